From an optimization exercise on the open Yosys and OpenROAD flow, aimed at small area and a short achievable clock period; shortcuts taken in it are not production practice.
RTL that was checked went through simulation tests only; none was proved equivalent to the original.
Runs are listed by start time; runs that overlapped did not see each other's results, and the first one shown may already differ from the original design.
Some runs may be left out. An edit can pass the tests and still lose a function that they never use.
Function not checked in runs 9 to 11, 17, 19 to 27, 31 and 34: the RTL went through the layout flow alone.
No activity file was given, so power comes from the tool's default toggle rates.

File: flow/run.sh
#!/bin/bash
# synth_recipe.tcl (not shown) runs the flow's synth.tcl, then flattens the netlist and writes it again
# the make line also repeats each setting of config.mk as NAME=value (left out here)
make -C /OpenROAD-flow-scripts/flow DESIGN_CONFIG=/design/flow/config.mk WORK_HOME=/design/flow/orfs CLKGATE_MAP_FILE= SYNTH_SCRIPT=/design/flow/synth_recipe.tcl finish
File: flow/config.mk
export PLATFORM = sky130hd
export DESIGN_NAME = FIR
export DESIGN_NICKNAME = FIR
export VERILOG_FILES = /design/flow/design.v
export SDC_FILE = /design/flow/constraint.sdc
export NUM_CORES = 4
export LEC_CHECK = 0
export ABC_CLOCK_PERIOD_IN_PS = 2000
export CAP_MARGIN = 20
export CORE_MARGIN = 2
export CORE_UTILIZATION = 40
export SETUP_SLACK_MARGIN = 5
export SLEW_MARGIN = 20
export SYNTH_HIERARCHICAL = 1
File: flow/constraint.sdc
create_clock -name core_clock -period 13.0 [get_ports {clk}]
set_input_delay 2.6000 -clock core_clock [delete_from_list [all_inputs] [get_ports {clk}]]
set_output_delay 2.6000 -clock core_clock [all_outputs]
set_load 0.01 [all_outputs]
File: flow/design.v
module FIR(Dout, Din, clk, reset);
output	[17:0]	Dout;
input 	[7:0] 	Din;
input 		clk, reset;
reg [7:0] h1, h2, h3, h4, h5, h6, h7;
reg [15:0] R;
wire s1, c1;
HA u1 (.a(h2[0]), .b(h4[0]), .s(s1), .co(c1));
wire s2, c2;
FA u2 (.a(h2[1]), .b(h4[1]), .c(c1), .s(s2), .co(c2));
wire s3, c3;
FA u3 (.a(h2[2]), .b(h4[2]), .c(c2), .s(s3), .co(c3));
wire s4, c4;
FA u4 (.a(h2[3]), .b(h4[3]), .c(c3), .s(s4), .co(c4));
wire s5, c5;
FA u5 (.a(h2[4]), .b(h4[4]), .c(c4), .s(s5), .co(c5));
wire s6, c6;
FA u6 (.a(h2[5]), .b(h4[5]), .c(c5), .s(s6), .co(c6));
wire s7, c7;
FA u7 (.a(h2[6]), .b(h4[6]), .c(c6), .s(s7), .co(c7));
wire s8, c8;
FA u8 (.a(h2[7]), .b(h4[7]), .c(c7), .s(s8), .co(c8));
wire s9, c9;
FA u9 (.a(h6[0]), .b(h7[0]), .c(Din[0]), .s(s9), .co(c9));
wire n10 = ~s1;
wire s11, c11;
FA u11 (.a(h6[1]), .b(h7[1]), .c(n10), .s(s11), .co(c11));
wire s12, c12;
FA u12 (.a(s11), .b(Din[1]), .c(c9), .s(s12), .co(c12));
wire n13 = ~h7[2];
wire s14, c14;
FA u14 (.a(h3[0]), .b(n13), .c(h6[2]), .s(s14), .co(c14));
wire n15 = ~c11;
wire s16, c16;
FA u16 (.a(s14), .b(s2), .c(n15), .s(s16), .co(c16));
wire n17 = ~s16;
wire s18, c18;
FA u18 (.a(n17), .b(Din[2]), .c(c12), .s(s18), .co(c18));
wire s19, c19;
FA u19 (.a(h6[3]), .b(h7[3]), .c(h6[2]), .s(s19), .co(c19));
wire s20, c20;
FA u20 (.a(h3[1]), .b(h7[0]), .c(c14), .s(s20), .co(c20));
wire s21, c21;
FA u21 (.a(s20), .b(s3), .c(c16), .s(s21), .co(c21));
wire n22 = ~s21;
wire s23, c23;
FA u23 (.a(s19), .b(n22), .c(Din[3]), .s(s23), .co(c23));
wire s24, c24;
FA u24 (.a(h6[0]), .b(h6[4]), .c(h7[4]), .s(s24), .co(c24));
wire s25, c25;
FA u25 (.a(h3[0]), .b(h3[2]), .c(h7[1]), .s(s25), .co(c25));
wire s26, c26;
FA u26 (.a(s1), .b(c19), .c(s24), .s(s26), .co(c26));
wire n27 = ~s26;
wire s28, c28;
FA u28 (.a(s25), .b(c20), .c(n27), .s(s28), .co(c28));
wire s29, c29;
FA u29 (.a(s28), .b(s4), .c(c21), .s(s29), .co(c29));
wire n30 = ~s29;
wire s31, c31;
FA u31 (.a(n30), .b(Din[0]), .c(Din[4]), .s(s31), .co(c31));
wire s32, c32;
FA u32 (.a(h6[1]), .b(h6[5]), .c(h7[5]), .s(s32), .co(c32));
wire s33, c33;
FA u33 (.a(h1[0]), .b(h5[0]), .c(h3[0]), .s(s33), .co(c33));
wire s34, c34;
FA u34 (.a(h3[1]), .b(h3[3]), .c(h7[2]), .s(s34), .co(c34));
wire s35, c35;
FA u35 (.a(s1), .b(c24), .c(s32), .s(s35), .co(c35));
wire s36, c36;
FA u36 (.a(c25), .b(s33), .c(s34), .s(s36), .co(c36));
wire s37, c37;
FA u37 (.a(s2), .b(c26), .c(s35), .s(s37), .co(c37));
wire n38 = ~s37;
wire s39, c39;
FA u39 (.a(s36), .b(n38), .c(c28), .s(s39), .co(c39));
wire s40, c40;
FA u40 (.a(s39), .b(s5), .c(c29), .s(s40), .co(c40));
wire n41 = ~s40;
wire s42, c42;
FA u42 (.a(Din[1]), .b(Din[5]), .c(n41), .s(s42), .co(c42));
wire s43, c43;
FA u43 (.a(h6[2]), .b(h6[6]), .c(h7[6]), .s(s43), .co(c43));
wire s44, c44;
FA u44 (.a(h1[1]), .b(h5[1]), .c(h3[1]), .s(s44), .co(c44));
wire s45, c45;
FA u45 (.a(h3[2]), .b(h3[4]), .c(h7[3]), .s(s45), .co(c45));
wire s46, c46;
FA u46 (.a(c33), .b(c34), .c(s44), .s(s46), .co(c46));
wire n47 = ~s45;
wire s48, c48;
FA u48 (.a(c32), .b(s43), .c(n47), .s(s48), .co(c48));
wire s49, c49;
FA u49 (.a(s2), .b(c35), .c(s48), .s(s49), .co(c49));
wire n50 = ~s3;
wire s51, c51;
FA u51 (.a(c36), .b(s46), .c(n50), .s(s51), .co(c51));
wire n52 = ~s51;
wire s53, c53;
FA u53 (.a(c37), .b(s49), .c(n52), .s(s53), .co(c53));
wire s54, c54;
FA u54 (.a(s53), .b(Din[2]), .c(Din[6]), .s(s54), .co(c54));
wire s55, c55;
FA u55 (.a(c39), .b(s6), .c(c40), .s(s55), .co(c55));
wire n56 = ~s55;
wire s57, c57;
FA u57 (.a(s54), .b(n56), .c(c42), .s(s57), .co(c57));
wire s58, c58;
FA u58 (.a(h6[3]), .b(h6[7]), .c(h7[7]), .s(s58), .co(c58));
wire s59, c59;
FA u59 (.a(h1[2]), .b(h5[2]), .c(h3[2]), .s(s59), .co(c59));
wire s60, c60;
FA u60 (.a(h3[3]), .b(h3[5]), .c(h7[4]), .s(s60), .co(c60));
wire s61, c61;
FA u61 (.a(c44), .b(c45), .c(s59), .s(s61), .co(c61));
wire n62 = ~s60;
wire s63, c63;
FA u63 (.a(c43), .b(s58), .c(n62), .s(s63), .co(c63));
wire s64, c64;
FA u64 (.a(c48), .b(s63), .c(s3), .s(s64), .co(c64));
wire s65, c65;
FA u65 (.a(c49), .b(s4), .c(s64), .s(s65), .co(c65));
wire s66, c66;
FA u66 (.a(c46), .b(s61), .c(c51), .s(s66), .co(c66));
wire n67 = ~s66;
wire s68, c68;
FA u68 (.a(s65), .b(n67), .c(c53), .s(s68), .co(c68));
wire s69, c69;
FA u69 (.a(Din[3]), .b(Din[7]), .c(s68), .s(s69), .co(c69));
wire n70 = ~c54;
wire s71, c71;
FA u71 (.a(s7), .b(n70), .c(c55), .s(s71), .co(c71));
wire n72 = ~s71;
wire s73, c73;
FA u73 (.a(s69), .b(n72), .c(c57), .s(s73), .co(c73));
wire s74, c74;
FA u74 (.a(h1[3]), .b(h5[3]), .c(h3[3]), .s(s74), .co(c74));
wire s75, c75;
FA u75 (.a(h3[4]), .b(h3[6]), .c(h7[5]), .s(s75), .co(c75));
wire s76, c76;
FA u76 (.a(c59), .b(c60), .c(s74), .s(s76), .co(c76));
wire n77 = ~s75;
wire s78, c78;
FA u78 (.a(h6[4]), .b(c58), .c(n77), .s(s78), .co(c78));
wire n79 = ~c63;
wire s80, c80;
FA u80 (.a(c61), .b(s76), .c(n79), .s(s80), .co(c80));
wire s81, c81;
FA u81 (.a(s78), .b(s4), .c(c64), .s(s81), .co(c81));
wire s82, c82;
FA u82 (.a(s5), .b(c65), .c(s81), .s(s82), .co(c82));
wire s83, c83;
FA u83 (.a(Din[4]), .b(s82), .c(c68), .s(s83), .co(c83));
wire s84, c84;
FA u84 (.a(s80), .b(c66), .c(s8), .s(s84), .co(c84));
wire n85 = ~c71;
wire s86, c86;
FA u86 (.a(c69), .b(s83), .c(n85), .s(s86), .co(c86));
wire n87 = ~s84;
wire s88, c88;
FA u88 (.a(n87), .b(s86), .c(c73), .s(s88), .co(c88));
wire s89, c89;
FA u89 (.a(h1[4]), .b(h5[4]), .c(h3[4]), .s(s89), .co(c89));
wire s90, c90;
FA u90 (.a(h3[5]), .b(h3[7]), .c(h7[6]), .s(s90), .co(c90));
wire s91, c91;
FA u91 (.a(h6[5]), .b(c74), .c(c75), .s(s91), .co(c91));
wire s92, c92;
FA u92 (.a(s89), .b(s90), .c(c76), .s(s92), .co(c92));
wire s93, c93;
FA u93 (.a(s91), .b(s92), .c(c80), .s(s93), .co(c93));
wire s94, c94;
FA u94 (.a(c78), .b(s5), .c(c81), .s(s94), .co(c94));
wire s95, c95;
FA u95 (.a(s6), .b(c82), .c(s94), .s(s95), .co(c95));
wire s96, c96;
FA u96 (.a(Din[5]), .b(s95), .c(c83), .s(s96), .co(c96));
wire s97, c97;
FA u97 (.a(s93), .b(c8), .c(c84), .s(s97), .co(c97));
wire n98 = ~s97;
wire s99, c99;
FA u99 (.a(s96), .b(c86), .c(n98), .s(s99), .co(c99));
wire s100, c100;
FA u100 (.a(h1[5]), .b(h5[5]), .c(h3[5]), .s(s100), .co(c100));
wire n101 = ~h6[6];
wire s102, c102;
FA u102 (.a(n101), .b(h3[6]), .c(h7[7]), .s(s102), .co(c102));
wire s103, c103;
FA u103 (.a(c89), .b(c90), .c(s100), .s(s103), .co(c103));
wire s104, c104;
FA u104 (.a(s102), .b(c91), .c(s103), .s(s104), .co(c104));
wire n105 = ~h6[5];
wire s106, c106;
FA u106 (.a(n105), .b(c92), .c(s104), .s(s106), .co(c106));
wire s107, c107;
FA u107 (.a(s6), .b(c94), .c(Din[6]), .s(s107), .co(c107));
wire s108, c108;
FA u108 (.a(s7), .b(c95), .c(s107), .s(s108), .co(c108));
wire n109 = ~s108;
wire s110, c110;
FA u110 (.a(s106), .b(c93), .c(n109), .s(s110), .co(c110));
wire n111 = ~c96;
wire s112, c112;
FA u112 (.a(n111), .b(s110), .c(c97), .s(s112), .co(c112));
wire s113, c113;
FA u113 (.a(h1[6]), .b(h5[6]), .c(h3[6]), .s(s113), .co(c113));
wire s114, c114;
FA u114 (.a(h3[7]), .b(h6[7]), .c(c100), .s(s114), .co(c114));
wire s115, c115;
FA u115 (.a(s113), .b(c102), .c(c103), .s(s115), .co(c115));
wire s116, c116;
FA u116 (.a(s114), .b(c104), .c(s115), .s(s116), .co(c116));
wire n117 = ~Din[7];
wire s118, c118;
FA u118 (.a(c106), .b(s116), .c(n117), .s(s118), .co(c118));
wire s119, c119;
FA u119 (.a(s7), .b(c107), .c(s8), .s(s119), .co(c119));
wire n120 = ~s118;
wire s121, c121;
FA u121 (.a(n120), .b(c108), .c(s119), .s(s121), .co(c121));
wire n122 = ~s121;
wire s123, c123;
FA u123 (.a(c110), .b(n122), .c(c112), .s(s123), .co(c123));
wire n124 = ~h6[7];
wire s125, c125;
FA u125 (.a(h5[7]), .b(h3[7]), .c(n124), .s(s125), .co(c125));
wire n126 = ~h1[7];
wire s127, c127;
FA u127 (.a(n126), .b(c113), .c(s125), .s(s127), .co(c127));
wire s128, c128;
FA u128 (.a(c114), .b(s127), .c(c115), .s(s128), .co(c128));
wire s129, c129;
FA u129 (.a(c116), .b(s128), .c(c118), .s(s129), .co(c129));
wire s130, c130;
FA u130 (.a(c8), .b(s8), .c(c119), .s(s130), .co(c130));
wire n131 = ~s129;
wire s132, c132;
FA u132 (.a(n131), .b(s130), .c(c121), .s(s132), .co(c132));
wire s133, c133;
FA u133 (.a(n126), .b(c125), .c(c127), .s(s133), .co(c133));
wire s134, c134;
FA u134 (.a(s133), .b(c128), .c(c129), .s(s134), .co(c134));
wire n135 = ~s134;
wire s136, c136;
FA u136 (.a(c8), .b(n135), .c(c130), .s(s136), .co(c136));
wire s137, c137;
FA u137 (.a(n126), .b(c133), .c(c134), .s(s137), .co(c137));
wire n138 = c18 ^ s23;
wire n139 = c18 & s23;
wire n140 = c23 ^ s31;
wire n141 = c23 & s31;
wire n142 = c31 ^ s42;
wire n143 = c31 & s42;
wire n144 = c88 ^ s99;
wire n145 = c88 & s99;
wire n146 = c99 ^ ~s112;
wire n147 = c99 & ~s112;
wire n148 = ~c123 ^ s132;
wire n149 = ~c123 & s132;
wire n150 = c132 ^ s136;
wire n151 = c132 & s136;
wire n152 = c136 ^ ~s137;
wire n153 = c136 & ~s137;
wire n154 = h1[7] ^ ~c137;
wire n155 = h1[7] & ~c137;
wire n156 = s12 & s9;
wire n157 = s18 & s12;
wire n158 = n138 & s18;
wire n159 = n141 | (n140 & n139);
wire n160 = n140 & n138;
wire n161 = n143 | (n142 & n141);
wire n162 = n142 & n140;
wire n163 = s57 & n143;
wire n164 = s57 & n142;
wire n165 = s73 & s57;
wire n166 = s88 & s73;
wire n167 = n144 & s88;
wire n168 = n147 | (n146 & n145);
wire n169 = n146 & n144;
wire n170 = ~s123 & n147;
wire n171 = ~s123 & n146;
wire n172 = n148 & ~s123;
wire n173 = n151 | (n150 & n149);
wire n174 = n150 & n148;
wire n175 = n153 | (n152 & n151);
wire n176 = n152 & n150;
wire n177 = n155 | (n154 & n153);
wire n178 = n154 & n152;
wire n179 = n157 & s9;
wire n180 = n158 & n156;
wire n181 = n160 & n157;
wire n182 = n161 | (n162 & n139);
wire n183 = n162 & n158;
wire n184 = n163 | (n164 & n159);
wire n185 = n164 & n160;
wire n186 = n165 & n161;
wire n187 = n165 & n162;
wire n188 = n166 & n163;
wire n189 = n166 & n164;
wire n190 = n167 & n165;
wire n191 = n169 & n166;
wire n192 = n170 | (n171 & n145);
wire n193 = n171 & n167;
wire n194 = n149 | (n172 & n168);
wire n195 = n172 & n169;
wire n196 = n173 | (n174 & n170);
wire n197 = n174 & n171;
wire n198 = n175 | (n176 & n149);
wire n199 = n176 & n172;
wire n200 = n177 | (n178 & n173);
wire n201 = n178 & n174;
wire n202 = n181 & s9;
wire n203 = n183 & n156;
wire n204 = n185 & n179;
wire n205 = n186 | (n187 & n139);
wire n206 = n187 & n180;
wire n207 = n188 | (n189 & n159);
wire n208 = n189 & n181;
wire n209 = n145 | (n190 & n182);
wire n210 = n190 & n183;
wire n211 = n168 | (n191 & n184);
wire n212 = n191 & n185;
wire n213 = n192 | (n193 & n186);
wire n214 = n193 & n187;
wire n215 = n194 | (n195 & n188);
wire n216 = n195 & n189;
wire n217 = n196 | (n197 & n145);
wire n218 = n197 & n190;
wire n219 = n198 | (n199 & n168);
wire n220 = n199 & n191;
wire n221 = n200 | (n201 & n192);
wire n222 = n201 & n193;
wire n223 = n208 & s9;
wire n224 = n210 & n156;
wire n225 = n212 & n179;
wire n226 = n213 | (n214 & n139);
wire n227 = n214 & n180;
wire n228 = n215 | (n216 & n159);
wire n229 = n216 & n202;
wire n230 = n217 | (n218 & n182);
wire n231 = n218 & n203;
wire n232 = n219 | (n220 & n184);
wire n233 = n220 & n204;
wire n234 = n221 | (n222 & n205);
wire n235 = n222 & n206;
wire n236 = n140 ^ n139;
wire n237 = n142 ^ n159;
wire n238 = s57 ^ n182;
wire n239 = s73 ^ n184;
wire n240 = s88 ^ n205;
wire n241 = n144 ^ n207;
wire n242 = n146 ^ n209;
wire n243 = ~s123 ^ n211;
wire n244 = n148 ^ n226;
wire n245 = n150 ^ n228;
wire n246 = n152 ^ n230;
wire n247 = n154 ^ n232;
wire [15:0] Rn = {n247, n246, n245, n244, n243, n242, n241, n240, n239, n238, n237, n236, n138, s18, s12, s9};
wire n248 = ~Din[0];
wire s249, c249;
HA u249 (.a(R[0]), .b(n248), .s(s249), .co(c249));
wire n250 = ~Din[1];
wire s251, c251;
HA u251 (.a(R[1]), .b(n250), .s(s251), .co(c251));
wire n252 = ~Din[2];
wire s253, c253;
HA u253 (.a(R[2]), .b(n252), .s(s253), .co(c253));
wire n254 = ~Din[3];
wire s255, c255;
FA u255 (.a(R[3]), .b(Din[0]), .c(n254), .s(s255), .co(c255));
wire n256 = ~Din[4];
wire s257, c257;
FA u257 (.a(R[4]), .b(Din[1]), .c(n256), .s(s257), .co(c257));
wire n258 = ~Din[5];
wire s259, c259;
FA u259 (.a(R[5]), .b(Din[2]), .c(n258), .s(s259), .co(c259));
wire n260 = ~Din[6];
wire s261, c261;
FA u261 (.a(R[6]), .b(Din[3]), .c(n260), .s(s261), .co(c261));
wire s262, c262;
FA u262 (.a(R[7]), .b(Din[4]), .c(n117), .s(s262), .co(c262));
wire s263, c263;
HA u263 (.a(R[8]), .b(Din[5]), .s(s263), .co(c263));
wire s264, c264;
HA u264 (.a(R[9]), .b(Din[6]), .s(s264), .co(c264));
wire s265, c265;
HA u265 (.a(R[10]), .b(Din[7]), .s(s265), .co(c265));
wire n266 = s251 ^ c249;
wire n267 = s251 & c249;
wire n268 = s253 ^ c251;
wire n269 = s253 & c251;
wire n270 = s255 ^ c253;
wire n271 = s255 & c253;
wire n272 = s257 ^ c255;
wire n273 = s257 & c255;
wire n274 = s259 ^ c257;
wire n275 = s259 & c257;
wire n276 = s261 ^ c259;
wire n277 = s261 & c259;
wire n278 = s262 ^ c261;
wire n279 = s262 & c261;
wire n280 = s263 ^ c262;
wire n281 = s263 & c262;
wire n282 = s264 ^ c263;
wire n283 = s264 & c263;
wire n284 = s265 ^ c264;
wire n285 = s265 & c264;
wire n286 = R[11] ^ c265;
wire n287 = R[11] & c265;
wire n288 = n266 & s249;
wire n289 = n269 | (n268 & n267);
wire n290 = n268 & n266;
wire n291 = n271 | (n270 & n269);
wire n292 = n270 & n268;
wire n293 = n273 | (n272 & n271);
wire n294 = n272 & n270;
wire n295 = n275 | (n274 & n273);
wire n296 = n274 & n272;
wire n297 = n277 | (n276 & n275);
wire n298 = n276 & n274;
wire n299 = n279 | (n278 & n277);
wire n300 = n278 & n276;
wire n301 = n281 | (n280 & n279);
wire n302 = n280 & n278;
wire n303 = n283 | (n282 & n281);
wire n304 = n282 & n280;
wire n305 = n285 | (n284 & n283);
wire n306 = n284 & n282;
wire n307 = n287 | (n286 & n285);
wire n308 = n286 & n284;
wire n309 = R[12] & n287;
wire n310 = R[12] & n286;
wire n311 = R[13] & R[12];
wire n312 = R[14] & R[13];
wire n313 = R[15] & R[14];
wire n314 = n290 & s249;
wire n315 = n291 | (n292 & n267);
wire n316 = n292 & n288;
wire n317 = n293 | (n294 & n289);
wire n318 = n294 & n290;
wire n319 = n295 | (n296 & n291);
wire n320 = n296 & n292;
wire n321 = n297 | (n298 & n293);
wire n322 = n298 & n294;
wire n323 = n299 | (n300 & n295);
wire n324 = n300 & n296;
wire n325 = n301 | (n302 & n297);
wire n326 = n302 & n298;
wire n327 = n303 | (n304 & n299);
wire n328 = n304 & n300;
wire n329 = n305 | (n306 & n301);
wire n330 = n306 & n302;
wire n331 = n307 | (n308 & n303);
wire n332 = n308 & n304;
wire n333 = n309 | (n310 & n305);
wire n334 = n310 & n306;
wire n335 = n311 & n307;
wire n336 = n311 & n308;
wire n337 = n312 & n309;
wire n338 = n312 & n310;
wire n339 = n313 & n311;
wire n340 = n318 & s249;
wire n341 = n319 | (n320 & n267);
wire n342 = n320 & n288;
wire n343 = n321 | (n322 & n289);
wire n344 = n322 & n314;
wire n345 = n323 | (n324 & n315);
wire n346 = n324 & n316;
wire n347 = n325 | (n326 & n317);
wire n348 = n326 & n318;
wire n349 = n327 | (n328 & n319);
wire n350 = n328 & n320;
wire n351 = n329 | (n330 & n321);
wire n352 = n330 & n322;
wire n353 = n331 | (n332 & n323);
wire n354 = n332 & n324;
wire n355 = n333 | (n334 & n325);
wire n356 = n334 & n326;
wire n357 = n335 | (n336 & n327);
wire n358 = n336 & n328;
wire n359 = n337 | (n338 & n329);
wire n360 = n338 & n330;
wire n361 = n339 & n331;
wire n362 = n339 & n332;
wire n363 = n348 & s249;
wire n364 = n349 | (n350 & n267);
wire n365 = n350 & n288;
wire n366 = n351 | (n352 & n289);
wire n367 = n352 & n314;
wire n368 = n353 | (n354 & n315);
wire n369 = n354 & n316;
wire n370 = n355 | (n356 & n317);
wire n371 = n356 & n340;
wire n372 = n357 | (n358 & n341);
wire n373 = n358 & n342;
wire n374 = n359 | (n360 & n343);
wire n375 = n360 & n344;
wire n376 = n361 | (n362 & n345);
wire n377 = n362 & n346;
wire n378 = n268 ^ n267;
wire n379 = n270 ^ n289;
wire n380 = n272 ^ n315;
wire n381 = n274 ^ n317;
wire n382 = n276 ^ n341;
wire n383 = n278 ^ n343;
wire n384 = n280 ^ n345;
wire n385 = n282 ^ n347;
wire n386 = n284 ^ n364;
wire n387 = n286 ^ n366;
wire n388 = R[12] ^ n368;
wire n389 = R[13] ^ n370;
wire n390 = R[14] ^ n372;
wire n391 = R[15] ^ n374;
wire [15:0] y = {n391, n390, n389, n388, n387, n386, n385, n384, n383, n382, n381, n380, n379, n378, n266, s249};
always @(posedge clk)
begin
	if (reset)
	begin
		h1 <= 8'hff;
		h2 <= 8'h00;
		h3 <= 8'hff;
		h4 <= 8'h00;
		h5 <= 8'hff;
		h6 <= 8'h00;
		h7 <= 8'hff;
		R <= 16'd65281;
	end
	else
	begin
		h1 <= ~Din;
		h2 <= ~h1;
		h3 <= ~h2;
		h4 <= ~h3;
		h5 <= ~h4;
		h6 <= ~h5;
		h7 <= ~h6;
		R <= Rn;
	end
end
assign Dout = {2'b00, y};
endmodule
module FA(input a, input b, input c, output s, output co);
assign s = a ^ b ^ c;
assign co = (a & b) | (a & c) | (b & c);
endmodule
module HA(input a, input b, output s, output co);
assign s = a ^ b;
assign co = a & b;
endmodule
==> out/results.ini, run 1 <==
[run]
maxCapViolCount = 0

[grt]
grt_overflow = 0
gr-usage-all-layers_pct = 15.4
grt_max_degree = 41
grt_pass1_wl_um = 16800
grt_pass1_vias = 3357
antenna_found_initial = 0

[clock_network]
cts_sinks = 72
cts_buffer_depth = 2
cts_hold_buffers = 0
clk_latency_ps = 330
clk_pin_slew_ps = 60
htreeDepth = 3
cts_setup_buffers = 0
cts_buffers = 9
clockRootBuffer = clkbuf_16
cts_tree = built

[timing]
rsz0062_at_grt = no
slew_viol_final = 0
hold_violations = 0
period_share_pct = 60.4
clock.fmax_mhz = 127
setup_viol = 0
fin_crit_ps = 7850
finalSetupTns_ps = 0
maxSlewHeadroom_pct = 67.5
worstMarginPinSlew_ps = 481
clock_skew_ps = 7.44

[placed_design]
dp.cells = 648
dpl.hpwl_um = 8000
globalplace.congestion = 0.843
port_buffers = 25

[die]
ios = 28
start_util_pct = 40.7
fp.dieH_um = 120
die_x_um = 120
core-area_um2 = 13100
dieArea_um2 = 14300
num_rows = 42

[critical_path]
worstSetupEndpointType = primary output
path_cells = clkdlybuf4s15_2, inv_1, fa_1, ha_2, nand3_1, nor2_1, o21ai_2, a311oi_2, xnor2_1, clkdlybuf4s50_1
worstPathMaxFanout = 6
cp_top_family = buffers and inverters
crit_slowest_cell = clkdlybuf4s50_1
worst_ep_arrival_time_ps = 5250
cp.required_ps = 10400
path_buf_inv = 3
critical-path-max-stage-delay_ps = 550
start_kind = input pin
crit_type = in2out

[route]
drc = 0
wl_per_cell_um = 14.5
ant_nets = 0
dr.first_iter.drc_count = 153
routed_wl_um = 9650
via_per_inst = 4.77
first_pass_iters = 4
num_vias = 3170

[yosys]
ys_types = 44
synth.avg_cell_area_um2 = 11.3
ys_ff_latch = 72
syn-instance-count = 472
syn_area_um2 = 5350
ys_warn_count = 7
ys_seq_area_share_pct = 26.9

[final_layout]
final_cell_mix = 110 x fa_1, 72 x dfxtp_1, 49 x inv_1, 45 x nand2_1, 36 x nor2_1
drive_above_1_share_pct = 7.99
final_cells = 664
final_nets = 629
area_delta_synth_final_pct = 12.6
num-fill-cells = 1220
antenna_cells = 0
final_common_cell = fa_1

[run_status]
status = complete, no violations

[power]
peakVddDrop_mv = 0.0883
p_per_area_nw_per_um2 = 215
power_leakage_nw = 2.48
total_power_mw = 1.30

[worst_hold_path]
hold_path_class = reg2reg

-- modules after synthesis (local to each module, per instance) --
module | cells inside | times used
FA | 1 | 108
FIR | 357 | 1
HA | 1 | 7
-- where the power goes --
| group | internal [mW] | leakage (nW) | total [mW] | switching (mW) |
|---|---|---|---|---|
| clock network | 0.189 | 0.164 | 0.285 | 0.0966 |
| logic | 0.361 | 1.73 | 0.753 | 0.392 |
| registers | 0.245 | 0.591 | 0.259 | 0.0142 |
| total | 0.795 | 2.48 | 1.30 | 0.503 |
-- worst register-to-register path: cells and delay by family (launching register included) --
| family | cells | cell delay, ps |
|---|---|---|
| simple gates | 2 | 310 |
| fa+ha+maj | 12 | 4890 |
| flops | 1 | 320 |
| buf+inv | 1 | 50 |
| compound gates | 3 | 730 |
-- registers in the layout, indices dropped and copies added, names as in the netlist --
signal / flops
R: 16
h1: 8
h2: 8
h3: 8
h4: 8
h5: 8
h6: 8
h7: 8
-- metal layers --
metal / vias up / part of all wire (%) / global-route usage, %
li1: 1500 / - / -
met1: 1620 / 45 / 20.7
met2: 45 / 51 / 25.0
met3: 5 / 3.4 / 3.94
met4: 0 / 0.84 / 3.60
met5: - / 0 / 0
-- cell type report --
type	instances	area [um2]	area share, %
clock buffer	10	229	3.80
clock inverter	6	115	1.91
inverter	50	188	3.12
multi-input combinational	323	3580	59.5
sequential	72	1440	23.9
tap	176	220	3.66
timing repair buffer	27	248	4.11
-- Yosys cell counts --
library cell    n  area (um2)
a21o_1          4        30.0
o21bai_1        2        15.0
nor2_1         36         135
o22ai_1         1        6.26
nor3b_1         1        7.51
a31oi_2         1        12.5
nand4b_1        1        8.76
or2_2           2        12.5
buf_2           1        5.00
clkbuf_1        6        22.5
o31ai_2         2        25.0
or4_1           1        7.51
and4_1          1        8.76
nand2b_1        2        12.5
dfxtp_1        72        1440
a21oi_1        18        90.1
and3_1          1        6.26
or3_1           2        12.5
xnor2_1        12         105
o31ai_1         2        15.0
o211ai_1        3        22.5
nand4_2         1        12.5
nand3_1         7        35.0
a211o_1         2        17.5
and2_1          1        6.26
o311ai_0        1        8.76
ha_1           26         325
a21oi_2         2        17.5
nor2b_1         6        37.5
nand4_1         2        12.5
nor3_1          8        40.0
nor4_1          1        6.26
inv_1          50         188
nand2_1        45         169
o211a_1         1        10.0
xor2_1          6        52.6
o21ai_0         6        30.0
conb_1          1        3.75
o21a_1          1        7.51
buf_1           3        11.3
o21ai_1         2        10.0
fa_1          110        2200
buf_4          18         135
a311oi_1        1        8.76
-- cell families after synthesis --
group / Yosys count / share of synthesized area, %
DFF: 72 / 26.9
buffers and inverters: 78 / 6.76
and+or+nand+nor: 118 / 9.92
adders and majority gates: 136 / 47.3
AOI/OAI and AO/OA: 49 / 6.11
xor gates and xnor gates: 18 / 2.95
other: 1 / 0.0701
-- per-stage QoR --
step / util, % / hold WS (ps) / setup slack [ps] / cell area [um2]
4_1_cts: 45.8 / 396 / 5000 / 6020
3_3_place_gp: 43.1 / 371 / 4590 / 5660
3_5_place_dp: 43.1 / 382 / 4540 / 5660
2_1_floorplan: - / 362 / 5890 / 5350
5_1_grt: 45.8 / 405 / 5000 / 6020
6_report: 45.8 / 390 / 5150 / 6020
-- repair_timing --
action | 4_1_cts | 5_1_grt
gates resized for setup | 24 | 17
endpoints found under the hold margin | 0 | 0
pin swaps | 0 | 1
setup endpoints to repair | 10 | 7
-- worst paths after layout --
check	startpoint	to	slack [ps]	cells past startpoint
worst min register to register	h4[0]$_SDFF_PP0_	h5[0]$_SDFF_PP1_	390	1
worst min-delay path	h4[0]$_SDFF_PP0_	h5[0]$_SDFF_PP1_	390	1
worst max register to register	h2[0]$_SDFF_PP0_	R[15]$_SDFF_PP1_	6640	18
worst max-delay path	Din[4]	Dout[12]	5150	10
==> run 2: changes to the inputs <==
--- a/flow/config.mk
+++ b/flow/config.mk
@@ -9,6 +9,7 @@
 export CAP_MARGIN = 20
 export CORE_MARGIN = 2
 export CORE_UTILIZATION = 40
+export GPL_TIMING_DRIVEN = 1
 export SETUP_SLACK_MARGIN = 5
 export SLEW_MARGIN = 20
 export SYNTH_HIERARCHICAL = 1
==> run 2 against run 1 <==
Maximum frequency did not move. Non-clock buffer count did not move. Synthesized cell count did not move. Synthesized area did not move. Final cell count did not move. First-iteration DRC count did not move. Sequential power barely moved. Clock-buffer cell count did not move. Critical endpoint unchanged.
==> out/results.ini, run 2 <==
[final_layout]
num-fill-cells = 1220
postLayoutCellArea_um2 = 6020
largest_reg_flops = 16
final_cell_mix = 110 x fa_1, 72 x dfxtp_1, 49 x inv_1, 45 x nand2_1, 36 x nor2_1
antenna_cells = 0
drive_above_1_share_pct = 7.99
final_common_cell = fa_1
top_register = R
area_delta_synth_final_pct = 12.6
final_nets = 629

[power]
peakVddDrop_mv = 0.0883
sequentialPowerShare_pct = 20.0
p_int_mw = 0.795
combPwrFrac_pct = 58.0
p_per_area_nw_per_um2 = 215
power_switching_share_pct = 38.8
power_leakage_nw = 2.48
p_switching_mw = 0.503
p_clk_share_pct = 22.0
total_power_mw = 1.30

[yosys]
synth_area_leaders = fa_1 41%, dfxtp_1 27%, ha_1 6.1%
yosysMostFrequentCell = fa_1
ys_top_cells_by_count = 110 x fa_1, 72 x dfxtp_1, 50 x inv_1
synth_top_area_cell = fa_1
synth.top_cell.area_share_pct = 41.2
syn_area_um2 = 5350
ys_warn_count = 7
ys_types = 44
synth_ff_type = dfxtp_1
synthArstFlopShare_pct = 0
ys_ff_latch = 72
syn-instance-count = 472
ys_seq_area_share_pct = 26.9
synth.avg_cell_area_um2 = 11.3
synth_edf_count = 0

[grt]
grt_pass1_wl_um = 16800
use_met1_pct = 20.7
grt_max_degree = 41
grt_overflow = 0
grt-busiest-layer = met2
gr-usage-all-layers_pct = 15.4
grt_util_met2_pct = 25.0
antenna_found_initial = 0
grt_pass1_vias = 3357
global_route.usage.met3_pct = 3.94

[route]
ant_nets = 0
dr.first_iter.drc_count = 153
routed_wl_um = 9650
drc = 0
first_pass_iters = 4
via_per_inst = 4.77
wl_per_cell_um = 14.5
num_vias = 3170

[die]
core-area_um2 = 13100
num_rows = 42
dieArea_um2 = 14300
start_util_pct = 40.7
fp.dieH_um = 120
die_x_um = 120
ios = 28

[clock_network]
cts_setup_buffers = 0
cts_tree = built
cts_sinks = 72
htreeDepth = 3
cts_buffer_depth = 2
cts_buffers = 9
cts_hold_buffers = 0
clockRootBuffer = clkbuf_16
clk_pin_slew_ps = 60
clk_latency_ps = 330

[critical_path]
crit_type = in2out
path_buf_inv = 3
cp_top_family = buffers and inverters
start_kind = input pin
worstPathMaxFanout = 6
crit_slowest_cell = clkdlybuf4s50_1
worst_ep_arrival_time_ps = 5250
path_cells = clkdlybuf4s15_2, inv_1, fa_1, ha_2, nand3_1, nor2_1, o21ai_2, a311oi_2, xnor2_1, clkdlybuf4s50_1
cp.required_ps = 10400
critical-path-max-stage-delay_ps = 550
worstSetupEndpointType = primary output

[timing]
fin_crit_ps = 7850
maxSlewHeadroom_pct = 67.5
worstMarginPinSlew_ps = 481
clock_skew_ps = 7.44
rsz0062_at_grt = no
setup_viol = 0
slew_viol_final = 0
hold_violations = 0
clock.fmax_mhz = 127
period_share_pct = 60.4
finalSetupTns_ps = 0

[placed_design]
post_dp_cell_area_um2 = 5660
globalplace.congestion = 0.843
dpl.hpwl_um = 8000
port_buffers = 25

[worst_hold_path]
hold_path_class = reg2reg

[run]
maxCapViolCount = 0

[run_status]
status = complete, no violations

[run 2: cell counts after synthesis]
Identical to the previous run, type by type.
[run 2: cell families (layout without fill, tap and decap cells)]
| family | after synthesis | count (layout) | share of synthesized area (%) |
|---|---|---|---|
| DFF | 72 | 72 | 26.9 |
| adders and majority gates | 136 | 136 | 47.3 |
| AOI/OAI and AO/OA | 49 | 49 | 6.11 |
| other | 1 | 2 | 0.0701 |
| xor gates and xnor gates | 18 | 18 | 2.95 |
| buffers and inverters | 78 | 93 | 6.76 |
| and+or+nand+nor | 118 | 118 | 9.92 |
[run 2: what timing repair did]
item,4_1_cts,5_1_grt
setup endpoints to repair,10,7
pin swaps,0,1
gates resized for setup,24,17
[run 2: worst reg2reg max path, delay by kind of cell, from the launching register on]
kind	cells	cell delay, ps
and+or+nand+nor	2	310
buffers and inverters	1	50
adders and majority gates	12	4890
AOI/OAI and AO/OA	3	730
DFF	1	320
[run 2: per-module statistics from Yosys (local to each module, per instance)]
module / cell area, um2 / copies in the design / cells
FIR: 3100 / 1 / 357
HA: 12.5 / 7 / 1
FA: 20.0 / 108 / 1
[run 2: metal layers]
metal  part of all wire [%]  up-vias
li1                       -     1500
met1                     45     1620
met2                     51       45
met3                    3.4        5
met5                      0        -
met4                   0.84        0
[run 2: cell type report]
type	instances	area, um2	share of cell area (%)
Inverter	50	188	3.12
Sequential cell	72	1440	23.9
Tap cell	176	220	3.66
Timing Repair Buffer	27	248	4.11
Clock inverter	6	115	1.91
Multi-Input combinational cell	323	3580	59.5
Clock buffer	10	229	3.80
[run 2: worst paths after layout]
| path | start | end | slack, ps | cells after the start |
|---|---|---|---|---|
| setup / recovery | Din[4] | Dout[12] | 5150 | 10 |
| hold / removal | h4[0]$_SDFF_PP0_ | h5[0]$_SDFF_PP1_ | 390 | 1 |
| setup reg to reg | h2[0]$_SDFF_PP0_ | R[15]$_SDFF_PP1_ | 6640 | 18 |
| hold reg to reg | h4[0]$_SDFF_PP0_ | h5[0]$_SDFF_PP1_ | 390 | 1 |
[run 2: power by group through the flow]
| stage | combinational (mW) | sequential, mW | clock [mW] |
|---|---|---|---|
| after floorplan | 0.610 | 0.261 | 0 |
| after global placement | 0.734 | 0.264 | 0 |
| after detailed placement | 0.747 | 0.265 | 0 |
| after CTS | 0.755 | 0.260 | 0.292 |
| after global routing | 0.853 | 0.263 | 0.302 |
| final | 0.753 | 0.259 | 0.285 |
[run 2: metrics by stage]
stage          instances  hold slack, ps  setup slack (ps)  util [%]
4_1_cts              664             396              5000      45.8
2_1_floorplan        473             362              5890         -
3_5_place_dp         648             382              4540      43.1
6_report             664             390              5150      45.8
5_1_grt              664             405              5000      45.8
3_3_place_gp         648             371              4590      43.1
==> run 3: changes to the inputs <==
--- a/flow/config.mk
+++ b/flow/config.mk
@@ -9,7 +9,9 @@
 export CAP_MARGIN = 20
 export CORE_MARGIN = 2
 export CORE_UTILIZATION = 40
-export GPL_TIMING_DRIVEN = 1
+export CTS_BUF_LIST = sky130_fd_sc_hd__clkbuf_8
+export CTS_CLUSTER_DIAMETER = 100
+export CTS_CLUSTER_SIZE = 36
 export SETUP_SLACK_MARGIN = 5
 export SLEW_MARGIN = 20
 export SYNTH_HIERARCHICAL = 1
==> run 3 against run 2 <==
Still clean. Synthesized area is the same. Critical path depth is the same. Routed wire length shrank 0.45%. Clock power shrank 24%. Via count is essentially flat. Clock skew grew 0.94 ps. Sequential power is essentially flat. Power shrank 5.2%. Critical path type unchanged.
==> out/results.ini, run 3 <==
[run_status]
status = complete, no violations

[clock_network]
clk_latency_ps = 360
cts_buffer_depth = 2
clockRootBuffer = clkbuf_8
cts_sinks = 72
clk_pin_slew_ps = 80
cts_setup_buffers = 0
cts_buffers = 9
htreeDepth = 3
cts_tree = built

[critical_path]
worstSetupEndpointType = primary output
crit_type = in2out
rr_endpoint = R[15]$_SDFF_PP1_
reg2reg_from = h2[0]$_SDFF_PP0_
critical-path-max-stage-delay_ps = 560
cp.required_ps = 10400
path_cells = clkdlybuf4s15_2, inv_1, fa_1, ha_2, nand3_1, nor2_1, o21ai_2, a311oi_2, xnor2_1, clkdlybuf4s50_1
crit_slowest_cell = clkdlybuf4s50_1
reg2reg_depth = 18
worstPathMaxFanout = 6
critPathLaunch = Din[4]
start_kind = input pin
worst_ep_arrival_time_ps = 5260
r2r_slack_ps = 6640

[worst_hold_path]
hold_depth = 1
hold_path_class = reg2reg
hold_path_end = h5[0]$_SDFF_PP1_
holdCritStartpoint = h4[0]$_SDFF_PP0_

[grt]
grt_overflow = 0
antenna_found_initial = 0
grt_max_degree = 41
gr-usage-all-layers_pct = 15.3
grt_pass1_vias = 3362
grt_pass1_wl_um = 16700

[die]
fp.dieH_um = 120
core-area_um2 = 13100
ios = 28
num_rows = 42
start_util_pct = 40.7
die_x_um = 120
dieArea_um2 = 14300

[yosys]
ys_types = 44
synth.avg_cell_area_um2 = 11.3
ys_seq_area_share_pct = 26.9
syn_area_um2 = 5350
synth_area_leaders = fa_1 41%, dfxtp_1 27%, ha_1 6.1%
syn-instance-count = 472
ys_top_cells_by_count = 110 x fa_1, 72 x dfxtp_1, 50 x inv_1
synthArstFlopShare_pct = 0
ys_warn_count = 7
synth_ff_type = dfxtp_1
ys_ff_latch = 72
yosysMostFrequentCell = fa_1
synth_top_area_cell = fa_1
synth_edf_count = 0
synth.top_cell.area_share_pct = 41.2

[final_layout]
top_register = R
final_cell_mix = 110 x fa_1, 72 x dfxtp_1, 50 x inv_1, 45 x nand2_1, 36 x nor2_1
area_delta_synth_final_pct = 10.7
drive_above_1_share_pct = 7.99
final_cells = 664
final_common_cell = fa_1
postLayoutCellArea_um2 = 5920
final_nets = 629
largest_reg_flops = 16
antenna_cells = 0
finish.utilization_pct = 45.1

[run]
maxCapViolCount = 0

[timing]
finalSetupTns_ps = 0
slew_viol_final = 0
fin_crit_ps = 7860
rsz0062_at_grt = no
hold_violations = 0
worstMarginPinSlew_ps = 493
clock.fmax_mhz = 127
clock_skew_ps = 8.38
setup_slack_ps = 5140
period_share_pct = 60.5
maxSlewHeadroom_pct = 66.7
setup_viol = 0

[route]
num_vias = 3173
drc = 0
first_pass_iters = 4
ant_nets = 0
met1_length_um = 4340
wl_met2_um = 4870
highest_layer = met4
via_per_inst = 4.78
dr.first_iter.drc_count = 118
wl_met3_um = 277
routed_wl_um = 9610
wl_per_cell_um = 14.5

[placed_design]
globalplace.congestion = 0.843
dpl.hpwl_um = 8000
post_dp_cell_area_um2 = 5660
pre_cts_ws_ps = 4540
port_buffers = 25
dp.cells = 648

[power]
p_per_area_nw_per_um2 = 208
peakVddDrop_mv = 0.0881
power_leakage_nw = 2.44

run 3: cell counts after synthesis:
Identical to the previous run, type by type.
run 3: report_power, final:
part | leakage, nW | internal (mW) | switching (mW) | total, mW
logic | 1.73 | 0.361 | 0.392 | 0.753
registers | 0.591 | 0.245 | 0.0141 | 0.259
clock network | 0.122 | 0.128 | 0.0897 | 0.218
run 3: kinds of logic after synthesis:
family / Yosys count / synth area share, %
other cells: 1 / 0.0701
fa+ha+maj: 136 / 47.3
simple gates: 118 / 9.92
flops: 72 / 26.9
compound gates: 49 / 6.11
xor+xnor: 18 / 2.95
buf+inv: 78 / 6.76
run 3: stage by stage:
| step | power (mW) | hold WS, ps |
|---|---|---|
| 5_1_grt | 1.35 | 411 |
| 3_3_place_gp | 0.998 | 371 |
| 4_1_cts | 1.24 | 401 |
| 3_5_place_dp | 1.01 | 382 |
| 2_1_floorplan | 0.871 | 362 |
| 6_report | 1.23 | 395 |
run 3: modules after synthesis (local to each module, per instance):
module	flip-flops and latches	cells inside	copies in the design	area, um2
FIR	72	357	1	3100
FA	0	1	108	20.0
HA	0	1	7	12.5
run 3: timing repair:
action                     4_1_cts  5_1_grt
pin swaps                        0        1
hold buffers                     0        0
gates resized for setup         24       17
setup endpoints to repair       10        7
gates cloned                     0        0
run 3: area by class of cell:
cell class                 count  area (um2)
sequential                    72        1440
tap                          176         220
clock inverter                 7         119
inverter                      50         188
clock buffer                   9         124
timing repair buffer          27         248
multi-input combinational    323        3580
fill                        1230        7220
run 3: how the worst max path moves through the flow:
stage          slack (ps)       end
2_1_floorplan        5890  Dout[11]
3_3_place_gp         4590  Dout[11]
3_5_place_dp         4540  Dout[11]
4_1_cts              5000  Dout[12]
5_1_grt              5000  Dout[15]
6_report             5140  Dout[12]
run 3: critical path: cells and delay by family:
kind | cells | cell delay (ps)
buf+inv | 3 | 910
fa+ha+maj | 2 | 860
compound gates | 2 | 430
simple gates | 2 | 310
xor+xnor | 1 | 150
run 3: per-layer routing:
layer / vias up / global-route usage, %
li1: 1497 / -
met3: 12 / 3.23
met1: 1620 / 20.5
met2: 44 / 24.9
met4: 0 / 5.37
met5: - / 0
==> run 4: changes to the inputs <==
==> flow/flow/run.sh (new file) <==
#!/bin/bash
# Layout flow: the standard flow (standard.sh), with its standard synthesis
# unchanged, then the layout steps with a larger setup margin for repair_timing,
# faster port buffers and a smaller clock tree. Each step's full output goes to
# a log in this folder.
set -euo pipefail
bash standard.sh synth > log_synth.txt 2>&1
bash standard.sh SETUP_SLACK_MARGIN=6.5 \
  "BUFFER_PORTS_ARGS=-buffer_cell sky130_fd_sc_hd__buf_2" \
  "CTS_ARGS=-sink_clustering_enable -repair_clock_nets -dont_use_dummy_load -buf_list sky130_fd_sc_hd__clkbuf_8 -sink_clustering_size 36 -sink_clustering_max_diameter 100" \
  finish > log_layout.txt 2>&1
==> flow/standard.sh (new file) <==
#!/bin/bash
# synth_recipe.tcl (not shown) runs the flow's synth.tcl, then flattens the netlist and writes it again
# the make line also repeats each setting of config.mk as NAME=value (left out here)
make -C /OpenROAD-flow-scripts/flow DESIGN_CONFIG=/design/flow/config.mk WORK_HOME=/design/flow/orfs CLKGATE_MAP_FILE= SYNTH_SCRIPT=/design/flow/synth_recipe.tcl "${@:-finish}"
--- a/flow/config.mk
+++ b/flow/config.mk
@@ -9,9 +9,5 @@
 export CAP_MARGIN = 20
 export CORE_MARGIN = 2
 export CORE_UTILIZATION = 40
-export CTS_BUF_LIST = sky130_fd_sc_hd__clkbuf_8
-export CTS_CLUSTER_DIAMETER = 100
-export CTS_CLUSTER_SIZE = 36
-export SETUP_SLACK_MARGIN = 5
 export SLEW_MARGIN = 20
 export SYNTH_HIERARCHICAL = 1
removed: flow/run.sh
==> run 4 against run 3 <==
Final area grew 6.0%. Combinational power grew 12%. Clock skew grew 19 ps. First-iteration DRC count is 14% higher. Critical path depth shrank 1. Routed wire length increased by 9.1%. Sequential share of layout area fell by 1.4 points. Power is 0.96% higher. Final cell count is 2.4% higher. Non-clock buffer count is 23 higher. Clock-buffer cell count is the same. Flip-flop and latch count stayed put.
==> out/results.ini, run 4 <==
[run_status]
status = complete, no violations

[timing]
worstMarginPinSlew_ps = 768
clock.fmax_mhz = 138
maxSlewHeadroom_pct = 48.8
setup_viol = 0
rsz0062_at_grt = yes
period_share_pct = 55.7
fin_crit_ps = 7240
clock_skew_ps = 27.2
finalSetupTns_ps = 0
hold_violations = 0
slew_viol_final = 0

[clock_network]
cts_sinks = 72
clk_pin_slew_ps = 80
clockRootBuffer = clkbuf_8
htreeDepth = 3
cts_tree = built
cts_buffer_depth = 2
cts_hold_buffers = 0
clk_latency_ps = 350
cts_buffers = 9

[route]
dr.first_iter.drc_count = 134
first_pass_iters = 4
routed_wl_um = 10500
drc = 0
via_per_inst = 4.83
wl_per_cell_um = 15.4
ant_nets = 0
num_vias = 3285

[yosys]
synth.avg_cell_area_um2 = 11.3
ys_warn_count = 7
yosysMostFrequentCell = fa_1
ys_ff_latch = 72
synth_top_area_cell = fa_1
syn_area_um2 = 5350
ys_types = 44
synth.top_cell.area_share_pct = 41.2
ys_seq_area_share_pct = 26.9
ys_top_cells_by_count = 110 x fa_1, 72 x dfxtp_1, 50 x inv_1
synth_ff_type = dfxtp_1
synthArstFlopShare_pct = 0
synth_edf_count = 0
synth_area_leaders = fa_1 41%, dfxtp_1 27%, ha_1 6.1%
syn-instance-count = 472

[grt]
gr-usage-all-layers_pct = 16.0
grt_pass1_wl_um = 17600
grt_max_degree = 38
grt_pass1_vias = 3620
antenna_found_initial = 0
grt_overflow = 0

[critical_path]
path_buf_inv = 2
worstPathMaxFanout = 5
cp.required_ps = 10400
reg2reg_depth = 18
crit_slowest_cell = fa_1
start_kind = input pin
rr_endpoint = R[15]$_SDFF_PP1_
crit_type = in2out
path_cells = buf_12, fa_1, ha_4, a211o_1, a31oi_4, o21ai_2, o31ai_2, xnor2_1, buf_2
critical-path-max-stage-delay_ps = 550
worst_ep_arrival_time_ps = 4640
reg2reg_from = h2[0]$_SDFF_PP0_
worstSetupEndpointType = primary output
r2r_slack_ps = 6820
cp_top_family = compound AO/OA/AOI/OAI gates

[die]
ios = 28
fp.dieH_um = 120
start_util_pct = 40.7
dieArea_um2 = 14300
num_rows = 42
core-area_um2 = 13100
die_x_um = 120

[power]
peakVddDrop_mv = 0.0836
combPwrFrac_pct = 68.3
power_switching_share_pct = 43.2
p_int_mw = 0.705
p_per_area_nw_per_um2 = 198
p_switching_mw = 0.536
power_leakage_nw = 2.54
sequentialPowerShare_pct = 20.9
p_clk_share_pct = 10.8

[final_layout]
drive_above_1_share_pct = 22.6
final_cell_mix = 104 x fa_1, 72 x dfxtp_1, 45 x inv_1, 44 x nand2_1, 33 x nor2_1
final_common_cell = fa_1
antenna_cells = 0
finish.utilization_pct = 47.8
final_nets = 652
area_delta_synth_final_pct = 17.4
top_register = R
largest_reg_flops = 16
num-fill-cells = 1190

[worst_hold_path]
holdCritStartpoint = h4[4]$_SDFF_PP0_
hold_path_end = h5[4]$_SDFF_PP1_
hold_depth = 1
hold_path_class = reg2reg

[placed_design]
globalplace.congestion = 0.811
dpl.hpwl_um = 8140
port_buffers = 25

[run]
maxCapViolCount = 0

[run 4: modules after synthesis, one instance, submodules excluded]
module	copies in the design	flip-flops and latches	cell area [um2]
FA	108	0	20.0
HA	7	0	12.5
FIR	1	72	3100
[run 4: area by class of cell]
type	instances	area (um2)	share of cell area [%]
sequential	72	1440	23.0
timing repair buffer	50	435	6.94
inverter	50	213	3.39
multi-input combinational	323	3840	61.2
clock buffer	9	124	1.97
tap	176	220	3.51
[run 4: cell families (layout without fill, tap and decap cells)]
family / count (synthesis) / in the layout / share of synthesized area [%]
AND/OR/NAND/NOR: 118 / 118 / 9.92
XOR/XNOR: 18 / 18 / 2.95
other: 1 / 2 / 0.0701
flip-flops: 72 / 72 / 26.9
adder cells (fa/ha/maj): 136 / 136 / 47.3
buffers and inverters: 78 / 109 / 6.76
AO/OA/AOI/OAI: 49 / 49 / 6.11
[run 4: per-stage QoR]
step / instance area (um2) / power, mW / hold slack (ps) / instances / worst slack [ps]
floorplan: 5480 / 0.899 / 362 / 473 / 5910
global placement: 5650 / 0.977 / 368 / 647 / 5510
detailed placement: 5650 / 0.990 / 376 / 647 / 5470
CTS: 6020 / 1.19 / 397 / 665 / 5710
global route: 6280 / 1.36 / 414 / 680 / 5700
finish: 6280 / 1.24 / 394 / 680 / 5760
[run 4: routing by layer]
metal	vias up	track usage, %	wire [um]
met3	11	3.33	343
met1	1691	20.3	4560
met2	51	27.5	5440
met5	-	0	0
li1	1532	-	-
met4	0	4.63	153
[run 4: timing repair]
| item | CTS | global route |
|---|---|---|
| buffers inserted | 9 | 15 |
| pin swaps | 25 | 20 |
| endpoints found under the setup margin | 14 | 15 |
| hold endpoints to repair | 0 | 0 |
| gates resized for setup | 40 | 31 |
[run 4: power groups by stage]
stage	Sequential, mW	Clock (mW)	Combinational [mW]
6_report	0.260	0.135	0.847
2_1_floorplan	0.261	0	0.638
4_1_cts	0.260	0.139	0.792
5_1_grt	0.263	0.149	0.949
3_3_place_gp	0.264	0	0.713
3_5_place_dp	0.265	0	0.725
[run 4: how the worst max path moves through the flow]
stage | cells past startpoint | slack (ps) | end | startpoint
after floorplan | 10 | 5910 | Dout[11] | Din[5]
after global placement | 10 | 5510 | Dout[15] | Din[5]
after detailed placement | 10 | 5470 | Dout[11] | Din[5]
after CTS | 10 | 5710 | Dout[11] | Din[5]
after global routing | 9 | 5700 | Dout[11] | Din[2]
final | 9 | 5760 | Dout[11] | Din[2]
[run 4: worst reg2reg max path, delay by kind of cell (launching register included)]
kind            cells  cell delay [ps]
compound gates      3              640
fa+ha+maj          11             4770
simple gates        1              170
buf+inv             3              200
flops               1              320
==> run 5: changes to the inputs <==
--- a/flow/flow/run.sh
+++ b/flow/flow/run.sh
@@ -5,7 +5,7 @@
 # a log in this folder.
 set -euo pipefail
 bash standard.sh synth > log_synth.txt 2>&1
-bash standard.sh SETUP_SLACK_MARGIN=6.5 \
+bash standard.sh SETUP_SLACK_MARGIN=5.0 \
   "BUFFER_PORTS_ARGS=-buffer_cell sky130_fd_sc_hd__buf_2" \
   "CTS_ARGS=-sink_clustering_enable -repair_clock_nets -dont_use_dummy_load -buf_list sky130_fd_sc_hd__clkbuf_8 -sink_clustering_size 36 -sink_clustering_max_diameter 100" \
   finish > log_layout.txt 2>&1
==> run 5 against run 4 <==
Highest routed layer unchanged. Sequential share of layout area increased by 2.5 points. Flip-flop and latch count unchanged. Synthesized area unchanged.
==> out/results.ini, run 5 <==
[power]
peakVddDrop_mv = 0.106
p_per_area_nw_per_um2 = 193
total_power_mw = 1.09
power_leakage_nw = 2.37

[grt]
grt_max_degree = 40
antenna_found_initial = 0
grt_pass1_wl_um = 16700
grt_overflow = 0
grt_pass1_vias = 3440
gr-usage-all-layers_pct = 15.1

[yosys]
synth_area_leaders = fa_1 41%, dfxtp_1 27%, ha_1 6.1%
synth.top_cell.area_share_pct = 41.2
ys_warn_count = 7
synth_edf_count = 0
synth.avg_cell_area_um2 = 11.3
synth_top_area_cell = fa_1
ys_seq_area_share_pct = 26.9
syn-instance-count = 472
syn_area_um2 = 5350
ys_types = 44
ys_top_cells_by_count = 110 x fa_1, 72 x dfxtp_1, 50 x inv_1
synthArstFlopShare_pct = 0
ys_ff_latch = 72
synth_ff_type = dfxtp_1
yosysMostFrequentCell = fa_1

[final_layout]
area_delta_synth_final_pct = 5.87
final_common_cell = fa_1
top_register = R
final_nets = 629
finish.utilization_pct = 43.1
antenna_cells = 0
final_cells = 657
final_cell_mix = 110 x fa_1, 72 x dfxtp_1, 50 x inv_1, 45 x nand2_1, 36 x nor2_1
drive_above_1_share_pct = 9.15
largest_reg_flops = 16

[worst_hold_path]
hold_path_end = h3[2]$_SDFF_PP1_
hold_depth = 1
hold_path_class = reg2reg
holdCritStartpoint = h2[2]$_SDFF_PP0_

[timing]
rsz0062_at_grt = no
finalSetupTns_ps = 0
clock.fmax_mhz = 133
fin_crit_ps = 7540
hold_violations = 0
hold-worst-slack_ps = 394
clock_skew_ps = 16.1
worstMarginPinSlew_ps = 491
period_share_pct = 58.0
maxSlewHeadroom_pct = 66.9
setup_viol = 0
slew_viol_final = 0

[clock_network]
cts_buffers = 9
cts-resized-gates = 0
cts_setup_buffers = 0
cts_tree = built
clk_pin_slew_ps = 70
cts_sinks = 72
cts_hold_buffers = 0
htreeDepth = 3
clk_latency_ps = 340
cts_buffer_depth = 2
clockRootBuffer = clkbuf_8

[die]
dieArea_um2 = 14300
die_x_um = 120
num_rows = 42
core-area_um2 = 13100
fp.dieH_um = 120
start_util_pct = 40.7
ios = 28

[critical_path]
worst_ep_arrival_time_ps = 4940
worstPathMaxFanout = 7
start_kind = input pin
r2r_slack_ps = 6660
cp.required_ps = 10400
worstSetupEndpointType = primary output
reg2reg_from = h2[0]$_SDFF_PP0_
reg2reg_depth = 18
crit_type = in2out
rr_endpoint = R[15]$_SDFF_PP1_

[route]
met1_length_um = 4270
num_vias = 3162
highest_layer = met4
wl_met2_um = 4940
first_pass_iters = 4
routed_wl_um = 9530
drc = 0
dr.first_iter.drc_count = 137
via_per_inst = 4.81
ant_nets = 0
wl_per_cell_um = 14.5
wl_met3_um = 236

[placed_design]
dp.cells = 648
globalplace.congestion = 0.829
port_buffers = 25
dpl.hpwl_um = 8060

[run]
maxCapViolCount = 0

[run_status]
status = complete, no violations

==> run 5: cell counts after synthesis <==
No cell type changed its count.
==> run 5: critical path, stage by stage <==
cell and delay, ps:
buf_2 190, inv_1 80, fa_1 430, ha_1 390, a211o_1 300, a31oi_2 250, o21ai_1 160, o31ai_2 230
xnor2_1 150, buf_2 150
==> run 5: logic make-up (layout without fill, tap and decap cells) <==
kind of cell | after synthesis | after routing | share of synthesized area [%]
DFF | 72 | 72 | 26.9
xor gates and xnor gates | 18 | 18 | 2.95
AOI/OAI and AO/OA | 49 | 49 | 6.11
other | 1 | 2 | 0.0701
buffers and inverters | 78 | 86 | 6.76
and+or+nand+nor | 118 | 118 | 9.92
adders and majority gates | 136 | 136 | 47.3
==> run 5: stage by stage <==
step | cell area (um2) | setup WS (ps)
global placement | 5540 | 5550
global route | 5660 | 5300
floorplan | 5350 | 5890
CTS | 5660 | 5460
detailed placement | 5540 | 5470
finish | 5660 | 5460
==> run 5: worst max-delay path by stage <==
stage | cells after the start | startpoint | end | slack, ps
after floorplan | 10 | Din[5] | Dout[11] | 5890
after global placement | 10 | Din[5] | Dout[11] | 5550
after detailed placement | 10 | Din[5] | Dout[11] | 5470
after CTS | 10 | Din[5] | Dout[11] | 5460
after global routing | 11 | Din[1] | Dout[11] | 5300
final | 10 | Din[5] | Dout[11] | 5460
==> run 5: power breakdown <==
part | internal (mW) | total [mW] | switching (mW)
clock | 0.0618 | 0.133 | 0.0711
combinational | 0.310 | 0.698 | 0.389
sequential | 0.245 | 0.259 | 0.0140
total | 0.616 | 1.09 | 0.474
==> run 5: per-layer routing <==
layer	GRT usage (%)	up-vias
met3	3.37	6
met2	25.2	30
met1	20.3	1638
met4	3.53	0
li1	-	1488
met5	0	-
==> run 5: area by class of cell <==
class	instances	area, um2
Tap cell	176	220
Sequential cell	72	1440
Multi-Input combinational cell	323	3550
Inverter	50	188
Fill cell	1267	7470
Timing Repair Buffer	27	140
Clock buffer	9	124
==> run 5: modules after synthesis (local to each module, per instance) <==
module / flip-flops and latches / area [um2]
HA: 0 / 12.5
FIR: 72 / 3100
FA: 0 / 20.0
==> run 6: changes to the inputs <==
--- a/flow/flow/run.sh
+++ b/flow/flow/run.sh
@@ -5,7 +5,7 @@
 # a log in this folder.
 set -euo pipefail
 bash standard.sh synth > log_synth.txt 2>&1
-bash standard.sh SETUP_SLACK_MARGIN=5.0 \
+bash standard.sh SETUP_SLACK_MARGIN=6.0 \
   "BUFFER_PORTS_ARGS=-buffer_cell sky130_fd_sc_hd__buf_2" \
   "CTS_ARGS=-sink_clustering_enable -repair_clock_nets -dont_use_dummy_load -buf_list sky130_fd_sc_hd__clkbuf_8 -sink_clustering_size 36 -sink_clustering_max_diameter 100" \
   finish > log_layout.txt 2>&1
==> run 6 against run 5 <==
Flip-flop and latch count unchanged. Routed wire length increased by 2.5%. Final area increased by 6.5%. Via count increased by 2.7%. Maximum frequency increased by 4.2%. Clock skew decreased by 4.4 ps. Sequential power about the same. Setup slack improved by 310 ps. Largest cell class unchanged.
==> out/results.ini, run 6 <==
[critical_path]
worstSetupEndpointType = primary output
critical-path-max-stage-delay_ps = 540
worstPathMaxFanout = 6
cp_top_family = compound AO/OA/AOI/OAI gates
crit_cells = 9
worst_ep_arrival_time_ps = 4630
start_kind = input pin
path_cells = buf_12, fa_1, ha_4, a211o_1, a31oi_4, o21ai_2, o31ai_2, xnor2_1, buf_2
reg2reg_depth = 18
path_buf_inv = 2
crit_slowest_cell = fa_1
cp.required_ps = 10400
crit_type = in2out

[yosys]
ys_warn_count = 7
synthArstFlopShare_pct = 0
synth_area_leaders = fa_1 41%, dfxtp_1 27%, ha_1 6.1%
ys_types = 44
synth_top_area_cell = fa_1
synth_edf_count = 0
yosysMostFrequentCell = fa_1
synth.avg_cell_area_um2 = 11.3
ys_ff_latch = 72
syn_area_um2 = 5350
synth_ff_type = dfxtp_1
syn-instance-count = 472
synth.top_cell.area_share_pct = 41.2
ys_seq_area_share_pct = 26.9
ys_top_cells_by_count = 110 x fa_1, 72 x dfxtp_1, 50 x inv_1

[route]
via_per_inst = 4.85
drc = 0
first_pass_iters = 4
wl_per_cell_um = 14.6
routed_wl_um = 9780
num_vias = 3247
ant_nets = 0
dr.first_iter.drc_count = 123

[clock_network]
clockRootBuffer = clkbuf_8
clk_latency_ps = 350
cts_buffers = 9
htreeDepth = 3
cts_sinks = 72
cts_hold_buffers = 0
clk_pin_slew_ps = 70
cts_tree = built
cts_buffer_depth = 2

[grt]
gr-usage-all-layers_pct = 14.8
antenna_found_initial = 0
grt_pass1_vias = 3345
grt_pass1_wl_um = 16400
grt_overflow = 0
grt_max_degree = 40

[run_status]
status = complete, no violations

[placed_design]
port_buffers = 25
globalplace.congestion = 0.826
pre_cts_ws_ps = 5430
dpl.hpwl_um = 7880

[timing]
finalSetupTns_ps = 0
hold_violations = 0
slew_viol_final = 0
setup_slack_ps = 5770
rsz0062_at_grt = yes
setup_viol = 0
period_share_pct = 55.6
worstMarginPinSlew_ps = 506
clock_skew_ps = 11.7
fin_crit_ps = 7230
clock.fmax_mhz = 138
maxSlewHeadroom_pct = 65.8

[worst_hold_path]
hold_path_class = reg2reg
hold_depth = 1

[die]
start_util_pct = 40.7
dieArea_um2 = 14300
ios = 28
num_rows = 42
core-area_um2 = 13100
die_x_um = 120
fp.dieH_um = 120

[final_layout]
drive_above_1_share_pct = 17.0
antenna_cells = 0
largest_reg_flops = 16
final_common_cell = fa_1
final_nets = 642
final_cell_mix = 109 x fa_1, 72 x dfxtp_1, 45 x inv_1, 44 x nand2_1, 35 x nor2_1
top_register = R
area_delta_synth_final_pct = 12.7

[run]
maxCapViolCount = 0

[power]
peakVddDrop_mv = 0.0871
power_leakage_nw = 2.46
p_per_area_nw_per_um2 = 195

[run 6: cell counts after synthesis]
No cell type changed its count.
[run 6: path summary, 6_finish.rpt]
path,startpoint,to,slack (ps)
setup reg to reg,h2[0]$_SDFF_PP0_,R[15]$_SDFF_PP1_,6680
setup / recovery,Din[2],Dout[11],5770
hold reg to reg,h2[0]$_SDFF_PP0_,h3[0]$_SDFF_PP1_,390
hold / removal,h2[0]$_SDFF_PP0_,h3[0]$_SDFF_PP1_,390
[run 6: final cells by class]
class | instances | area [um2]
clock buffers | 9 | 124
fillers | 1215 | 7110
inverters | 50 | 195
multi-input cells | 323 | 3730
flip-flops and latches | 72 | 1440
well taps | 176 | 220
repair buffers | 40 | 323
[run 6: timing repair]
action | 4_1_cts | 5_1_grt
setup buffers | 9 | 4
endpoints found under the setup margin | 11 | 11
pin swaps | 21 | 21
cloned | 0 | 0
resized for setup | 39 | 23
[run 6: power breakdown]
group | switching, mW | internal [mW]
Sequential | 0.0147 | 0.245
Clock | 0.0726 | 0.0617
Combinational | 0.418 | 0.361
Total | 0.506 | 0.668
[run 6: routing by layer]
layer	GRT usage (%)	vias to the layer above	share of wire, %	wire length, um
met5	0	-	0	0
met3	3.47	9	3.6	355
li1	-	1510	-	-
met1	19.9	1691	45	4370
met4	3.09	0	0.91	89
met2	24.7	37	51	4960
[run 6: cells by family (layout without fill, tap and decap cells)]
kind of cell	after synthesis	after routing	synth area share, %
other	1	2	0.0701
buffers and inverters	78	99	6.76
AOI/OAI and AO/OA	49	49	6.11
DFF	72	72	26.9
adders and majority gates	136	136	47.3
and+or+nand+nor	118	118	9.92
xor gates and xnor gates	18	18	2.95
[run 6: per-stage QoR]
| step | instances | instance area, um2 | total power, mW | hold slack (ps) | util (%) |
|---|---|---|---|---|---|
| 2_1_floorplan | 473 | 5370 | 0.877 | 362 | - |
| 3_3_place_gp | 648 | 5550 | 0.950 | 371 | 42.2 |
| 3_5_place_dp | 648 | 5550 | 0.963 | 373 | 42.2 |
| 4_1_cts | 666 | 5900 | 1.17 | 393 | 44.9 |
| 5_1_grt | 670 | 6030 | 1.29 | 411 | 45.9 |
| 6_report | 670 | 6030 | 1.17 | 388 | 45.9 |
[run 6: modules after synthesis, one instance, submodules excluded]
module  cells  copies in the design  flip-flops and latches  area (um2)
FIR       357                     1                      72        3100
HA          1                     7                       0        12.5
FA          1                   108                       0        20.0
==> run 7: changes to the inputs <==
--- a/flow/flow/run.sh
+++ b/flow/flow/run.sh
@@ -5,7 +5,7 @@
 # a log in this folder.
 set -euo pipefail
 bash standard.sh synth > log_synth.txt 2>&1
-bash standard.sh SETUP_SLACK_MARGIN=6.0 \
+bash standard.sh SETUP_SLACK_MARGIN=4.0 \
   "BUFFER_PORTS_ARGS=-buffer_cell sky130_fd_sc_hd__buf_2" \
   "CTS_ARGS=-sink_clustering_enable -repair_clock_nets -dont_use_dummy_load -buf_list sky130_fd_sc_hd__clkbuf_8 -sink_clustering_size 36 -sink_clustering_max_diameter 100" \
   finish > log_layout.txt 2>&1
==> run 7 against run 6 <==
Still clean on timing, DRC and antenna. Final cell count shrank 1.9%. Flip-flop and latch count is the same. Via count shrank 2.6%. Clock-buffer cell count is the same. Synthesized area is the same. Largest cell class unchanged. Largest power group unchanged.
==> out/results.ini, run 7 <==
[worst_hold_path]
hold_path_class = reg2reg

[yosys]
syn-instance-count = 472
ys_types = 44
synth_top_area_cell = fa_1
synth.avg_cell_area_um2 = 11.3
ys_seq_area_share_pct = 26.9
synth_area_leaders = fa_1 41%, dfxtp_1 27%, ha_1 6.1%
ys_top_cells_by_count = 110 x fa_1, 72 x dfxtp_1, 50 x inv_1
synthArstFlopShare_pct = 0
yosysMostFrequentCell = fa_1
syn_area_um2 = 5350
synth.top_cell.area_share_pct = 41.2
synth_edf_count = 0
ys_warn_count = 7
ys_ff_latch = 72
synth_ff_type = dfxtp_1

[route]
ant_nets = 0
dr.first_iter.drc_count = 137
via_per_inst = 4.81
wl_per_cell_um = 14.5
routed_wl_um = 9530
drc = 0
first_pass_iters = 4
num_vias = 3162

[grt]
grt_pass1_vias = 3440
gr-usage-all-layers_pct = 15.1
grt_overflow = 0
grt_pass1_wl_um = 16700
grt_max_degree = 40
antenna_found_initial = 0

[final_layout]
multi_input_area_um2 = 3550
num-fill-cells = 1267
final_common_cell = fa_1
largest_reg_flops = 16
final-seq-area_um2 = 1440
area_delta_synth_final_pct = 5.87
top_register = R
final_nets = 629
antenna_cells = 0
drive_above_1_share_pct = 9.15
final_cell_mix = 110 x fa_1, 72 x dfxtp_1, 50 x inv_1, 45 x nand2_1, 36 x nor2_1

[clock_network]
cts_tree = built
cts_sinks = 72
cts-resized-gates = 0
cts_hold_buffers = 0
clockRootBuffer = clkbuf_8
cts_buffers = 9
cts_buffer_depth = 2
clk_pin_slew_ps = 70
htreeDepth = 3
clk_latency_ps = 340
cts_setup_buffers = 0

[run]
maxCapViolCount = 0

[timing]
clock.fmax_mhz = 133
worstMarginPinSlew_ps = 491
finalSetupTns_ps = 0
setup_viol = 0
clock_skew_ps = 16.1
fin_crit_ps = 7540
slew_viol_final = 0
maxSlewHeadroom_pct = 66.9
rsz0062_at_grt = no
hold_violations = 0
period_share_pct = 58.0

[power]
peakVddDrop_mv = 0.106
total_power_mw = 1.09
power_leakage_nw = 2.37
p_per_area_nw_per_um2 = 193

[critical_path]
crit_slowest_cell = fa_1
start_kind = input pin
cp.required_ps = 10400
path_cells = buf_2, inv_1, fa_1, ha_1, a211o_1, a31oi_2, o21ai_1, o31ai_2, xnor2_1, buf_2
crit_type = in2out
critical-path-max-stage-delay_ps = 430
cp_top_family = compound AO/OA/AOI/OAI gates
crit_path_frequent_cell = buf_2
worst_ep_arrival_time_ps = 4940
worstPathMaxFanout = 7
worstSetupEndpointType = primary output
path_buf_inv = 3

[die]
fp.dieH_um = 120
die_x_um = 120
num_rows = 42
dieArea_um2 = 14300
ios = 28
core-area_um2 = 13100
start_util_pct = 40.7

[placed_design]
port_buffers = 25
dpl.hpwl_um = 8060
globalplace.congestion = 0.829

[run_status]
status = complete, no violations

## run 7: cell type report
type / count / share of cell area [%]
Timing Repair Buffer: 27 / 2.47
Multi-Input combinational cell: 323 / 62.7
Sequential cell: 72 / 25.5
Clock buffer: 9 / 2.19
Tap cell: 176 / 3.89
Inverter: 50 / 3.31
## run 7: cells by family after synthesis
family                   count (synthesis)  synth area share [%]
adder cells (fa/ha/maj)                136                  47.3
AO/OA/AOI/OAI                           49                  6.11
flip-flops                              72                  26.9
buffers and inverters                   78                  6.76
other                                    1                0.0701
XOR/XNOR                                18                  2.95
AND/OR/NAND/NOR                        118                  9.92
## run 7: power by group
group / internal (mW) / leakage (nW) / switching (mW)
Combinational: 0.310 / 1.71 / 0.389
Clock: 0.0618 / 0.0647 / 0.0711
Sequential: 0.245 / 0.591 / 0.0140
Total: 0.616 / 2.37 / 0.474
## run 7: worst reg2reg max path: cells and delay by family (launching register included)
kind / cells / cell delay, ps
compound gates: 3 / 710
fa+ha+maj: 12 / 4860
buf+inv: 1 / 50
flops: 1 / 320
simple gates: 2 / 310
## run 7: path summary, 6_finish.rpt
kind / startpoint / to / slack [ps] / cells past startpoint
hold / removal: h2[2]$_SDFF_PP0_ / h3[2]$_SDFF_PP1_ / 390 / 1
hold reg to reg: h2[2]$_SDFF_PP0_ / h3[2]$_SDFF_PP1_ / 390 / 1
setup reg to reg: h2[0]$_SDFF_PP0_ / R[15]$_SDFF_PP1_ / 6660 / 18
setup / recovery: Din[5] / Dout[11] / 5460 / 10
## run 7: per-layer routing
layer,up-vias,wire length [um],global-route usage [%]
li1,1488,-,-
met1,1638,4270,20.3
met2,30,4940,25.2
met3,6,236,3.37
met4,0,85,3.53
met5,-,0,0
## run 7: Yosys stat by module (local to each module, per instance)
| module | flops+latches | times used | cells inside | area [um2] |
|---|---|---|---|---|
| FIR | 72 | 1 | 357 | 3100 |
| FA | 0 | 108 | 1 | 20.0 |
| HA | 0 | 7 | 1 | 12.5 |
## run 7: stage by stage
step	cells	setup WS [ps]	hold WS [ps]	utilization, %	instance area, um2
floorplan	473	5890	362	-	5350
global placement	648	5550	371	42.2	5540
detailed placement	648	5470	379	42.2	5540
CTS	657	5460	396	43.1	5660
global route	657	5300	414	43.1	5660
finish	657	5460	394	43.1	5660
==> run 8: changes to the inputs <==
--- a/flow/flow/run.sh
+++ b/flow/flow/run.sh
@@ -5,7 +5,7 @@
 # a log in this folder.
 set -euo pipefail
 bash standard.sh synth > log_synth.txt 2>&1
-bash standard.sh SETUP_SLACK_MARGIN=4.0 \
+bash standard.sh SETUP_SLACK_MARGIN=5.5 \
   "BUFFER_PORTS_ARGS=-buffer_cell sky130_fd_sc_hd__buf_2" \
   "CTS_ARGS=-sink_clustering_enable -repair_clock_nets -dont_use_dummy_load -buf_list sky130_fd_sc_hd__clkbuf_8 -sink_clustering_size 36 -sink_clustering_max_diameter 100" \
   finish > log_layout.txt 2>&1
==> run 8 against run 7 <==
Synthesized cell count stayed put. Core utilization grew 0.51 points. Critical path type unchanged. Power increased by 1.7%. Worst hold slack improved by 0.52 ps. Still clean on timing, DRC and antenna. Die area unchanged. Highest routed layer unchanged. Clock-buffer cell count is the same.
==> out/results.ini, run 8 <==
[timing]
clock.fmax_mhz = 135
clock_skew_ps = 16.1
setup_viol = 0
maxSlewHeadroom_pct = 66.9
period_share_pct = 56.9
hold-worst-slack_ps = 395
slew_viol_final = 0
finalSetupTns_ps = 0
worstMarginPinSlew_ps = 491
hold_violations = 0
fin_crit_ps = 7400
rsz0062_at_grt = no

[clock_network]
clockRootBuffer = clkbuf_8
clk_latency_ps = 340
cts_hold_buffers = 0
htreeDepth = 3
cts_buffers = 9
clk_pin_slew_ps = 70
cts_buffer_depth = 2
cts_tree = built
cts_sinks = 72

[route]
first_pass_iters = 4
drc = 0
via_per_inst = 4.82
num_vias = 3174
ant_nets = 0
routed_wl_um = 9550
wl_per_cell_um = 14.5
dr.first_iter.drc_count = 132

[critical_path]
rr_endpoint = R[15]$_SDFF_PP1_
reg2reg_depth = 18
worstPathMaxFanout = 7
r2r_slack_ps = 6660
cp.required_ps = 10400
worstSetupEndpointType = primary output
worst_ep_arrival_time_ps = 4800
reg2reg_from = h2[0]$_SDFF_PP0_
crit_type = in2out
start_kind = input pin

[grt]
grt_max_degree = 40
grt_pass1_vias = 3440
grt_pass1_wl_um = 16700
antenna_found_initial = 0
grt_overflow = 0
gr-usage-all-layers_pct = 15.1

[yosys]
synth_area_leaders = fa_1 41%, dfxtp_1 27%, ha_1 6.1%
syn_area_um2 = 5350
yosysMostFrequentCell = fa_1
synth.top_cell.area_share_pct = 41.2
ys_top_cells_by_count = 110 x fa_1, 72 x dfxtp_1, 50 x inv_1
ys_warn_count = 7
synth.avg_cell_area_um2 = 11.3
ys_types = 44
synth_top_area_cell = fa_1
synth_edf_count = 0
syn-instance-count = 472
ys_ff_latch = 72
ys_seq_area_share_pct = 26.9
synthArstFlopShare_pct = 0
synth_ff_type = dfxtp_1

[power]
p_per_area_nw_per_um2 = 193
p_switching_mw = 0.481
p_clk_share_pct = 12.0
sequentialPowerShare_pct = 23.4
power_leakage_nw = 2.38
peakVddDrop_mv = 0.106
total_power_mw = 1.11
combPwrFrac_pct = 64.6
power_switching_share_pct = 43.4
p_int_mw = 0.628

[worst_hold_path]
hold_path_end = h3[2]$_SDFF_PP1_
holdCritStartpoint = h2[2]$_SDFF_PP0_
hold_path_class = reg2reg
hold_depth = 1

[placed_design]
globalplace.congestion = 0.829
post_dp_cell_area_um2 = 5540
dpl.hpwl_um = 8060
port_buffers = 25

[final_layout]
antenna_cells = 0
num-fill-cells = 1257
drive_above_1_share_pct = 11.0
final_cell_mix = 109 x fa_1, 72 x dfxtp_1, 50 x inv_1, 45 x nand2_1, 35 x nor2_1
final-seq-area_um2 = 1440
top_register = R
multi_input_area_um2 = 3590
area_delta_synth_final_pct = 7.13
largest_reg_flops = 16
final_common_cell = fa_1
finish.utilization_pct = 43.6
final_nets = 631
postLayoutCellArea_um2 = 5730

[run]
maxCapViolCount = 0

[die]
start_util_pct = 40.7
ios = 28
core-area_um2 = 13100
dieArea_um2 = 14300
num_rows = 42
die_x_um = 120
fp.dieH_um = 120

[run_status]
status = complete, no violations

[run 8: critical path, cell delays in order]
cell and delay (ps):
buf_2 160, fa_1 560, ha_4 230, a211o_1 330, a31oi_4 210, o21ai_2 110
o31ai_2 290, xnor2_1 150, buf_2 150
[run 8: power by group through the flow]
stage               Sequential [mW]  Clock (mW)  Combinational [mW]
finish                        0.259       0.133               0.716
global placement              0.264           0               0.683
detailed placement            0.265           0               0.701
floorplan                     0.261           0               0.610
global route                  0.263       0.148               0.810
CTS                           0.260       0.140               0.712
[run 8: per-module statistics from Yosys (local to each module, per instance)]
module	times used	flops+latches
FIR	1	72
FA	108	0
HA	7	0
[run 8: cells by family after synthesis]
group                    after synthesis  share of synthesized area (%)
other                                  1                         0.0701
XOR/XNOR                              18                           2.95
flip-flops                            72                           26.9
AND/OR/NAND/NOR                      118                           9.92
buffers and inverters                 78                           6.76
AO/OA/AOI/OAI                         49                           6.11
adder cells (fa/ha/maj)              136                           47.3
[run 8: cell type report]
cell class / count / area share [%]
inverter: 50 / 3.28
sequential: 72 / 25.2
tap: 176 / 3.84
multi-input combinational: 323 / 62.7
timing repair buffer: 29 / 2.90
clock buffer: 9 / 2.16
[run 8: worst max path at each step]
stage / startpoint / end / slack, ps / cells past startpoint
floorplan: Din[5] / Dout[11] / 5890 / 10
global placement: Din[5] / Dout[11] / 5550 / 10
detailed placement: Din[5] / Dout[11] / 5470 / 10
CTS: Din[4] / Dout[12] / 5510 / 10
global route: Din[1] / Dout[11] / 5500 / 11
finish: Din[2] / Dout[11] / 5600 / 9
[run 8: per-layer routing]
metal | vias to the layer above | global-route usage [%] | share of wire (%)
met5 | - | 0 | 0
met4 | 0 | 3.53 | 0.98
met3 | 8 | 3.37 | 2.8
met2 | 34 | 25.2 | 52
met1 | 1639 | 20.3 | 44
li1 | 1493 | - | -
[run 8: what timing repair did]
item                                    CTS  global route
gates resized for setup                   2            12
endpoints found under the setup margin    1             7
pin swaps                                 0             4
gates cloned                              0             0
buffers inserted                          0             2
[run 8: through the flow]
step / setup slack [ps] / std cells
after CTS: 5510 / 657
final: 5600 / 659
after global placement: 5550 / 648
after floorplan: 5890 / 473
after global routing: 5500 / 659
after detailed placement: 5470 / 648
==> run 9: changes to the inputs <==
==> flow/design.v (replaced) <==
module FIR(Dout, Din, clk, reset);
output	[17:0]	Dout;
input 	[7:0] 	Din;
input 		clk, reset;
reg [7:0] h1, h2, h3, h4, h5, h6, h7;
reg [15:0] R;
wire s1, c1;
HA u1 (.a(h2[0]), .b(h4[0]), .s(s1), .co(c1));
wire s2, c2;
FA u2 (.a(h2[1]), .b(h4[1]), .c(c1), .s(s2), .co(c2));
wire s3, c3;
FA u3 (.a(h2[2]), .b(h4[2]), .c(c2), .s(s3), .co(c3));
wire s4, c4;
FA u4 (.a(h2[3]), .b(h4[3]), .c(c3), .s(s4), .co(c4));
wire s5, c5;
FA u5 (.a(h2[4]), .b(h4[4]), .c(c4), .s(s5), .co(c5));
wire s6, c6;
FA u6 (.a(h2[5]), .b(h4[5]), .c(c5), .s(s6), .co(c6));
wire s7, c7;
FA u7 (.a(h2[6]), .b(h4[6]), .c(c6), .s(s7), .co(c7));
wire s8, c8;
FA u8 (.a(h2[7]), .b(h4[7]), .c(c7), .s(s8), .co(c8));
wire s9, c9;
FA u9 (.a(h6[0]), .b(h7[0]), .c(Din[0]), .s(s9), .co(c9));
wire n10 = ~s1;
wire s11, c11;
FA u11 (.a(h6[1]), .b(h7[1]), .c(n10), .s(s11), .co(c11));
wire s12, c12;
FA u12 (.a(s11), .b(Din[1]), .c(c9), .s(s12), .co(c12));
wire n13 = ~h7[2];
wire s14, c14;
FA u14 (.a(h3[0]), .b(n13), .c(h6[2]), .s(s14), .co(c14));
wire n15 = ~c11;
wire s16, c16;
FA u16 (.a(s14), .b(s2), .c(n15), .s(s16), .co(c16));
wire n17 = ~s16;
wire s18, c18;
FA u18 (.a(n17), .b(Din[2]), .c(c12), .s(s18), .co(c18));
wire s19, c19;
FA u19 (.a(h6[3]), .b(h7[3]), .c(h6[2]), .s(s19), .co(c19));
wire s20, c20;
FA u20 (.a(h3[1]), .b(h7[0]), .c(c14), .s(s20), .co(c20));
wire s21, c21;
FA u21 (.a(s20), .b(s3), .c(c16), .s(s21), .co(c21));
wire n22 = ~s21;
wire s23, c23;
FA u23 (.a(s19), .b(n22), .c(Din[3]), .s(s23), .co(c23));
wire s24, c24;
FA u24 (.a(h6[0]), .b(h6[4]), .c(h7[4]), .s(s24), .co(c24));
wire s25, c25;
FA u25 (.a(h3[0]), .b(h3[2]), .c(h7[1]), .s(s25), .co(c25));
wire s26, c26;
FA u26 (.a(s1), .b(c19), .c(s24), .s(s26), .co(c26));
wire n27 = ~s26;
wire s28, c28;
FA u28 (.a(s25), .b(c20), .c(n27), .s(s28), .co(c28));
wire s29, c29;
FA u29 (.a(s28), .b(s4), .c(c21), .s(s29), .co(c29));
wire s30, c30;
FA u30 (.a(Din[0]), .b(Din[4]), .c(c23), .s(s30), .co(c30));
wire s31, c31;
FA u31 (.a(h6[1]), .b(h6[5]), .c(h7[5]), .s(s31), .co(c31));
wire s32, c32;
FA u32 (.a(h1[0]), .b(h5[0]), .c(h3[0]), .s(s32), .co(c32));
wire s33, c33;
FA u33 (.a(h3[1]), .b(h3[3]), .c(h7[2]), .s(s33), .co(c33));
wire s34, c34;
FA u34 (.a(s1), .b(c24), .c(s31), .s(s34), .co(c34));
wire s35, c35;
FA u35 (.a(c25), .b(s32), .c(s33), .s(s35), .co(c35));
wire s36, c36;
FA u36 (.a(s2), .b(c26), .c(s34), .s(s36), .co(c36));
wire n37 = ~s36;
wire s38, c38;
FA u38 (.a(s35), .b(n37), .c(c28), .s(s38), .co(c38));
wire s39, c39;
FA u39 (.a(s38), .b(s5), .c(c29), .s(s39), .co(c39));
wire n40 = ~s39;
wire s41, c41;
FA u41 (.a(Din[1]), .b(Din[5]), .c(n40), .s(s41), .co(c41));
wire s42, c42;
FA u42 (.a(h6[2]), .b(h6[6]), .c(h7[6]), .s(s42), .co(c42));
wire s43, c43;
FA u43 (.a(h1[1]), .b(h5[1]), .c(h3[1]), .s(s43), .co(c43));
wire s44, c44;
FA u44 (.a(h3[2]), .b(h3[4]), .c(h7[3]), .s(s44), .co(c44));
wire s45, c45;
FA u45 (.a(c32), .b(c33), .c(s43), .s(s45), .co(c45));
wire s46, c46;
FA u46 (.a(c31), .b(s42), .c(s2), .s(s46), .co(c46));
wire s47, c47;
FA u47 (.a(s44), .b(c35), .c(s45), .s(s47), .co(c47));
wire s48, c48;
FA u48 (.a(c34), .b(s3), .c(s46), .s(s48), .co(c48));
wire n49 = ~s47;
wire s50, c50;
FA u50 (.a(c36), .b(n49), .c(s48), .s(s50), .co(c50));
wire s51, c51;
FA u51 (.a(s50), .b(Din[2]), .c(Din[6]), .s(s51), .co(c51));
wire s52, c52;
FA u52 (.a(c38), .b(s6), .c(c39), .s(s52), .co(c52));
wire n53 = ~s52;
wire s54, c54;
FA u54 (.a(s51), .b(n53), .c(c41), .s(s54), .co(c54));
wire s55, c55;
FA u55 (.a(h6[3]), .b(h6[7]), .c(h7[7]), .s(s55), .co(c55));
wire s56, c56;
FA u56 (.a(h1[2]), .b(h5[2]), .c(h3[2]), .s(s56), .co(c56));
wire s57, c57;
FA u57 (.a(h3[3]), .b(h3[5]), .c(h7[4]), .s(s57), .co(c57));
wire s58, c58;
FA u58 (.a(c43), .b(c44), .c(s56), .s(s58), .co(c58));
wire s59, c59;
FA u59 (.a(s57), .b(c45), .c(s58), .s(s59), .co(c59));
wire s60, c60;
FA u60 (.a(c42), .b(s55), .c(s3), .s(s60), .co(c60));
wire s61, c61;
FA u61 (.a(c46), .b(s4), .c(c48), .s(s61), .co(c61));
wire s62, c62;
FA u62 (.a(s60), .b(c50), .c(s61), .s(s62), .co(c62));
wire s63, c63;
FA u63 (.a(Din[3]), .b(Din[7]), .c(s62), .s(s63), .co(c63));
wire s64, c64;
FA u64 (.a(c47), .b(s59), .c(s7), .s(s64), .co(c64));
wire s65, c65;
FA u65 (.a(c51), .b(s63), .c(c54), .s(s65), .co(c65));
wire n66 = ~s65;
wire s67, c67;
FA u67 (.a(c52), .b(s64), .c(n66), .s(s67), .co(c67));
wire s68, c68;
FA u68 (.a(h1[3]), .b(h5[3]), .c(h3[3]), .s(s68), .co(c68));
wire s69, c69;
FA u69 (.a(h3[4]), .b(h3[6]), .c(h7[5]), .s(s69), .co(c69));
wire s70, c70;
FA u70 (.a(c56), .b(c57), .c(s68), .s(s70), .co(c70));
wire s71, c71;
FA u71 (.a(s69), .b(c58), .c(s70), .s(s71), .co(c71));
wire s72, c72;
FA u72 (.a(h6[4]), .b(c55), .c(s4), .s(s72), .co(c72));
wire s73, c73;
FA u73 (.a(c60), .b(s5), .c(c61), .s(s73), .co(c73));
wire s74, c74;
FA u74 (.a(s72), .b(Din[4]), .c(c62), .s(s74), .co(c74));
wire s75, c75;
FA u75 (.a(s73), .b(c63), .c(s74), .s(s75), .co(c75));
wire s76, c76;
FA u76 (.a(c59), .b(s71), .c(s8), .s(s76), .co(c76));
wire n77 = ~s75;
wire s78, c78;
FA u78 (.a(c64), .b(n77), .c(s76), .s(s78), .co(c78));
wire n79 = ~c65;
wire s80, c80;
FA u80 (.a(n79), .b(s78), .c(c67), .s(s80), .co(c80));
wire s81, c81;
FA u81 (.a(h1[4]), .b(h5[4]), .c(h3[4]), .s(s81), .co(c81));
wire s82, c82;
FA u82 (.a(h3[5]), .b(h3[7]), .c(h7[6]), .s(s82), .co(c82));
wire s83, c83;
FA u83 (.a(h6[5]), .b(c68), .c(c69), .s(s83), .co(c83));
wire s84, c84;
FA u84 (.a(s81), .b(s82), .c(c70), .s(s84), .co(c84));
wire s85, c85;
FA u85 (.a(s83), .b(c71), .c(s84), .s(s85), .co(c85));
wire s86, c86;
FA u86 (.a(s5), .b(c72), .c(s6), .s(s86), .co(c86));
wire s87, c87;
FA u87 (.a(c73), .b(Din[5]), .c(s86), .s(s87), .co(c87));
wire s88, c88;
FA u88 (.a(c74), .b(s87), .c(c75), .s(s88), .co(c88));
wire s89, c89;
FA u89 (.a(s85), .b(c8), .c(c76), .s(s89), .co(c89));
wire n90 = ~s88;
wire s91, c91;
FA u91 (.a(n90), .b(s89), .c(c78), .s(s91), .co(c91));
wire s92, c92;
FA u92 (.a(h1[5]), .b(h5[5]), .c(h3[5]), .s(s92), .co(c92));
wire s93, c93;
FA u93 (.a(h3[6]), .b(h7[7]), .c(c81), .s(s93), .co(c93));
wire s94, c94;
FA u94 (.a(c82), .b(s92), .c(c83), .s(s94), .co(c94));
wire s95, c95;
FA u95 (.a(s93), .b(s94), .c(c84), .s(s95), .co(c95));
wire n96 = ~c85;
wire s97, c97;
FA u97 (.a(h6[6]), .b(h6[5]), .c(n96), .s(s97), .co(c97));
wire s98, c98;
FA u98 (.a(s97), .b(s6), .c(Din[6]), .s(s98), .co(c98));
wire s99, c99;
FA u99 (.a(s7), .b(c86), .c(s98), .s(s99), .co(c99));
wire s100, c100;
FA u100 (.a(c87), .b(s99), .c(c88), .s(s100), .co(c100));
wire s101, c101;
FA u101 (.a(s95), .b(c89), .c(c91), .s(s101), .co(c101));
wire s102, c102;
FA u102 (.a(h1[6]), .b(h5[6]), .c(h3[6]), .s(s102), .co(c102));
wire s103, c103;
FA u103 (.a(h3[7]), .b(h6[7]), .c(c92), .s(s103), .co(c103));
wire s104, c104;
FA u104 (.a(s102), .b(c93), .c(s103), .s(s104), .co(c104));
wire s105, c105;
FA u105 (.a(c94), .b(s104), .c(c95), .s(s105), .co(c105));
wire s106, c106;
FA u106 (.a(c97), .b(Din[7]), .c(s7), .s(s106), .co(c106));
wire s107, c107;
FA u107 (.a(c98), .b(s8), .c(s106), .s(s107), .co(c107));
wire s108, c108;
FA u108 (.a(c99), .b(s107), .c(c100), .s(s108), .co(c108));
wire n109 = ~s108;
wire s110, c110;
FA u110 (.a(s105), .b(n109), .c(c101), .s(s110), .co(c110));
wire s111, c111;
FA u111 (.a(h5[7]), .b(h3[7]), .c(c102), .s(s111), .co(c111));
wire s112, c112;
FA u112 (.a(c103), .b(s111), .c(c104), .s(s112), .co(c112));
wire n113 = ~s112;
wire s114, c114;
FA u114 (.a(h6[7]), .b(h1[7]), .c(n113), .s(s114), .co(c114));
wire s115, c115;
FA u115 (.a(s114), .b(c8), .c(s8), .s(s115), .co(c115));
wire s116, c116;
FA u116 (.a(c106), .b(c107), .c(s115), .s(s116), .co(c116));
wire n117 = ~c105;
wire s118, c118;
FA u118 (.a(n117), .b(s116), .c(c108), .s(s118), .co(c118));
wire n119 = ~h1[7];
wire s120, c120;
FA u120 (.a(n119), .b(c111), .c(c112), .s(s120), .co(c120));
wire s121, c121;
FA u121 (.a(c114), .b(c8), .c(c115), .s(s121), .co(c121));
wire n122 = ~s120;
wire s123, c123;
FA u123 (.a(n122), .b(s121), .c(c116), .s(s123), .co(c123));
wire s124, c124;
FA u124 (.a(h1[7]), .b(c121), .c(c123), .s(s124), .co(c124));
wire n125 = c18 ^ s23;
wire n126 = c18 & s23;
wire n127 = ~s29 ^ s30;
wire n128 = ~s29 & s30;
wire n129 = c30 ^ s41;
wire n130 = c30 & s41;
wire n131 = ~c80 ^ ~s91;
wire n132 = ~c80 & ~s91;
wire n133 = s100 ^ ~s101;
wire n134 = s100 & ~s101;
wire n135 = ~c110 ^ s118;
wire n136 = ~c110 & s118;
wire n137 = c118 ^ s123;
wire n138 = c118 & s123;
wire n139 = ~c120 ^ s124;
wire n140 = ~c120 & s124;
wire n141 = h1[7] ^ c124;
wire n142 = h1[7] & c124;
wire n143 = s12 & s9;
wire n144 = n125 & s18;
wire n145 = n130 | (n129 & n128);
wire n146 = n129 & n127;
wire n147 = ~s67 & s54;
wire n148 = n131 & ~s80;
wire n149 = ~s110 & n134;
wire n150 = ~s110 & n133;
wire n151 = n138 | (n137 & n136);
wire n152 = n137 & n135;
wire n153 = n142 | (n141 & n140);
wire n154 = n141 & n139;
wire n155 = s18 & n143;
wire n156 = n144 & n143;
wire n157 = s54 & n145;
wire n158 = s54 & n146;
wire n159 = n147 & n145;
wire n160 = n147 & n146;
wire n161 = n134 | (n133 & n132);
wire n162 = n133 & n148;
wire n163 = n149 | (n150 & n132);
wire n164 = n150 & n148;
wire n165 = n140 | (n139 & n151);
wire n166 = n139 & n152;
wire n167 = n153 | (n154 & n151);
wire n168 = n154 & n152;
wire n169 = n128 | (n127 & n126);
wire n170 = n127 & n156;
wire n171 = n145 | (n146 & n126);
wire n172 = n146 & n156;
wire n173 = n157 | (n158 & n126);
wire n174 = n158 & n156;
wire n175 = n159 | (n160 & n126);
wire n176 = n160 & n156;
wire n177 = n136 | (n135 & n163);
wire n178 = n135 & n164;
wire n179 = n151 | (n152 & n163);
wire n180 = n152 & n164;
wire n181 = n165 | (n166 & n163);
wire n182 = n166 & n164;
wire n183 = n167 | (n168 & n163);
wire n184 = n168 & n164;
wire n185 = ~s80 & n175;
wire n186 = ~s80 & n176;
wire n187 = n132 | (n148 & n175);
wire n188 = n148 & n176;
wire n189 = n161 | (n162 & n175);
wire n190 = n162 & n176;
wire n191 = n163 | (n164 & n175);
wire n192 = n164 & n176;
wire n193 = n177 | (n178 & n175);
wire n194 = n178 & n176;
wire n195 = n179 | (n180 & n175);
wire n196 = n180 & n176;
wire n197 = n181 | (n182 & n175);
wire n198 = n182 & n176;
wire n199 = n183 | (n184 & n175);
wire n200 = n184 & n176;
wire n201 = n127 ^ n126;
wire n202 = n129 ^ n169;
wire n203 = s54 ^ n171;
wire n204 = ~s67 ^ n173;
wire n205 = ~s80 ^ n175;
wire n206 = n131 ^ n185;
wire n207 = n133 ^ n187;
wire n208 = ~s110 ^ n189;
wire n209 = n135 ^ n191;
wire n210 = n137 ^ n193;
wire n211 = n139 ^ n195;
wire n212 = n141 ^ n197;
wire [15:0] Rn = {n212, n211, n210, n209, n208, n207, n206, n205, n204, n203, n202, n201, n125, s18, s12, s9};
wire [15:0] y;
FIR_dout udout (.R(R), .Din(Din), .y(y));
always @(posedge clk)
begin
	if (reset)
	begin
		h1 <= 8'hff;
		h2 <= 8'h00;
		h3 <= 8'hff;
		h4 <= 8'h00;
		h5 <= 8'hff;
		h6 <= 8'h00;
		h7 <= 8'hff;
		R <= 16'd65281;
	end
	else
	begin
		h1 <= ~Din;
		h2 <= ~h1;
		h3 <= ~h2;
		h4 <= ~h3;
		h5 <= ~h4;
		h6 <= ~h5;
		h7 <= ~h6;
		R <= Rn;
	end
end
assign Dout = {2'b00, y};
endmodule
module FIR_dout(input [15:0] R, input [7:0] Din, output [15:0] y);
wire n213 = ~Din[0];
wire s214, c214;
HA u214 (.a(R[0]), .b(n213), .s(s214), .co(c214));
wire n215 = ~Din[1];
wire s216, c216;
HA u216 (.a(R[1]), .b(n215), .s(s216), .co(c216));
wire n217 = ~Din[2];
wire s218, c218;
HA u218 (.a(R[2]), .b(n217), .s(s218), .co(c218));
wire n219 = ~Din[3];
wire s220, c220;
FA u220 (.a(R[3]), .b(Din[0]), .c(n219), .s(s220), .co(c220));
wire n221 = ~Din[4];
wire s222, c222;
FA u222 (.a(R[4]), .b(Din[1]), .c(n221), .s(s222), .co(c222));
wire n223 = ~Din[5];
wire s224, c224;
FA u224 (.a(R[5]), .b(Din[2]), .c(n223), .s(s224), .co(c224));
wire n225 = ~Din[6];
wire s226, c226;
FA u226 (.a(R[6]), .b(Din[3]), .c(n225), .s(s226), .co(c226));
wire n227 = ~Din[7];
wire s228, c228;
FA u228 (.a(R[7]), .b(Din[4]), .c(n227), .s(s228), .co(c228));
wire s229, c229;
HA u229 (.a(R[8]), .b(Din[5]), .s(s229), .co(c229));
wire s230, c230;
HA u230 (.a(R[9]), .b(Din[6]), .s(s230), .co(c230));
wire s231, c231;
HA u231 (.a(R[10]), .b(Din[7]), .s(s231), .co(c231));
wire [15:0] ya = {R[15], R[14], R[13], R[12], R[11], s231, s230, s229, s228, s226, s224, s222, s220, s218, s216, s214};
wire [15:0] yb = {1'b0, 1'b0, 1'b0, 1'b0, c231, c230, c229, c228, c226, c224, c222, c220, c218, c216, c214, 1'b0};
wire [15:0] y = ya + yb;
endmodule
module FA(input a, input b, input c, output s, output co);
assign s = a ^ b ^ c;
assign co = (a & b) | (a & c) | (b & c);
endmodule
module HA(input a, input b, output s, output co);
assign s = a ^ b;
assign co = a & b;
endmodule
==> run 9 against run 8 <==
Clock-buffer cell count stayed put. First-iteration DRC count is 41% higher. Via count is 4.3% lower. Routed wire length is 0.37% higher. Synthesized cell count is 6.4% lower. Critical path depth is 1 higher.
==> out/results.ini, run 9 <==
[power]
total_power_mw = 1.13
power_leakage_nw = 2.36
peakVddDrop_mv = 0.0978
p_switching_mw = 0.488
p_per_area_nw_per_um2 = 200
p_clk_share_pct = 11.8
sequentialPowerShare_pct = 23.0
power_switching_share_pct = 43.0
p_int_mw = 0.647
combPwrFrac_pct = 65.2

[timing]
finalSetupTns_ps = 0
clock.fmax_mhz = 136
setup_slack_ps = 5630
rsz0062_at_grt = yes
maxSlewHeadroom_pct = 50.3
clock_skew_ps = 28.2
slew_viol_final = 0
setup_viol = 0
fin_crit_ps = 7370
hold_violations = 0
worstMarginPinSlew_ps = 745
period_share_pct = 56.7

[grt]
grt_pass1_wl_um = 17200
antenna_found_initial = 0
grt_pass1_vias = 3446
grt_max_degree = 38
gr-usage-all-layers_pct = 15.6
grt_overflow = 0

[clock_network]
clk_pin_slew_ps = 60
cts-resized-gates = 0
clockRootBuffer = clkbuf_8
cts_sinks = 72
htreeDepth = 3
cts_buffers = 9
cts_hold_buffers = 0
cts_tree = built
clk_latency_ps = 350
cts_setup_buffers = 0
cts_buffer_depth = 2

[route]
ant_nets = 0
routed_wl_um = 9580
via_per_inst = 4.77
wl_per_cell_um = 15.1
dr.first_iter.drc_count = 186
num_vias = 3036
first_pass_iters = 4
drc = 0

[final_layout]
final_cell_mix = 110 x fa_1, 72 x dfxtp_1, 42 x nand2_1, 41 x inv_1, 35 x nor2_1
top_register = R
multi_input_area_um2 = 3600
area_delta_synth_final_pct = 7.88
final-seq-area_um2 = 1440
largest_reg_flops = 16
antenna_cells = 0
num-fill-cells = 1233
drive_above_1_share_pct = 11.0
final_nets = 613
final_common_cell = fa_1

[yosys]
synth_ff_type = dfxtp_1
ys_ff_latch = 72
synth.avg_cell_area_um2 = 11.9
synth.top_cell.area_share_pct = 41.9
syn_area_um2 = 5250
synthArstFlopShare_pct = 0
synth_top_area_cell = fa_1
yosysMostFrequentCell = fa_1
ys_seq_area_share_pct = 27.4
synth_area_leaders = fa_1 42%, dfxtp_1 27%, ha_1 6.4%
ys_warn_count = 7
ys_top_cells_by_count = 110 x fa_1, 72 x dfxtp_1, 42 x nand2_1
ys_types = 51
syn-instance-count = 442
synth_edf_count = 0

[die]
start_util_pct = 41.3
die_x_um = 119
dieArea_um2 = 14100
num_rows = 41
fp.dieH_um = 119
core-area_um2 = 12700
ios = 28

[worst_hold_path]
hold_path_class = reg2reg
hold_path_end = h5[0]$_SDFF_PP1_
hold_depth = 1
holdCritStartpoint = h4[0]$_SDFF_PP0_

[critical_path]
start_kind = input pin
worst_ep_arrival_time_ps = 4770
worstPathMaxFanout = 5
crit_slowest_cell = fa_1
cp.required_ps = 10400
critPathLaunch = Din[5]
rr_endpoint = R[15]$_SDFF_PP1_
r2r_slack_ps = 6220
crit_type = in2out
reg2reg_depth = 18
reg2reg_from = h2[0]$_SDFF_PP0_
worstSetupEndpointType = primary output
path_cells = buf_2, inv_1, fa_1, ha_2, a21oi_1, nand2_1, o211ai_2, and4b_1, nor3_2, buf_2
critical-path-max-stage-delay_ps = 490
crit_path_frequent_cell = buf_2

[placed_design]
pre_cts_ws_ps = 5610
globalplace.congestion = 0.834
dpl.hpwl_um = 7990
port_buffers = 25

[run_status]
status = complete, no violations

[run]
maxCapViolCount = 0

run 9: cell count changes in the layout (fill, tap and decap cells not counted), moves of 3 or more:
cell | previous run | this run
a21oi_1 | 18 | 15
inv_1 | 50 | 41
xnor2_1 | 12 | 9
buf_2 | 22 | 25
nand2_1 | 45 | 42
buf_4 | 4 | 1
o211ai_1 | 3 | 0
run 9: how the worst max path moves through the flow:
stage                     endpoint  cells after the start
final                     Dout[12]                     10
after CTS                 Dout[15]                     10
after global placement    Dout[15]                     10
after detailed placement  Dout[15]                     10
after floorplan           Dout[12]                      8
after global routing      Dout[15]                     10
run 9: power by group through the flow:
stage | registers, mW | logic (mW) | clock network (mW)
floorplan | 0.261 | 0.592 | 0
global placement | 0.266 | 0.723 | 0
detailed placement | 0.266 | 0.741 | 0
CTS | 0.261 | 0.747 | 0.140
global route | 0.265 | 0.855 | 0.150
finish | 0.261 | 0.740 | 0.134
run 9: stage by stage:
stage / hold WS (ps) / util [%] / cells / cell area [um2]
detailed placement: 372 / 43.5 / 627 / 5530
CTS: 384 / 44.4 / 636 / 5650
global route: 387 / 44.5 / 636 / 5670
floorplan: 362 / - / 443 / 5260
global placement: 366 / 43.5 / 627 / 5530
finish: 380 / 44.5 / 636 / 5670
run 9: layout make-up:
class                           count  area share, %
Timing Repair Buffer               26           2.34
Clock buffer                        9           2.19
Inverter                           41           2.72
Sequential cell                    72           25.4
Multi-Input combinational cell    316           63.5
Tap cell                          172           3.80
run 9: layer usage:
| layer | routed length (um) | global-route usage [%] |
|---|---|---|
| met1 | 4740 | 21.5 |
| met4 | 98 | 4.17 |
| met5 | 0 | 0 |
| met2 | 4480 | 25.6 |
| met3 | 262 | 2.70 |
run 9: cells by family (layout without fill, tap and decap cells):
kind of cell / Yosys count / in the layout / synth area share (%)
XOR/XNOR: 16 / 16 / 2.67
multiplexers: 2 / 2 / 0.381
AO/OA/AOI/OAI: 47 / 47 / 6.77
other: 1 / 2 / 0.0714
AND/OR/NAND/NOR: 112 / 112 / 9.93
flip-flops: 72 / 72 / 27.4
adder cells (fa/ha/maj): 137 / 137 / 48.4
buffers and inverters: 55 / 76 / 4.38
run 9: Yosys stat by module (local to each module, per instance):
module | area, um2 | copies in the design | flip-flops and latches
FIR_dout | 704 | 1 | 0
FIR | 2300 | 1 | 72
HA | 12.5 | 7 | 0
FA | 20.0 | 108 | 0
run 9: worst max-delay path, delay by kind of cell:
family / cells / cell delay [ps]
buf+inv: 3 / 400
simple gates: 3 / 440
fa+ha+maj: 2 / 790
compound gates: 2 / 530
==> run 10: changes to the inputs <==
--- a/flow/flow/run.sh
+++ b/flow/flow/run.sh
@@ -5,7 +5,7 @@
 # a log in this folder.
 set -euo pipefail
 bash standard.sh synth > log_synth.txt 2>&1
-bash standard.sh SETUP_SLACK_MARGIN=5.5 \
+bash standard.sh SETUP_SLACK_MARGIN=6.3 \
   "BUFFER_PORTS_ARGS=-buffer_cell sky130_fd_sc_hd__buf_2" \
   "CTS_ARGS=-sink_clustering_enable -repair_clock_nets -dont_use_dummy_load -buf_list sky130_fd_sc_hd__clkbuf_8 -sink_clustering_size 36 -sink_clustering_max_diameter 100" \
   finish > log_layout.txt 2>&1
==> run 10 against run 9 <==
Clock-buffer cell count did not move. Clock power barely moved. Global-route usage rose by 0.71 points. Maximum frequency rose by 2.8%. Largest power group unchanged.
==> out/results.ini, run 10 <==
[power]
p_per_area_nw_per_um2 = 212
power_leakage_nw = 2.52
peakVddDrop_mv = 0.149

[clock_network]
cts_tree = built
clockRootBuffer = clkbuf_8
clk_latency_ps = 360
cts_sinks = 72
cts_buffer_depth = 2
htreeDepth = 3
clk_pin_slew_ps = 80
cts_buffers = 9

[timing]
rsz0062_at_grt = yes
finalSetupTns_ps = 0
period_share_pct = 55.2
clock.fmax_mhz = 139
setup_viol = 0
maxSlewHeadroom_pct = 50.6
slew_viol_final = 0
setup_slack_ps = 5830
worstMarginPinSlew_ps = 741
clock_skew_ps = 26.5
hold_violations = 0
fin_crit_ps = 7170

[die]
start_util_pct = 41.3
num_rows = 41
core-area_um2 = 12700
ios = 28
fp.dieH_um = 119
die_x_um = 119
dieArea_um2 = 14100

[yosys]
synth_top_area_cell = fa_1
yosysMostFrequentCell = fa_1
yosys.area_share.adder_pct = 48.4
synth_simple_gate_area_share_pct = 9.93
synthMuxAreaShare_pct = 0.381
synth_xor_area_share_pct = 2.67
synth.avg_cell_area_um2 = 11.9
syn_area_um2 = 5250
ys_warn_count = 7
synth_top_family_by_area = adder cells
synth_area_leaders = fa_1 42%, dfxtp_1 27%, ha_1 6.4%
ys_top_cells_by_count = 110 x fa_1, 72 x dfxtp_1, 42 x nand2_1
synth.top_cell.area_share_pct = 41.9
synth_ff_type = dfxtp_1
synth_compound_area_share_pct = 6.77
syn-instance-count = 442
ys_seq_area_share_pct = 27.4
ys_ff_latch = 72
synthArstFlopShare_pct = 0
synth_edf_count = 0
ys_types = 51

[final_layout]
antenna_cells = 0
top_register = R
largest_reg_flops = 16
multi_input_area_um2 = 3920
num-fill-cells = 1175
final_common_cell = fa_1
area_delta_synth_final_pct = 19.6
final_cell_mix = 97 x fa_1, 70 x dfxtp_1, 39 x nand2_1, 35 x inv_1, 35 x nor2_1
final_nets = 635
final-seq-area_um2 = 1440
drive_above_1_share_pct = 25.1

[placed_design]
port_buffers = 25
globalplace.congestion = 0.842
dpl.hpwl_um = 8070
pre_cts_ws_ps = 5680

[run]
maxCapViolCount = 0

[critical_path]
worstPathMaxFanout = 4
crit_type = in2out
worstSetupEndpointType = primary output
worst_ep_arrival_time_ps = 4570
start_kind = input pin
cp.required_ps = 10400

[grt]
gr-usage-all-layers_pct = 16.3
grt_pass1_vias = 3545
grt_max_degree = 39
grt_overflow = 0
antenna_found_initial = 0
grt_pass1_wl_um = 17600

[route]
first_pass_iters = 4
dr.first_iter.drc_count = 146
num_vias = 3177
drc = 0
routed_wl_um = 10400
wl_per_cell_um = 15.9
via_per_inst = 4.83
ant_nets = 0

[run_status]
status = complete, no violations

[worst_hold_path]
hold_path_class = reg2reg

run 10: cell counts after synthesis:
No cell type changed its count.
run 10: final timing paths:
path	from	endpoint	slack (ps)	cells past startpoint
worst max-delay path	Din[0]	Dout[11]	5830	9
worst max register to register	h4[0]$_SDFF_PP0_	R[12]$_SDFF_PP1_	6500	18
worst min-delay path	h4[3]$_SDFF_PP0_	h5[3]$_SDFF_PP1_	390	1
worst min register to register	h4[3]$_SDFF_PP0_	h5[3]$_SDFF_PP1_	390	1
run 10: cell type report:
type | count | area share (%)
Sequential cell | 72 | 23.0
Timing Repair Buffer | 48 | 6.55
Tap cell | 172 | 3.42
Multi-Input combinational cell | 316 | 62.4
Clock buffer | 9 | 1.97
Inverter | 41 | 2.69
run 10: through the flow:
| step | hold WS (ps) | utilization [%] | instances | instance area, um2 | power, mW |
|---|---|---|---|---|---|
| final | 388 | 49.4 | 658 | 6280 | 1.33 |
| after global routing | 407 | 49.4 | 658 | 6280 | 1.46 |
| after CTS | 385 | 47.6 | 647 | 6050 | 1.24 |
| after detailed placement | 374 | 44.3 | 627 | 5640 | 1.04 |
| after global placement | 366 | 44.3 | 627 | 5640 | 1.03 |
| after floorplan | 362 | - | 443 | 5370 | 0.881 |
run 10: cells by family after synthesis:
logic type / count (synthesis)
multiplexers: 2
adder cells (fa/ha/maj): 137
buffers and inverters: 55
flip-flops: 72
other: 1
AO/OA/AOI/OAI: 47
XOR/XNOR: 16
AND/OR/NAND/NOR: 112
run 10: metal layers:
| layer | track usage [%] | wire length [um] | share of wire [%] |
|---|---|---|---|
| met5 | 0 | 0 | 0 |
| met4 | 5.06 | 169 | 1.6 |
| met3 | 3.28 | 273 | 2.6 |
| met2 | 26.3 | 5020 | 48 |
| met1 | 22.3 | 4980 | 48 |
run 10: critical path: stages:
cell       delay (ps)
buf_12            110
fa_1              510
ha_4              320
a21oi_4            70
o211ai_4          210
o2111ai_4         190
a32oi_2           260
xor2_1            150
buf_2             140
run 10: repair_timing:
action,4_1_cts,5_1_grt
endpoints found under the setup margin,14,17
hold buffers,0,0
buffers inserted,11,11
pin swaps,28,32
resized for setup,48,35
run 10: power breakdown:
part / internal [mW] / switching [mW] / leakage (nW)
logic: 0.456 / 0.479 / 1.86
registers: 0.245 / 0.0172 / 0.591
clock network: 0.0616 / 0.0723 / 0.0647
run 10: per-module statistics from Yosys (local to each module, per instance):
module,copies in the design,cells inside
FA,108,1
FIR,1,229
FIR_dout,1,98
HA,7,1
==> run 11: changes to the inputs <==
--- a/flow/flow/run.sh
+++ b/flow/flow/run.sh
@@ -5,7 +5,7 @@
 # a log in this folder.
 set -euo pipefail
 bash standard.sh synth > log_synth.txt 2>&1
-bash standard.sh SETUP_SLACK_MARGIN=6.3 \
+bash standard.sh SETUP_SLACK_MARGIN=6.0 \
   "BUFFER_PORTS_ARGS=-buffer_cell sky130_fd_sc_hd__buf_2" \
   "CTS_ARGS=-sink_clustering_enable -repair_clock_nets -dont_use_dummy_load -buf_list sky130_fd_sc_hd__clkbuf_8 -sink_clustering_size 36 -sink_clustering_max_diameter 100" \
   finish > log_layout.txt 2>&1
==> run 11 against run 10 <==
Largest power group unchanged. Critical path depth rose by 1. Maximum frequency up 0.21%. Synthesized cell count did not move. Flip-flop and latch count unchanged. Critical endpoint is now Dout[12]. Global-route usage hardly changed. Final area down 2.9%. Routed wire length fell by 3.2%.
==> out/results.ini, run 11 <==
[grt]
antenna_found_initial = 0
grt_pass1_wl_um = 17900
grt_pass1_vias = 3546
grt_overflow = 0
gr-usage-all-layers_pct = 16.3
grt_max_degree = 38

[worst_hold_path]
hold_path_class = reg2reg
hold_depth = 1

[placed_design]
globalplace.congestion = 0.834
port_buffers = 25
dpl.hpwl_um = 7990

[yosys]
syn_area_um2 = 5250
synth_simple_gate_area_share_pct = 9.93
synth_area_leaders = fa_1 42%, dfxtp_1 27%, ha_1 6.4%
ys_types = 51
syn-instance-count = 442
synthMuxAreaShare_pct = 0.381
synth_edf_count = 0
synth.avg_cell_area_um2 = 11.9
synth_xor_area_share_pct = 2.67
ys_top_cells_by_count = 110 x fa_1, 72 x dfxtp_1, 42 x nand2_1
synth_compound_area_share_pct = 6.77
synth_top_area_cell = fa_1
synth_top_family_by_area = adder cells
synth.top_cell.area_share_pct = 41.9
yosys.area_share.adder_pct = 48.4
ys_ff_latch = 72
ys_seq_area_share_pct = 27.4
synthArstFlopShare_pct = 0
ys_warn_count = 7
yosysMostFrequentCell = fa_1
synth_ff_type = dfxtp_1

[timing]
setup_viol = 0
hold-worst-slack_ps = 380
clock.fmax_mhz = 140
clock_skew_ps = 29.1
worstMarginPinSlew_ps = 757
period_share_pct = 55.0
hold_violations = 0
slew_viol_final = 0
fin_crit_ps = 7160
maxSlewHeadroom_pct = 49.5
rsz0062_at_grt = yes
finalSetupTns_ps = 0

[power]
power_leakage_nw = 2.51
peakVddDrop_mv = 0.102
p_per_area_nw_per_um2 = 201
total_power_mw = 1.23

[critical_path]
start_kind = input pin
cp.required_ps = 10400
worst_ep_arrival_time_ps = 4560
worstSetupEndpointType = primary output
worstPathMaxFanout = 4
crit_type = in2out
reg2reg_depth = 18

[die]
num_rows = 41
fp.dieH_um = 119
start_util_pct = 41.3
ios = 28
core-area_um2 = 12700
die_x_um = 119
dieArea_um2 = 14100

[route]
dr.first_iter.drc_count = 137
via_per_inst = 4.79
wl_per_cell_um = 15.4
drc = 0
first_pass_iters = 6
ant_nets = 0
routed_wl_um = 10100
num_vias = 3137

[final_layout]
final_nets = 632
area_delta_synth_final_pct = 16.1
largest_reg_flops = 16
final_common_cell = fa_1
top_register = R
antenna_cells = 0
drive_above_1_share_pct = 18.8
finish.utilization_pct = 47.9
num-fill-cells = 1182
final_cell_mix = 109 x fa_1, 72 x dfxtp_1, 41 x nand2_1, 38 x inv_1, 35 x nor2_1

[clock_network]
cts_tree = built
cts_hold_buffers = 0
clockRootBuffer = clkbuf_8
clk_latency_ps = 350
cts_buffers = 9
cts_sinks = 72
clk_pin_slew_ps = 60
htreeDepth = 3
cts_buffer_depth = 2

[run_status]
status = complete, no violations

[run]
maxCapViolCount = 0

run 11: cell counts after synthesis:
Identical to the previous run, type by type.
run 11: metrics by stage:
step	cell area, um2	std cells	setup WS (ps)
floorplan	5260	443	6120
finish	6100	655	5840
CTS	5950	648	5790
detailed placement	5530	627	5610
global placement	5530	627	5650
global route	6100	655	5760
run 11: critical path, stage by stage:
cell and delay [ps]:
buf_12 110, fa_1 490, ha_4 320, nand2_4 50, buf_6 120, nor3b_4 270
o211ai_4 120, and4b_1 210, nor3_2 130, buf_2 140
run 11: what timing repair did:
action	CTS	global route
endpoints found under the setup margin	11	13
hold endpoints to repair	0	0
resized for setup	47	16
pin swaps	24	22
buffers inserted	12	7
run 11: area by class of cell:
cell class	instances	area [um2]	area share, %
multi-input cells	316	3770	61.9
flip-flops and latches	72	1440	23.6
repair buffers	45	385	6.32
well taps	172	215	3.53
inverters	41	159	2.61
clock buffers	9	124	2.03
run 11: path summary, 6_finish.rpt:
kind                    start          endpoint  slack (ps)
max reg2reg  h2[0]$_SDFF_PP0_  R[15]$_SDFF_PP1_        6340
min reg2reg  h4[0]$_SDFF_PP0_  h5[0]$_SDFF_PP1_         380
min          h4[0]$_SDFF_PP0_  h5[0]$_SDFF_PP1_         380
max                    Din[2]          Dout[12]        5840
run 11: kinds of logic after synthesis:
family | Yosys count
adders and majority gates | 137
and+or+nand+nor | 112
DFF | 72
buffers and inverters | 55
AOI/OAI and AO/OA | 47
xor gates and xnor gates | 16
muxes | 2
other | 1
run 11: Yosys stat by module, one instance, submodules excluded:
module,copies in the design,flops+latches
FA,108,0
FIR_dout,1,0
HA,7,0
FIR,1,72
run 11: power breakdown:
group          internal (mW)  total (mW)  switching, mW
clock                 0.0617       0.135         0.0731
sequential             0.245       0.262         0.0170
combinational          0.396       0.831          0.435
total                  0.702        1.23          0.526
run 11: routing by layer:
layer | wire (um) | global-route usage [%] | vias to the layer above
li1 | - | - | 1483
met1 | 4990 | 22.7 | 1601
met2 | 4750 | 26.7 | 43
met3 | 239 | 2.75 | 10
met4 | 116 | 4.09 | 0
met5 | 0 | 0 | -
==> run 12: changes to the inputs <==
--- a/flow/design.v
+++ b/flow/design.v
@@ -383,7 +383,7 @@
 HA u231 (.a(R[10]), .b(Din[7]), .s(s231), .co(c231));
 wire [15:0] ya = {R[15], R[14], R[13], R[12], R[11], s231, s230, s229, s228, s226, s224, s222, s220, s218, s216, s214};
 wire [15:0] yb = {1'b0, 1'b0, 1'b0, 1'b0, c231, c230, c229, c228, c226, c224, c222, c220, c218, c216, c214, 1'b0};
-wire [15:0] y = ya + yb;
+assign y = ya + yb;
 endmodule
 module FA(input a, input b, input c, output s, output co);
 assign s = a ^ b ^ c;
--- a/flow/flow/run.sh
+++ b/flow/flow/run.sh
@@ -5,7 +5,7 @@
 # a log in this folder.
 set -euo pipefail
 bash standard.sh synth > log_synth.txt 2>&1
-bash standard.sh SETUP_SLACK_MARGIN=6.0 \
+bash standard.sh SETUP_SLACK_MARGIN=5.5 \
   "BUFFER_PORTS_ARGS=-buffer_cell sky130_fd_sc_hd__buf_2" \
   "CTS_ARGS=-sink_clustering_enable -repair_clock_nets -dont_use_dummy_load -buf_list sky130_fd_sc_hd__clkbuf_8 -sink_clustering_size 36 -sink_clustering_max_diameter 100" \
   finish > log_layout.txt 2>&1
==> run 12 against run 11 <==
Still clean on timing, DRC and antenna. Routed wire length down 5.1%. Clock skew shrank 0.90 ps. Global-route usage is 0.69 points lower. Combinational power fell by 11%. Register-to-register slack got worse by 120 ps. Clock-buffer cell count unchanged. Synthesized area stayed put. First-iteration DRC count rose by 36%. Critical path depth stayed put. Critical endpoint unchanged.
==> out/results.ini, run 12 <==
[yosys]
synth_area_leaders = fa_1 42%, dfxtp_1 27%, ha_1 6.4%
synth_ff_type = dfxtp_1
synth_top_area_cell = fa_1
syn_area_um2 = 5250
ys_ff_latch = 72
ys_seq_area_share_pct = 27.4
ys_top_cells_by_count = 110 x fa_1, 72 x dfxtp_1, 42 x nand2_1
syn-instance-count = 442
synth_edf_count = 0
ys_types = 51
yosysMostFrequentCell = fa_1
ys_warn_count = 7
synthArstFlopShare_pct = 0
synth.top_cell.area_share_pct = 41.9
synth.avg_cell_area_um2 = 11.9

[clock_network]
clk_latency_ps = 350
cts-resized-gates = 0
cts_buffers = 9
cts_hold_buffers = 0
cts_tree = built
clockRootBuffer = clkbuf_8
cts_buffer_depth = 2
clk_pin_slew_ps = 60
cts_sinks = 72
cts_setup_buffers = 0
htreeDepth = 3

[critical_path]
crit_type = in2out
rr_endpoint = R[15]$_SDFF_PP1_
reg2reg_depth = 18
reg2reg_from = h2[0]$_SDFF_PP0_
start_kind = input pin
cp.required_ps = 10400
worstPathMaxFanout = 5
worstSetupEndpointType = primary output
r2r_slack_ps = 6220
worst_ep_arrival_time_ps = 4770

[route]
first_pass_iters = 4
dr.first_iter.drc_count = 186
wl_per_cell_um = 15.1
via_per_inst = 4.77
ant_nets = 0
num_vias = 3036
routed_wl_um = 9580
drc = 0

[grt]
gr-usage-all-layers_pct = 15.6
grt_pass1_vias = 3446
grt_overflow = 0
grt_pass1_wl_um = 17200
antenna_found_initial = 0
grt_max_degree = 38

[worst_hold_path]
hold_depth = 1
hold_path_class = reg2reg
hold_path_end = h5[0]$_SDFF_PP1_
holdCritStartpoint = h4[0]$_SDFF_PP0_

[final_layout]
top_register = R
antenna_cells = 0
final_common_cell = fa_1
drive_above_1_share_pct = 11.0
final_nets = 613
largest_reg_flops = 16
num-fill-cells = 1233
area_delta_synth_final_pct = 7.88
final_cell_mix = 110 x fa_1, 72 x dfxtp_1, 42 x nand2_1, 41 x inv_1, 35 x nor2_1
postLayoutCellArea_um2 = 5670

[placed_design]
globalplace.congestion = 0.834
dpl.hpwl_um = 7990
port_buffers = 25
post_dp_cell_area_um2 = 5530

[power]
power_leakage_nw = 2.36
peakVddDrop_mv = 0.0978
p_per_area_nw_per_um2 = 200
total_power_mw = 1.13

[timing]
finalSetupTns_ps = 0
period_share_pct = 56.7
worstMarginPinSlew_ps = 745
maxSlewHeadroom_pct = 50.3
fin_crit_ps = 7370
setup_viol = 0
slew_viol_final = 0
clock_skew_ps = 28.2
clock.fmax_mhz = 136
hold_violations = 0
rsz0062_at_grt = yes

[run]
maxCapViolCount = 0

[die]
dieArea_um2 = 14100
core-area_um2 = 12700
start_util_pct = 41.3
fp.dieH_um = 119
die_x_um = 119
num_rows = 41
ios = 28

[run_status]
status = complete, no violations

-- run 12: cell count changes in the layout (fill, tap and decap cells not counted), moves of 4 or more --
cell	change
buf_12	-6
buf_6	-4
buf_4	-17
ha_1	+6
buf_2	+8
ha_4	-6
-- run 12: worst max path at each step --
stage	from	endpoint	slack (ps)	cells past startpoint
after floorplan	Din[4]	Dout[12]	6120	8
after global placement	Din[4]	Dout[15]	5650	10
after detailed placement	Din[4]	Dout[15]	5610	10
after CTS	Din[4]	Dout[15]	5600	10
after global routing	Din[5]	Dout[15]	5480	10
final	Din[5]	Dout[12]	5630	10
-- run 12: cells by family after synthesis --
family                     synth area share, %
DFF                                       27.4
muxes                                    0.381
xor gates and xnor gates                  2.67
AOI/OAI and AO/OA                         6.77
buffers and inverters                     4.38
and+or+nand+nor                           9.93
adders and majority gates                 48.4
other                                   0.0714
-- run 12: modules after synthesis, one instance, submodules excluded --
| module | area, um2 | copies in the design | flops+latches |
|---|---|---|---|
| FIR | 2300 | 1 | 72 |
| FIR_dout | 704 | 1 | 0 |
| FA | 20.0 | 108 | 0 |
| HA | 12.5 | 7 | 0 |
-- run 12: per-layer routing --
metal  GRT usage, %  share of wire [%]
met1           21.5                 49
met5              0                  0
met4           4.17                1.0
met2           25.6                 47
met3           2.70                2.7
-- run 12: worst max-delay path: stages --
cell and delay (ps):
buf_2 190, inv_1 80, fa_1 490, ha_2 300, a21oi_1 250, nand2_1 140, o211ai_2 280, and4b_1 250
nor3_2 50, buf_2 130
-- run 12: power by group --
| group | switching, mW | total [mW] | internal [mW] | leakage, nW |
|---|---|---|---|---|
| Clock | 0.0722 | 0.134 | 0.0617 | 0.0647 |
| Combinational | 0.400 | 0.740 | 0.340 | 1.71 |
| Sequential | 0.0161 | 0.261 | 0.245 | 0.591 |
| Total | 0.488 | 1.13 | 0.647 | 2.36 |
-- run 12: stage by stage --
step,setup slack [ps],cells,hold slack [ps],utilization (%)
after floorplan,6120,443,362,-
after global placement,5650,627,366,43.5
after detailed placement,5610,627,372,43.5
after CTS,5600,636,384,44.4
after global routing,5480,636,387,44.5
final,5630,636,380,44.5
-- run 12: layout make-up --
cell class	instances	area (um2)	area share, %
clock buffer	9	124	2.19
inverter	41	154	2.72
multi-input combinational	316	3600	63.5
sequential	72	1440	25.4
tap	172	215	3.80
timing repair buffer	26	133	2.34
==> run 13: changes to the inputs <==
--- a/flow/flow/run.sh
+++ b/flow/flow/run.sh
@@ -7,5 +7,5 @@
 bash standard.sh synth > log_synth.txt 2>&1
 bash standard.sh SETUP_SLACK_MARGIN=5.5 \
   "BUFFER_PORTS_ARGS=-buffer_cell sky130_fd_sc_hd__buf_2" \
-  "CTS_ARGS=-sink_clustering_enable -repair_clock_nets -dont_use_dummy_load -buf_list sky130_fd_sc_hd__clkbuf_8 -sink_clustering_size 36 -sink_clustering_max_diameter 100" \
+  "CTS_ARGS=-sink_clustering_enable -repair_clock_nets -dont_use_dummy_load -buf_list sky130_fd_sc_hd__clkbuf_4 -root_buf sky130_fd_sc_hd__clkbuf_8 -sink_clustering_size 36 -sink_clustering_max_diameter 100" \
   finish > log_layout.txt 2>&1
==> run 13 against run 12 <==
Sequential share of layout area unchanged. First-iteration DRC count unchanged. Global-route usage unchanged. Maximum frequency unchanged. Routed wire length unchanged. Synthesized cell count unchanged. Final cell count unchanged. Combinational power about the same. Final area unchanged. Setup slack unchanged. Die area unchanged. Via count unchanged. Critical path type unchanged. Largest power group unchanged.
==> out/results.ini, run 13 <==
[timing]
hold_violations = 0
fin_crit_ps = 7370
setup_slack_ps = 5630
clock_skew_ps = 28.2
slew_viol_final = 0
period_share_pct = 56.7
worstMarginPinSlew_ps = 745
finalSetupTns_ps = 0
hold-worst-slack_ps = 380
maxSlewHeadroom_pct = 50.3
clock.fmax_mhz = 136
setup_viol = 0
rsz0062_at_grt = yes

[final_layout]
num-fill-cells = 1233
drive_above_1_share_pct = 11.0
antenna_cells = 0
final_cell_mix = 110 x fa_1, 72 x dfxtp_1, 42 x nand2_1, 41 x inv_1, 35 x nor2_1
top_register = R
largest_reg_flops = 16
final_common_cell = fa_1
area_delta_synth_final_pct = 7.88
multi_input_area_um2 = 3600
final_nets = 613
final-seq-area_um2 = 1440

[critical_path]
path_buf_inv = 3
worstSetupEndpointType = primary output
worst_ep_arrival_time_ps = 4770
cp_top_family = adder cells
worstPathMaxFanout = 5
crit_path_frequent_cell = buf_2
critical-path-max-stage-delay_ps = 490
cp.required_ps = 10400
crit_type = in2out
start_kind = input pin
crit_slowest_cell = fa_1
path_cells = buf_2, inv_1, fa_1, ha_2, a21oi_1, nand2_1, o211ai_2, and4b_1, nor3_2, buf_2

[power]
power_leakage_nw = 2.36
p_per_area_nw_per_um2 = 200
peakVddDrop_mv = 0.0978

[placed_design]
pre_cts_ws_ps = 5610
port_buffers = 25
dpl.hpwl_um = 7990
globalplace.congestion = 0.834

[yosys]
ys_top_cells_by_count = 110 x fa_1, 72 x dfxtp_1, 42 x nand2_1
syn-instance-count = 442
ys_warn_count = 7
synth_top_area_cell = fa_1
ys_ff_latch = 72
ys_types = 51
synth.top_cell.area_share_pct = 41.9
yosysMostFrequentCell = fa_1
synth.avg_cell_area_um2 = 11.9
synth_edf_count = 0
synth_area_leaders = fa_1 42%, dfxtp_1 27%, ha_1 6.4%
ys_seq_area_share_pct = 27.4
syn_area_um2 = 5250
synthArstFlopShare_pct = 0
synth_ff_type = dfxtp_1

[clock_network]
cts_buffers = 9
cts_buffer_depth = 2
clk_pin_slew_ps = 60
cts_tree = built
clk_latency_ps = 350
clockRootBuffer = clkbuf_8
cts_sinks = 72
htreeDepth = 3

[die]
dieArea_um2 = 14100
start_util_pct = 41.3
ios = 28
core-area_um2 = 12700
die_x_um = 119
fp.dieH_um = 119
num_rows = 41

[worst_hold_path]
hold_path_class = reg2reg

[grt]
grt_overflow = 0
antenna_found_initial = 0
use_met1_pct = 21.5
grt_util_met2_pct = 25.6
global_route.usage.met3_pct = 2.70
gr-usage-all-layers_pct = 15.6
grt-busiest-layer = met2
grt_pass1_wl_um = 17200
grt_pass1_vias = 3446
grt_max_degree = 38

[route]
num_vias = 3036
drc = 0
first_pass_iters = 4
via_per_inst = 4.77
routed_wl_um = 9580
wl_per_cell_um = 15.1
dr.first_iter.drc_count = 186
ant_nets = 0

[run]
maxCapViolCount = 0

[run_status]
status = complete, no violations

==> run 13: timing repair <==
action / CTS / global route
gates resized for setup: 0 / 2
endpoints found under the hold margin: 0 / 0
setup buffers: 0 / 0
endpoints found under the setup margin: 0 / 4
hold buffers: 0 / 0
==> run 13: area by class of cell <==
class / count / share of cell area [%]
Multi-Input combinational cell: 316 / 63.5
Timing Repair Buffer: 26 / 2.34
Sequential cell: 72 / 25.4
Clock buffer: 9 / 2.19
Tap cell: 172 / 3.80
Inverter: 41 / 2.72
==> run 13: per-stage QoR <==
| step | std cells | instance area (um2) | util [%] | total power [mW] |
|---|---|---|---|---|
| after floorplan | 443 | 5260 | - | 0.853 |
| after global placement | 627 | 5530 | 43.5 | 0.989 |
| after detailed placement | 627 | 5530 | 43.5 | 1.01 |
| after CTS | 636 | 5650 | 44.4 | 1.15 |
| after global routing | 636 | 5670 | 44.5 | 1.27 |
| final | 636 | 5670 | 44.5 | 1.13 |
==> run 13: worst paths after layout <==
kind | cells past startpoint | start | slack, ps | end
hold / removal | 1 | h4[0]$_SDFF_PP0_ | 380 | h5[0]$_SDFF_PP1_
hold reg to reg | 1 | h4[0]$_SDFF_PP0_ | 380 | h5[0]$_SDFF_PP1_
setup reg to reg | 18 | h2[0]$_SDFF_PP0_ | 6220 | R[15]$_SDFF_PP1_
setup / recovery | 10 | Din[5] | 5630 | Dout[12]
==> run 13: kinds of logic (layout without fill, tap and decap cells) <==
group,after synthesis,after routing,share of synthesized area [%]
AO/OA/AOI/OAI,47,47,6.77
other,1,2,0.0714
XOR/XNOR,16,16,2.67
buffers and inverters,55,76,4.38
AND/OR/NAND/NOR,112,112,9.93
flip-flops,72,72,27.4
adder cells (fa/ha/maj),137,137,48.4
multiplexers,2,2,0.381
==> run 13: metal layers <==
layer | wire length, um | vias to the layer above | share of wire (%)
li1 | - | 1444 | -
met3 | 262 | 8 | 2.7
met2 | 4480 | 43 | 47
met5 | 0 | - | 0
met4 | 98 | 0 | 1.0
met1 | 4740 | 1541 | 49
==> run 13: worst register-to-register path, stage by stage, from the launching register on <==
cell	delay, ps
dfxtp_1	310
ha_1	220
fa_1	410
fa_1	390
fa_1	400
fa_1	400
fa_1	410
fa_1	430
fa_1	620
fa_1	480
fa_1	390
fa_1	390
fa_1	480
inv_1	40
ha_1	320
a21oi_1	330
o31ai_4	170
o21a_1	210
o31a_1	270
==> run 13: modules after synthesis (local to each module, per instance) <==
module,flip-flops and latches,cell area [um2]
FA,0,20.0
HA,0,12.5
FIR_dout,0,704
FIR,72,2300
==> run 13: power by group <==
part	switching, mW	total, mW	internal, mW
combinational	0.400	0.740	0.340
sequential	0.0161	0.261	0.245
clock	0.0722	0.134	0.0617
total	0.488	1.13	0.647
==> run 14: changes to the inputs <==
--- a/flow/flow/run.sh
+++ b/flow/flow/run.sh
@@ -7,5 +7,5 @@
 bash standard.sh synth > log_synth.txt 2>&1
 bash standard.sh SETUP_SLACK_MARGIN=5.5 \
   "BUFFER_PORTS_ARGS=-buffer_cell sky130_fd_sc_hd__buf_2" \
-  "CTS_ARGS=-sink_clustering_enable -repair_clock_nets -dont_use_dummy_load -buf_list sky130_fd_sc_hd__clkbuf_4 -root_buf sky130_fd_sc_hd__clkbuf_8 -sink_clustering_size 36 -sink_clustering_max_diameter 100" \
+  "CTS_ARGS=-sink_clustering_enable -repair_clock_nets -dont_use_dummy_load -buf_list sky130_fd_sc_hd__clkbuf_8 -sink_clustering_size 36 -sink_clustering_max_diameter 100" \
   finish > log_layout.txt 2>&1
--- a/flow/config.mk
+++ b/flow/config.mk
@@ -5,7 +5,7 @@
 export SDC_FILE = /design/flow/constraint.sdc
 export NUM_CORES = 4
 export LEC_CHECK = 0
-export ABC_CLOCK_PERIOD_IN_PS = 2000
+export ABC_CLOCK_PERIOD_IN_PS = 1200
 export CAP_MARGIN = 20
 export CORE_MARGIN = 2
 export CORE_UTILIZATION = 40
==> run 14 against run 13 <==
Non-clock buffer count stayed put. Die area unchanged. Combinational power barely moved. Routed wire length unchanged. First-iteration DRC count stayed put. Flip-flop and latch count unchanged. Sequential share of layout area is the same.
==> out/results.ini, run 14 <==
[critical_path]
critical-path-max-stage-delay_ps = 490
crit_slowest_cell = fa_1
crit_type = in2out
path_cells = buf_2, inv_1, fa_1, ha_2, a21oi_1, nand2_1, o211ai_2, and4b_1, nor3_2, buf_2
r2r_slack_ps = 6220
path_buf_inv = 3
start_kind = input pin
cp.required_ps = 10400
reg2reg_depth = 18
worstSetupEndpointType = primary output
crit_path_frequent_cell = buf_2
reg2reg_from = h2[0]$_SDFF_PP0_
rr_endpoint = R[15]$_SDFF_PP1_
cp_top_family = adder cells
worst_ep_arrival_time_ps = 4770
worstPathMaxFanout = 5

[timing]
clock.fmax_mhz = 136
period_share_pct = 56.7
slew_viol_final = 0
setup_slack_ps = 5630
hold_violations = 0
rsz0062_at_grt = yes
finalSetupTns_ps = 0
setup_viol = 0
clock_skew_ps = 28.2
worstMarginPinSlew_ps = 745
maxSlewHeadroom_pct = 50.3
fin_crit_ps = 7370

[route]
first_pass_iters = 4
num_vias = 3036
drc = 0
ant_nets = 0
wl_per_cell_um = 15.1
dr.first_iter.drc_count = 186
via_per_inst = 4.77
routed_wl_um = 9580

[worst_hold_path]
hold_depth = 1
holdCritStartpoint = h4[0]$_SDFF_PP0_
hold_path_end = h5[0]$_SDFF_PP1_
hold_path_class = reg2reg

[die]
start_util_pct = 41.3
core-area_um2 = 12700
fp.dieH_um = 119
dieArea_um2 = 14100
ios = 28
num_rows = 41
die_x_um = 119

[power]
p_switching_mw = 0.488
power_leakage_nw = 2.36
power_switching_share_pct = 43.0
peakVddDrop_mv = 0.0978
combPwrFrac_pct = 65.2
sequentialPowerShare_pct = 23.0
p_clk_share_pct = 11.8
p_per_area_nw_per_um2 = 200
p_int_mw = 0.647

[yosys]
ys_seq_area_share_pct = 27.4
synth_top_area_cell = fa_1
synth_ff_type = dfxtp_1
ys_top_cells_by_count = 110 x fa_1, 72 x dfxtp_1, 42 x nand2_1
synthMuxAreaShare_pct = 0.381
synth_edf_count = 0
ys_warn_count = 7
synth_xor_area_share_pct = 2.67
syn-instance-count = 442
synth_simple_gate_area_share_pct = 9.93
synth_area_leaders = fa_1 42%, dfxtp_1 27%, ha_1 6.4%
synth.avg_cell_area_um2 = 11.9
ys_ff_latch = 72
synth_top_family_by_area = adder cells
ys_types = 51
yosysMostFrequentCell = fa_1
syn_area_um2 = 5250
yosys.area_share.adder_pct = 48.4
synth.top_cell.area_share_pct = 41.9
synth_compound_area_share_pct = 6.77
synthArstFlopShare_pct = 0

[clock_network]
clk_pin_slew_ps = 60
clockRootBuffer = clkbuf_8
cts_buffers = 9
cts-resized-gates = 0
clk_latency_ps = 350
cts_tree = built
htreeDepth = 3
cts_buffer_depth = 2
cts_setup_buffers = 0
cts_sinks = 72
cts_hold_buffers = 0

[final_layout]
postLayoutCellArea_um2 = 5670
num-fill-cells = 1233
final_cell_mix = 110 x fa_1, 72 x dfxtp_1, 42 x nand2_1, 41 x inv_1, 35 x nor2_1
multi_input_area_um2 = 3600
final_common_cell = fa_1
final-seq-area_um2 = 1440
antenna_cells = 0
top_register = R
drive_above_1_share_pct = 11.0
largest_reg_flops = 16
area_delta_synth_final_pct = 7.88
final_nets = 613

[grt]
grt_overflow = 0
antenna_found_initial = 0
grt_pass1_vias = 3446
gr-usage-all-layers_pct = 15.6
grt_pass1_wl_um = 17200
grt_max_degree = 38

[placed_design]
post_dp_cell_area_um2 = 5530
globalplace.congestion = 0.834
dpl.hpwl_um = 7990
pre_cts_ws_ps = 5610
port_buffers = 25

[run]
maxCapViolCount = 0

[run_status]
status = complete, no violations

[run 14: cell counts after synthesis]
No cell type changed its count.
[run 14: kinds of logic after synthesis]
kind of cell | after synthesis
AOI/OAI and AO/OA | 47
xor gates and xnor gates | 16
adders and majority gates | 137
buffers and inverters | 55
DFF | 72
muxes | 2
other | 1
and+or+nand+nor | 112
[run 14: through the flow]
stage,hold slack (ps),instances,total power [mW],util (%)
2_1_floorplan,362,443,0.853,-
3_3_place_gp,366,627,0.989,43.5
3_5_place_dp,372,627,1.01,43.5
4_1_cts,384,636,1.15,44.4
5_1_grt,387,636,1.27,44.5
6_report,380,636,1.13,44.5
[run 14: power groups by stage]
stage	clock [mW]	combinational [mW]	sequential, mW
final	0.134	0.740	0.261
after global routing	0.150	0.855	0.265
after CTS	0.140	0.747	0.261
after detailed placement	0	0.741	0.266
after global placement	0	0.723	0.266
after floorplan	0	0.592	0.261
[run 14: worst max-delay path by stage]
stage,from,endpoint,slack (ps),depth (start not counted)
2_1_floorplan,Din[4],Dout[12],6120,8
3_3_place_gp,Din[4],Dout[15],5650,10
3_5_place_dp,Din[4],Dout[15],5610,10
4_1_cts,Din[4],Dout[15],5600,10
5_1_grt,Din[5],Dout[15],5480,10
6_report,Din[5],Dout[12],5630,10
[run 14: layout make-up]
cell class              instances  share of cell area [%]
multi-input cells             316                    63.5
repair buffers                 26                    2.34
inverters                      41                    2.72
flip-flops and latches         72                    25.4
clock buffers                   9                    2.19
well taps                     172                    3.80
[run 14: worst reg2reg max path, delay by kind of cell, from the launching register on]
| family | cells | cell delay (ps) |
|---|---|---|
| DFF | 1 | 310 |
| buffers and inverters | 1 | 40 |
| adders and majority gates | 13 | 5340 |
| AOI/OAI and AO/OA | 4 | 980 |
[run 14: per-module statistics from Yosys (local to each module, per instance)]
module	cells	flip-flops and latches	area, um2	copies in the design
FIR	229	72	2300	1
FA	1	0	20.0	108
FIR_dout	98	0	704	1
HA	1	0	12.5	7
[run 14: metal layers]
metal | track usage, % | share of wire [%]
met5 | 0 | 0
met4 | 4.17 | 1.0
met3 | 2.70 | 2.7
met2 | 25.6 | 47
met1 | 21.5 | 49
==> run 15: changes to the inputs <==
--- a/flow/flow/run.sh
+++ b/flow/flow/run.sh
@@ -6,6 +6,6 @@
 set -euo pipefail
 bash standard.sh synth > log_synth.txt 2>&1
 bash standard.sh SETUP_SLACK_MARGIN=5.5 \
-  "BUFFER_PORTS_ARGS=-buffer_cell sky130_fd_sc_hd__buf_2" \
+  "BUFFER_PORTS_ARGS=-buffer_cell sky130_fd_sc_hd__buf_1" \
   "CTS_ARGS=-sink_clustering_enable -repair_clock_nets -dont_use_dummy_load -buf_list sky130_fd_sc_hd__clkbuf_8 -sink_clustering_size 36 -sink_clustering_max_diameter 100" \
   finish > log_layout.txt 2>&1
--- a/flow/config.mk
+++ b/flow/config.mk
@@ -5,7 +5,7 @@
 export SDC_FILE = /design/flow/constraint.sdc
 export NUM_CORES = 4
 export LEC_CHECK = 0
-export ABC_CLOCK_PERIOD_IN_PS = 1200
+export ABC_CLOCK_PERIOD_IN_PS = 2000
 export CAP_MARGIN = 20
 export CORE_MARGIN = 2
 export CORE_UTILIZATION = 40
==> run 15 against run 14 <==
Critical path depth is the same. First-iteration DRC count shrank 19%. Final cell count is 0.16% higher. Largest power group unchanged.
==> out/results.ini, run 15 <==
[final_layout]
num-fill-cells = 1233
final_cell_mix = 110 x fa_1, 72 x dfxtp_1, 42 x nand2_1, 41 x inv_1, 35 x nor2_1
top_register = R
final_nets = 614
largest_reg_flops = 16
drive_above_1_share_pct = 7.96
area_delta_synth_final_pct = 8.00
final_cells = 637
final_common_cell = fa_1
antenna_cells = 0

[die]
dieArea_um2 = 14100
ios = 28
start_util_pct = 41.3
fp.dieH_um = 119
num_rows = 41
die_x_um = 119
core-area_um2 = 12700

[timing]
period_share_pct = 56.4
clock_skew_ps = 31.6
finalSetupTns_ps = 0
clock.fmax_mhz = 136
rsz0062_at_grt = no
fin_crit_ps = 7330
hold-worst-slack_ps = 393
slew_viol_final = 0
hold_violations = 0
setup_viol = 0

[yosys]
ys_ff_latch = 72
ys_warn_count = 7
synth_area_leaders = fa_1 42%, dfxtp_1 27%, ha_1 6.4%
ys_seq_area_share_pct = 27.4
ys_types = 51
syn-instance-count = 442
synth_top_family_by_area = adder cells
synthArstFlopShare_pct = 0
synth_edf_count = 0
synth_top_area_cell = fa_1
synth_ff_type = dfxtp_1
synth_simple_gate_area_share_pct = 9.93
synth.top_cell.area_share_pct = 41.9
synth.avg_cell_area_um2 = 11.9
yosys.area_share.adder_pct = 48.4
synth_compound_area_share_pct = 6.77
synth_xor_area_share_pct = 2.67
syn_area_um2 = 5250
ys_top_cells_by_count = 110 x fa_1, 72 x dfxtp_1, 42 x nand2_1
synthMuxAreaShare_pct = 0.381
yosysMostFrequentCell = fa_1

[route]
via_per_inst = 4.82
ant_nets = 0
dr.first_iter.drc_count = 150
drc = 0
first_pass_iters = 4
routed_wl_um = 9750
num_vias = 3070
wl_per_cell_um = 15.3

[critical_path]
reg2reg_from = h2[0]$_SDFF_PP0_
path_cells = clkbuf_4, inv_1, fa_1, ha_2, nand2_2, o211ai_2, o2111ai_4, o31ai_4, xor2_1, clkbuf_2
crit_type = in2out
worstSetupEndpointType = primary output
r2r_slack_ps = 6230
worst_ep_arrival_time_ps = 4730
reg2reg_depth = 18
rr_endpoint = R[15]$_SDFF_PP1_
critical-path-max-stage-delay_ps = 440
crit_slowest_cell = fa_1
cp.required_ps = 10400
start_kind = input pin
worstPathMaxFanout = 5

[grt]
gr-usage-all-layers_pct = 15.5
grt_util_met2_pct = 25.3
grt_pass1_wl_um = 17100
grt_max_degree = 38
antenna_found_initial = 0
grt_overflow = 0
global_route.usage.met3_pct = 2.46
grt-busiest-layer = met2
grt_pass1_vias = 3440
use_met1_pct = 21.4

[worst_hold_path]
hold_depth = 1
holdCritStartpoint = h2[0]$_SDFF_PP0_
hold_path_end = h3[0]$_SDFF_PP1_
hold_path_class = reg2reg

[clock_network]
clk_latency_ps = 360
cts_sinks = 72
clk_pin_slew_ps = 60
clockRootBuffer = clkbuf_8
htreeDepth = 3
cts_hold_buffers = 0
cts_buffers = 9
cts_setup_buffers = 0
cts_tree = built
cts_buffer_depth = 2

[placed_design]
dpl.hpwl_um = 8040
port_buffers = 25
dp.cells = 628
globalplace.congestion = 0.825

[power]
peakVddDrop_mv = 0.101
power_leakage_nw = 2.33
p_per_area_nw_per_um2 = 201

[run]
maxCapViolCount = 0

[run_status]
status = complete, no violations

run 15: cell counts after synthesis:
No cell type changed its count.
run 15: per-stage QoR:
stage                     utilization, %  total power [mW]  setup WS, ps  area, um2
final                               44.6              1.14          5670       5670
after global routing                44.6              1.26          5510       5670
after CTS                           44.3              1.14          5510       5640
after detailed placement            43.3             0.992          5370       5500
after global placement              43.3             0.976          5410       5500
after floorplan                        -             0.853          6120       5260
run 15: how the worst max path moves through the flow:
stage	startpoint	to	slack, ps
after detailed placement	Din[4]	Dout[15]	5370
after global placement	Din[4]	Dout[15]	5410
after global routing	Din[5]	Dout[12]	5510
after CTS	Din[0]	Dout[15]	5510
after floorplan	Din[4]	Dout[12]	6120
final	Din[4]	Dout[15]	5670
run 15: kinds of logic after synthesis:
family | count (synthesis)
compound gates | 47
xor+xnor | 16
fa+ha+maj | 137
buf+inv | 55
flops | 72
mux | 2
other cells | 1
simple gates | 112
run 15: per-module statistics from Yosys, one instance, submodules excluded:
module,copies in the design,flops+latches,cells
FA,108,0,1
FIR,1,72,229
HA,7,0,1
FIR_dout,1,0,98
run 15: layout make-up:
class / instances / area [um2] / share of cell area [%]
sequential: 72 / 1440 / 25.4
multi-input combinational: 316 / 3610 / 63.7
tap: 172 / 215 / 3.79
timing repair buffer: 27 / 125 / 2.21
clock buffer: 9 / 124 / 2.18
inverter: 41 / 154 / 2.71
run 15: per-layer routing:
metal	part of all wire [%]	wire, um	up-vias
met5	0	0	-
met4	1.6	157	0
met3	3.3	326	14
met2	47	4560	54
met1	48	4710	1558
li1	-	-	1444
run 15: power breakdown:
group / leakage [nW] / switching [mW] / total, mW / internal (mW)
sequential: 0.591 / 0.0162 / 0.261 / 0.245
clock: 0.0647 / 0.0746 / 0.136 / 0.0617
combinational: 1.67 / 0.412 / 0.741 / 0.329
total: 2.33 / 0.503 / 1.14 / 0.636
run 15: critical path, delay by kind of cell:
kind | cells | cell delay, ps
buf+inv | 3 | 410
xor+xnor | 1 | 170
fa+ha+maj | 2 | 830
simple gates | 1 | 100
compound gates | 3 | 630
run 15: repair_timing:
action / in CTS / in global routing
gates resized for setup: 6 / 10
hold endpoints to repair: 0 / 0
setup endpoints to repair: 6 / 6
pin swaps: 0 / 1
==> run 16: changes to the inputs <==
--- a/flow/flow/run.sh
+++ b/flow/flow/run.sh
@@ -6,6 +6,6 @@
 set -euo pipefail
 bash standard.sh synth > log_synth.txt 2>&1
 bash standard.sh SETUP_SLACK_MARGIN=5.5 \
-  "BUFFER_PORTS_ARGS=-buffer_cell sky130_fd_sc_hd__buf_1" \
+  "BUFFER_PORTS_ARGS=-buffer_cell sky130_fd_sc_hd__buf_2" \
   "CTS_ARGS=-sink_clustering_enable -repair_clock_nets -dont_use_dummy_load -buf_list sky130_fd_sc_hd__clkbuf_8 -sink_clustering_size 36 -sink_clustering_max_diameter 100" \
   finish > log_layout.txt 2>&1
--- a/flow/config.mk
+++ b/flow/config.mk
@@ -8,6 +8,6 @@
 export ABC_CLOCK_PERIOD_IN_PS = 2000
 export CAP_MARGIN = 20
 export CORE_MARGIN = 2
-export CORE_UTILIZATION = 40
+export CORE_UTILIZATION = 65
 export SLEW_MARGIN = 20
 export SYNTH_HIERARCHICAL = 1
==> run 16 against run 15 <==
Still clean on timing, DRC and antenna. First-iteration DRC count fell by 53%. Final area fell by 1.8%. Clock power fell by 4%. Synthesized area did not move. Final cell count fell by 11%. Synthesized cell count did not move. Maximum frequency barely moved. Combinational power fell by 0.9%. Critical path depth did not move. Largest cell class unchanged.
==> out/results.ini, run 16 <==
[run_status]
status = complete, no violations

[grt]
grt_max_degree = 39
antenna_found_initial = 0
grt_pass1_vias = 3346
grt_pass1_wl_um = 15800
gr-usage-all-layers_pct = 23.9
grt_overflow = 0

[critical_path]
crit_type = in2out
worstPathMaxFanout = 5
cp.required_ps = 10400
start_kind = input pin
worst_ep_arrival_time_ps = 4730
worstSetupEndpointType = primary output
reg2reg_depth = 18

[yosys]
yosys.area_share.adder_pct = 48.4
synth.top_cell.area_share_pct = 41.9
syn_area_um2 = 5250
synth_compound_area_share_pct = 6.77
synth_area_leaders = fa_1 42%, dfxtp_1 27%, ha_1 6.4%
ys_top_cells_by_count = 110 x fa_1, 72 x dfxtp_1, 42 x nand2_1
ys_warn_count = 7
synth_top_family_by_area = adder cells
yosysMostFrequentCell = fa_1
ys_types = 51
synthMuxAreaShare_pct = 0.381
synth_simple_gate_area_share_pct = 9.93
synthArstFlopShare_pct = 0
ys_ff_latch = 72
synth_top_area_cell = fa_1
syn-instance-count = 442
synth_xor_area_share_pct = 2.67
synth.avg_cell_area_um2 = 11.9
synth_ff_type = dfxtp_1
synth_edf_count = 0
ys_seq_area_share_pct = 27.4

[timing]
slew_viol_final = 0
clock_skew_ps = 41.0
setup_viol = 0
hold_violations = 0
worstMarginPinSlew_ps = 705
clock.fmax_mhz = 136
period_share_pct = 56.4
rsz0062_at_grt = no
hold-worst-slack_ps = 392
finalSetupTns_ps = 0
maxSlewHeadroom_pct = 53.0
fin_crit_ps = 7330

[route]
num_vias = 3066
dr.first_iter.drc_count = 71
routed_wl_um = 9140
ant_nets = 0
wl_per_cell_um = 16.2
first_pass_iters = 4
drc = 0
via_per_inst = 5.42

[die]
fp.dieH_um = 93.9
die_x_um = 93.9
ios = 28
dieArea_um2 = 8820
core-area_um2 = 7770
start_util_pct = 67.6
num_rows = 32

[placed_design]
port_buffers = 25
dpl.hpwl_um = 7540
dp.cells = 557
globalplace.congestion = 0.807
post_dp_cell_area_um2 = 5440

[final_layout]
antenna_cells = 0
final_cells = 566
area_delta_synth_final_pct = 6.05
final-seq-area_um2 = 1440
final_common_cell = fa_1
drive_above_1_share_pct = 11.0
largest_reg_flops = 16
final_cell_mix = 110 x fa_1, 72 x dfxtp_1, 42 x nand2_1, 41 x inv_1, 35 x nor2_1
finish.utilization_pct = 71.7
top_register = R
final_nets = 613
postLayoutCellArea_um2 = 5570
num-fill-cells = 582
multi_input_area_um2 = 3590

[clock_network]
cts_buffers = 9
cts_sinks = 72
cts_buffer_depth = 2
htreeDepth = 3
cts_tree = built
cts_setup_buffers = 0
clk_pin_slew_ps = 60
clockRootBuffer = clkbuf_8
clk_latency_ps = 350

[power]
peakVddDrop_mv = 0.0839
power_leakage_nw = 2.37
p_per_area_nw_per_um2 = 202

[worst_hold_path]
hold_path_class = reg2reg
hold_depth = 1

[run]
maxCapViolCount = 0

run 16: cell types whose count changed in the layout (fill, tap and decap cells not counted), moves of 2 or more:
cell	before	now
buf_1	16	0
buf_2	4	25
clkbuf_2	3	0
clkbuf_4	2	0
run 16: area by class of cell:
class                           count  area share [%]
Timing Repair Buffer               26            2.38
Sequential cell                    72            25.9
Tap cell                          102            2.29
Multi-Input combinational cell    316            64.5
Clock buffer                        9            2.22
Inverter                           41            2.76
run 16: worst paths after layout:
check	start	to	slack (ps)
max reg2reg	h2[0]$_SDFF_PP0_	R[15]$_SDFF_PP1_	6190
max	Din[4]	Dout[12]	5670
min	h4[0]$_SDFF_PP0_	h5[0]$_SDFF_PP1_	390
min reg2reg	h4[0]$_SDFF_PP0_	h5[0]$_SDFF_PP1_	390
run 16: kinds of logic (layout without fill, tap and decap cells):
family	after synthesis	count (layout)
simple gates	112	112
flops	72	72
xor+xnor	16	16
other cells	1	2
fa+ha+maj	137	137
buf+inv	55	76
compound gates	47	47
mux	2	2
run 16: critical path, stage by stage:
cell and delay [ps]:
buf_2 200, inv_1 80, fa_1 440, ha_1 370, nand2_2 110, nor3b_4 230
o211ai_2 160, and4b_1 240, nor3_2 150, buf_2 140
run 16: report_power, final:
| group | internal (mW) | leakage, nW | total (mW) | switching (mW) |
|---|---|---|---|---|
| registers | 0.245 | 0.591 | 0.261 | 0.0163 |
| clock network | 0.0616 | 0.0647 | 0.131 | 0.0695 |
| logic | 0.338 | 1.71 | 0.734 | 0.396 |
| total | 0.645 | 2.37 | 1.13 | 0.482 |
run 16: per-layer routing:
layer  track usage [%]  vias up  share of wire [%]
met5                 0        -                  0
met1              31.1     1567                 46
li1                  -     1444                  -
met4              5.68        0                1.1
met3              4.41       10                2.8
met2              42.1       45                 50
run 16: Yosys stat by module, one instance, submodules excluded:
module,flops+latches,area [um2],cells inside,times used
FIR,72,2300,229,1
FIR_dout,0,704,98,1
FA,0,20.0,1,108
HA,0,12.5,1,7
run 16: timing repair:
action | in CTS | in global routing
endpoints found under the setup margin | 0 | 2
resized for setup | 0 | 2
hold buffers | 0 | 0
run 16: through the flow:
step | setup slack [ps] | power, mW
finish | 5670 | 1.13
global placement | 5700 | 0.976
global route | 5510 | 1.24
detailed placement | 5620 | 0.999
floorplan | 6120 | 0.853
CTS | 5600 | 1.13
==> run 17: changes to the inputs <==
--- a/flow/design.v
+++ b/flow/design.v
@@ -351,39 +351,7 @@
 assign Dout = {2'b00, y};
 endmodule
 module FIR_dout(input [15:0] R, input [7:0] Din, output [15:0] y);
-wire n213 = ~Din[0];
-wire s214, c214;
-HA u214 (.a(R[0]), .b(n213), .s(s214), .co(c214));
-wire n215 = ~Din[1];
-wire s216, c216;
-HA u216 (.a(R[1]), .b(n215), .s(s216), .co(c216));
-wire n217 = ~Din[2];
-wire s218, c218;
-HA u218 (.a(R[2]), .b(n217), .s(s218), .co(c218));
-wire n219 = ~Din[3];
-wire s220, c220;
-FA u220 (.a(R[3]), .b(Din[0]), .c(n219), .s(s220), .co(c220));
-wire n221 = ~Din[4];
-wire s222, c222;
-FA u222 (.a(R[4]), .b(Din[1]), .c(n221), .s(s222), .co(c222));
-wire n223 = ~Din[5];
-wire s224, c224;
-FA u224 (.a(R[5]), .b(Din[2]), .c(n223), .s(s224), .co(c224));
-wire n225 = ~Din[6];
-wire s226, c226;
-FA u226 (.a(R[6]), .b(Din[3]), .c(n225), .s(s226), .co(c226));
-wire n227 = ~Din[7];
-wire s228, c228;
-FA u228 (.a(R[7]), .b(Din[4]), .c(n227), .s(s228), .co(c228));
-wire s229, c229;
-HA u229 (.a(R[8]), .b(Din[5]), .s(s229), .co(c229));
-wire s230, c230;
-HA u230 (.a(R[9]), .b(Din[6]), .s(s230), .co(c230));
-wire s231, c231;
-HA u231 (.a(R[10]), .b(Din[7]), .s(s231), .co(c231));
-wire [15:0] ya = {R[15], R[14], R[13], R[12], R[11], s231, s230, s229, s228, s226, s224, s222, s220, s218, s216, s214};
-wire [15:0] yb = {1'b0, 1'b0, 1'b0, 1'b0, c231, c230, c229, c228, c226, c224, c222, c220, c218, c216, c214, 1'b0};
-assign y = ya + yb;
+assign y = R + {5'b0, Din, 3'b0} + {8'b0, ~Din};
 endmodule
 module FA(input a, input b, input c, output s, output co);
 assign s = a ^ b ^ c;
==> run 17 against run 16 <==
Still clean. Register-to-register slack better by 20 ps. Setup slack worse by 43 ps. Global-route usage up 2.3 points. Synthesized cell count down 1.8%. Sequential share of layout area up 0.13 points. Clock skew down 18 ps. Synthesized area down 2.0%. Final area down 0.49%. Final cell count down 0.71%. Sequential power down 2%. Routed wire length up 1.1%. Clock-buffer cell count unchanged. Critical path type unchanged.
==> out/results.ini, run 17 <==
[clock_network]
clockRootBuffer = clkbuf_8
htreeDepth = 3
clk_latency_ps = 350
cts_buffers = 9
cts_hold_buffers = 0
cts_tree = built
cts_buffer_depth = 2
cts_setup_buffers = 0
clk_pin_slew_ps = 80
cts_sinks = 72

[run_status]
status = complete, no violations

[grt]
grt_pass1_wl_um = 16800
antenna_found_initial = 0
gr-usage-all-layers_pct = 26.2
grt_max_degree = 39
grt_overflow = 0
grt_pass1_vias = 3468

[yosys]
ys_ff_latch = 72
synth_ff_type = dfxtp_1
ys_types = 44
syn-instance-count = 434
ys_warn_count = 7
synth_area_leaders = fa_1 43%, dfxtp_1 28%, ha_1 6.6%
synth.avg_cell_area_um2 = 11.9
synth_top_area_cell = fa_1
synthArstFlopShare_pct = 0
syn_area_um2 = 5150
ys_top_cells_by_count = 110 x fa_1, 72 x dfxtp_1, 50 x inv_1
yosysMostFrequentCell = fa_1
synth.top_cell.area_share_pct = 42.8
ys_seq_area_share_pct = 28.0
synth_edf_count = 0

[final_layout]
largest_reg_flops = 16
drive_above_1_share_pct = 11.7
final_cell_mix = 110 x fa_1, 72 x dfxtp_1, 49 x inv_1, 43 x nand2_1, 33 x nor2_1
num-fill-cells = 585
final_common_cell = fa_1
antenna_cells = 0
final_nets = 609
final-seq-area_um2 = 1440
multi_input_area_um2 = 3530
area_delta_synth_final_pct = 7.63
top_register = R
finish.utilization_pct = 72.1

[timing]
rsz0062_at_grt = yes
worstMarginPinSlew_ps = 710
fin_crit_ps = 7370
setup_slack_ps = 5630
clock_skew_ps = 22.6
finalSetupTns_ps = 0
clock.fmax_mhz = 136
hold_violations = 0
setup_viol = 0
maxSlewHeadroom_pct = 52.7
period_share_pct = 56.7
slew_viol_final = 0

[critical_path]
start_kind = input pin
worst_ep_arrival_time_ps = 4770
rr_endpoint = R[15]$_SDFF_PP1_
reg2reg_from = h2[0]$_SDFF_PP0_
worstPathMaxFanout = 4
crit_type = in2out
worstSetupEndpointType = primary output
cp.required_ps = 10400
reg2reg_depth = 18
r2r_slack_ps = 6210

[die]
fp.dieH_um = 93.0
start_util_pct = 67.0
die_x_um = 93.0
core-area_um2 = 7690
ios = 28
dieArea_um2 = 8650
num_rows = 32

[power]
power_leakage_nw = 2.35
peakVddDrop_mv = 0.160
p_per_area_nw_per_um2 = 205

[route]
routed_wl_um = 9240
num_vias = 2978
via_per_inst = 5.30
first_pass_iters = 4
dr.first_iter.drc_count = 61
drc = 0
ant_nets = 0
wl_per_cell_um = 16.4

[worst_hold_path]
holdCritStartpoint = h4[0]$_SDFF_PP0_
hold_depth = 1
hold_path_end = h5[0]$_SDFF_PP1_
hold_path_class = reg2reg

[placed_design]
globalplace.congestion = 0.811
pre_cts_ws_ps = 5540
dpl.hpwl_um = 7600
port_buffers = 25

[run]
maxCapViolCount = 0

==> run 17: critical path, cell delays in order <==
cell	delay, ps
buf_2	140
inv_1	80
ha_1	280
ha_1	220
fa_1	470
a21oi_2	200
o21ai_1	150
a211oi_2	270
a211oi_2	70
xor2_1	150
buf_2	140
==> run 17: how the worst max path moves through the flow <==
| stage | from | cells past startpoint | slack (ps) | endpoint |
|---|---|---|---|---|
| 3_5_place_dp | Din[1] | 11 | 5540 | Dout[11] |
| 5_1_grt | Din[1] | 11 | 5480 | Dout[9] |
| 6_report | Din[1] | 11 | 5630 | Dout[11] |
| 4_1_cts | Din[1] | 11 | 5520 | Dout[11] |
| 3_3_place_gp | Din[1] | 11 | 5570 | Dout[11] |
| 2_1_floorplan | Din[1] | 9 | 5950 | Dout[11] |
==> run 17: cell type report <==
cell class | instances | area share [%]
repair buffers | 26 | 2.39
flip-flops and latches | 72 | 26.0
clock buffers | 9 | 2.23
inverters | 50 | 3.39
well taps | 102 | 2.30
multi-input cells | 303 | 63.7
==> run 17: cells by family after synthesis <==
| group | count (synthesis) | synth area share (%) |
|---|---|---|
| other | 1 | 0.0728 |
| AO/OA/AOI/OAI | 46 | 6.46 |
| AND/OR/NAND/NOR | 99 | 8.38 |
| buffers and inverters | 60 | 4.52 |
| XOR/XNOR | 18 | 3.06 |
| adder cells (fa/ha/maj) | 137 | 49.3 |
| multiplexers | 1 | 0.194 |
| flip-flops | 72 | 28.0 |
==> run 17: what timing repair did <==
action,4_1_cts,5_1_grt
resized for setup,0,11
endpoints found under the setup margin,0,7
endpoints found under the hold margin,0,0
==> run 17: where the power goes <==
part           switching [mW]  internal [mW]  total (mW)
Combinational           0.409          0.340       0.749
Sequential             0.0113          0.245       0.256
Clock                  0.0707         0.0617       0.132
==> run 17: routing by layer <==
metal  global-route usage, %  wire (um)  vias to the layer above
met5                       0          0                        -
met4                    6.37        107                        0
met3                    5.08        278                        8
met2                    45.2       4820                       40
met1                    34.7       4030                     1525
li1                        -          -                     1405
==> run 17: metrics by stage <==
step	hold slack [ps]	instances	total power [mW]	area, um2
after floorplan	362	435	0.827	5150
after global placement	373	553	0.981	5370
after detailed placement	373	553	0.992	5370
after CTS	395	562	1.13	5490
after global routing	403	562	1.27	5540
final	392	562	1.14	5540
==> run 17: Yosys stat by module, one instance, submodules excluded <==
module	cell area (um2)	copies in the design
HA	12.5	1
FIR_dout	777	1
FIR	2300	1
FA	20.0	103
==> run 18: changes to the inputs <==
--- a/flow/design.v
+++ b/flow/design.v
@@ -351,7 +351,39 @@
 assign Dout = {2'b00, y};
 endmodule
 module FIR_dout(input [15:0] R, input [7:0] Din, output [15:0] y);
-assign y = R + {5'b0, Din, 3'b0} + {8'b0, ~Din};
+wire n213 = ~Din[0];
+wire s214, c214;
+HA u214 (.a(R[0]), .b(n213), .s(s214), .co(c214));
+wire n215 = ~Din[1];
+wire s216, c216;
+HA u216 (.a(R[1]), .b(n215), .s(s216), .co(c216));
+wire n217 = ~Din[2];
+wire s218, c218;
+HA u218 (.a(R[2]), .b(n217), .s(s218), .co(c218));
+wire n219 = ~Din[3];
+wire s220, c220;
+FA u220 (.a(R[3]), .b(Din[0]), .c(n219), .s(s220), .co(c220));
+wire n221 = ~Din[4];
+wire s222, c222;
+FA u222 (.a(R[4]), .b(Din[1]), .c(n221), .s(s222), .co(c222));
+wire n223 = ~Din[5];
+wire s224, c224;
+FA u224 (.a(R[5]), .b(Din[2]), .c(n223), .s(s224), .co(c224));
+wire n225 = ~Din[6];
+wire s226, c226;
+FA u226 (.a(R[6]), .b(Din[3]), .c(n225), .s(s226), .co(c226));
+wire n227 = ~Din[7];
+wire s228, c228;
+FA u228 (.a(R[7]), .b(Din[4]), .c(n227), .s(s228), .co(c228));
+wire s229, c229;
+HA u229 (.a(R[8]), .b(Din[5]), .s(s229), .co(c229));
+wire s230, c230;
+HA u230 (.a(R[9]), .b(Din[6]), .s(s230), .co(c230));
+wire s231, c231;
+HA u231 (.a(R[10]), .b(Din[7]), .s(s231), .co(c231));
+wire [15:0] ya = {R[15], R[14], R[13], R[12], R[11], s231, s230, s229, s228, s226, s224, s222, s220, s218, s216, s214};
+wire [15:0] yb = {1'b0, 1'b0, 1'b0, 1'b0, c231, c230, c229, c228, c226, c224, c222, c220, c218, c216, c214, 1'b0};
+assign y = ya + yb;
 endmodule
 module FA(input a, input b, input c, output s, output co);
 assign s = a ^ b ^ c;
--- a/flow/config.mk
+++ b/flow/config.mk
@@ -5,6 +5,7 @@
 export SDC_FILE = /design/flow/constraint.sdc
 export NUM_CORES = 4
 export LEC_CHECK = 0
+export ABC_AREA = 1
 export ABC_CLOCK_PERIOD_IN_PS = 2000
 export CAP_MARGIN = 20
 export CORE_MARGIN = 2
==> run 18 against run 17 <==
First-iteration DRC count up 110%. Register-to-register slack about the same. Combinational power up 5.6%. Worst hold slack worse by 9.0 ps. Critical path depth up 3. Non-clock buffer count unchanged. Synthesized area up 6.0%. Sequential share of layout area down 1.2 points. Core utilization down 1.2 points. Critical path type unchanged. Critical endpoint is now Dout[15]. Largest cell class unchanged. Largest power group unchanged. Highest routed layer unchanged.
==> out/results.ini, run 18 <==
[final_layout]
final_nets = 724
final_cells = 680
top_register = R
num-fill-cells = 642
final_cell_mix = 122 x nand2_1, 110 x fa_1, 86 x inv_1, 72 x dfxtp_1, 48 x nor2_1
antenna_cells = 0
drive_above_1_share_pct = 10.3
area_delta_synth_final_pct = 6.26
postLayoutCellArea_um2 = 5800
final_common_cell = nand2_1
finish.utilization_pct = 70.9
largest_reg_flops = 16

[power]
p_per_area_nw_per_um2 = 204
power_leakage_nw = 2.78
peakVddDrop_mv = 0.0990

[clock_network]
cts_buffer_depth = 2
cts_setup_buffers = 0
cts_sinks = 72
cts_hold_buffers = 0
cts-resized-gates = 0
htreeDepth = 3
cts_buffers = 9
cts_tree = built
clk_pin_slew_ps = 80
clk_latency_ps = 350
clockRootBuffer = clkbuf_8

[timing]
finalSetupTns_ps = 0
slew_viol_final = 0
period_share_pct = 54.6
hold_violations = 0
rsz0062_at_grt = no
clock.fmax_mhz = 141
setup_viol = 0
fin_crit_ps = 7090
maxSlewHeadroom_pct = 57.7
worstMarginPinSlew_ps = 635
clock_skew_ps = 32.5

[grt]
grt_max_degree = 34
antenna_found_initial = 0
grt_util_met2_pct = 46.2
grt-busiest-layer = met2
gr-usage-all-layers_pct = 26.1
use_met1_pct = 34.0
grt_pass1_wl_um = 17500
global_route.usage.met3_pct = 4.27
grt_pass1_vias = 3746
grt_overflow = 0

[route]
via_per_inst = 5.18
dr.first_iter.drc_count = 128
first_pass_iters = 5
wl_per_cell_um = 14.8
ant_nets = 0
routed_wl_um = 10000
drc = 0
num_vias = 3521

[critical_path]
worstPathMaxFanout = 5
cp.required_ps = 10400
reg2reg_from = h2[0]$_SDFF_PP0_
critPathLaunch = Din[1]
worst_ep_arrival_time_ps = 4490
crit_type = in2out
start_kind = input pin
worstSetupEndpointType = primary output

[yosys]
synth_compound_area_share_pct = 1.03
ys_ff_latch = 72
yosys.area_share.adder_pct = 46.5
ys_seq_area_share_pct = 26.4
synth.avg_cell_area_um2 = 9.94
synth_simple_gate_area_share_pct = 17.2
synthMuxAreaShare_pct = 0
syn-instance-count = 549
synth_top_area_cell = fa_1
ys_types = 29
synthArstFlopShare_pct = 0
synth_top_family_by_area = adder cells
ys_top_cells_by_count = 122 x nand2_1, 110 x fa_1, 86 x inv_1
synth_xor_area_share_pct = 1.60
synth_edf_count = 0
synth.top_cell.area_share_pct = 40.3
ys_warn_count = 7
synth_area_leaders = fa_1 40%, dfxtp_1 26%, nand2_1 8.4%
syn_area_um2 = 5460
synth_ff_type = dfxtp_1
yosysMostFrequentCell = nand2_1

[placed_design]
dp.cells = 671
globalplace.congestion = 0.850
post_dp_cell_area_um2 = 5680
port_buffers = 25
dpl.hpwl_um = 8470

[die]
dieArea_um2 = 9150
fp.dieH_um = 95.6
die_x_um = 95.6
start_util_pct = 66.8
core-area_um2 = 8180
num_rows = 33
ios = 28

[worst_hold_path]
holdCritStartpoint = h4[0]$_SDFF_PP0_
hold_path_class = reg2reg

[run_status]
status = complete, no violations

[run]
maxCapViolCount = 0

[run 18: kinds of logic after synthesis]
group,after synthesis
other,1
AO/OA/AOI/OAI,10
XOR/XNOR,10
buffers and inverters,100
flip-flops,72
adder cells (fa/ha/maj),137
AND/OR/NAND/NOR,219
[run 18: per-stage QoR]
step	power [mW]	hold slack [ps]	setup WS, ps
after floorplan	0.882	370	6360
after global placement	1.03	377	5950
after detailed placement	1.06	386	5910
after CTS	1.19	389	5890
after global routing	1.32	404	5750
final	1.18	383	5910
[run 18: path summary, 6_finish.rpt]
check | end | cells after the start | slack (ps)
max | Dout[15] | 14 | 5910
min | h5[0]$_SDFF_PP1_ | 1 | 380
max reg2reg | R[15]$_SDFF_PP1_ | 23 | 6200
min reg2reg | h5[0]$_SDFF_PP1_ | 1 | 380
[run 18: power by group]
group	internal [mW]	switching, mW
clock	0.0617	0.0715
sequential	0.245	0.0155
combinational	0.320	0.471
[run 18: Yosys stat by module (local to each module, per instance)]
| module | cells | cell area (um2) |
|---|---|---|
| FA | 1 | 20.0 |
| FIR | 277 | 2390 |
| FIR_dout | 157 | 816 |
| HA | 1 | 12.5 |
[run 18: final cells by class]
class | count | area [um2] | area share (%)
repair buffers | 26 | 133 | 2.29
well taps | 105 | 131 | 2.27
multi-input cells | 378 | 3630 | 62.6
inverters | 90 | 338 | 5.83
flip-flops and latches | 72 | 1440 | 24.9
clock buffers | 9 | 124 | 2.14
[run 18: per-layer routing]
layer	up-vias	part of all wire (%)
met3	10	3.8
met4	0	1.0
met1	1769	43
met5	-	0
li1	1677	-
met2	65	52
[run 18: critical path: stages]
cell and delay (ps):
buf_2 190, inv_1 70, ha_1 280, ha_1 230
fa_1 430, nand2_2 110, nand2_1 50, nand3_1 90
nand2_2 90, nand2_1 90, nand2_1 50, nand2_1 60
nand2_1 40, buf_2 130
==> run 19: changes to the inputs <==
--- a/flow/design.v
+++ b/flow/design.v
@@ -351,39 +351,7 @@
 assign Dout = {2'b00, y};
 endmodule
 module FIR_dout(input [15:0] R, input [7:0] Din, output [15:0] y);
-wire n213 = ~Din[0];
-wire s214, c214;
-HA u214 (.a(R[0]), .b(n213), .s(s214), .co(c214));
-wire n215 = ~Din[1];
-wire s216, c216;
-HA u216 (.a(R[1]), .b(n215), .s(s216), .co(c216));
-wire n217 = ~Din[2];
-wire s218, c218;
-HA u218 (.a(R[2]), .b(n217), .s(s218), .co(c218));
-wire n219 = ~Din[3];
-wire s220, c220;
-FA u220 (.a(R[3]), .b(Din[0]), .c(n219), .s(s220), .co(c220));
-wire n221 = ~Din[4];
-wire s222, c222;
-FA u222 (.a(R[4]), .b(Din[1]), .c(n221), .s(s222), .co(c222));
-wire n223 = ~Din[5];
-wire s224, c224;
-FA u224 (.a(R[5]), .b(Din[2]), .c(n223), .s(s224), .co(c224));
-wire n225 = ~Din[6];
-wire s226, c226;
-FA u226 (.a(R[6]), .b(Din[3]), .c(n225), .s(s226), .co(c226));
-wire n227 = ~Din[7];
-wire s228, c228;
-FA u228 (.a(R[7]), .b(Din[4]), .c(n227), .s(s228), .co(c228));
-wire s229, c229;
-HA u229 (.a(R[8]), .b(Din[5]), .s(s229), .co(c229));
-wire s230, c230;
-HA u230 (.a(R[9]), .b(Din[6]), .s(s230), .co(c230));
-wire s231, c231;
-HA u231 (.a(R[10]), .b(Din[7]), .s(s231), .co(c231));
-wire [15:0] ya = {R[15], R[14], R[13], R[12], R[11], s231, s230, s229, s228, s226, s224, s222, s220, s218, s216, s214};
-wire [15:0] yb = {1'b0, 1'b0, 1'b0, 1'b0, c231, c230, c229, c228, c226, c224, c222, c220, c218, c216, c214, 1'b0};
-assign y = ya + yb;
+assign y = R + {5'b0, Din, 3'b0} + {8'b0, ~Din};
 endmodule
 module FA(input a, input b, input c, output s, output co);
 assign s = a ^ b ^ c;
--- a/flow/flow/run.sh
+++ b/flow/flow/run.sh
@@ -7,5 +7,5 @@
 bash standard.sh synth > log_synth.txt 2>&1
 bash standard.sh SETUP_SLACK_MARGIN=5.5 \
   "BUFFER_PORTS_ARGS=-buffer_cell sky130_fd_sc_hd__buf_2" \
-  "CTS_ARGS=-sink_clustering_enable -repair_clock_nets -dont_use_dummy_load -buf_list sky130_fd_sc_hd__clkbuf_8 -sink_clustering_size 36 -sink_clustering_max_diameter 100" \
+  "CTS_ARGS=-sink_clustering_enable -repair_clock_nets -dont_use_dummy_load -buf_list sky130_fd_sc_hd__clkbuf_8 -sink_clustering_size 24 -sink_clustering_max_diameter 60 -sink_clustering_levels 1" \
   finish > log_layout.txt 2>&1
--- a/flow/config.mk
+++ b/flow/config.mk
@@ -5,7 +5,6 @@
 export SDC_FILE = /design/flow/constraint.sdc
 export NUM_CORES = 4
 export LEC_CHECK = 0
-export ABC_AREA = 1
 export ABC_CLOCK_PERIOD_IN_PS = 2000
 export CAP_MARGIN = 20
 export CORE_MARGIN = 2
==> run 19 against run 18 <==
Still clean on timing, DRC and antenna. Critical path depth is 3 lower. Non-clock buffer count stayed put. Global-route usage is 0.16 points higher. Register-to-register slack is essentially flat. Sequential share of layout area up 1.2 points. Die area fell by 5.4%. Core utilization up 1.2 points. First-iteration DRC count decreased by 52%. Setup slack got worse by 280 ps. Final cell count fell by 17%.
==> out/results.ini, run 19 <==
[route]
first_pass_iters = 4
dr.first_iter.drc_count = 61
num_vias = 2978
ant_nets = 0
routed_wl_um = 9240
drc = 0
via_per_inst = 5.30
wl_per_cell_um = 16.4

[yosys]
synth_ff_type = dfxtp_1
synth_area_leaders = fa_1 43%, dfxtp_1 28%, ha_1 6.6%
yosysMostFrequentCell = fa_1
ys_ff_latch = 72
synthArstFlopShare_pct = 0
synth_edf_count = 0
ys_seq_area_share_pct = 28.0
synth.avg_cell_area_um2 = 11.9
ys_types = 44
synth_top_area_cell = fa_1
ys_top_cells_by_count = 110 x fa_1, 72 x dfxtp_1, 50 x inv_1
syn-instance-count = 434
syn_area_um2 = 5150
ys_warn_count = 7
synth.top_cell.area_share_pct = 42.8

[grt]
grt_pass1_wl_um = 16800
grt_max_degree = 39
grt_overflow = 0
gr-usage-all-layers_pct = 26.2
grt_pass1_vias = 3468
antenna_found_initial = 0

[critical_path]
critPathLaunch = Din[1]
crit_type = in2out
r2r_slack_ps = 6210
crit_slowest_cell = fa_1
reg2reg_from = h2[0]$_SDFF_PP0_
rr_endpoint = R[15]$_SDFF_PP1_
start_kind = input pin
cp.required_ps = 10400
worst_ep_arrival_time_ps = 4770
worstSetupEndpointType = primary output
worstPathMaxFanout = 4
critical-path-max-stage-delay_ps = 470
reg2reg_depth = 18
crit_end = Dout[11]
path_cells = buf_2, inv_1, ha_1, ha_1, fa_1, a21oi_2, o21ai_1, a211oi_2, a211oi_2, xor2_1, buf_2

[clock_network]
cts_hold_buffers = 0
clockRootBuffer = clkbuf_8
clk_pin_slew_ps = 80
cts_buffer_depth = 2
cts_buffers = 9
clk_latency_ps = 350
cts-resized-gates = 0
cts_setup_buffers = 0
cts_tree = built
htreeDepth = 3
cts_sinks = 72

[power]
p_switching_mw = 0.491
p_per_area_nw_per_um2 = 205
peakVddDrop_mv = 0.160
total_power_mw = 1.14
p_clk_share_pct = 11.6
power_switching_share_pct = 43.1
p_int_mw = 0.647
combPwrFrac_pct = 65.8
power_leakage_nw = 2.35
sequentialPowerShare_pct = 22.5

[final_layout]
final_cell_mix = 110 x fa_1, 72 x dfxtp_1, 49 x inv_1, 43 x nand2_1, 33 x nor2_1
multi_input_area_um2 = 3530
postLayoutCellArea_um2 = 5540
drive_above_1_share_pct = 11.7
largest_reg_flops = 16
area_delta_synth_final_pct = 7.63
antenna_cells = 0
final_common_cell = fa_1
top_register = R
final_nets = 609
final-seq-area_um2 = 1440
finish.utilization_pct = 72.1
num-fill-cells = 585

[timing]
slew_viol_final = 0
fin_crit_ps = 7370
rsz0062_at_grt = yes
hold_violations = 0
worstMarginPinSlew_ps = 710
clock_skew_ps = 22.6
clock.fmax_mhz = 136
finalSetupTns_ps = 0
maxSlewHeadroom_pct = 52.7
setup_viol = 0
period_share_pct = 56.7

[die]
start_util_pct = 67.0
fp.dieH_um = 93.0
num_rows = 32
dieArea_um2 = 8650
ios = 28
die_x_um = 93.0
core-area_um2 = 7690

[placed_design]
port_buffers = 25
dpl.hpwl_um = 7600
globalplace.congestion = 0.811
post_dp_cell_area_um2 = 5370

[run_status]
status = complete, no violations

[run]
maxCapViolCount = 0

[worst_hold_path]
holdCritStartpoint = h4[0]$_SDFF_PP0_
hold_path_class = reg2reg

## run 19: worst min path at each step
stage,end,slack [ps],cells after the start
after global routing,h5[0]$_SDFF_PP1_,400,1
after global placement,h5[0]$_SDFF_PP1_,370,1
final,h5[0]$_SDFF_PP1_,390,1
after CTS,h3[2]$_SDFF_PP1_,400,1
after floorplan,h5[0]$_SDFF_PP1_,360,1
after detailed placement,h3[0]$_SDFF_PP1_,370,1
## run 19: cell type report
class	instances	share of cell area [%]
clock buffer	9	2.23
inverter	50	3.39
multi-input combinational	303	63.7
sequential	72	26.0
tap	102	2.30
timing repair buffer	26	2.39
## run 19: metrics by stage
stage | instances | hold slack [ps] | setup WS [ps]
floorplan | 435 | 362 | 5950
global placement | 553 | 373 | 5570
detailed placement | 553 | 373 | 5540
CTS | 562 | 395 | 5520
global route | 562 | 403 | 5480
finish | 562 | 392 | 5630
## run 19: routing by layer
metal,global-route usage (%),routed length [um]
met5,0,0
met4,6.37,107
met3,5.08,278
met2,45.2,4820
met1,34.7,4030
## run 19: logic make-up after synthesis
kind of cell | share of synthesized area, %
flops | 28.0
other cells | 0.0728
simple gates | 8.38
compound gates | 6.46
xor+xnor | 3.06
mux | 0.194
fa+ha+maj | 49.3
buf+inv | 4.52
## run 19: worst max-delay path, delay by kind of cell
kind	cells	cell delay, ps
AO/OA/AOI/OAI	4	690
XOR/XNOR	1	150
adder cells (fa/ha/maj)	3	970
buffers and inverters	3	360
## run 19: power groups by stage
stage	sequential [mW]	combinational (mW)	clock (mW)
finish	0.256	0.749	0.132
global route	0.259	0.868	0.146
CTS	0.257	0.738	0.137
detailed placement	0.261	0.731	0
global placement	0.261	0.720	0
floorplan	0.259	0.568	0
## run 19: Yosys stat by module (local to each module, per instance)
module	cell area [um2]	cells	flip-flops and latches
FIR	2300	229	72
HA	12.5	1	0
FIR_dout	777	101	0
FA	20.0	1	0
==> run 20: changes to the inputs <==
--- a/flow/flow/run.sh
+++ b/flow/flow/run.sh
@@ -7,5 +7,5 @@
 bash standard.sh synth > log_synth.txt 2>&1
 bash standard.sh SETUP_SLACK_MARGIN=5.5 \
   "BUFFER_PORTS_ARGS=-buffer_cell sky130_fd_sc_hd__buf_2" \
-  "CTS_ARGS=-sink_clustering_enable -repair_clock_nets -dont_use_dummy_load -buf_list sky130_fd_sc_hd__clkbuf_8 -sink_clustering_size 24 -sink_clustering_max_diameter 60 -sink_clustering_levels 1" \
+  "CTS_ARGS=-repair_clock_nets -dont_use_dummy_load -buf_list sky130_fd_sc_hd__clkbuf_4 -root_buf sky130_fd_sc_hd__clkbuf_16" \
   finish > log_layout.txt 2>&1
==> run 20 against run 19 <==
Still clean. Setup slack better by 69 ps. Non-clock buffer count unchanged. Clock-buffer cell count unchanged. Synthesized cell count unchanged. Register-to-register slack worse by 40 ps. Final area up 1.9%. Combinational power up 0.9%. First-iteration DRC count down 1.6%. Routed wire length up 4.8%. Maximum frequency up 0.95%. Clock skew down 4.5 ps. Power up 6.7%. Critical path type unchanged. Largest cell class unchanged. Largest power group unchanged.
==> out/results.ini, run 20 <==
[timing]
maxSlewHeadroom_pct = 53.4
finalSetupTns_ps = 0
clock.fmax_mhz = 137
fin_crit_ps = 7300
period_share_pct = 56.2
clock_skew_ps = 18.1
hold_violations = 0
slew_viol_final = 0
worstMarginPinSlew_ps = 700
setup_viol = 0
rsz0062_at_grt = yes

[placed_design]
dpl.hpwl_um = 7600
globalplace.congestion = 0.811
port_buffers = 25

[yosys]
synthArstFlopShare_pct = 0
synth_xor_area_share_pct = 3.06
synth_top_family_by_area = adder cells
ys_top_cells_by_count = 110 x fa_1, 72 x dfxtp_1, 50 x inv_1
synth.avg_cell_area_um2 = 11.9
syn-instance-count = 434
yosysMostFrequentCell = fa_1
synthMuxAreaShare_pct = 0.194
yosys.area_share.adder_pct = 49.3
synth_top_area_cell = fa_1
ys_warn_count = 7
synth_simple_gate_area_share_pct = 8.38
synth_compound_area_share_pct = 6.46
syn_area_um2 = 5150
synth_ff_type = dfxtp_1
ys_seq_area_share_pct = 28.0
synth.top_cell.area_share_pct = 42.8
synth_area_leaders = fa_1 43%, dfxtp_1 28%, ha_1 6.6%
ys_types = 44
ys_ff_latch = 72
synth_edf_count = 0

[critical_path]
reg2reg_depth = 18
r2r_slack_ps = 6170
crit_slowest_cell = fa_1
start_kind = input pin
reg2reg_from = h2[0]$_SDFF_PP0_
rr_endpoint = R[15]$_SDFF_PP1_
worst_ep_arrival_time_ps = 4700
path_cells = buf_2, inv_1, fa_1, inv_1, ha_1, a211oi_2, nor2_1, o31ai_2, a21oi_1, xor2_1, buf_2
worstPathMaxFanout = 6
worstSetupEndpointType = primary output
crit_end = Dout[14]
critPathLaunch = Din[3]
cp.required_ps = 10400
critical-path-max-stage-delay_ps = 510
crit_type = in2out

[grt]
grt_pass1_wl_um = 17300
grt_max_degree = 39
antenna_found_initial = 0
global_route.usage.met3_pct = 4.27
grt-busiest-layer = met2
use_met1_pct = 35.7
grt_pass1_vias = 3481
grt_overflow = 0
grt_util_met2_pct = 46.5
gr-usage-all-layers_pct = 27.4

[power]
sequentialPowerShare_pct = 21.2
p_switching_mw = 0.504
power_switching_share_pct = 41.6
power_leakage_nw = 2.40
total_power_mw = 1.21
p_per_area_nw_per_um2 = 215
p_int_mw = 0.709
p_clk_share_pct = 16.6
combPwrFrac_pct = 62.3
peakVddDrop_mv = 0.170

[route]
via_per_inst = 5.35
num_vias = 3006
wl_per_cell_um = 17.2
first_pass_iters = 4
dr.first_iter.drc_count = 60
ant_nets = 0
drc = 0
routed_wl_um = 9680

[final_layout]
num-fill-cells = 558
area_delta_synth_final_pct = 9.72
final_common_cell = fa_1
antenna_cells = 0
largest_reg_flops = 16
top_register = R
final_nets = 609
drive_above_1_share_pct = 12.4
final_cell_mix = 109 x fa_1, 72 x dfxtp_1, 48 x inv_1, 43 x nand2_1, 33 x nor2_1

[clock_network]
cts_buffers = 9
cts_hold_buffers = 0
cts_sinks = 72
cts_buffer_depth = 2
clk_latency_ps = 330
htreeDepth = 3
clk_pin_slew_ps = 60
cts_tree = built
cts_setup_buffers = 0
clockRootBuffer = clkbuf_16

[die]
num_rows = 32
dieArea_um2 = 8650
core-area_um2 = 7690
ios = 28
start_util_pct = 67.0
fp.dieH_um = 93.0
die_x_um = 93.0

[run_status]
status = complete, no violations

[run]
maxCapViolCount = 0

[worst_hold_path]
hold_path_class = reg2reg

==> run 20: final cells by class <==
class	count	area, um2	share of cell area, %
inverters	50	188	3.32
repair buffers	26	133	2.35
well taps	102	128	2.26
clock buffers	9	225	3.99
flip-flops and latches	72	1440	25.5
multi-input cells	303	3540	62.6
==> run 20: power by group through the flow <==
stage                     combinational (mW)  sequential [mW]  clock (mW)
after floorplan                        0.568            0.259           0
after global placement                 0.720            0.261           0
after detailed placement               0.731            0.261           0
after CTS                              0.743            0.257       0.207
after global routing                   0.871            0.259       0.215
final                                  0.756            0.257       0.201
==> run 20: worst min-delay path by stage <==
| stage | startpoint | end | slack, ps | cells after the start |
|---|---|---|---|---|
| after CTS | h4[0]$_SDFF_PP0_ | h5[0]$_SDFF_PP1_ | 390 | 1 |
| after floorplan | h4[0]$_SDFF_PP0_ | h5[0]$_SDFF_PP1_ | 360 | 1 |
| final | h2[0]$_SDFF_PP0_ | h3[0]$_SDFF_PP1_ | 390 | 1 |
| after global placement | h4[0]$_SDFF_PP0_ | h5[0]$_SDFF_PP1_ | 370 | 1 |
| after global routing | h4[0]$_SDFF_PP0_ | h5[0]$_SDFF_PP1_ | 400 | 1 |
| after detailed placement | h2[0]$_SDFF_PP0_ | h3[0]$_SDFF_PP1_ | 370 | 1 |
==> run 20: timing repair <==
action,in CTS,in global routing
hold endpoints to repair,0,0
resized for setup,0,14
setup endpoints to repair,0,7
==> run 20: per-module statistics from Yosys (local to each module, per instance) <==
module	cells inside	flip-flops and latches	copies in the design	cell area, um2
FIR	229	72	1	2300
FIR_dout	101	0	1	777
FA	1	0	103	20.0
HA	1	0	1	12.5
==> run 20: cell families after synthesis <==
| group | Yosys count |
|---|---|
| adders and majority gates | 137 |
| and+or+nand+nor | 99 |
| DFF | 72 |
| buffers and inverters | 60 |
| AOI/OAI and AO/OA | 46 |
| xor gates and xnor gates | 18 |
| other | 1 |
| muxes | 1 |
==> run 20: per-layer routing <==
metal	wire length [um]	up-vias
met5	0	-
met3	352	22
met4	282	0
met2	5040	53
met1	4010	1524
li1	-	1407
==> run 20: metrics by stage <==
step / hold slack [ps] / cells / cell area, um2 / utilization (%) / setup slack [ps]
after global placement: 373 / 553 / 5370 / 69.8 / 5570
final: 390 / 562 / 5650 / 73.5 / 5700
after floorplan: 362 / 435 / 5150 / - / 5950
after detailed placement: 373 / 553 / 5370 / 69.8 / 5540
after global routing: 398 / 562 / 5650 / 73.5 / 5490
after CTS: 392 / 562 / 5590 / 72.8 / 5510
==> run 20: critical path, delay by kind of cell <==
kind	cells	cell delay, ps
AOI/OAI and AO/OA	3	650
xor gates and xnor gates	1	150
adders and majority gates	2	780
buffers and inverters	4	430
and+or+nand+nor	1	90
==> run 21: changes to the inputs <==
--- a/flow/flow/run.sh
+++ b/flow/flow/run.sh
@@ -7,5 +7,5 @@
 bash standard.sh synth > log_synth.txt 2>&1
 bash standard.sh SETUP_SLACK_MARGIN=5.5 \
   "BUFFER_PORTS_ARGS=-buffer_cell sky130_fd_sc_hd__buf_2" \
-  "CTS_ARGS=-repair_clock_nets -dont_use_dummy_load -buf_list sky130_fd_sc_hd__clkbuf_4 -root_buf sky130_fd_sc_hd__clkbuf_16" \
+  "CTS_ARGS=-sink_clustering_enable -repair_clock_nets -dont_use_dummy_load -buf_list sky130_fd_sc_hd__clkbuf_4 -root_buf sky130_fd_sc_hd__clkbuf_8 -tree_buf sky130_fd_sc_hd__clkbuf_4" \
   finish > log_layout.txt 2>&1
==> run 21 against run 20 <==
Still clean on timing, DRC and antenna. Register-to-register slack better by 40 ps. Sequential power hardly changed. Maximum frequency is 0.94% lower. Non-clock buffer count stayed put. Via count is 0.93% lower. Core utilization is 1.4 points lower. Synthesized cell count stayed put. Critical path type unchanged. Largest cell class unchanged. Largest power group unchanged.
==> out/results.ini, run 21 <==
[final_layout]
drive_above_1_share_pct = 11.7
finish.utilization_pct = 72.1
num-fill-cells = 585
final_common_cell = fa_1
final-seq-area_um2 = 1440
multi_input_area_um2 = 3530
largest_reg_flops = 16
antenna_cells = 0
postLayoutCellArea_um2 = 5540
final_cell_mix = 110 x fa_1, 72 x dfxtp_1, 49 x inv_1, 43 x nand2_1, 33 x nor2_1
final_nets = 609
top_register = R
area_delta_synth_final_pct = 7.63

[yosys]
synth_top_area_cell = fa_1
synth.avg_cell_area_um2 = 11.9
synth_edf_count = 0
ys_types = 44
synth.top_cell.area_share_pct = 42.8
yosysMostFrequentCell = fa_1
ys_seq_area_share_pct = 28.0
ys_ff_latch = 72
synth_ff_type = dfxtp_1
ys_top_cells_by_count = 110 x fa_1, 72 x dfxtp_1, 50 x inv_1
ys_warn_count = 7
synthArstFlopShare_pct = 0
syn_area_um2 = 5150
synth_area_leaders = fa_1 43%, dfxtp_1 28%, ha_1 6.6%
syn-instance-count = 434

[die]
dieArea_um2 = 8650
ios = 28
die_x_um = 93.0
core-area_um2 = 7690
fp.dieH_um = 93.0
start_util_pct = 67.0
num_rows = 32

[power]
p_per_area_nw_per_um2 = 205
power_leakage_nw = 2.35
peakVddDrop_mv = 0.160

[run_status]
status = complete, no violations

[route]
ant_nets = 0
drc = 0
dr.first_iter.drc_count = 61
via_per_inst = 5.30
routed_wl_um = 9240
wl_per_cell_um = 16.4
first_pass_iters = 4
num_vias = 2978

[timing]
worstMarginPinSlew_ps = 710
hold_violations = 0
clock_skew_ps = 22.6
setup_viol = 0
fin_crit_ps = 7370
clock.fmax_mhz = 136
maxSlewHeadroom_pct = 52.7
setup_slack_ps = 5630
period_share_pct = 56.7
finalSetupTns_ps = 0
slew_viol_final = 0
rsz0062_at_grt = yes

[critical_path]
start_kind = input pin
crit_type = in2out
worstSetupEndpointType = primary output
worstPathMaxFanout = 4
crit_slowest_cell = fa_1
path_cells = buf_2, inv_1, ha_1, ha_1, fa_1, a21oi_2, o21ai_1, a211oi_2, a211oi_2, xor2_1, buf_2
cp.required_ps = 10400
worst_ep_arrival_time_ps = 4770
critical-path-max-stage-delay_ps = 470

[clock_network]
cts_hold_buffers = 0
clk_latency_ps = 350
htreeDepth = 3
cts-resized-gates = 0
cts_setup_buffers = 0
clockRootBuffer = clkbuf_8
clk_pin_slew_ps = 80
cts_sinks = 72
cts_buffer_depth = 2
cts_tree = built
cts_buffers = 9

[grt]
grt_pass1_vias = 3468
grt_max_degree = 39
antenna_found_initial = 0
grt_pass1_wl_um = 16800
gr-usage-all-layers_pct = 26.2
grt_overflow = 0

[placed_design]
pre_cts_ws_ps = 5540
port_buffers = 25
dpl.hpwl_um = 7600
post_dp_cell_area_um2 = 5370
globalplace.congestion = 0.811

[run]
maxCapViolCount = 0

[worst_hold_path]
hold_path_class = reg2reg

run 21: cell counts after synthesis:
No cell type changed its count.
run 21: where the power goes:
part | internal, mW | total [mW] | switching, mW
logic | 0.340 | 0.749 | 0.409
clock network | 0.0617 | 0.132 | 0.0707
registers | 0.245 | 0.256 | 0.0113
run 21: path summary, 6_finish.rpt:
| path | slack [ps] | cells after the start | endpoint | from |
|---|---|---|---|---|
| setup / recovery | 5630 | 11 | Dout[11] | Din[1] |
| hold / removal | 390 | 1 | h5[0]$_SDFF_PP1_ | h4[0]$_SDFF_PP0_ |
| setup reg to reg | 6210 | 18 | R[15]$_SDFF_PP1_ | h2[0]$_SDFF_PP0_ |
| hold reg to reg | 390 | 1 | h5[0]$_SDFF_PP1_ | h4[0]$_SDFF_PP0_ |
run 21: final cells by class:
type | instances | area share, %
Timing Repair Buffer | 26 | 2.39
Multi-Input combinational cell | 303 | 63.7
Inverter | 50 | 3.39
Clock buffer | 9 | 2.23
Sequential cell | 72 | 26.0
Tap cell | 102 | 2.30
run 21: modules after synthesis (local to each module, per instance):
module    cells  copies in the design  cell area, um2  flops+latches
FA            1                   103            20.0              0
FIR         229                     1            2300             72
FIR_dout    101                     1             777              0
HA            1                     1            12.5              0
run 21: logic make-up after synthesis:
group           share of synthesized area (%)
other cells                            0.0728
buf+inv                                  4.52
mux                                     0.194
xor+xnor                                 3.06
simple gates                             8.38
fa+ha+maj                                49.3
compound gates                           6.46
flops                                    28.0
run 21: critical path: cells and delay by family:
kind / cells / cell delay, ps
fa+ha+maj: 3 / 970
compound gates: 4 / 690
buf+inv: 3 / 360
xor+xnor: 1 / 150
run 21: per-stage QoR:
stage | power [mW] | hold WS [ps] | std cells
3_3_place_gp | 0.981 | 373 | 553
4_1_cts | 1.13 | 395 | 562
2_1_floorplan | 0.827 | 362 | 435
6_report | 1.14 | 392 | 562
5_1_grt | 1.27 | 403 | 562
3_5_place_dp | 0.992 | 373 | 553
run 21: per-layer routing:
layer	up-vias	part of all wire, %	track usage (%)
met3	8	3.0	5.08
met2	40	52	45.2
met5	-	0	0
li1	1405	-	-
met4	0	1.2	6.37
met1	1525	44	34.7
==> run 22: changes to the inputs <==
==> flow/flow/run.sh (replaced) <==
#!/bin/bash
# Layout flow: the standard flow (standard.sh), with its standard synthesis
# unchanged, then the layout steps with a larger setup margin for repair_timing,
# faster port buffers and a smaller clock tree. Each step's full output goes to
# a log in this folder.
set -euo pipefail
bash standard.sh synth > log_synth.txt 2>&1
bash standard.sh SETUP_SLACK_MARGIN=5.7 \
  "BUFFER_PORTS_ARGS=-buffer_cell sky130_fd_sc_hd__buf_2" \
  "CTS_ARGS=-sink_clustering_enable -repair_clock_nets -dont_use_dummy_load -buf_list sky130_fd_sc_hd__clkbuf_8 -sink_clustering_size 36 -sink_clustering_max_diameter 100" \
  finish > log_layout.txt 2>&1
==> run 22 against run 21 <==
Flip-flop and latch count is the same. Final cell count grew 0.53%. First-iteration DRC count shrank 20%. Global-route usage grew 0.12 points. Setup slack gained 180 ps. Final area grew 2.5%. Power grew 2.6%. Sequential power is essentially flat. Register-to-register slack is essentially flat. Critical endpoint unchanged. Maximum frequency grew 2.5%. Synthesized cell count is the same. Still clean.
==> out/results.ini, run 22 <==
[critical_path]
r2r_slack_ps = 6210
crit_path_frequent_cell = a211oi_2
worstSetupEndpointType = primary output
critPathLaunch = Din[2]
crit_type = in2out
critical-path-max-stage-delay_ps = 540
reg2reg_from = h2[0]$_SDFF_PP0_
worstPathMaxFanout = 5
cp_top_family = adder cells
rr_endpoint = R[15]$_SDFF_PP1_
worst_ep_arrival_time_ps = 4590
path_buf_inv = 4
crit_cells = 11
cp.required_ps = 10400
crit_slowest_cell = fa_1
start_kind = input pin
reg2reg_depth = 18
crit_end = Dout[11]
path_cells = buf_12, inv_6, fa_1, inv_2, ha_4, a21oi_2, o21ai_1, a211oi_2, a211oi_2, xor2_1, buf_2

[route]
first_pass_iters = 4
via_per_inst = 5.31
routed_wl_um = 9490
ant_nets = 0
drc = 0
wl_per_cell_um = 16.8
num_vias = 2999
dr.first_iter.drc_count = 49

[clock_network]
htreeDepth = 3
clk_latency_ps = 350
cts_buffers = 9
cts_sinks = 72
cts_buffer_depth = 2
clk_pin_slew_ps = 80
cts_tree = built
clockRootBuffer = clkbuf_8

[yosys]
ys_warn_count = 7
synthArstFlopShare_pct = 0
ys_ff_latch = 72
syn-instance-count = 434
syn_area_um2 = 5150
synth.avg_cell_area_um2 = 11.9
synth_ff_type = dfxtp_1
synth_edf_count = 0
synth.top_cell.area_share_pct = 42.8
synth_top_area_cell = fa_1
ys_types = 44
yosysMostFrequentCell = fa_1
ys_seq_area_share_pct = 28.0
synth_area_leaders = fa_1 43%, dfxtp_1 28%, ha_1 6.6%
ys_top_cells_by_count = 110 x fa_1, 72 x dfxtp_1, 50 x inv_1

[timing]
slew_viol_final = 0
rsz0062_at_grt = yes
finalSetupTns_ps = 0
worstMarginPinSlew_ps = 715
hold-worst-slack_ps = 392
maxSlewHeadroom_pct = 52.3
fin_crit_ps = 7190
clock.fmax_mhz = 139
clock_skew_ps = 22.6
hold_violations = 0
setup_viol = 0
period_share_pct = 55.3

[power]
power_switching_share_pct = 43.1
p_clk_share_pct = 11.3
total_power_mw = 1.17
p_int_mw = 0.664
peakVddDrop_mv = 0.160
power_leakage_nw = 2.38
p_per_area_nw_per_um2 = 205
p_switching_mw = 0.503
combPwrFrac_pct = 66.7
sequentialPowerShare_pct = 21.9

[placed_design]
dpl.hpwl_um = 7600
port_buffers = 25
globalplace.congestion = 0.811

[grt]
antenna_found_initial = 0
grt_max_degree = 39
grt_pass1_vias = 3474
grt_pass1_wl_um = 16900
grt_overflow = 0
gr-usage-all-layers_pct = 26.3

[final_layout]
antenna_cells = 0
multi_input_area_um2 = 3600
area_delta_synth_final_pct = 10.3
num-fill-cells = 547
final_cell_mix = 109 x fa_1, 72 x dfxtp_1, 46 x inv_1, 42 x nand2_1, 31 x nor2_1
top_register = R
final_common_cell = fa_1
drive_above_1_share_pct = 14.9
largest_reg_flops = 16
final-seq-area_um2 = 1440
final_nets = 612

[die]
fp.dieH_um = 93.0
start_util_pct = 67.0
num_rows = 32
core-area_um2 = 7690
ios = 28
die_x_um = 93.0
dieArea_um2 = 8650

[run_status]
status = complete, no violations

[worst_hold_path]
hold_path_class = reg2reg

[run]
maxCapViolCount = 0

[run 22: changes by cell type in the layout (fill, tap and decap cells not counted), sizes merged]
cell,change
buf,+3
[run 22: worst min path at each step]
stage               cells past startpoint  slack (ps)                to        startpoint
global placement                        1         370  h5[0]$_SDFF_PP1_  h4[0]$_SDFF_PP0_
floorplan                               1         360  h5[0]$_SDFF_PP1_  h4[0]$_SDFF_PP0_
finish                                  1         390  h5[0]$_SDFF_PP1_  h4[0]$_SDFF_PP0_
detailed placement                      1         370  h3[0]$_SDFF_PP1_  h2[0]$_SDFF_PP0_
CTS                                     1         400  h3[2]$_SDFF_PP1_  h2[2]$_SDFF_PP0_
global route                            1         400  h5[0]$_SDFF_PP1_  h4[0]$_SDFF_PP0_
[run 22: through the flow]
stage	utilization (%)	instances	instance area (um2)	setup WS (ps)
5_1_grt	73.9	565	5680	5670
3_5_place_dp	69.8	553	5370	5540
4_1_cts	72.1	562	5540	5670
3_3_place_gp	69.8	553	5370	5570
2_1_floorplan	-	435	5150	5950
6_report	73.9	565	5680	5810
[run 22: layer usage]
metal	wire length [um]	vias up	part of all wire, %	GRT usage, %
met4	108	0	1.1	6.37
li1	-	1414	-	-
met5	0	-	0	0
met2	4990	42	53	45.5
met1	4060	1535	43	34.8
met3	333	8	3.5	5.08
[run 22: timing repair]
item	CTS	global route
setup buffers	0	3
pin swaps	6	14
setup endpoints to repair	9	8
hold buffers	0	0
gates resized for setup	10	35
[run 22: logic make-up after synthesis]
| family | after synthesis | synth area share [%] |
|---|---|---|
| adder cells (fa/ha/maj) | 137 | 49.3 |
| other | 1 | 0.0728 |
| AND/OR/NAND/NOR | 99 | 8.38 |
| AO/OA/AOI/OAI | 46 | 6.46 |
| flip-flops | 72 | 28.0 |
| buffers and inverters | 60 | 4.52 |
| multiplexers | 1 | 0.194 |
| XOR/XNOR | 18 | 3.06 |
[run 22: area by class of cell]
type,instances,area share [%]
timing repair buffer,29,3.37
clock buffer,9,2.18
multi-input combinational,303,63.4
sequential,72,25.4
tap,102,2.25
inverter,50,3.43
[run 22: Yosys stat by module (local to each module, per instance)]
module / flops+latches / copies in the design
FIR: 72 / 1
FIR_dout: 0 / 1
HA: 0 / 1
FA: 0 / 103
[run 22: power by group through the flow]
stage	registers, mW	clock network (mW)	logic, mW
6_report	0.256	0.132	0.779
5_1_grt	0.259	0.146	0.899
4_1_cts	0.257	0.137	0.753
3_5_place_dp	0.261	0	0.731
3_3_place_gp	0.261	0	0.720
2_1_floorplan	0.259	0	0.568
==> run 23: changes to the inputs <==
==> flow/flow/run.sh (replaced) <==
#!/bin/bash
# Layout flow: the standard flow (standard.sh), with its standard synthesis
# unchanged, then the layout steps with a larger setup margin for repair_timing,
# faster port buffers and a smaller clock tree. Each step's full output goes to
# a log in this folder.
set -euo pipefail
bash standard.sh synth > log_synth.txt 2>&1
bash standard.sh SETUP_SLACK_MARGIN=5.5 \
  "BUFFER_PORTS_ARGS=-buffer_cell sky130_fd_sc_hd__buf_2" \
  "CTS_ARGS=-sink_clustering_enable -repair_clock_nets -dont_use_dummy_load -buf_list sky130_fd_sc_hd__clkbuf_4 -root_buf sky130_fd_sc_hd__clkbuf_4 -tree_buf sky130_fd_sc_hd__clkbuf_4" \
  finish > log_layout.txt 2>&1
--- a/flow/config.mk
+++ b/flow/config.mk
@@ -8,6 +8,6 @@
 export ABC_CLOCK_PERIOD_IN_PS = 2000
 export CAP_MARGIN = 20
 export CORE_MARGIN = 2
-export CORE_UTILIZATION = 65
+export CORE_UTILIZATION = 75
 export SLEW_MARGIN = 20
 export SYNTH_HIERARCHICAL = 1
==> run 23 against run 22 <==
Still clean on timing, DRC and antenna. Worst hold slack better by 16 ps. Synthesized cell count stayed put. Critical path depth did not move. Combinational power is 3.9% lower. Via count increased by 3.7%. Final cell count fell by 4.4%. Flip-flop and latch count did not move. Largest cell class unchanged. Largest power group unchanged. Highest routed layer unchanged.
==> out/results.ini, run 23 <==
[final_layout]
final_cells = 540
antenna_cells = 0
postLayoutCellArea_um2 = 5450
largest_reg_flops = 16
final_cell_mix = 109 x fa_1, 72 x dfxtp_1, 50 x inv_1, 43 x nand2_1, 33 x nor2_1
final_nets = 609
top_register = R
area_delta_synth_final_pct = 5.81
final_common_cell = fa_1
drive_above_1_share_pct = 12.0

[route]
ant_nets = 0
via_per_inst = 5.76
wl_per_cell_um = 18.6
routed_wl_um = 10000
drc = 0
num_vias = 3110
first_pass_iters = 7
dr.first_iter.drc_count = 129

[yosys]
syn-instance-count = 434
synth_area_leaders = fa_1 43%, dfxtp_1 28%, ha_1 6.6%
ys_top_cells_by_count = 110 x fa_1, 72 x dfxtp_1, 50 x inv_1
synth_ff_type = dfxtp_1
ys_warn_count = 7
synthArstFlopShare_pct = 0
ys_ff_latch = 72
syn_area_um2 = 5150
synth_top_area_cell = fa_1
synth.top_cell.area_share_pct = 42.8
ys_seq_area_share_pct = 28.0
yosysMostFrequentCell = fa_1
synth_edf_count = 0
synth.avg_cell_area_um2 = 11.9
ys_types = 44

[grt]
grt_max_degree = 38
grt_overflow = 0
antenna_found_initial = 0
grt_pass1_wl_um = 16500
gr-usage-all-layers_pct = 30.6
grt_pass1_vias = 3400

[placed_design]
post_dp_cell_area_um2 = 5340
port_buffers = 25
dpl.hpwl_um = 8270
dp.cells = 531
pre_cts_ws_ps = 5570
globalplace.congestion = 0.861

[die]
die_x_um = 86.9
fp.dieH_um = 86.9
start_util_pct = 76.6
ios = 28
num_rows = 30
core-area_um2 = 6720
dieArea_um2 = 7550

[timing]
worstMarginPinSlew_ps = 760
finalSetupTns_ps = 0
hold_violations = 0
fin_crit_ps = 7370
clock_skew_ps = 39.9
period_share_pct = 56.7
slew_viol_final = 0
setup_viol = 0
clock.fmax_mhz = 136
rsz0062_at_grt = yes
setup_slack_ps = 5630
hold-worst-slack_ps = 408
maxSlewHeadroom_pct = 49.3

[critical_path]
reg2reg_from = h2[0]$_SDFF_PP0_
worst_ep_arrival_time_ps = 4770
critical-path-max-stage-delay_ps = 510
worstSetupEndpointType = primary output
worstPathMaxFanout = 6
cp.required_ps = 10400
path_cells = buf_2, inv_1, fa_1, inv_1, ha_2, nand2_1, nor2_1, o211ai_1, a21oi_1, xor2_1, buf_2
crit_type = in2out
crit_slowest_cell = fa_1
critPathLaunch = Din[4]
start_kind = input pin

[worst_hold_path]
hold_path_class = reg2reg
holdCritStartpoint = h4[6]$_SDFF_PP0_

[clock_network]
cts_sinks = 72
htreeDepth = 3
cts_buffer_depth = 2
cts_buffers = 9
clk_latency_ps = 420
cts_tree = built
cts_setup_buffers = 0
clk_pin_slew_ps = 90
cts_hold_buffers = 0
clockRootBuffer = clkbuf_4

[power]
p_per_area_nw_per_um2 = 203
power_leakage_nw = 2.33
peakVddDrop_mv = 0.116

[run_status]
status = complete, no violations

[run]
maxCapViolCount = 0

==> run 23: cell counts after synthesis <==
Identical to the previous run, type by type.
==> run 23: power by group <==
group	switching [mW]	leakage, nW	internal [mW]
logic	0.411	1.70	0.338
registers	0.0120	0.591	0.245
clock network	0.0701	0.0414	0.0323
==> run 23: path summary, 6_finish.rpt <==
check	to	slack [ps]	cells past startpoint
max	Dout[15]	5630	11
min reg2reg	h5[6]$_SDFF_PP1_	410	1
max reg2reg	R[15]$_SDFF_PP1_	6180	18
min	h5[6]$_SDFF_PP1_	410	1
==> run 23: metal layers <==
layer / vias up / track usage [%] / routed length (um)
met5: - / 0 / 0
met4: 0 / 9.23 / 243
met3: 20 / 6.26 / 497
met2: 85 / 53.6 / 5340
met1: 1600 / 38.6 / 3950
li1: 1405 / - / -
==> run 23: logic make-up after synthesis <==
logic type	share of synthesized area [%]
multiplexers	0.194
XOR/XNOR	3.06
other	0.0728
buffers and inverters	4.52
AND/OR/NAND/NOR	8.38
AO/OA/AOI/OAI	6.46
adder cells (fa/ha/maj)	49.3
flip-flops	28.0
==> run 23: final cells by class <==
cell class	count	area (um2)
Inverter	50	188
Fill cell	411	1270
Timing Repair Buffer	26	133
Sequential cell	72	1440
Tap cell	80	100
Clock buffer	9	67.6
Multi-Input combinational cell	303	3520
==> run 23: worst max-delay path, delay by kind of cell <==
kind | cells | cell delay (ps)
buf+inv | 4 | 450
compound gates | 2 | 410
fa+ha+maj | 2 | 900
simple gates | 2 | 270
xor+xnor | 1 | 150
==> run 23: per-stage QoR <==
stage               power (mW)  utilization, %
finish                    1.11            81.1
global route              1.22            81.1
CTS                       1.10            80.5
detailed placement       0.992            79.5
global placement         0.962            79.5
floorplan                0.827               -
==> run 23: Yosys stat by module (local to each module, per instance) <==
module | cell area [um2] | times used | flip-flops and latches
FIR | 2300 | 1 | 72
FIR_dout | 777 | 1 | 0
FA | 20.0 | 103 | 0
HA | 12.5 | 1 | 0
==> run 23: repair_timing <==
| action | CTS | global route |
|---|---|---|
| endpoints found under the setup margin | 0 | 6 |
| hold endpoints to repair | 0 | 0 |
| resized for setup | 0 | 10 |
==> run 24: changes to the inputs <==
--- a/flow/config.mk
+++ b/flow/config.mk
@@ -8,6 +8,6 @@
 export ABC_CLOCK_PERIOD_IN_PS = 2000
 export CAP_MARGIN = 20
 export CORE_MARGIN = 2
-export CORE_UTILIZATION = 75
+export CORE_UTILIZATION = 85
 export SLEW_MARGIN = 20
 export SYNTH_HIERARCHICAL = 1
==> run 24 against run 23 <==
The run now fails in 5_1_grt. Synthesized area is the same. Synthesized cell count unchanged.
==> out/results.ini, run 24 <==
[run_status]
status = stopped before the end
haltStage = 5_1_grt
error_message = [ERROR GRT-0232] Routing congestion too high. Check the congestion heatmap in the GUI.

[die]
ios = 28
start_util_pct = 87.5
fp.dieH_um = 81.8
num_rows = 28
die_x_um = 81.8

[placed_design]
port_buffers = 25
dpl.hpwl_um = 10500
post_dp_cell_area_um2 = 5340
globalplace.congestion = 0.858

[timing]
worstEpCategory = top-level output
worst_endpoint = Dout[12]

[yosys]
synthArstFlopShare_pct = 0
ys_types = 44
ys_seq_area_share_pct = 28.0
syn-instance-count = 434
synth_ff_type = dfxtp_1
synth.avg_cell_area_um2 = 11.9
synth_area_leaders = fa_1 43%, dfxtp_1 28%, ha_1 6.6%
ys_warn_count = 7
ys_ff_latch = 72
synth_edf_count = 0
synth_top_area_cell = fa_1
syn_area_um2 = 5150
yosysMostFrequentCell = fa_1
synth.top_cell.area_share_pct = 42.8
ys_top_cells_by_count = 110 x fa_1, 72 x dfxtp_1, 50 x inv_1

[clock_network]
cts_sinks = 72
htreeDepth = 3
clockRootBuffer = clkbuf_4
cts_buffer_depth = 2
cts_buffers = 9

[grt]
grt_max_degree = 38
gr-usage-all-layers_pct = 64.8
grt_overflow = 22

[run 24: layer usage]
| layer | GRT usage (%) | overflow |
|---|---|---|
| met2 | 85.1 | 14 |
| met4 | 58.7 | 8 |
| met5 | 7.50 | 0 |
| met3 | 47.5 | 0 |
| met1 | 65.9 | 0 |
[run 24: through the flow]
step / instances / worst slack (ps)
after CTS: 535 / 5520
after floorplan: 435 / 5950
after global placement: 526 / 5630
after detailed placement: 526 / 5450
[run 24: cells by family after synthesis]
logic type | synth area share, %
adders and majority gates | 49.3
other | 0.0728
and+or+nand+nor | 8.38
xor gates and xnor gates | 3.06
buffers and inverters | 4.52
AOI/OAI and AO/OA | 6.46
muxes | 0.194
DFF | 28.0
[run 24: power groups by stage]
stage	combinational (mW)	sequential (mW)	clock [mW]
floorplan	0.568	0.259	0
global placement	0.694	0.261	0
detailed placement	0.814	0.263	0
CTS	0.829	0.258	0.101
[run 24: how the worst max path moves through the flow]
stage / endpoint / slack (ps) / cells after the start
detailed placement: Dout[14] / 5450 / 11
global placement: Dout[11] / 5630 / 11
CTS: Dout[14] / 5520 / 11
floorplan: Dout[11] / 5950 / 9
[run 24: what timing repair did]
item / CTS
setup endpoints to repair: 6
hold buffers: 0
hold endpoints to repair: 0
pin swaps: 1
resized for setup: 4
buffers inserted: 0
[run 24: per-module statistics from Yosys (local to each module, per instance)]
module    area, um2  times used  cells
FA             20.0         103      1
FIR            2300           1    229
FIR_dout        777           1    101
HA             12.5           1      1
==> run 25: changes to the inputs <==
--- a/flow/config.mk
+++ b/flow/config.mk
@@ -8,6 +8,7 @@
 export ABC_CLOCK_PERIOD_IN_PS = 2000
 export CAP_MARGIN = 20
 export CORE_MARGIN = 2
-export CORE_UTILIZATION = 85
+export CORE_UTILIZATION = 75
+export PLACE_DENSITY = 0.85
 export SLEW_MARGIN = 20
 export SYNTH_HIERARCHICAL = 1
==> run 25 against run 24 <==
The run now finishes clean. Synthesized cell count did not move. Synthesized area did not move.
==> out/results.ini, run 25 <==
[yosys]
ys_types = 44
synth.top_cell.area_share_pct = 42.8
synth_top_area_cell = fa_1
synthArstFlopShare_pct = 0
ys_seq_area_share_pct = 28.0
synth.avg_cell_area_um2 = 11.9
synth_ff_type = dfxtp_1
syn-instance-count = 434
ys_top_cells_by_count = 110 x fa_1, 72 x dfxtp_1, 50 x inv_1
ys_ff_latch = 72
yosysMostFrequentCell = fa_1
syn_area_um2 = 5150
synth_edf_count = 0
synth_area_leaders = fa_1 43%, dfxtp_1 28%, ha_1 6.6%
ys_warn_count = 7

[timing]
finalSetupTns_ps = 0
clock.fmax_mhz = 136
clock_skew_ps = 40.0
period_share_pct = 56.6
hold_violations = 0
setup_slack_ps = 5640
fin_crit_ps = 7360
slew_viol_final = 0
worstMarginPinSlew_ps = 727
setup_viol = 0
rsz0062_at_grt = no
maxSlewHeadroom_pct = 51.5

[power]
p_per_area_nw_per_um2 = 204
peakVddDrop_mv = 0.126
power_leakage_nw = 2.33

[placed_design]
dpl.hpwl_um = 8200
dp.cells = 531
port_buffers = 25
pre_cts_ws_ps = 5460
globalplace.congestion = 0.840
post_dp_cell_area_um2 = 5340

[final_layout]
antenna_cells = 0
final_nets = 609
postLayoutCellArea_um2 = 5450
final_cell_mix = 109 x fa_1, 72 x dfxtp_1, 50 x inv_1, 43 x nand2_1, 33 x nor2_1
drive_above_1_share_pct = 11.7
multi_input_area_um2 = 3520
final_common_cell = fa_1
area_delta_synth_final_pct = 5.86
final-seq-area_um2 = 1440
num-fill-cells = 395
final_cells = 540
top_register = R
largest_reg_flops = 16

[clock_network]
clk_pin_slew_ps = 120
htreeDepth = 3
clk_latency_ps = 420
cts_setup_buffers = 0
cts_buffer_depth = 2
cts_sinks = 72
clockRootBuffer = clkbuf_4
cts_buffers = 9
cts_tree = built

[critical_path]
worst_ep_arrival_time_ps = 4760
cp_top_family = adder cells
r2r_slack_ps = 6160
critical-path-max-stage-delay_ps = 500
crit_type = in2out
worstPathMaxFanout = 6
worstSetupEndpointType = primary output
start_kind = input pin
path_cells = buf_2, inv_1, fa_1, inv_1, ha_1, nand2_1, nor2_1, o211ai_1, a21boi_1, xor2_1, buf_2
path_buf_inv = 4
crit_slowest_cell = fa_1
cp.required_ps = 10400

[grt]
grt_overflow = 0
grt_max_degree = 38
grt_pass1_wl_um = 16800
antenna_found_initial = 0
grt_pass1_vias = 3606
gr-usage-all-layers_pct = 30.6

[die]
ios = 28
num_rows = 30
die_x_um = 86.9
core-area_um2 = 6720
dieArea_um2 = 7550
fp.dieH_um = 86.9
start_util_pct = 76.6

[route]
routed_wl_um = 9810
via_per_inst = 5.87
dr.first_iter.drc_count = 141
drc = 0
first_pass_iters = 4
wl_per_cell_um = 18.2
ant_nets = 0
num_vias = 3171

[run]
maxCapViolCount = 0

[worst_hold_path]
hold_path_class = reg2reg

[run_status]
status = complete, no violations

-- run 25: worst register-to-register path, stage by stage (launching register included) --
cell	delay, ps
dfxtp_1	340
ha_1	210
fa_1	400
fa_1	400
fa_1	400
fa_1	400
fa_1	390
fa_1	430
fa_1	640
fa_1	480
fa_1	420
fa_1	400
fa_1	490
inv_1	40
ha_1	320
a21oi_1	300
o31ai_4	170
o21a_1	210
o31a_1	270
-- run 25: final timing paths --
path,start,depth (start not counted),end
max,Din[4],11,Dout[13]
min,h4[0]$_SDFF_PP0_,1,h5[0]$_SDFF_PP1_
max reg2reg,h2[0]$_SDFF_PP0_,18,R[15]$_SDFF_PP1_
min reg2reg,h4[0]$_SDFF_PP0_,1,h5[0]$_SDFF_PP1_
-- run 25: report_power, final --
part / internal [mW] / total, mW / switching [mW] / leakage, nW
clock: 0.0322 / 0.102 / 0.0696 / 0.0414
combinational: 0.336 / 0.752 / 0.416 / 1.70
sequential: 0.245 / 0.257 / 0.0119 / 0.591
-- run 25: cells by family after synthesis --
kind of cell               Yosys count  synth area share [%]
DFF                                 72                  28.0
and+or+nand+nor                     99                  8.38
AOI/OAI and AO/OA                   46                  6.46
other                                1                0.0728
adders and majority gates          137                  49.3
buffers and inverters               60                  4.52
xor gates and xnor gates            18                  3.06
muxes                                1                 0.194
-- run 25: area by class of cell --
| cell class | instances | area share [%] |
|---|---|---|
| Multi-Input combinational cell | 303 | 64.6 |
| Clock buffer | 9 | 1.24 |
| Timing Repair Buffer | 26 | 2.43 |
| Tap cell | 80 | 1.84 |
| Sequential cell | 72 | 26.4 |
| Inverter | 50 | 3.44 |
-- run 25: routing by layer --
metal  track usage, %  part of all wire, %
met5                0                    0
met4             13.1                  3.1
met3             5.12                  4.3
met2             53.4                   53
met1             38.0                   39
-- run 25: timing repair --
item,in CTS,in global routing
endpoints found under the setup margin,1,6
pin swaps,0,4
hold buffers,0,0
resized for setup,1,9
-- run 25: through the flow --
stage               power [mW]  util, %  hold WS [ps]
CTS                       1.10     80.6           369
floorplan                0.827        -           362
global route              1.22     81.1           383
finish                    1.11     81.1           382
global placement         0.958     79.5           367
detailed placement       0.999     79.5           379
-- run 25: per-module statistics from Yosys, one instance, submodules excluded --
module | cells | times used
HA | 1 | 1
FIR | 229 | 1
FIR_dout | 101 | 1
FA | 1 | 103
==> run 26: changes to the inputs <==
==> flow/flow/run.sh (replaced) <==
#!/bin/bash
# Layout flow: the standard flow (standard.sh), with its standard synthesis
# unchanged, then the layout steps with a larger setup margin for repair_timing,
# faster port buffers and a smaller clock tree. Each step's full output goes to
# a log in this folder.
set -euo pipefail
bash standard.sh synth > log_synth.txt 2>&1
bash standard.sh SETUP_SLACK_MARGIN=5.8 \
  "BUFFER_PORTS_ARGS=-buffer_cell sky130_fd_sc_hd__buf_2" \
  "CTS_ARGS=-sink_clustering_enable -repair_clock_nets -dont_use_dummy_load -buf_list sky130_fd_sc_hd__clkbuf_8 -sink_clustering_size 36 -sink_clustering_max_diameter 100" \
  finish > log_layout.txt 2>&1
--- a/flow/config.mk
+++ b/flow/config.mk
@@ -9,6 +9,5 @@
 export CAP_MARGIN = 20
 export CORE_MARGIN = 2
 export CORE_UTILIZATION = 75
-export PLACE_DENSITY = 0.85
 export SLEW_MARGIN = 20
 export SYNTH_HIERARCHICAL = 1
==> run 26 against run 25 <==
Still clean on timing, DRC and antenna. Register-to-register slack better by 50 ps. Flip-flop and latch count stayed put. Power is 9.7% higher. Setup slack better by 130 ps. Combinational power is 9.8% higher. Sequential share of layout area is 1.4 points lower. Worst hold slack better by 19 ps. Clock-buffer cell count stayed put. Critical endpoint is now Dout[10]. Highest routed layer unchanged.
==> out/results.ini, run 26 <==
[clock_network]
cts_hold_buffers = 0
htreeDepth = 3
clk_latency_ps = 350
cts_sinks = 72
cts_buffers = 9
clk_pin_slew_ps = 60
cts_tree = built
clockRootBuffer = clkbuf_8
cts_buffer_depth = 2

[timing]
setup_viol = 0
worstMarginPinSlew_ps = 750
setup_slack_ps = 5770
hold-worst-slack_ps = 401
rsz0062_at_grt = yes
period_share_pct = 55.6
clock_skew_ps = 19.1
hold_violations = 0
clock.fmax_mhz = 138
maxSlewHeadroom_pct = 50.0
fin_crit_ps = 7230
finalSetupTns_ps = 0
slew_viol_final = 0

[die]
ios = 28
die_x_um = 86.9
core-area_um2 = 6720
fp.dieH_um = 86.9
start_util_pct = 76.6
dieArea_um2 = 7550
num_rows = 30

[critical_path]
reg2reg_from = h2[0]$_SDFF_PP0_
rr_endpoint = R[15]$_SDFF_PP1_
crit_type = in2out
start_kind = input pin
critical-path-max-stage-delay_ps = 550
path_buf_inv = 4
worst_ep_arrival_time_ps = 4630
cp_top_family = adder cells
worstPathMaxFanout = 5
reg2reg_depth = 18
r2r_slack_ps = 6210
cp.required_ps = 10400
crit_slowest_cell = fa_1
path_cells = buf_12, inv_4, fa_1, inv_2, ha_4, nand3_4, o211ai_4, nand2_1, o21ai_1, xor2_1, buf_2
worstSetupEndpointType = primary output

[grt]
grt_max_degree = 38
antenna_found_initial = 0
grt_overflow = 0
grt_pass1_vias = 3524
gr-usage-all-layers_pct = 31.4
grt_pass1_wl_um = 16900

[final_layout]
antenna_cells = 0
num-fill-cells = 355
final-seq-area_um2 = 1440
final_cell_mix = 109 x fa_1, 72 x dfxtp_1, 45 x inv_1, 41 x nand2_1, 31 x nor2_1
final_nets = 617
final_cells = 548
postLayoutCellArea_um2 = 5750
top_register = R
multi_input_area_um2 = 3650
final_common_cell = fa_1
drive_above_1_share_pct = 16.7
area_delta_synth_final_pct = 11.7
finish.utilization_pct = 85.6
largest_reg_flops = 16

[placed_design]
dpl.hpwl_um = 8270
post_dp_cell_area_um2 = 5340
port_buffers = 25
pre_cts_ws_ps = 5570
dp.cells = 531
globalplace.congestion = 0.861

[power]
power_leakage_nw = 2.42
peakVddDrop_mv = 0.117
total_power_mw = 1.22
p_per_area_nw_per_um2 = 212

[yosys]
syn-instance-count = 434
synth.top_cell.area_share_pct = 42.8
ys_warn_count = 7
synthArstFlopShare_pct = 0
ys_top_cells_by_count = 110 x fa_1, 72 x dfxtp_1, 50 x inv_1
ys_types = 44
synth.avg_cell_area_um2 = 11.9
ys_seq_area_share_pct = 28.0
synth_edf_count = 0
synth_area_leaders = fa_1 43%, dfxtp_1 28%, ha_1 6.6%
yosysMostFrequentCell = fa_1
synth_top_area_cell = fa_1
ys_ff_latch = 72
syn_area_um2 = 5150
synth_ff_type = dfxtp_1

[run]
maxCapViolCount = 0

[route]
first_pass_iters = 4
wl_per_cell_um = 19.6
drc = 0
num_vias = 3193
routed_wl_um = 10700
ant_nets = 0
via_per_inst = 5.83
dr.first_iter.drc_count = 109

[worst_hold_path]
hold_path_class = reg2reg
hold_path_end = h5[6]$_SDFF_PP1_
holdCritStartpoint = h4[6]$_SDFF_PP0_
hold_depth = 1

[run_status]
status = complete, no violations

## run 26: cell counts after synthesis
Identical to the previous run, type by type.
## run 26: worst max-delay path by stage
stage	cells past startpoint	slack [ps]	start	to
floorplan	9	5950	Din[1]	Dout[11]
global placement	11	5620	Din[1]	Dout[11]
detailed placement	11	5570	Din[1]	Dout[9]
CTS	11	5800	Din[3]	Dout[12]
global route	11	5700	Din[2]	Dout[10]
finish	11	5770	Din[1]	Dout[10]
## run 26: Yosys stat by module (local to each module, per instance)
| module | cell area [um2] | cells inside | flops+latches | copies in the design |
|---|---|---|---|---|
| HA | 12.5 | 1 | 0 | 1 |
| FA | 20.0 | 1 | 0 | 103 |
| FIR | 2300 | 229 | 72 | 1 |
| FIR_dout | 777 | 101 | 0 | 1 |
## run 26: power breakdown
group | total [mW] | internal (mW) | switching [mW] | leakage, nW
sequential | 0.257 | 0.245 | 0.0119 | 0.591
combinational | 0.826 | 0.374 | 0.452 | 1.76
clock | 0.135 | 0.0617 | 0.0730 | 0.0647
total | 1.22 | 0.681 | 0.537 | 2.42
## run 26: kinds of logic (layout without fill, tap and decap cells)
logic type      count (synthesis)  after routing  share of synthesized area [%]
buf+inv                        60             93                           4.52
xor+xnor                       18             18                           3.06
simple gates                   99             99                           8.38
flops                          72             72                           28.0
fa+ha+maj                     137            137                           49.3
mux                             1              1                          0.194
other cells                     1              2                         0.0728
compound gates                 46             46                           6.46
## run 26: layout make-up
class	instances	share of cell area (%)
Timing Repair Buffer	34	4.24
Clock buffer	9	2.15
Multi-Input combinational cell	303	63.4
Inverter	50	3.39
Tap cell	80	1.74
Sequential cell	72	25.1
## run 26: worst register-to-register path, delay by kind of cell, from the launching register on
| kind | cells | cell delay [ps] |
|---|---|---|
| AO/OA/AOI/OAI | 4 | 970 |
| flip-flops | 1 | 320 |
| adder cells (fa/ha/maj) | 13 | 5310 |
| buffers and inverters | 1 | 40 |
## run 26: metal layers
layer	vias up	routed length (um)	GRT usage [%]
met5	-	0	0
met4	0	399	15.2
met3	32	496	4.93
met2	109	5640	53.6
met1	1629	4180	39.4
li1	1423	-	-
## run 26: what timing repair did
item                                    CTS  global route
setup buffers                             1             7
pin swaps                                10            20
endpoints found under the setup margin    9             8
gates resized for setup                  24            33
==> run 27: changes to the inputs <==
--- a/flow/flow/run.sh
+++ b/flow/flow/run.sh
@@ -5,7 +5,7 @@
 # a log in this folder.
 set -euo pipefail
 bash standard.sh synth > log_synth.txt 2>&1
-bash standard.sh SETUP_SLACK_MARGIN=5.8 \
+bash standard.sh SETUP_SLACK_MARGIN=5.5 \
   "BUFFER_PORTS_ARGS=-buffer_cell sky130_fd_sc_hd__buf_2" \
   "CTS_ARGS=-sink_clustering_enable -repair_clock_nets -dont_use_dummy_load -buf_list sky130_fd_sc_hd__clkbuf_8 -sink_clustering_size 36 -sink_clustering_max_diameter 100" \
   finish > log_layout.txt 2>&1
==> run 27 against run 26 <==
Via count fell by 3.0%. Clock skew hardly changed. Worst hold slack about the same. Synthesized cell count unchanged. Sequential power about the same. Global-route usage shrank 0.60 points. Core utilization is 3.7 points lower. Power decreased by 6.2%. Register-to-register slack about the same. Largest cell class unchanged.
==> out/results.ini, run 27 <==
[worst_hold_path]
holdCritStartpoint = h4[6]$_SDFF_PP0_
hold_depth = 1
hold_path_class = reg2reg
hold_path_end = h5[6]$_SDFF_PP1_

[yosys]
synth_area_leaders = fa_1 43%, dfxtp_1 28%, ha_1 6.6%
ys_warn_count = 7
ys_top_cells_by_count = 110 x fa_1, 72 x dfxtp_1, 50 x inv_1
synth_top_area_cell = fa_1
syn-instance-count = 434
ys_types = 44
syn_area_um2 = 5150
synth.top_cell.area_share_pct = 42.8
synth_edf_count = 0
ys_ff_latch = 72
synthArstFlopShare_pct = 0
synth_ff_type = dfxtp_1
ys_seq_area_share_pct = 28.0
yosysMostFrequentCell = fa_1
synth.avg_cell_area_um2 = 11.9

[die]
fp.dieH_um = 86.9
die_x_um = 86.9
ios = 28
num_rows = 30
start_util_pct = 76.6
core-area_um2 = 6720
dieArea_um2 = 7550

[route]
first_pass_iters = 4
wl_per_cell_um = 18.5
ant_nets = 0
via_per_inst = 5.74
drc = 0
num_vias = 3098
dr.first_iter.drc_count = 116
routed_wl_um = 9970

[clock_network]
clk_pin_slew_ps = 60
cts_sinks = 72
htreeDepth = 3
clk_latency_ps = 350
cts_buffer_depth = 2
cts_tree = built
cts_buffers = 9
clockRootBuffer = clkbuf_8
cts_setup_buffers = 0

[timing]
period_share_pct = 56.7
clock.fmax_mhz = 136
setup_viol = 0
hold-worst-slack_ps = 401
worstMarginPinSlew_ps = 748
maxSlewHeadroom_pct = 50.1
setup_slack_ps = 5620
hold_violations = 0
slew_viol_final = 0
fin_crit_ps = 7380
finalSetupTns_ps = 0
clock_skew_ps = 19.6
rsz0062_at_grt = yes

[critical_path]
reg2reg_depth = 18
start_kind = input pin
worstSetupEndpointType = primary output
r2r_slack_ps = 6210
rr_endpoint = R[15]$_SDFF_PP1_
worst_ep_arrival_time_ps = 4780
reg2reg_from = h2[0]$_SDFF_PP0_
worstPathMaxFanout = 6
cp.required_ps = 10400
crit_type = in2out

[grt]
grt_overflow = 0
grt_pass1_wl_um = 16600
grt_max_degree = 38
gr-usage-all-layers_pct = 30.8
grt_pass1_vias = 3446
antenna_found_initial = 0

[run]
maxCapViolCount = 0

[final_layout]
area_delta_synth_final_pct = 6.90
multi_input_area_um2 = 3520
top_register = R
final-seq-area_um2 = 1440
largest_reg_flops = 16
final_common_cell = fa_1
antenna_cells = 0
final_cell_mix = 109 x fa_1, 72 x dfxtp_1, 50 x inv_1, 43 x nand2_1, 33 x nor2_1
finish.utilization_pct = 81.9
drive_above_1_share_pct = 12.0
final_nets = 609
num-fill-cells = 398

[placed_design]
pre_cts_ws_ps = 5570
globalplace.congestion = 0.861
dpl.hpwl_um = 8270
port_buffers = 25

[run_status]
status = complete, no violations

[power]
power_leakage_nw = 2.35
p_per_area_nw_per_um2 = 208
peakVddDrop_mv = 0.115

run 27: changes by cell type in the layout (fill, tap and decap cells not counted), sizes merged:
cell    change
buf         -7
clkbuf      -1
run 27: timing repair:
action | 4_1_cts | 5_1_grt
endpoints found under the setup margin | 0 | 6
hold endpoints to repair | 0 | 0
gates resized for setup | 0 | 10
hold buffers | 0 | 0
run 27: routing by layer:
layer  global-route usage, %  up-vias  share of wire [%]  wire length, um
li1                        -     1405                  -                -
met1                    38.7     1581                 40             4000
met2                    52.6       87                 52             5230
met3                    4.83       25                3.9              387
met4                    14.8        0                3.6              359
met5                       0        -                  0                0
run 27: Yosys stat by module (local to each module, per instance):
module,area (um2),copies in the design,flops+latches,cells
FA,20.0,103,0,1
HA,12.5,1,0,1
FIR_dout,777,1,0,101
FIR,2300,1,72,229
run 27: cell families after synthesis:
family | synth area share (%)
xor gates and xnor gates | 3.06
and+or+nand+nor | 8.38
adders and majority gates | 49.3
muxes | 0.194
buffers and inverters | 4.52
other | 0.0728
DFF | 28.0
AOI/OAI and AO/OA | 6.46
run 27: final cells by class:
type                       instances  share of cell area, %
clock buffer                       9                   2.25
inverter                          50                   3.41
multi-input combinational        303                   63.9
sequential                        72                   26.2
tap                               80                   1.82
timing repair buffer              26                   2.41
run 27: worst max-delay path by stage:
stage / from / to / slack (ps)
6_report: Din[4] / Dout[15] / 5620
5_1_grt: Din[2] / Dout[14] / 5470
4_1_cts: Din[1] / Dout[9] / 5560
3_5_place_dp: Din[1] / Dout[9] / 5570
3_3_place_gp: Din[1] / Dout[11] / 5620
2_1_floorplan: Din[1] / Dout[11] / 5950
run 27: report_power, final:
group | total, mW | leakage (nW) | switching [mW] | internal, mW
clock network | 0.135 | 0.0647 | 0.0732 | 0.0618
logic | 0.751 | 1.70 | 0.413 | 0.338
registers | 0.257 | 0.591 | 0.0120 | 0.245
run 27: per-stage QoR:
step / instances / power, mW / cell area (um2)
after floorplan: 435 / 0.827 / 5150
after global placement: 531 / 0.962 / 5340
after detailed placement: 531 / 0.992 / 5340
after CTS: 540 / 1.13 / 5470
after global routing: 540 / 1.26 / 5510
final: 540 / 1.14 / 5510
run 27: worst max-delay path, cell delays in order:
cell and delay, ps:
buf_2 190, inv_1 100, fa_1 510, inv_1 40
ha_2 390, nand2_1 90, nor2_1 180, o211ai_1 190
a21oi_1 210, xor2_1 150, buf_2 140
==> run 28: changes to the inputs <==
==> flow/design.v (replaced) <==
module FIR(Dout, Din, clk, reset);
output	[17:0]	Dout;
input 	[7:0] 	Din;
input 		clk, reset;
reg [7:0] h1, h2, h3, h4, h5, h6, h7;
reg [15:0] R;
wire s1, c1;
HA u1 (.a(h2[0]), .b(h4[0]), .s(s1), .co(c1));
wire s2, c2;
FA u2 (.a(h2[1]), .b(h4[1]), .c(c1), .s(s2), .co(c2));
wire s3, c3;
FA u3 (.a(h2[2]), .b(h4[2]), .c(c2), .s(s3), .co(c3));
wire s4, c4;
FA u4 (.a(h2[3]), .b(h4[3]), .c(c3), .s(s4), .co(c4));
wire s5, c5;
FA u5 (.a(h2[4]), .b(h4[4]), .c(c4), .s(s5), .co(c5));
wire s6, c6;
FA u6 (.a(h2[5]), .b(h4[5]), .c(c5), .s(s6), .co(c6));
wire s7, c7;
FA u7 (.a(h2[6]), .b(h4[6]), .c(c6), .s(s7), .co(c7));
wire s8, c8;
FA u8 (.a(h2[7]), .b(h4[7]), .c(c7), .s(s8), .co(c8));
wire s9, c9;
HA u9 (.a(s1), .b(h3[0]), .s(s9), .co(c9));
wire s10, c10;
FA u10 (.a(s2), .b(h3[1]), .c(c9), .s(s10), .co(c10));
wire s11, c11;
FA u11 (.a(s3), .b(h3[2]), .c(c10), .s(s11), .co(c11));
wire s12, c12;
FA u12 (.a(s4), .b(h3[3]), .c(c11), .s(s12), .co(c12));
wire s13, c13;
FA u13 (.a(s5), .b(h3[4]), .c(c12), .s(s13), .co(c13));
wire s14, c14;
FA u14 (.a(s6), .b(h3[5]), .c(c13), .s(s14), .co(c14));
wire s15, c15;
FA u15 (.a(s7), .b(h3[6]), .c(c14), .s(s15), .co(c15));
wire s16, c16;
FA u16 (.a(s8), .b(h3[7]), .c(c15), .s(s16), .co(c16));
wire s17, c17;
HA u17 (.a(c8), .b(c16), .s(s17), .co(c17));
wire s18, c18;
FA u18 (.a(h6[0]), .b(h7[0]), .c(Din[0]), .s(s18), .co(c18));
wire n19 = ~s1;
wire s20, c20;
FA u20 (.a(h6[1]), .b(h7[1]), .c(n19), .s(s20), .co(c20));
wire s21, c21;
FA u21 (.a(s20), .b(Din[1]), .c(c18), .s(s21), .co(c21));
wire n22 = ~h6[2];
wire s23, c23;
FA u23 (.a(h3[0]), .b(h7[2]), .c(n22), .s(s23), .co(c23));
wire n24 = ~s2;
wire s25, c25;
FA u25 (.a(s23), .b(n24), .c(c20), .s(s25), .co(c25));
wire s26, c26;
FA u26 (.a(s25), .b(Din[2]), .c(c21), .s(s26), .co(c26));
wire s27, c27;
FA u27 (.a(h6[3]), .b(h3[1]), .c(h7[3]), .s(s27), .co(c27));
wire s28, c28;
FA u28 (.a(h6[2]), .b(s27), .c(c23), .s(s28), .co(c28));
wire n29 = ~s28;
wire s30, c30;
FA u30 (.a(h7[0]), .b(n29), .c(s3), .s(s30), .co(c30));
wire n31 = ~s30;
wire s32, c32;
FA u32 (.a(c25), .b(n31), .c(Din[3]), .s(s32), .co(c32));
wire s33, c33;
FA u33 (.a(h6[0]), .b(h6[4]), .c(h3[2]), .s(s33), .co(c33));
wire s34, c34;
FA u34 (.a(h7[4]), .b(c27), .c(s33), .s(s34), .co(c34));
wire s35, c35;
FA u35 (.a(c28), .b(s34), .c(s9), .s(s35), .co(c35));
wire s36, c36;
FA u36 (.a(h7[1]), .b(s4), .c(c30), .s(s36), .co(c36));
wire s37, c37;
FA u37 (.a(s35), .b(Din[0]), .c(Din[4]), .s(s37), .co(c37));
wire n38 = ~s36;
wire s39, c39;
FA u39 (.a(n38), .b(c32), .c(s37), .s(s39), .co(c39));
wire s40, c40;
FA u40 (.a(h6[1]), .b(h6[5]), .c(h3[3]), .s(s40), .co(c40));
wire s41, c41;
FA u41 (.a(h1[0]), .b(h5[0]), .c(h7[2]), .s(s41), .co(c41));
wire s42, c42;
FA u42 (.a(h7[5]), .b(c33), .c(s40), .s(s42), .co(c42));
wire s43, c43;
FA u43 (.a(c34), .b(s42), .c(s9), .s(s43), .co(c43));
wire s44, c44;
FA u44 (.a(s10), .b(c35), .c(s43), .s(s44), .co(c44));
wire s45, c45;
FA u45 (.a(s41), .b(s5), .c(c36), .s(s45), .co(c45));
wire s46, c46;
FA u46 (.a(s44), .b(Din[1]), .c(Din[5]), .s(s46), .co(c46));
wire s47, c47;
FA u47 (.a(c37), .b(s46), .c(c39), .s(s47), .co(c47));
wire s48, c48;
FA u48 (.a(h6[2]), .b(h6[6]), .c(h3[4]), .s(s48), .co(c48));
wire s49, c49;
FA u49 (.a(h1[1]), .b(h5[1]), .c(h7[3]), .s(s49), .co(c49));
wire s50, c50;
FA u50 (.a(h7[6]), .b(c40), .c(s48), .s(s50), .co(c50));
wire n51 = ~c42;
wire s52, c52;
FA u52 (.a(c41), .b(s49), .c(n51), .s(s52), .co(c52));
wire s53, c53;
FA u53 (.a(s50), .b(s10), .c(c43), .s(s53), .co(c53));
wire s54, c54;
FA u54 (.a(s11), .b(c44), .c(s53), .s(s54), .co(c54));
wire s55, c55;
FA u55 (.a(s52), .b(s6), .c(c45), .s(s55), .co(c55));
wire s56, c56;
FA u56 (.a(s54), .b(Din[2]), .c(Din[6]), .s(s56), .co(c56));
wire n57 = ~s55;
wire s58, c58;
FA u58 (.a(n57), .b(c46), .c(s56), .s(s58), .co(c58));
wire s59, c59;
FA u59 (.a(h6[3]), .b(h6[7]), .c(h3[5]), .s(s59), .co(c59));
wire s60, c60;
FA u60 (.a(h1[2]), .b(h5[2]), .c(h7[4]), .s(s60), .co(c60));
wire s61, c61;
FA u61 (.a(h7[7]), .b(c48), .c(s59), .s(s61), .co(c61));
wire s62, c62;
FA u62 (.a(c49), .b(s60), .c(c52), .s(s62), .co(c62));
wire s63, c63;
FA u63 (.a(c50), .b(s61), .c(s11), .s(s63), .co(c63));
wire s64, c64;
FA u64 (.a(c53), .b(s12), .c(c54), .s(s64), .co(c64));
wire s65, c65;
FA u65 (.a(s63), .b(Din[3]), .c(Din[7]), .s(s65), .co(c65));
wire s66, c66;
FA u66 (.a(s62), .b(s7), .c(c55), .s(s66), .co(c66));
wire s67, c67;
FA u67 (.a(s64), .b(c56), .c(s65), .s(s67), .co(c67));
wire n68 = ~s66;
wire s69, c69;
FA u69 (.a(n68), .b(c58), .c(s67), .s(s69), .co(c69));
wire s70, c70;
FA u70 (.a(h1[3]), .b(h5[3]), .c(h7[5]), .s(s70), .co(c70));
wire s71, c71;
FA u71 (.a(h6[4]), .b(h3[6]), .c(c59), .s(s71), .co(c71));
wire n72 = ~c61;
wire s73, c73;
FA u73 (.a(c60), .b(s70), .c(n72), .s(s73), .co(c73));
wire s74, c74;
FA u74 (.a(s71), .b(c63), .c(s12), .s(s74), .co(c74));
wire s75, c75;
FA u75 (.a(Din[4]), .b(s13), .c(c64), .s(s75), .co(c75));
wire s76, c76;
FA u76 (.a(s74), .b(c65), .c(s75), .s(s76), .co(c76));
wire s77, c77;
FA u77 (.a(s73), .b(c62), .c(s8), .s(s77), .co(c77));
wire s78, c78;
FA u78 (.a(c67), .b(s76), .c(c69), .s(s78), .co(c78));
wire n79 = ~s78;
wire s80, c80;
FA u80 (.a(c66), .b(s77), .c(n79), .s(s80), .co(c80));
wire s81, c81;
FA u81 (.a(h1[4]), .b(h5[4]), .c(h7[6]), .s(s81), .co(c81));
wire s82, c82;
FA u82 (.a(h6[5]), .b(c70), .c(s81), .s(s82), .co(c82));
wire n83 = ~s82;
wire s84, c84;
FA u84 (.a(h3[7]), .b(c71), .c(n83), .s(s84), .co(c84));
wire s85, c85;
FA u85 (.a(s84), .b(Din[5]), .c(s13), .s(s85), .co(c85));
wire s86, c86;
FA u86 (.a(c74), .b(s14), .c(c75), .s(s86), .co(c86));
wire s87, c87;
FA u87 (.a(s85), .b(c76), .c(s86), .s(s87), .co(c87));
wire s88, c88;
FA u88 (.a(c73), .b(c8), .c(c77), .s(s88), .co(c88));
wire n89 = ~s88;
wire s90, c90;
FA u90 (.a(s87), .b(n89), .c(c78), .s(s90), .co(c90));
wire s91, c91;
FA u91 (.a(h1[5]), .b(h5[5]), .c(h7[7]), .s(s91), .co(c91));
wire s92, c92;
FA u92 (.a(c81), .b(s91), .c(c82), .s(s92), .co(c92));
wire s93, c93;
FA u93 (.a(h6[6]), .b(h6[5]), .c(c84), .s(s93), .co(c93));
wire n94 = ~s92;
wire s95, c95;
FA u95 (.a(n94), .b(s93), .c(Din[6]), .s(s95), .co(c95));
wire s96, c96;
FA u96 (.a(s95), .b(c85), .c(s14), .s(s96), .co(c96));
wire s97, c97;
FA u97 (.a(s15), .b(c86), .c(s96), .s(s97), .co(c97));
wire n98 = ~c88;
wire s99, c99;
FA u99 (.a(c87), .b(s97), .c(n98), .s(s99), .co(c99));
wire s100, c100;
FA u100 (.a(h1[6]), .b(h5[6]), .c(h6[7]), .s(s100), .co(c100));
wire s101, c101;
FA u101 (.a(c91), .b(s100), .c(c92), .s(s101), .co(c101));
wire s102, c102;
FA u102 (.a(c93), .b(Din[7]), .c(c95), .s(s102), .co(c102));
wire s103, c103;
FA u103 (.a(s102), .b(c96), .c(s15), .s(s103), .co(c103));
wire s104, c104;
FA u104 (.a(s16), .b(c97), .c(s103), .s(s104), .co(c104));
wire n105 = ~s101;
wire s106, c106;
FA u106 (.a(n105), .b(s104), .c(c99), .s(s106), .co(c106));
wire n107 = ~h5[7];
wire s108, c108;
FA u108 (.a(n107), .b(h6[7]), .c(h1[7]), .s(s108), .co(c108));
wire n109 = ~s108;
wire s110, c110;
FA u110 (.a(c100), .b(n109), .c(c101), .s(s110), .co(c110));
wire s111, c111;
FA u111 (.a(c102), .b(s16), .c(c103), .s(s111), .co(c111));
wire s112, c112;
FA u112 (.a(c104), .b(s111), .c(s17), .s(s112), .co(c112));
wire n113 = ~s110;
wire s114, c114;
FA u114 (.a(n113), .b(c106), .c(s112), .s(s114), .co(c114));
wire n115 = ~c110;
wire s116, c116;
FA u116 (.a(h1[7]), .b(c108), .c(n115), .s(s116), .co(c116));
wire s117, c117;
FA u117 (.a(s116), .b(c111), .c(s17), .s(s117), .co(c117));
wire s118, c118;
FA u118 (.a(c17), .b(c112), .c(s117), .s(s118), .co(c118));
wire s119, c119;
FA u119 (.a(h1[7]), .b(c116), .c(c17), .s(s119), .co(c119));
wire s120, c120;
FA u120 (.a(c117), .b(s119), .c(c118), .s(s120), .co(c120));
wire s121, c121;
FA u121 (.a(h1[7]), .b(c119), .c(c120), .s(s121), .co(c121));
wire n122 = c26 ^ s32;
wire n123 = c26 & s32;
wire n124 = ~s45 ^ s47;
wire n125 = ~s45 & s47;
wire n126 = c47 ^ s58;
wire n127 = c47 & s58;
wire n128 = ~c80 ^ s90;
wire n129 = ~c80 & s90;
wire n130 = c90 ^ s99;
wire n131 = c90 & s99;
wire n132 = c114 ^ s118;
wire n133 = c114 & s118;
wire n134 = s21 & s18;
wire n135 = n122 & s26;
wire n136 = n124 & s39;
wire n137 = s69 & n127;
wire n138 = s69 & n126;
wire n139 = n128 & ~s80;
wire n140 = s106 & n131;
wire n141 = s106 & n130;
wire n142 = n132 & s114;
wire n143 = s121 & s120;
wire n144 = s26 & n134;
wire n145 = n135 & n134;
wire n146 = n127 | (n126 & n125);
wire n147 = n126 & n136;
wire n148 = n137 | (n138 & n125);
wire n149 = n138 & n136;
wire n150 = n131 | (n130 & n129);
wire n151 = n130 & n139;
wire n152 = n140 | (n141 & n129);
wire n153 = n141 & n139;
wire n154 = s120 & n133;
wire n155 = s120 & n142;
wire n156 = n143 & n133;
wire n157 = n143 & n142;
wire n158 = s39 & n123;
wire n159 = s39 & n145;
wire n160 = n125 | (n136 & n123);
wire n161 = n136 & n145;
wire n162 = n146 | (n147 & n123);
wire n163 = n147 & n145;
wire n164 = n148 | (n149 & n123);
wire n165 = n149 & n145;
wire n166 = s114 & n152;
wire n167 = s114 & n153;
wire n168 = n133 | (n142 & n152);
wire n169 = n142 & n153;
wire n170 = n154 | (n155 & n152);
wire n171 = n155 & n153;
wire n172 = n156 | (n157 & n152);
wire n173 = n157 & n153;
wire n174 = ~s80 & n164;
wire n175 = ~s80 & n165;
wire n176 = n129 | (n139 & n164);
wire n177 = n139 & n165;
wire n178 = n150 | (n151 & n164);
wire n179 = n151 & n165;
wire n180 = n152 | (n153 & n164);
wire n181 = n153 & n165;
wire n182 = n166 | (n167 & n164);
wire n183 = n167 & n165;
wire n184 = n168 | (n169 & n164);
wire n185 = n169 & n165;
wire n186 = n170 | (n171 & n164);
wire n187 = n171 & n165;
wire n188 = n172 | (n173 & n164);
wire n189 = n173 & n165;
wire n190 = s39 ^ n123;
wire n191 = n124 ^ n158;
wire n192 = n126 ^ n160;
wire n193 = s69 ^ n162;
wire n194 = ~s80 ^ n164;
wire n195 = n128 ^ n174;
wire n196 = n130 ^ n176;
wire n197 = s106 ^ n178;
wire n198 = s114 ^ n180;
wire n199 = n132 ^ n182;
wire n200 = s120 ^ n184;
wire n201 = s121 ^ n186;
wire [15:0] Rn = {n201, n200, n199, n198, n197, n196, n195, n194, n193, n192, n191, n190, n122, s26, s21, s18};
wire [15:0] y;
FIR_dout udout (.R(R), .Din(Din), .y(y));
always @(posedge clk)
begin
	if (reset)
	begin
		h1 <= 8'hff;
		h2 <= 8'h00;
		h3 <= 8'h00;
		h4 <= 8'h00;
		h5 <= 8'hff;
		h6 <= 8'h00;
		h7 <= 8'hff;
		R <= 16'd65281;
	end
	else
	begin
		h1 <= ~Din;
		h2 <= ~h1;
		h3 <= h2;
		h4 <= h3;
		h5 <= ~h4;
		h6 <= ~h5;
		h7 <= ~h6;
		R <= Rn;
	end
end
assign Dout = {2'b00, y};
endmodule
module FIR_dout(input [15:0] R, input [7:0] Din, output [15:0] y);
assign y = R + {5'b0, Din, 3'b0} + {8'b0, ~Din};
endmodule
module FA(input a, input b, input c, output s, output co);
assign s = a ^ b ^ c;
assign co = (a & b) | (a & c) | (b & c);
endmodule
module HA(input a, input b, output s, output co);
assign s = a ^ b;
assign co = a & b;
endmodule
--- a/flow/config.mk
+++ b/flow/config.mk
@@ -8,6 +8,6 @@
 export ABC_CLOCK_PERIOD_IN_PS = 2000
 export CAP_MARGIN = 20
 export CORE_MARGIN = 2
-export CORE_UTILIZATION = 75
+export CORE_UTILIZATION = 65
 export SLEW_MARGIN = 20
 export SYNTH_HIERARCHICAL = 1
==> run 28 against run 27 <==
Sequential power hardly changed. Sequential share of layout area is 1.0 points higher. Non-clock buffer count is 1 lower. Register-to-register slack worse by 140 ps. Final area is 3.7% lower. Via count is 8.7% lower. Critical path depth stayed put. Flip-flop and latch count stayed put. Maximum frequency is 0.34% higher. Routed wire length is 17% lower. Core utilization is 9.6 points lower. Largest power group unchanged.
==> out/results.ini, run 28 <==
[power]
peakVddDrop_mv = 0.0981
total_power_mw = 1.07
p_per_area_nw_per_um2 = 201
power_leakage_nw = 2.31

[timing]
setup_slack_ps = 5650
period_share_pct = 56.5
slew_viol_final = 0
clock_skew_ps = 44.1
finalSetupTns_ps = 0
maxSlewHeadroom_pct = 44.7
hold_violations = 0
worstMarginPinSlew_ps = 829
rsz0062_at_grt = no
clock.fmax_mhz = 136
fin_crit_ps = 7350
hold-worst-slack_ps = 387
setup_viol = 0

[grt]
antenna_found_initial = 0
gr-usage-all-layers_pct = 22.7
grt_util_met2_pct = 37.8
grt_max_degree = 45
grt-busiest-layer = met2
global_route.usage.met3_pct = 4.48
grt_pass1_wl_um = 14200
use_met1_pct = 31.3
grt_overflow = 0
grt_pass1_vias = 2984

[final_layout]
drive_above_1_share_pct = 11.4
final_cell_mix = 104 x fa_1, 72 x dfxtp_1, 34 x inv_1, 34 x nand2_1, 28 x ha_1
multi_input_area_um2 = 3350
final_nets = 572
antenna_cells = 0
final-seq-area_um2 = 1440
final_cells = 527
top_register = R
postLayoutCellArea_um2 = 5300
largest_reg_flops = 16
finish.utilization_pct = 72.3
num-fill-cells = 529
area_delta_synth_final_pct = 7.13
final_common_cell = fa_1

[critical_path]
crit_slowest_cell = fa_1
worstPathMaxFanout = 5
crit_type = in2out
r2r_slack_ps = 6070
cp.required_ps = 10400
reg2reg_from = h6[2]$_SDFF_PP0_
worst_ep_arrival_time_ps = 4750
path_cells = buf_2, inv_1, ha_1, ha_1, fa_1, a21oi_2, o21ai_1, a211oi_2, a211oi_2, xor2_1, buf_2
start_kind = input pin
critical-path-max-stage-delay_ps = 420
critPathLaunch = Din[1]
worstSetupEndpointType = primary output

[route]
ant_nets = 0
drc = 0
num_vias = 2830
routed_wl_um = 8300
wl_per_cell_um = 15.8
dr.first_iter.drc_count = 106
via_per_inst = 5.37
first_pass_iters = 4

[yosys]
syn_area_um2 = 4950
syn-instance-count = 403
ys_warn_count = 7
synthArstFlopShare_pct = 0
synthMuxAreaShare_pct = 0.202
ys_seq_area_share_pct = 29.1
ys_ff_latch = 72
synth_compound_area_share_pct = 5.87
synth_edf_count = 0
synth_xor_area_share_pct = 3.19
synth_top_area_cell = fa_1
ys_top_cells_by_count = 104 x fa_1, 72 x dfxtp_1, 34 x inv_1, 34 x nand2_1, 28 x ha_1
synth_ff_type = dfxtp_1
synth_area_leaders = fa_1 42%, dfxtp_1 29%, ha_1 7.1%
yosys.area_share.adder_pct = 49.2
yosysMostFrequentCell = fa_1
synth_top_family_by_area = adder cells
synth.top_cell.area_share_pct = 42.1
synth_simple_gate_area_share_pct = 8.80
synth.avg_cell_area_um2 = 12.3
ys_types = 41

[die]
num_rows = 31
die_x_um = 91.2
start_util_pct = 67.5
dieArea_um2 = 8320
fp.dieH_um = 91.2
core-area_um2 = 7330
ios = 28

[clock_network]
cts_setup_buffers = 0
htreeDepth = 3
clk_pin_slew_ps = 80
cts-resized-gates = 0
clk_latency_ps = 350
clockRootBuffer = clkbuf_8
cts_hold_buffers = 0
cts_tree = built
cts_buffer_depth = 2
cts_buffers = 9
cts_sinks = 72

[placed_design]
dp.cells = 518
globalplace.congestion = 0.873
dpl.hpwl_um = 6920
pre_cts_ws_ps = 5550
post_dp_cell_area_um2 = 5150
port_buffers = 25

[worst_hold_path]
hold_path_class = reg2reg
holdCritStartpoint = h4[0]$_SDFF_PP0_

[run]
maxCapViolCount = 0

[run_status]
status = complete, no violations

[run 28: layer usage]
metal	share of wire, %	up-vias
met1	45	1452
met5	0	-
met4	0.70	0
met2	50	55
li1	-	1316
met3	3.7	7
[run 28: final timing paths]
kind,to,cells after the start
setup / recovery,Dout[11],11
hold reg to reg,h5[0]$_SDFF_PP1_,1
setup reg to reg,R[15]$_SDFF_PP1_,17
hold / removal,h5[0]$_SDFF_PP1_,1
[run 28: per-module statistics from Yosys, one instance, submodules excluded]
module | area (um2) | flip-flops and latches | cells inside
FIR_dout | 734 | 0 | 92
FIR | 2210 | 72 | 210
FA | 20.0 | 0 | 1
HA | 12.5 | 0 | 1
[run 28: where the power goes]
part	switching, mW	total, mW	internal [mW]
Sequential	0.0128	0.258	0.246
Clock	0.0695	0.131	0.0616
Combinational	0.353	0.677	0.324
[run 28: area by class of cell]
cell class	instances	area share [%]
sequential	72	27.2
inverter	35	2.48
timing repair buffer	25	2.36
tap	99	2.34
clock buffer	9	2.34
multi-input combinational	287	63.3
[run 28: cell families (layout without fill, tap and decap cells)]
family	after synthesis	in the layout
compound gates	41	41
xor+xnor	18	18
fa+ha+maj	132	132
buf+inv	45	69
flops	72	72
mux	1	1
other cells	1	2
simple gates	93	93
[run 28: worst max-delay path, delay by kind of cell]
family | cells | cell delay [ps]
buffers and inverters | 3 | 380
adder cells (fa/ha/maj) | 3 | 930
XOR/XNOR | 1 | 150
AO/OA/AOI/OAI | 4 | 690
==> run 29: changes to the inputs <==
--- a/flow/config.mk
+++ b/flow/config.mk
@@ -8,6 +8,6 @@
 export ABC_CLOCK_PERIOD_IN_PS = 2000
 export CAP_MARGIN = 20
 export CORE_MARGIN = 2
-export CORE_UTILIZATION = 65
+export CORE_UTILIZATION = 75
 export SLEW_MARGIN = 20
 export SYNTH_HIERARCHICAL = 1
==> run 29 against run 28 <==
Still clean. Final cell count shrank 4.2%. Flip-flop and latch count is the same. Via count grew 3.4%. Final area shrank 0.64%. First-iteration DRC count shrank 12%. Non-clock buffer count is the same. Worst hold slack gained 13 ps. Maximum frequency shrank 0.13%. Synthesized area is the same. Critical path type unchanged. Critical endpoint is now Dout[14]. Largest cell class unchanged.
==> out/results.ini, run 29 <==
[critical_path]
crit_path_frequent_cell = buf_2
worstPathMaxFanout = 5
crit_slowest_cell = fa_1
path_buf_inv = 3
path_cells = buf_2, inv_1, fa_1, ha_2, nand3_1, o211ai_2, a31oi_1, a21oi_1, xor2_1, buf_2
crit_type = in2out
worstSetupEndpointType = primary output
start_kind = input pin
r2r_slack_ps = 5980
cp_top_family = adder cells
cp.required_ps = 10400
critical-path-max-stage-delay_ps = 440
worst_ep_arrival_time_ps = 4760

[timing]
fin_crit_ps = 7360
clock_skew_ps = 37.1
setup_viol = 0
period_share_pct = 56.6
worstMarginPinSlew_ps = 821
maxSlewHeadroom_pct = 45.2
slew_viol_final = 0
rsz0062_at_grt = no
finalSetupTns_ps = 0
clock.fmax_mhz = 136
hold_violations = 0

[clock_network]
cts_hold_buffers = 0
clockRootBuffer = clkbuf_8
cts_buffer_depth = 2
clk_latency_ps = 350
clk_pin_slew_ps = 70
cts_tree = built
cts_buffers = 9
htreeDepth = 3
cts_sinks = 72

[die]
num_rows = 29
ios = 28
fp.dieH_um = 85.2
core-area_um2 = 6350
dieArea_um2 = 7260
die_x_um = 85.2
start_util_pct = 77.9

[yosys]
synth_edf_count = 0
synth_area_leaders = fa_1 42%, dfxtp_1 29%, ha_1 7.1%
ys_top_cells_by_count = 104 x fa_1, 72 x dfxtp_1, 34 x inv_1, 34 x nand2_1, 28 x ha_1
yosysMostFrequentCell = fa_1
syn-instance-count = 403
ys_types = 41
synth_top_area_cell = fa_1
syn_area_um2 = 4950
synth.top_cell.area_share_pct = 42.1
synth.avg_cell_area_um2 = 12.3
ys_seq_area_share_pct = 29.1
synthArstFlopShare_pct = 0
ys_warn_count = 7
synth_ff_type = dfxtp_1
ys_ff_latch = 72

[route]
routed_wl_um = 9600
wl_per_cell_um = 19.0
dr.first_iter.drc_count = 93
num_vias = 2925
via_per_inst = 5.79
ant_nets = 0
drc = 0
first_pass_iters = 4

[grt]
grt_pass1_vias = 3376
gr-usage-all-layers_pct = 30.0
grt_overflow = 0
grt_max_degree = 45
antenna_found_initial = 0
grt_pass1_wl_um = 16100

[final_layout]
final_common_cell = fa_1
num-fill-cells = 350
antenna_cells = 0
finish.utilization_pct = 82.9
largest_reg_flops = 16
final_cells = 505
final_cell_mix = 104 x fa_1, 72 x dfxtp_1, 34 x inv_1, 34 x nand2_1, 27 x ha_1
postLayoutCellArea_um2 = 5270
final_nets = 572
drive_above_1_share_pct = 11.2
top_register = R
area_delta_synth_final_pct = 6.45

[run]
maxCapViolCount = 0

[placed_design]
post_dp_cell_area_um2 = 5130
globalplace.congestion = 0.880
dp.cells = 496
port_buffers = 25
dpl.hpwl_um = 8040

[power]
peakVddDrop_mv = 0.198
p_per_area_nw_per_um2 = 208
power_leakage_nw = 2.30

[run_status]
status = complete, no violations

[worst_hold_path]
hold_path_class = reg2reg

## run 29: what timing repair did
| item | in CTS | in global routing |
|---|---|---|
| endpoints found under the setup margin | 0 | 5 |
| gates resized for setup | 0 | 4 |
| buffers inserted | 0 | 0 |
## run 29: per-layer routing
layer	part of all wire, %	track usage (%)
met5	0	0
met4	1.7	9.96
met3	5.1	5.93
met2	55	54.8
met1	38	35.6
## run 29: path summary, 6_finish.rpt
check	startpoint	endpoint	cells past startpoint
worst max-delay path	Din[4]	Dout[14]	10
worst max register to register	h6[5]$_SDFF_PP0_	R[15]$_SDFF_PP1_	16
worst min-delay path	h4[0]$_SDFF_PP0_	h5[0]$_SDFF_PP1_	1
worst min register to register	h4[0]$_SDFF_PP0_	h5[0]$_SDFF_PP1_	1
## run 29: logic make-up (layout without fill, tap and decap cells)
group,count (synthesis),count (layout),synth area share (%)
muxes,1,1,0.202
other,1,2,0.0758
and+or+nand+nor,93,93,8.80
xor gates and xnor gates,18,18,3.19
buffers and inverters,45,69,3.57
adders and majority gates,132,132,49.2
AOI/OAI and AO/OA,41,41,5.87
DFF,72,72,29.1
## run 29: Yosys stat by module (local to each module, per instance)
module,times used,cells inside,area (um2),flip-flops and latches
FIR,1,210,2210,72
FIR_dout,1,92,734,0
FA,98,1,20.0,0
HA,3,1,12.5,0
## run 29: cell type report
class                   count  area (um2)  area share, %
multi-input cells         287        3350           63.6
repair buffers             25         125           2.38
inverters                  35         131           2.49
flip-flops and latches     72        1440           27.4
clock buffers               9         124           2.35
well taps                  77        96.3           1.83
## run 29: worst register-to-register path, delay by kind of cell (launching register included)
kind / cells / cell delay (ps)
adder cells (fa/ha/maj): 14 / 6090
flip-flops: 1 / 470
AND/OR/NAND/NOR: 1 / 180
multiplexers: 1 / 130
## run 29: where the power goes
part           internal (mW)  switching [mW]
clock network         0.0615          0.0697
logic                  0.328           0.379
registers              0.246          0.0137
total                  0.636           0.462
## run 29: per-stage QoR
step | hold slack (ps) | setup slack [ps] | total power [mW]
final | 400 | 5640 | 1.10
after floorplan | 362 | 6010 | 0.800
after CTS | 395 | 5560 | 1.10
after global routing | 415 | 5500 | 1.20
after global placement | 377 | 5630 | 0.916
after detailed placement | 389 | 5560 | 0.953
==> run 30: changes to the inputs <==
--- a/flow/flow/run.sh
+++ b/flow/flow/run.sh
@@ -5,7 +5,7 @@
 # a log in this folder.
 set -euo pipefail
 bash standard.sh synth > log_synth.txt 2>&1
-bash standard.sh SETUP_SLACK_MARGIN=5.5 \
+bash standard.sh SETUP_SLACK_MARGIN=5.7 \
   "BUFFER_PORTS_ARGS=-buffer_cell sky130_fd_sc_hd__buf_2" \
   "CTS_ARGS=-sink_clustering_enable -repair_clock_nets -dont_use_dummy_load -buf_list sky130_fd_sc_hd__clkbuf_8 -sink_clustering_size 36 -sink_clustering_max_diameter 100" \
   finish > log_layout.txt 2>&1
--- a/flow/config.mk
+++ b/flow/config.mk
@@ -8,6 +8,6 @@
 export ABC_CLOCK_PERIOD_IN_PS = 2000
 export CAP_MARGIN = 20
 export CORE_MARGIN = 2
-export CORE_UTILIZATION = 75
+export CORE_UTILIZATION = 65
 export SLEW_MARGIN = 20
 export SYNTH_HIERARCHICAL = 1
==> run 30 against run 29 <==
Synthesized area did not move. First-iteration DRC count rose by 13%. Die area rose by 15%. Routed wire length fell by 12%. Power fell by 0.17%. Final area rose by 2.5%. Largest cell class unchanged. Highest routed layer unchanged.
==> out/results.ini, run 30 <==
[final_layout]
antenna_cells = 0
drive_above_1_share_pct = 14.2
final_nets = 573
largest_reg_flops = 16
top_register = R
area_delta_synth_final_pct = 9.08
final_common_cell = fa_1
final_cell_mix = 103 x fa_1, 72 x dfxtp_1, 34 x inv_1, 34 x nand2_1
finish.utilization_pct = 73.6

[power]
combPwrFrac_pct = 64.5
power_switching_share_pct = 40.7
peakVddDrop_mv = 0.102
sequentialPowerShare_pct = 23.6
p_per_area_nw_per_um2 = 203
p_int_mw = 0.650
p_switching_mw = 0.446
p_clk_share_pct = 12.0
power_leakage_nw = 2.31

[worst_hold_path]
hold_path_end = h5[0]$_SDFF_PP1_
hold_depth = 1
hold_path_class = reg2reg
holdCritStartpoint = h4[0]$_SDFF_PP0_

[grt]
grt_util_met2_pct = 37.8
grt_overflow = 0
antenna_found_initial = 0
grt_pass1_vias = 2983
global_route.usage.met3_pct = 4.48
grt-busiest-layer = met2
grt_pass1_wl_um = 14300
use_met1_pct = 31.4
grt_max_degree = 45
gr-usage-all-layers_pct = 22.7

[die]
fp.dieH_um = 91.2
num_rows = 31
dieArea_um2 = 8320
start_util_pct = 67.5
ios = 28
die_x_um = 91.2
core-area_um2 = 7330

[timing]
slew_viol_final = 0
finalSetupTns_ps = 0
clock_skew_ps = 44.2
maxSlewHeadroom_pct = 44.9
period_share_pct = 55.5
rsz0062_at_grt = yes
clock.fmax_mhz = 139
fin_crit_ps = 7210
worstMarginPinSlew_ps = 827
setup_viol = 0
hold_violations = 0

[run_status]
status = complete, no violations

[critical_path]
rr_endpoint = R[15]$_SDFF_PP1_
worstSetupEndpointType = primary output
reg2reg_from = h6[2]$_SDFF_PP0_
r2r_slack_ps = 6070
crit_type = in2out
start_kind = input pin
worstPathMaxFanout = 5
worst_ep_arrival_time_ps = 4610
reg2reg_depth = 17
cp.required_ps = 10400

[yosys]
syn-instance-count = 403
ys_warn_count = 7
ys_types = 41
synth.avg_cell_area_um2 = 12.3
synth_edf_count = 0
synth_ff_type = dfxtp_1
ys_top_cells_by_count = 104 x fa_1, 72 x dfxtp_1, 34 x inv_1, 34 x nand2_1, 28 x ha_1
synth_area_leaders = fa_1 42%, dfxtp_1 29%, ha_1 7.1%
ys_ff_latch = 72
synthArstFlopShare_pct = 0
synth.top_cell.area_share_pct = 42.1
synth_top_area_cell = fa_1
syn_area_um2 = 4950
yosysMostFrequentCell = fa_1
ys_seq_area_share_pct = 29.1

[route]
routed_wl_um = 8430
drc = 0
wl_per_cell_um = 16.0
via_per_inst = 5.35
num_vias = 2825
dr.first_iter.drc_count = 105
ant_nets = 0
first_pass_iters = 4

[clock_network]
clk_latency_ps = 350
clk_pin_slew_ps = 80
htreeDepth = 3
cts_buffers = 9
cts_tree = built
clockRootBuffer = clkbuf_8
cts_sinks = 72
cts_buffer_depth = 2

[placed_design]
port_buffers = 25
dpl.hpwl_um = 6920
globalplace.congestion = 0.873

[run]
maxCapViolCount = 0

[run 30: area by class of cell]
type                       instances  area [um2]
clock buffer                       9         124
tap                               99         124
fill                             517        1930
sequential                        72        1440
inverter                          35         131
multi-input combinational        287        3430
timing repair buffer              26         143
[run 30: worst max path at each step]
stage | start | endpoint | slack [ps]
after CTS | Din[5] | Dout[11] | 5690
after floorplan | Din[1] | Dout[11] | 6010
after detailed placement | Din[1] | Dout[11] | 5550
after global routing | Din[1] | Dout[11] | 5670
final | Din[3] | Dout[15] | 5790
after global placement | Din[1] | Dout[11] | 5620
[run 30: Yosys stat by module, one instance, submodules excluded]
module / area (um2) / times used / flops+latches / cells inside
FA: 20.0 / 98 / 0 / 1
FIR: 2210 / 1 / 72 / 210
FIR_dout: 734 / 1 / 0 / 92
HA: 12.5 / 3 / 0 / 1
[run 30: timing repair]
| item | 4_1_cts | 5_1_grt |
|---|---|---|
| endpoints found under the hold margin | 0 | 0 |
| gates cloned | 0 | 0 |
| endpoints found under the setup margin | 6 | 8 |
| gates resized for setup | 6 | 18 |
| pin swaps | 2 | 4 |
| buffers inserted | 0 | 1 |
| hold buffers | 0 | 0 |
[run 30: power groups by stage]
| stage | combinational (mW) | clock, mW | sequential, mW |
|---|---|---|---|
| 4_1_cts | 0.684 | 0.136 | 0.259 |
| 6_report | 0.706 | 0.131 | 0.258 |
| 3_3_place_gp | 0.656 | 0 | 0.263 |
| 5_1_grt | 0.798 | 0.144 | 0.261 |
| 3_5_place_dp | 0.672 | 0 | 0.264 |
| 2_1_floorplan | 0.539 | 0 | 0.261 |
[run 30: cell families (layout without fill, tap and decap cells)]
kind of cell,count (synthesis),count (layout),share of synthesized area (%)
AO/OA/AOI/OAI,41,41,5.87
XOR/XNOR,18,18,3.19
adder cells (fa/ha/maj),132,132,49.2
buffers and inverters,45,70,3.57
flip-flops,72,72,29.1
multiplexers,1,1,0.202
other,1,2,0.0758
AND/OR/NAND/NOR,93,93,8.80
[run 30: through the flow]
stage / hold slack (ps) / setup WS, ps / area (um2) / cells / power (mW)
after floorplan: 362 / 6010 / 4950 / 404 / 0.800
after global placement: 379 / 5620 / 5150 / 518 / 0.919
after detailed placement: 388 / 5550 / 5150 / 518 / 0.935
after CTS: 391 / 5690 / 5300 / 527 / 1.08
after global routing: 422 / 5670 / 5400 / 528 / 1.20
final: 386 / 5790 / 5400 / 528 / 1.10
[run 30: routing by layer]
layer  wire, um  up-vias
met5          0        -
met4         58        0
met3        298        7
met2       4210       48
met1       3860     1452
li1           -     1318
[run 30: worst max-delay path, stage by stage]
cell      delay [ps]
clkbuf_4         180
inv_1             70
fa_1             490
ha_4             330
a21oi_4           70
o211ai_1         220
o211ai_1         160
a21oi_2          200
xor2_1           150
buf_2            140
==> run 31: changes to the inputs <==
--- a/flow/design.v
+++ b/flow/design.v
@@ -337,7 +337,39 @@
 assign Dout = {2'b00, y};
 endmodule
 module FIR_dout(input [15:0] R, input [7:0] Din, output [15:0] y);
-assign y = R + {5'b0, Din, 3'b0} + {8'b0, ~Din};
+wire n202 = ~Din[0];
+wire s203, c203;
+HA u203 (.a(R[0]), .b(n202), .s(s203), .co(c203));
+wire n204 = ~Din[1];
+wire s205, c205;
+HA u205 (.a(R[1]), .b(n204), .s(s205), .co(c205));
+wire n206 = ~Din[2];
+wire s207, c207;
+HA u207 (.a(R[2]), .b(n206), .s(s207), .co(c207));
+wire n208 = ~Din[3];
+wire s209, c209;
+FA u209 (.a(R[3]), .b(Din[0]), .c(n208), .s(s209), .co(c209));
+wire n210 = ~Din[4];
+wire s211, c211;
+FA u211 (.a(R[4]), .b(Din[1]), .c(n210), .s(s211), .co(c211));
+wire n212 = ~Din[5];
+wire s213, c213;
+FA u213 (.a(R[5]), .b(Din[2]), .c(n212), .s(s213), .co(c213));
+wire n214 = ~Din[6];
+wire s215, c215;
+FA u215 (.a(R[6]), .b(Din[3]), .c(n214), .s(s215), .co(c215));
+wire n216 = ~Din[7];
+wire s217, c217;
+FA u217 (.a(R[7]), .b(Din[4]), .c(n216), .s(s217), .co(c217));
+wire s218, c218;
+HA u218 (.a(R[8]), .b(Din[5]), .s(s218), .co(c218));
+wire s219, c219;
+HA u219 (.a(R[9]), .b(Din[6]), .s(s219), .co(c219));
+wire s220, c220;
+HA u220 (.a(R[10]), .b(Din[7]), .s(s220), .co(c220));
+wire [15:0] ya = {R[15], R[14], R[13], R[12], R[11], s220, s219, s218, s217, s215, s213, s211, s209, s207, s205, s203};
+wire [15:0] yb = {1'b0, 1'b0, 1'b0, 1'b0, c220, c219, c218, c217, c215, c213, c211, c209, c207, c205, c203, 1'b0};
+assign y = ya + yb;
 endmodule
 module FA(input a, input b, input c, output s, output co);
 assign s = a ^ b ^ c;
--- a/flow/flow/run.sh
+++ b/flow/flow/run.sh
@@ -5,7 +5,7 @@
 # a log in this folder.
 set -euo pipefail
 bash standard.sh synth > log_synth.txt 2>&1
-bash standard.sh SETUP_SLACK_MARGIN=5.7 \
+bash standard.sh SETUP_SLACK_MARGIN=5.5 \
   "BUFFER_PORTS_ARGS=-buffer_cell sky130_fd_sc_hd__buf_2" \
   "CTS_ARGS=-sink_clustering_enable -repair_clock_nets -dont_use_dummy_load -buf_list sky130_fd_sc_hd__clkbuf_8 -sink_clustering_size 36 -sink_clustering_max_diameter 100" \
   finish > log_layout.txt 2>&1
==> run 31 against run 30 <==
Power fell by 0.43%. Critical endpoint is now Dout[11]. Largest cell class unchanged. Highest routed layer unchanged. Die area rose by 2.8%. Final area rose by 0.12%. Maximum frequency decreased by 1.8%. Clock skew decreased by 3.5 ps. Via count up 1.7%. Synthesized cell count is 4.2% higher. Largest power group unchanged. Clock-buffer cell count did not move.
==> out/results.ini, run 31 <==
[run_status]
status = complete, no violations

[critical_path]
path_cells = buf_2, inv_1, ha_1, ha_1, fa_1, a21oi_2, o211ai_2, o2111ai_2, a32oi_1, xor2_1, buf_2
critical-path-max-stage-delay_ps = 480
crit_slowest_cell = fa_1
cp_top_family = adder cells
cp.required_ps = 10400
worst_ep_arrival_time_ps = 4740
worstSetupEndpointType = primary output
crit_type = in2out
path_buf_inv = 3
worstPathMaxFanout = 5
start_kind = input pin

[route]
ant_nets = 0
routed_wl_um = 8500
via_per_inst = 5.29
wl_per_cell_um = 15.7
wl_met2_um = 4050
first_pass_iters = 4
num_vias = 2874
highest_layer = met4
drc = 0
met1_length_um = 3950
dr.first_iter.drc_count = 88
wl_met3_um = 297

[yosys]
synth_ff_type = dfxtp_1
yosysMostFrequentCell = fa_1
syn_area_um2 = 5090
ys_warn_count = 7
synth_top_area_cell = fa_1
ys_top_cells_by_count = 104 x fa_1, 72 x dfxtp_1, 34 x inv_1
synthArstFlopShare_pct = 0
synth.top_cell.area_share_pct = 40.9
ys_types = 49
synth.avg_cell_area_um2 = 12.1
synth_edf_count = 0
synth_area_leaders = fa_1 41%, dfxtp_1 28%, ha_1 6.9%
ys_ff_latch = 72
syn-instance-count = 420
ys_seq_area_share_pct = 28.3

[placed_design]
dpl.hpwl_um = 7000
globalplace.congestion = 0.813
pre_cts_ws_ps = 5630
dp.cells = 534
port_buffers = 25

[timing]
finalSetupTns_ps = 0
slew_viol_final = 0
maxSlewHeadroom_pct = 46.4
worstMarginPinSlew_ps = 805
setup_viol = 0
clock.fmax_mhz = 136
fin_crit_ps = 7340
period_share_pct = 56.5
clock_skew_ps = 40.7
hold_violations = 0
setup_slack_ps = 5660
rsz0062_at_grt = no
hold-worst-slack_ps = 385

[clock_network]
htreeDepth = 3
cts_buffer_depth = 2
cts_setup_buffers = 0
clk_latency_ps = 360
cts_tree = built
clockRootBuffer = clkbuf_8
clk_pin_slew_ps = 70
cts-resized-gates = 0
cts_sinks = 72
cts_hold_buffers = 0
cts_buffers = 9

[die]
die_x_um = 92.5
start_util_pct = 66.6
ios = 28
num_rows = 32
dieArea_um2 = 8560
fp.dieH_um = 92.5
core-area_um2 = 7650

[worst_hold_path]
hold_path_class = reg2reg

[grt]
grt_pass1_wl_um = 15000
grt_max_degree = 45
grt_pass1_vias = 3125
gr-usage-all-layers_pct = 23.5
antenna_found_initial = 0
grt_overflow = 0

[final_layout]
antenna_cells = 0
final_cell_mix = 104 x fa_1, 72 x dfxtp_1, 34 x inv_1, 33 x nand2_1, 27 x ha_1
final_nets = 585
top_register = R
final_common_cell = fa_1
area_delta_synth_final_pct = 6.09
drive_above_1_share_pct = 11.8
final_cells = 543
largest_reg_flops = 16

[power]
peakVddDrop_mv = 0.106
p_per_area_nw_per_um2 = 202
power_leakage_nw = 2.35

[run]
maxCapViolCount = 0

[run 31: cell count changes after synthesis, moves of 2 or more]
| cell | delta |
|---|---|
| a211oi_1 | -2 |
| a21o_1 | +2 |
| buf_4 | +2 |
| nand4_1 | +2 |
| nor2_1 | +2 |
| nor3_1 | +2 |
| o211ai_1 | -2 |
| o21ai_0 | +2 |
| xnor2_1 | +2 |
| xor2_1 | -4 |
[run 31: through the flow]
step	total power, mW	util [%]	instance area (um2)
after floorplan	0.832	-	5100
after global placement	0.945	68.9	5270
after detailed placement	0.964	68.9	5270
after CTS	1.10	70.6	5400
after global routing	1.21	70.6	5400
final	1.09	70.6	5400
[run 31: per-module statistics from Yosys, one instance, submodules excluded]
module	flops+latches	cells inside
FIR	72	210
FIR_dout	0	98
HA	0	1
FA	0	1
[run 31: path summary, 6_finish.rpt]
path / slack (ps) / to / start / cells after the start
max reg2reg: 6110 / R[15]$_SDFF_PP1_ / h6[5]$_SDFF_PP0_ / 16
min: 390 / h5[0]$_SDFF_PP1_ / h4[0]$_SDFF_PP0_ / 1
min reg2reg: 390 / h5[0]$_SDFF_PP1_ / h4[0]$_SDFF_PP0_ / 1
max: 5660 / Dout[11] / Din[1] / 11
[run 31: cells by family after synthesis]
group / count (synthesis) / synth area share (%)
buf+inv: 49 / 4.08
flops: 72 / 28.3
mux: 2 / 0.393
simple gates: 106 / 10.4
xor+xnor: 16 / 2.75
compound gates: 42 / 6.22
fa+ha+maj: 132 / 47.8
other cells: 1 / 0.0736
[run 31: routing by layer]
metal,track usage (%),up-vias
met1,31.7,1431
li1,-,1374
met3,5.45,16
met4,7.96,0
met5,0,-
met2,37.9,53
[run 31: layout make-up]
class                           instances  area (um2)
Inverter                               35         131
Sequential cell                        72        1440
Timing Repair Buffer                   25         125
Clock buffer                            9         124
Fill cell                             571        2240
Tap cell                              102         128
Multi-Input combinational cell        300        3450
[run 31: where the power goes]
group	internal (mW)	switching [mW]
combinational	0.334	0.361
sequential	0.245	0.0155
clock	0.0616	0.0727
==> run 32: changes to the inputs <==
--- a/flow/design.v
+++ b/flow/design.v
@@ -337,39 +337,7 @@
 assign Dout = {2'b00, y};
 endmodule
 module FIR_dout(input [15:0] R, input [7:0] Din, output [15:0] y);
-wire n202 = ~Din[0];
-wire s203, c203;
-HA u203 (.a(R[0]), .b(n202), .s(s203), .co(c203));
-wire n204 = ~Din[1];
-wire s205, c205;
-HA u205 (.a(R[1]), .b(n204), .s(s205), .co(c205));
-wire n206 = ~Din[2];
-wire s207, c207;
-HA u207 (.a(R[2]), .b(n206), .s(s207), .co(c207));
-wire n208 = ~Din[3];
-wire s209, c209;
-FA u209 (.a(R[3]), .b(Din[0]), .c(n208), .s(s209), .co(c209));
-wire n210 = ~Din[4];
-wire s211, c211;
-FA u211 (.a(R[4]), .b(Din[1]), .c(n210), .s(s211), .co(c211));
-wire n212 = ~Din[5];
-wire s213, c213;
-FA u213 (.a(R[5]), .b(Din[2]), .c(n212), .s(s213), .co(c213));
-wire n214 = ~Din[6];
-wire s215, c215;
-FA u215 (.a(R[6]), .b(Din[3]), .c(n214), .s(s215), .co(c215));
-wire n216 = ~Din[7];
-wire s217, c217;
-FA u217 (.a(R[7]), .b(Din[4]), .c(n216), .s(s217), .co(c217));
-wire s218, c218;
-HA u218 (.a(R[8]), .b(Din[5]), .s(s218), .co(c218));
-wire s219, c219;
-HA u219 (.a(R[9]), .b(Din[6]), .s(s219), .co(c219));
-wire s220, c220;
-HA u220 (.a(R[10]), .b(Din[7]), .s(s220), .co(c220));
-wire [15:0] ya = {R[15], R[14], R[13], R[12], R[11], s220, s219, s218, s217, s215, s213, s211, s209, s207, s205, s203};
-wire [15:0] yb = {1'b0, 1'b0, 1'b0, 1'b0, c220, c219, c218, c217, c215, c213, c211, c209, c207, c205, c203, 1'b0};
-assign y = ya + yb;
+assign y = R + {5'b0, Din, 3'b0} + {8'b0, ~Din};
 endmodule
 module FA(input a, input b, input c, output s, output co);
 assign s = a ^ b ^ c;
--- a/flow/flow/run.sh
+++ b/flow/flow/run.sh
@@ -7,5 +7,5 @@
 bash standard.sh synth > log_synth.txt 2>&1
 bash standard.sh SETUP_SLACK_MARGIN=5.5 \
   "BUFFER_PORTS_ARGS=-buffer_cell sky130_fd_sc_hd__buf_2" \
-  "CTS_ARGS=-sink_clustering_enable -repair_clock_nets -dont_use_dummy_load -buf_list sky130_fd_sc_hd__clkbuf_8 -sink_clustering_size 36 -sink_clustering_max_diameter 100" \
+  "CTS_ARGS=-repair_clock_nets -dont_use_dummy_load -buf_list sky130_fd_sc_hd__clkbuf_8 -root_buf sky130_fd_sc_hd__clkbuf_8 -sink_clustering_enable -sink_clustering_size 20 -sink_clustering_max_diameter 60 -sink_clustering_buffer sky130_fd_sc_hd__clkbuf_4" \
   finish > log_layout.txt 2>&1
==> run 32 against run 31 <==
Still clean. Clock-buffer cell count stayed put. Synthesized area is 2.9% lower. Combinational power is 3% lower. Clock skew is 3.5 ps higher. Flip-flop and latch count stayed put. Final area is 1.9% lower. Routed wire length is 2.4% lower. Critical path type unchanged. Largest cell class unchanged. Highest routed layer unchanged.
==> out/results.ini, run 32 <==
[clock_network]
cts_tree = built
cts_sinks = 72
cts_buffers = 9
htreeDepth = 3
cts_setup_buffers = 0
cts_hold_buffers = 0
clk_pin_slew_ps = 80
cts_buffer_depth = 2
clockRootBuffer = clkbuf_8
clk_latency_ps = 350

[final_layout]
top_register = R
antenna_cells = 0
final_cell_mix = 104 x fa_1, 72 x dfxtp_1, 34 x inv_1, 34 x nand2_1, 28 x ha_1
postLayoutCellArea_um2 = 5300
area_delta_synth_final_pct = 7.13
final_nets = 572
largest_reg_flops = 16
final_common_cell = fa_1
drive_above_1_share_pct = 11.4

[timing]
clock.fmax_mhz = 136
finalSetupTns_ps = 0
slew_viol_final = 0
setup_viol = 0
fin_crit_ps = 7350
maxSlewHeadroom_pct = 44.7
worstMarginPinSlew_ps = 829
hold-worst-slack_ps = 387
hold_violations = 0
clock_skew_ps = 44.1
period_share_pct = 56.5
rsz0062_at_grt = no

[yosys]
synth.top_cell.area_share_pct = 42.1
synth_edf_count = 0
synth.avg_cell_area_um2 = 12.3
ys_ff_latch = 72
ys_types = 41
synthArstFlopShare_pct = 0
synth_area_leaders = fa_1 42%, dfxtp_1 29%, ha_1 7.1%
synth_top_area_cell = fa_1
ys_seq_area_share_pct = 29.1
ys_top_cells_by_count = 104 x fa_1, 72 x dfxtp_1, 34 x inv_1, 34 x nand2_1, 28 x ha_1
synth_ff_type = dfxtp_1
syn_area_um2 = 4950
yosysMostFrequentCell = fa_1
syn-instance-count = 403
ys_warn_count = 7

[critical_path]
worstSetupEndpointType = primary output
crit_slowest_cell = fa_1
worstPathMaxFanout = 5
cp.required_ps = 10400
worst_ep_arrival_time_ps = 4750
path_cells = buf_2, inv_1, ha_1, ha_1, fa_1, a21oi_2, o21ai_1, a211oi_2, a211oi_2, xor2_1, buf_2
crit_type = in2out
start_kind = input pin
critical-path-max-stage-delay_ps = 420

[grt]
grt_max_degree = 45
antenna_found_initial = 0
grt_pass1_wl_um = 14200
grt_overflow = 0
grt_pass1_vias = 2984
gr-usage-all-layers_pct = 22.7

[power]
total_power_mw = 1.07
power_leakage_nw = 2.31
peakVddDrop_mv = 0.0981
p_per_area_nw_per_um2 = 201

[run]
maxCapViolCount = 0

[route]
dr.first_iter.drc_count = 106
ant_nets = 0
drc = 0
via_per_inst = 5.37
num_vias = 2830
routed_wl_um = 8300
wl_per_cell_um = 15.8
first_pass_iters = 4

[die]
start_util_pct = 67.5
dieArea_um2 = 8320
ios = 28
die_x_um = 91.2
fp.dieH_um = 91.2
num_rows = 31
core-area_um2 = 7330

[placed_design]
port_buffers = 25
post_dp_cell_area_um2 = 5150
dpl.hpwl_um = 6920
globalplace.congestion = 0.873

[worst_hold_path]
hold_path_class = reg2reg

[run_status]
status = complete, no violations

[run 32: cell types whose count changed in the layout (fill, tap and decap cells not counted), sizes merged, moves of 2 or more]
cell	delta
nor3	-3
xor2	+4
a21o	-2
nor2	-2
nand4	-2
a211oi	+3
xnor2	-2
[run 32: worst max-delay path, delay by kind of cell]
kind            cells  cell delay [ps]
xor+xnor            1              150
buf+inv             3              380
fa+ha+maj           3              930
compound gates      4              690
[run 32: kinds of logic after synthesis]
kind of cell | Yosys count | synth area share (%)
compound gates | 41 | 5.87
xor+xnor | 18 | 3.19
fa+ha+maj | 132 | 49.2
buf+inv | 45 | 3.57
flops | 72 | 29.1
mux | 1 | 0.202
other cells | 1 | 0.0758
simple gates | 93 | 8.80
[run 32: metal layers]
metal  part of all wire (%)  track usage (%)  wire (um)  vias up
met3                    3.7             4.48        309        7
met2                     50             37.8       4180       55
met5                      0                0          0        -
met1                     45             31.3       3750     1452
li1                       -                -          -     1316
met4                   0.70             4.92         58        0
[run 32: modules after synthesis, one instance, submodules excluded]
module / flops+latches / cells
FA: 0 / 1
FIR: 72 / 210
FIR_dout: 0 / 92
HA: 0 / 1
[run 32: through the flow]
step / std cells / util, % / setup slack (ps)
3_5_place_dp: 518 / 70.3 / 5550
4_1_cts: 527 / 72.0 / 5550
5_1_grt: 527 / 72.3 / 5530
2_1_floorplan: 404 / - / 6010
3_3_place_gp: 518 / 70.3 / 5620
6_report: 527 / 72.3 / 5650
[run 32: layout make-up]
cell class / instances / area [um2]
Multi-Input combinational cell: 287 / 3350
Fill cell: 529 / 2030
Sequential cell: 72 / 1440
Inverter: 35 / 131
Timing Repair Buffer: 25 / 125
Clock buffer: 9 / 124
Tap cell: 99 / 124
[run 32: power breakdown]
part           total (mW)  internal (mW)  switching (mW)
sequential          0.258          0.246          0.0128
combinational       0.677          0.324           0.353
clock               0.131         0.0616          0.0695
[run 32: path summary, 6_finish.rpt]
check	start	to	slack, ps	depth (start not counted)
worst max-delay path	Din[1]	Dout[11]	5650	11
worst min-delay path	h4[0]$_SDFF_PP0_	h5[0]$_SDFF_PP1_	390	1
worst max register to register	h6[2]$_SDFF_PP0_	R[15]$_SDFF_PP1_	6070	17
worst min register to register	h4[0]$_SDFF_PP0_	h5[0]$_SDFF_PP1_	390	1
[run 32: repair_timing]
action | 4_1_cts | 5_1_grt
setup endpoints to repair | 0 | 3
endpoints found under the hold margin | 0 | 0
resized for setup | 0 | 5
==> run 33: changes to the inputs <==
==> flow/flow/run.sh (replaced) <==
#!/bin/bash
# Layout flow: the standard flow (standard.sh), with its standard synthesis
# unchanged, then the layout steps with a larger setup margin for repair_timing,
# faster port buffers and a smaller clock tree. Each step's full output goes to
# a log in this folder.
set -euo pipefail
bash standard.sh synth > log_synth.txt 2>&1
bash standard.sh SETUP_SLACK_MARGIN=5.5 \
  "BUFFER_PORTS_ARGS=-buffer_cell sky130_fd_sc_hd__buf_2" \
  "CTS_ARGS=-repair_clock_nets -dont_use_dummy_load -buf_list sky130_fd_sc_hd__clkbuf_8 -root_buf sky130_fd_sc_hd__clkbuf_16 -distance_between_buffers 200 -branching_point_buffers_distance 200" \
  finish > log_layout.txt 2>&1
==> run 33 against run 32 <==
Still clean on timing, DRC and antenna. Final cell count unchanged. Power grew 7.6%. Maximum frequency about the same. First-iteration DRC count fell by 0.94%. Via count grew 0.64%. Global-route usage rose by 1.0 points. Clock power up 51%. Critical path depth unchanged. Die area did not move. Flip-flop and latch count unchanged. Sequential power about the same. Non-clock buffer count unchanged. Critical path type unchanged. Critical endpoint unchanged. Largest cell class unchanged. Highest routed layer unchanged.
==> out/results.ini, run 33 <==
[route]
dr.first_iter.drc_count = 105
num_vias = 2848
first_pass_iters = 4
drc = 0
via_per_inst = 5.40
ant_nets = 0
wl_per_cell_um = 16.5
routed_wl_um = 8690

[placed_design]
dp.cells = 518
globalplace.congestion = 0.873
port_buffers = 25
dpl.hpwl_um = 6920

[die]
core-area_um2 = 7330
ios = 28
dieArea_um2 = 8320
start_util_pct = 67.5
fp.dieH_um = 91.2
die_x_um = 91.2
num_rows = 31

[critical_path]
crit_slowest_cell = fa_1
critical-path-max-stage-delay_ps = 420
worst_ep_arrival_time_ps = 4750
crit_type = in2out
worstPathMaxFanout = 5
cp.required_ps = 10400
start_kind = input pin
worstSetupEndpointType = primary output
path_cells = buf_2, inv_1, ha_1, ha_1, fa_1, a21oi_2, o21ai_1, a211oi_2, a211oi_2, xor2_1, buf_2

[yosys]
yosysMostFrequentCell = fa_1
synth_edf_count = 0
ys_ff_latch = 72
ys_warn_count = 7
synth_top_area_cell = fa_1
ys_types = 41
syn-instance-count = 403
ys_seq_area_share_pct = 29.1
synth_ff_type = dfxtp_1
ys_top_cells_by_count = 104 x fa_1, 72 x dfxtp_1, 34 x inv_1, 34 x nand2_1, 28 x ha_1
syn_area_um2 = 4950
synth.avg_cell_area_um2 = 12.3
synthArstFlopShare_pct = 0
synth.top_cell.area_share_pct = 42.1
synth_area_leaders = fa_1 42%, dfxtp_1 29%, ha_1 7.1%

[clock_network]
cts_buffer_depth = 2
clockRootBuffer = clkbuf_16
clk_latency_ps = 330
cts_sinks = 72
cts_buffers = 9
htreeDepth = 3
cts_tree = built
clk_pin_slew_ps = 60

[timing]
clock.fmax_mhz = 136
clock_skew_ps = 30.1
slew_viol_final = 0
fin_crit_ps = 7350
rsz0062_at_grt = no
maxSlewHeadroom_pct = 44.9
worstMarginPinSlew_ps = 826
hold_violations = 0
period_share_pct = 56.5
setup_viol = 0
finalSetupTns_ps = 0

[final_layout]
top_register = R
drive_above_1_share_pct = 11.4
final_common_cell = fa_1
final_nets = 572
final_cell_mix = 104 x fa_1, 72 x dfxtp_1, 34 x inv_1, 34 x nand2_1, 28 x ha_1
largest_reg_flops = 16
final_cells = 527
area_delta_synth_final_pct = 9.18
antenna_cells = 0

[run_status]
status = complete, no violations

[power]
p_per_area_nw_per_um2 = 212
power_leakage_nw = 2.35
peakVddDrop_mv = 0.0968
power_switching_share_pct = 39.5
p_int_mw = 0.695
sequentialPowerShare_pct = 22.5
p_clk_share_pct = 17.2
p_switching_mw = 0.453
combPwrFrac_pct = 60.2

[grt]
grt_max_degree = 45
gr-usage-all-layers_pct = 23.7
grt_overflow = 0
grt_pass1_vias = 3047
grt_pass1_wl_um = 14800
antenna_found_initial = 0

[run]
maxCapViolCount = 0

[worst_hold_path]
hold_path_class = reg2reg

-- run 33: power by group through the flow --
stage | clock network (mW) | logic (mW) | registers [mW]
finish | 0.198 | 0.691 | 0.259
global route | 0.211 | 0.777 | 0.262
CTS | 0.201 | 0.690 | 0.259
detailed placement | 0 | 0.672 | 0.264
global placement | 0 | 0.656 | 0.263
floorplan | 0 | 0.539 | 0.261
-- run 33: worst paths after layout --
| path | from | endpoint | slack, ps | depth (start not counted) |
|---|---|---|---|---|
| worst min register to register | h4[0]$_SDFF_PP0_ | h5[0]$_SDFF_PP1_ | 390 | 1 |
| worst max-delay path | Din[1] | Dout[11] | 5650 | 11 |
| worst min-delay path | h4[0]$_SDFF_PP0_ | h5[0]$_SDFF_PP1_ | 390 | 1 |
| worst max register to register | h6[2]$_SDFF_PP0_ | R[15]$_SDFF_PP1_ | 5990 | 17 |
-- run 33: through the flow --
stage                     hold WS, ps  total power, mW  util [%]  instance area [um2]  worst slack (ps)
after global placement            379            0.919      70.3                 5150              5620
after floorplan                   362            0.800         -                 4950              6010
after CTS                         393             1.15      73.4                 5380              5550
after detailed placement          388            0.935      70.3                 5150              5550
after global routing              421             1.25      73.7                 5400              5530
final                             393             1.15      73.7                 5400              5650
-- run 33: modules after synthesis, one instance, submodules excluded --
module    cells inside  cell area (um2)
HA                   1             12.5
FIR_dout            92              734
FIR                210             2210
FA                   1             20.0
-- run 33: logic make-up (layout without fill, tap and decap cells) --
logic type | after synthesis | after routing | synth area share (%)
compound gates | 41 | 41 | 5.87
xor+xnor | 18 | 18 | 3.19
fa+ha+maj | 132 | 132 | 49.2
buf+inv | 45 | 69 | 3.57
flops | 72 | 72 | 29.1
mux | 1 | 1 | 0.202
other cells | 1 | 2 | 0.0758
simple gates | 93 | 93 | 8.80
-- run 33: layout make-up --
class	count	area, um2
flip-flops and latches	72	1440
well taps	99	124
fillers	511	1930
multi-input cells	287	3350
repair buffers	25	125
inverters	35	131
clock buffers	9	225
-- run 33: what timing repair did --
item / in CTS / in global routing
hold buffers: 0 / 0
buffers inserted: 0 / 0
endpoints found under the setup margin: 0 / 3
gates resized for setup: 0 / 5
-- run 33: critical path: cells and delay by family --
kind / cells / cell delay, ps
adder cells (fa/ha/maj): 3 / 930
XOR/XNOR: 1 / 150
AO/OA/AOI/OAI: 4 / 700
buffers and inverters: 3 / 380
-- run 33: per-layer routing --
layer | vias up | share of wire [%] | track usage [%]
met3 | 9 | 3.1 | 3.07
met2 | 58 | 51 | 39.7
met1 | 1463 | 45 | 32.5
li1 | 1318 | - | -
met5 | - | 0 | 0
met4 | 0 | 1.2 | 7.70
==> run 34: changes to the inputs <==
--- a/flow/design.v
+++ b/flow/design.v
@@ -5,21 +5,21 @@
 reg [7:0] h1, h2, h3, h4, h5, h6, h7;
 reg [15:0] R;
 wire s1, c1;
-HA u1 (.a(h2[0]), .b(h4[0]), .s(s1), .co(c1));
+HA u1 (.a(~h2[0]), .b(h4[0]), .s(s1), .co(c1));
 wire s2, c2;
-FA u2 (.a(h2[1]), .b(h4[1]), .c(c1), .s(s2), .co(c2));
+FA u2 (.a(~h2[1]), .b(h4[1]), .c(c1), .s(s2), .co(c2));
 wire s3, c3;
-FA u3 (.a(h2[2]), .b(h4[2]), .c(c2), .s(s3), .co(c3));
+FA u3 (.a(~h2[2]), .b(h4[2]), .c(c2), .s(s3), .co(c3));
 wire s4, c4;
-FA u4 (.a(h2[3]), .b(h4[3]), .c(c3), .s(s4), .co(c4));
+FA u4 (.a(~h2[3]), .b(h4[3]), .c(c3), .s(s4), .co(c4));
 wire s5, c5;
-FA u5 (.a(h2[4]), .b(h4[4]), .c(c4), .s(s5), .co(c5));
+FA u5 (.a(~h2[4]), .b(h4[4]), .c(c4), .s(s5), .co(c5));
 wire s6, c6;
-FA u6 (.a(h2[5]), .b(h4[5]), .c(c5), .s(s6), .co(c6));
+FA u6 (.a(~h2[5]), .b(h4[5]), .c(c5), .s(s6), .co(c6));
 wire s7, c7;
-FA u7 (.a(h2[6]), .b(h4[6]), .c(c6), .s(s7), .co(c7));
+FA u7 (.a(~h2[6]), .b(h4[6]), .c(c6), .s(s7), .co(c7));
 wire s8, c8;
-FA u8 (.a(h2[7]), .b(h4[7]), .c(c7), .s(s8), .co(c8));
+FA u8 (.a(~h2[7]), .b(h4[7]), .c(c7), .s(s8), .co(c8));
 wire s9, c9;
 HA u9 (.a(s1), .b(h3[0]), .s(s9), .co(c9));
 wire s10, c10;
@@ -314,7 +314,7 @@
 	if (reset)
 	begin
 		h1 <= 8'hff;
-		h2 <= 8'h00;
+		h2 <= 8'hff;
 		h3 <= 8'h00;
 		h4 <= 8'h00;
 		h5 <= 8'hff;
@@ -325,8 +325,8 @@
 	else
 	begin
 		h1 <= ~Din;
-		h2 <= ~h1;
-		h3 <= h2;
+		h2 <= h1;
+		h3 <= ~h2;
 		h4 <= h3;
 		h5 <= ~h4;
 		h6 <= ~h5;
--- a/flow/flow/run.sh
+++ b/flow/flow/run.sh
@@ -7,5 +7,5 @@
 bash standard.sh synth > log_synth.txt 2>&1
 bash standard.sh SETUP_SLACK_MARGIN=5.5 \
   "BUFFER_PORTS_ARGS=-buffer_cell sky130_fd_sc_hd__buf_2" \
-  "CTS_ARGS=-repair_clock_nets -dont_use_dummy_load -buf_list sky130_fd_sc_hd__clkbuf_8 -root_buf sky130_fd_sc_hd__clkbuf_16 -distance_between_buffers 200 -branching_point_buffers_distance 200" \
+  "CTS_ARGS=-sink_clustering_enable -repair_clock_nets -dont_use_dummy_load -buf_list sky130_fd_sc_hd__clkbuf_8 -sink_clustering_size 36 -sink_clustering_max_diameter 100" \
   finish > log_layout.txt 2>&1
==> run 34 against run 33 <==
Sequential share of layout area grew 0.43 points. Clock power shrank 33%. Setup slack lost 44 ps. Critical endpoint is now Dout[9]. Highest routed layer unchanged. Routed wire length shrank 2.0%. Die area grew 0.56%. Largest cell class unchanged. Register-to-register slack gained 20 ps. Final cell count grew 1.5%. Critical path type unchanged. Still clean. Combinational power shrank 3%.
==> out/results.ini, run 34 <==
[yosys]
synth.top_cell.area_share_pct = 41.8
synth_top_family_by_area = adder cells
ys_seq_area_share_pct = 29.0
synthArstFlopShare_pct = 0
ys_warn_count = 7
synth_simple_gate_area_share_pct = 8.73
yosys.area_share.adder_pct = 48.9
yosysMostFrequentCell = fa_1
synthMuxAreaShare_pct = 0.201
synth_area_leaders = fa_1 42%, dfxtp_1 29%, ha_1 7.0%
synth.avg_cell_area_um2 = 12.1
ys_top_cells_by_count = 104 x fa_1, 72 x dfxtp_1, 42 x inv_1
ys_ff_latch = 72
syn_area_um2 = 4980
synth_compound_area_share_pct = 5.83
synth_ff_type = dfxtp_1
synth_edf_count = 0
syn-instance-count = 411
synth_top_area_cell = fa_1
ys_types = 41
synth_xor_area_share_pct = 3.17

[power]
peakVddDrop_mv = 0.0962
p_per_area_nw_per_um2 = 200
power_leakage_nw = 2.37

[timing]
clock.fmax_mhz = 135
setup_slack_ps = 5600
maxSlewHeadroom_pct = 49.0
fin_crit_ps = 7400
period_share_pct = 56.9
slew_viol_final = 0
rsz0062_at_grt = yes
hold-worst-slack_ps = 382
hold_violations = 0
setup_viol = 0
clock_skew_ps = 32.6
finalSetupTns_ps = 0
worstMarginPinSlew_ps = 766

[clock_network]
clockRootBuffer = clkbuf_8
cts_buffer_depth = 2
clk_latency_ps = 350
htreeDepth = 3
cts_buffers = 9
clk_pin_slew_ps = 50
cts_tree = built
cts_sinks = 72
cts_hold_buffers = 0

[route]
routed_wl_um = 8510
drc = 0
ant_nets = 0
wl_per_cell_um = 15.9
dr.first_iter.drc_count = 123
first_pass_iters = 6
num_vias = 2856
via_per_inst = 5.34

[critical_path]
path_cells = buf_2, inv_1, fa_1, ha_1, a21oi_1, o21ai_1, a21oi_1, o21ai_0, xor2_1, buf_2
crit_slowest_cell = fa_1
worstPathMaxFanout = 5
start_kind = input pin
crit_end = Dout[9]
critical-path-max-stage-delay_ps = 440
crit_type = in2out
r2r_slack_ps = 6010
worstSetupEndpointType = primary output
cp.required_ps = 10400
critPathLaunch = Din[5]
reg2reg_from = h6[5]$_SDFF_PP0_
reg2reg_depth = 16
rr_endpoint = R[15]$_SDFF_PP1_
worst_ep_arrival_time_ps = 4800

[run]
maxCapViolCount = 0

[die]
core-area_um2 = 7330
dieArea_um2 = 8370
fp.dieH_um = 91.5
ios = 28
die_x_um = 91.5
start_util_pct = 67.9
num_rows = 31

[grt]
gr-usage-all-layers_pct = 22.7
antenna_found_initial = 0
grt_overflow = 0
grt_pass1_wl_um = 14300
grt_max_degree = 45
grt_pass1_vias = 3042

[final_layout]
antenna_cells = 0
area_delta_synth_final_pct = 6.84
final_common_cell = fa_1
drive_above_1_share_pct = 11.9
final_nets = 580
final_cell_mix = 104 x fa_1, 72 x dfxtp_1, 42 x inv_1, 34 x nand2_1, 28 x ha_1
top_register = R
finish.utilization_pct = 72.5
postLayoutCellArea_um2 = 5320
largest_reg_flops = 16

[placed_design]
post_dp_cell_area_um2 = 5180
pre_cts_ws_ps = 5570
port_buffers = 25
dpl.hpwl_um = 7130
globalplace.congestion = 0.832

[run_status]
status = complete, no violations

[worst_hold_path]
hold_path_class = reg2reg

[run 34: worst min-delay path by stage]
stage	startpoint	end	cells past startpoint
2_1_floorplan	h4[0]$_SDFF_PP0_	h5[0]$_SDFF_PP1_	1
3_3_place_gp	h4[0]$_SDFF_PP0_	h5[0]$_SDFF_PP1_	1
3_5_place_dp	h4[0]$_SDFF_PP0_	h5[0]$_SDFF_PP1_	1
4_1_cts	h4[0]$_SDFF_PP0_	h5[0]$_SDFF_PP1_	1
5_1_grt	h4[0]$_SDFF_PP0_	h5[0]$_SDFF_PP1_	1
6_report	h4[0]$_SDFF_PP0_	h5[0]$_SDFF_PP1_	1
[run 34: power breakdown]
group	switching (mW)	leakage, nW	internal, mW
clock network	0.0713	0.0647	0.0617
logic	0.351	1.72	0.320
registers	0.0126	0.590	0.246
[run 34: area by class of cell]
class,instances,area (um2)
sequential,72,1440
inverter,43,161
multi-input combinational,287,3340
timing repair buffer,25,125
tap,99,124
clock buffer,9,124
fill,536,2010
[run 34: per-module statistics from Yosys, one instance, submodules excluded]
module / cells / flops+latches / area, um2 / copies in the design
FA: 1 / 0 / 20.0 / 98
FIR: 218 / 72 / 2240 / 1
FIR_dout: 92 / 0 / 734 / 1
HA: 1 / 0 / 12.5 / 3
[run 34: timing repair]
item                       in CTS  in global routing
setup endpoints to repair       0                  3
gates resized for setup         0                  2
setup buffers                   0                  0
[run 34: worst max-delay path: cells and delay by family]
family	cells	cell delay (ps)
XOR/XNOR	1	160
AO/OA/AOI/OAI	4	810
buffers and inverters	3	410
adder cells (fa/ha/maj)	2	820
[run 34: logic make-up after synthesis]
family                   Yosys count
AO/OA/AOI/OAI                     41
XOR/XNOR                          18
adder cells (fa/ha/maj)          132
buffers and inverters             53
flip-flops                        72
multiplexers                       1
other                              1
AND/OR/NAND/NOR                   93
[run 34: layer usage]
layer,vias up,global-route usage [%],part of all wire [%]
li1,1337,-,-
met2,48,38.5,50
met3,11,2.74,2.4
met5,-,0,0
met1,1460,29.9,45
met4,0,9.34,2.1
[run 34: through the flow]
stage / power, mW / std cells
6_report: 1.06 / 535
5_1_grt: 1.16 / 535
4_1_cts: 1.07 / 535
3_5_place_dp: 0.937 / 526
3_3_place_gp: 0.916 / 526
2_1_floorplan: 0.798 / 412
==> run 35: changes to the inputs <==
--- a/flow/design.v
+++ b/flow/design.v
@@ -5,21 +5,21 @@
 reg [7:0] h1, h2, h3, h4, h5, h6, h7;
 reg [15:0] R;
 wire s1, c1;
-HA u1 (.a(~h2[0]), .b(h4[0]), .s(s1), .co(c1));
+HA u1 (.a(h2[0]), .b(h4[0]), .s(s1), .co(c1));
 wire s2, c2;
-FA u2 (.a(~h2[1]), .b(h4[1]), .c(c1), .s(s2), .co(c2));
+FA u2 (.a(h2[1]), .b(h4[1]), .c(c1), .s(s2), .co(c2));
 wire s3, c3;
-FA u3 (.a(~h2[2]), .b(h4[2]), .c(c2), .s(s3), .co(c3));
+FA u3 (.a(h2[2]), .b(h4[2]), .c(c2), .s(s3), .co(c3));
 wire s4, c4;
-FA u4 (.a(~h2[3]), .b(h4[3]), .c(c3), .s(s4), .co(c4));
+FA u4 (.a(h2[3]), .b(h4[3]), .c(c3), .s(s4), .co(c4));
 wire s5, c5;
-FA u5 (.a(~h2[4]), .b(h4[4]), .c(c4), .s(s5), .co(c5));
+FA u5 (.a(h2[4]), .b(h4[4]), .c(c4), .s(s5), .co(c5));
 wire s6, c6;
-FA u6 (.a(~h2[5]), .b(h4[5]), .c(c5), .s(s6), .co(c6));
+FA u6 (.a(h2[5]), .b(h4[5]), .c(c5), .s(s6), .co(c6));
 wire s7, c7;
-FA u7 (.a(~h2[6]), .b(h4[6]), .c(c6), .s(s7), .co(c7));
+FA u7 (.a(h2[6]), .b(h4[6]), .c(c6), .s(s7), .co(c7));
 wire s8, c8;
-FA u8 (.a(~h2[7]), .b(h4[7]), .c(c7), .s(s8), .co(c8));
+FA u8 (.a(h2[7]), .b(h4[7]), .c(c7), .s(s8), .co(c8));
 wire s9, c9;
 HA u9 (.a(s1), .b(h3[0]), .s(s9), .co(c9));
 wire s10, c10;
@@ -314,7 +314,7 @@
 	if (reset)
 	begin
 		h1 <= 8'hff;
-		h2 <= 8'hff;
+		h2 <= 8'h00;
 		h3 <= 8'h00;
 		h4 <= 8'h00;
 		h5 <= 8'hff;
@@ -325,8 +325,8 @@
 	else
 	begin
 		h1 <= ~Din;
-		h2 <= h1;
-		h3 <= ~h2;
+		h2 <= ~h1;
+		h3 <= h2;
 		h4 <= h3;
 		h5 <= ~h4;
 		h6 <= ~h5;
--- a/flow/flow/run.sh
+++ b/flow/flow/run.sh
@@ -7,5 +7,5 @@
 bash standard.sh synth > log_synth.txt 2>&1
 bash standard.sh SETUP_SLACK_MARGIN=5.5 \
   "BUFFER_PORTS_ARGS=-buffer_cell sky130_fd_sc_hd__buf_2" \
-  "CTS_ARGS=-sink_clustering_enable -repair_clock_nets -dont_use_dummy_load -buf_list sky130_fd_sc_hd__clkbuf_8 -sink_clustering_size 36 -sink_clustering_max_diameter 100" \
+  "CTS_ARGS=-repair_clock_nets -dont_use_dummy_load -buf_list sky130_fd_sc_hd__clkbuf_8 -wire_unit 200" \
   finish > log_layout.txt 2>&1
==> run 35 against run 34 <==
Power up 0.43%. First-iteration DRC count down 14%. Clock power about the same. Sequential share of layout area up 0.083 points. Clock skew up 12 ps. Global-route usage down 0.053 points. Via count down 0.91%. Clock-buffer cell count unchanged. Flip-flop and latch count unchanged. Synthesized area down 0.58%. Combinational power up 0.9%. Critical endpoint is now Dout[11]. Largest cell class unchanged. Highest routed layer unchanged.
==> out/results.ini, run 35 <==
[run_status]
status = complete, no violations

[die]
fp.dieH_um = 91.2
dieArea_um2 = 8320
start_util_pct = 67.5
core-area_um2 = 7330
num_rows = 31
die_x_um = 91.2
ios = 28

[final_layout]
largest_reg_flops = 16
final_common_cell = fa_1
final_nets = 572
final_cell_mix = 104 x fa_1, 72 x dfxtp_1, 34 x inv_1, 34 x nand2_1, 28 x ha_1
multi_input_area_um2 = 3350
antenna_cells = 0
area_delta_synth_final_pct = 7.13
top_register = R
num-fill-cells = 529
drive_above_1_share_pct = 11.4
final-seq-area_um2 = 1440
finish.utilization_pct = 72.3

[timing]
worstMarginPinSlew_ps = 829
setup_viol = 0
period_share_pct = 56.5
rsz0062_at_grt = no
finalSetupTns_ps = 0
clock.fmax_mhz = 136
slew_viol_final = 0
clock_skew_ps = 44.1
fin_crit_ps = 7350
maxSlewHeadroom_pct = 44.7
hold_violations = 0
setup_slack_ps = 5650

[placed_design]
globalplace.congestion = 0.873
dpl.hpwl_um = 6920
pre_cts_ws_ps = 5550
port_buffers = 25

[route]
via_per_inst = 5.37
routed_wl_um = 8300
num_vias = 2830
wl_per_cell_um = 15.8
dr.first_iter.drc_count = 106
ant_nets = 0
first_pass_iters = 4
drc = 0

[yosys]
synth.top_cell.area_share_pct = 42.1
synth_top_area_cell = fa_1
synth.avg_cell_area_um2 = 12.3
yosysMostFrequentCell = fa_1
synth_xor_area_share_pct = 3.19
synth_simple_gate_area_share_pct = 8.80
ys_types = 41
synthArstFlopShare_pct = 0
ys_warn_count = 7
yosys.area_share.adder_pct = 49.2
ys_top_cells_by_count = 104 x fa_1, 72 x dfxtp_1, 34 x inv_1, 34 x nand2_1, 28 x ha_1
synthMuxAreaShare_pct = 0.202
syn-instance-count = 403
synth_edf_count = 0
syn_area_um2 = 4950
synth_area_leaders = fa_1 42%, dfxtp_1 29%, ha_1 7.1%
synth_compound_area_share_pct = 5.87
ys_ff_latch = 72
ys_seq_area_share_pct = 29.1
synth_top_family_by_area = adder cells
synth_ff_type = dfxtp_1

[grt]
gr-usage-all-layers_pct = 22.7
grt_overflow = 0
antenna_found_initial = 0
grt_pass1_wl_um = 14200
grt_max_degree = 45
grt_pass1_vias = 2984

[clock_network]
htreeDepth = 3
cts_sinks = 72
cts_hold_buffers = 0
clk_latency_ps = 350
cts_buffers = 9
clockRootBuffer = clkbuf_8
clk_pin_slew_ps = 80
cts_buffer_depth = 2
cts_tree = built

[critical_path]
cp.required_ps = 10400
worst_ep_arrival_time_ps = 4750
crit_type = in2out
start_kind = input pin
worstPathMaxFanout = 5
worstSetupEndpointType = primary output

[power]
peakVddDrop_mv = 0.0981
power_leakage_nw = 2.31
p_per_area_nw_per_um2 = 201

[worst_hold_path]
hold_path_class = reg2reg

[run]
maxCapViolCount = 0

run 35: cell count changes after synthesis:
cell,before,now
inv_1,42,34
or2_1,2,1
or2_2,8,1
and3b_1,1,0
and3b_2,0,1
nor2b_1,14,22
run 35: power breakdown:
group          switching [mW]  internal, mW
Combinational           0.353         0.324
Clock                  0.0695        0.0616
Sequential             0.0128         0.246
Total                   0.435         0.631
run 35: metal layers:
metal / GRT usage, % / part of all wire, %
met4: 4.92 / 0.70
met3: 4.48 / 3.7
met1: 31.3 / 45
met5: 0 / 0
met2: 37.8 / 50
run 35: repair_timing:
item / in CTS / in global routing
buffers inserted: 0 / 0
resized for setup: 0 / 5
endpoints found under the setup margin: 0 / 3
run 35: modules after synthesis, one instance, submodules excluded:
module    cells inside  cell area, um2  copies in the design  flip-flops and latches
FIR_dout            92             734                     1                       0
HA                   1            12.5                     3                       0
FIR                210            2210                     1                      72
FA                   1            20.0                    98                       0
run 35: path summary, 6_finish.rpt:
check	start	end	slack, ps	cells after the start
max reg2reg	h6[2]$_SDFF_PP0_	R[15]$_SDFF_PP1_	6070	17
min reg2reg	h4[0]$_SDFF_PP0_	h5[0]$_SDFF_PP1_	390	1
max	Din[1]	Dout[11]	5650	11
min	h4[0]$_SDFF_PP0_	h5[0]$_SDFF_PP1_	390	1
run 35: through the flow:
step                      power (mW)  cell area (um2)  std cells  hold slack, ps
after floorplan                0.800             4950        404             362
after global placement         0.919             5150        518             379
after detailed placement       0.935             5150        518             388
after CTS                       1.07             5280        527             391
after global routing            1.17             5300        527             422
final                           1.07             5300        527             387
run 35: area by class of cell:
| class | instances | share of cell area (%) |
|---|---|---|
| clock buffers | 9 | 2.34 |
| multi-input cells | 287 | 63.3 |
| inverters | 35 | 2.48 |
| flip-flops and latches | 72 | 27.2 |
| well taps | 99 | 2.34 |
| repair buffers | 25 | 2.36 |
run 35: cell families (layout without fill, tap and decap cells):
family,after synthesis,in the layout
AO/OA/AOI/OAI,41,41
XOR/XNOR,18,18
adder cells (fa/ha/maj),132,132
buffers and inverters,45,69
flip-flops,72,72
multiplexers,1,1
other,1,2
AND/OR/NAND/NOR,93,93
run 35: worst max-delay path: stages:
cell and delay (ps):
buf_2 170, inv_1 70, ha_1 280, ha_1 230, fa_1 420, a21oi_2 200, o21ai_1 150, a211oi_2 260
a211oi_2 80, xor2_1 150, buf_2 140
==> run 36: changes to the inputs <==
--- a/flow/flow/run.sh
+++ b/flow/flow/run.sh
@@ -7,5 +7,5 @@
 bash standard.sh synth > log_synth.txt 2>&1
 bash standard.sh SETUP_SLACK_MARGIN=5.5 \
   "BUFFER_PORTS_ARGS=-buffer_cell sky130_fd_sc_hd__buf_2" \
-  "CTS_ARGS=-repair_clock_nets -dont_use_dummy_load -buf_list sky130_fd_sc_hd__clkbuf_8 -wire_unit 200" \
+  "CTS_ARGS=-sink_clustering_enable -repair_clock_nets -dont_use_dummy_load -buf_list sky130_fd_sc_hd__clkbuf_8 -sink_clustering_size 72 -sink_clustering_max_diameter 1000 -sink_clustering_levels 1" \
   finish > log_layout.txt 2>&1
==> run 36 against run 35 <==
Critical endpoint unchanged. Largest power group unchanged. Worst hold slack stayed put. Clock skew unchanged. Final area unchanged. Global-route usage unchanged. Flip-flop and latch count is the same. Die area unchanged. Clock-buffer cell count stayed put.
==> out/results.ini, run 36 <==
[timing]
period_share_pct = 56.5
finalSetupTns_ps = 0
rsz0062_at_grt = no
slew_viol_final = 0
worstMarginPinSlew_ps = 829
hold_violations = 0
setup_slack_ps = 5650
clock_skew_ps = 44.1
maxSlewHeadroom_pct = 44.7
clock.fmax_mhz = 136
setup_viol = 0
fin_crit_ps = 7350

[worst_hold_path]
hold_path_class = reg2reg
hold_path_end = h5[0]$_SDFF_PP1_
holdCritStartpoint = h4[0]$_SDFF_PP0_
hold_depth = 1

[run]
maxCapViolCount = 0

[final_layout]
final_nets = 572
finish.utilization_pct = 72.3
final_cell_mix = 104 x fa_1, 72 x dfxtp_1, 34 x inv_1, 34 x nand2_1, 28 x ha_1
final_common_cell = fa_1
largest_reg_flops = 16
antenna_cells = 0
postLayoutCellArea_um2 = 5300
area_delta_synth_final_pct = 7.13
top_register = R
drive_above_1_share_pct = 11.4

[placed_design]
globalplace.congestion = 0.873
port_buffers = 25
pre_cts_ws_ps = 5550
dpl.hpwl_um = 6920
post_dp_cell_area_um2 = 5150

[critical_path]
start_kind = input pin
crit_type = in2out
worst_ep_arrival_time_ps = 4750
rr_endpoint = R[15]$_SDFF_PP1_
crit_slowest_cell = fa_1
reg2reg_from = h6[2]$_SDFF_PP0_
worstSetupEndpointType = primary output
reg2reg_depth = 17
r2r_slack_ps = 6070
path_cells = buf_2, inv_1, ha_1, ha_1, fa_1, a21oi_2, o21ai_1, a211oi_2, a211oi_2, xor2_1, buf_2
worstPathMaxFanout = 5
critical-path-max-stage-delay_ps = 420
cp.required_ps = 10400

[route]
first_pass_iters = 4
ant_nets = 0
dr.first_iter.drc_count = 106
num_vias = 2830
drc = 0
routed_wl_um = 8300
via_per_inst = 5.37
wl_per_cell_um = 15.8

[clock_network]
cts_buffers = 9
clk_pin_slew_ps = 80
htreeDepth = 3
cts_hold_buffers = 0
clockRootBuffer = clkbuf_8
cts_sinks = 72
cts_buffer_depth = 2
clk_latency_ps = 350
cts_setup_buffers = 0
cts_tree = built

[power]
p_per_area_nw_per_um2 = 201
total_power_mw = 1.07
peakVddDrop_mv = 0.0981
power_leakage_nw = 2.31

[yosys]
synth_area_leaders = fa_1 42%, dfxtp_1 29%, ha_1 7.1%
synth_ff_type = dfxtp_1
ys_top_cells_by_count = 104 x fa_1, 72 x dfxtp_1, 34 x inv_1, 34 x nand2_1, 28 x ha_1
syn-instance-count = 403
ys_ff_latch = 72
yosysMostFrequentCell = fa_1
synth_top_area_cell = fa_1
ys_warn_count = 7
ys_types = 41
synthArstFlopShare_pct = 0
synth_edf_count = 0
syn_area_um2 = 4950
ys_seq_area_share_pct = 29.1
synth.top_cell.area_share_pct = 42.1
synth.avg_cell_area_um2 = 12.3

[die]
ios = 28
die_x_um = 91.2
num_rows = 31
dieArea_um2 = 8320
core-area_um2 = 7330
start_util_pct = 67.5
fp.dieH_um = 91.2

[grt]
grt_pass1_wl_um = 14200
grt_pass1_vias = 2984
antenna_found_initial = 0
grt_max_degree = 45
gr-usage-all-layers_pct = 22.7
grt_overflow = 0

[run_status]
status = complete, no violations

run 36: layer usage:
layer / routed length, um / global-route usage (%) / vias up / share of wire [%]
li1: - / - / 1316 / -
met1: 3750 / 31.3 / 1452 / 45
met2: 4180 / 37.8 / 55 / 50
met3: 309 / 4.48 / 7 / 3.7
met4: 58 / 4.92 / 0 / 0.70
met5: 0 / 0 / - / 0
run 36: what timing repair did:
action,4_1_cts,5_1_grt
hold endpoints to repair,0,0
endpoints found under the setup margin,0,3
gates resized for setup,0,5
run 36: worst max-delay path by stage:
stage	start	endpoint	slack, ps	depth (start not counted)
floorplan	Din[1]	Dout[11]	6010	9
finish	Din[1]	Dout[11]	5650	11
CTS	Din[1]	Dout[11]	5550	11
detailed placement	Din[1]	Dout[11]	5550	11
global placement	Din[1]	Dout[11]	5620	11
global route	Din[5]	Dout[11]	5530	10
run 36: cell type report:
| class | count | area, um2 |
|---|---|---|
| clock buffers | 9 | 124 |
| fillers | 529 | 2030 |
| inverters | 35 | 131 |
| multi-input cells | 287 | 3350 |
| flip-flops and latches | 72 | 1440 |
| well taps | 99 | 124 |
| repair buffers | 25 | 125 |
run 36: Yosys stat by module (local to each module, per instance):
module | copies in the design | cell area, um2 | cells inside
HA | 3 | 12.5 | 1
FA | 98 | 20.0 | 1
FIR_dout | 1 | 734 | 92
FIR | 1 | 2210 | 210
run 36: kinds of logic (layout without fill, tap and decap cells):
group | Yosys count | in the layout | share of synthesized area [%]
fa+ha+maj | 132 | 132 | 49.2
other cells | 1 | 2 | 0.0758
simple gates | 93 | 93 | 8.80
mux | 1 | 1 | 0.202
buf+inv | 45 | 69 | 3.57
flops | 72 | 72 | 29.1
compound gates | 41 | 41 | 5.87
xor+xnor | 18 | 18 | 3.19
run 36: power breakdown:
group	internal (mW)	switching (mW)	leakage, nW
registers	0.246	0.0128	0.590
logic	0.324	0.353	1.65
clock network	0.0616	0.0695	0.0647
total	0.631	0.435	2.31
run 36: critical path: cells and delay by family:
| kind | cells | cell delay (ps) |
|---|---|---|
| xor gates and xnor gates | 1 | 150 |
| AOI/OAI and AO/OA | 4 | 690 |
| buffers and inverters | 3 | 380 |
| adders and majority gates | 3 | 930 |
run 36: metrics by stage:
stage / hold slack, ps / instances
floorplan: 362 / 404
global placement: 379 / 518
detailed placement: 388 / 518
CTS: 391 / 527
global route: 422 / 527
finish: 387 / 527

==> re-timing with driven ports <==
Ports are ideal in the flow. The routed layouts listed here were re-timed in OpenROAD. Step 1: set_driving_cell puts a clkbuf_16 on clk and a buf_2 on each other input, an assumption about the parent block. Step 2 moves the port delays by t, midway between the first and last clock arrival at a register: inputs arrive t later, outputs are due t later. That takes back most of the time a late clock gives input paths. a / b / c = no drivers / after step 1 / after step 2; a / b = the first two.
run | t, ns | slack for setup (ns) | hold WS [ns] | worst setup path after step 2 | worst register clock-pin slew, ns
run 1 | 0.371 | 5.151 / 5.118 / 5.118 | 0.390 / 0.390 / 0.390 | input to output | 0.06 / 0.06
run 2 | 0.371 | 5.151 / 5.118 / 5.118 | 0.390 / 0.390 / 0.390 | input to output | 0.06 / 0.06
run 3 | 0.388 | 5.139 / 5.106 / 5.106 | 0.395 / 0.395 / 0.395 | input to output | 0.08 / 0.08
run 4 | 0.374 | 5.763 / 5.709 / 5.709 | 0.394 / 0.394 / 0.394 | input to output | 0.08 / 0.08
run 5 | 0.367 | 5.462 / 5.440 / 5.440 | 0.394 / 0.394 / 0.394 | input to output | 0.07 / 0.07
run 6 | 0.370 | 5.768 / 5.712 / 5.712 | 0.388 / 0.388 / 0.388 | input to output | 0.07 / 0.07
run 7 | 0.367 | 5.462 / 5.440 / 5.440 | 0.394 / 0.394 / 0.394 | input to output | 0.07 / 0.07
run 8 | 0.367 | 5.598 / 5.573 / 5.573 | 0.395 / 0.395 / 0.395 | input to output | 0.07 / 0.07
run 9 | 0.364 | 5.628 / 5.609 / 5.609 | 0.380 / 0.380 / 0.380 | input to output | 0.08 / 0.08
run 10 | 0.374 | 5.829 / 5.776 / 5.776 | 0.388 / 0.388 / 0.388 | input to output | 0.08 / 0.08
run 11 | 0.368 | 5.844 / 5.784 / 5.784 | 0.380 / 0.380 / 0.380 | input to output | 0.08 / 0.08
run 12 | 0.364 | 5.628 / 5.609 / 5.609 | 0.380 / 0.380 / 0.380 | input to output | 0.08 / 0.08
run 13 | 0.364 | 5.628 / 5.609 / 5.609 | 0.380 / 0.380 / 0.380 | input to output | 0.08 / 0.08
run 14 | 0.364 | 5.628 / 5.609 / 5.609 | 0.380 / 0.380 / 0.380 | input to output | 0.08 / 0.08
run 15 | 0.372 | 5.668 / 5.646 / 5.646 | 0.393 / 0.393 / 0.393 | input to output | 0.09 / 0.09
run 16 | 0.355 | 5.671 / 5.651 / 5.651 | 0.392 / 0.392 / 0.392 | input to output | 0.09 / 0.09
run 17 | 0.371 | 5.628 / 5.605 / 5.605 | 0.392 / 0.392 / 0.392 | input to output | 0.08 / 0.08
run 18 | 0.360 | 5.907 / 5.883 / 5.883 | 0.383 / 0.383 / 0.383 | input to output | 0.08 / 0.08
run 19 | 0.371 | 5.628 / 5.605 / 5.605 | 0.392 / 0.392 / 0.392 | input to output | 0.08 / 0.08
run 20 | 0.364 | 5.697 / 5.673 / 5.673 | 0.390 / 0.390 / 0.390 | input to output | 0.06 / 0.06
run 21 | 0.371 | 5.628 / 5.605 / 5.605 | 0.392 / 0.392 / 0.392 | input to output | 0.08 / 0.08
run 22 | 0.370 | 5.807 / 5.731 / 5.731 | 0.392 / 0.392 / 0.392 | input to output | 0.08 / 0.08
run 23 | 0.428 | 5.627 / 5.603 / 5.603 | 0.408 / 0.408 / 0.408 | input to output | 0.12 / 0.12
run 25 | 0.429 | 5.644 / 5.620 / 5.620 | 0.382 / 0.382 / 0.382 | input to output | 0.12 / 0.12
run 26 | 0.372 | 5.772 / 5.706 / 5.706 | 0.401 / 0.401 / 0.401 | input to output | 0.08 / 0.08
run 27 | 0.367 | 5.624 / 5.601 / 5.601 | 0.401 / 0.401 / 0.401 | input to output | 0.08 / 0.08
run 28 | 0.356 | 5.649 / 5.626 / 5.626 | 0.387 / 0.387 / 0.387 | input to output | 0.09 / 0.09
run 29 | 0.363 | 5.639 / 5.619 / 5.619 | 0.400 / 0.400 / 0.400 | input to output | 0.09 / 0.09
run 30 | 0.356 | 5.786 / 5.764 / 5.764 | 0.386 / 0.386 / 0.386 | input to output | 0.09 / 0.09
run 31 | 0.374 | 5.656 / 5.634 / 5.634 | 0.385 / 0.385 / 0.385 | input to output | 0.09 / 0.09
run 32 | 0.356 | 5.649 / 5.626 / 5.626 | 0.387 / 0.387 / 0.387 | input to output | 0.09 / 0.09
run 33 | 0.350 | 5.649 / 5.626 / 5.626 | 0.393 / 0.393 / 0.393 | input to output | 0.06 / 0.06
run 34 | 0.367 | 5.605 / 5.584 / 5.584 | 0.382 / 0.382 / 0.382 | input to output | 0.09 / 0.09
run 35 | 0.356 | 5.649 / 5.626 / 5.626 | 0.387 / 0.387 / 0.387 | input to output | 0.09 / 0.09
run 36 | 0.356 | 5.649 / 5.626 / 5.626 | 0.387 / 0.387 / 0.387 | input to output | 0.09 / 0.09
After both steps setup and hold are still met in every run listed. For run 22, which loses most, drivers alone change the setup slack by -0.076 ns; drivers and shift together by -0.076 ns.
